Background: an optimization exercise with open tools, aiming at small area and a short achievable clock period. Do not read the settings as production practice. RTL that was checked went through simulation tests only; none was proved equivalent to the original. Order is by start time. A run may have started before the one above it ended, and the first run may already hold edits. Some runs may be left out. An edit can pass the tests and still lose a function that they never use. For runs 1 to 8, 11 to 14, 17, 18, 26, 27 and 30, only the layout was checked, not whether the RTL still works.

`flow/constraint.sdc`:
```
create_clock -name core_clock -period 16.0 [get_ports {clk}]
set_input_delay 3.2000 -clock core_clock [delete_from_list [all_inputs] [get_ports {clk}]]
set_output_delay 3.2000 -clock core_clock [all_outputs]
set_load 0.01 [all_outputs]
```
`flow/design.v`:
```
module hb_filter(input logic clk,
		 input logic reset_n,
		 input logic signed [15:0] x_in,    
		 output logic signed [15:0] y_out
		 );
	logic signed [15:0] taps [26:0];   
	logic signed [30:0] sum;
	logic signed [30:0] p[0:6];       
	function automatic logic signed [15:0] w(input int i);
		case (i)
			0: w =   460;
			1: w =  -483;
			2: w =   750;
			3: w = -1153;
			4: w =  1835;
			5: w = -3322;
			default: w = 10378;
		endcase
	endfunction
	localparam logic signed [15:0] w13=16384;
	always_ff @(posedge clk or negedge reset_n) begin
		if (~reset_n) begin
		  for (int k = 0; k < 27; k = k+1)
		    taps[k] <= 16'b0000000000000000;
		end else begin
		  for (int k = 26; k > 0; k = k-1)
		    taps[k] <= taps[k-1];
		  taps[0] <= x_in;
		end
	end
  always_comb begin
	for (int i = 0; i < 7; i = i+1)
		p[i] = w(i) * (taps[i*2] + taps[26-i*2]);
    sum = p[0] + p[1] + p[2] + p[3] + p[4] + p[5] + p[6] + w13*taps[13];  
  end
    always_ff @(posedge clk or negedge reset_n) begin
		if (~reset_n) 
			y_out <=0;
		else 
			y_out <= sum >>> 15;    
	end
endmodule
```
`flow/run.sh`:
```
#!/bin/bash
# synth_recipe.tcl (not shown) runs the flow's synth.tcl, then flattens the netlist and writes it again
# the make line also repeats each setting of config.mk as NAME=value (left out here)
make -C /OpenROAD-flow-scripts/flow DESIGN_CONFIG=/design/flow/config.mk WORK_HOME=/design/flow/orfs CLKGATE_MAP_FILE= SYNTH_SCRIPT=/design/flow/synth_recipe.tcl finish
```
`flow/config.mk`:
```
export PLATFORM = sky130hd
export DESIGN_NAME = hb_filter
export DESIGN_NICKNAME = hb_filter
export VERILOG_FILES = /design/flow/design.v
export SDC_FILE = /design/flow/constraint.sdc
export NUM_CORES = 4
export LEC_CHECK = 0
export CAP_MARGIN = 20
export CORE_MARGIN = 2
export CORE_UTILIZATION = 40
export SLEW_MARGIN = 20
```
==> results of run 1 <==
==> placed cells by master (no fill, tap or decap), types with 7 or more instances in the layout <==
| cell | netlist | final |
|---|---|---|
| o21bai_1 | 27 | 27 |
| mux2i_1 | 7 | 7 |
| xnor2_1 | 185 | 185 |
| nand3_1 | 40 | 40 |
| a31oi_1 | 15 | 15 |
| nand2b_1 | 19 | 19 |
| o21ai_0 | 69 | 69 |
| inv_1 | 1092 | 1092 |
| or2_2 | 12 | 12 |
| or3_1 | 18 | 18 |
| a21oi_1 | 147 | 147 |
| a211o_1 | 8 | 8 |
| clkbuf_16 | 0 | 47 |
| nor2b_1 | 26 | 26 |
| xor2_1 | 72 | 72 |
| nand2_1 | 70 | 70 |
| a21o_1 | 44 | 44 |
| ha_1 | 666 | 666 |
| o211ai_1 | 11 | 11 |
| fa_1 | 698 | 698 |
| dfrtp_1 | 448 | 448 |
| buf_4 | 1 | 36 |
| bufinv_16 | 0 | 9 |
| nor2_1 | 108 | 108 |
| and2_1 | 13 | 13 |
| clkbuf_8 | 0 | 7 |
| o21a_1 | 29 | 29 |
| nand4_1 | 9 | 9 |
| nor3b_1 | 8 | 8 |
| a211oi_1 | 14 | 13 |
| o31a_1 | 7 | 7 |
| nand3b_1 | 7 | 7 |
| clkdlybuf4s50_1 | 0 | 32 |
| nor3_1 | 49 | 49 |
| and3_1 | 26 | 26 |
==> layout make-up <==
class	count	share of cell area [%]
Inverter	1093	8.28
Clock buffer	58	2.60
Sequential cell	448	22.6
Tap cell	1500	3.79
Timing Repair Buffer	70	1.24
Multi-Input combinational cell	2523	60.6
Clock inverter	26	0.866
Antenna cell	1	0.00505
==> cells by family after synthesis <==
| group | after synthesis | synth area share (%) |
|---|---|---|
| compound gates | 460 | 6.89 |
| xor+xnor | 260 | 5.08 |
| fa+ha+maj | 1364 | 49.1 |
| buf+inv | 1100 | 9.12 |
| flops | 448 | 24.7 |
| mux | 13 | 0.303 |
| simple gates | 426 | 4.78 |
==> per-layer routing <==
metal	routed length (microns)	vias to the layer above	global-route usage, %
li1	-	13000	-
met2	46700	579	28.8
met4	3820	2	6.25
met1	51800	13800	29.4
met3	6440	110	3.87
met5	7	-	0
==> critical path: cells and delay by family, from the launching register on <==
| family | cells | cell delay, ns |
|---|---|---|
| buffers and inverters | 8 | 0.61 |
| AND/OR/NAND/NOR | 1 | 0.10 |
| flip-flops | 1 | 0.40 |
| AO/OA/AOI/OAI | 18 | 5.20 |
| adder cells (fa/ha/maj) | 15 | 6.78 |
| XOR/XNOR | 2 | 0.68 |
==> state kept, by name (all words and copies together), names as in the netlist <==
register  flops
taps        432
y_out        16
==> worst paths after layout <==
path                                        from                     end  slack [ns]  cells after the start
setup / recovery            taps[4][1]$_DFF_PN0_     y_out[15]$_DFF_PN0_        2.10                     44
hold / removal             taps[11][1]$_DFF_PN0_   taps[12][1]$_DFF_PN0_        0.34                      0
setup reg to reg            taps[4][1]$_DFF_PN0_     y_out[15]$_DFF_PN0_        2.10                     44
hold reg to reg            taps[11][1]$_DFF_PN0_   taps[12][1]$_DFF_PN0_        0.34                      0
max in group asynchronous                reset_n  taps[20][15]$_DFF_PN0_       11.10                      3
min in group asynchronous                reset_n   taps[25][3]$_DFF_PN0_        2.58                      1
==> through the flow <==
stage,instance area [sq um],hold WS (ns),setup slack (ns)
after global routing,49600,0.351,1.41
final,49600,0.343,2.10
after global placement,47800,0.331,2.51
after CTS,49600,0.344,2.22
after detailed placement,47800,0.335,2.28
after floorplan,45400,0.331,4.06
==> results.py, run 1 <==
metrics = {
    "worst_setup_path": {
        "cpPeakStageDelay_ns": 0.66,
        "path_class": "reg2reg",
        "crit_fanout": 7,
        "worst_path_most_repeated_cell": "fa_1",
        "worstSetupEndpointType": "flop",
        "slowest_stage": "a311oi_1",
        "arrival_ns": 14.39,
        "cp_data_required_time_ns": 16.49,
        "critPathLaunchType": "flop",
    },
    "detailed_routing": {
        "drc": 0,
        "via_per_inst": 4.80,
        "num_vias": 27400,
        "wl_per_cell_microns": 19.0,
        "drt_iter0_markers": 1551,
        "ant_nets": 0,
        "wl_mm": 109,
        "drt-pass1-iter-count": 5,
    },
    "clock_tree": {
        "clock-sinks": 448,
        "hold_buffers": 0,
        "cts_buffer_depth": 3,
        "cts_tree": "done",
        "htreeDepth": 2,
        "clk_latency_ns": 0.62,
        "cts_resized": 0,
        "cts_buffers": 46,
        "path_clk_slew_ns": 0.07,
        "root_buffer": "clkbuf_16",
        "cts_setup_buffers": 0,
    },
    "sta": {
        "drv_slew": 0,
        "setup-tns-final_ns": 0,
        "fin_crit_ns": 13.90,
        "period_share_pct": 86.8,
        "slew_headroom_pct": 26.2,
        "rsz0062_at_grt": "no",
        "setup_viol": 0,
        "hold_viol": 0,
        "fin_worst_skew_ns": 0.0363,
        "worst_pin_slew_ns": 1.10,
        "fmaxAchievable_mhz": 72.0,
    },
    "synthesis": {
        "synth-async-reset-ratio_pct": 100,
        "synth_area_leaders": "fa_1 31%, dfrtp_1 25%, ha_1 18%",
        "synthMostInstantiatedCell": "inv_1",
        "synthesis.nets": 5453,
        "synth-main-ff-cell": "dfrtp_1",
        "synth.largest_area_cell": "fa_1",
        "synth_area_sq_um": 45400,
        "ys_types": 92,
        "ys_warn_count": 3,
        "synth_top_cell_area_share_pct": 30.8,
        "ys_seq_elements": 448,
        "synth_edf_count": 0,
        "ys_top_cells_by_count": "1,092 x inv_1, 698 x fa_1, 666 x ha_1",
        "synthCells": 4071,
        "synth-seq-area-share_pct": 24.7,
        "syn_area_per_cell_sq_um": 11.2,
    },
    "place": {
        "hpwl_mm": 94.5,
        "portBuffers": 33,
        "placed_cells": 5634,
        "gp_congestion": 0.937,
    },
    "worst_hold_path": {
        "hold_class": "reg2reg",
    },
    "final_layout": {
        "fin_util_pct": 44.1,
        "fill_cells": 10500,
        "nNetsFinal": 5564,
        "layout.cells.non_filler": 5719,
        "multiInputGateArea_sq_um": 30000,
        "seq_area_sq_um": 11200,
        "drive_gt1_share_pct": 4.03,
        "syn2layout_area_growth_pct": 9.22,
    },
    "floorplanning": {
        "core_area_sq_um": 112000,
        "die_w_microns": 341,
        "die-height_microns": 341,
        "row_count": 123,
        "start_util_pct": 40.3,
        "io_pins": 34,
        "die-area_sq_um": 116000,
    },
    "global_route": {
        "grt_pass1_wl_mm": 172,
        "grt-ovfl-total": 0,
        "antenna_found_initial": 3,
        "grt_usage_pct": 19.7,
        "first_global_vias": 28500,
        "grt_max_degree": 87,
    },
    "run": {
        "drv_cap": 0,
    },
    "run_status": {
        "outcome": "complete, no violations",
    },
}
Power of run 1 is not shown: default switching activity piles up to over one toggle a cycle in this logic, so the estimate is an artifact.
--- run 2: outline of the changes from run 1 ---
flow/design.v: 42 -> 1888 lines; modules unchanged: 0
  hb_filter: edited, 42 -> 1888 lines, shown in part
==> module hb_filter, changes in run 2, first 57 of 1928 lines <==
@@ -1,42 +1,1888 @@
 module hb_filter(input logic clk,
-		 input logic reset_n,
-		 input logic signed [15:0] x_in,    
-		 output logic signed [15:0] y_out
-		 );
-	logic signed [15:0] taps [26:0];   
-	logic signed [30:0] sum;
-	logic signed [30:0] p[0:6];       
-	function automatic logic signed [15:0] w(input int i);
-		case (i)
-			0: w =   460;
-			1: w =  -483;
-			2: w =   750;
-			3: w = -1153;
-			4: w =  1835;
-			5: w = -3322;
-			default: w = 10378;
-		endcase
-	endfunction
-	localparam logic signed [15:0] w13=16384;
-	always_ff @(posedge clk or negedge reset_n) begin
-		if (~reset_n) begin
-		  for (int k = 0; k < 27; k = k+1)
-		    taps[k] <= 16'b0000000000000000;
-		end else begin
-		  for (int k = 26; k > 0; k = k-1)
-		    taps[k] <= taps[k-1];
-		  taps[0] <= x_in;
-		end
-	end
-  always_comb begin
-	for (int i = 0; i < 7; i = i+1)
-		p[i] = w(i) * (taps[i*2] + taps[26-i*2]);
-    sum = p[0] + p[1] + p[2] + p[3] + p[4] + p[5] + p[6] + w13*taps[13];  
+                 input logic reset_n,
+                 input logic signed [15:0] x_in,
+                 output logic signed [15:0] y_out);
+  logic signed [15:0] taps [0:24];
+  always_ff @(posedge clk or negedge reset_n) begin
+    if (~reset_n) begin
+      for (int k = 0; k < 25; k = k + 1) taps[k] <= 16'sd0;
+    end else begin
+      for (int k = 24; k > 0; k = k - 1) taps[k] <= taps[k-1];
+      taps[0] <= x_in;
+    end
   end
-    always_ff @(posedge clk or negedge reset_n) begin
-		if (~reset_n) 
-			y_out <=0;
-		else 
-			y_out <= sum >>> 15;    
-	end
+  wire signed [16:0] u0_2 = taps[2] + taps[20];
+  wire signed [16:0] u0_3 = taps[4] + taps[18];
+  wire signed [16:0] u0_4 = taps[6] + taps[16];
+  wire signed [16:0] u0_5 = taps[8] + taps[14];
==> run 2 against run 1 <==
Effect of this change:
- die area fell by 29%
- critical endpoint is now sreg1[27]$_DFF_PN0_
- final cell count is 34% lower
- sequential share of layout area is 11 points higher
- still clean
- hold slack lost 0.020 ns
- critical path depth down 24
==> results.py, run 2 <==
metrics = {
    "global_route": {
        "grt-ovfl-total": 0,
        "grt_pass1_wl_mm": 126,
        "grt_usage_pct": 21.2,
        "antenna_found_initial": 1,
        "first_global_vias": 19900,
        "grt_max_degree": 104,
    },
    "clock_tree": {
        "path_clk_slew_ns": 0.06,
        "clk_latency_ns": 0.62,
        "hold_buffers": 0,
        "root_buffer": "clkbuf_16",
        "cts_buffer_depth": 3,
        "cts_resized": 0,
        "cts_tree": "done",
        "htreeDepth": 2,
        "cts_buffers": 54,
        "cts_setup_buffers": 0,
        "clock-sinks": 492,
    },
    "synthesis": {
        "synth-seq-area-share_pct": 37.9,
        "synth_area_sq_um": 31900,
        "synth.largest_area_cell": "dfrtp_1",
        "synth-async-reset-ratio_pct": 90.4,
        "synth-main-ff-cell": "dfrtp_1",
        "synthCells": 2562,
        "ys_top_cells_by_count": "773 x inv_1, 535 x fa_1, 445 x dfrtp_1",
        "ys_warn_count": 2,
        "synth_edf_count": 0,
        "ys_types": 69,
        "ys_seq_elements": 492,
        "synthMostInstantiatedCell": "inv_1",
        "syn_area_per_cell_sq_um": 12.4,
        "synthesis.nets": 3286,
        "synth_top_cell_area_share_pct": 34.9,
        "synth_area_leaders": "dfrtp_1 35%, fa_1 34%, inv_1 9.1%",
    },
    "worst_setup_path": {
        "reg2reg_to": "sreg1[27]$_DFF_PN0_",
        "rrSetupSlack_ns": 8.12,
        "cp_data_required_time_ns": 16.52,
        "r2r_start": "taps[23][1]$_DFF_PN0_",
        "worstSetupEndpointType": "flop",
        "arrival_ns": 8.39,
        "r2r_cells": 20,
        "crit_fanout": 4,
        "critPathLaunchType": "flop",
        "path_class": "reg2reg",
    },
    "detailed_routing": {
        "drt_iter0_markers": 1021,
        "via_per_inst": 4.60,
        "wl_met2_mm": 38.4,
        "wl_per_cell_microns": 21.6,
        "drt-met1-wl_mm": 36.2,
        "ant_nets": 0,
        "dr_wl_met3_mm": 3.28,
        "wl_mm": 80.9,
        "drt-pass1-iter-count": 5,
        "highest_layer": "met5",
        "drc": 0,
        "num_vias": 17300,
    },
    "place": {
        "placed_cells": 3653,
        "gp_congestion": 0.934,
        "portBuffers": 33,
        "hpwl_mm": 68.8,
        "place_area_sq_um": 33600,
    },
    "sta": {
        "setup-tns-final_ns": 0,
        "rsz0062_at_grt": "no",
        "period_share_pct": 49.2,
        "fmaxAchievable_mhz": 127,
        "fin_crit_ns": 7.88,
        "worst_pin_slew_ns": 1.05,
        "slew_headroom_pct": 29.3,
        "drv_slew": 0,
        "setup_viol": 0,
        "hold_viol": 0,
        "fin_worst_skew_ns": 0.0310,
    },
    "final_layout": {
        "largest_register_ffs": 400,
        "drive_gt1_share_pct": 5.14,
        "antenna_cells": 0,
        "nNetsFinal": 3383,
        "multiInputGateArea_sq_um": 16900,
        "final_common_cell": "inv_1",
        "layout_common_cells": "773 x inv_1, 535 x fa_1, 445 x dfrtp_1",
        "seq_area_sq_um": 12100,
        "reg.largest.list": "taps (400), sreg1 (29), y_out (16)",
        "syn2layout_area_growth_pct": 11.3,
        "top_register": "taps",
        "fill_cells": 7214,
        "layout.cells.non_filler": 3754,
        "finish.instance_area_sq_um": 35500,
        "fin_util_pct": 44.9,
    },
    "worst_hold_path": {
        "whs_endpoint": "taps[23][9]$_DFF_PN0_",
        "min-delay-start": "taps[22][9]$_DFF_PN0_",
        "hold_depth": 0,
        "hold_class": "reg2reg",
    },
    "floorplanning": {
        "row_count": 103,
        "core_area_sq_um": 79000,
        "die-height_microns": 286,
        "die-area_sq_um": 82000,
        "io_pins": 34,
        "die_w_microns": 286,
        "start_util_pct": 40.3,
    },
    "run_status": {
        "outcome": "complete, no violations",
    },
    "run": {
        "drv_cap": 0,
    },
}
run 2: changes by cell type in the layout (fill, tap and decap cells not counted), sizes merged, moves of 25 or more:
| cell | delta |
|---|---|
| buf | -27 |
| fa | -163 |
| nor2 | -51 |
| ha | -495 |
| nand2 | -37 |
| inv | -323 |
| a21oi | -80 |
| xnor2 | -97 |
| a21o | -25 |
| dfxtp | +47 |
| o21ai | -35 |
run 2: worst max-delay path by stage:
stage,from,endpoint
finish,taps[23][1]$_DFF_PN0_,sreg1[27]$_DFF_PN0_
global route,taps[23][1]$_DFF_PN0_,sreg1[27]$_DFF_PN0_
CTS,taps[23][1]$_DFF_PN0_,sreg1[27]$_DFF_PN0_
detailed placement,taps[14][0]$_DFF_PN0_,r0_20_0$_DFF_P_
global placement,taps[6][1]$_DFF_PN0_,r0_20_0$_DFF_P_
floorplan,taps[8][0]$_DFF_PN0_,r0_20_0$_DFF_P_
run 2: worst max-delay path, cell delays in order (launching register included):
cell and delay [ns]:
dfrtp_1 0.44, ha_1 0.31, a21oi_1 0.22, a2bb2oi_1 0.40, a211oi_1 0.19, o31ai_1 0.66
xnor2_1 0.48, fa_1 0.58, fa_1 0.51, fa_1 0.43, fa_1 0.46, fa_1 0.46
fa_1 0.61, and4_1 0.22, nand2_1 0.06, o21bai_1 0.22, a31oi_1 0.18, o21bai_1 0.41
a21boi_0 0.31, or4_1 0.52, o2111ai_1 0.11
run 2: cell type report:
type	count	share of cell area [%]
clock buffers	73	4.18
clock inverters	28	1.09
inverters	774	8.19
multi-input cells	1294	47.6
flip-flops and latches	492	34.1
well taps	1050	3.70
repair buffers	43	1.16
run 2: cell families after synthesis:
kind of cell / synth area share [%]
fa+ha+maj: 40.4
compound gates: 5.18
simple gates: 3.18
xor+xnor: 4.19
flops: 37.9
buf+inv: 9.15
run 2: per-layer routing:
layer / global-route usage, % / vias up
met5: 0 / -
met4: 7.16 / 2
met3: 3.29 / 117
met2: 34.5 / 321
met1: 29.2 / 9064
li1: - / 7777
run 2: per-stage QoR:
step	worst slack [ns]	hold slack (ns)
after CTS	8.21	0.323
after floorplan	9.21	0.331
after global placement	8.27	0.331
after detailed placement	8.24	0.335
after global routing	7.74	0.349
final	8.12	0.323
Power of run 2 is left out for the same reason.
--- run 3: outline of the changes from run 2 ---
flow/design.v: 1888 -> 1888 lines; modules unchanged: 0
  hb_filter: edited, 1888 -> 1888 lines, shown in part
==> module hb_filter, changes in run 3, first 42 of 2931 lines <==
@@ -17,1301 +17,1301 @@
   wire signed [16:0] u0_5 = taps[8] + taps[14];
   wire signed [16:0] u0_6 = taps[10] + taps[12];
   wire s1, c2;
-  assign s1 = ~(~u0_2[0] ^ ~u0_5[0]);
-  assign c2 = ~u0_2[0] | ~u0_5[0];
+  assign s1 = u0_2[0] ^ u0_5[0];
+  assign c2 = u0_2[0] & u0_5[0];
   wire s3, c4;
-  assign s3 = ~u0_6[0] ^ u0_3[1] ^ u0_4[1];
-  assign c4 = (~u0_6[0] & u0_3[1]) | (~u0_6[0] & u0_4[1]) | (u0_3[1] & u0_4[1]);
+  assign s3 = u0_3[1] ^ u0_4[1] ^ s1;
+  assign c4 = (u0_3[1] & u0_4[1]) | (u0_3[1] & s1) | (u0_4[1] & s1);
   wire s5, c6;
-  assign s5 = ~(~taps[24][0] ^ ~u0_4[0]);
-  assign c6 = ~taps[24][0] | ~u0_4[0];
+  assign s5 = taps[24][0] ^ u0_4[0];
+  assign c6 = taps[24][0] & u0_4[0];
   wire s7, c8;
-  assign s7 = u0_2[1] ^ u0_5[1] ^ ~u0_6[1];
-  assign c8 = (u0_2[1] & u0_5[1]) | (u0_2[1] & ~u0_6[1]) | (u0_5[1] & ~u0_6[1]);
+  assign s7 = u0_2[1] ^ u0_5[1] ^ u0_3[2];
+  assign c8 = (u0_2[1] & u0_5[1]) | (u0_2[1] & u0_3[2]) | (u0_5[1] & u0_3[2]);
   wire s9, c10;
-  assign s9 = u0_3[2] ^ u0_4[2] ^ ~c2;
-  assign c10 = (u0_3[2] & u0_4[2]) | (u0_3[2] & ~c2) | (u0_4[2] & ~c2);
+  assign s9 = u0_4[2] ^ c2 ^ s5;
+  assign c10 = (u0_4[2] & c2) | (u0_4[2] & s5) | (c2 & s5);
   wire s11, c12;
-  assign s11 = ~s5 ^ c4 ^ s7;
-  assign c12 = (~s5 & c4) | (~s5 & s7) | (c4 & s7);
+  assign s11 = s7 ^ c4 ^ s9;
+  assign c12 = (s7 & c4) | (s7 & s9) | (c4 & s9);
   wire s13, c14;
-  assign s13 = ~(~taps[24][1] ^ u0_5[0]);
-  assign c14 = ~taps[24][1] | u0_5[0];
+  assign s13 = taps[24][1] ^ u0_4[1];
+  assign c14 = taps[24][1] & u0_4[1];
   wire s15, c16;
-  assign s15 = ~u0_6[0] ^ u0_4[1] ^ u0_2[2];
-  assign c16 = (~u0_6[0] & u0_4[1]) | (~u0_6[0] & u0_2[2]) | (u0_4[1] & u0_2[2]);
+  assign s15 = u0_5[0] ^ u0_6[0] ^ u0_6[2];
removed: flow/run.sh
==> flow/flow/run.sh (new file) <==
#!/bin/bash
# Standard layout; synthesis skips Yosys's early "abc -fast" so that the full-adder
# trees written in the RTL reach extract_fa unchanged.
set -euo pipefail
bash standard.sh SYNTH_ARGS=-noabc finish > standard.log 2>&1
==> flow/standard.sh (new file) <==
#!/bin/bash
# synth_recipe.tcl (not shown) runs the flow's synth.tcl, then flattens the netlist and writes it again
# the make line also repeats each setting of config.mk as NAME=value (left out here)
make -C /OpenROAD-flow-scripts/flow DESIGN_CONFIG=/design/flow/config.mk WORK_HOME=/design/flow/orfs CLKGATE_MAP_FILE= SYNTH_SCRIPT=/design/flow/synth_recipe.tcl "${@:-finish}"
==> run 3 against run 2 <==
Effect of this change:
- register-to-register slack worse by 0.65 ns
- synthesized cell count shrank 22%
- global-route usage down 0.54 points
- sequential share of layout area up 2.2 points
- routed wire length decreased by 9.5%
- hold slack better by 0.013 ns
- fmax is 7.6% lower
- largest cell class unchanged
==> results.py, run 3 <==
metrics = {
    "clock_tree": {
        "root_buffer": "clkbuf_16",
        "cts_resized": 0,
        "clk_latency_ns": 0.60,
        "cts_setup_buffers": 0,
        "clock-sinks": 492,
        "cts_buffers": 51,
        "htreeDepth": 2,
        "cts_buffer_depth": 3,
        "path_clk_slew_ns": 0.06,
        "cts_tree": "done",
        "hold_buffers": 0,
    },
    "worst_hold_path": {
        "whs_endpoint": "taps[23][10]$_DFF_PN0_",
        "hold_class": "reg2reg",
        "hold_depth": 0,
        "min-delay-start": "taps[22][10]$_DFF_PN0_",
    },
    "synthesis": {
        "synth-seq-area-share_pct": 40.7,
        "synth.largest_area_cell": "dfrtp_1",
        "ys_top_cells_by_count": "548 x fa_1, 445 x dfrtp_1, 256 x inv_1",
        "ys_seq_elements": 492,
        "synth_area_leaders": "dfrtp_1 38%, fa_1 37%, ha_1 6.8%",
        "synthCells": 2007,
        "syn_area_per_cell_sq_um": 14.8,
        "synth-async-reset-ratio_pct": 90.4,
        "synth_area_sq_um": 29600,
        "synth_edf_count": 0,
        "ys_types": 65,
        "synth-main-ff-cell": "dfrtp_1",
        "synthMostInstantiatedCell": "fa_1",
        "synth_mux_area_share_pct": 0.135,
        "synthesis.nets": 2734,
        "synth-xor-area-share_pct": 3.43,
        "synth_top_cell_area_share_pct": 37.6,
        "synth_top_family_by_area": "adder cells",
        "ys_warn_count": 2,
        "synth_compound_area_share_pct": 5.57,
        "synth_fa_ha_area_share_pct": 43.8,
        "yosys.area_share.simple_pct": 3.02,
    },
    "sta": {
        "period_share_pct": 53.3,
        "slew_headroom_pct": 14.3,
        "hold_viol": 0,
        "fin_crit_ns": 8.52,
        "rsz0062_at_grt": "no",
        "setup_viol": 0,
        "fin_worst_skew_ns": 0.0220,
        "worst_pin_slew_ns": 1.28,
        "fmaxAchievable_mhz": 117,
        "setup-tns-final_ns": 0,
        "drv_slew": 0,
    },
    "floorplanning": {
        "core_area_sq_um": 73200,
        "io_pins": 34,
        "die-area_sq_um": 76300,
        "die-height_microns": 276,
        "die_w_microns": 276,
        "row_count": 99,
        "start_util_pct": 40.5,
    },
    "global_route": {
        "grt_max_degree": 86,
        "grt_pass1_wl_mm": 116,
        "use_met2_pct": 32.4,
        "grtUsageMet3_pct": 3.91,
        "antenna_found_initial": 0,
        "first_global_vias": 18100,
        "met1_usage_pct": 28.7,
        "top_usage_layer": "met2",
        "grt_usage_pct": 20.7,
        "grt-ovfl-total": 0,
    },
    "worst_setup_path": {
        "cp_data_required_time_ns": 16.47,
        "slowest_stage": "xnor2_1",
        "reg2reg_to": "r0_27_0$_DFF_P_",
        "cpPeakStageDelay_ns": 0.67,
        "crit_fanout": 5,
        "cp_num_buf_inv": 5,
        "cp_top_family": "adder cells",
        "path_class": "reg2reg",
        "arrival_ns": 9.00,
        "worstSetupEndpointType": "flop",
        "r2r_start": "taps[12][0]$_DFF_PN0_",
        "critPathLaunchType": "flop",
        "rrSetupSlack_ns": 7.48,
        "r2r_cells": 25,
        "worst_path_most_repeated_cell": "fa_1",
    },
    "final_layout": {
        "nNetsFinal": 2865,
        "top_register": "taps",
        "largest_register_ffs": 400,
        "drive_gt1_share_pct": 7.47,
        "final_common_cell": "fa_1",
        "syn2layout_area_growth_pct": 12.3,
        "reg.largest.list": "taps (400), sreg1 (29), y_out (16)",
        "layout_common_cells": "548 x fa_1, 445 x dfrtp_1, 256 x inv_1",
        "antenna_cells": 0,
    },
    "detailed_routing": {
        "num_vias": 15600,
        "drc": 0,
        "drt-pass1-iter-count": 6,
        "ant_nets": 0,
        "via_per_inst": 4.96,
        "wl_per_cell_microns": 23.3,
        "wl_mm": 73.2,
        "drt_iter0_markers": 1031,
    },
    "place": {
        "hpwl_mm": 59.9,
        "portBuffers": 33,
        "gp_congestion": 0.924,
    },
    "run": {
        "drv_cap": 0,
    },
    "run_status": {
        "outcome": "complete, no violations",
    },
}
-- run 3: changes by cell type after synthesis, sizes merged, moves of 11 or more --
| cell | previous run | this run |
|---|---|---|
| xnor2 | 90 | 75 |
| a21oi | 69 | 81 |
| nor3 | 26 | 15 |
| a21o | 19 | 40 |
| xor2 | 59 | 41 |
| inv | 774 | 256 |
| fa | 535 | 548 |
-- run 3: how the worst max path moves through the flow --
| stage | from | end | slack [ns] | cells after the start |
|---|---|---|---|---|
| final | taps[12][0]$_DFF_PN0_ | r0_27_0$_DFF_P_ | 7.48 | 25 |
| after global routing | taps[12][0]$_DFF_PN0_ | r0_27_0$_DFF_P_ | 7.02 | 25 |
| after CTS | taps[12][0]$_DFF_PN0_ | r0_27_0$_DFF_P_ | 7.51 | 25 |
| after detailed placement | taps[10][0]$_DFF_PN0_ | r0_27_0$_DFF_P_ | 7.57 | 25 |
| after global placement | taps[12][0]$_DFF_PN0_ | r0_27_0$_DFF_P_ | 7.75 | 25 |
| after floorplan | taps[6][0]$_DFF_PN0_ | r0_27_0$_DFF_P_ | 8.36 | 23 |
-- run 3: final cells by class --
type / instances / area (sq um)
clock buffer: 73 / 1450
clock inverter: 23 / 220
fill: 6428 / 39900
inverter: 256 / 961
multi-input combinational: 1256 / 16700
sequential: 492 / 12100
tap: 959 / 1200
timing repair buffer: 81 / 703
-- run 3: through the flow --
stage / hold WS (ns) / utilization (%) / area, sq um / instances / setup slack, ns
floorplan: 0.331 / - / 29600 / 2007 / 8.36
global placement: 0.332 / 43.1 / 31600 / 3044 / 7.75
detailed placement: 0.335 / 43.2 / 31600 / 3044 / 7.57
CTS: 0.343 / 45.5 / 33300 / 3140 / 7.51
global route: 0.336 / 45.5 / 33300 / 3140 / 7.02
finish: 0.336 / 45.5 / 33300 / 3140 / 7.48
-- run 3: worst reg2reg max path: stages, from the launching register on --
cell,delay (ns)
dfrtp_1,0.40
ha_1,0.23
fa_1,0.44
a21oi_1,0.22
o21ai_0,0.19
a2111oi_0,0.56
buf_4,0.21
o32ai_1,0.14
nor4_1,0.22
nor3_1,0.11
xnor2_1,0.67
fa_1,0.58
fa_1,0.41
fa_1,0.49
fa_1,0.41
fa_1,0.53
inv_1,0.06
fa_1,0.39
inv_1,0.09
fa_1,0.41
inv_1,0.08
fa_1,0.19
inv_1,0.07
fa_1,0.42
fa_1,0.43
fa_1,0.45
-- run 3: layer usage --
layer | vias to the layer above | wire length (microns) | share of wire, %
li1 | 6691 | - | -
met1 | 8395 | 32100 | 44
met2 | 355 | 34400 | 47
met3 | 137 | 3510 | 4.8
met4 | 0 | 3190 | 4.4
met5 | - | 0 | 0
-- run 3: logic make-up after synthesis --
group / Yosys count
adder cells (fa/ha/maj): 710
flip-flops: 492
buffers and inverters: 259
AO/OA/AOI/OAI: 250
AND/OR/NAND/NOR: 176
XOR/XNOR: 116
multiplexers: 4
Power of run 3 is left out for the same reason.
==> run 4: changes to the inputs <==
==> flow/flow/run.sh (replaced) <==
#!/bin/bash
# Standard layout; synthesis skips Yosys's early "abc -fast" so that the full-adder
# trees written in the RTL reach extract_fa unchanged; repair aims at a large setup margin.
set -euo pipefail
bash standard.sh SYNTH_ARGS=-noabc SETUP_SLACK_MARGIN=11 finish > standard.log 2>&1
==> run 4 against run 3 <==
Effect of this change:
- still clean on timing, DRC and antenna
- register-to-register slack better by 1.4 ns
- die area unchanged
- clock skew increased by 0.0036 ns
- final cell count is 3.4% higher
- utilization up 4.3 points
- area after synthesis did not move
- flip-flop and latch count unchanged
- hold slack better by 0.0063 ns
- synthesized cell count stayed put
- fmax rose by 20%
- critical endpoint is now r0_20_0$_DFF_P_
- largest cell class unchanged
- highest routed layer is now met5
==> results.py, run 4 <==
metrics = {
    "floorplanning": {
        "start_util_pct": 40.5,
        "die_w_microns": 276,
        "row_count": 99,
        "core_area_sq_um": 73200,
        "die-area_sq_um": 76300,
        "io_pins": 34,
        "die-height_microns": 276,
    },
    "sta": {
        "setup_viol": 0,
        "setup-tns-final_ns": 0,
        "rsz0062_at_grt": "yes",
        "worst_pin_slew_ns": 1.02,
        "fin_crit_ns": 7.08,
        "drv_slew": 0,
        "slew_headroom_pct": 31.5,
        "hold_viol": 0,
        "fin_worst_skew_ns": 0.0256,
        "period_share_pct": 44.3,
        "fmaxAchievable_mhz": 141,
    },
    "detailed_routing": {
        "drt-pass1-iter-count": 5,
        "highest_layer": "met5",
        "ant_nets": 0,
        "wl_met2_mm": 38.3,
        "drt_iter0_markers": 920,
        "dr_wl_met3_mm": 3.75,
        "num_vias": 16100,
        "via_per_inst": 4.96,
        "drt-met1-wl_mm": 33.9,
        "wl_per_cell_microns": 24.3,
        "wl_mm": 78.8,
        "drc": 0,
    },
    "final_layout": {
        "drive_gt1_share_pct": 27.0,
        "largest_register_ffs": 400,
        "syn2layout_area_growth_pct": 22.9,
        "nNetsFinal": 2972,
        "reg.largest.list": "taps (400), sreg1 (29), y_out (16)",
        "top_register": "taps",
        "multiInputGateArea_sq_um": 18600,
        "fill_cells": 6163,
        "seq_area_sq_um": 12100,
        "finish.instance_area_sq_um": 36400,
        "layout_common_cells": "433 x fa_1, 433 x dfrtp_1, 202 x inv_1",
        "antenna_cells": 0,
    },
    "global_route": {
        "grt_usage_pct": 22.0,
        "antenna_found_initial": 4,
        "grt_max_degree": 105,
        "first_global_vias": 18800,
        "grt_pass1_wl_mm": 122,
        "grt-ovfl-total": 0,
    },
    "synthesis": {
        "ys_types": 65,
        "synthMostInstantiatedCell": "fa_1",
        "ys_warn_count": 2,
        "ys_seq_elements": 492,
        "synthesis.nets": 2734,
        "synth-seq-area-share_pct": 40.7,
        "synthCells": 2007,
        "synth_edf_count": 0,
        "synth-async-reset-ratio_pct": 90.4,
        "synth-main-ff-cell": "dfrtp_1",
        "synth.largest_area_cell": "dfrtp_1",
        "synth_top_cell_area_share_pct": 37.6,
        "ys_top_cells_by_count": "548 x fa_1, 445 x dfrtp_1, 256 x inv_1",
        "syn_area_per_cell_sq_um": 14.8,
        "synth_area_leaders": "dfrtp_1 38%, fa_1 37%, ha_1 6.8%",
        "synth_area_sq_um": 29600,
    },
    "worst_setup_path": {
        "worst_path_most_repeated_cell": "fa_2",
        "crit_fanout": 3,
        "cp_num_buf_inv": 2,
        "arrival_ns": 7.60,
        "critPathLaunchType": "flop",
        "rrSetupSlack_ns": 8.92,
        "slowest_stage": "fa_1",
        "cpPeakStageDelay_ns": 0.55,
        "cp_data_required_time_ns": 16.52,
        "crit_chain": "ha_4 -> fa_2 -> a211oi_4 -> o211ai_1 -> a31oi_2 -> a21oi_4 -> a311o_1 -> a21oi_2 -> xnor2_4 -> fa_2 -> fa_1 -> fa_1 -> fa_1 -> fa_2 -> fa_1 -> inv_2 -> fa_2 -> fa_2 -> fa_2 -> inv_1",
        "worstSetupEndpointType": "flop",
        "cp_top_family": "adder cells",
        "path_class": "reg2reg",
    },
    "run_status": {
        "outcome": "complete, no violations",
    },
    "clock_tree": {
        "htreeDepth": 2,
        "path_clk_slew_ns": 0.07,
        "clock-sinks": 492,
        "root_buffer": "clkbuf_16",
        "cts_buffer_depth": 3,
        "cts_tree": "done",
        "cts_buffers": 53,
        "hold_buffers": 0,
        "clk_latency_ns": 0.62,
    },
    "place": {
        "hpwl_mm": 61.7,
        "place_area_sq_um": 32200,
        "gp_congestion": 0.891,
        "portBuffers": 33,
    },
    "worst_hold_path": {
        "hold_class": "reg2reg",
    },
    "run": {
        "drv_cap": 0,
    },
}
## run 4: cell counts after synthesis
Identical to the previous run, type by type.
## run 4: routing by layer
layer	vias to the layer above	GRT usage, %
li1	6912	-
met5	-	0
met4	4	7.02
met2	333	35.8
met1	8712	30.2
met3	132	3.91
## run 4: logic make-up after synthesis
kind of cell | count (synthesis) | synth area share [%]
fa+ha+maj | 710 | 43.8
flops | 492 | 40.7
buf+inv | 259 | 3.28
compound gates | 250 | 5.57
simple gates | 176 | 3.02
xor+xnor | 116 | 3.43
mux | 4 | 0.135
## run 4: path summary, 6_finish.rpt
check / startpoint / to / cells after the start
worst max-delay path: taps[4][0]$_DFF_PN0_ / r0_20_0$_DFF_P_ / 20
worst min-delay path: taps[22][12]$_DFF_PN0_ / taps[23][12]$_DFF_PN0_ / 0
worst max register to register: taps[4][0]$_DFF_PN0_ / r0_20_0$_DFF_P_ / 20
worst min register to register: taps[22][12]$_DFF_PN0_ / taps[23][12]$_DFF_PN0_ / 0
max in group asynchronous: reset_n / taps[20][12]$_DFF_PN0_ / 3
min in group asynchronous: reset_n / taps[6][6]$_DFF_PN0_ / 1
## run 4: layout make-up
cell class	count	area share, %
timing repair buffer	186	4.53
sequential	492	33.2
clock inverter	25	1.21
tap	959	3.29
inverter	256	2.64
clock buffer	73	4.15
multi-input combinational	1256	51.0
## run 4: timing repair
item / in CTS / in global routing
hold endpoints to repair: 0 / 0
endpoints found under the setup margin: 144 / 219
setup buffers: 73 / 50
pin swaps: 91 / 93
resized for setup: 189 / 82
## run 4: per-stage QoR
stage                     hold slack, ns  cells  setup WS, ns  utilization (%)
after floorplan                    0.331   2007          9.15                -
after global placement             0.332   3026          8.37             44.0
after detailed placement           0.335   3026          8.34             44.0
after CTS                          0.348   3197          8.79             48.7
after global routing               0.353   3247          8.69             49.8
final                              0.342   3247          8.92             49.8
Power of run 4 is left out for the same reason.
==> run 5: too many edits to list; what changed since run 4 <==
flow/design.v: 1888 -> 2328 lines; modules unchanged: 0
  hb_filter: edited, 1888 -> 2328 lines, shown in part
==> module hb_filter, changes in run 5, first 44 of 3719 lines <==
@@ -11,1878 +11,2318 @@
       taps[0] <= x_in;
     end
   end
-  wire signed [16:0] u0_2 = taps[2] + taps[20];
-  wire signed [16:0] u0_3 = taps[4] + taps[18];
-  wire signed [16:0] u0_4 = taps[6] + taps[16];
-  wire signed [16:0] u0_5 = taps[8] + taps[14];
-  wire signed [16:0] u0_6 = taps[10] + taps[12];
+  logic signed [16:0] u0_2;
+  always_ff @(posedge clk) u0_2 <= taps[1] + taps[19];
+  logic signed [16:0] u0_3;
+  always_ff @(posedge clk) u0_3 <= taps[3] + taps[17];
+  logic signed [16:0] u0_4;
+  always_ff @(posedge clk) u0_4 <= taps[5] + taps[15];
+  logic signed [16:0] u0_5;
+  always_ff @(posedge clk) u0_5 <= taps[7] + taps[13];
+  logic signed [16:0] u0_6;
+  always_ff @(posedge clk) u0_6 <= taps[9] + taps[11];
   wire s1, c2;
-  assign s1 = u0_2[0] ^ u0_5[0];
-  assign c2 = u0_2[0] & u0_5[0];
+  assign s1 = u0_4[2] ^ u0_5[5];
+  assign c2 = u0_4[2] & u0_5[5];
   wire s3, c4;
-  assign s3 = u0_3[1] ^ u0_4[1] ^ s1;
-  assign c4 = (u0_3[1] & u0_4[1]) | (u0_3[1] & s1) | (u0_4[1] & s1);
+  assign s3 = u0_4[3] ^ u0_5[6] ^ u0_6[8];
+  assign c4 = (u0_4[3] & u0_5[6]) | (u0_4[3] & u0_6[8]) | (u0_5[6] & u0_6[8]);
   wire s5, c6;
-  assign s5 = taps[24][0] ^ u0_4[0];
-  assign c6 = taps[24][0] & u0_4[0];
+  assign s5 = u0_6[6] ^ u0_6[2];
+  assign c6 = u0_6[6] & u0_6[2];
   wire s7, c8;
-  assign s7 = u0_2[1] ^ u0_5[1] ^ u0_3[2];
-  assign c8 = (u0_2[1] & u0_5[1]) | (u0_2[1] & u0_3[2]) | (u0_5[1] & u0_3[2]);
+  assign s7 = u0_2[0] ^ u0_4[4] ^ u0_5[7];
+  assign c8 = (u0_2[0] & u0_4[4]) | (u0_2[0] & u0_5[7]) | (u0_4[4] & u0_5[7]);
   wire s9, c10;
-  assign s9 = u0_4[2] ^ c2 ^ s5;
-  assign c10 = (u0_4[2] & c2) | (u0_4[2] & s5) | (c2 & s5);
+  assign s9 = u0_5[0] ^ u0_6[9] ^ u0_6[7];
+  assign c10 = (u0_5[0] & u0_6[9]) | (u0_5[0] & u0_6[7]) | (u0_6[9] & u0_6[7]);
==> flow/flow/run.sh (replaced) <==
#!/bin/bash
# Standard layout; synthesis skips Yosys's early "abc -fast" so that the full-adder
# trees written in the RTL reach extract_fa unchanged.
set -euo pipefail
bash standard.sh SYNTH_ARGS=-noabc finish > standard.log 2>&1
==> run 5 against run 4 <==
Effect of this change:
- largest cell class unchanged
- routed wire length is 6.7% higher
- worst setup slack better by 1.5 ns
- final cell count is 13% higher
- clock skew is 0.025 ns higher
- still clean
- area after synthesis is 16% higher
- utilization is 4.4 points lower
- sequential share of layout area is 7.1 points higher
==> results.py, run 5 <==
metrics = {
    "floorplanning": {
        "die-area_sq_um": 88500,
        "die-height_microns": 298,
        "row_count": 107,
        "io_pins": 34,
        "die_w_microns": 298,
        "start_util_pct": 40.4,
        "core_area_sq_um": 85300,
    },
    "global_route": {
        "met1_usage_pct": 27.7,
        "grt_pass1_wl_mm": 129,
        "antenna_found_initial": 7,
        "first_global_vias": 20400,
        "grt-ovfl-total": 0,
        "grt_usage_pct": 19.9,
        "use_met2_pct": 32.6,
        "top_usage_layer": "met2",
        "grtUsageMet3_pct": 3.51,
        "grt_max_degree": 136,
    },
    "synthesis": {
        "synthesis.nets": 3144,
        "synth_area_leaders": "dfrtp_1 35%, fa_1 32%, ha_1 7.8%",
        "ys_top_cells_by_count": "547 x fa_1, 487 x dfrtp_1, 412 x inv_1",
        "ys_seq_elements": 641,
        "synth_edf_count": 0,
        "synthMostInstantiatedCell": "fa_1",
        "syn_area_per_cell_sq_um": 14.6,
        "synth-async-reset-ratio_pct": 84.1,
        "ys_warn_count": 2,
        "synthCells": 2363,
        "synth-main-ff-cell": "dfrtp_1",
        "synth_top_cell_area_share_pct": 35.4,
        "ys_types": 66,
        "synth.largest_area_cell": "dfrtp_1",
        "synth-seq-area-share_pct": 45.3,
        "synth_area_sq_um": 34500,
    },
    "final_layout": {
        "syn2layout_area_growth_pct": 12.3,
        "drive_gt1_share_pct": 7.61,
        "top_register": "taps",
        "nNetsFinal": 3247,
        "fill_cells": 7479,
        "antenna_cells": 0,
        "final_common_cell": "fa_1",
        "largest_register_ffs": 400,
        "layout_common_cells": "547 x fa_1, 487 x dfrtp_1, 412 x inv_1",
    },
    "place": {
        "gp_congestion": 0.920,
        "hpwl_mm": 68.3,
        "portBuffers": 33,
    },
    "run_status": {
        "outcome": "complete, no violations",
    },
    "worst_setup_path": {
        "worstSetupEndpointType": "async pin",
        "crit_fanout": 135,
        "arrival_ns": 6.19,
        "rrSetupSlack_ns": 11.35,
        "critPathLaunchType": "input pin",
        "path_class": "in2async",
        "cp_data_required_time_ns": 16.60,
    },
    "detailed_routing": {
        "drc": 0,
        "wl_per_cell_microns": 22.9,
        "drt_iter0_markers": 1122,
        "drt-pass1-iter-count": 5,
        "num_vias": 17900,
        "via_per_inst": 4.87,
        "ant_nets": 0,
        "wl_mm": 84.0,
    },
    "sta": {
        "setup_viol": 0,
        "setup-tns-final_ns": 0,
        "slew_headroom_pct": 35.3,
        "hold_viol": 0,
        "period_share_pct": 35.0,
        "fmaxAchievable_mhz": 179,
        "fin_worst_skew_ns": 0.0507,
        "drv_slew": 0,
        "worst_pin_slew_ns": 0.970,
        "rsz0062_at_grt": "no",
        "fin_crit_ns": 5.60,
    },
    "clock_tree": {
        "cts_buffers": 69,
        "cts_resized": 0,
        "path_clk_slew_ns": 0.06,
        "clock-sinks": 641,
        "cts_setup_buffers": 0,
        "cts_buffer_depth": 3,
        "root_buffer": "clkbuf_16",
        "hold_buffers": 0,
        "htreeDepth": 3,
        "clk_latency_ns": 0.64,
        "cts_tree": "done",
    },
    "worst_hold_path": {
        "hold_class": "reg2reg",
    },
    "run": {
        "drv_cap": 0,
    },
}
[run 5: final timing paths]
path	from	to	cells past startpoint
min reg2reg	taps[14][8]$_DFF_PN0_	taps[15][8]$_DFF_PN0_	0
max	reset_n	r1_12_1$_DFF_PN0_	4
min	taps[14][8]$_DFF_PN0_	taps[15][8]$_DFF_PN0_	0
max in group core_clock	y_out[12]$_DFF_PN0_	y_out[12]	1
min in group asynchronous	reset_n	taps[8][13]$_DFF_PN0_	1
max reg2reg	u0_4[6]$_DFF_P_	r0_18_1$_DFF_PN1_	10
[run 5: area by class of cell]
type / count / area, sq um / area share (%)
Multi-Input combinational cell: 1301 / 17300 / 44.6
Sequential cell: 641 / 15600 / 40.3
Clock buffer: 97 / 1950 / 5.04
Inverter: 412 / 1550 / 3.99
Tap cell: 1144 / 1430 / 3.70
Clock inverter: 31 / 518 / 1.34
Timing Repair Buffer: 41 / 395 / 1.02
[run 5: per-stage QoR]
step	hold WS (ns)	util [%]	cells	area, sq um	setup WS (ns)
after CTS	0.343	45.4	3667	38700	10.21
after floorplan	0.331	-	2363	34500	11.85
after detailed placement	0.335	42.5	3539	36200	9.56
after global placement	0.331	42.5	3539	36200	9.65
after global routing	0.347	45.4	3667	38700	9.79
final	0.343	45.4	3667	38700	10.40
[run 5: worst max-delay path, stage by stage]
cell   delay, ns
buf_8       0.67
buf_4       0.78
buf_4       0.58
buf_4       0.77
[run 5: routing by layer]
layer | part of all wire (%) | vias up
li1 | - | 7704
met2 | 48 | 393
met5 | 0 | -
met4 | 1.9 | 0
met1 | 45 | 9668
met3 | 5.2 | 100
[run 5: cells by family after synthesis]
kind of cell | Yosys count | synth area share [%]
fa+ha+maj | 763 | 39.6
flops | 641 | 45.3
buf+inv | 421 | 4.64
compound gates | 282 | 5.57
simple gates | 157 | 2.39
xor+xnor | 96 | 2.44
mux | 3 | 0.0908
Power of run 5 is left out for the same reason.
==> run 6: changes to the inputs <==
==> flow/flow/run.sh (replaced) <==
#!/bin/bash
# Standard layout; synthesis skips Yosys's early "abc -fast" so that the full-adder
# trees written in the RTL reach extract_fa unchanged; repair aims at a large setup margin.
set -euo pipefail
bash standard.sh SYNTH_ARGS=-noabc SETUP_SLACK_MARGIN=11 finish > standard.log 2>&1
==> run 6 against run 5 <==
Effect of this change:
- fmax up 20%
- utilization about the same
- first-iteration DRC count down 0.18%
- non-clock buffer count unchanged
- highest routed layer unchanged
- still clean on timing, DRC and antenna
==> results.py, run 6 <==
metrics = {
    "sta": {
        "period_share_pct": 29.2,
        "fin_crit_ns": 4.67,
        "final.setup.worst_slack_ns": 11.33,
        "drv_slew": 0,
        "fmaxAchievable_mhz": 214,
        "worst_pin_slew_ns": 0.908,
        "fin_worst_skew_ns": 0.0502,
        "setup-tns-final_ns": 0,
        "hold_viol": 0,
        "setup_viol": 0,
        "slew_headroom_pct": 39.5,
        "rsz0062_at_grt": "no",
    },
    "synthesis": {
        "synth-seq-area-share_pct": 45.3,
        "synth_top_cell_area_share_pct": 35.4,
        "synth-async-reset-ratio_pct": 84.1,
        "ys_warn_count": 2,
        "synthCells": 2363,
        "synth_area_leaders": "dfrtp_1 35%, fa_1 32%, ha_1 7.8%",
        "ys_top_cells_by_count": "547 x fa_1, 487 x dfrtp_1, 412 x inv_1",
        "synth.largest_area_cell": "dfrtp_1",
        "synthesis.nets": 3144,
        "synthMostInstantiatedCell": "fa_1",
        "syn_area_per_cell_sq_um": 14.6,
        "synth-main-ff-cell": "dfrtp_1",
        "ys_types": 66,
        "synth_edf_count": 0,
        "ys_seq_elements": 641,
        "synth_area_sq_um": 34500,
    },
    "worst_setup_path": {
        "cp_data_required_time_ns": 12.80,
        "crit_chain": "clkdlybuf4s50_1",
        "path_class": "reg2out",
        "worstSetupPathDepth": 1,
        "cpPeakStageDelay_ns": 0.53,
        "crit_fanout": 1,
        "cp_num_buf_inv": 1,
        "slowest_stage": "clkdlybuf4s50_1",
        "r2r_cells": 10,
        "critPathLaunchType": "flop",
        "cp_top_family": "buffers and inverters",
        "r2r_start": "u0_4[6]$_DFF_P_",
        "worstSetupEndpointType": "output pin",
        "endpoint": "y_out[12]",
        "rrSetupSlack_ns": 11.36,
        "arrival_ns": 1.47,
        "crit_path_start": "y_out[12]$_DFF_PN0_",
        "reg2reg_to": "r0_18_1$_DFF_PN1_",
    },
    "detailed_routing": {
        "drc": 0,
        "drt_iter0_markers": 1120,
        "wl_mm": 84.1,
        "ant_nets": 0,
        "drt-pass1-iter-count": 7,
        "via_per_inst": 4.87,
        "num_vias": 17900,
        "wl_per_cell_microns": 22.9,
    },
    "floorplanning": {
        "die-area_sq_um": 88500,
        "core_area_sq_um": 85300,
        "die_w_microns": 298,
        "row_count": 107,
        "die-height_microns": 298,
        "start_util_pct": 40.4,
        "io_pins": 34,
    },
    "clock_tree": {
        "clk_latency_ns": 0.64,
        "cts_buffer_depth": 3,
        "cts_tree": "done",
        "clock-sinks": 641,
        "root_buffer": "clkbuf_16",
        "hold_buffers": 0,
        "htreeDepth": 3,
        "cts_setup_buffers": 0,
        "cts_buffers": 69,
        "path_clk_slew_ns": 0.06,
    },
    "run": {
        "drv_cap": 0,
    },
    "place": {
        "gp_congestion": 0.920,
        "hpwl_mm": 68.3,
        "placed_cells": 3539,
        "dp_slack_ns": 9.56,
        "portBuffers": 33,
    },
    "final_layout": {
        "top_register": "taps",
        "syn2layout_area_growth_pct": 12.4,
        "final_common_cell": "fa_1",
        "layout.cells.non_filler": 3667,
        "largest_register_ffs": 400,
        "antenna_cells": 0,
        "layout_common_cells": "547 x fa_1, 487 x dfrtp_1, 412 x inv_1",
        "drive_gt1_share_pct": 7.61,
        "fill_cells": 7471,
        "nNetsFinal": 3247,
    },
    "worst_hold_path": {
        "hold_class": "reg2reg",
    },
    "global_route": {
        "first_global_vias": 20400,
        "grt_usage_pct": 19.9,
        "grt_pass1_wl_mm": 129,
        "grt-ovfl-total": 0,
        "antenna_found_initial": 7,
        "grt_max_degree": 136,
    },
    "run_status": {
        "outcome": "complete, no violations",
    },
}
[run 6: cell counts after synthesis]
No cell type changed its count.
[run 6: worst min-delay path by stage]
| stage | from | end | slack [ns] | cells after the start |
|---|---|---|---|---|
| CTS | taps[20][12]$_DFF_PN0_ | taps[21][12]$_DFF_PN0_ | 0.34 | 0 |
| global route | taps[16][15]$_DFF_PN0_ | taps[17][15]$_DFF_PN0_ | 0.35 | 0 |
| floorplan | taps[10][0]$_DFF_PN0_ | taps[11][0]$_DFF_PN0_ | 0.33 | 0 |
| finish | taps[16][14]$_DFF_PN0_ | taps[17][14]$_DFF_PN0_ | 0.34 | 0 |
| detailed placement | taps[14][15]$_DFF_PN0_ | taps[15][15]$_DFF_PN0_ | 0.33 | 0 |
| global placement | taps[23][3]$_DFF_PN0_ | taps[24][3]$_DFF_PN0_ | 0.33 | 0 |
[run 6: cells by family (layout without fill, tap and decap cells)]
family	after synthesis	count (layout)	synth area share [%]
AO/OA/AOI/OAI	282	282	5.57
adder cells (fa/ha/maj)	763	763	39.6
AND/OR/NAND/NOR	157	157	2.39
XOR/XNOR	96	96	2.44
flip-flops	641	641	45.3
multiplexers	3	3	0.0908
buffers and inverters	421	581	4.64
[run 6: layer usage]
metal | vias up | GRT usage (%) | wire length, microns
met5 | - | 0 | 0
met4 | 0 | 4.77 | 1630
met3 | 104 | 3.51 | 4300
met2 | 379 | 32.6 | 40200
met1 | 9689 | 27.7 | 38000
li1 | 7699 | - | -
[run 6: stage by stage]
step / hold slack [ns] / util, % / instance area, sq um
final: 0.343 / 45.4 / 38700
after global routing: 0.347 / 45.4 / 38700
after CTS: 0.343 / 45.4 / 38700
after detailed placement: 0.335 / 42.5 / 36200
after global placement: 0.331 / 42.5 / 36200
after floorplan: 0.331 / - / 34500
[run 6: what timing repair did]
item	in CTS	in global routing
resized for setup	6	3
hold endpoints to repair	0	0
setup endpoints to repair	148	74
[run 6: layout make-up]
cell class | instances | area (sq um) | share of cell area [%]
multi-input combinational | 1301 | 17300 | 44.6
sequential | 641 | 15600 | 40.3
clock buffer | 97 | 1950 | 5.04
inverter | 412 | 1550 | 3.99
tap | 1144 | 1430 | 3.69
clock inverter | 31 | 518 | 1.34
timing repair buffer | 41 | 425 | 1.10
Power of run 6 is left out for the same reason.
==> run 7: changes to the inputs <==
==> flow/flow/run.sh (replaced) <==
#!/bin/bash
# Standard layout; synthesis skips Yosys's early "abc -fast" so that the full-adder
# trees written in the RTL reach extract_fa unchanged; repair aims at a large setup margin.
set -euo pipefail
bash standard.sh SYNTH_ARGS=-noabc SETUP_SLACK_MARGIN=12 finish > standard.log 2>&1
==> run 7 against run 6 <==
Effect of this change:
- critical path depth up 11
- first-iteration DRC count is 1.3% higher
- global-route usage up 0.17 points
- fmax grew 7.5%
- design area increased by 3.7%
- die area unchanged
- clock-buffer cell count rose by 10
- utilization grew 1.7 points
- critical path type is now reg2reg
- final cell count increased by 2.6%
==> results.py, run 7 <==
metrics = {
    "detailed_routing": {
        "drt-met1-wl_mm": 37.1,
        "drc": 0,
        "via_per_inst": 4.82,
        "highest_layer": "met5",
        "num_vias": 18100,
        "drt-pass1-iter-count": 5,
        "dr_wl_met3_mm": 5.64,
        "drt_iter0_markers": 1134,
        "wl_mm": 85.3,
        "wl_per_cell_microns": 22.7,
        "wl_met2_mm": 39.6,
        "ant_nets": 0,
    },
    "global_route": {
        "grt_usage_pct": 20.1,
        "first_global_vias": 20700,
        "grt-ovfl-total": 0,
        "grt_max_degree": 95,
        "grt_pass1_wl_mm": 130,
        "antenna_found_initial": 3,
    },
    "worst_setup_path": {
        "slowest_stage": "fa_2",
        "r2r_cells": 12,
        "critPathLaunchType": "flop",
        "cp_top_family": "adder cells",
        "crit_fanout": 3,
        "worst_path_most_repeated_cell": "fa_2",
        "rrSetupSlack_ns": 11.65,
        "cp_num_buf_inv": 5,
        "r2r_start": "taps[24][9]$_DFF_PN0_",
        "crit_chain": "fa_2 -> fa_1 -> fa_1 -> inv_2 -> fa_2 -> inv_2 -> fa_2 -> inv_2 -> fa_2 -> inv_2 -> fa_2 -> inv_1",
        "reg2reg_to": "r0_13_1$_DFF_PN1_",
        "path_class": "reg2reg",
        "arrival_ns": 4.90,
        "cpPeakStageDelay_ns": 0.58,
        "cp_data_required_time_ns": 16.55,
        "worstSetupEndpointType": "flop",
    },
    "floorplanning": {
        "die-height_microns": 298,
        "core_area_sq_um": 85300,
        "start_util_pct": 40.4,
        "io_pins": 34,
        "die-area_sq_um": 88500,
        "die_w_microns": 298,
        "row_count": 107,
    },
    "place": {
        "dp_slack_ns": 10.43,
        "portBuffers": 33,
        "gp_congestion": 0.910,
        "place_area_sq_um": 36300,
        "hpwl_mm": 67.1,
    },
    "final_layout": {
        "nNetsFinal": 3340,
        "fill_cells": 7396,
        "multiInputGateArea_sq_um": 17700,
        "seq_area_sq_um": 15900,
        "finish.instance_area_sq_um": 40200,
        "final_common_cell": "fa_1",
        "top_register": "taps",
        "largest_register_ffs": 400,
        "drive_gt1_share_pct": 20.0,
        "syn2layout_area_growth_pct": 16.6,
        "layout_common_cells": "496 x fa_1, 464 x dfrtp_1, 384 x inv_1",
    },
    "worst_hold_path": {
        "hold_class": "reg2reg",
        "min-delay-start": "taps[18][7]$_DFF_PN0_",
        "hold_depth": 0,
        "whs_endpoint": "taps[19][7]$_DFF_PN0_",
    },
    "clock_tree": {
        "htreeDepth": 3,
        "path_clk_slew_ns": 0.06,
        "cts_buffers": 72,
        "clock-sinks": 641,
        "clk_latency_ns": 0.62,
        "hold_buffers": 0,
        "cts_buffer_depth": 3,
        "cts_tree": "done",
        "root_buffer": "clkbuf_16",
    },
    "sta": {
        "hold_viol": 0,
        "setup-tns-final_ns": 0,
        "period_share_pct": 27.2,
        "fin_crit_ns": 4.35,
        "slew_headroom_pct": 46.8,
        "fmaxAchievable_mhz": 230,
        "fin_worst_skew_ns": 0.0241,
        "drv_slew": 0,
        "rsz0062_at_grt": "yes",
        "final.setup.worst_slack_ns": 11.65,
        "setup_viol": 0,
        "hold_ws_ns": 0.339,
        "worst_pin_slew_ns": 0.789,
    },
    "synthesis": {
        "ys_warn_count": 2,
        "synth_top_cell_area_share_pct": 35.4,
        "ys_top_cells_by_count": "547 x fa_1, 487 x dfrtp_1, 412 x inv_1",
        "synthesis.nets": 3144,
        "synthCells": 2363,
        "synth_area_leaders": "dfrtp_1 35%, fa_1 32%, ha_1 7.8%",
        "synth_area_sq_um": 34500,
        "ys_seq_elements": 641,
        "synth-seq-area-share_pct": 45.3,
        "synthMostInstantiatedCell": "fa_1",
        "synth-async-reset-ratio_pct": 84.1,
        "synth.largest_area_cell": "dfrtp_1",
        "synth-main-ff-cell": "dfrtp_1",
        "syn_area_per_cell_sq_um": 14.6,
        "ys_types": 66,
        "synth_edf_count": 0,
    },
    "run_status": {
        "outcome": "complete, no violations",
    },
    "run": {
        "drv_cap": 0,
    },
}
[run 7: cell counts after synthesis]
No cell type changed its count.
[run 7: metal layers]
metal  vias to the layer above  global-route usage, %
met5                         -                      0
met2                       447                   31.9
li1                       7897                      -
met1                      9617                   27.0
met4                         2                   6.23
met3                       161                   5.41
[run 7: cells by family after synthesis]
logic type	count (synthesis)	share of synthesized area (%)
fa+ha+maj	763	39.6
flops	641	45.3
buf+inv	421	4.64
compound gates	282	5.57
simple gates	157	2.39
xor+xnor	96	2.44
mux	3	0.0908
[run 7: what timing repair did]
item | CTS | global route
resized for setup | 254 | 92
setup endpoints to repair | 443 | 130
endpoints found under the hold margin | 0 | 0
setup buffers | 58 | 34
gates cloned | 1 | 0
pin swaps | 51 | 57
[run 7: layout make-up]
class	instances	area share, %
Multi-Input combinational cell	1301	44.0
Sequential cell	641	39.5
Clock buffer	107	5.36
Inverter	412	3.85
Tap cell	1144	3.56
Timing Repair Buffer	131	2.92
Clock inverter	25	0.778
Antenna cell	1	0.00623
[run 7: how the worst max path moves through the flow]
stage                           from               endpoint  slack [ns]  depth (start not counted)
2_1_floorplan  taps[24][9]$_DFF_PN0_      r0_13_1$_DFF_PN1_       11.99                         12
3_3_place_gp                 reset_n  taps[17][0]$_DFF_PN0_       10.50                          3
3_5_place_dp                 reset_n  taps[17][1]$_DFF_PN0_       10.43                          3
4_1_cts          y_out[12]$_DFF_PN0_              y_out[12]       11.62                          1
5_1_grt        taps[24][9]$_DFF_PN0_      r0_13_1$_DFF_PN1_       11.57                         12
6_report       taps[24][9]$_DFF_PN0_      r0_13_1$_DFF_PN1_       11.65                         12
[run 7: stage by stage]
stage / cells / util [%]
final: 3762 / 47.1
after global routing: 3761 / 47.1
after CTS: 3727 / 46.4
after detailed placement: 3536 / 42.5
after global placement: 3536 / 42.5
after floorplan: 2363 / -
Power of run 7 is left out for the same reason.
==> run 8: changes to the inputs <==
==> flow/flow/run.sh (replaced) <==
#!/bin/bash
# Standard layout; synthesis skips Yosys's early "abc -fast" so that the full-adder
# trees written in the RTL reach extract_fa unchanged; repair aims at a large setup margin.
set -euo pipefail
bash standard.sh SYNTH_ARGS=-noabc SETUP_SLACK_MARGIN=12 CTS_CLUSTER_SIZE=30 CTS_CLUSTER_DIAMETER=100 finish > standard.log 2>&1
==> run 8 against run 7 <==
Effect of this change:
- utilization is 1.6 points lower
- still clean
- highest routed layer unchanged
- design area shrank 3.5%
- fmax fell by 0.47%
- clock-buffer cell count down 67
- critical path type is now reg2out
- register-to-register slack worse by 0.02 ns
- via count decreased by 1.7%
- area after synthesis did not move
- largest cell class unchanged
- final cell count down 1.8%
==> results.py, run 8 <==
metrics = {
    "detailed_routing": {
        "drt_iter0_markers": 1104,
        "drc": 0,
        "drt-pass1-iter-count": 5,
        "ant_nets": 0,
        "via_per_inst": 4.82,
        "wl_per_cell_microns": 22.7,
        "wl_mm": 84.1,
        "num_vias": 17800,
    },
    "synthesis": {
        "synthMostInstantiatedCell": "fa_1",
        "synthesis.nets": 3144,
        "synth-seq-area-share_pct": 45.3,
        "synth.largest_area_cell": "dfrtp_1",
        "synthCells": 2363,
        "synth-main-ff-cell": "dfrtp_1",
        "synth_top_cell_area_share_pct": 35.4,
        "ys_types": 66,
        "ys_seq_elements": 641,
        "synth_edf_count": 0,
        "ys_top_cells_by_count": "547 x fa_1, 487 x dfrtp_1, 412 x inv_1",
        "synth_area_leaders": "dfrtp_1 35%, fa_1 32%, ha_1 7.8%",
        "ys_warn_count": 2,
        "synth-async-reset-ratio_pct": 84.1,
        "synth_area_sq_um": 34500,
        "syn_area_per_cell_sq_um": 14.6,
    },
    "global_route": {
        "antenna_found_initial": 5,
        "first_global_vias": 20300,
        "grt_usage_pct": 19.6,
        "grt_max_degree": 95,
        "grt_pass1_wl_mm": 128,
        "grt-ovfl-total": 0,
    },
    "run_status": {
        "outcome": "complete, no violations",
    },
    "sta": {
        "fin_crit_ns": 4.37,
        "period_share_pct": 27.3,
        "fin_worst_skew_ns": 0.0600,
        "setup-tns-final_ns": 0,
        "worst_pin_slew_ns": 0.751,
        "setup_viol": 0,
        "hold_viol": 0,
        "drv_slew": 0,
        "fmaxAchievable_mhz": 229,
        "slew_headroom_pct": 49.4,
        "rsz0062_at_grt": "yes",
    },
    "final_layout": {
        "top_register": "taps",
        "nNetsFinal": 3309,
        "final_common_cell": "fa_1",
        "syn2layout_area_growth_pct": 12.6,
        "layout_common_cells": "492 x fa_1, 463 x dfrtp_1, 385 x inv_1",
        "drive_gt1_share_pct": 18.3,
        "largest_register_ffs": 400,
    },
    "floorplanning": {
        "die-area_sq_um": 88500,
        "core_area_sq_um": 85300,
        "start_util_pct": 40.4,
        "io_pins": 34,
        "row_count": 107,
        "die-height_microns": 298,
        "die_w_microns": 298,
    },
    "clock_tree": {
        "root_buffer": "clkbuf_16",
        "clk_latency_ns": 0.65,
        "hold_buffers": 0,
        "htreeDepth": 1,
        "cts_buffer_depth": 3,
        "cts_buffers": 29,
        "clock-sinks": 641,
        "path_clk_slew_ns": 0.11,
        "cts_tree": "done",
    },
    "place": {
        "portBuffers": 33,
        "gp_congestion": 0.910,
        "hpwl_mm": 67.1,
    },
    "worst_setup_path": {
        "path_class": "reg2out",
        "cp_data_required_time_ns": 12.80,
        "arrival_ns": 1.17,
        "slowest_stage": "dfrtp_1",
        "cp_num_buf_inv": 1,
        "crit_chain": "buf_2",
        "worstSetupEndpointType": "output pin",
        "crit_fanout": 1,
        "cpPeakStageDelay_ns": 0.40,
        "critPathLaunchType": "flop",
        "cp_top_family": "flip-flops",
    },
    "worst_hold_path": {
        "hold_class": "reg2reg",
    },
    "run": {
        "drv_cap": 0,
    },
}
[run 8: cell types whose count changed in the layout (fill, tap and decap cells not counted), sizes merged]
cell      previous run  this run
inv                415       418
clkinv              14         7
clkbuf             107        40
clkinvlp             4         0
bufinv               4         1
buf                115       127
[run 8: per-layer routing]
layer  global-route usage (%)  wire, microns  vias to the layer above
li1                         -              -                     7782
met1                     27.2          37400                     9501
met5                        0             12                        -
met2                     31.6          38900                      408
met4                     5.22           2700                        2
met3                     4.17           5000                      117
[run 8: timing repair]
item                       CTS  global route
setup endpoints to repair  417           129
gates resized for setup    281            66
pin swaps                   59            56
cloned                       1             0
setup buffers               66            38
[run 8: cell families (layout without fill, tap and decap cells)]
family	count (synthesis)	in the layout	share of synthesized area [%]
adders and majority gates	763	763	39.6
DFF	641	641	45.3
buffers and inverters	421	609	4.64
AOI/OAI and AO/OA	282	282	5.57
and+or+nand+nor	157	157	2.39
xor gates and xnor gates	96	96	2.44
muxes	3	3	0.0908
other	0	1	0
[run 8: final timing paths]
| check | cells past startpoint | slack [ns] | endpoint | start |
|---|---|---|---|---|
| worst max-delay path | 1 | 11.63 | y_out[12] | y_out[12]$_DFF_PN0_ |
| worst min-delay path | 0 | 0.34 | taps[3][2]$_DFF_PN0_ | taps[2][2]$_DFF_PN0_ |
| worst max register to register | 12 | 11.63 | r0_13_1$_DFF_PN1_ | taps[24][9]$_DFF_PN0_ |
| worst min register to register | 0 | 0.34 | taps[3][2]$_DFF_PN0_ | taps[2][2]$_DFF_PN0_ |
| max in group asynchronous | 3 | 12.22 | taps[15][0]$_DFF_PN0_ | reset_n |
| min in group asynchronous | 1 | 2.48 | taps[5][13]$_DFF_PN0_ | reset_n |
[run 8: area by class of cell]
| class | instances | area (sq um) |
|---|---|---|
| fillers | 7545 | 46500 |
| diodes | 1 | 2.50 |
| multi-input cells | 1301 | 17700 |
| flip-flops and latches | 641 | 15900 |
| clock buffers | 40 | 767 |
| repair buffers | 143 | 1260 |
| clock inverters | 14 | 218 |
| inverters | 412 | 1550 |
| well taps | 1144 | 1430 |
[run 8: per-stage QoR]
| stage | area [sq um] | cells | setup slack [ns] | hold slack (ns) | util [%] |
|---|---|---|---|---|---|
| finish | 38800 | 3696 | 11.63 | 0.340 | 45.5 |
| global route | 38800 | 3695 | 11.55 | 0.353 | 45.5 |
| floorplan | 34500 | 2363 | 11.99 | 0.331 | - |
| CTS | 38300 | 3657 | 11.58 | 0.342 | 44.9 |
| global placement | 36300 | 3536 | 10.50 | 0.331 | 42.5 |
| detailed placement | 36300 | 3536 | 10.43 | 0.335 | 42.5 |
Power of run 8 is left out for the same reason.
--- run 9: outline of the changes from run 8 ---
flow/design.v: 2328 -> 2027 lines; modules unchanged: 0
  hb_filter: edited, 2328 -> 2027 lines, shown in part
==> module hb_filter, changes in run 9, first 41 of 3671 lines <==
@@ -2,1327 +2,1567 @@
                  input logic reset_n,
                  input logic signed [15:0] x_in,
                  output logic signed [15:0] y_out);
-  logic signed [15:0] taps [0:24];
+  logic signed [15:0] taps [0:25];
   always_ff @(posedge clk or negedge reset_n) begin
     if (~reset_n) begin
-      for (int k = 0; k < 25; k = k + 1) taps[k] <= 16'sd0;
+      for (int k = 0; k < 26; k = k + 1) taps[k] <= 16'sd0;
     end else begin
-      for (int k = 24; k > 0; k = k - 1) taps[k] <= taps[k-1];
+      for (int k = 25; k > 0; k = k - 1) taps[k] <= taps[k-1];
       taps[0] <= x_in;
     end
   end
+  logic signed [16:0] u0_1;
+  always_ff @(posedge clk) u0_1 <= taps[0] + taps[22];
   logic signed [16:0] u0_2;
-  always_ff @(posedge clk) u0_2 <= taps[1] + taps[19];
+  always_ff @(posedge clk) u0_2 <= ~(taps[2] + taps[20]);
   logic signed [16:0] u0_3;
-  always_ff @(posedge clk) u0_3 <= taps[3] + taps[17];
+  always_ff @(posedge clk) u0_3 <= ~(taps[4] + taps[18]);
   logic signed [16:0] u0_4;
-  always_ff @(posedge clk) u0_4 <= taps[5] + taps[15];
+  always_ff @(posedge clk) u0_4 <= ~(taps[6] + taps[16]);
   logic signed [16:0] u0_5;
-  always_ff @(posedge clk) u0_5 <= taps[7] + taps[13];
+  always_ff @(posedge clk) u0_5 <= ~(taps[8] + taps[14]);
   logic signed [16:0] u0_6;
-  always_ff @(posedge clk) u0_6 <= taps[9] + taps[11];
+  always_ff @(posedge clk) u0_6 <= taps[10] + taps[12];
   wire s1, c2;
-  assign s1 = u0_4[2] ^ u0_5[5];
-  assign c2 = u0_4[2] & u0_5[5];
+  assign s1 = u0_1[11] ^ u0_1[6] ^ u0_2[10];
+  assign c2 = (u0_1[11] & u0_1[6]) | (u0_1[11] & u0_2[10]) | (u0_1[6] & u0_2[10]);
   wire s3, c4;
-  assign s3 = u0_4[3] ^ u0_5[6] ^ u0_6[8];
-  assign c4 = (u0_4[3] & u0_5[6]) | (u0_4[3] & u0_6[8]) | (u0_5[6] & u0_6[8]);
==> run 9 against run 8 <==
Effect of this change:
- highest routed layer unchanged
- still clean
- area after synthesis is 6.1% lower
- sequential share of layout area is 0.55 points lower
- die area is 6.0% lower
- utilization is 0.059 points lower
- routed wire length is 4.1% lower
- register-to-register slack worse by 0.17 ns
- via count is 5.6% lower
- critical path depth is 12 higher
==> results.py, run 9 <==
metrics = {
    "floorplanning": {
        "die-area_sq_um": 83200,
        "die_w_microns": 288,
        "core_area_sq_um": 80300,
        "io_pins": 34,
        "die-height_microns": 288,
        "row_count": 104,
        "start_util_pct": 40.3,
    },
    "worst_setup_path": {
        "path_class": "reg2reg",
        "arrival_ns": 5.07,
        "rrSetupSlack_ns": 11.47,
        "reg2reg_to": "r0_17_1$_DFF_PN0_",
        "worstSetupEndpointType": "flop",
        "crit_fanout": 3,
        "cp_data_required_time_ns": 16.54,
        "critPathLaunchType": "flop",
        "r2r_cells": 13,
        "r2r_start": "u0_4[15]$_DFF_P_",
    },
    "global_route": {
        "first_global_vias": 19200,
        "grt_max_degree": 106,
        "grt-ovfl-total": 0,
        "antenna_found_initial": 3,
        "grt_pass1_wl_mm": 122,
        "grt_usage_pct": 20.4,
    },
    "synthesis": {
        "synth_area_sq_um": 32400,
        "synth_top_cell_area_share_pct": 35.7,
        "synth_edf_count": 0,
        "ys_seq_elements": 596,
        "synth.largest_area_cell": "dfrtp_1",
        "syn_area_per_cell_sq_um": 14.8,
        "synth-async-reset-ratio_pct": 82.9,
        "synth_area_leaders": "dfrtp_1 36%, fa_1 34%, ha_1 7.0%",
        "ys_warn_count": 2,
        "synthesis.nets": 2927,
        "synth-main-ff-cell": "dfrtp_1",
        "synthCells": 2181,
        "ys_top_cells_by_count": "548 x fa_1, 462 x dfrtp_1, 358 x inv_1",
        "ys_types": 66,
        "synth-seq-area-share_pct": 44.6,
        "synthMostInstantiatedCell": "fa_1",
    },
    "place": {
        "place_area_sq_um": 34100,
        "portBuffers": 33,
        "hpwl_mm": 63.1,
        "dp_slack_ns": 9.41,
        "gp_congestion": 0.934,
    },
    "sta": {
        "setup_viol": 0,
        "drv_slew": 0,
        "worst_pin_slew_ns": 1.00,
        "setup-tns-final_ns": 0,
        "hold_ws_ns": 0.314,
        "fmaxAchievable_mhz": 221,
        "fin_worst_skew_ns": 0.0508,
        "period_share_pct": 28.3,
        "slew_headroom_pct": 32.5,
        "rsz0062_at_grt": "yes",
        "fin_crit_ns": 4.53,
        "final.setup.worst_slack_ns": 11.47,
        "hold_viol": 0,
    },
    "clock_tree": {
        "clock-sinks": 596,
        "cts_tree": "done",
        "path_clk_slew_ns": 0.11,
        "clk_latency_ns": 0.63,
        "cts_buffer_depth": 3,
        "cts_buffers": 26,
        "htreeDepth": 1,
        "root_buffer": "clkbuf_16",
    },
    "detailed_routing": {
        "drt-pass1-iter-count": 5,
        "drc": 0,
        "wl_per_cell_microns": 23.8,
        "drt_iter0_markers": 1264,
        "num_vias": 16800,
        "via_per_inst": 4.95,
        "ant_nets": 0,
        "wl_mm": 80.6,
    },
    "final_layout": {
        "nNetsFinal": 3056,
        "finish.instance_area_sq_um": 36500,
        "top_register": "taps",
        "largest_register_ffs": 416,
        "syn2layout_area_growth_pct": 12.7,
        "final_common_cell": "fa_1",
        "drive_gt1_share_pct": 19.1,
        "layout_common_cells": "470 x fa_1, 441 x dfrtp_1, 321 x inv_1",
    },
    "run": {
        "drv_cap": 0,
    },
    "worst_hold_path": {
        "whs_endpoint": "taps[18][8]$_DFF_PN0_",
        "hold_depth": 0,
        "min-delay-start": "taps[17][8]$_DFF_PN0_",
        "hold_class": "reg2reg",
    },
    "run_status": {
        "outcome": "complete, no violations",
    },
}
## run 9: how the worst max path moves through the flow
stage                          start                    to  slack, ns
finish              u0_4[15]$_DFF_P_     r0_17_1$_DFF_PN0_      11.47
global placement             reset_n  taps[0][1]$_DFF_PN0_       9.55
detailed placement           reset_n  taps[0][2]$_DFF_PN0_       9.41
CTS                  u0_3[6]$_DFF_P_     r0_17_1$_DFF_PN0_      11.46
floorplan            u0_4[8]$_DFF_P_     r0_17_1$_DFF_PN0_      11.65
global route        u0_4[15]$_DFF_P_     r0_17_1$_DFF_PN0_      11.35
## run 9: repair_timing
item                       CTS  global route
hold buffers                 0             0
resized for setup          280            91
pin swaps                   79            64
setup endpoints to repair  452           250
gates cloned                 3             2
setup buffers               40            27
## run 9: layout make-up
type	count	area (sq um)
sequential	596	14700
clock inverter	6	108
multi-input combinational	1218	17000
antenna	2	5.00
tap	1060	1330
inverter	358	1350
timing repair buffer	110	1170
clock buffer	42	742
fill	7061	43800
## run 9: worst max-delay path, stage by stage, from the launching register on
cell     delay, ns
dfxtp_4       0.39
buf_6         0.12
fa_2          0.38
fa_2          0.40
fa_1          0.54
inv_2         0.04
fa_1          0.46
fa_1          0.52
inv_1         0.05
fa_1          0.45
fa_1          0.51
inv_2         0.04
fa_2          0.52
inv_1         0.04
## run 9: kinds of logic (layout without fill, tap and decap cells)
family | after synthesis | in the layout | share of synthesized area, %
compound gates | 224 | 224 | 4.75
xor+xnor | 95 | 95 | 2.57
fa+ha+maj | 728 | 728 | 40.9
buf+inv | 367 | 516 | 4.26
flops | 596 | 596 | 44.6
mux | 3 | 3 | 0.0967
other cells | 0 | 2 | 0
simple gates | 168 | 168 | 2.82
## run 9: routing by layer
metal  track usage [%]  wire length, microns  vias up
li1                  -                     -     7156
met5                 0                     7        -
met3              3.93                  4820      126
met4              5.95                  2680        2
met1              27.2                 33500     9093
met2              34.0                 39600      430
## run 9: through the flow
| stage | std cells | utilization, % |
|---|---|---|
| after floorplan | 2181 | - |
| after global placement | 3270 | 42.5 |
| after detailed placement | 3270 | 42.5 |
| after CTS | 3361 | 44.7 |
| after global routing | 3390 | 45.4 |
| final | 3392 | 45.4 |
Power of run 9 is left out for the same reason.
==> run 10: changes to the inputs <==
==> flow/flow/run.sh (replaced) <==
#!/bin/bash
# Standard layout; synthesis skips Yosys's early "abc -fast" so that the full-adder
# trees written in the RTL reach extract_fa unchanged; repair aims at a large setup margin.
set -euo pipefail
bash standard.sh SYNTH_ARGS=-noabc SETUP_SLACK_MARGIN=12 CTS_CLUSTER_SIZE=20 CTS_CLUSTER_DIAMETER=80 finish > standard.log 2>&1
==> run 10 against run 9 <==
Effect of this change:
- hold slack gained 0.020 ns
- via count is essentially flat
- die area is the same
- clock skew shrank 0.026 ns
- first-iteration DRC count shrank 14%
- area after synthesis is the same
- worst setup slack lost 0.019 ns
- routed wire length is essentially flat
- clock-buffer cell count grew 18
- highest routed layer unchanged
==> results.py, run 10 <==
metrics = {
    "detailed_routing": {
        "ant_nets": 0,
        "via_per_inst": 4.93,
        "drt_iter0_markers": 1085,
        "num_vias": 16800,
        "wl_per_cell_microns": 23.7,
        "drt-pass1-iter-count": 5,
        "drc": 0,
        "wl_mm": 80.6,
    },
    "sta": {
        "setup_viol": 0,
        "period_share_pct": 28.5,
        "drv_slew": 0,
        "fin_crit_ns": 4.55,
        "worst_pin_slew_ns": 1.04,
        "rsz0062_at_grt": "yes",
        "hold_ws_ns": 0.334,
        "hold_viol": 0,
        "fmaxAchievable_mhz": 220,
        "fin_worst_skew_ns": 0.0251,
        "setup-tns-final_ns": 0,
        "slew_headroom_pct": 30.0,
    },
    "final_layout": {
        "finish.instance_area_sq_um": 36700,
        "top_register": "taps",
        "fill_cells": 7009,
        "nNetsFinal": 3060,
        "largest_register_ffs": 416,
        "multiInputGateArea_sq_um": 17000,
        "syn2layout_area_growth_pct": 13.5,
        "final_common_cell": "fa_1",
        "layout.cells.non_filler": 3406,
        "layout_common_cells": "471 x fa_1, 444 x dfrtp_1, 320 x inv_1",
        "drive_gt1_share_pct": 18.9,
        "seq_area_sq_um": 14700,
    },
    "worst_setup_path": {
        "slowest_stage": "fa_1",
        "r2r_start": "u0_6[13]$_DFF_P_",
        "cp_data_required_time_ns": 16.48,
        "crit_chain": "ha_1 -> fa_2 -> fa_1 -> inv_2 -> fa_1 -> fa_1 -> inv_1 -> fa_1 -> fa_1 -> inv_2 -> fa_2 -> inv_1",
        "cpPeakStageDelay_ns": 0.57,
        "crit_fanout": 4,
        "critPathLaunchType": "flop",
        "r2r_cells": 12,
        "worst_path_most_repeated_cell": "fa_1",
        "crit_path_start": "u0_6[13]$_DFF_P_",
        "path_class": "reg2reg",
        "arrival_ns": 5.04,
        "worstSetupEndpointType": "flop",
    },
    "global_route": {
        "grt-ovfl-total": 0,
        "grt_usage_pct": 20.6,
        "antenna_found_initial": 3,
        "grt_max_degree": 84,
        "first_global_vias": 19500,
        "grt_pass1_wl_mm": 123,
    },
    "synthesis": {
        "synthesis.nets": 2927,
        "synthCells": 2181,
        "synth_area_sq_um": 32400,
        "synth.largest_area_cell": "dfrtp_1",
        "synth_edf_count": 0,
        "synth_top_cell_area_share_pct": 35.7,
        "ys_warn_count": 2,
        "synthMostInstantiatedCell": "fa_1",
        "synth_area_leaders": "dfrtp_1 36%, fa_1 34%, ha_1 7.0%",
        "syn_area_per_cell_sq_um": 14.8,
        "synth-main-ff-cell": "dfrtp_1",
        "ys_types": 66,
        "ys_seq_elements": 596,
        "synth-seq-area-share_pct": 44.6,
        "synth-async-reset-ratio_pct": 82.9,
        "ys_top_cells_by_count": "548 x fa_1, 462 x dfrtp_1, 358 x inv_1",
    },
    "floorplanning": {
        "die-area_sq_um": 83200,
        "io_pins": 34,
        "start_util_pct": 40.3,
        "row_count": 104,
        "core_area_sq_um": 80300,
        "die-height_microns": 288,
        "die_w_microns": 288,
    },
    "place": {
        "gp_congestion": 0.934,
        "portBuffers": 33,
        "hpwl_mm": 63.1,
        "placed_cells": 3270,
        "place_area_sq_um": 34100,
    },
    "run_status": {
        "outcome": "complete, no violations",
    },
    "worst_hold_path": {
        "hold_class": "reg2reg",
        "min-delay-start": "taps[3][8]$_DFF_PN0_",
        "hold_depth": 0,
    },
    "clock_tree": {
        "clk_latency_ns": 0.59,
        "clock-sinks": 596,
        "cts_tree": "done",
        "cts_buffers": 40,
        "htreeDepth": 2,
        "cts_buffer_depth": 3,
        "root_buffer": "clkbuf_16",
        "path_clk_slew_ns": 0.08,
    },
    "run": {
        "drv_cap": 0,
    },
}
run 10: cell counts after synthesis:
No cell type changed its count.
run 10: repair_timing:
item	in CTS	in global routing
resized for setup	295	79
buffers inserted	42	16
hold buffers	0	0
cloned	3	1
setup endpoints to repair	453	110
pin swaps	80	30
run 10: per-layer routing:
metal | track usage, % | part of all wire, % | vias to the layer above
li1 | - | - | 7182
met1 | 27.4 | 42 | 9006
met2 | 34.2 | 49 | 465
met3 | 4.14 | 5.7 | 150
met4 | 6.70 | 3.5 | 2
met5 | 0 | 0.012 | -
run 10: critical path, delay by kind of cell (launching register included):
family                     cells  cell delay, ns
DFF                            1            0.41
adders and majority gates      8            3.85
buffers and inverters          4            0.18
run 10: final timing paths:
path | endpoint | slack, ns
setup / recovery | r0_17_1$_DFF_PN0_ | 11.45
hold / removal | taps[4][8]$_DFF_PN0_ | 0.33
setup reg to reg | r0_17_1$_DFF_PN0_ | 11.45
hold reg to reg | taps[4][8]$_DFF_PN0_ | 0.33
max in group asynchronous | taps[18][2]$_DFF_PN0_ | 12.18
min in group asynchronous | taps[20][8]$_DFF_PN0_ | 2.49
run 10: cell type report:
class	instances	area share, %
Antenna cell	1	0.00681
Tap cell	1060	3.61
Inverter	358	3.67
Timing Repair Buffer	100	2.89
Sequential cell	596	40.1
Clock buffer	60	2.93
Multi-Input combinational cell	1218	46.3
Clock inverter	13	0.470
run 10: cell families after synthesis:
group | count (synthesis) | share of synthesized area [%]
AO/OA/AOI/OAI | 224 | 4.75
multiplexers | 3 | 0.0967
adder cells (fa/ha/maj) | 728 | 40.9
XOR/XNOR | 95 | 2.57
buffers and inverters | 367 | 4.26
AND/OR/NAND/NOR | 168 | 2.82
flip-flops | 596 | 44.6
run 10: stage by stage:
stage,utilization [%],worst slack [ns]
floorplan,-,11.65
global placement,42.5,9.55
detailed placement,42.5,9.41
CTS,45.2,11.44
global route,45.7,11.32
finish,45.8,11.45
Power of run 10 is left out for the same reason.
--- run 11: outline of the changes from run 10 ---
flow/design.v: 2027 -> 1735 lines; modules unchanged: 0
  hb_filter: edited, 2027 -> 1735 lines, shown in part
==> module hb_filter, changes in run 11, first 42 of 3165 lines <==
@@ -2,1563 +2,1271 @@
                  input logic reset_n,
                  input logic signed [15:0] x_in,
                  output logic signed [15:0] y_out);
-  logic signed [15:0] taps [0:25];
+  logic signed [15:0] taps [0:24];
   always_ff @(posedge clk or negedge reset_n) begin
     if (~reset_n) begin
-      for (int k = 0; k < 26; k = k + 1) taps[k] <= 16'sd0;
+      for (int k = 0; k < 25; k = k + 1) taps[k] <= 16'sd0;
     end else begin
-      for (int k = 25; k > 0; k = k - 1) taps[k] <= taps[k-1];
+      for (int k = 24; k > 0; k = k - 1) taps[k] <= taps[k-1];
       taps[0] <= x_in;
     end
   end
-  logic signed [16:0] u0_1;
-  always_ff @(posedge clk) u0_1 <= taps[0] + taps[22];
-  logic signed [16:0] u0_2;
-  always_ff @(posedge clk) u0_2 <= ~(taps[2] + taps[20]);
-  logic signed [16:0] u0_3;
-  always_ff @(posedge clk) u0_3 <= ~(taps[4] + taps[18]);
-  logic signed [16:0] u0_4;
-  always_ff @(posedge clk) u0_4 <= ~(taps[6] + taps[16]);
-  logic signed [16:0] u0_5;
-  always_ff @(posedge clk) u0_5 <= ~(taps[8] + taps[14]);
-  logic signed [16:0] u0_6;
-  always_ff @(posedge clk) u0_6 <= taps[10] + taps[12];
+  logic signed [16:0] u1;
+  always_ff @(posedge clk) u1 <= taps[0] + taps[22];
+  logic signed [16:0] u2;
+  always_ff @(posedge clk) u2 <= ~(taps[2] + taps[20]);
+  logic signed [18:0] w35;
+  always_ff @(posedge clk) w35 <= ~(taps[8] * 19'sd2 + taps[14] * 19'sd2 + taps[4] + taps[18]);
+  logic signed [16:0] u5;
+  always_ff @(posedge clk) u5 <= taps[8] + taps[14];
+  logic signed [16:0] u6;
+  always_ff @(posedge clk) u6 <= taps[10] + taps[12];
+  logic signed [19:0] w4;
+  always_ff @(posedge clk) w4 <= taps[6] * 20'sd4 + taps[16] * 20'sd4 + taps[24];
+  logic signed [16:0] u4;
+  always_ff @(posedge clk) u4 <= ~(taps[6] + taps[16]);
==> flow/flow/run.sh (replaced) <==
#!/bin/bash
# Standard layout; synthesis skips Yosys's early "abc -fast" so that the full-adder
# trees written in the RTL reach extract_fa unchanged; repair aims at a large setup margin.
set -euo pipefail
bash standard.sh SYNTH_ARGS=-noabc SETUP_SLACK_MARGIN=12 CTS_CLUSTER_SIZE=30 CTS_CLUSTER_DIAMETER=100 finish > standard.log 2>&1
==> run 11 against run 10 <==
Effect of this change:
- highest routed layer is now met4
- utilization down 0.77 points
- sequential share of layout area increased by 1.4 points
- non-clock buffer count rose by 3
- design area shrank 3.4%
- flip-flop and latch count is 6 higher
- clock-buffer cell count decreased by 20
- critical endpoint is now y_out[11]
- via count down 1.7%
- final cell count down 0.76%
- register-to-register slack better by 0.22 ns
- fmax grew 4.8%
==> results.py, run 11 <==
metrics = {
    "run_status": {
        "outcome": "complete, no violations",
    },
    "worst_setup_path": {
        "cp_top_family": "flip-flops",
        "crit_fanout": 1,
        "slowest_stage": "dfrtp_1",
        "crit_chain": "buf_6",
        "cp_data_required_time_ns": 12.80,
        "worstSetupPathDepth": 1,
        "r2r_start": "r0_18_0$_DFF_PN1_",
        "cp_num_buf_inv": 1,
        "cpPeakStageDelay_ns": 0.41,
        "endpoint": "y_out[11]",
        "rrSetupSlack_ns": 11.67,
        "critPathLaunchType": "flop",
        "r2r_cells": 14,
        "worstSetupEndpointType": "output pin",
        "crit_path_start": "y_out[11]$_DFF_PN0_",
        "reg2reg_to": "y_out[15]$_DFF_PN0_",
        "arrival_ns": 1.15,
        "path_class": "reg2out",
    },
    "synthesis": {
        "synth_area_sq_um": 31800,
        "synth_edf_count": 0,
        "ys_warn_count": 2,
        "ys_types": 59,
        "synthCells": 2177,
        "syn_area_per_cell_sq_um": 14.6,
        "synth-seq-area-share_pct": 45.6,
        "synthesis.nets": 2893,
        "synth.largest_area_cell": "dfrtp_1",
        "synthMostInstantiatedCell": "fa_1",
        "ys_top_cells_by_count": "500 x fa_1, 448 x dfrtp_1, 322 x inv_1",
        "synth_top_cell_area_share_pct": 35.3,
        "synth_area_leaders": "dfrtp_1 35%, fa_1 31%, dfxtp_1 7.8%",
        "synth-main-ff-cell": "dfrtp_1",
        "synth-async-reset-ratio_pct": 79.4,
        "ys_seq_elements": 602,
    },
    "sta": {
        "fmaxAchievable_mhz": 230,
        "slew_headroom_pct": 56.6,
        "hold_viol": 0,
        "setup-tns-final_ns": 0,
        "setup_viol": 0,
        "fin_worst_skew_ns": 0.0443,
        "period_share_pct": 27.2,
        "worst_pin_slew_ns": 0.651,
        "fin_crit_ns": 4.35,
        "rsz0062_at_grt": "yes",
        "drv_slew": 0,
    },
    "clock_tree": {
        "path_clk_slew_ns": 0.11,
        "htreeDepth": 1,
        "root_buffer": "clkbuf_16",
        "clock-sinks": 602,
        "hold_buffers": 0,
        "cts_buffer_depth": 3,
        "cts_buffers": 26,
        "clk_latency_ns": 0.63,
        "cts_tree": "done",
    },
    "final_layout": {
        "syn2layout_area_growth_pct": 11.6,
        "drive_gt1_share_pct": 14.6,
        "layout_common_cells": "461 x fa_1, 432 x dfrtp_1, 317 x inv_1",
        "top_register": "taps",
        "reg.largest.list": "taps (400), w4 (20), w35 (19)",
        "nNetsFinal": 3024,
        "layout.cells.non_filler": 3380,
        "largest_register_ffs": 400,
        "final_common_cell": "fa_1",
    },
    "place": {
        "hpwl_mm": 62.2,
        "placed_cells": 3264,
        "gp_congestion": 0.939,
        "portBuffers": 33,
    },
    "floorplanning": {
        "die-area_sq_um": 81700,
        "io_pins": 34,
        "row_count": 103,
        "die_w_microns": 286,
        "core_area_sq_um": 78900,
        "start_util_pct": 40.3,
        "die-height_microns": 286,
    },
    "global_route": {
        "grt_usage_pct": 19.6,
        "antenna_found_initial": 6,
        "grt-ovfl-total": 0,
        "grt_max_degree": 103,
        "grt_pass1_wl_mm": 117,
        "first_global_vias": 18400,
    },
    "detailed_routing": {
        "via_per_inst": 4.89,
        "drc": 0,
        "drt_iter0_markers": 1085,
        "drt-pass1-iter-count": 5,
        "wl_per_cell_microns": 22.8,
        "num_vias": 16500,
        "wl_mm": 77.1,
        "ant_nets": 0,
    },
    "run": {
        "drv_cap": 0,
    },
    "worst_hold_path": {
        "hold_class": "reg2reg",
    },
}
==> run 11: logic make-up after synthesis <==
group / synth area share [%]
AO/OA/AOI/OAI: 5.41
flip-flops: 45.6
AND/OR/NAND/NOR: 2.86
buffers and inverters: 3.80
XOR/XNOR: 3.03
multiplexers: 0.0354
adder cells (fa/ha/maj): 39.3
==> run 11: worst register-to-register path, cell delays in order, from the launching register on <==
cell and delay, ns:
dfstp_2 0.56, ha_4 0.20, fa_1 0.53, fa_1 0.45, fa_1 0.54, ha_4 0.32, nand2_2 0.05, o211ai_1 0.10
buf_4 0.18, nor3_4 0.05, a211oi_4 0.42, a41oi_2 0.24, a21oi_4 0.28, and4_1 0.24, nor3_2 0.05
==> run 11: through the flow <==
step / hold slack (ns) / area, sq um / setup WS, ns / utilization [%]
floorplan: 0.317 / 31800 / 12.07 / -
global placement: 0.330 / 33500 / 9.62 / 42.4
detailed placement: 0.333 / 33500 / 9.54 / 42.4
CTS: 0.340 / 34900 / 11.61 / 44.2
global route: 0.350 / 35500 / 11.57 / 45.0
finish: 0.334 / 35500 / 11.65 / 45.0
==> run 11: layer usage <==
metal,wire (microns),track usage (%)
met1,35900,29.1
met2,35300,31.1
met3,3600,2.09
met4,2320,4.65
met5,0,0
==> run 11: final cells by class <==
type,instances,area [sq um]
fillers,6960,43400
repair buffers,103,965
clock inverters,8,97.6
diodes,2,5.00
flip-flops and latches,602,14700
multi-input cells,1253,16400
clock buffers,40,744
well taps,1050,1310
inverters,322,1210
==> run 11: how the worst min path moves through the flow <==
stage                          start                     to  slack (ns)  depth (start not counted)
6_report       taps[15][1]$_DFF_PN0_  taps[16][1]$_DFF_PN0_        0.33                          0
4_1_cts        taps[15][1]$_DFF_PN0_  taps[16][1]$_DFF_PN0_        0.34                          0
3_3_place_gp   taps[24][0]$_DFF_PN0_          w4[0]$_DFF_P_        0.33                          0
3_5_place_dp   taps[24][1]$_DFF_PN0_          w4[1]$_DFF_P_        0.33                          0
5_1_grt        taps[13][7]$_DFF_PN0_  taps[14][7]$_DFF_PN0_        0.35                          0
2_1_floorplan          u4[0]$_DFF_P_       r0_0_1$_DFF_PN1_        0.32                          0
==> run 11: what timing repair did <==
item / CTS / global route
resized for setup: 233 / 77
pin swaps: 26 / 35
cloned: 2 / 1
setup endpoints to repair: 268 / 124
setup buffers: 28 / 35
Power of run 11 is left out for the same reason.
==> run 12: changes to the inputs <==
==> flow/flow/run.sh (replaced) <==
#!/bin/bash
# Standard layout; synthesis skips Yosys's early "abc -fast" so that the full-adder
# trees written in the RTL reach extract_fa unchanged; repair aims at a large setup margin.
set -euo pipefail
bash standard.sh SYNTH_ARGS=-noabc SETUP_SLACK_MARGIN=12 CTS_CLUSTER_SIZE=20 CTS_CLUSTER_DIAMETER=80 finish > standard.log 2>&1
==> run 12 against run 11 <==
Effect of this change:
- worst setup slack improved by 0.032 ns
- synthesized cell count did not move
- hold slack got worse by 0.012 ns
- clock skew is 0.0046 ns higher
- flip-flop and latch count unchanged
- non-clock buffer count shrank 1
- register-to-register slack better by 0.08 ns
- fmax is 0.73% higher
- final cell count is 0.56% higher
- routed wire length increased by 1.1%
==> results.py, run 12 <==
metrics = {
    "synthesis": {
        "synth-main-ff-cell": "dfrtp_1",
        "synth_area_sq_um": 31800,
        "ys_seq_elements": 602,
        "synth-async-reset-ratio_pct": 79.4,
        "synth_top_cell_area_share_pct": 35.3,
        "syn_area_per_cell_sq_um": 14.6,
        "ys_types": 59,
        "synth_edf_count": 0,
        "synth-seq-area-share_pct": 45.6,
        "synth.largest_area_cell": "dfrtp_1",
        "synthCells": 2177,
        "ys_warn_count": 2,
        "synthMostInstantiatedCell": "fa_1",
        "synthesis.nets": 2893,
        "ys_top_cells_by_count": "500 x fa_1, 448 x dfrtp_1, 322 x inv_1",
        "synth_area_leaders": "dfrtp_1 35%, fa_1 31%, dfxtp_1 7.8%",
    },
    "floorplanning": {
        "die-area_sq_um": 81700,
        "die-height_microns": 286,
        "io_pins": 34,
        "die_w_microns": 286,
        "start_util_pct": 40.3,
        "row_count": 103,
        "core_area_sq_um": 78900,
    },
    "final_layout": {
        "layout_common_cells": "462 x fa_1, 434 x dfrtp_1, 313 x inv_1",
        "fill_cells": 6930,
        "finish.instance_area_sq_um": 35800,
        "multiInputGateArea_sq_um": 16400,
        "reg.largest.list": "taps (400), w4 (20), w35 (19)",
        "top_register": "taps",
        "seq_area_sq_um": 14700,
        "largest_register_ffs": 400,
        "drive_gt1_share_pct": 14.8,
        "final_common_cell": "fa_1",
        "nNetsFinal": 3035,
        "syn2layout_area_growth_pct": 12.8,
        "layout.cells.non_filler": 3399,
    },
    "worst_setup_path": {
        "slowest_stage": "dfrtp_1",
        "path_class": "reg2out",
        "critPathLaunchType": "flop",
        "worstSetupEndpointType": "output pin",
        "cp_num_buf_inv": 1,
        "r2r_start": "r0_18_0$_DFF_PN1_",
        "cp_data_required_time_ns": 12.80,
        "cpPeakStageDelay_ns": 0.40,
        "rrSetupSlack_ns": 11.75,
        "crit_path_start": "y_out[11]$_DFF_PN0_",
        "cp_top_family": "flip-flops",
        "arrival_ns": 1.11,
        "crit_chain": "buf_6",
        "crit_fanout": 1,
    },
    "global_route": {
        "grt-ovfl-total": 0,
        "grt_max_degree": 103,
        "antenna_found_initial": 6,
        "grt_pass1_wl_mm": 119,
        "grt_usage_pct": 19.9,
        "first_global_vias": 18600,
    },
    "detailed_routing": {
        "via_per_inst": 4.89,
        "ant_nets": 0,
        "num_vias": 16600,
        "drt-pass1-iter-count": 5,
        "wl_per_cell_microns": 22.9,
        "drc": 0,
        "wl_mm": 77.9,
        "drt_iter0_markers": 1152,
    },
    "place": {
        "hpwl_mm": 62.2,
        "placed_cells": 3264,
        "gp_congestion": 0.939,
        "place_area_sq_um": 33500,
        "portBuffers": 33,
    },
    "sta": {
        "fin_crit_ns": 4.31,
        "setup_viol": 0,
        "drv_slew": 0,
        "setup-tns-final_ns": 0,
        "fin_worst_skew_ns": 0.0489,
        "rsz0062_at_grt": "yes",
        "slew_headroom_pct": 56.2,
        "period_share_pct": 27.0,
        "hold_viol": 0,
        "worst_pin_slew_ns": 0.657,
        "fmaxAchievable_mhz": 232,
    },
    "worst_hold_path": {
        "min-delay-start": "taps[7][8]$_DFF_PN0_",
        "hold_class": "reg2reg",
    },
    "run": {
        "drv_cap": 0,
    },
    "clock_tree": {
        "clock-sinks": 602,
        "cts_buffer_depth": 3,
        "clk_latency_ns": 0.62,
        "cts_tree": "done",
        "cts_buffers": 38,
        "path_clk_slew_ns": 0.09,
        "htreeDepth": 2,
        "root_buffer": "clkbuf_16",
    },
    "run_status": {
        "outcome": "complete, no violations",
    },
}
## run 12: area by class of cell
type	count	area share (%)
antenna	2	0.0140
clock buffer	60	2.94
clock inverter	8	0.349
inverter	322	3.37
multi-input combinational	1253	45.8
sequential	602	41.0
tap	1050	3.67
timing repair buffer	102	2.80
## run 12: worst reg2reg max path: cells and delay by family, from the launching register on
family,cells,cell delay [ns]
adders and majority gates,5,2.03
and+or+nand+nor,4,0.37
DFF,1,0.55
AOI/OAI and AO/OA,4,0.82
buffers and inverters,2,0.35
## run 12: cells by family (layout without fill, tap and decap cells)
logic type                 Yosys count  in the layout  synth area share, %
AOI/OAI and AO/OA                  264            264                 5.41
xor gates and xnor gates           110            110                 3.03
adders and majority gates          698            698                 39.3
buffers and inverters              322            492                 3.80
DFF                                602            602                 45.6
muxes                                1              1               0.0354
other                                0              2                    0
and+or+nand+nor                    180            180                 2.86
## run 12: path summary, 6_finish.rpt
check | end | cells after the start
hold reg to reg | taps[8][8]$_DFF_PN0_ | 0
setup reg to reg | y_out[15]$_DFF_PN0_ | 15
min in group asynchronous | taps[16][1]$_DFF_PN0_ | 1
max in group asynchronous | taps[11][13]$_DFF_PN0_ | 4
setup / recovery | y_out[11] | 1
hold / removal | taps[8][8]$_DFF_PN0_ | 0
## run 12: repair_timing
action | in CTS | in global routing
endpoints found under the setup margin | 283 | 184
pin swaps | 34 | 37
gates cloned | 2 | 1
setup buffers | 26 | 36
hold buffers | 0 | 0
resized for setup | 237 | 71
## run 12: stage by stage
stage	hold slack, ns	worst slack [ns]	util, %
2_1_floorplan	0.317	12.07	-
3_3_place_gp	0.330	9.62	42.4
3_5_place_dp	0.333	9.54	42.4
4_1_cts	0.328	11.65	44.7
5_1_grt	0.343	11.60	45.4
6_report	0.322	11.69	45.4
## run 12: layer usage
layer	global-route usage (%)	part of all wire [%]
met1	29.2	47
met2	31.3	45
met3	2.85	4.8
met4	5.38	2.9
met5	0	0
Power of run 12 is left out for the same reason.
==> run 13: changes to the inputs <==
--- a/flow/design.v
+++ b/flow/design.v
@@ -11,20 +11,23 @@
       taps[0] <= x_in;
     end
   end
+  wire signed [16:0] pc3 = taps[4] + taps[18];
+  wire signed [16:0] pc4 = taps[6] + taps[16];
+  wire signed [16:0] pc5 = taps[8] + taps[14];
   logic signed [16:0] u1;
   always_ff @(posedge clk) u1 <= taps[0] + taps[22];
   logic signed [16:0] u2;
   always_ff @(posedge clk) u2 <= ~(taps[2] + taps[20]);
   logic signed [18:0] w35;
-  always_ff @(posedge clk) w35 <= ~(taps[8] * 19'sd2 + taps[14] * 19'sd2 + taps[4] + taps[18]);
+  always_ff @(posedge clk) w35 <= ~((pc5 * 19'sd2) + pc3);
   logic signed [16:0] u5;
-  always_ff @(posedge clk) u5 <= taps[8] + taps[14];
+  always_ff @(posedge clk) u5 <= pc5;
   logic signed [16:0] u6;
   always_ff @(posedge clk) u6 <= taps[10] + taps[12];
   logic signed [19:0] w4;
-  always_ff @(posedge clk) w4 <= taps[6] * 20'sd4 + taps[16] * 20'sd4 + taps[24];
+  always_ff @(posedge clk) w4 <= (pc4 * 20'sd4) + taps[24];
   logic signed [16:0] u4;
-  always_ff @(posedge clk) u4 <= ~(taps[6] + taps[16]);
+  always_ff @(posedge clk) u4 <= ~(pc4);
   wire s1, c2;
   assign s1 = u1[9] ^ u1[4];
   assign c2 = u1[9] & u1[4];
==> flow/flow/run.sh (replaced) <==
#!/bin/bash
# Standard layout; synthesis skips Yosys's early "abc -fast" so that the full-adder
# trees written in the RTL reach extract_fa unchanged; repair aims at a large setup margin.
set -euo pipefail
bash standard.sh SYNTH_ARGS=-noabc SETUP_SLACK_MARGIN=12 CTS_CLUSTER_SIZE=30 CTS_CLUSTER_DIAMETER=100 finish > standard.log 2>&1
==> run 13 against run 12 <==
Effect of this change:
- largest cell class unchanged
- register-to-register slack worse by 0.07 ns
- worst setup slack worse by 0.040 ns
- highest routed layer is now met5
- critical path type unchanged
- critical path depth unchanged
- fmax down 0.92%
==> results.py, run 13 <==
metrics = {
    "run_status": {
        "outcome": "complete, no violations",
    },
    "synthesis": {
        "synth.largest_area_cell": "dfrtp_1",
        "ys_types": 59,
        "synth_area_leaders": "dfrtp_1 36%, fa_1 30%, ha_1 8.0%",
        "synth-seq-area-share_pct": 46.0,
        "ys_warn_count": 2,
        "synth_area_sq_um": 31500,
        "ys_top_cells_by_count": "468 x fa_1, 448 x dfrtp_1, 326 x inv_1",
        "synth_edf_count": 0,
        "synthesis.nets": 2876,
        "synthCells": 2190,
        "synthMostInstantiatedCell": "fa_1",
        "syn_area_per_cell_sq_um": 14.4,
        "synth-async-reset-ratio_pct": 79.4,
        "synth-main-ff-cell": "dfrtp_1",
        "ys_seq_elements": 602,
        "synth_top_cell_area_share_pct": 35.6,
    },
    "floorplanning": {
        "die-height_microns": 284,
        "die-area_sq_um": 80900,
        "core_area_sq_um": 77700,
        "row_count": 102,
        "start_util_pct": 40.5,
        "io_pins": 34,
        "die_w_microns": 284,
    },
    "final_layout": {
        "drive_gt1_share_pct": 18.1,
        "nNetsFinal": 3039,
        "syn2layout_area_growth_pct": 13.9,
        "multiInputGateArea_sq_um": 16500,
        "top_register": "taps",
        "final_common_cell": "fa_1",
        "largest_register_ffs": 400,
        "layout_common_cells": "436 x fa_1, 431 x dfrtp_1, 313 x inv_1",
        "seq_area_sq_um": 14700,
        "reg.largest.list": "taps (400), w4 (20), w35 (19)",
        "fill_cells": 6817,
    },
    "sta": {
        "worst_pin_slew_ns": 0.813,
        "fmaxAchievable_mhz": 230,
        "slew_headroom_pct": 44.4,
        "rsz0062_at_grt": "yes",
        "fin_crit_ns": 4.35,
        "setup_viol": 0,
        "setup-tns-final_ns": 0,
        "hold_viol": 0,
        "fin_worst_skew_ns": 0.0561,
        "drv_slew": 0,
        "period_share_pct": 27.2,
    },
    "worst_setup_path": {
        "crit_chain": "buf_6",
        "cpPeakStageDelay_ns": 0.40,
        "cp_num_buf_inv": 1,
        "r2r_start": "taps[14][0]$_DFF_PN0_",
        "worstSetupEndpointType": "output pin",
        "arrival_ns": 1.15,
        "critPathLaunchType": "flop",
        "cp_top_family": "flip-flops",
        "cp_data_required_time_ns": 12.80,
        "path_class": "reg2out",
        "slowest_stage": "dfrtp_1",
        "crit_fanout": 1,
        "crit_path_start": "y_out[4]$_DFF_PN0_",
    },
    "clock_tree": {
        "clk_latency_ns": 0.64,
        "hold_buffers": 0,
        "htreeDepth": 1,
        "root_buffer": "clkbuf_16",
        "cts_buffers": 28,
        "path_clk_slew_ns": 0.11,
        "cts_tree": "done",
        "clock-sinks": 602,
        "cts_buffer_depth": 3,
    },
    "detailed_routing": {
        "drt_iter0_markers": 1117,
        "drt-pass1-iter-count": 5,
        "ant_nets": 0,
        "drc": 0,
        "num_vias": 16600,
        "wl_per_cell_microns": 22.5,
        "wl_mm": 76.9,
        "via_per_inst": 4.86,
    },
    "global_route": {
        "grt-ovfl-total": 0,
        "antenna_found_initial": 3,
        "grt_usage_pct": 19.9,
        "first_global_vias": 18600,
        "grt_max_degree": 91,
        "grt_pass1_wl_mm": 118,
    },
    "place": {
        "portBuffers": 33,
        "gp_congestion": 0.922,
        "hpwl_mm": 61.8,
    },
    "run": {
        "drv_cap": 0,
    },
    "worst_hold_path": {
        "hold_class": "reg2reg",
        "min-delay-start": "u4[0]$_DFF_P_",
    },
}
-- run 13: per-layer routing --
metal / up-vias / global-route usage (%) / wire [microns]
li1: 7333 / - / -
met1: 8875 / 28.9 / 36100
met2: 325 / 31.8 / 35600
met3: 76 / 2.92 / 3570
met4: 2 / 4.39 / 1710
met5: - / 0 / 13
-- run 13: final cells by class --
| cell class | count | area share (%) |
|---|---|---|
| multi-input cells | 1258 | 45.9 |
| flip-flops and latches | 602 | 41.1 |
| well taps | 1040 | 3.63 |
| inverters | 326 | 3.42 |
| repair buffers | 137 | 3.30 |
| clock buffers | 41 | 2.15 |
| clock inverters | 11 | 0.482 |
| diodes | 2 | 0.0140 |
-- run 13: path summary, 6_finish.rpt --
| kind | to | slack [ns] | cells after the start |
|---|---|---|---|
| max | y_out[4] | 11.65 | 1 |
| min | r0_0_1$_DFF_PN1_ | 0.34 | 0 |
| max reg2reg | w35[18]$_DFF_P_ | 11.68 | 20 |
| min reg2reg | r0_0_1$_DFF_PN1_ | 0.34 | 0 |
| max in group asynchronous | r0_23_0$_DFF_PN1_ | 12.24 | 3 |
| min in group asynchronous | taps[5][2]$_DFF_PN0_ | 2.51 | 1 |
-- run 13: what timing repair did --
item	in CTS	in global routing
setup buffers	52	47
setup endpoints to repair	457	299
pin swaps	75	77
resized for setup	335	62
-- run 13: through the flow --
step           util (%)  setup WS (ns)  area, sq um  instances  hold WS (ns)
3_5_place_dp       42.6          10.24        33100       3264         0.327
5_1_grt            46.1          11.48        35800       3415         0.356
2_1_floorplan         -          12.00        31500       2190         0.317
4_1_cts            45.3          11.59        35200       3368         0.344
3_3_place_gp       42.6          10.31        33100       3264         0.327
6_report           46.1          11.65        35800       3417         0.336
-- run 13: kinds of logic after synthesis --
logic type / Yosys count / synth area share [%]
and+or+nand+nor: 166 / 2.62
xor gates and xnor gates: 114 / 3.17
adders and majority gates: 668 / 37.7
buffers and inverters: 330 / 3.94
AOI/OAI and AO/OA: 307 / 6.42
muxes: 3 / 0.0954
DFF: 602 / 46.0
Power of run 13 is left out for the same reason.
==> run 14: changes to the inputs <==
==> flow/flow/run.sh (replaced) <==
#!/bin/bash
# Standard layout; synthesis skips Yosys's early "abc -fast" so that the full-adder
# trees written in the RTL reach extract_fa unchanged; repair aims at a large setup margin.
set -euo pipefail
bash standard.sh SYNTH_ARGS=-noabc SETUP_SLACK_MARGIN=12 CTS_CLUSTER_SIZE=20 CTS_CLUSTER_DIAMETER=80 finish > standard.log 2>&1
==> run 14 against run 13 <==
Effect of this change:
- still clean
- area after synthesis is the same
- flip-flop and latch count unchanged
- synthesized cell count is the same
- non-clock buffer count rose by 8
- clock skew down 0.035 ns
- critical endpoint is now w35[18]$_DFF_P_
==> results.py, run 14 <==
metrics = {
    "detailed_routing": {
        "ant_nets": 0,
        "wl_mm": 77.9,
        "drc": 0,
        "drt-pass1-iter-count": 5,
        "num_vias": 16700,
        "drt_iter0_markers": 1061,
        "wl_per_cell_microns": 22.6,
        "via_per_inst": 4.86,
    },
    "sta": {
        "rsz0062_at_grt": "yes",
        "worst_pin_slew_ns": 0.839,
        "setup-tns-final_ns": 0,
        "fmaxAchievable_mhz": 231,
        "drv_slew": 0,
        "fin_worst_skew_ns": 0.0209,
        "hold_viol": 0,
        "setup_viol": 0,
        "slew_headroom_pct": 42.6,
        "fin_crit_ns": 4.33,
        "period_share_pct": 27.0,
    },
    "clock_tree": {
        "clk_latency_ns": 0.59,
        "htreeDepth": 2,
        "clock-sinks": 602,
        "root_buffer": "clkbuf_16",
        "hold_buffers": 0,
        "path_clk_slew_ns": 0.08,
        "cts_buffer_depth": 3,
        "cts_tree": "done",
        "cts_buffers": 39,
    },
    "synthesis": {
        "synth-async-reset-ratio_pct": 79.4,
        "synth.largest_area_cell": "dfrtp_1",
        "synth_fa_ha_area_share_pct": 37.7,
        "synth_area_sq_um": 31500,
        "syn_area_per_cell_sq_um": 14.4,
        "synth-main-ff-cell": "dfrtp_1",
        "synth_top_family_by_area": "adder cells",
        "ys_warn_count": 2,
        "ys_top_cells_by_count": "468 x fa_1, 448 x dfrtp_1, 326 x inv_1",
        "synthesis.nets": 2876,
        "synth-xor-area-share_pct": 3.17,
        "synth_top_cell_area_share_pct": 35.6,
        "synth_compound_area_share_pct": 6.42,
        "yosys.area_share.simple_pct": 2.62,
        "ys_types": 59,
        "synthCells": 2190,
        "synth_area_leaders": "dfrtp_1 36%, fa_1 30%, ha_1 8.0%",
        "ys_seq_elements": 602,
        "synth-seq-area-share_pct": 46.0,
        "synth_edf_count": 0,
        "synth_mux_area_share_pct": 0.0954,
        "synthMostInstantiatedCell": "fa_1",
    },
    "worst_setup_path": {
        "crit_fanout": 3,
        "cpPeakStageDelay_ns": 0.49,
        "cp_num_buf_inv": 4,
        "worst_path_most_repeated_cell": "a21oi_2",
        "cp_top_family": "compound AO/OA/AOI/OAI gates",
        "critPathLaunchType": "flop",
        "crit_chain": "ha_4 -> fa_2 -> a21o_1 -> a21oi_2 -> o21bai_2 -> a211oi_2 -> buf_4 -> buf_12 -> nor2_2 -> a211o_1 -> a21oi_2 -> xnor2_2 -> fa_1 -> ha_4 -> buf_4 -> nand4_1 -> inv_1 -> a31o_2 -> a21oi_2 -> xnor2_1",
        "path_class": "reg2reg",
        "arrival_ns": 4.85,
        "worstSetupEndpointType": "flop",
        "slowest_stage": "fa_1",
        "cp_data_required_time_ns": 16.52,
    },
    "place": {
        "hpwl_mm": 61.8,
        "gp_congestion": 0.922,
        "place_area_sq_um": 33100,
        "portBuffers": 33,
        "placed_cells": 3264,
    },
    "final_layout": {
        "finish.instance_area_sq_um": 36200,
        "final_common_cell": "fa_1",
        "layout_common_cells": "432 x fa_1, 431 x dfrtp_1, 313 x inv_1",
        "reg.largest.list": "taps (400), w4 (20), w35 (19)",
        "layout.cells.non_filler": 3443,
        "syn2layout_area_growth_pct": 15.1,
        "drive_gt1_share_pct": 19.0,
        "top_register": "taps",
        "largest_register_ffs": 400,
        "fin_util_pct": 46.6,
        "nNetsFinal": 3058,
        "fill_cells": 6795,
    },
    "global_route": {
        "antenna_found_initial": 5,
        "grt-ovfl-total": 0,
        "grt_pass1_wl_mm": 118,
        "first_global_vias": 18700,
        "grt_max_degree": 91,
        "grt_usage_pct": 20.1,
    },
    "worst_hold_path": {
        "hold_class": "reg2reg",
    },
    "floorplanning": {
        "row_count": 102,
        "die-height_microns": 284,
        "io_pins": 34,
        "core_area_sq_um": 77700,
        "start_util_pct": 40.5,
        "die-area_sq_um": 80900,
        "die_w_microns": 284,
    },
    "run_status": {
        "outcome": "complete, no violations",
    },
    "run": {
        "drv_cap": 0,
    },
}
-- run 14: cells by family after synthesis --
family	count (synthesis)
AO/OA/AOI/OAI	307
buffers and inverters	330
adder cells (fa/ha/maj)	668
XOR/XNOR	114
multiplexers	3
flip-flops	602
AND/OR/NAND/NOR	166
-- run 14: worst register-to-register path, stage by stage (launching register included) --
cell and delay [ns]:
dfrtp_1 0.42, ha_4 0.19, fa_2 0.34, a21o_1 0.20, a21oi_2 0.19, o21bai_2 0.10
a211oi_2 0.18, buf_4 0.16, buf_12 0.10, nor2_2 0.03, a211o_1 0.37, a21oi_2 0.20
xnor2_2 0.16, fa_1 0.49, ha_4 0.26, buf_4 0.14, nand4_1 0.15, inv_1 0.06
a31o_2 0.26, a21oi_2 0.14, xnor2_1 0.12
-- run 14: path summary, 6_finish.rpt --
| kind | from | endpoint | slack, ns | cells past startpoint |
|---|---|---|---|---|
| max | taps[8][0]$_DFF_PN0_ | w35[18]$_DFF_P_ | 11.67 | 20 |
| min | u4[0]$_DFF_P_ | r0_0_1$_DFF_PN1_ | 0.34 | 0 |
| max reg2reg | taps[8][0]$_DFF_PN0_ | w35[18]$_DFF_P_ | 11.67 | 20 |
| min reg2reg | u4[0]$_DFF_P_ | r0_0_1$_DFF_PN1_ | 0.34 | 0 |
| max in group asynchronous | reset_n | r0_21_1$_DFF_PN1_ | 12.29 | 3 |
| min in group asynchronous | reset_n | taps[5][4]$_DFF_PN0_ | 2.57 | 1 |
-- run 14: through the flow --
stage,worst slack [ns],hold slack (ns)
finish,11.67,0.337
floorplan,12.00,0.317
global route,11.51,0.350
global placement,10.31,0.327
CTS,11.66,0.339
detailed placement,10.24,0.327
-- run 14: cell type report --
class | count | area (sq um) | area share [%]
antenna | 2 | 5.00 | 0.0138
multi-input combinational | 1258 | 16500 | 45.6
clock buffer | 60 | 1080 | 2.97
clock inverter | 10 | 93.8 | 0.259
sequential | 602 | 14700 | 40.6
inverter | 326 | 1230 | 3.38
timing repair buffer | 145 | 1270 | 3.51
tap | 1040 | 1300 | 3.59
-- run 14: per-layer routing --
metal	track usage [%]	wire, microns	vias up
met3	5.29	5200	123
met5	0	16	-
met4	6.12	2690	2
met1	27.6	34700	8830
met2	31.3	35300	395
li1	-	-	7371
-- run 14: timing repair --
item | in CTS | in global routing
resized for setup | 327 | 87
endpoints found under the hold margin | 0 | 0
pin swaps | 81 | 88
setup buffers | 54 | 51
gates cloned | 0 | 2
endpoints found under the setup margin | 457 | 242
Power of run 14 is left out for the same reason.
==> run 15: changes to the inputs <==
--- a/flow/design.v
+++ b/flow/design.v
@@ -1733,6 +1733,5 @@
   wire [30:0] ca1 = {c1006, c1004, c1002, c1000, c998, ~c996, ~c994, c992, ~c990, ~c988, ~c986, ~c984, c982, c980, c978, c976, c974, ~c972, c970, c968, ~c966, ~c964, c962, ~c960, c958, ~c956, ~c954, c952, s951, r0_1_0, r0_0_0};
   wire [30:0] cb1 = {s1007, s1005, s1003, s1001, s999, s997, ~s995, ~s993, s991, ~s989, ~s987, ~s985, ~s983, s981, s979, s977, s975, s973, ~s971, s969, s967, ~s965, ~s963, s961, ~s959, s957, ~s955, ~s953, 1'b1, r0_1_1, r0_0_1};
   wire [30:0] cs1 = ca1 + cb1;
-  always_ff @(posedge clk or negedge reset_n)
-    if (~reset_n) y_out <= 16'sd0; else y_out <= cs1[30:15];
+  always_ff @(posedge clk) y_out <= cs1[30:15];
 endmodule
==> flow/flow/run.sh (replaced) <==
#!/bin/bash
# Standard layout; synthesis skips Yosys's early "abc -fast" so that the full-adder
# trees written in the RTL reach extract_fa unchanged; repair aims at a large setup margin.
set -euo pipefail
bash standard.sh SYNTH_ARGS=-noabc SETUP_SLACK_MARGIN=11.5 CTS_CLUSTER_SIZE=20 CTS_CLUSTER_DIAMETER=80 finish > standard.log 2>&1
==> run 15 against run 14 <==
Effect of this change:
- flip-flop and latch count unchanged
- still clean on timing, DRC and antenna
- non-clock buffer count fell by 83
- routed wire length shrank 0.73%
- design area down 4.3%
==> results.py, run 15 <==
metrics = {
    "worst_setup_path": {
        "crit_fanout": 1,
        "slowest_stage": "dfxtp_1",
        "worstSetupEndpointType": "output pin",
        "cp_data_required_time_ns": 12.80,
        "critPathLaunchType": "flop",
        "path_class": "reg2out",
        "cp_top_family": "flip-flops",
        "r2r_start": "u6[14]$_DFF_P_",
        "cp_num_buf_inv": 1,
        "crit_chain": "dlygate4sd2_1",
        "crit_path_start": "y_out[10]$_DFF_P_",
        "cpPeakStageDelay_ns": 0.33,
        "arrival_ns": 1.23,
    },
    "synthesis": {
        "ys_seq_elements": 602,
        "synthCells": 2190,
        "synthMostInstantiatedCell": "fa_1",
        "synth_area_sq_um": 31400,
        "ys_types": 59,
        "ys_top_cells_by_count": "468 x fa_1, 432 x dfrtp_1, 326 x inv_1",
        "synth-seq-area-share_pct": 45.9,
        "ys_warn_count": 2,
        "synth_area_leaders": "dfrtp_1 34%, fa_1 30%, dfxtp_1 8.9%",
        "synth-async-reset-ratio_pct": 76.7,
        "synth-main-ff-cell": "dfrtp_1",
        "synthesis.nets": 2876,
        "synth.largest_area_cell": "dfrtp_1",
        "synth_top_cell_area_share_pct": 34.4,
        "syn_area_per_cell_sq_um": 14.3,
        "synth_edf_count": 0,
    },
    "sta": {
        "worst_pin_slew_ns": 0.926,
        "fmaxAchievable_mhz": 226,
        "hold_viol": 0,
        "setup-tns-final_ns": 0,
        "rsz0062_at_grt": "yes",
        "fin_worst_skew_ns": 0.0200,
        "slew_headroom_pct": 38.3,
        "period_share_pct": 27.7,
        "drv_slew": 0,
        "setup_viol": 0,
        "fin_crit_ns": 4.43,
    },
    "final_layout": {
        "syn2layout_area_growth_pct": 10.5,
        "top_register": "taps",
        "layout_common_cells": "467 x fa_1, 421 x dfrtp_1, 326 x inv_1",
        "reg.largest.list": "taps (400), w4 (20), w35 (19)",
        "final_common_cell": "fa_1",
        "largest_register_ffs": 400,
        "nNetsFinal": 2975,
        "drive_gt1_share_pct": 7.59,
        "antenna_cells": 0,
    },
    "global_route": {
        "grt-ovfl-total": 0,
        "antenna_found_initial": 3,
        "grt_max_degree": 123,
        "grt_usage_pct": 20.2,
        "grt_pass1_wl_mm": 119,
        "first_global_vias": 18600,
    },
    "clock_tree": {
        "cts_buffer_depth": 3,
        "cts_tree": "done",
        "cts_buffers": 39,
        "path_clk_slew_ns": 0.08,
        "htreeDepth": 2,
        "clk_latency_ns": 0.60,
        "root_buffer": "clkbuf_16",
        "clock-sinks": 602,
    },
    "floorplanning": {
        "die_w_microns": 284,
        "start_util_pct": 40.4,
        "io_pins": 34,
        "row_count": 102,
        "die-height_microns": 284,
        "die-area_sq_um": 80700,
        "core_area_sq_um": 77600,
    },
    "place": {
        "gp_congestion": 0.906,
        "portBuffers": 33,
        "hpwl_mm": 63.0,
    },
    "detailed_routing": {
        "via_per_inst": 4.93,
        "drt-pass1-iter-count": 5,
        "drt_iter0_markers": 1113,
        "drc": 0,
        "wl_mm": 77.3,
        "num_vias": 16600,
        "wl_per_cell_microns": 23.0,
        "ant_nets": 0,
    },
    "run_status": {
        "outcome": "complete, no violations",
    },
    "worst_hold_path": {
        "min-delay-start": "taps[15][3]$_DFF_PN0_",
        "hold_class": "reg2reg",
    },
    "run": {
        "drv_cap": 0,
    },
}
run 15: cell count changes in the layout (fill, tap and decap cells not counted), sizes merged:
cell / before / now
buf: 127 / 30
dfrtp: 448 / 432
dfxtp: 124 / 140
dlygate4sd2: 0 / 16
clkinvlp: 1 / 3
diode: 2 / 0
inv: 333 / 331
run 15: through the flow:
stage	cell area, sq um	hold slack, ns	instances	setup slack, ns	utilization (%)
final	34700	0.343	3360	11.57	44.7
after global routing	34700	0.349	3360	11.39	44.7
after CTS	34400	0.344	3343	11.49	44.3
after detailed placement	33100	0.335	3265	9.51	42.6
after global placement	33100	0.331	3265	9.65	42.6
after floorplan	31400	0.317	2190	11.86	-
run 15: area by class of cell:
type,count,area (sq um)
repair buffers,62,589
fillers,7013,42900
flip-flops and latches,602,14400
clock buffers,62,1080
well taps,1040,1300
clock inverters,10,123
multi-input cells,1258,15900
inverters,326,1220
run 15: path summary, 6_finish.rpt:
kind	slack (ns)	depth (start not counted)	end
setup / recovery	11.57	1	y_out[10]
hold / removal	0.34	0	taps[16][3]$_DFF_PN0_
setup reg to reg	11.63	9	r0_16_1$_DFF_PN1_
hold reg to reg	0.34	0	taps[16][3]$_DFF_PN0_
max in group asynchronous	11.77	4	r0_21_1$_DFF_PN1_
min in group asynchronous	2.55	1	taps[7][1]$_DFF_PN0_
run 15: cell families (layout without fill, tap and decap cells):
kind of cell | Yosys count | after routing | share of synthesized area (%)
buffers and inverters | 330 | 460 | 3.95
adder cells (fa/ha/maj) | 668 | 668 | 37.8
AO/OA/AOI/OAI | 307 | 307 | 6.43
multiplexers | 3 | 3 | 0.0957
XOR/XNOR | 114 | 114 | 3.18
flip-flops | 602 | 602 | 45.9
AND/OR/NAND/NOR | 166 | 166 | 2.62
run 15: repair_timing:
action | 4_1_cts | 5_1_grt
setup buffers | 6 | 17
gates resized for setup | 50 | 40
hold buffers | 0 | 0
setup endpoints to repair | 218 | 95
pin swaps | 7 | 14
run 15: metal layers:
metal  share of wire [%]  up-vias  track usage [%]
met4                 2.6        0             5.33
met5                   0        -                0
met1                  46     8873             28.9
met2                  46      366             32.1
li1                    -     7227                -
met3                 5.0      105             3.31
Power of run 15 is left out for the same reason.
==> run 16: changes to the inputs <==
==> flow/flow/run.sh (replaced) <==
#!/bin/bash
# Standard layout; synthesis skips Yosys's early "abc -fast" so that the full-adder
# trees written in the RTL reach extract_fa unchanged; repair aims at a large setup margin.
set -euo pipefail
bash standard.sh SYNTH_ARGS=-noabc SETUP_SLACK_MARGIN=11.7 CTS_CLUSTER_SIZE=20 CTS_CLUSTER_DIAMETER=80 finish > standard.log 2>&1
==> run 16 against run 15 <==
Effect of this change:
- global-route usage increased by 0.073 points
- critical path depth increased by 18
- non-clock buffer count increased by 18
- via count increased by 0.20%
- sequential share of layout area decreased by 0.29 points
- fmax increased by 3.2%
- final cell count increased by 0.57%
- die area unchanged
- worst setup slack improved by 0.14 ns
- clock skew decreased by 0.00053 ns
- hold slack improved by 0.0014 ns
- design area increased by 1.0%
- highest routed layer is now met5
==> results.py, run 16 <==
metrics = {
    "worst_setup_path": {
        "path_class": "reg2reg",
        "cpPeakStageDelay_ns": 0.52,
        "worst_path_most_repeated_cell": "a21oi_2",
        "slowest_stage": "fa_1",
        "crit_fanout": 4,
        "cp_top_family": "compound AO/OA/AOI/OAI gates",
        "critPathLaunchType": "flop",
        "cp_data_required_time_ns": 16.53,
        "cp_num_buf_inv": 1,
        "worstSetupEndpointType": "flop",
        "arrival_ns": 4.82,
        "crit_chain": "ha_4 -> fa_2 -> a21o_1 -> a21oi_2 -> o21bai_2 -> a211oi_2 -> o31ai_2 -> xor2_1 -> buf_4 -> fa_1 -> ha_4 -> a21o_1 -> a21oi_2 -> nand2_1 -> a21oi_2 -> a21oi_4 -> a211o_1 -> a21oi_2 -> xor2_1",
    },
    "floorplanning": {
        "io_pins": 34,
        "start_util_pct": 40.4,
        "core_area_sq_um": 77600,
        "die_w_microns": 284,
        "row_count": 102,
        "die-area_sq_um": 80700,
        "die-height_microns": 284,
    },
    "final_layout": {
        "top_register": "taps",
        "layout.cells.non_filler": 3379,
        "largest_register_ffs": 400,
        "final_common_cell": "fa_1",
        "nNetsFinal": 2993,
        "finish.instance_area_sq_um": 35000,
        "layout_common_cells": "467 x fa_1, 418 x dfrtp_1, 326 x inv_1",
        "syn2layout_area_growth_pct": 11.6,
        "reg.largest.list": "taps (400), w4 (20), w35 (19)",
        "drive_gt1_share_pct": 11.7,
    },
    "synthesis": {
        "synth_top_cell_area_share_pct": 34.4,
        "synthesis.nets": 2876,
        "ys_top_cells_by_count": "468 x fa_1, 432 x dfrtp_1, 326 x inv_1",
        "synth_area_sq_um": 31400,
        "ys_warn_count": 2,
        "synth.largest_area_cell": "dfrtp_1",
        "synth_edf_count": 0,
        "ys_types": 59,
        "synth-async-reset-ratio_pct": 76.7,
        "syn_area_per_cell_sq_um": 14.3,
        "synthCells": 2190,
        "synthMostInstantiatedCell": "fa_1",
        "synth-seq-area-share_pct": 45.9,
        "synth-main-ff-cell": "dfrtp_1",
        "ys_seq_elements": 602,
        "synth_area_leaders": "dfrtp_1 34%, fa_1 30%, dfxtp_1 8.9%",
    },
    "worst_hold_path": {
        "hold_class": "reg2reg",
    },
    "clock_tree": {
        "cts_buffers": 39,
        "clk_latency_ns": 0.59,
        "cts_tree": "done",
        "clock-sinks": 602,
        "htreeDepth": 2,
        "path_clk_slew_ns": 0.08,
        "root_buffer": "clkbuf_16",
        "cts_buffer_depth": 3,
    },
    "global_route": {
        "grt_usage_pct": 20.3,
        "grt-ovfl-total": 0,
        "grt_pass1_wl_mm": 120,
        "grt_max_degree": 123,
        "antenna_found_initial": 2,
        "first_global_vias": 18700,
    },
    "place": {
        "place_area_sq_um": 33100,
        "hpwl_mm": 63.0,
        "gp_congestion": 0.906,
        "portBuffers": 33,
        "placed_cells": 3265,
    },
    "sta": {
        "fin_crit_ns": 4.29,
        "hold_viol": 0,
        "slew_headroom_pct": 38.6,
        "worst_pin_slew_ns": 0.921,
        "setup_viol": 0,
        "drv_slew": 0,
        "period_share_pct": 26.8,
        "rsz0062_at_grt": "yes",
        "fin_worst_skew_ns": 0.0194,
        "setup-tns-final_ns": 0,
        "fmaxAchievable_mhz": 233,
    },
    "detailed_routing": {
        "via_per_inst": 4.91,
        "drc": 0,
        "num_vias": 16600,
        "ant_nets": 0,
        "wl_per_cell_microns": 23.1,
        "drt-pass1-iter-count": 5,
        "wl_mm": 78.0,
        "drt_iter0_markers": 1059,
    },
    "run_status": {
        "outcome": "complete, no violations",
    },
    "run": {
        "drv_cap": 0,
    },
}
[run 16: cell types whose count changed in the layout (fill, tap and decap cells not counted), moves of 8 or more]
cell,before,now
dfxtp_1,134,99
dfxtp_2,6,41
buf_4,25,41
dlygate4sd2_1,16,0
buf_2,0,15
a21oi_1,86,78
[run 16: logic make-up after synthesis]
logic type | Yosys count | synth area share, %
buffers and inverters | 330 | 3.95
and+or+nand+nor | 166 | 2.62
adders and majority gates | 668 | 37.8
muxes | 3 | 0.0957
DFF | 602 | 45.9
xor gates and xnor gates | 114 | 3.18
AOI/OAI and AO/OA | 307 | 6.43
[run 16: area by class of cell]
type,instances,area (sq um)
Fill cell,6985,42600
Sequential cell,602,14500
Multi-Input combinational cell,1258,16100
Tap cell,1040,1300
Timing Repair Buffer,80,709
Antenna cell,1,2.50
Clock inverter,10,123
Inverter,326,1220
Clock buffer,62,1080
[run 16: repair_timing]
item,in CTS,in global routing
resized for setup,140,73
setup buffers,17,23
cloned,0,1
hold buffers,0,0
pin swaps,19,34
setup endpoints to repair,265,151
[run 16: layer usage]
metal  share of wire, %  global-route usage [%]  wire, microns  vias up
met4                2.7                    5.32           2140        2
met2                 46                    32.2          36300      344
met5              0.017                       0             13        -
li1                   -                       -              -     7251
met3                5.0                    3.50           3930      105
met1                 46                    28.9          35700     8902
[run 16: stage by stage]
step	util (%)	setup WS, ns	hold WS [ns]
2_1_floorplan	-	11.86	0.317
5_1_grt	45.1	11.48	0.349
4_1_cts	44.6	11.67	0.344
3_5_place_dp	42.6	9.51	0.335
6_report	45.1	11.71	0.344
3_3_place_gp	42.6	9.65	0.331
[run 16: worst reg2reg max path: cells and delay by family (launching register included)]
family	cells	cell delay (ns)
AO/OA/AOI/OAI	11	1.98
adder cells (fa/ha/maj)	4	1.25
flip-flops	1	0.43
XOR/XNOR	2	0.31
buffers and inverters	1	0.16
AND/OR/NAND/NOR	1	0.10
[run 16: final timing paths]
kind / depth (start not counted) / start / endpoint / slack (ns)
min reg2reg: 0 / taps[15][3]$_DFF_PN0_ / taps[16][3]$_DFF_PN0_ / 0.34
min in group asynchronous: 1 / reset_n / taps[10][4]$_DFF_PN0_ / 2.50
max reg2reg: 19 / taps[8][0]$_DFF_PN0_ / w35[16]$_DFF_P_ / 11.71
max: 19 / taps[8][0]$_DFF_PN0_ / w35[16]$_DFF_P_ / 11.71
max in group asynchronous: 4 / reset_n / r0_21_1$_DFF_PN1_ / 12.00
min: 0 / taps[15][3]$_DFF_PN0_ / taps[16][3]$_DFF_PN0_ / 0.34
Power of run 16 is left out for the same reason.
==> run 17: changes to the inputs <==
==> flow/design.v (replaced) <==
module hb_filter(input logic clk,
                 input logic reset_n,
                 input logic signed [15:0] x_in,
                 output logic signed [15:0] y_out);
  logic signed [15:0] taps [0:24];
  always_ff @(posedge clk or negedge reset_n) begin
    if (~reset_n) begin
      for (int k = 0; k < 25; k = k + 1) taps[k] <= 16'sd0;
    end else begin
      for (int k = 24; k > 0; k = k - 1) taps[k] <= taps[k-1];
      taps[0] <= x_in;
    end
  end
  wire signed [16:0] pc3 = taps[4] + taps[18];
  wire signed [16:0] pc4 = taps[6] + taps[16];
  wire signed [16:0] pc5 = taps[8] + taps[14];
  logic signed [16:0] u1;
  always_ff @(posedge clk) u1 <= ~(taps[0] + taps[22]);
  logic signed [16:0] u2;
  always_ff @(posedge clk) u2 <= ~(taps[2] + taps[20]);
  logic signed [18:0] w35;
  always_ff @(posedge clk) w35 <= ~((pc5 * 19'sd2) + pc3);
  logic signed [16:0] u5;
  always_ff @(posedge clk) u5 <= ~(pc5);
  logic signed [16:0] u6;
  always_ff @(posedge clk) u6 <= taps[10] + taps[12];
  logic signed [19:0] w4;
  always_ff @(posedge clk) w4 <= (pc4 * 20'sd4) + taps[24];
  logic signed [16:0] u4;
  always_ff @(posedge clk) u4 <= ~(pc4);
  wire s1, c2;
  assign s1 = u1[7] ^ u1[0];
  assign c2 = u1[7] & u1[0];
  wire s3, c4;
  assign s3 = u1[8] ^ u1[1] ^ u2[9];
  assign c4 = (u1[8] & u1[1]) | (u1[8] & u2[9]) | (u1[1] & u2[9]);
  wire s5, c6;
  assign s5 = u2[6] ^ u2[2] ^ w35[10];
  assign c6 = (u2[6] & u2[2]) | (u2[6] & w35[10]) | (u2[2] & w35[10]);
  wire s7, c8;
  assign s7 = u1[9] ^ u1[2] ^ u2[10];
  assign c8 = (u1[9] & u1[2]) | (u1[9] & u2[10]) | (u1[2] & u2[10]);
  wire s9, c10;
  assign s9 = u2[7] ^ u2[3] ^ w35[11];
  assign c10 = (u2[7] & u2[3]) | (u2[7] & w35[11]) | (u2[3] & w35[11]);
  wire s11, c12;
  assign s11 = w35[4] ^ w35[1] ^ u5[1];
  assign c12 = (w35[4] & w35[1]) | (w35[4] & u5[1]) | (w35[1] & u5[1]);
  wire s13, c14;
  assign s13 = u6[10] ^ u6[8];
  assign c14 = u6[10] & u6[8];
  wire s15, c16;
  assign s15 = u1[10] ^ u1[3] ^ u2[11];
  assign c16 = (u1[10] & u1[3]) | (u1[10] & u2[11]) | (u1[3] & u2[11]);
  wire s17, c18;
  assign s17 = u2[8] ^ u2[4] ^ w35[12];
  assign c18 = (u2[8] & u2[4]) | (u2[8] & w35[12]) | (u2[4] & w35[12]);
  wire s19, c20;
  assign s19 = w35[5] ^ w35[2] ^ u5[2];
  assign c20 = (w35[5] & w35[2]) | (w35[5] & u5[2]) | (w35[2] & u5[2]);
  wire s21, c22;
  assign s21 = u6[11] ^ u6[9] ^ u6[5];
  assign c22 = (u6[11] & u6[9]) | (u6[11] & u6[5]) | (u6[9] & u6[5]);
  wire s23, c24;
  assign s23 = u1[11] ^ u1[4] ^ u2[12];
  assign c24 = (u1[11] & u1[4]) | (u1[11] & u2[12]) | (u1[4] & u2[12]);
  wire s25, c26;
  assign s25 = u2[9] ^ u2[5] ^ w35[13];
  assign c26 = (u2[9] & u2[5]) | (u2[9] & w35[13]) | (u2[5] & w35[13]);
  wire s27, c28;
  assign s27 = w35[6] ^ w35[3] ^ u5[3];
  assign c28 = (w35[6] & w35[3]) | (w35[6] & u5[3]) | (w35[3] & u5[3]);
  wire s29, c30;
  assign s29 = u6[12] ^ u6[10] ^ u6[6];
  assign c30 = (u6[12] & u6[10]) | (u6[12] & u6[6]) | (u6[10] & u6[6]);
  wire s31, c32;
  assign s31 = u6[2] ^ u6[0];
  assign c32 = u6[2] & u6[0];
  wire s33, c34;
  assign s33 = u1[12] ^ u1[5] ^ u2[13];
  assign c34 = (u1[12] & u1[5]) | (u1[12] & u2[13]) | (u1[5] & u2[13]);
  wire s35, c36;
  assign s35 = u2[10] ^ u2[6] ^ w35[14];
  assign c36 = (u2[10] & u2[6]) | (u2[10] & w35[14]) | (u2[6] & w35[14]);
  wire s37, c38;
  assign s37 = w35[7] ^ w35[4] ^ u5[4];
  assign c38 = (w35[7] & w35[4]) | (w35[7] & u5[4]) | (w35[4] & u5[4]);
  wire s39, c40;
  assign s39 = u6[13] ^ u6[11] ^ u6[7];
  assign c40 = (u6[13] & u6[11]) | (u6[13] & u6[7]) | (u6[11] & u6[7]);
  wire s41, c42;
  assign s41 = u6[3] ^ u6[1] ^ w4[10];
  assign c42 = (u6[3] & u6[1]) | (u6[3] & w4[10]) | (u6[1] & w4[10]);
  wire s43, c44;
  assign s43 = w4[5] ^ u4[14];
  assign c44 = w4[5] & u4[14];
  wire s45, c46;
  assign s45 = u1[13] ^ u1[6] ^ u2[14];
  assign c46 = (u1[13] & u1[6]) | (u1[13] & u2[14]) | (u1[6] & u2[14]);
  wire s47, c48;
  assign s47 = u2[11] ^ u2[7] ^ w35[15];
  assign c48 = (u2[11] & u2[7]) | (u2[11] & w35[15]) | (u2[7] & w35[15]);
  wire s49, c50;
  assign s49 = w35[8] ^ w35[5] ^ u5[5];
  assign c50 = (w35[8] & w35[5]) | (w35[8] & u5[5]) | (w35[5] & u5[5]);
  wire s51, c52;
  assign s51 = u6[14] ^ u6[12] ^ u6[8];
  assign c52 = (u6[14] & u6[12]) | (u6[14] & u6[8]) | (u6[12] & u6[8]);
  wire s53, c54;
  assign s53 = u6[4] ^ u6[2] ^ w4[11];
  assign c54 = (u6[4] & u6[2]) | (u6[4] & w4[11]) | (u6[2] & w4[11]);
  wire s55, c56;
  assign s55 = w4[6] ^ u4[15] ^ u4[13];
  assign c56 = (w4[6] & u4[15]) | (w4[6] & u4[13]) | (u4[15] & u4[13]);
  wire s57, c58;
  assign s57 = u1[16] ^ u1[14] ^ u1[7];
  assign c58 = (u1[16] & u1[14]) | (u1[16] & u1[7]) | (u1[14] & u1[7]);
  wire s59, c60;
  assign s59 = u2[15] ^ u2[12] ^ u2[8];
  assign c60 = (u2[15] & u2[12]) | (u2[15] & u2[8]) | (u2[12] & u2[8]);
  wire s61, c62;
  assign s61 = w35[16] ^ w35[9] ^ w35[6];
  assign c62 = (w35[16] & w35[9]) | (w35[16] & w35[6]) | (w35[9] & w35[6]);
  wire s63, c64;
  assign s63 = u5[6] ^ u6[15] ^ u6[13];
  assign c64 = (u5[6] & u6[15]) | (u5[6] & u6[13]) | (u6[15] & u6[13]);
  wire s65, c66;
  assign s65 = u6[9] ^ u6[5] ^ u6[3];
  assign c66 = (u6[9] & u6[5]) | (u6[9] & u6[3]) | (u6[5] & u6[3]);
  wire s67, c68;
  assign s67 = w4[12] ^ w4[7] ^ u4[14];
  assign c68 = (w4[12] & w4[7]) | (w4[12] & u4[14]) | (w4[7] & u4[14]);
  wire s69, c70;
  assign s69 = u1[15] ^ u1[8] ^ u2[13];
  assign c70 = (u1[15] & u1[8]) | (u1[15] & u2[13]) | (u1[8] & u2[13]);
  wire s71, c72;
  assign s71 = u2[9] ^ w35[17] ^ w35[10];
  assign c72 = (u2[9] & w35[17]) | (u2[9] & w35[10]) | (w35[17] & w35[10]);
  wire s73, c74;
  assign s73 = w35[7] ^ u5[7] ^ u6[14];
  assign c74 = (w35[7] & u5[7]) | (w35[7] & u6[14]) | (u5[7] & u6[14]);
  wire s75, c76;
  assign s75 = u6[10] ^ u6[6] ^ u6[4];
  assign c76 = (u6[10] & u6[6]) | (u6[10] & u6[4]) | (u6[6] & u6[4]);
  wire s77, c78;
  assign s77 = w4[13] ^ w4[8] ^ u4[15];
  assign c78 = (w4[13] & w4[8]) | (w4[13] & u4[15]) | (w4[8] & u4[15]);
  wire s79, c80;
  assign s79 = ~u1[12] ^ ~u2[16];
  assign c80 = ~u1[12] & ~u2[16];
  wire s81, c82;
  assign s81 = u1[9] ^ u2[14] ^ u2[10];
  assign c82 = (u1[9] & u2[14]) | (u1[9] & u2[10]) | (u2[14] & u2[10]);
  wire s83, c84;
  assign s83 = w35[11] ^ w35[8] ^ u5[8];
  assign c84 = (w35[11] & w35[8]) | (w35[11] & u5[8]) | (w35[8] & u5[8]);
  wire s85, c86;
  assign s85 = u6[15] ^ u6[11] ^ u6[7];
  assign c86 = (u6[15] & u6[11]) | (u6[15] & u6[7]) | (u6[11] & u6[7]);
  wire s87, c88;
  assign s87 = u6[5] ^ w4[14] ^ w4[9];
  assign c88 = (u6[5] & w4[14]) | (u6[5] & w4[9]) | (w4[14] & w4[9]);
  wire s89, c90;
  assign s89 = ~u1[16] ^ ~u1[13];
  assign c90 = ~u1[16] & ~u1[13];
  wire s91, c92;
  assign s91 = u1[10] ^ u2[15] ^ u2[11];
  assign c92 = (u1[10] & u2[15]) | (u1[10] & u2[11]) | (u2[15] & u2[11]);
  wire s93, c94;
  assign s93 = w35[12] ^ w35[9] ^ u5[16];
  assign c94 = (w35[12] & w35[9]) | (w35[12] & u5[16]) | (w35[9] & u5[16]);
  wire s95, c96;
  assign s95 = u5[9] ^ u6[12];
  assign c96 = u5[9] & u6[12];
  wire s97, c98;
  assign s97 = u1[3] ^ u2[4];
  assign c98 = u1[3] & u2[4];
  wire s99, c100;
  assign s99 = u1[4] ^ u2[5] ^ u2[2];
  assign c100 = (u1[4] & u2[5]) | (u1[4] & u2[2]) | (u2[5] & u2[2]);
  wire s101, c102;
  assign s101 = w35[6] ^ u6[5];
  assign c102 = w35[6] & u6[5];
  wire s103, c104;
  assign s103 = u1[5] ^ u2[6] ^ u2[3];
  assign c104 = (u1[5] & u2[6]) | (u1[5] & u2[3]) | (u2[6] & u2[3]);
  wire s105, c106;
  assign s105 = w35[7] ^ w35[0] ^ u6[6];
  assign c106 = (w35[7] & w35[0]) | (w35[7] & u6[6]) | (w35[0] & u6[6]);
  wire s107, c108;
  assign s107 = u6[4] ^ u6[0] ^ w4[3];
  assign c108 = (u6[4] & u6[0]) | (u6[4] & w4[3]) | (u6[0] & w4[3]);
  wire s109, c110;
  assign s109 = u1[6] ^ u2[7] ^ u2[4];
  assign c110 = (u1[6] & u2[7]) | (u1[6] & u2[4]) | (u2[7] & u2[4]);
  wire s111, c112;
  assign s111 = u2[0] ^ w35[8] ^ w35[1];
  assign c112 = (u2[0] & w35[8]) | (u2[0] & w35[1]) | (w35[8] & w35[1]);
  wire s113, c114;
  assign s113 = u6[7] ^ u6[5] ^ u6[1];
  assign c114 = (u6[7] & u6[5]) | (u6[7] & u6[1]) | (u6[5] & u6[1]);
  wire s115, c116;
  assign s115 = w4[4] ^ u4[8] ^ u4[6];
  assign c116 = (w4[4] & u4[8]) | (w4[4] & u4[6]) | (u4[8] & u4[6]);
  wire s117, c118;
  assign s117 = u2[8] ^ u2[5] ^ u2[1];
  assign c118 = (u2[8] & u2[5]) | (u2[8] & u2[1]) | (u2[5] & u2[1]);
  wire s119, c120;
  assign s119 = w35[9] ^ w35[2] ^ u6[8];
  assign c120 = (w35[9] & w35[2]) | (w35[9] & u6[8]) | (w35[2] & u6[8]);
  wire s121, c122;
  assign s121 = u6[6] ^ u6[2] ^ w4[5];
  assign c122 = (u6[6] & u6[2]) | (u6[6] & w4[5]) | (u6[2] & w4[5]);
  wire s123, c124;
  assign s123 = w4[0] ^ u4[9] ^ u4[7];
  assign c124 = (w4[0] & u4[9]) | (w4[0] & u4[7]) | (u4[9] & u4[7]);
  wire s125, c126;
  assign s125 = u1[9] ^ u1[4] ^ u5[6];
  assign c126 = (u1[9] & u1[4]) | (u1[9] & u5[6]) | (u1[4] & u5[6]);
  wire s127, c128;
  assign s127 = w35[3] ^ w35[0] ^ u5[0];
  assign c128 = (w35[3] & w35[0]) | (w35[3] & u5[0]) | (w35[0] & u5[0]);
  wire s129, c130;
  assign s129 = u6[9] ^ u6[7] ^ u6[3];
  assign c130 = (u6[9] & u6[7]) | (u6[9] & u6[3]) | (u6[7] & u6[3]);
  wire s131, c132;
  assign s131 = w4[6] ^ w4[1] ^ u4[10];
  assign c132 = (w4[6] & w4[1]) | (w4[6] & u4[10]) | (w4[1] & u4[10]);
  wire s133, c134;
  assign s133 = u1[10] ^ u1[5] ^ u2[0];
  assign c134 = (u1[10] & u1[5]) | (u1[10] & u2[0]) | (u1[5] & u2[0]);
  wire s135, c136;
  assign s135 = u5[7] ^ w4[8] ^ w4[4];
  assign c136 = (u5[7] & w4[8]) | (u5[7] & w4[4]) | (w4[8] & w4[4]);
  wire s137, c138;
  assign s137 = u4[8] ^ c2;
  assign c138 = u4[8] & c2;
  wire s139, c140;
  assign s139 = u6[4] ^ u6[0] ^ w4[7];
  assign c140 = (u6[4] & u6[0]) | (u6[4] & w4[7]) | (u6[0] & w4[7]);
  wire s141, c142;
  assign s141 = w4[2] ^ u4[11] ^ u4[9];
  assign c142 = (w4[2] & u4[11]) | (w4[2] & u4[9]) | (u4[11] & u4[9]);
  wire s143, c144;
  assign s143 = u1[11] ^ u1[6] ^ u2[1];
  assign c144 = (u1[11] & u1[6]) | (u1[11] & u2[1]) | (u1[6] & u2[1]);
  wire s145, c146;
  assign s145 = u5[8] ^ w4[9] ^ w4[5];
  assign c146 = (u5[8] & w4[9]) | (u5[8] & w4[5]) | (w4[9] & w4[5]);
  wire s147, c148;
  assign s147 = s13 ^ c4 ^ c6;
  assign c148 = (s13 & c4) | (s13 & c6) | (c4 & c6);
  wire s149, c150;
  assign s149 = s7 ^ s9 ^ s11;
  assign c150 = (s7 & s9) | (s7 & s11) | (s9 & s11);
  wire s151, c152;
  assign s151 = u6[1] ^ w4[8] ^ w4[3];
  assign c152 = (u6[1] & w4[8]) | (u6[1] & w4[3]) | (w4[8] & w4[3]);
  wire s153, c154;
  assign s153 = u1[12] ^ u1[7] ^ u2[2];
  assign c154 = (u1[12] & u1[7]) | (u1[12] & u2[2]) | (u1[7] & u2[2]);
  wire s155, c156;
  assign s155 = u5[9] ^ w4[10] ^ w4[6];
  assign c156 = (u5[9] & w4[10]) | (u5[9] & w4[6]) | (w4[10] & w4[6]);
  wire s157, c158;
  assign s157 = u4[12] ^ u4[10] ^ c14;
  assign c158 = (u4[12] & u4[10]) | (u4[12] & c14) | (u4[10] & c14);
  wire s159, c160;
  assign s159 = c8 ^ c10 ^ c12;
  assign c160 = (c8 & c10) | (c8 & c12) | (c10 & c12);
  wire s161, c162;
  assign s161 = s15 ^ s17 ^ s19;
  assign c162 = (s15 & s17) | (s15 & s19) | (s17 & s19);
  wire s163, c164;
  assign s163 = w4[9] ^ w4[4] ^ u4[13];
  assign c164 = (w4[9] & w4[4]) | (w4[9] & u4[13]) | (w4[4] & u4[13]);
  wire s165, c166;
  assign s165 = u1[13] ^ u1[8] ^ u2[3];
  assign c166 = (u1[13] & u1[8]) | (u1[13] & u2[3]) | (u1[8] & u2[3]);
  wire s167, c168;
  assign s167 = u5[10] ^ w4[11] ^ w4[7];
  assign c168 = (u5[10] & w4[11]) | (u5[10] & w4[7]) | (w4[11] & w4[7]);
  wire s169, c170;
  assign s169 = u4[11] ^ s31 ^ c16;
  assign c170 = (u4[11] & s31) | (u4[11] & c16) | (s31 & c16);
  wire s171, c172;
  assign s171 = c18 ^ c20 ^ c22;
  assign c172 = (c18 & c20) | (c18 & c22) | (c20 & c22);
  wire s173, c174;
  assign s173 = s23 ^ s25 ^ s27;
  assign c174 = (s23 & s25) | (s23 & s27) | (s25 & s27);
  wire s175, c176;
  assign s175 = u1[14] ^ u1[9] ^ u2[4];
  assign c176 = (u1[14] & u1[9]) | (u1[14] & u2[4]) | (u1[9] & u2[4]);
  wire s177, c178;
  assign s177 = u5[11] ^ w4[12] ^ w4[8];
  assign c178 = (u5[11] & w4[12]) | (u5[11] & w4[8]) | (w4[12] & w4[8]);
  wire s179, c180;
  assign s179 = u4[12] ^ taps[12][0] ^ c32;
  assign c180 = (u4[12] & taps[12][0]) | (u4[12] & c32) | (taps[12][0] & c32);
  wire s181, c182;
  assign s181 = s43 ^ c24 ^ c26;
  assign c182 = (s43 & c24) | (s43 & c26) | (c24 & c26);
  wire s183, c184;
  assign s183 = c28 ^ c30 ^ s33;
  assign c184 = (c28 & c30) | (c28 & s33) | (c30 & s33);
  wire s185, c186;
  assign s185 = s35 ^ s37 ^ s39;
  assign c186 = (s35 & s37) | (s35 & s39) | (s37 & s39);
  wire s187, c188;
  assign s187 = u1[15] ^ u1[10] ^ u2[5];
  assign c188 = (u1[15] & u1[10]) | (u1[15] & u2[5]) | (u1[10] & u2[5]);
  wire s189, c190;
  assign s189 = u5[12] ^ w4[13] ^ w4[9];
  assign c190 = (u5[12] & w4[13]) | (u5[12] & w4[9]) | (w4[13] & w4[9]);
  wire s191, c192;
  assign s191 = taps[12][1] ^ c44 ^ c34;
  assign c192 = (taps[12][1] & c44) | (taps[12][1] & c34) | (c44 & c34);
  wire s193, c194;
  assign s193 = c36 ^ c38 ^ c40;
  assign c194 = (c36 & c38) | (c36 & c40) | (c38 & c40);
  wire s195, c196;
  assign s195 = c42 ^ s45 ^ s47;
  assign c196 = (c42 & s45) | (c42 & s47) | (s45 & s47);
  wire s197, c198;
  assign s197 = s49 ^ s51 ^ s53;
  assign c198 = (s49 & s51) | (s49 & s53) | (s51 & s53);
  wire s199, c200;
  assign s199 = u1[11] ^ u2[6] ^ u5[13];
  assign c200 = (u1[11] & u2[6]) | (u1[11] & u5[13]) | (u2[6] & u5[13]);
  wire s201, c202;
  assign s201 = w4[14] ^ w4[10] ^ u4[16];
  assign c202 = (w4[14] & w4[10]) | (w4[14] & u4[16]) | (w4[10] & u4[16]);
  wire s203, c204;
  assign s203 = taps[12][2] ^ c46 ^ c48;
  assign c204 = (taps[12][2] & c46) | (taps[12][2] & c48) | (c46 & c48);
  wire s205, c206;
  assign s205 = c50 ^ c52 ^ c54;
  assign c206 = (c50 & c52) | (c50 & c54) | (c52 & c54);
  wire s207, c208;
  assign s207 = c56 ^ s57 ^ s59;
  assign c208 = (c56 & s57) | (c56 & s59) | (s57 & s59);
  wire s209, c210;
  assign s209 = s61 ^ s63 ^ s65;
  assign c210 = (s61 & s63) | (s61 & s65) | (s63 & s65);
  wire s211, c212;
  assign s211 = u2[7] ^ u5[14] ^ u6[16];
  assign c212 = (u2[7] & u5[14]) | (u2[7] & u6[16]) | (u5[14] & u6[16]);
  wire s213, c214;
  assign s213 = w4[15] ^ w4[11];
  assign c214 = w4[15] & w4[11];
  wire s215, c216;
  assign s215 = taps[12][3] ^ s79 ^ c58;
  assign c216 = (taps[12][3] & s79) | (taps[12][3] & c58) | (s79 & c58);
  wire s217, c218;
  assign s217 = c60 ^ c62 ^ c64;
  assign c218 = (c60 & c62) | (c60 & c64) | (c62 & c64);
  wire s219, c220;
  assign s219 = c66 ^ c68 ^ s69;
  assign c220 = (c66 & c68) | (c66 & s69) | (c68 & s69);
  wire s221, c222;
  assign s221 = s71 ^ s73 ^ s75;
  assign c222 = (s71 & s73) | (s71 & s75) | (s73 & s75);
  wire s223, c224;
  assign s223 = u2[8] ^ w35[18] ^ u5[15];
  assign c224 = (u2[8] & w35[18]) | (u2[8] & u5[15]) | (w35[18] & u5[15]);
  wire s225, c226;
  assign s225 = w4[16] ^ w4[12] ^ u4[16];
  assign c226 = (w4[16] & w4[12]) | (w4[16] & u4[16]) | (w4[12] & u4[16]);
  wire s227, c228;
  assign s227 = taps[12][4] ^ c80 ^ s89;
  assign c228 = (taps[12][4] & c80) | (taps[12][4] & s89) | (c80 & s89);
  wire s229, c230;
  assign s229 = c70 ^ c72 ^ c74;
  assign c230 = (c70 & c72) | (c70 & c74) | (c72 & c74);
  wire s231, c232;
  assign s231 = c76 ^ c78 ^ s81;
  assign c232 = (c76 & c78) | (c76 & s81) | (c78 & s81);
  wire s233, c234;
  assign s233 = s83 ^ s85 ^ s87;
  assign c234 = (s83 & s85) | (s83 & s87) | (s85 & s87);
  wire s235, c236;
  assign s235 = u6[8] ^ u6[6] ^ w4[15];
  assign c236 = (u6[8] & u6[6]) | (u6[8] & w4[15]) | (u6[6] & w4[15]);
  wire s237, c238;
  assign s237 = u1[14] ^ u2[9] ^ u6[16];
  assign c238 = (u1[14] & u2[9]) | (u1[14] & u6[16]) | (u2[9] & u6[16]);
  wire s239, c240;
  assign s239 = w4[17] ^ w4[13];
  assign c240 = w4[17] & w4[13];
  wire s241, c242;
  assign s241 = w4[10] ^ taps[12][5] ^ c90;
  assign c242 = (w4[10] & taps[12][5]) | (w4[10] & c90) | (taps[12][5] & c90);
  wire s243, c244;
  assign s243 = s95 ^ c82 ^ c84;
  assign c244 = (s95 & c82) | (s95 & c84) | (c82 & c84);
  wire s245, c246;
  assign s245 = c86 ^ c88 ^ s91;
  assign c246 = (c86 & c88) | (c86 & s91) | (c88 & s91);
  wire s247, c248;
  assign s247 = u1[11] ^ u2[12] ^ w35[13];
  assign c248 = (u1[11] & u2[12]) | (u1[11] & w35[13]) | (u2[12] & w35[13]);
  wire s249, c250;
  assign s249 = w35[10] ^ u5[10] ^ u6[13];
  assign c250 = (w35[10] & u5[10]) | (w35[10] & u6[13]) | (u5[10] & u6[13]);
  wire s251, c252;
  assign s251 = u6[9] ^ u6[7] ^ w4[16];
  assign c252 = (u6[9] & u6[7]) | (u6[9] & w4[16]) | (u6[7] & w4[16]);
  wire s253, c254;
  assign s253 = u1[15] ^ u2[16] ^ u2[10];
  assign c254 = (u1[15] & u2[16]) | (u1[15] & u2[10]) | (u2[16] & u2[10]);
  wire s255, c256;
  assign s255 = w4[11] ^ taps[12][6] ^ c96;
  assign c256 = (w4[11] & taps[12][6]) | (w4[11] & c96) | (taps[12][6] & c96);
  wire s257, c258;
  assign s257 = ~w4[18] ^ ~w4[14] ^ c92;
  assign c258 = (~w4[18] & ~w4[14]) | (~w4[18] & c92) | (~w4[14] & c92);
  wire s259, c260;
  assign s259 = u1[16] ^ u1[12] ^ u2[13];
  assign c260 = (u1[16] & u1[12]) | (u1[16] & u2[13]) | (u1[12] & u2[13]);
  wire s261, c262;
  assign s261 = w35[14] ^ w35[11] ^ u5[11];
  assign c262 = (w35[14] & w35[11]) | (w35[14] & u5[11]) | (w35[11] & u5[11]);
  wire s263, c264;
  assign s263 = u6[14] ^ u6[10] ^ u6[8];
  assign c264 = (u6[14] & u6[10]) | (u6[14] & u6[8]) | (u6[10] & u6[8]);
  wire s265, c266;
  assign s265 = w4[19] ^ w4[17] ^ w4[12];
  assign c266 = (w4[19] & w4[17]) | (w4[19] & w4[12]) | (w4[17] & w4[12]);
  wire s267, c268;
  assign s267 = u1[13] ^ u2[14] ^ w35[15];
  assign c268 = (u1[13] & u2[14]) | (u1[13] & w35[15]) | (u2[14] & w35[15]);
  wire s269, c270;
  assign s269 = w35[12] ^ u5[12] ^ u6[15];
  assign c270 = (w35[12] & u5[12]) | (w35[12] & u6[15]) | (u5[12] & u6[15]);
  wire s271, c272;
  assign s271 = u1[14] ^ u2[15] ^ w35[16];
  assign c272 = (u1[14] & u2[15]) | (u1[14] & w35[16]) | (u2[15] & w35[16]);
  wire s273, c274;
  assign s273 = w35[13] ^ u5[13];
  assign c274 = w35[13] & u5[13];
  wire s275, c276;
  assign s275 = u1[15] ^ w35[17];
  assign c276 = u1[15] & w35[17];
  wire s277, c278;
  assign s277 = u1[1] ^ u2[2];
  assign c278 = u1[1] & u2[2];
  wire s279, c280;
  assign s279 = u1[2] ^ u2[3] ^ u2[0];
  assign c280 = (u1[2] & u2[3]) | (u1[2] & u2[0]) | (u2[3] & u2[0]);
  wire s281, c282;
  assign s281 = w35[4] ^ u6[3] ^ u6[1];
  assign c282 = (w35[4] & u6[3]) | (w35[4] & u6[1]) | (u6[3] & u6[1]);
  wire s283, c284;
  assign s283 = u2[1] ^ w35[5] ^ u6[4];
  assign c284 = (u2[1] & w35[5]) | (u2[1] & u6[4]) | (w35[5] & u6[4]);
  wire s285, c286;
  assign s285 = u6[2] ^ w4[1] ^ u4[5];
  assign c286 = (u6[2] & w4[1]) | (u6[2] & u4[5]) | (w4[1] & u4[5]);
  wire s287, c288;
  assign s287 = u1[5] ^ u1[0] ^ u5[2];
  assign c288 = (u1[5] & u1[0]) | (u1[5] & u5[2]) | (u1[0] & u5[2]);
  wire s289, c290;
  assign s289 = u6[3] ^ w4[2] ^ u4[6];
  assign c290 = (u6[3] & w4[2]) | (u6[3] & u4[6]) | (w4[2] & u4[6]);
  wire s291, c292;
  assign s291 = u1[6] ^ u1[1] ^ u5[3];
  assign c292 = (u1[6] & u1[1]) | (u1[6] & u5[3]) | (u1[1] & u5[3]);
  wire s293, c294;
  assign s293 = w4[4] ^ w4[0];
  assign c294 = w4[4] & w4[0];
  wire s295, c296;
  assign s295 = u4[4] ^ c98;
  assign c296 = u4[4] & c98;
  wire s297, c298;
  assign s297 = u1[7] ^ u1[2] ^ u5[4];
  assign c298 = (u1[7] & u1[2]) | (u1[7] & u5[4]) | (u1[2] & u5[4]);
  wire s299, c300;
  assign s299 = w4[5] ^ w4[1];
  assign c300 = w4[5] & w4[1];
  wire s301, c302;
  assign s301 = u4[7] ^ u4[5] ^ c102;
  assign c302 = (u4[7] & u4[5]) | (u4[7] & c102) | (u4[5] & c102);
  wire s303, c304;
  assign s303 = c100 ^ s103 ^ s105;
  assign c304 = (c100 & s103) | (c100 & s105) | (s103 & s105);
  wire s305, c306;
  assign s305 = u1[8] ^ u1[3] ^ u5[5];
  assign c306 = (u1[8] & u1[3]) | (u1[8] & u5[5]) | (u1[3] & u5[5]);
  wire s307, c308;
  assign s307 = w4[6] ^ w4[2];
  assign c308 = w4[6] & w4[2];
  wire s309, c310;
  assign s309 = c104 ^ c106 ^ c108;
  assign c310 = (c104 & c106) | (c104 & c108) | (c106 & c108);
  wire s311, c312;
  assign s311 = s109 ^ s111 ^ s113;
  assign c312 = (s109 & s111) | (s109 & s113) | (s111 & s113);
  wire s313, c314;
  assign s313 = w4[7] ^ w4[3];
  assign c314 = w4[7] & w4[3];
  wire s315, c316;
  assign s315 = s1 ^ c110 ^ c112;
  assign c316 = (s1 & c110) | (s1 & c112) | (c110 & c112);
  wire s317, c318;
  assign s317 = c114 ^ c116 ^ s117;
  assign c318 = (c114 & c116) | (c114 & s117) | (c116 & s117);
  wire s319, c320;
  assign s319 = s119 ^ s121 ^ s123;
  assign c320 = (s119 & s121) | (s119 & s123) | (s121 & s123);
  wire s321, c322;
  assign s321 = c118 ^ c120 ^ c122;
  assign c322 = (c118 & c120) | (c118 & c122) | (c120 & c122);
  wire s323, c324;
  assign s323 = c124 ^ s127 ^ s129;
  assign c324 = (c124 & s127) | (c124 & s129) | (s127 & s129);
  wire s325, c326;
  assign s325 = s131 ^ s3 ^ s5;
  assign c326 = (s131 & s3) | (s131 & s5) | (s3 & s5);
  wire s327, c328;
  assign s327 = c126 ^ s133 ^ s135;
  assign c328 = (c126 & s133) | (c126 & s135) | (s133 & s135);
  wire s329, c330;
  assign s329 = c128 ^ c130 ^ c132;
  assign c330 = (c128 & c130) | (c128 & c132) | (c130 & c132);
  wire s331, c332;
  assign s331 = c134 ^ c136;
  assign c332 = c134 & c136;
  wire s333, c334;
  assign s333 = c138 ^ s139 ^ s141;
  assign c334 = (c138 & s139) | (c138 & s141) | (s139 & s141);
  wire s335, c336;
  assign s335 = ~s143 ^ ~s145 ^ s147;
  assign c336 = (~s143 & ~s145) | (~s143 & s147) | (~s145 & s147);
  wire s337, c338;
  assign s337 = c140 ^ c142 ^ s151;
  assign c338 = (c140 & c142) | (c140 & s151) | (c142 & s151);
  wire s339, c340;
  assign s339 = c144 ^ c146 ^ s153;
  assign c340 = (c144 & c146) | (c144 & s153) | (c146 & s153);
  wire s341, c342;
  assign s341 = s21 ^ s157 ^ c148;
  assign c342 = (s21 & s157) | (s21 & c148) | (s157 & c148);
  wire s343, c344;
  assign s343 = c150 ^ s159 ^ s161;
  assign c344 = (c150 & s159) | (c150 & s161) | (s159 & s161);
  wire s345, c346;
  assign s345 = c152 ^ s163 ^ s29;
  assign c346 = (c152 & s163) | (c152 & s29) | (s163 & s29);
  wire s347, c348;
  assign s347 = c154 ^ c156 ^ s165;
  assign c348 = (c154 & c156) | (c154 & s165) | (c156 & s165);
  wire s349, c350;
  assign s349 = c158 ^ c160 ^ c162;
  assign c350 = (c158 & c160) | (c158 & c162) | (c160 & c162);
  wire s351, c352;
  assign s351 = s169 ^ s171 ^ s173;
  assign c352 = (s169 & s171) | (s169 & s173) | (s171 & s173);
  wire s353, c354;
  assign s353 = c166 ^ c168 ^ s175;
  assign c354 = (c166 & c168) | (c166 & s175) | (c168 & s175);
  wire s355, c356;
  assign s355 = c164 ^ s41 ^ s179;
  assign c356 = (c164 & s41) | (c164 & s179) | (s41 & s179);
  wire s357, c358;
  assign s357 = c170 ^ c172 ^ c174;
  assign c358 = (c170 & c172) | (c170 & c174) | (c172 & c174);
  wire s359, c360;
  assign s359 = s181 ^ s183 ^ s185;
  assign c360 = (s181 & s183) | (s181 & s185) | (s183 & s185);
  wire s361, c362;
  assign s361 = c176 ^ c178 ^ s187;
  assign c362 = (c176 & c178) | (c176 & s187) | (c178 & s187);
  wire s363, c364;
  assign s363 = s55 ^ c180 ^ c182;
  assign c364 = (s55 & c180) | (s55 & c182) | (c180 & c182);
  wire s365, c366;
  assign s365 = c184 ^ c186 ^ s191;
  assign c366 = (c184 & c186) | (c184 & s191) | (c186 & s191);
  wire s367, c368;
  assign s367 = s193 ^ s195 ^ s197;
  assign c368 = (s193 & s195) | (s193 & s197) | (s195 & s197);
  wire s369, c370;
  assign s369 = c188 ^ c190 ^ s199;
  assign c370 = (c188 & c190) | (c188 & s199) | (c190 & s199);
  wire s371, c372;
  assign s371 = s67 ^ c192 ^ c194;
  assign c372 = (s67 & c192) | (s67 & c194) | (c192 & c194);
  wire s373, c374;
  assign s373 = c196 ^ c198 ^ s203;
  assign c374 = (c196 & c198) | (c196 & s203) | (c198 & s203);
  wire s375, c376;
  assign s375 = s205 ^ s207 ^ s209;
  assign c376 = (s205 & s207) | (s205 & s209) | (s207 & s209);
  wire s377, c378;
  assign s377 = s213 ^ c200 ^ c202;
  assign c378 = (s213 & c200) | (s213 & c202) | (c200 & c202);
  wire s379, c380;
  assign s379 = s77 ^ c204 ^ c206;
  assign c380 = (s77 & c204) | (s77 & c206) | (c204 & c206);
  wire s381, c382;
  assign s381 = c208 ^ c210 ^ s215;
  assign c382 = (c208 & c210) | (c208 & s215) | (c210 & s215);
  wire s383, c384;
  assign s383 = s217 ^ s219 ^ s221;
  assign c384 = (s217 & s219) | (s217 & s221) | (s219 & s221);
  wire s385, c386;
  assign s385 = c214 ^ c212;
  assign c386 = c214 & c212;
  wire s387, c388;
  assign s387 = s227 ^ c216 ^ c218;
  assign c388 = (s227 & c216) | (s227 & c218) | (c216 & c218);
  wire s389, c390;
  assign s389 = c220 ^ c222 ^ s229;
  assign c390 = (c220 & c222) | (c220 & s229) | (c222 & s229);
  wire s391, c392;
  assign s391 = ~s223 ^ ~s225 ^ s231;
  assign c392 = (~s223 & ~s225) | (~s223 & s231) | (~s225 & s231);
  wire s393, c394;
  assign s393 = s239 ^ c224 ^ c226;
  assign c394 = (s239 & c224) | (s239 & c226) | (c224 & c226);
  wire s395, c396;
  assign s395 = s235 ^ s93 ^ c228;
  assign c396 = (s235 & s93) | (s235 & c228) | (s93 & c228);
  wire s397, c398;
  assign s397 = s241 ^ c230 ^ c232;
  assign c398 = (s241 & c230) | (s241 & c232) | (c230 & c232);
  wire s399, c400;
  assign s399 = c234 ^ s243 ^ s245;
  assign c400 = (c234 & s243) | (c234 & s245) | (s243 & s245);
  wire s401, c402;
  assign s401 = c236 ^ c94 ^ s247;
  assign c402 = (c236 & c94) | (c236 & s247) | (c94 & s247);
  wire s403, c404;
  assign s403 = c240 ^ c238 ^ s253;
  assign c404 = (c240 & c238) | (c240 & s253) | (c238 & s253);
  wire s405, c406;
  assign s405 = s249 ^ s251 ^ c242;
  assign c406 = (s249 & s251) | (s249 & c242) | (s251 & c242);
  wire s407, c408;
  assign s407 = s255 ^ c244 ^ c246;
  assign c408 = (s255 & c244) | (s255 & c246) | (c244 & c246);
  wire s409, c410;
  assign s409 = ~u2[11] ^ ~w4[15] ^ taps[12][7];
  assign c410 = (~u2[11] & ~w4[15]) | (~u2[11] & taps[12][7]) | (~w4[15] & taps[12][7]);
  wire s411, c412;
  assign s411 = c248 ^ c250 ^ c252;
  assign c412 = (c248 & c250) | (c248 & c252) | (c250 & c252);
  wire s413, c414;
  assign s413 = s259 ^ s261 ^ s263;
  assign c414 = (s259 & s261) | (s259 & s263) | (s261 & s263);
  wire s415, c416;
  assign s415 = s265 ^ c256 ^ c258;
  assign c416 = (s265 & c256) | (s265 & c258) | (c256 & c258);
  wire s417, c418;
  assign s417 = u6[11] ^ u6[9] ^ w4[18];
  assign c418 = (u6[11] & u6[9]) | (u6[11] & w4[18]) | (u6[9] & w4[18]);
  wire s419, c420;
  assign s419 = ~u2[12] ^ ~w4[16] ^ w4[13];
  assign c420 = (~u2[12] & ~w4[16]) | (~u2[12] & w4[13]) | (~w4[16] & w4[13]);
  wire s421, c422;
  assign s421 = taps[12][8] ^ c260 ^ c262;
  assign c422 = (taps[12][8] & c260) | (taps[12][8] & c262) | (c260 & c262);
  wire s423, c424;
  assign s423 = c264 ^ c266 ^ s267;
  assign c424 = (c264 & c266) | (c264 & s267) | (c266 & s267);
  wire s425, c426;
  assign s425 = u6[12] ^ u6[10] ^ w4[14];
  assign c426 = (u6[12] & u6[10]) | (u6[12] & w4[14]) | (u6[10] & w4[14]);
  wire s427, c428;
  assign s427 = u2[13] ^ u6[16] ^ w4[19];
  assign c428 = (u2[13] & u6[16]) | (u2[13] & w4[19]) | (u6[16] & w4[19]);
  wire s429, c430;
  assign s429 = taps[12][9] ^ s273 ^ c268;
  assign c430 = (taps[12][9] & s273) | (taps[12][9] & c268) | (s273 & c268);
  wire s431, c432;
  assign s431 = ~(c270 ^ s271);
  assign c432 = c270 | s271;
  wire s433, c434;
  assign s433 = w35[14] ^ u5[14] ^ u6[13];
  assign c434 = (w35[14] & u5[14]) | (w35[14] & u6[13]) | (u5[14] & u6[13]);
  wire s435, c436;
  assign s435 = u6[11] ^ w4[15] ^ taps[12][10];
  assign c436 = (u6[11] & w4[15]) | (u6[11] & taps[12][10]) | (w4[15] & taps[12][10]);
  wire s437, c438;
  assign s437 = u2[16] ^ u2[14] ^ w4[18];
  assign c438 = (u2[16] & u2[14]) | (u2[16] & w4[18]) | (u2[14] & w4[18]);
  wire s439, c440;
  assign s439 = c274 ^ s275 ^ c272;
  assign c440 = (c274 & s275) | (c274 & c272) | (s275 & c272);
  wire s441, c442;
  assign s441 = w35[15] ^ u5[15] ^ u6[14];
  assign c442 = (w35[15] & u5[15]) | (w35[15] & u6[14]) | (u5[15] & u6[14]);
  wire s443, c444;
  assign s443 = u6[12] ^ w4[19] ^ w4[16];
  assign c444 = (u6[12] & w4[19]) | (u6[12] & w4[16]) | (w4[19] & w4[16]);
  wire s445, c446;
  assign s445 = u1[16] ^ u2[15] ^ w35[18];
  assign c446 = (u1[16] & u2[15]) | (u1[16] & w35[18]) | (u2[15] & w35[18]);
  wire s447, c448;
  assign s447 = taps[12][11] ^ c276;
  assign c448 = taps[12][11] & c276;
  wire s449, c450;
  assign s449 = u2[16] ^ w35[16] ^ u6[15];
  assign c450 = (u2[16] & w35[16]) | (u2[16] & u6[15]) | (w35[16] & u6[15]);
  wire s451, c452;
  assign s451 = u6[13] ^ w4[17];
  assign c452 = u6[13] & w4[17];
  wire s453, c454;
  assign s453 = u1[0] ^ u2[1] ^ w35[2];
  assign c454 = (u1[0] & u2[1]) | (u1[0] & w35[2]) | (u2[1] & w35[2]);
  wire s455, c456;
  assign s455 = w35[3] ^ u6[2] ^ u6[0];
  assign c456 = (w35[3] & u6[2]) | (w35[3] & u6[0]) | (u6[2] & u6[0]);
  wire s457, c458;
  assign s457 = u1[3] ^ u5[0] ^ w4[1];
  assign c458 = (u1[3] & u5[0]) | (u1[3] & w4[1]) | (u5[0] & w4[1]);
  wire s459, c460;
  assign s459 = w4[0] ^ u4[4] ^ u4[2];
  assign c460 = (w4[0] & u4[4]) | (w4[0] & u4[2]) | (u4[4] & u4[2]);
  wire s461, c462;
  assign s461 = u1[4] ^ u5[1] ^ w4[2];
  assign c462 = (u1[4] & u5[1]) | (u1[4] & w4[2]) | (u5[1] & w4[2]);
  wire s463, c464;
  assign s463 = c278 ^ s279;
  assign c464 = c278 & s279;
  wire s465, c466;
  assign s465 = u4[3] ^ s97 ^ c280;
  assign c466 = (u4[3] & s97) | (u4[3] & c280) | (s97 & c280);
  wire s467, c468;
  assign s467 = c282 ^ s283 ^ s285;
  assign c468 = (c282 & s283) | (c282 & s285) | (s283 & s285);
  wire s469, c470;
  assign s469 = w4[3] ^ s287;
  assign c470 = w4[3] & s287;
  wire s471, c472;
  assign s471 = s101 ^ c284 ^ c286;
  assign c472 = (s101 & c284) | (s101 & c286) | (c284 & c286);
  wire s473, c474;
  assign s473 = s293 ^ c288 ^ s291;
  assign c474 = (s293 & c288) | (s293 & s291) | (c288 & s291);
  wire s475, c476;
  assign s475 = s289 ^ s99 ^ s295;
  assign c476 = (s289 & s99) | (s289 & s295) | (s99 & s295);
  wire s477, c478;
  assign s477 = c294 ^ s299 ^ c292;
  assign c478 = (c294 & s299) | (c294 & c292) | (s299 & c292);
  wire s479, c480;
  assign s479 = c290 ^ c296 ^ s107;
  assign c480 = (c290 & c296) | (c290 & s107) | (c296 & s107);
  wire s481, c482;
  assign s481 = s297 ^ ~s301 ^ ~s303;
  assign c482 = (s297 & ~s301) | (s297 & ~s303) | (~s301 & ~s303);
  wire s483, c484;
  assign s483 = c300 ^ s307 ^ c298;
  assign c484 = (c300 & s307) | (c300 & c298) | (s307 & c298);
  wire s485, c486;
  assign s485 = s115 ^ c302 ^ c304;
  assign c486 = (s115 & c302) | (s115 & c304) | (c302 & c304);
  wire s487, c488;
  assign s487 = s305 ^ ~s309 ^ ~s311;
  assign c488 = (s305 & ~s309) | (s305 & ~s311) | (~s309 & ~s311);
  wire s489, c490;
  assign s489 = c308 ^ s313 ^ c306;
  assign c490 = (c308 & s313) | (c308 & c306) | (s313 & c306);
  wire s491, c492;
  assign s491 = c310 ^ c312 ^ s315;
  assign c492 = (c310 & c312) | (c310 & s315) | (c312 & s315);
  wire s493, c494;
  assign s493 = s125 ^ ~s317 ^ ~s319;
  assign c494 = (s125 & ~s317) | (s125 & ~s319) | (~s317 & ~s319);
  wire s495, c496;
  assign s495 = s137 ^ c316 ^ c318;
  assign c496 = (s137 & c316) | (s137 & c318) | (c316 & c318);
  wire s497, c498;
  assign s497 = c320 ^ s321 ^ s323;
  assign c498 = (c320 & s321) | (c320 & s323) | (s321 & s323);
  wire s499, c500;
  assign s499 = ~c314 ^ s325 ^ ~s327;
  assign c500 = (~c314 & s325) | (~c314 & ~s327) | (s325 & ~s327);
  wire s501, c502;
  assign s501 = c322 ^ c324 ^ c326;
  assign c502 = (c322 & c324) | (c322 & c326) | (c324 & c326);
  wire s503, c504;
  assign s503 = s329 ^ s333 ^ s149;
  assign c504 = (s329 & s333) | (s329 & s149) | (s333 & s149);
  wire s505, c506;
  assign s505 = ~s331 ^ ~c328 ^ s335;
  assign c506 = (~s331 & ~c328) | (~s331 & s335) | (~c328 & s335);
  wire s507, c508;
  assign s507 = c330 ^ c334 ^ s337;
  assign c508 = (c330 & c334) | (c330 & s337) | (c334 & s337);
  wire s509, c510;
  assign s509 = s155 ^ c332 ^ s339;
  assign c510 = (s155 & c332) | (s155 & s339) | (c332 & s339);
  wire s511, c512;
  assign s511 = c336 ^ s341 ^ s343;
  assign c512 = (c336 & s341) | (c336 & s343) | (s341 & s343);
  wire s513, c514;
  assign s513 = s167 ^ c340 ^ s347;
  assign c514 = (s167 & c340) | (s167 & s347) | (c340 & s347);
  wire s515, c516;
  assign s515 = c338 ^ s345 ^ c342;
  assign c516 = (c338 & s345) | (c338 & c342) | (s345 & c342);
  wire s517, c518;
  assign s517 = c344 ^ s349 ^ s351;
  assign c518 = (c344 & s349) | (c344 & s351) | (s349 & s351);
  wire s519, c520;
  assign s519 = s177 ^ c348 ^ s353;
  assign c520 = (s177 & c348) | (s177 & s353) | (c348 & s353);
  wire s521, c522;
  assign s521 = c346 ^ s355 ^ c350;
  assign c522 = (c346 & s355) | (c346 & c350) | (s355 & c350);
  wire s523, c524;
  assign s523 = c352 ^ s357 ^ s359;
  assign c524 = (c352 & s357) | (c352 & s359) | (s357 & s359);
  wire s525, c526;
  assign s525 = s189 ^ c354 ^ s361;
  assign c526 = (s189 & c354) | (s189 & s361) | (c354 & s361);
  wire s527, c528;
  assign s527 = c356 ^ c358 ^ s363;
  assign c528 = (c356 & c358) | (c356 & s363) | (c358 & s363);
  wire s529, c530;
  assign s529 = c360 ^ s365 ^ s367;
  assign c530 = (c360 & s365) | (c360 & s367) | (s365 & s367);
  wire s531, c532;
  assign s531 = s201 ^ c362 ^ s369;
  assign c532 = (s201 & c362) | (s201 & s369) | (c362 & s369);
  wire s533, c534;
  assign s533 = c364 ^ c366 ^ s371;
  assign c534 = (c364 & c366) | (c364 & s371) | (c366 & s371);
  wire s535, c536;
  assign s535 = c368 ^ s373 ^ s375;
  assign c536 = (c368 & s373) | (c368 & s375) | (s373 & s375);
  wire s537, c538;
  assign s537 = s211 ^ c370 ^ s377;
  assign c538 = (s211 & c370) | (s211 & s377) | (c370 & s377);
  wire s539, c540;
  assign s539 = c372 ^ c374 ^ s379;
  assign c540 = (c372 & c374) | (c372 & s379) | (c374 & s379);
  wire s541, c542;
  assign s541 = c376 ^ s381 ^ s383;
  assign c542 = (c376 & s381) | (c376 & s383) | (s381 & s383);
  wire s543, c544;
  assign s543 = ~s385 ^ ~c378 ^ s233;
  assign c544 = (~s385 & ~c378) | (~s385 & s233) | (~c378 & s233);
  wire s545, c546;
  assign s545 = c380 ^ c382 ^ s387;
  assign c546 = (c380 & c382) | (c380 & s387) | (c382 & s387);
  wire s547, c548;
  assign s547 = c384 ^ s389 ^ s391;
  assign c548 = (c384 & s389) | (c384 & s391) | (s389 & s391);
  wire s549, c550;
  assign s549 = s237 ^ c386 ^ s393;
  assign c550 = (s237 & c386) | (s237 & s393) | (c386 & s393);
  wire s551, c552;
  assign s551 = s395 ^ c388 ^ c390;
  assign c552 = (s395 & c388) | (s395 & c390) | (c388 & c390);
  wire s553, c554;
  assign s553 = c392 ^ s397 ^ s399;
  assign c554 = (c392 & s397) | (c392 & s399) | (s397 & s399);
  wire s555, c556;
  assign s555 = s257 ^ s401 ^ c396;
  assign c556 = (s257 & s401) | (s257 & c396) | (s401 & c396);
  wire s557, c558;
  assign s557 = s405 ^ c398 ^ c400;
  assign c558 = (s405 & c398) | (s405 & c400) | (c398 & c400);
  wire s559, c560;
  assign s559 = ~c394 ^ ~s403 ^ s407;
  assign c560 = (~c394 & ~s403) | (~c394 & s407) | (~s403 & s407);
  wire s561, c562;
  assign s561 = s409 ^ c402 ^ s411;
  assign c562 = (s409 & c402) | (s409 & s411) | (c402 & s411);
  wire s563, c564;
  assign s563 = ~c254 ^ ~c404 ^ s413;
  assign c564 = (~c254 & ~c404) | (~c254 & s413) | (~c404 & s413);
  wire s565, c566;
  assign s565 = c406 ^ c408 ^ s415;
  assign c566 = (c406 & c408) | (c406 & s415) | (c408 & s415);
  wire s567, c568;
  assign s567 = c410 ^ s417 ^ s419;
  assign c568 = (c410 & s417) | (c410 & s419) | (s417 & s419);
  wire s569, c570;
  assign s569 = s269 ^ c412 ^ c414;
  assign c570 = (s269 & c412) | (s269 & c414) | (c412 & c414);
  wire s571, c572;
  assign s571 = s421 ^ s423 ^ c416;
  assign c572 = (s421 & s423) | (s421 & c416) | (s423 & c416);
  wire s573, c574;
  assign s573 = c418 ^ c420 ^ s425;
  assign c574 = (c418 & c420) | (c418 & s425) | (c420 & s425);
  wire s575, c576;
  assign s575 = s431 ^ c422 ^ c424;
  assign c576 = (s431 & c422) | (s431 & c424) | (c422 & c424);
  wire s577, c578;
  assign s577 = ~w4[17] ^ ~s427 ^ s429;
  assign c578 = (~w4[17] & ~s427) | (~w4[17] & s429) | (~s427 & s429);
  wire s579, c580;
  assign s579 = c426 ^ s433 ^ s435;
  assign c580 = (c426 & s433) | (c426 & s435) | (s433 & s435);
  wire s581, c582;
  assign s581 = c428 ^ s437;
  assign c582 = c428 & s437;
  wire s583, c584;
  assign s583 = c432 ^ c430 ^ s439;
  assign c584 = (c432 & c430) | (c432 & s439) | (c430 & s439);
  wire s585, c586;
  assign s585 = c434 ^ c436 ^ s441;
  assign c586 = (c434 & c436) | (c434 & s441) | (c436 & s441);
  wire s587, c588;
  assign s587 = c438 ^ s445;
  assign c588 = c438 & s445;
  wire s589, c590;
  assign s589 = s443 ^ s447 ^ c440;
  assign c590 = (s443 & s447) | (s443 & c440) | (s447 & c440);
  wire s591, c592;
  assign s591 = taps[12][12] ^ s451 ^ c442;
  assign c592 = (taps[12][12] & s451) | (taps[12][12] & c442) | (s451 & c442);
  wire s593, c594;
  assign s593 = u5[16] ^ c446;
  assign c594 = u5[16] & c446;
  wire s595, c596;
  assign s595 = c444 ^ c448 ^ s449;
  assign c596 = (c444 & c448) | (c444 & s449) | (c448 & s449);
  wire s597, c598;
  assign s597 = w35[17] ^ u6[14] ^ w4[18];
  assign c598 = (w35[17] & u6[14]) | (w35[17] & w4[18]) | (u6[14] & w4[18]);
  wire s599, c600;
  assign s599 = taps[12][13] ^ c452 ^ c450;
  assign c600 = (taps[12][13] & c452) | (taps[12][13] & c450) | (c452 & c450);
  wire s601, c602;
  assign s601 = u2[0] ^ w35[1];
  assign c602 = u2[0] & w35[1];
  wire s603, c604;
  assign s603 = u6[1] ^ u4[2] ^ u4[0];
  assign c604 = (u6[1] & u4[2]) | (u6[1] & u4[0]) | (u4[2] & u4[0]);
  wire s605, c606;
  assign s605 = ~u1[2] ^ ~w4[0];
  assign c606 = ~u1[2] & ~w4[0];
  wire s607, c608;
  assign s607 = u4[3] ^ u4[1] ^ s277;
  assign c608 = (u4[3] & u4[1]) | (u4[3] & s277) | (u4[1] & s277);
  wire s609, c610;
  assign s609 = ~c454 ^ ~s455 ^ s457;
  assign c610 = (~c454 & ~s455) | (~c454 & s457) | (~s455 & s457);
  wire s611, c612;
  assign s611 = c456 ^ s459 ^ s281;
  assign c612 = (c456 & s459) | (c456 & s281) | (s459 & s281);
  wire s613, c614;
  assign s613 = ~c458 ^ ~s461 ^ s463;
  assign c614 = (~c458 & ~s461) | (~c458 & s463) | (~s461 & s463);
  wire s615, c616;
  assign s615 = c460 ^ c464 ^ s465;
  assign c616 = (c460 & c464) | (c460 & s465) | (c464 & s465);
  wire s617, c618;
  assign s617 = ~c462 ^ ~s469 ^ s467;
  assign c618 = (~c462 & ~s469) | (~c462 & s467) | (~s469 & s467);
  wire s619, c620;
  assign s619 = c466 ^ c468 ^ s471;
  assign c620 = (c466 & c468) | (c466 & s471) | (c468 & s471);
  wire s621, c622;
  assign s621 = ~c470 ^ ~s473 ^ s475;
  assign c622 = (~c470 & ~s473) | (~c470 & s475) | (~s473 & s475);
  wire s623, c624;
  assign s623 = c472 ^ c476 ^ s479;
  assign c624 = (c472 & c476) | (c472 & s479) | (c476 & s479);
  wire s625, c626;
  assign s625 = c474 ^ s477 ^ s481;
  assign c626 = (c474 & s477) | (c474 & s481) | (s477 & s481);
  wire s627, c628;
  assign s627 = ~c478 ^ c480 ^ ~s483;
  assign c628 = (~c478 & c480) | (~c478 & ~s483) | (c480 & ~s483);
  wire s629, c630;
  assign s629 = ~c482 ^ s485 ^ ~s487;
  assign c630 = (~c482 & s485) | (~c482 & ~s487) | (s485 & ~s487);
  wire s631, c632;
  assign s631 = c484 ^ s489 ^ c488;
  assign c632 = (c484 & s489) | (c484 & c488) | (s489 & c488);
  wire s633, c634;
  assign s633 = ~c486 ^ ~s491 ^ s493;
  assign c634 = (~c486 & ~s491) | (~c486 & s493) | (~s491 & s493);
  wire s635, c636;
  assign s635 = c492 ^ s495 ^ s497;
  assign c636 = (c492 & s495) | (c492 & s497) | (s495 & s497);
  wire s637, c638;
  assign s637 = ~c490 ^ ~c494 ^ s499;
  assign c638 = (~c490 & ~c494) | (~c490 & s499) | (~c494 & s499);
  wire s639, c640;
  assign s639 = c496 ^ c498 ^ c500;
  assign c640 = (c496 & c498) | (c496 & c500) | (c498 & c500);
  wire s641, c642;
  assign s641 = s501 ^ s503 ^ s505;
  assign c642 = (s501 & s503) | (s501 & s505) | (s503 & s505);
  wire s643, c644;
  assign s643 = c502 ^ c504 ^ s507;
  assign c644 = (c502 & c504) | (c502 & s507) | (c504 & s507);
  wire s645, c646;
  assign s645 = s509 ^ ~c506 ^ ~s511;
  assign c646 = (s509 & ~c506) | (s509 & ~s511) | (~c506 & ~s511);
  wire s647, c648;
  assign s647 = c508 ^ ~c510 ^ ~s513;
  assign c648 = (c508 & ~c510) | (c508 & ~s513) | (~c510 & ~s513);
  wire s649, c650;
  assign s649 = s515 ^ c512 ^ s517;
  assign c650 = (s515 & c512) | (s515 & s517) | (c512 & s517);
  wire s651, c652;
  assign s651 = c516 ^ s521 ^ c518;
  assign c652 = (c516 & s521) | (c516 & c518) | (s521 & c518);
  wire s653, c654;
  assign s653 = ~c514 ^ ~s519 ^ s523;
  assign c654 = (~c514 & ~s519) | (~c514 & s523) | (~s519 & s523);
  wire s655, c656;
  assign s655 = c522 ^ s527 ^ c524;
  assign c656 = (c522 & s527) | (c522 & c524) | (s527 & c524);
  wire s657, c658;
  assign s657 = ~c520 ^ ~s525 ^ s529;
  assign c658 = (~c520 & ~s525) | (~c520 & s529) | (~s525 & s529);
  wire s659, c660;
  assign s659 = c528 ^ s533 ^ c530;
  assign c660 = (c528 & s533) | (c528 & c530) | (s533 & c530);
  wire s661, c662;
  assign s661 = ~c526 ^ ~s531 ^ s535;
  assign c662 = (~c526 & ~s531) | (~c526 & s535) | (~s531 & s535);
  wire s663, c664;
  assign s663 = c534 ^ s539 ^ c536;
  assign c664 = (c534 & s539) | (c534 & c536) | (s539 & c536);
  wire s665, c666;
  assign s665 = ~c532 ^ ~s537 ^ s541;
  assign c666 = (~c532 & ~s537) | (~c532 & s541) | (~s537 & s541);
  wire s667, c668;
  assign s667 = s543 ^ c540 ^ s545;
  assign c668 = (s543 & c540) | (s543 & s545) | (c540 & s545);
  wire s669, c670;
  assign s669 = c538 ^ ~c542 ^ ~s547;
  assign c670 = (c538 & ~c542) | (c538 & ~s547) | (~c542 & ~s547);
  wire s671, c672;
  assign s671 = c544 ^ c546 ^ s551;
  assign c672 = (c544 & c546) | (c544 & s551) | (c546 & s551);
  wire s673, c674;
  assign s673 = s549 ^ ~c548 ^ ~s553;
  assign c674 = (s549 & ~c548) | (s549 & ~s553) | (~c548 & ~s553);
  wire s675, c676;
  assign s675 = s555 ^ c552 ^ c554;
  assign c676 = (s555 & c552) | (s555 & c554) | (c552 & c554);
  wire s677, c678;
  assign s677 = c550 ^ ~s557 ^ ~s559;
  assign c678 = (c550 & ~s557) | (c550 & ~s559) | (~s557 & ~s559);
  wire s679, c680;
  assign s679 = s561 ^ s563 ^ c556;
  assign c680 = (s561 & s563) | (s561 & c556) | (s563 & c556);
  wire s681, c682;
  assign s681 = c558 ^ c560 ^ s565;
  assign c682 = (c558 & c560) | (c558 & s565) | (c560 & s565);
  wire s683, c684;
  assign s683 = s567 ^ c562 ^ c564;
  assign c684 = (s567 & c562) | (s567 & c564) | (c562 & c564);
  wire s685, c686;
  assign s685 = s569 ^ c566 ^ s571;
  assign c686 = (s569 & c566) | (s569 & s571) | (c566 & s571);
  wire s687, c688;
  assign s687 = c568 ^ s573 ^ c570;
  assign c688 = (c568 & s573) | (c568 & c570) | (s573 & c570);
  wire s689, c690;
  assign s689 = s575 ^ s577 ^ c572;
  assign c690 = (s575 & s577) | (s575 & c572) | (s577 & c572);
  wire s691, c692;
  assign s691 = s581 ^ ~c574 ^ ~s579;
  assign c692 = (s581 & ~c574) | (s581 & ~s579) | (~c574 & ~s579);
  wire s693, c694;
  assign s693 = c576 ^ c578 ^ s583;
  assign c694 = (c576 & c578) | (c576 & s583) | (c578 & s583);
  wire s695, c696;
  assign s695 = ~c582 ^ ~s587 ^ c580;
  assign c696 = (~c582 & ~s587) | (~c582 & c580) | (~s587 & c580);
  wire s697, c698;
  assign s697 = s585 ^ c584 ^ s589;
  assign c698 = (s585 & c584) | (s585 & s589) | (c584 & s589);
  wire s699, c700;
  assign s699 = c586 ^ s591 ^ s595;
  assign c700 = (c586 & s591) | (c586 & s595) | (s591 & s595);
  wire s701, c702;
  assign s701 = ~c588 ^ ~s593 ^ c590;
  assign c702 = (~c588 & ~s593) | (~c588 & c590) | (~s593 & c590);
  wire s703, c704;
  assign s703 = s597 ^ c592 ^ c596;
  assign c704 = (s597 & c592) | (s597 & c596) | (c592 & c596);
  wire s705, c706;
  assign s705 = ~u6[16] ^ ~c594 ^ s599;
  assign c706 = (~u6[16] & ~c594) | (~u6[16] & s599) | (~c594 & s599);
  wire s707, c708;
  assign s707 = ~w35[18] ^ u6[15] ^ ~w4[19];
  assign c708 = (~w35[18] & u6[15]) | (~w35[18] & ~w4[19]) | (u6[15] & ~w4[19]);
  wire s709, c710;
  assign s709 = taps[12][14] ^ c598 ^ c600;
  assign c710 = (taps[12][14] & c598) | (taps[12][14] & c600) | (c598 & c600);
  wire s711, c712;
  assign s711 = u6[0] ^ u4[1];
  assign c712 = u6[0] & u4[1];
  wire s713, c714;
  assign s713 = c602 ^ s605 ^ s603;
  assign c714 = (c602 & s605) | (c602 & s603) | (s605 & s603);
  wire s715, c716;
  assign s715 = c606 ^ c604 ^ s607;
  assign c716 = (c606 & c604) | (c606 & s607) | (c604 & s607);
  wire s717, c718;
  assign s717 = c608 ^ s611 ^ s613;
  assign c718 = (c608 & s611) | (c608 & s613) | (s611 & s613);
  wire s719, c720;
  assign s719 = c612 ^ c614 ^ s615;
  assign c720 = (c612 & c614) | (c612 & s615) | (c614 & s615);
  wire s721, c722;
  assign s721 = c616 ^ c618 ^ s619;
  assign c722 = (c616 & c618) | (c616 & s619) | (c618 & s619);
  wire s723, c724;
  assign s723 = c620 ^ c622 ^ s623;
  assign c724 = (c620 & c622) | (c620 & s623) | (c622 & s623);
  wire s725, c726;
  assign s725 = c624 ^ s627 ^ s629;
  assign c726 = (c624 & s627) | (c624 & s629) | (s627 & s629);
  wire s727, c728;
  assign s727 = ~c628 ^ ~c630 ^ s631;
  assign c728 = (~c628 & ~c630) | (~c628 & s631) | (~c630 & s631);
  wire s729, c730;
  assign s729 = ~c632 ^ ~c634 ^ s635;
  assign c730 = (~c632 & ~c634) | (~c632 & s635) | (~c634 & s635);
  wire s731, c732;
  assign s731 = c636 ^ c638 ^ s639;
  assign c732 = (c636 & c638) | (c636 & s639) | (c638 & s639);
  wire s733, c734;
  assign s733 = c640 ^ s643 ^ c642;
  assign c734 = (c640 & s643) | (c640 & c642) | (s643 & c642);
  wire s735, c736;
  assign s735 = c644 ^ s647 ^ s649;
  assign c736 = (c644 & s647) | (c644 & s649) | (s647 & s649);
  wire s737, c738;
  assign s737 = c648 ^ c650 ^ s651;
  assign c738 = (c648 & c650) | (c648 & s651) | (c650 & s651);
  wire s739, c740;
  assign s739 = c652 ^ c654 ^ s655;
  assign c740 = (c652 & c654) | (c652 & s655) | (c654 & s655);
  wire s741, c742;
  assign s741 = c656 ^ c658 ^ s659;
  assign c742 = (c656 & c658) | (c656 & s659) | (c658 & s659);
  wire s743, c744;
  assign s743 = c660 ^ c662 ^ s663;
  assign c744 = (c660 & c662) | (c660 & s663) | (c662 & s663);
  wire s745, c746;
  assign s745 = c664 ^ s667 ^ c666;
  assign c746 = (c664 & s667) | (c664 & c666) | (s667 & c666);
  wire s747, c748;
  assign s747 = ~c668 ^ ~s671 ^ c670;
  assign c748 = (~c668 & ~s671) | (~c668 & c670) | (~s671 & c670);
  wire s749, c750;
  assign s749 = ~c672 ^ c674 ^ ~s675;
  assign c750 = (~c672 & c674) | (~c672 & ~s675) | (c674 & ~s675);
  wire s751, c752;
  assign s751 = s679 ^ c676 ^ s681;
  assign c752 = (s679 & c676) | (s679 & s681) | (c676 & s681);
  wire s753, c754;
  assign s753 = s683 ^ c680 ^ c682;
  assign c754 = (s683 & c680) | (s683 & c682) | (c680 & c682);
  wire s755, c756;
  assign s755 = c684 ^ s687 ^ s689;
  assign c756 = (c684 & s687) | (c684 & s689) | (s687 & s689);
  wire s757, c758;
  assign s757 = c688 ^ s693 ^ c690;
  assign c758 = (c688 & s693) | (c688 & c690) | (s693 & c690);
  wire s759, c760;
  assign s759 = s695 ^ c694 ^ s697;
  assign c760 = (s695 & c694) | (s695 & s697) | (c694 & s697);
  wire s761, c762;
  assign s761 = c696 ^ s699 ^ c698;
  assign c762 = (c696 & s699) | (c696 & c698) | (s699 & c698);
  wire s763, c764;
  assign s763 = c700 ^ s703 ^ s705;
  assign c764 = (c700 & s703) | (c700 & s705) | (s703 & s705);
  wire s765, c766;
  assign s765 = s707 ^ c704 ^ c706;
  assign c766 = (s707 & c704) | (s707 & c706) | (c704 & c706);
  wire s767, c768;
  assign s767 = ~u6[16] ^ ~taps[12][15] ^ c708;
  assign c768 = (~u6[16] & ~taps[12][15]) | (~u6[16] & c708) | (~taps[12][15] & c708);
  wire s769, c770;
  assign s769 = w35[0] ^ u4[0];
  assign c770 = w35[0] & u4[0];
  wire s771, c772;
  assign s771 = u1[1] ^ ~s711 ^ ~s601;
  assign c772 = (u1[1] & ~s711) | (u1[1] & ~s601) | (~s711 & ~s601);
  wire s773, c774;
  assign s773 = c712 ^ s453 ^ s713;
  assign c774 = (c712 & s453) | (c712 & s713) | (s453 & s713);
  wire s775, c776;
  assign s775 = ~c714 ^ s609 ^ ~s715;
  assign c776 = (~c714 & s609) | (~c714 & ~s715) | (s609 & ~s715);
  wire s777, c778;
  assign s777 = c610 ^ ~c716 ^ ~s717;
  assign c778 = (c610 & ~c716) | (c610 & ~s717) | (~c716 & ~s717);
  wire s779, c780;
  assign s779 = s617 ^ c718 ^ s719;
  assign c780 = (s617 & c718) | (s617 & s719) | (c718 & s719);
  wire s781, c782;
  assign s781 = s621 ^ c720 ^ s721;
  assign c782 = (s621 & c720) | (s621 & s721) | (c720 & s721);
  wire s783, c784;
  assign s783 = ~c722 ^ ~s723 ^ s625;
  assign c784 = (~c722 & ~s723) | (~c722 & s625) | (~s723 & s625);
  wire s785, c786;
  assign s785 = ~c724 ^ c626 ^ ~s725;
  assign c786 = (~c724 & c626) | (~c724 & ~s725) | (c626 & ~s725);
  wire s787, c788;
  assign s787 = ~s633 ^ c726 ^ ~s727;
  assign c788 = (~s633 & c726) | (~s633 & ~s727) | (c726 & ~s727);
  wire s789, c790;
  assign s789 = ~s637 ^ c728 ^ ~s729;
  assign c790 = (~s637 & c728) | (~s637 & ~s729) | (c728 & ~s729);
  wire s791, c792;
  assign s791 = c730 ^ s731 ^ s641;
  assign c792 = (c730 & s731) | (c730 & s641) | (s731 & s641);
  wire s793, c794;
  assign s793 = ~c732 ^ s645 ^ ~s733;
  assign c794 = (~c732 & s645) | (~c732 & ~s733) | (s645 & ~s733);
  wire s795, c796;
  assign s795 = c646 ^ ~c734 ^ ~s735;
  assign c796 = (c646 & ~c734) | (c646 & ~s735) | (~c734 & ~s735);
  wire s797, c798;
  assign s797 = s653 ^ c736 ^ s737;
  assign c798 = (s653 & c736) | (s653 & s737) | (c736 & s737);
  wire s799, c800;
  assign s799 = s657 ^ c738 ^ s739;
  assign c800 = (s657 & c738) | (s657 & s739) | (c738 & s739);
  wire s801, c802;
  assign s801 = s661 ^ c740 ^ s741;
  assign c802 = (s661 & c740) | (s661 & s741) | (c740 & s741);
  wire s803, c804;
  assign s803 = s665 ^ c742 ^ s743;
  assign c804 = (s665 & c742) | (s665 & s743) | (c742 & s743);
  wire s805, c806;
  assign s805 = s669 ^ ~c744 ^ ~s745;
  assign c806 = (s669 & ~c744) | (s669 & ~s745) | (~c744 & ~s745);
  wire s807, c808;
  assign s807 = ~s673 ^ c746 ^ ~s747;
  assign c808 = (~s673 & c746) | (~s673 & ~s747) | (c746 & ~s747);
  wire s809, c810;
  assign s809 = s677 ^ c748 ^ s749;
  assign c810 = (s677 & c748) | (s677 & s749) | (c748 & s749);
  wire s811, c812;
  assign s811 = ~c678 ^ s751 ^ ~c750;
  assign c812 = (~c678 & s751) | (~c678 & ~c750) | (s751 & ~c750);
  wire s813, c814;
  assign s813 = s685 ^ c752 ^ s753;
  assign c814 = (s685 & c752) | (s685 & s753) | (c752 & s753);
  wire s815, c816;
  assign s815 = c686 ^ s755 ^ c754;
  assign c816 = (c686 & s755) | (c686 & c754) | (s755 & c754);
  wire s817, c818;
  assign s817 = s691 ^ ~c756 ^ ~s757;
  assign c818 = (s691 & ~c756) | (s691 & ~s757) | (~c756 & ~s757);
  wire s819, c820;
  assign s819 = c692 ^ ~s759 ^ ~c758;
  assign c820 = (c692 & ~s759) | (c692 & ~c758) | (~s759 & ~c758);
  wire s821, c822;
  assign s821 = s701 ^ s761 ^ c760;
  assign c822 = (s701 & s761) | (s701 & c760) | (s761 & c760);
  wire s823, c824;
  assign s823 = c702 ^ s763 ^ c762;
  assign c824 = (c702 & s763) | (c702 & c762) | (s763 & c762);
  wire s825, c826;
  assign s825 = s709 ^ c764 ^ s765;
  assign c826 = (s709 & c764) | (s709 & s765) | (c764 & s765);
  wire s827, c828;
  assign s827 = s767 ^ c710 ^ c766;
  assign c828 = (s767 & c710) | (s767 & c766) | (c710 & c766);
  logic r0_0_0;
  logic r0_0_1;
  logic r0_1_0;
  logic r0_1_1;
  logic r0_2_0;
  logic r0_2_1;
  logic r0_3_0;
  logic r0_3_1;
  logic r0_4_0;
  logic r0_4_1;
  logic r0_5_0;
  logic r0_5_1;
  logic r0_6_0;
  logic r0_6_1;
  logic r0_7_0;
  logic r0_7_1;
  logic r0_8_0;
  logic r0_8_1;
  logic r0_9_0;
  logic r0_9_1;
  logic r0_10_0;
  logic r0_10_1;
  logic r0_11_0;
  logic r0_11_1;
  logic r0_12_0;
  logic r0_12_1;
  logic r0_13_0;
  logic r0_13_1;
  logic r0_14_0;
  logic r0_14_1;
  logic r0_15_0;
  logic r0_15_1;
  logic r0_16_0;
  logic r0_16_1;
  logic r0_17_0;
  logic r0_17_1;
  logic r0_18_0;
  logic r0_18_1;
  logic r0_19_0;
  logic r0_19_1;
  logic r0_20_0;
  logic r0_20_1;
  logic r0_21_0;
  logic r0_21_1;
  logic r0_22_0;
  logic r0_22_1;
  logic r0_23_0;
  logic r0_23_1;
  logic r0_24_0;
  logic r0_24_1;
  logic r0_25_0;
  logic r0_25_1;
  logic r0_26_0;
  logic r0_26_1;
  logic r0_27_0;
  logic r0_27_1;
  logic r0_28_0;
  logic r0_28_1;
  logic r0_29_0;
  logic r0_29_1;
  logic r0_30_0;
  logic r0_30_1;
  always_ff @(posedge clk or negedge reset_n)
    if (~reset_n) begin
      r0_0_0 <= 1'b0;
      r0_0_1 <= 1'b1;
      r0_1_0 <= 1'b1;
      r0_1_1 <= 1'b0;
      r0_2_0 <= 1'b1;
      r0_2_1 <= 1'b1;
      r0_3_0 <= 1'b0;
      r0_3_1 <= 1'b0;
      r0_4_0 <= 1'b0;
      r0_4_1 <= 1'b1;
      r0_5_0 <= 1'b0;
      r0_5_1 <= 1'b0;
      r0_6_0 <= 1'b1;
      r0_6_1 <= 1'b0;
      r0_7_0 <= 1'b0;
      r0_7_1 <= 1'b0;
      r0_8_0 <= 1'b1;
      r0_8_1 <= 1'b0;
      r0_9_0 <= 1'b1;
      r0_9_1 <= 1'b1;
      r0_10_0 <= 1'b1;
      r0_10_1 <= 1'b1;
      r0_11_0 <= 1'b0;
      r0_11_1 <= 1'b0;
      r0_12_0 <= 1'b0;
      r0_12_1 <= 1'b0;
      r0_13_0 <= 1'b1;
      r0_13_1 <= 1'b0;
      r0_14_0 <= 1'b1;
      r0_14_1 <= 1'b1;
      r0_15_0 <= 1'b1;
      r0_15_1 <= 1'b0;
      r0_16_0 <= 1'b1;
      r0_16_1 <= 1'b0;
      r0_17_0 <= 1'b0;
      r0_17_1 <= 1'b1;
      r0_18_0 <= 1'b1;
      r0_18_1 <= 1'b1;
      r0_19_0 <= 1'b0;
      r0_19_1 <= 1'b0;
      r0_20_0 <= 1'b0;
      r0_20_1 <= 1'b0;
      r0_21_0 <= 1'b0;
      r0_21_1 <= 1'b0;
      r0_22_0 <= 1'b1;
      r0_22_1 <= 1'b0;
      r0_23_0 <= 1'b1;
      r0_23_1 <= 1'b0;
      r0_24_0 <= 1'b0;
      r0_24_1 <= 1'b0;
      r0_25_0 <= 1'b0;
      r0_25_1 <= 1'b1;
      r0_26_0 <= 1'b1;
      r0_26_1 <= 1'b1;
      r0_27_0 <= 1'b0;
      r0_27_1 <= 1'b1;
      r0_28_0 <= 1'b1;
      r0_28_1 <= 1'b0;
      r0_29_0 <= 1'b0;
      r0_29_1 <= 1'b1;
      r0_30_0 <= 1'b0;
      r0_30_1 <= 1'b1;
    end else begin
      r0_0_0 <= s769;
      r0_0_1 <= u1[0];
      r0_1_0 <= c770;
      r0_1_1 <= s771;
      r0_2_0 <= c772;
      r0_2_1 <= s773;
      r0_3_0 <= c774;
      r0_3_1 <= s775;
      r0_4_0 <= c776;
      r0_4_1 <= s777;
      r0_5_0 <= c778;
      r0_5_1 <= s779;
      r0_6_0 <= c780;
      r0_6_1 <= s781;
      r0_7_0 <= c782;
      r0_7_1 <= s783;
      r0_8_0 <= c784;
      r0_8_1 <= s785;
      r0_9_0 <= c786;
      r0_9_1 <= s787;
      r0_10_0 <= c788;
      r0_10_1 <= s789;
      r0_11_0 <= c790;
      r0_11_1 <= s791;
      r0_12_0 <= c792;
      r0_12_1 <= s793;
      r0_13_0 <= c794;
      r0_13_1 <= s795;
      r0_14_0 <= c796;
      r0_14_1 <= s797;
      r0_15_0 <= c798;
      r0_15_1 <= s799;
      r0_16_0 <= c800;
      r0_16_1 <= s801;
      r0_17_0 <= c802;
      r0_17_1 <= s803;
      r0_18_0 <= c804;
      r0_18_1 <= s805;
      r0_19_0 <= c806;
      r0_19_1 <= s807;
      r0_20_0 <= c808;
      r0_20_1 <= s809;
      r0_21_0 <= c810;
      r0_21_1 <= s811;
      r0_22_0 <= c812;
      r0_22_1 <= s813;
      r0_23_0 <= c814;
      r0_23_1 <= s815;
      r0_24_0 <= c816;
      r0_24_1 <= s817;
      r0_25_0 <= c818;
      r0_25_1 <= s819;
      r0_26_0 <= c820;
      r0_26_1 <= s821;
      r0_27_0 <= c822;
      r0_27_1 <= s823;
      r0_28_0 <= c824;
      r0_28_1 <= s825;
      r0_29_0 <= c826;
      r0_29_1 <= s827;
      r0_30_0 <= c828;
      r0_30_1 <= c768;
    end
  wire s829, c830;
  assign s829 = r0_17_0 ^ r0_17_1;
  assign c830 = r0_17_0 & r0_17_1;
  wire s831, c832;
  assign s831 = r0_18_0 ^ taps[0][14];
  assign c832 = r0_18_0 & taps[0][14];
  wire s833, c834;
  assign s833 = r0_6_0 ^ r0_6_1 ^ taps[0][2];
  assign c834 = (r0_6_0 & r0_6_1) | (r0_6_0 & taps[0][2]) | (r0_6_1 & taps[0][2]);
  wire s835, c836;
  assign s835 = r0_7_1 ^ taps[0][5] ^ taps[0][1];
  assign c836 = (r0_7_1 & taps[0][5]) | (r0_7_1 & taps[0][1]) | (taps[0][5] & taps[0][1]);
  wire s837, c838;
  assign s837 = r0_8_0 ^ r0_8_1 ^ taps[0][6];
  assign c838 = (r0_8_0 & r0_8_1) | (r0_8_0 & taps[0][6]) | (r0_8_1 & taps[0][6]);
  wire s839, c840;
  assign s839 = r0_9_1 ^ taps[0][5] ^ taps[0][0];
  assign c840 = (r0_9_1 & taps[0][5]) | (r0_9_1 & taps[0][0]) | (taps[0][5] & taps[0][0]);
  wire s841, c842;
  assign s841 = ~r0_9_0 ^ ~taps[0][7];
  assign c842 = ~r0_9_0 & ~taps[0][7];
  wire s843, c844;
  assign s843 = r0_10_0 ^ taps[0][6] ^ taps[0][1];
  assign c844 = (r0_10_0 & taps[0][6]) | (r0_10_0 & taps[0][1]) | (taps[0][6] & taps[0][1]);
  wire s845, c846;
  assign s845 = r0_10_1 ^ taps[0][8] ^ taps[0][4];
  assign c846 = (r0_10_1 & taps[0][8]) | (r0_10_1 & taps[0][4]) | (taps[0][8] & taps[0][4]);
  wire s847, c848;
  assign s847 = r0_11_1 ^ taps[0][7] ^ taps[0][2];
  assign c848 = (r0_11_1 & taps[0][7]) | (r0_11_1 & taps[0][2]) | (taps[0][7] & taps[0][2]);
  wire s849, c850;
  assign s849 = r0_11_0 ^ taps[0][9] ^ taps[0][5];
  assign c850 = (r0_11_0 & taps[0][9]) | (r0_11_0 & taps[0][5]) | (taps[0][9] & taps[0][5]);
  wire s851, c852;
  assign s851 = r0_12_0 ^ taps[0][8] ^ taps[0][3];
  assign c852 = (r0_12_0 & taps[0][8]) | (r0_12_0 & taps[0][3]) | (taps[0][8] & taps[0][3]);
  wire s853, c854;
  assign s853 = r0_12_1 ^ taps[0][10] ^ taps[0][6];
  assign c854 = (r0_12_1 & taps[0][10]) | (r0_12_1 & taps[0][6]) | (taps[0][10] & taps[0][6]);
  wire s855, c856;
  assign s855 = r0_13_0 ^ r0_13_1 ^ taps[0][11];
  assign c856 = (r0_13_0 & r0_13_1) | (r0_13_0 & taps[0][11]) | (r0_13_1 & taps[0][11]);
  wire s857, c858;
  assign s857 = ~taps[0][9] ^ taps[0][7] ^ ~taps[0][4];
  assign c858 = (~taps[0][9] & taps[0][7]) | (~taps[0][9] & ~taps[0][4]) | (taps[0][7] & ~taps[0][4]);
  wire s859, c860;
  assign s859 = r0_14_1 ^ taps[0][10] ^ taps[0][5];
  assign c860 = (r0_14_1 & taps[0][10]) | (r0_14_1 & taps[0][5]) | (taps[0][10] & taps[0][5]);
  wire s861, c862;
  assign s861 = r0_14_0 ^ taps[0][12] ^ taps[0][8];
  assign c862 = (r0_14_0 & taps[0][12]) | (r0_14_0 & taps[0][8]) | (taps[0][12] & taps[0][8]);
  wire s863, c864;
  assign s863 = r0_15_0 ^ r0_15_1 ^ taps[0][11];
  assign c864 = (r0_15_0 & r0_15_1) | (r0_15_0 & taps[0][11]) | (r0_15_1 & taps[0][11]);
  wire s865, c866;
  assign s865 = ~taps[0][13] ^ ~taps[0][9] ^ taps[0][6];
  assign c866 = (~taps[0][13] & ~taps[0][9]) | (~taps[0][13] & taps[0][6]) | (~taps[0][9] & taps[0][6]);
  wire s867, c868;
  assign s867 = r0_16_0 ^ r0_16_1 ^ taps[0][12];
  assign c868 = (r0_16_0 & r0_16_1) | (r0_16_0 & taps[0][12]) | (r0_16_1 & taps[0][12]);
  wire s869, c870;
  assign s869 = ~taps[0][14] ^ ~taps[0][10] ^ taps[0][7];
  assign c870 = (~taps[0][14] & ~taps[0][10]) | (~taps[0][14] & taps[0][7]) | (~taps[0][10] & taps[0][7]);
  wire s871, c872;
  assign s871 = taps[0][15] ^ taps[0][13] ^ taps[0][8];
  assign c872 = (taps[0][15] & taps[0][13]) | (taps[0][15] & taps[0][8]) | (taps[0][13] & taps[0][8]);
  wire s873, c874;
  assign s873 = ~(~taps[0][11] ^ s829);
  assign c874 = ~taps[0][11] | s829;
  wire s875, c876;
  assign s875 = r0_18_1 ^ taps[0][12];
  assign c876 = r0_18_1 & taps[0][12];
  wire s877, c878;
  assign s877 = taps[0][9] ^ c830 ^ s831;
  assign c878 = (taps[0][9] & c830) | (taps[0][9] & s831) | (c830 & s831);
  wire s879, c880;
  assign s879 = r0_19_0 ^ taps[0][15] ^ taps[0][13];
  assign c880 = (r0_19_0 & taps[0][15]) | (r0_19_0 & taps[0][13]) | (taps[0][15] & taps[0][13]);
  wire s881, c882;
  assign s881 = r0_19_1 ^ taps[0][10] ^ c832;
  assign c882 = (r0_19_1 & taps[0][10]) | (r0_19_1 & c832) | (taps[0][10] & c832);
  wire s883, c884;
  assign s883 = r0_20_1 ^ taps[0][14];
  assign c884 = r0_20_1 & taps[0][14];
  wire s885, c886;
  assign s885 = r0_20_0 ^ taps[0][11];
  assign c886 = r0_20_0 & taps[0][11];
  wire s887, c888;
  assign s887 = r0_21_1 ^ taps[0][15] ^ taps[0][12];
  assign c888 = (r0_21_1 & taps[0][15]) | (r0_21_1 & taps[0][12]) | (taps[0][15] & taps[0][12]);
  wire s889, c890;
  assign s889 = r0_22_0 ^ r0_22_1;
  assign c890 = r0_22_0 & r0_22_1;
  wire s891, c892;
  assign s891 = r0_23_0 ^ r0_23_1;
  assign c892 = r0_23_0 & r0_23_1;
  wire s893, c894;
  assign s893 = ~r0_2_0 ^ ~taps[0][0];
  assign c894 = ~r0_2_0 & ~taps[0][0];
  wire s895, c896;
  assign s895 = ~r0_3_1 ^ ~taps[0][1];
  assign c896 = ~r0_3_1 & ~taps[0][1];
  wire s897, c898;
  assign s897 = r0_4_0 ^ r0_4_1 ^ taps[0][2];
  assign c898 = (r0_4_0 & r0_4_1) | (r0_4_0 & taps[0][2]) | (r0_4_1 & taps[0][2]);
  wire s899, c900;
  assign s899 = ~r0_5_0 ^ r0_5_1 ^ ~taps[0][3];
  assign c900 = (~r0_5_0 & r0_5_1) | (~r0_5_0 & ~taps[0][3]) | (r0_5_1 & ~taps[0][3]);
  wire s901, c902;
  assign s901 = taps[0][4] ^ taps[0][0];
  assign c902 = taps[0][4] & taps[0][0];
  wire s903, c904;
  assign s903 = r0_7_0 ^ taps[0][3] ^ c834;
  assign c904 = (r0_7_0 & taps[0][3]) | (r0_7_0 & c834) | (taps[0][3] & c834);
  wire s905, c906;
  assign s905 = taps[0][2] ^ c836 ^ s837;
  assign c906 = (taps[0][2] & c836) | (taps[0][2] & s837) | (c836 & s837);
  wire s907, c908;
  assign s907 = ~taps[0][3] ^ s841 ^ ~c838;
  assign c908 = (~taps[0][3] & s841) | (~taps[0][3] & ~c838) | (s841 & ~c838);
  wire s909, c910;
  assign s909 = c842 ^ c840 ^ s843;
  assign c910 = (c842 & c840) | (c842 & s843) | (c840 & s843);
  wire s911, c912;
  assign s911 = ~c844 ^ c846 ^ ~s847;
  assign c912 = (~c844 & c846) | (~c844 & ~s847) | (c846 & ~s847);
  wire s913, c914;
  assign s913 = ~c848 ^ c850 ^ ~s851;
  assign c914 = (~c848 & c850) | (~c848 & ~s851) | (c850 & ~s851);
  wire s915, c916;
  assign s915 = c854 ^ s855 ^ s857;
  assign c916 = (c854 & s855) | (c854 & s857) | (s855 & s857);
  wire s917, c918;
  assign s917 = c856 ^ c858 ^ s861;
  assign c918 = (c856 & c858) | (c856 & s861) | (c858 & s861);
  wire s919, c920;
  assign s919 = c860 ^ s863 ^ s865;
  assign c920 = (c860 & s863) | (c860 & s865) | (s863 & s865);
  wire s921, c922;
  assign s921 = c864 ^ c866 ^ s867;
  assign c922 = (c864 & c866) | (c864 & s867) | (c866 & s867);
  wire s923, c924;
  assign s923 = c868 ^ c870 ^ s871;
  assign c924 = (c868 & c870) | (c868 & s871) | (c870 & s871);
  wire s925, c926;
  assign s925 = c872 ^ c874 ^ s877;
  assign c926 = (c872 & c874) | (c872 & s877) | (c874 & s877);
  wire s927, c928;
  assign s927 = ~c876 ^ ~s879 ^ c878;
  assign c928 = (~c876 & ~s879) | (~c876 & c878) | (~s879 & c878);
  wire s929, c930;
  assign s929 = ~s883 ^ s885 ^ ~c880;
  assign c930 = (~s883 & s885) | (~s883 & ~c880) | (s885 & ~c880);
  wire s931, c932;
  assign s931 = ~r0_21_0 ^ ~c884 ^ c886;
  assign c932 = (~r0_21_0 & ~c884) | (~r0_21_0 & c886) | (~c884 & c886);
  wire s933, c934;
  assign s933 = taps[0][13] ^ s889 ^ c888;
  assign c934 = (taps[0][13] & s889) | (taps[0][13] & c888) | (s889 & c888);
  wire s935, c936;
  assign s935 = taps[0][14] ^ c890 ^ s891;
  assign c936 = (taps[0][14] & c890) | (taps[0][14] & s891) | (c890 & s891);
  wire s937, c938;
  assign s937 = r0_24_0 ^ ~r0_24_1 ^ ~taps[0][15];
  assign c938 = (r0_24_0 & ~r0_24_1) | (r0_24_0 & ~taps[0][15]) | (~r0_24_1 & ~taps[0][15]);
  wire s939, c940;
  assign s939 = ~r0_25_0 ^ ~r0_25_1;
  assign c940 = ~r0_25_0 & ~r0_25_1;
  wire s941, c942;
  assign s941 = ~r0_26_0 ^ r0_26_1;
  assign c942 = ~r0_26_0 & r0_26_1;
  wire s943, c944;
  assign s943 = r0_27_0 ^ r0_27_1;
  assign c944 = r0_27_0 & r0_27_1;
  wire s945, c946;
  assign s945 = r0_28_0 ^ r0_28_1;
  assign c946 = r0_28_0 & r0_28_1;
  wire s947, c948;
  assign s947 = r0_29_0 ^ r0_29_1;
  assign c948 = r0_29_0 & r0_29_1;
  wire s949, c950;
  assign s949 = r0_30_0 ^ r0_30_1;
  assign c950 = r0_30_0 & r0_30_1;
  wire s951, c952;
  assign s951 = r0_2_1 ^ s893;
  assign c952 = r0_2_1 & s893;
  wire s953, c954;
  assign s953 = r0_3_0 ^ c894 ^ s895;
  assign c954 = (r0_3_0 & c894) | (r0_3_0 & s895) | (c894 & s895);
  wire s955, c956;
  assign s955 = ~taps[0][0] ^ ~c896 ^ s897;
  assign c956 = (~taps[0][0] & ~c896) | (~taps[0][0] & s897) | (~c896 & s897);
  wire s957, c958;
  assign s957 = ~taps[0][1] ^ c898 ^ ~s899;
  assign c958 = (~taps[0][1] & c898) | (~taps[0][1] & ~s899) | (c898 & ~s899);
  wire s959, c960;
  assign s959 = s901 ^ ~c900 ^ ~s833;
  assign c960 = (s901 & ~c900) | (s901 & ~s833) | (~c900 & ~s833);
  wire s961, c962;
  assign s961 = ~c902 ^ ~s835 ^ s903;
  assign c962 = (~c902 & ~s835) | (~c902 & s903) | (~s835 & s903);
  wire s963, c964;
  assign s963 = ~taps[0][4] ^ ~c904 ^ s905;
  assign c964 = (~taps[0][4] & ~c904) | (~taps[0][4] & s905) | (~c904 & s905);
  wire s965, c966;
  assign s965 = ~s839 ^ c906 ^ ~s907;
  assign c966 = (~s839 & c906) | (~s839 & ~s907) | (c906 & ~s907);
  wire s967, c968;
  assign s967 = s845 ^ ~c908 ^ ~s909;
  assign c968 = (s845 & ~c908) | (s845 & ~s909) | (~c908 & ~s909);
  wire s969, c970;
  assign s969 = ~s849 ^ c910 ^ ~s911;
  assign c970 = (~s849 & c910) | (~s849 & ~s911) | (c910 & ~s911);
  wire s971, c972;
  assign s971 = s853 ^ c912 ^ s913;
  assign c972 = (s853 & c912) | (s853 & s913) | (c912 & s913);
  wire s973, c974;
  assign s973 = c852 ^ ~c914 ^ ~s915;
  assign c974 = (c852 & ~c914) | (c852 & ~s915) | (~c914 & ~s915);
  wire s975, c976;
  assign s975 = s859 ^ ~c916 ^ ~s917;
  assign c976 = (s859 & ~c916) | (s859 & ~s917) | (~c916 & ~s917);
  wire s977, c978;
  assign s977 = ~c862 ^ ~c918 ^ s919;
  assign c978 = (~c862 & ~c918) | (~c862 & s919) | (~c918 & s919);
  wire s979, c980;
  assign s979 = s869 ^ c920 ^ s921;
  assign c980 = (s869 & c920) | (s869 & s921) | (c920 & s921);
  wire s981, c982;
  assign s981 = s873 ^ c922 ^ s923;
  assign c982 = (s873 & c922) | (s873 & s923) | (c922 & s923);
  wire s983, c984;
  assign s983 = s875 ^ ~c924 ^ ~s925;
  assign c984 = (s875 & ~c924) | (s875 & ~s925) | (~c924 & ~s925);
  wire s985, c986;
  assign s985 = s881 ^ c926 ^ s927;
  assign c986 = (s881 & c926) | (s881 & s927) | (c926 & s927);
  wire s987, c988;
  assign s987 = c882 ^ s929 ^ c928;
  assign c988 = (c882 & s929) | (c882 & c928) | (s929 & c928);
  wire s989, c990;
  assign s989 = s887 ^ s931 ^ c930;
  assign c990 = (s887 & s931) | (s887 & c930) | (s931 & c930);
  wire s991, c992;
  assign s991 = ~(c932 ^ s933);
  assign c992 = c932 | s933;
  wire s993, c994;
  assign s993 = ~(s935 ^ c934);
  assign c994 = s935 | c934;
  wire s995, c996;
  assign s995 = c892 ^ s937 ^ c936;
  assign c996 = (c892 & s937) | (c892 & c936) | (s937 & c936);
  wire s997, c998;
  assign s997 = ~(s939 ^ c938);
  assign c998 = s939 | c938;
  wire s999, c1000;
  assign s999 = ~(c940 ^ s941);
  assign c1000 = c940 | s941;
  wire s1001, c1002;
  assign s1001 = ~(c942 ^ s943);
  assign c1002 = c942 | s943;
  wire s1003, c1004;
  assign s1003 = ~(c944 ^ s945);
  assign c1004 = c944 | s945;
  wire s1005, c1006;
  assign s1005 = ~(c946 ^ s947);
  assign c1006 = c946 | s947;
  wire s1007, c1008;
  assign s1007 = ~(c948 ^ s949);
  assign c1008 = c948 | s949;
  wire [30:0] ca1 = {c1006, c1004, c1002, c1000, c998, c996, c994, c992, c990, c988, c986, ~c984, c982, c980, c978, c976, c974, ~c972, c970, ~c968, ~c966, ~c964, c962, ~c960, ~c958, ~c956, c954, c952, s951, r0_1_0, r0_0_0};
  wire [30:0] cb1 = {s1007, s1005, s1003, s1001, s999, s997, s995, s993, s991, s989, s987, s985, ~s983, s981, s979, s977, s975, s973, ~s971, s969, ~s967, ~s965, ~s963, s961, ~s959, ~s957, ~s955, s953, 1'b1, ~r0_1_1, ~r0_0_1};
  wire [30:0] cs1 = ca1 + cb1;
  always_ff @(posedge clk) y_out <= cs1[30:15];
endmodule
==> run 17 against run 16 <==
Effect of this change:
- critical path depth stayed put
- fmax decreased by 0.11%
- clock skew grew 0.0082 ns
- first-iteration DRC count grew 4.8%
- non-clock buffer count fell by 1
- synthesized cell count grew 0.59%
- critical path type unchanged
- largest cell class unchanged
==> results.py, run 17 <==
metrics = {
    "run_status": {
        "outcome": "complete, no violations",
    },
    "worst_setup_path": {
        "critPathLaunchType": "flop",
        "cp_num_buf_inv": 1,
        "cpPeakStageDelay_ns": 0.56,
        "worstSetupEndpointType": "flop",
        "path_class": "reg2reg",
        "crit_chain": "ha_2 -> fa_2 -> a21o_1 -> a21oi_2 -> o21bai_1 -> a21oi_2 -> o21bai_2 -> a21oi_2 -> buf_4 -> o21ai_4 -> mux2_4 -> fa_2 -> ha_4 -> a21oi_2 -> nor2_1 -> nor2_2 -> nor2_1 -> a2111oi_2 -> o211ai_1",
        "slowest_stage": "fa_2",
        "arrival_ns": 4.76,
        "worst_path_most_repeated_cell": "a21oi_2",
        "cp_data_required_time_ns": 16.47,
        "cp_top_family": "compound AO/OA/AOI/OAI gates",
        "crit_fanout": 6,
    },
    "final_layout": {
        "fill_cells": 6950,
        "multiInputGateArea_sq_um": 16500,
        "layout_common_cells": "460 x fa_1, 419 x dfrtp_1, 323 x inv_1",
        "reg.largest.list": "taps (400), w4 (20), w35 (19)",
        "final_common_cell": "fa_1",
        "largest_register_ffs": 400,
        "finish.instance_area_sq_um": 35500,
        "nNetsFinal": 3007,
        "seq_area_sq_um": 14500,
        "drive_gt1_share_pct": 13.9,
        "syn2layout_area_growth_pct": 12.3,
        "top_register": "taps",
    },
    "clock_tree": {
        "clock-sinks": 602,
        "root_buffer": "clkbuf_16",
        "htreeDepth": 2,
        "path_clk_slew_ns": 0.09,
        "cts_buffer_depth": 3,
        "clk_latency_ns": 0.61,
        "hold_buffers": 0,
        "cts_tree": "done",
        "cts_buffers": 40,
    },
    "synthesis": {
        "synth-async-reset-ratio_pct": 76.7,
        "ys_warn_count": 2,
        "synth_edf_count": 0,
        "syn_area_per_cell_sq_um": 14.3,
        "ys_seq_elements": 602,
        "ys_top_cells_by_count": "467 x fa_1, 434 x dfrtp_1, 325 x inv_1",
        "synth_area_sq_um": 31600,
        "synth-main-ff-cell": "dfrtp_1",
        "synth_area_leaders": "dfrtp_1 34%, fa_1 30%, dfxtp_1 8.9%",
        "synth.largest_area_cell": "dfrtp_1",
        "synth_top_cell_area_share_pct": 34.4,
        "synthCells": 2203,
        "synthMostInstantiatedCell": "fa_1",
        "ys_types": 74,
        "synthesis.nets": 2890,
        "synth-seq-area-share_pct": 45.6,
    },
    "place": {
        "gp_congestion": 0.928,
        "portBuffers": 33,
        "hpwl_mm": 63.6,
        "place_area_sq_um": 33300,
    },
    "sta": {
        "setup_viol": 0,
        "hold_ws_ns": 0.333,
        "fin_worst_skew_ns": 0.0277,
        "fin_crit_ns": 4.29,
        "fmaxAchievable_mhz": 233,
        "period_share_pct": 26.8,
        "hold_viol": 0,
        "slew_headroom_pct": 55.6,
        "drv_slew": 0,
        "rsz0062_at_grt": "yes",
        "worst_pin_slew_ns": 0.660,
        "setup-tns-final_ns": 0,
    },
    "global_route": {
        "grt_pass1_wl_mm": 122,
        "grt-ovfl-total": 0,
        "antenna_found_initial": 2,
        "first_global_vias": 19000,
        "grt_max_degree": 111,
        "grt_usage_pct": 20.4,
    },
    "detailed_routing": {
        "ant_nets": 0,
        "via_per_inst": 4.93,
        "num_vias": 16800,
        "wl_mm": 79.1,
        "drt_iter0_markers": 1110,
        "wl_per_cell_microns": 23.3,
        "drc": 0,
        "drt-pass1-iter-count": 5,
    },
    "run": {
        "drv_cap": 0,
    },
    "floorplanning": {
        "die-area_sq_um": 81200,
        "io_pins": 34,
        "die_w_microns": 285,
        "die-height_microns": 285,
        "start_util_pct": 40.2,
        "core_area_sq_um": 78600,
        "row_count": 103,
    },
    "worst_hold_path": {
        "hold_class": "reg2reg",
    },
}
[run 17: cell count changes after synthesis, sizes merged, moves of 8 or more]
| cell | delta |
|---|---|
| nor2 | +21 |
| o21ai | -15 |
| nand2b | -9 |
| a21oi | -21 |
| xor2 | -8 |
| o31ai | +10 |
| nor3 | +11 |
| a21o | -25 |
[run 17: metrics by stage]
step / instances / setup slack [ns] / util (%)
after detailed placement: 3286 / 10.32 / 42.3
after floorplan: 2203 / 11.79 / -
after global routing: 3400 / 11.54 / 45.1
final: 3402 / 11.71 / 45.1
after global placement: 3286 / 10.43 / 42.3
after CTS: 3387 / 11.69 / 44.5
[run 17: kinds of logic after synthesis]
kind of cell	after synthesis	share of synthesized area, %
buffers and inverters	329	3.91
muxes	7	0.234
adders and majority gates	669	37.6
xor gates and xnor gates	113	3.13
AOI/OAI and AO/OA	269	6.10
DFF	602	45.6
and+or+nand+nor	214	3.46
[run 17: worst paths after layout]
| check | from | endpoint | slack (ns) | cells past startpoint |
|---|---|---|---|---|
| max | taps[8][0]$_DFF_PN0_ | w35[18]$_DFF_P_ | 11.71 | 19 |
| min | taps[5][6]$_DFF_PN0_ | taps[6][6]$_DFF_PN0_ | 0.33 | 0 |
| max reg2reg | taps[8][0]$_DFF_PN0_ | w35[18]$_DFF_P_ | 11.71 | 19 |
| min reg2reg | taps[5][6]$_DFF_PN0_ | taps[6][6]$_DFF_PN0_ | 0.33 | 0 |
| max in group asynchronous | reset_n | r0_16_0$_DFF_PN1_ | 11.92 | 3 |
| min in group asynchronous | reset_n | taps[13][4]$_DFF_PN0_ | 2.57 | 1 |
[run 17: what timing repair did]
item,CTS,global route
pin swaps,29,41
endpoints found under the setup margin,284,186
resized for setup,145,106
cloned,1,0
setup buffers,28,13
[run 17: cell type report]
type                            count  area share (%)
Antenna cell                        2          0.0141
Sequential cell                   602            40.9
Inverter                          325            3.44
Tap cell                         1050            3.70
Clock buffer                       59            3.02
Timing Repair Buffer               79            1.96
Multi-Input combinational cell   1272            46.4
Clock inverter                     13           0.561
[run 17: routing by layer]
metal	vias up	GRT usage [%]	wire length, microns
met3	107	2.52	3180
met4	0	5.20	2340
met2	352	32.8	36800
met5	-	0	0
met1	8992	29.6	36800
li1	7311	-	-
Power of run 17 is left out for the same reason.
==> run 18: changes to the inputs <==
==> flow/flow/run.sh (replaced) <==
#!/bin/bash
# Standard layout; synthesis skips Yosys's early "abc -fast" so that the full-adder
# trees written in the RTL reach extract_fa unchanged; repair aims at a large setup margin.
set -euo pipefail
bash standard.sh SYNTH_ARGS=-noabc SETUP_SLACK_MARGIN=11.85 CTS_CLUSTER_SIZE=20 CTS_CLUSTER_DIAMETER=80 finish > standard.log 2>&1
==> run 18 against run 17 <==
Effect of this change:
- first-iteration DRC count down 5.9%
- design area up 1.9%
- synthesized cell count unchanged
- clock-buffer cell count up 2
- critical endpoint is now w35[17]$_DFF_P_
- worst setup slack worse by 0.015 ns
- non-clock buffer count up 39
- global-route usage down 0.28 points
- fmax down 0.35%
- critical path depth up 1
- register-to-register slack about the same
- sequential share of layout area down 0.49 points
- flip-flop and latch count unchanged
==> results.py, run 18 <==
metrics = {
    "worst_setup_path": {
        "worst_path_most_repeated_cell": "a21oi_2",
        "r2r_start": "taps[14][0]$_DFF_PN0_",
        "reg2reg_to": "w35[17]$_DFF_P_",
        "crit_path_start": "taps[14][0]$_DFF_PN0_",
        "cp_data_required_time_ns": 16.53,
        "slowest_stage": "fa_1",
        "crit_fanout": 3,
        "cp_num_buf_inv": 2,
        "cp_top_family": "compound AO/OA/AOI/OAI gates",
        "worstSetupEndpointType": "flop",
        "r2r_cells": 20,
        "cpPeakStageDelay_ns": 0.50,
        "critPathLaunchType": "flop",
        "crit_chain": "ha_4 -> fa_2 -> a21o_1 -> a21oi_2 -> o21bai_1 -> a21oi_2 -> o21bai_2 -> a21oi_2 -> buf_4 -> xor2_4 -> inv_2 -> fa_1 -> ha_4 -> o21ai_2 -> nand2b_1 -> nand2_2 -> o21ai_4 -> a41oi_4 -> o31ai_2 -> xnor2_1",
        "path_class": "reg2reg",
        "rrSetupSlack_ns": 11.69,
        "arrival_ns": 4.84,
    },
    "floorplanning": {
        "start_util_pct": 40.2,
        "die_w_microns": 285,
        "die-area_sq_um": 81200,
        "core_area_sq_um": 78600,
        "io_pins": 34,
        "row_count": 103,
        "die-height_microns": 285,
    },
    "sta": {
        "slew_headroom_pct": 53.1,
        "period_share_pct": 26.9,
        "drv_slew": 0,
        "worst_pin_slew_ns": 0.698,
        "fin_worst_skew_ns": 0.0325,
        "rsz0062_at_grt": "yes",
        "hold_viol": 0,
        "fmaxAchievable_mhz": 232,
        "setup-tns-final_ns": 0,
        "setup_viol": 0,
        "fin_crit_ns": 4.31,
    },
    "final_layout": {
        "fill_cells": 6960,
        "reg.largest.list": "taps (400), w4 (20), w35 (19)",
        "layout_common_cells": "444 x fa_1, 420 x dfrtp_1, 319 x inv_1",
        "top_register": "taps",
        "syn2layout_area_growth_pct": 14.5,
        "final_common_cell": "fa_1",
        "nNetsFinal": 3044,
        "largest_register_ffs": 400,
        "drive_gt1_share_pct": 17.6,
    },
    "detailed_routing": {
        "wl_per_cell_microns": 23.1,
        "ant_nets": 0,
        "via_per_inst": 4.91,
        "drc": 0,
        "drt-pass1-iter-count": 5,
        "drt_iter0_markers": 1044,
        "wl_mm": 79.4,
        "num_vias": 16900,
    },
    "clock_tree": {
        "clk_latency_ns": 0.61,
        "cts_buffers": 38,
        "htreeDepth": 2,
        "clock-sinks": 602,
        "hold_buffers": 0,
        "root_buffer": "clkbuf_16",
        "path_clk_slew_ns": 0.08,
        "cts_buffer_depth": 3,
        "cts_tree": "done",
    },
    "synthesis": {
        "synth_edf_count": 0,
        "ys_warn_count": 2,
        "synthMostInstantiatedCell": "fa_1",
        "synth_area_sq_um": 31600,
        "synth.largest_area_cell": "dfrtp_1",
        "synth-seq-area-share_pct": 45.6,
        "synth_area_leaders": "dfrtp_1 34%, fa_1 30%, dfxtp_1 8.9%",
        "synth-main-ff-cell": "dfrtp_1",
        "synth-async-reset-ratio_pct": 76.7,
        "ys_types": 74,
        "synthCells": 2203,
        "ys_seq_elements": 602,
        "synthesis.nets": 2890,
        "ys_top_cells_by_count": "467 x fa_1, 434 x dfrtp_1, 325 x inv_1",
        "synth_top_cell_area_share_pct": 34.4,
        "syn_area_per_cell_sq_um": 14.3,
    },
    "place": {
        "gp_congestion": 0.933,
        "hpwl_mm": 63.1,
        "portBuffers": 33,
    },
    "run_status": {
        "outcome": "complete, no violations",
    },
    "run": {
        "drv_cap": 0,
    },
    "global_route": {
        "first_global_vias": 18800,
        "antenna_found_initial": 2,
        "grt_max_degree": 181,
        "grt_pass1_wl_mm": 120,
        "grt_usage_pct": 20.1,
        "grt-ovfl-total": 0,
    },
    "worst_hold_path": {
        "min-delay-start": "taps[19][1]$_DFF_PN0_",
        "whs_endpoint": "taps[20][1]$_DFF_PN0_",
        "hold_class": "reg2reg",
        "hold_depth": 0,
    },
}
## run 18: cell counts after synthesis
No cell type changed its count.
## run 18: metrics by stage
stage                     hold WS (ns)  utilization (%)  instances  setup WS (ns)  cell area (sq um)
after floorplan                  0.324                -       2203          11.87              31600
after global placement           0.331             42.3       3286          10.17              33300
after detailed placement         0.335             42.3       3286          10.08              33300
after CTS                        0.335             45.0       3399          11.69              35400
after global routing             0.334             46.0       3436          11.47              36200
final                            0.336             46.0       3438          11.69              36200
## run 18: final cells by class
cell class / instances / area (sq um) / share of cell area [%]
inverter: 325 / 1220 / 3.38
clock inverter: 8 / 123 / 0.339
antenna: 2 / 5.00 / 0.0138
sequential: 602 / 14600 / 40.4
clock buffer: 61 / 1100 / 3.04
timing repair buffer: 118 / 1040 / 2.88
multi-input combinational: 1272 / 16800 / 46.3
tap: 1050 / 1310 / 3.63
## run 18: cells by family after synthesis
group / share of synthesized area (%)
AOI/OAI and AO/OA: 6.10
xor gates and xnor gates: 3.13
adders and majority gates: 37.6
buffers and inverters: 3.91
DFF: 45.6
muxes: 0.234
and+or+nand+nor: 3.46
## run 18: worst max-delay path by stage
stage	cells past startpoint	end	slack, ns
6_report	20	w35[17]$_DFF_P_	11.69
5_1_grt	17	w35[16]$_DFF_P_	11.47
4_1_cts	18	w35[15]$_DFF_P_	11.69
3_5_place_dp	3	r0_16_1$_DFF_PN0_	10.08
3_3_place_gp	3	r0_16_1$_DFF_PN0_	10.17
2_1_floorplan	18	w35[18]$_DFF_P_	11.87
## run 18: metal layers
layer	share of wire, %	track usage (%)
met1	46	29.0
met2	48	32.8
met3	3.5	2.00
met4	2.6	5.34
met5	0	0
## run 18: what timing repair did
| item | 4_1_cts | 5_1_grt |
|---|---|---|
| endpoints found under the hold margin | 0 | 0 |
| setup buffers | 44 | 36 |
| gates resized for setup | 230 | 130 |
| cloned | 0 | 1 |
| pin swaps | 58 | 53 |
| endpoints found under the setup margin | 368 | 260 |
Power of run 18 is left out for the same reason.
--- run 19: outline of the changes from run 18 ---
flow/design.v: 1737 -> 1983 lines; modules unchanged: 0
  hb_filter: edited, 1737 -> 1983 lines, shown in part
==> module hb_filter, changes in run 19, first 43 of 3500 lines <==
@@ -14,1262 +14,1508 @@
   wire signed [16:0] pc3 = taps[4] + taps[18];
   wire signed [16:0] pc4 = taps[6] + taps[16];
   wire signed [16:0] pc5 = taps[8] + taps[14];
-  logic signed [16:0] u1;
-  always_ff @(posedge clk) u1 <= ~(taps[0] + taps[22]);
-  logic signed [16:0] u2;
-  always_ff @(posedge clk) u2 <= ~(taps[2] + taps[20]);
-  logic signed [18:0] w35;
-  always_ff @(posedge clk) w35 <= ~((pc5 * 19'sd2) + pc3);
-  logic signed [16:0] u5;
-  always_ff @(posedge clk) u5 <= ~(pc5);
-  logic signed [16:0] u6;
-  always_ff @(posedge clk) u6 <= taps[10] + taps[12];
-  logic signed [19:0] w4;
-  always_ff @(posedge clk) w4 <= (pc4 * 20'sd4) + taps[24];
-  logic signed [16:0] u4;
-  always_ff @(posedge clk) u4 <= ~(pc4);
+  logic [7:0] u1_l;
+  logic u1_c;
+  logic [8:0] u1_h;
   wire s1, c2;
-  assign s1 = u1[7] ^ u1[0];
-  assign c2 = u1[7] & u1[0];
+  assign s1 = taps[0][0] ^ taps[22][0];
+  assign c2 = taps[0][0] & taps[22][0];
+  always_ff @(posedge clk) u1_l[0] <= s1;
   wire s3, c4;
-  assign s3 = u1[8] ^ u1[1] ^ u2[9];
-  assign c4 = (u1[8] & u1[1]) | (u1[8] & u2[9]) | (u1[1] & u2[9]);
+  assign s3 = taps[0][1] ^ taps[22][1] ^ c2;
+  assign c4 = (taps[0][1] & taps[22][1]) | (taps[0][1] & c2) | (taps[22][1] & c2);
+  always_ff @(posedge clk) u1_l[1] <= s3;
   wire s5, c6;
-  assign s5 = u2[6] ^ u2[2] ^ w35[10];
-  assign c6 = (u2[6] & u2[2]) | (u2[6] & w35[10]) | (u2[2] & w35[10]);
+  assign s5 = taps[0][2] ^ taps[22][2] ^ c4;
+  assign c6 = (taps[0][2] & taps[22][2]) | (taps[0][2] & c4) | (taps[22][2] & c4);
+  always_ff @(posedge clk) u1_l[2] <= s5;
   wire s7, c8;
-  assign s7 = u1[9] ^ u1[2] ^ u2[10];
-  assign c8 = (u1[9] & u1[2]) | (u1[9] & u2[10]) | (u1[2] & u2[10]);
+  assign s7 = taps[0][3] ^ taps[22][3] ^ c6;
==> flow/flow/run.sh (replaced) <==
#!/bin/bash
# Standard layout; synthesis skips Yosys's early "abc -fast" so that the full-adder
# trees written in the RTL reach extract_fa unchanged; repair aims at a large setup margin.
set -euo pipefail
bash standard.sh SYNTH_ARGS=-noabc SETUP_SLACK_MARGIN=11.7 CTS_CLUSTER_SIZE=20 CTS_CLUSTER_DIAMETER=80 finish > standard.log 2>&1
==> run 19 against run 18 <==
Effect of this change:
- flip-flop and latch count is 3 higher
- global-route usage is 0.45 points lower
- largest cell class unchanged
- non-clock buffer count is 22 lower
- first-iteration DRC count decreased by 3.4%
- die area decreased by 3.1%
- worst setup slack got worse by 0.0029 ns
- fmax barely moved
- clock skew increased by 0.0046 ns
- final cell count decreased by 8.4%
==> results.py, run 19 <==
metrics = {
    "sta": {
        "period_share_pct": 26.9,
        "fin_crit_ns": 4.31,
        "setup-tns-final_ns": 0,
        "final.setup.worst_slack_ns": 11.69,
        "hold_ws_ns": 0.328,
        "setup_viol": 0,
        "rsz0062_at_grt": "yes",
        "drv_slew": 0,
        "fin_worst_skew_ns": 0.0372,
        "slew_headroom_pct": 32.2,
        "hold_viol": 0,
        "fmaxAchievable_mhz": 232,
        "worst_pin_slew_ns": 0.992,
    },
    "synthesis": {
        "ys_seq_elements": 605,
        "synth-seq-area-share_pct": 47.3,
        "synthesis.nets": 2701,
        "synthCells": 2005,
        "synth-main-ff-cell": "dfrtp_1",
        "synthMostInstantiatedCell": "fa_1",
        "ys_top_cells_by_count": "520 x fa_1, 434 x dfrtp_1, 340 x inv_1",
        "syn_area_per_cell_sq_um": 15.3,
        "synth_edf_count": 0,
        "synth.largest_area_cell": "dfrtp_1",
        "synth_area_leaders": "dfrtp_1 35%, fa_1 34%, dfxtp_1 9.4%",
        "synth_top_cell_area_share_pct": 35.5,
        "ys_warn_count": 2,
        "synth-async-reset-ratio_pct": 76.4,
        "ys_types": 53,
        "synth_area_sq_um": 30600,
    },
    "floorplanning": {
        "row_count": 101,
        "core_area_sq_um": 75800,
        "io_pins": 34,
        "die-area_sq_um": 78700,
        "start_util_pct": 40.3,
        "die-height_microns": 281,
        "die_w_microns": 281,
    },
    "clock_tree": {
        "clock-sinks": 605,
        "cts_buffer_depth": 3,
        "clk_latency_ns": 0.61,
        "root_buffer": "clkbuf_16",
        "htreeDepth": 2,
        "hold_buffers": 0,
        "cts_tree": "done",
        "cts_buffers": 38,
        "path_clk_slew_ns": 0.09,
    },
    "final_layout": {
        "drive_gt1_share_pct": 15.5,
        "syn2layout_area_growth_pct": 12.9,
        "reg.largest.list": "taps (400), w4 (20), w35 (19)",
        "top_register": "taps",
        "nNetsFinal": 2834,
        "seq_area_sq_um": 14600,
        "fill_cells": 6635,
        "final_common_cell": "fa_1",
        "multiInputGateArea_sq_um": 15400,
        "largest_register_ffs": 400,
        "layout_common_cells": "512 x fa_1, 414 x dfrtp_1, 336 x inv_1",
        "finish.instance_area_sq_um": 34500,
    },
    "worst_setup_path": {
        "rrSetupSlack_ns": 11.69,
        "cp_num_buf_inv": 2,
        "crit_chain": "ha_4 -> fa_2 -> a21o_1 -> a21o_1 -> a21oi_2 -> inv_1 -> a21oi_2 -> xor2_2 -> inv_1 -> fa_2 -> ha_4 -> a211o_1 -> o311a_4 -> a211oi_4 -> o21ai_2 -> o41ai_2 -> xnor2_1",
        "cp_data_required_time_ns": 16.54,
        "path_class": "reg2reg",
        "cpPeakStageDelay_ns": 0.56,
        "slowest_stage": "fa_2",
        "crit_fanout": 3,
        "critPathLaunchType": "flop",
        "arrival_ns": 4.86,
        "worstSetupEndpointType": "flop",
        "cp_top_family": "compound AO/OA/AOI/OAI gates",
    },
    "global_route": {
        "first_global_vias": 17200,
        "grt-ovfl-total": 0,
        "grt_max_degree": 111,
        "grt_pass1_wl_mm": 110,
        "antenna_found_initial": 2,
        "grt_usage_pct": 19.7,
    },
    "detailed_routing": {
        "via_per_inst": 4.77,
        "drt-pass1-iter-count": 5,
        "wl_mm": 73.0,
        "ant_nets": 0,
        "wl_per_cell_microns": 23.2,
        "num_vias": 15000,
        "drt_iter0_markers": 1009,
        "drc": 0,
    },
    "worst_hold_path": {
        "hold_class": "reg2reg",
    },
    "place": {
        "gp_congestion": 0.936,
        "place_area_sq_um": 32200,
        "dp_slack_ns": 9.26,
        "hpwl_mm": 58.7,
        "portBuffers": 33,
    },
    "run": {
        "drv_cap": 0,
    },
    "run_status": {
        "outcome": "complete, no violations",
    },
}
## run 19: changes by cell type in the layout (fill, tap and decap cells not counted), sizes merged, moves of 11 or more
cell,change
ha,-44
buf,-21
inv,+16
nand3,-11
fa,+53
xnor2,-32
a21o,-15
o31ai,-15
o21ai,-11
a21oi,-22
nand2,-14
nor2,-25
## run 19: metrics by stage
step | std cells | utilization (%)
6_report | 3149 | 45.6
3_5_place_dp | 3018 | 42.4
3_3_place_gp | 3018 | 42.4
2_1_floorplan | 2005 | -
4_1_cts | 3110 | 44.7
5_1_grt | 3146 | 45.6
## run 19: cell families after synthesis
logic type	share of synthesized area (%)
buf+inv	4.21
simple gates	2.19
fa+ha+maj	40.5
xor+xnor	2.32
mux	0.0695
flops	47.3
compound gates	3.46
## run 19: timing repair
item / CTS / global route
pin swaps: 19 / 37
buffers inserted: 22 / 35
setup endpoints to repair: 280 / 189
cloned: 0 / 1
gates resized for setup: 194 / 100
## run 19: cell type report
| cell class | count | share of cell area, % |
|---|---|---|
| Clock buffer | 60 | 2.99 |
| Sequential cell | 605 | 42.3 |
| Clock inverter | 10 | 0.456 |
| Tap cell | 978 | 3.54 |
| Inverter | 340 | 3.69 |
| Antenna cell | 3 | 0.0217 |
| Multi-Input combinational cell | 1057 | 44.5 |
| Timing Repair Buffer | 96 | 2.45 |
## run 19: layer usage
| layer | track usage [%] | wire [microns] | up-vias |
|---|---|---|---|
| met5 | 0 | 0 | - |
| met4 | 5.81 | 2160 | 0 |
| met3 | 4.50 | 4190 | 97 |
| met2 | 30.8 | 33900 | 327 |
| met1 | 27.6 | 32800 | 8128 |
| li1 | - | - | 6467 |
## run 19: final timing paths
check / endpoint / cells after the start / startpoint
hold reg to reg: taps[12][6]$_DFF_PN0_ / 0 / taps[11][6]$_DFF_PN0_
setup reg to reg: w35[18]$_DFF_P_ / 17 / taps[8][0]$_DFF_PN0_
min in group asynchronous: taps[19][7]$_DFF_PN0_ / 1 / reset_n
hold / removal: taps[12][6]$_DFF_PN0_ / 0 / taps[11][6]$_DFF_PN0_
setup / recovery: w35[18]$_DFF_P_ / 17 / taps[8][0]$_DFF_PN0_
max in group asynchronous: r0_28_0$_DFF_PN1_ / 4 / reset_n
Power of run 19 is left out for the same reason.
==> run 20: changes to the inputs <==
==> flow/flow/run.sh (replaced) <==
#!/bin/bash
# Standard layout; synthesis skips Yosys's early "abc -fast" so that the full-adder
# trees written in the RTL reach extract_fa unchanged; repair aims at a large setup margin.
set -euo pipefail
bash standard.sh SYNTH_ARGS=-noabc SETUP_SLACK_MARGIN=11.55 CTS_CLUSTER_SIZE=20 CTS_CLUSTER_DIAMETER=80 finish > standard.log 2>&1
==> run 20 against run 19 <==
Effect of this change:
- design area shrank 1.7%
- non-clock buffer count is 31 lower
- clock-buffer cell count is the same
- die area unchanged
- flip-flop and latch count unchanged
- register-to-register slack lost 0.07 ns
- highest routed layer unchanged
- worst setup slack got worse by 0.093 ns
- critical endpoint is now y_out[9]
==> results.py, run 20 <==
metrics = {
    "run_status": {
        "outcome": "complete, no violations",
    },
    "synthesis": {
        "synth-main-ff-cell": "dfrtp_1",
        "synth_area_leaders": "dfrtp_1 35%, fa_1 34%, dfxtp_1 9.4%",
        "ys_top_cells_by_count": "520 x fa_1, 434 x dfrtp_1, 340 x inv_1",
        "synthesis.nets": 2701,
        "synth-async-reset-ratio_pct": 76.4,
        "synthMostInstantiatedCell": "fa_1",
        "synth_top_cell_area_share_pct": 35.5,
        "synth_area_sq_um": 30600,
        "synth_edf_count": 0,
        "syn_area_per_cell_sq_um": 15.3,
        "ys_types": 53,
        "synth.largest_area_cell": "dfrtp_1",
        "synth-seq-area-share_pct": 47.3,
        "ys_seq_elements": 605,
        "ys_warn_count": 2,
        "synthCells": 2005,
    },
    "worst_setup_path": {
        "slowest_stage": "dfxtp_1",
        "crit_chain": "dlygate4sd2_1",
        "cpPeakStageDelay_ns": 0.34,
        "critPathLaunchType": "flop",
        "arrival_ns": 1.20,
        "crit_fanout": 1,
        "cp_data_required_time_ns": 12.80,
        "cp_num_buf_inv": 1,
        "worstSetupEndpointType": "output pin",
        "cp_top_family": "flip-flops",
        "path_class": "reg2out",
    },
    "clock_tree": {
        "htreeDepth": 2,
        "cts_buffers": 38,
        "root_buffer": "clkbuf_16",
        "path_clk_slew_ns": 0.09,
        "cts_buffer_depth": 3,
        "clk_latency_ns": 0.60,
        "cts_tree": "done",
        "clock-sinks": 605,
    },
    "detailed_routing": {
        "dr_wl_met3_mm": 4.19,
        "drt-pass1-iter-count": 5,
        "drt-met1-wl_mm": 32.5,
        "wl_per_cell_microns": 23.1,
        "wl_mm": 72.1,
        "ant_nets": 0,
        "via_per_inst": 4.78,
        "highest_layer": "met4",
        "drt_iter0_markers": 1004,
        "wl_met2_mm": 33.2,
        "drc": 0,
        "num_vias": 14900,
    },
    "sta": {
        "worst_pin_slew_ns": 0.942,
        "hold_viol": 0,
        "rsz0062_at_grt": "yes",
        "slew_headroom_pct": 35.6,
        "final.setup.worst_slack_ns": 11.60,
        "fmaxAchievable_mhz": 227,
        "drv_slew": 0,
        "fin_crit_ns": 4.40,
        "fin_worst_skew_ns": 0.0352,
        "setup-tns-final_ns": 0,
        "period_share_pct": 27.5,
        "setup_viol": 0,
    },
    "place": {
        "place_area_sq_um": 32200,
        "portBuffers": 33,
        "dp_slack_ns": 9.26,
        "gp_congestion": 0.936,
        "hpwl_mm": 58.7,
    },
    "worst_hold_path": {
        "hold_class": "reg2reg",
    },
    "global_route": {
        "grt_max_degree": 111,
        "grt_usage_pct": 19.6,
        "grt_pass1_wl_mm": 110,
        "first_global_vias": 17100,
        "grt-ovfl-total": 0,
        "antenna_found_initial": 2,
    },
    "final_layout": {
        "drive_gt1_share_pct": 9.69,
        "top_register": "taps",
        "largest_register_ffs": 400,
        "reg.largest.list": "taps (400), w4 (20), w35 (19)",
        "layout_common_cells": "518 x fa_1, 420 x dfrtp_1, 340 x inv_1",
        "finish.instance_area_sq_um": 34000,
        "syn2layout_area_growth_pct": 11.0,
        "final_common_cell": "fa_1",
        "nNetsFinal": 2803,
    },
    "floorplanning": {
        "io_pins": 34,
        "start_util_pct": 40.3,
        "die-area_sq_um": 78700,
        "die-height_microns": 281,
        "core_area_sq_um": 75800,
        "row_count": 101,
        "die_w_microns": 281,
    },
    "run": {
        "drv_cap": 0,
    },
}
-- run 20: final cells by class --
type                       count  area [sq um]
tap                          978          1220
multi-input combinational   1057         15100
inverter                     340          1280
fill                        6706         41900
clock inverter                10           158
clock buffer                  60          1030
antenna                        3          7.51
timing repair buffer          65           634
sequential                   605         14500
-- run 20: stage by stage --
step / hold WS (ns) / util, % / instances
floorplan: 0.301 / - / 2005
global route: 0.343 / 44.8 / 3115
detailed placement: 0.326 / 42.4 / 3018
finish: 0.327 / 44.8 / 3118
CTS: 0.322 / 44.5 / 3104
global placement: 0.331 / 42.4 / 3018
-- run 20: kinds of logic (layout without fill, tap and decap cells) --
family	count (synthesis)	in the layout	share of synthesized area, %
AO/OA/AOI/OAI	161	161	3.46
XOR/XNOR	81	81	2.32
adder cells (fa/ha/maj)	678	678	40.5
buffers and inverters	343	475	4.21
flip-flops	605	605	47.3
multiplexers	2	2	0.0695
other	0	3	0
AND/OR/NAND/NOR	135	135	2.19
-- run 20: routing by layer --
layer / vias up / global-route usage, %
met3: 97 / 4.44
met1: 8079 / 27.6
met4: 0 / 5.65
li1: 6398 / -
met5: - / 0
met2: 331 / 30.8
-- run 20: worst paths after layout --
path	start	end	slack, ns	depth (start not counted)
setup / recovery	y_out[9]$_DFF_P_	y_out[9]	11.60	1
hold / removal	taps[11][6]$_DFF_PN0_	taps[12][6]$_DFF_PN0_	0.33	0
setup reg to reg	taps[14][1]$_DFF_PN0_	w35[17]$_DFF_P_	11.62	16
hold reg to reg	taps[11][6]$_DFF_PN0_	taps[12][6]$_DFF_PN0_	0.33	0
max in group asynchronous	reset_n	r0_28_0$_DFF_PN1_	11.79	4
min in group asynchronous	reset_n	taps[7][1]$_DFF_PN0_	2.57	1
-- run 20: what timing repair did --
action	CTS	global route
pin swaps	15	12
setup buffers	16	11
setup endpoints to repair	266	143
resized for setup	78	54
hold buffers	0	0
Power of run 20 is left out for the same reason.
==> run 21: changes to the inputs <==
==> flow/flow/run.sh (replaced) <==
#!/bin/bash
# Standard layout; synthesis skips Yosys's early "abc -fast" so that the full-adder
# trees written in the RTL reach extract_fa unchanged; repair aims at a large setup margin.
set -euo pipefail
bash standard.sh SYNTH_ARGS=-noabc SETUP_SLACK_MARGIN=11.55 CORE_UTILIZATION=55 CTS_CLUSTER_SIZE=20 CTS_CLUSTER_DIAMETER=80 finish > standard.log 2>&1
==> run 21 against run 20 <==
Effect of this change:
- still clean on timing, DRC and antenna
- critical path type unchanged
- sequential share of layout area rose by 0.49 points
- register-to-register slack barely moved
- final cell count fell by 7.7%
==> results.py, run 21 <==
metrics = {
    "clock_tree": {
        "cts_buffers": 39,
        "root_buffer": "clkbuf_16",
        "cts_buffer_depth": 3,
        "cts_tree": "done",
        "clock-sinks": 605,
        "htreeDepth": 2,
        "path_clk_slew_ns": 0.08,
        "hold_buffers": 0,
        "clk_latency_ns": 0.59,
    },
    "worst_setup_path": {
        "cp_num_buf_inv": 1,
        "cpPeakStageDelay_ns": 0.33,
        "critPathLaunchType": "flop",
        "rrSetupSlack_ns": 11.62,
        "slowest_stage": "dfxtp_1",
        "crit_fanout": 1,
        "crit_chain": "dlygate4sd2_1",
        "arrival_ns": 1.19,
        "path_class": "reg2out",
        "worstSetupEndpointType": "output pin",
        "cp_top_family": "flip-flops",
        "cp_data_required_time_ns": 12.80,
    },
    "synthesis": {
        "ys_warn_count": 2,
        "synth_top_cell_area_share_pct": 35.5,
        "ys_types": 53,
        "synth-main-ff-cell": "dfrtp_1",
        "synthCells": 2005,
        "synth-async-reset-ratio_pct": 76.4,
        "synthMostInstantiatedCell": "fa_1",
        "ys_top_cells_by_count": "520 x fa_1, 434 x dfrtp_1, 340 x inv_1",
        "synthesis.nets": 2701,
        "synth_edf_count": 0,
        "synth_area_sq_um": 30600,
        "ys_seq_elements": 605,
        "synth_area_leaders": "dfrtp_1 35%, fa_1 34%, dfxtp_1 9.4%",
        "synth-seq-area-share_pct": 47.3,
        "syn_area_per_cell_sq_um": 15.3,
        "synth.largest_area_cell": "dfrtp_1",
    },
    "final_layout": {
        "fin_util_pct": 60.9,
        "drive_gt1_share_pct": 9.35,
        "largest_register_ffs": 400,
        "final_common_cell": "fa_1",
        "top_register": "taps",
        "reg.largest.list": "taps (400), w4 (20), w35 (19)",
        "layout_common_cells": "519 x fa_1, 419 x dfrtp_1, 340 x inv_1",
        "finish.instance_area_sq_um": 33600,
        "nNetsFinal": 2794,
        "syn2layout_area_growth_pct": 9.71,
    },
    "global_route": {
        "grt-ovfl-total": 0,
        "antenna_found_initial": 1,
        "grt_pass1_wl_mm": 107,
        "first_global_vias": 16800,
        "grt_max_degree": 116,
        "grt_usage_pct": 26.5,
    },
    "floorplanning": {
        "core_area_sq_um": 55100,
        "die-area_sq_um": 57500,
        "start_util_pct": 55.5,
        "row_count": 86,
        "die_w_microns": 240,
        "io_pins": 34,
        "die-height_microns": 240,
    },
    "detailed_routing": {
        "wl_per_cell_microns": 24.4,
        "via_per_inst": 5.13,
        "drc": 0,
        "drt-pass1-iter-count": 5,
        "ant_nets": 0,
        "wl_mm": 70.1,
        "drt_iter0_markers": 896,
        "num_vias": 14800,
    },
    "sta": {
        "period_share_pct": 27.4,
        "fin_crit_ns": 4.39,
        "slew_headroom_pct": 40.1,
        "worst_pin_slew_ns": 0.896,
        "drv_slew": 0,
        "rsz0062_at_grt": "yes",
        "fmaxAchievable_mhz": 228,
        "setup_viol": 0,
        "fin_worst_skew_ns": 0.0226,
        "setup-tns-final_ns": 0,
        "hold_viol": 0,
    },
    "run_status": {
        "outcome": "complete, no violations",
    },
    "worst_hold_path": {
        "hold_class": "reg2reg",
    },
    "place": {
        "portBuffers": 33,
        "hpwl_mm": 57.3,
        "gp_congestion": 0.930,
        "place_area_sq_um": 31900,
    },
    "run": {
        "drv_cap": 0,
    },
}
[run 21: layer usage]
metal,global-route usage (%),up-vias,routed length [microns]
li1,-,6375,-
met1,41.8,7973,34400
met2,39.0,334,30400
met3,3.86,96,3350
met4,7.57,0,1990
met5,0,-,0
[run 21: path summary, 6_finish.rpt]
kind                                           start                   end  cells after the start
worst max register to register  taps[8][0]$_DFF_PN0_       w35[17]$_DFF_P_                     18
worst min register to register         u4[0]$_DFF_P_      r0_0_1$_DFF_PN1_                      0
min in group asynchronous                    reset_n  taps[4][2]$_DFF_PN0_                      1
max in group asynchronous                    reset_n     r0_24_1$_DFF_PN1_                      3
worst min-delay path                   u4[0]$_DFF_P_      r0_0_1$_DFF_PN1_                      0
worst max-delay path                y_out[9]$_DFF_P_              y_out[9]                      1
[run 21: what timing repair did]
item                                    4_1_cts  5_1_grt
gates resized for setup                      53       66
buffers inserted                              5       11
pin swaps                                     5       16
endpoints found under the setup margin      106       89
gates cloned                                  0        0
[run 21: per-stage QoR]
stage | std cells | hold WS, ns | setup slack (ns)
after floorplan | 2005 | 0.301 | 11.88
after global placement | 2788 | 0.321 | 10.29
after detailed placement | 2788 | 0.328 | 10.20
after CTS | 2865 | 0.339 | 11.56
after global routing | 2877 | 0.341 | 11.44
final | 2878 | 0.343 | 11.61
[run 21: cells by family after synthesis]
logic type / Yosys count / share of synthesized area (%)
muxes: 2 / 0.0695
AOI/OAI and AO/OA: 161 / 3.46
xor gates and xnor gates: 81 / 2.32
and+or+nand+nor: 135 / 2.19
adders and majority gates: 678 / 40.5
buffers and inverters: 343 / 4.21
DFF: 605 / 47.3
[run 21: layout make-up]
type                    count  area, sq um
clock buffers              63         1110
flip-flops and latches    605        14500
repair buffers             55          520
diodes                      1         2.50
clock inverters             9          110
fillers                  4291        21500
well taps                 748          936
multi-input cells        1057        15100
inverters                 340         1280
Power of run 21 is left out for the same reason.
==> run 22: changes to the inputs <==
==> flow/flow/run.sh (replaced) <==
#!/bin/bash
# Standard layout; synthesis skips Yosys's early "abc -fast" so that the full-adder
# trees written in the RTL reach extract_fa unchanged; repair aims at a large setup margin.
set -euo pipefail
bash standard.sh SYNTH_ARGS=-noabc SETUP_SLACK_MARGIN=11.55 CORE_UTILIZATION=65 PLACE_DENSITY=0.75 CTS_CLUSTER_SIZE=20 CTS_CLUSTER_DIAMETER=80 finish > standard.log 2>&1
==> run 22 against run 21 <==
Effect of this change:
- highest routed layer unchanged
- routed wire length is 2.6% lower
- utilization increased by 11 points
- synthesized cell count unchanged
- hold slack worse by 0.018 ns
- fmax barely moved
==> results.py, run 22 <==
metrics = {
    "worst_setup_path": {
        "crit_fanout": 4,
        "path_class": "reg2reg",
        "critPathLaunchType": "flop",
        "arrival_ns": 4.91,
        "cp_data_required_time_ns": 16.52,
        "cpPeakStageDelay_ns": 0.62,
        "cp_num_buf_inv": 2,
        "worstSetupEndpointType": "flop",
        "cp_top_family": "compound AO/OA/AOI/OAI gates",
        "slowest_stage": "fa_1",
        "rrSetupSlack_ns": 11.61,
        "crit_chain": "ha_2 -> fa_2 -> a21o_1 -> a21o_1 -> a21oi_2 -> inv_1 -> a21oi_2 -> xor2_1 -> inv_1 -> fa_1 -> ha_4 -> a211o_1 -> o311a_4 -> a211oi_4 -> o21ai_2 -> o41ai_2 -> xnor2_1",
    },
    "synthesis": {
        "ys_top_cells_by_count": "520 x fa_1, 434 x dfrtp_1, 340 x inv_1",
        "ys_warn_count": 2,
        "ys_seq_elements": 605,
        "synth_area_leaders": "dfrtp_1 35%, fa_1 34%, dfxtp_1 9.4%",
        "ys_types": 53,
        "synth-seq-area-share_pct": 47.3,
        "synth_area_sq_um": 30600,
        "synthCells": 2005,
        "synthMostInstantiatedCell": "fa_1",
        "synth-main-ff-cell": "dfrtp_1",
        "synth-async-reset-ratio_pct": 76.4,
        "synth_edf_count": 0,
        "syn_area_per_cell_sq_um": 15.3,
        "synthesis.nets": 2701,
        "synth_top_cell_area_share_pct": 35.5,
        "synth.largest_area_cell": "dfrtp_1",
    },
    "floorplanning": {
        "core_area_sq_um": 46500,
        "die-area_sq_um": 48800,
        "row_count": 79,
        "die-height_microns": 221,
        "io_pins": 34,
        "die_w_microns": 221,
        "start_util_pct": 65.9,
    },
    "detailed_routing": {
        "num_vias": 15200,
        "wl_per_cell_microns": 24.9,
        "dr_wl_met3_mm": 5.16,
        "drt-pass1-iter-count": 7,
        "ant_nets": 0,
        "via_per_inst": 5.54,
        "highest_layer": "met4",
        "drt-met1-wl_mm": 29.6,
        "wl_mm": 68.3,
        "wl_met2_mm": 30.8,
        "drt_iter0_markers": 1284,
        "drc": 0,
    },
    "place": {
        "hpwl_mm": 54.9,
        "portBuffers": 33,
        "gp_congestion": 0.979,
    },
    "final_layout": {
        "final_common_cell": "fa_1",
        "reg.largest.list": "taps (400), w4 (20), w35 (19)",
        "layout_common_cells": "518 x fa_1, 419 x dfrtp_1, 340 x inv_1",
        "fill_cells": 2956,
        "top_register": "taps",
        "drive_gt1_share_pct": 9.41,
        "largest_register_ffs": 400,
        "syn2layout_area_growth_pct": 9.17,
        "nNetsFinal": 2803,
    },
    "run": {
        "drv_cap": 0,
    },
    "global_route": {
        "grt_pass1_wl_mm": 104,
        "grt_usage_pct": 29.6,
        "grt_max_degree": 188,
        "antenna_found_initial": 1,
        "first_global_vias": 17000,
        "grt-ovfl-total": 0,
    },
    "clock_tree": {
        "path_clk_slew_ns": 0.08,
        "hold_buffers": 0,
        "cts_tree": "done",
        "root_buffer": "clkbuf_16",
        "htreeDepth": 2,
        "cts_buffer_depth": 3,
        "clk_latency_ns": 0.60,
        "cts_buffers": 39,
        "clock-sinks": 605,
    },
    "run_status": {
        "outcome": "complete, no violations",
    },
    "sta": {
        "rsz0062_at_grt": "yes",
        "fmaxAchievable_mhz": 228,
        "hold_ws_ns": 0.326,
        "drv_slew": 0,
        "setup_viol": 0,
        "slew_headroom_pct": 38.5,
        "hold_viol": 0,
        "setup-tns-final_ns": 0,
        "fin_crit_ns": 4.39,
        "worst_pin_slew_ns": 0.900,
        "period_share_pct": 27.4,
        "fin_worst_skew_ns": 0.0504,
    },
    "worst_hold_path": {
        "hold_class": "reg2reg",
    },
}
run 22: changes by cell type in the layout (fill, tap and decap cells not counted), moves of 2 or more:
cell	previous run	this run
a21oi_4	2	0
buf_4	19	27
buf_6	0	2
clkinv_4	0	3
clkinvlp_4	2	0
dfxtp_2	39	26
dfxtp_4	1	15
diode_2	1	3
ha_4	4	2
o21ai_0	10	12
run 22: stage by stage:
stage	setup WS, ns	instances	util [%]	instance area (sq um)
finish	11.61	2746	71.9	33400
global route	11.40	2743	71.9	33400
CTS	11.55	2720	71.1	33000
detailed placement	10.77	2646	68.3	31700
global placement	10.83	2646	68.3	31700
floorplan	11.88	2005	-	30600
run 22: kinds of logic (layout without fill, tap and decap cells):
| group | after synthesis | in the layout | synth area share (%) |
|---|---|---|---|
| compound gates | 161 | 161 | 3.46 |
| xor+xnor | 81 | 81 | 2.32 |
| simple gates | 135 | 135 | 2.19 |
| mux | 2 | 2 | 0.0695 |
| flops | 605 | 605 | 47.3 |
| other cells | 0 | 3 | 0 |
| buf+inv | 343 | 474 | 4.21 |
| fa+ha+maj | 678 | 678 | 40.5 |
run 22: repair_timing:
| item | 4_1_cts | 5_1_grt |
|---|---|---|
| cloned | 0 | 1 |
| resized for setup | 52 | 68 |
| setup buffers | 4 | 22 |
| pin swaps | 5 | 20 |
| setup endpoints to repair | 99 | 84 |
run 22: final cells by class:
type | instances | area (sq um) | share of cell area (%)
inverter | 340 | 1280 | 3.82
sequential | 605 | 14600 | 43.6
clock buffer | 63 | 1090 | 3.26
tap | 607 | 759 | 2.27
multi-input combinational | 1057 | 15000 | 44.9
antenna | 3 | 7.51 | 0.0225
clock inverter | 7 | 100 | 0.300
timing repair buffer | 64 | 593 | 1.78
run 22: path summary, 6_finish.rpt:
path                       cells past startpoint                     to                   from
max reg2reg                                   17        w35[18]$_DFF_P_  taps[14][0]$_DFF_PN0_
min reg2reg                                    0  taps[18][0]$_DFF_PN0_  taps[17][0]$_DFF_PN0_
max in group asynchronous                      2   taps[0][8]$_DFF_PN0_                reset_n
max                                           17        w35[18]$_DFF_P_  taps[14][0]$_DFF_PN0_
min                                            0  taps[18][0]$_DFF_PN0_  taps[17][0]$_DFF_PN0_
min in group asynchronous                      1   taps[4][1]$_DFF_PN0_                reset_n
run 22: metal layers:
| layer | GRT usage, % | vias up |
|---|---|---|
| li1 | - | 6396 |
| met1 | 44.3 | 8178 |
| met2 | 44.2 | 501 |
| met3 | 6.81 | 133 |
| met4 | 9.94 | 0 |
| met5 | 0 | - |
run 22: worst register-to-register path: cells and delay by family (launching register included):
kind	cells	cell delay (ns)
XOR/XNOR	2	0.34
AO/OA/AOI/OAI	9	2.01
buffers and inverters	2	0.17
adder cells (fa/ha/maj)	4	1.41
flip-flops	1	0.39
Power of run 22 is left out for the same reason.
==> run 23: changes to the inputs <==
==> flow/flow/run.sh (replaced) <==
#!/bin/bash
# Standard layout; synthesis skips Yosys's early "abc -fast" so that the full-adder
# trees written in the RTL reach extract_fa unchanged; repair aims at a large setup margin.
set -euo pipefail
bash standard.sh SYNTH_ARGS=-noabc SETUP_SLACK_MARGIN=11.55 CORE_UTILIZATION=55 CTS_CLUSTER_SIZE=25 CTS_CLUSTER_DIAMETER=90 finish > standard.log 2>&1
==> run 23 against run 22 <==
Effect of this change:
- still clean on timing, DRC and antenna
- clock-buffer cell count is 15 lower
- critical path depth is 16 lower
- flip-flop and latch count stayed put
- first-iteration DRC count is 36% lower
- via count is 3.7% lower
- hold slack better by 0.018 ns
- global-route usage is 3.5 points lower
==> results.py, run 23 <==
metrics = {
    "synthesis": {
        "ys_seq_elements": 605,
        "synth-async-reset-ratio_pct": 76.4,
        "synthesis.nets": 2701,
        "ys_top_cells_by_count": "520 x fa_1, 434 x dfrtp_1, 340 x inv_1",
        "syn_area_per_cell_sq_um": 15.3,
        "ys_types": 53,
        "synthCells": 2005,
        "synthMostInstantiatedCell": "fa_1",
        "synth-main-ff-cell": "dfrtp_1",
        "synth_area_leaders": "dfrtp_1 35%, fa_1 34%, dfxtp_1 9.4%",
        "synth-seq-area-share_pct": 47.3,
        "synth_edf_count": 0,
        "synth_top_cell_area_share_pct": 35.5,
        "synth_area_sq_um": 30600,
        "synth.largest_area_cell": "dfrtp_1",
        "ys_warn_count": 2,
    },
    "worst_setup_path": {
        "cpPeakStageDelay_ns": 0.31,
        "worstSetupEndpointType": "output pin",
        "critPathLaunchType": "flop",
        "arrival_ns": 1.19,
        "slowest_stage": "dfxtp_1",
        "crit_fanout": 1,
        "cp_top_family": "flip-flops",
        "crit_chain": "dlygate4sd2_1",
        "path_class": "reg2out",
        "cp_num_buf_inv": 1,
        "cp_data_required_time_ns": 12.80,
    },
    "place": {
        "portBuffers": 33,
        "gp_congestion": 0.930,
        "hpwl_mm": 57.3,
    },
    "run_status": {
        "outcome": "complete, no violations",
    },
    "sta": {
        "hold_viol": 0,
        "rsz0062_at_grt": "yes",
        "slew_headroom_pct": 43.6,
        "period_share_pct": 27.4,
        "setup_viol": 0,
        "setup-tns-final_ns": 0,
        "fmaxAchievable_mhz": 228,
        "fin_crit_ns": 4.39,
        "fin_worst_skew_ns": 0.0202,
        "hold_ws_ns": 0.344,
        "drv_slew": 0,
        "worst_pin_slew_ns": 0.843,
    },
    "global_route": {
        "top_usage_layer": "met1",
        "first_global_vias": 16700,
        "grt-ovfl-total": 0,
        "grt_max_degree": 116,
        "use_met2_pct": 38.8,
        "grt_usage_pct": 26.2,
        "grt_pass1_wl_mm": 106,
        "antenna_found_initial": 4,
        "met1_usage_pct": 40.7,
        "grtUsageMet3_pct": 4.83,
    },
    "clock_tree": {
        "root_buffer": "clkbuf_16",
        "clock-sinks": 605,
        "path_clk_slew_ns": 0.10,
        "cts_buffers": 31,
        "hold_buffers": 0,
        "htreeDepth": 1,
        "clk_latency_ns": 0.61,
        "cts_tree": "done",
        "cts_buffer_depth": 3,
    },
    "floorplanning": {
        "die-height_microns": 240,
        "die_w_microns": 240,
        "io_pins": 34,
        "core_area_sq_um": 55100,
        "die-area_sq_um": 57500,
        "row_count": 86,
        "start_util_pct": 55.5,
    },
    "final_layout": {
        "syn2layout_area_growth_pct": 9.24,
        "drive_gt1_share_pct": 9.48,
        "layout_common_cells": "519 x fa_1, 418 x dfrtp_1, 339 x inv_1",
        "nNetsFinal": 2792,
        "final_common_cell": "fa_1",
        "largest_register_ffs": 400,
        "fin_util_pct": 60.7,
        "top_register": "taps",
        "reg.largest.list": "taps (400), w4 (20), w35 (19)",
    },
    "detailed_routing": {
        "drc": 0,
        "drt_iter0_markers": 827,
        "wl_per_cell_microns": 24.3,
        "num_vias": 14700,
        "via_per_inst": 5.10,
        "drt-pass1-iter-count": 5,
        "wl_mm": 69.7,
        "ant_nets": 0,
    },
    "worst_hold_path": {
        "hold_class": "reg2reg",
    },
    "run": {
        "drv_cap": 0,
    },
}
-- run 23: cell count changes in the layout (fill, tap and decap cells not counted), moves of 3 or more --
cell             delta
clkbuf_1            -6
clkbuf_16          -10
clkdlybuf4s15_1     +6
clkinv_4            -3
dfxtp_2            +14
dfxtp_4            -13
dlygate4sd2_1       -6
-- run 23: stage by stage --
step / instance area, sq um / std cells / setup WS (ns)
2_1_floorplan: 30600 / 2005 / 11.88
3_3_place_gp: 31900 / 2788 / 10.29
3_5_place_dp: 31900 / 2788 / 10.20
4_1_cts: 33000 / 2851 / 11.55
5_1_grt: 33400 / 2869 / 11.47
6_report: 33400 / 2871 / 11.61
-- run 23: layout make-up --
| type | count | area, sq um |
|---|---|---|
| diodes | 2 | 5.00 |
| clock buffers | 48 | 840 |
| clock inverters | 10 | 169 |
| fillers | 4281 | 21700 |
| inverters | 340 | 1280 |
| multi-input cells | 1057 | 15100 |
| flip-flops and latches | 605 | 14500 |
| well taps | 748 | 936 |
| repair buffers | 61 | 573 |
-- run 23: path summary, 6_finish.rpt --
check                      cells past startpoint                endpoint  slack, ns                   start
max                                            1                y_out[8]      11.61        y_out[8]$_DFF_P_
min                                            0  taps[18][14]$_DFF_PN0_       0.34  taps[17][14]$_DFF_PN0_
max reg2reg                                    9       r0_15_1$_DFF_PN0_      11.65         u2_l[4]$_DFF_P_
min reg2reg                                    0  taps[18][14]$_DFF_PN0_       0.34  taps[17][14]$_DFF_PN0_
max in group asynchronous                      3       r0_24_1$_DFF_PN1_      11.94                 reset_n
min in group asynchronous                      1    taps[4][2]$_DFF_PN0_       2.55                 reset_n
-- run 23: per-layer routing --
layer / part of all wire, % / vias to the layer above / wire [microns]
met2: 44 / 370 / 30400
met3: 6.2 / 97 / 4290
met4: 2.7 / 0 / 1880
li1: - / 6361 / -
met1: 48 / 7823 / 33100
met5: 0 / - / 0
-- run 23: cell families after synthesis --
group,count (synthesis),synth area share [%]
AO/OA/AOI/OAI,161,3.46
XOR/XNOR,81,2.32
adder cells (fa/ha/maj),678,40.5
buffers and inverters,343,4.21
flip-flops,605,47.3
multiplexers,2,0.0695
AND/OR/NAND/NOR,135,2.19
-- run 23: repair_timing --
action	CTS	global route
pin swaps	4	23
resized for setup	54	78
setup buffers	5	17
endpoints found under the setup margin	106	96
Power of run 23 is left out for the same reason.
==> run 24: changes to the inputs <==
==> flow/flow/run.sh (replaced) <==
#!/bin/bash
# Standard layout; synthesis skips Yosys's early "abc -fast" so that the full-adder
# trees written in the RTL reach extract_fa unchanged; repair aims at a large setup margin.
set -euo pipefail
bash standard.sh SYNTH_ARGS=-noabc SETUP_SLACK_MARGIN=11.65 CORE_UTILIZATION=55 CTS_CLUSTER_SIZE=20 CTS_CLUSTER_DIAMETER=80 finish > standard.log 2>&1
==> run 24 against run 23 <==
Effect of this change:
- critical path type unchanged
- routed wire length up 0.93%
- still clean
- largest cell class unchanged
- via count up 1.2%
- flip-flop and latch count unchanged
- utilization up 0.68 points
- highest routed layer unchanged
==> results.py, run 24 <==
metrics = {
    "sta": {
        "worst_pin_slew_ns": 0.835,
        "fin_crit_ns": 4.30,
        "hold_viol": 0,
        "period_share_pct": 26.9,
        "rsz0062_at_grt": "yes",
        "setup_viol": 0,
        "fmaxAchievable_mhz": 233,
        "drv_slew": 0,
        "setup-tns-final_ns": 0,
        "slew_headroom_pct": 44.3,
        "fin_worst_skew_ns": 0.0226,
    },
    "global_route": {
        "grt_pass1_wl_mm": 107,
        "grt_usage_pct": 26.5,
        "first_global_vias": 16800,
        "antenna_found_initial": 1,
        "grt_max_degree": 116,
        "grt-ovfl-total": 0,
    },
    "worst_setup_path": {
        "cp_num_buf_inv": 1,
        "cp_top_family": "flip-flops",
        "critPathLaunchType": "flop",
        "cpPeakStageDelay_ns": 0.31,
        "cp_data_required_time_ns": 12.80,
        "slowest_stage": "dfxtp_1",
        "crit_fanout": 1,
        "path_class": "reg2out",
        "arrival_ns": 1.10,
        "r2r_cells": 11,
        "worstSetupPathDepth": 1,
        "worstSetupEndpointType": "output pin",
        "crit_chain": "clkdlybuf4s15_2",
    },
    "synthesis": {
        "synth_fa_ha_area_share_pct": 40.5,
        "yosys.area_share.simple_pct": 2.19,
        "synth-xor-area-share_pct": 2.32,
        "syn_area_per_cell_sq_um": 15.3,
        "synth-async-reset-ratio_pct": 76.4,
        "synth_edf_count": 0,
        "synth_area_leaders": "dfrtp_1 35%, fa_1 34%, dfxtp_1 9.4%",
        "synth_compound_area_share_pct": 3.46,
        "ys_types": 53,
        "synth-seq-area-share_pct": 47.3,
        "synth.largest_area_cell": "dfrtp_1",
        "ys_warn_count": 2,
        "synth_mux_area_share_pct": 0.0695,
        "synth_top_family_by_area": "adder cells",
        "synth-main-ff-cell": "dfrtp_1",
        "synth_top_cell_area_share_pct": 35.5,
        "synthCells": 2005,
        "ys_top_cells_by_count": "520 x fa_1, 434 x dfrtp_1, 340 x inv_1",
        "synthesis.nets": 2701,
        "ys_seq_elements": 605,
        "synth_area_sq_um": 30600,
        "synthMostInstantiatedCell": "fa_1",
    },
    "detailed_routing": {
        "drt-pass1-iter-count": 5,
        "via_per_inst": 5.13,
        "drt_iter0_markers": 860,
        "num_vias": 14800,
        "drc": 0,
        "wl_per_cell_microns": 24.3,
        "ant_nets": 0,
        "wl_mm": 70.4,
    },
    "clock_tree": {
        "cts_tree": "done",
        "cts_buffers": 39,
        "clk_latency_ns": 0.59,
        "cts_buffer_depth": 3,
        "root_buffer": "clkbuf_16",
        "path_clk_slew_ns": 0.08,
        "hold_buffers": 0,
        "clock-sinks": 605,
        "htreeDepth": 2,
    },
    "place": {
        "portBuffers": 33,
        "hpwl_mm": 57.3,
        "gp_congestion": 0.930,
    },
    "final_layout": {
        "fill_cells": 4262,
        "nNetsFinal": 2807,
        "fin_util_pct": 61.3,
        "final_common_cell": "fa_1",
        "drive_gt1_share_pct": 12.4,
        "seq_area_sq_um": 14600,
        "syn2layout_area_growth_pct": 10.5,
        "largest_register_ffs": 400,
        "reg.largest.list": "taps (400), w4 (20), w35 (19)",
        "multiInputGateArea_sq_um": 15200,
        "top_register": "taps",
        "layout_common_cells": "517 x fa_1, 417 x dfrtp_1, 339 x inv_1",
    },
    "floorplanning": {
        "die-height_microns": 240,
        "start_util_pct": 55.5,
        "die_w_microns": 240,
        "io_pins": 34,
        "die-area_sq_um": 57500,
        "row_count": 86,
        "core_area_sq_um": 55100,
    },
    "run_status": {
        "outcome": "complete, no violations",
    },
    "worst_hold_path": {
        "hold_class": "reg2reg",
        "hold_depth": 0,
    },
    "run": {
        "drv_cap": 0,
    },
}
==> run 24: layer usage <==
metal  global-route usage, %  vias up  wire, microns
met1                    41.7     8009          34200
li1                        -     6398              -
met4                    7.42        0           2020
met3                    3.86      104           3550
met2                    39.0      314          30600
met5                       0        -              0
==> run 24: worst paths after layout <==
path | start | to | slack (ns)
setup / recovery | y_out[15]$_DFF_P_ | y_out[15] | 11.70
hold / removal | u4[0]$_DFF_P_ | r0_0_1$_DFF_PN1_ | 0.34
hold reg to reg | u4[0]$_DFF_P_ | r0_0_1$_DFF_PN1_ | 0.34
setup reg to reg | w35[9]$_DFF_P_ | r0_16_1$_DFF_PN0_ | 11.75
min in group asynchronous | reset_n | taps[5][1]$_DFF_PN0_ | 2.59
max in group asynchronous | reset_n | r0_24_1$_DFF_PN1_ | 12.01
==> run 24: final cells by class <==
| class | count | area share (%) |
|---|---|---|
| Antenna cell | 1 | 0.00740 |
| Clock buffer | 63 | 3.28 |
| Clock inverter | 9 | 0.326 |
| Inverter | 340 | 3.78 |
| Multi-Input combinational cell | 1057 | 44.9 |
| Sequential cell | 605 | 43.2 |
| Tap cell | 748 | 2.77 |
| Timing Repair Buffer | 68 | 1.68 |
==> run 24: cell families after synthesis <==
logic type	after synthesis
and+or+nand+nor	135
xor gates and xnor gates	81
adders and majority gates	678
AOI/OAI and AO/OA	161
DFF	605
buffers and inverters	343
muxes	2
==> run 24: timing repair <==
action | in CTS | in global routing
resized for setup | 131 | 97
pin swaps | 10 | 22
gates cloned | 0 | 0
buffers inserted | 6 | 23
endpoints found under the setup margin | 114 | 150
==> run 24: metrics by stage <==
stage	instance area, sq um	worst slack (ns)	hold WS (ns)	cells
3_3_place_gp	31900	10.29	0.321	2788
3_5_place_dp	31900	10.20	0.328	2788
2_1_floorplan	30600	11.88	0.301	2005
4_1_cts	33300	11.65	0.339	2866
5_1_grt	33800	11.56	0.341	2890
6_report	33800	11.70	0.342	2891
Power of run 24 is left out for the same reason.
==> run 25: changes to the inputs <==
==> flow/flow/run.sh (replaced) <==
#!/bin/bash
# Standard layout; synthesis skips Yosys's early "abc -fast" so that the full-adder
# trees written in the RTL reach extract_fa unchanged; repair aims at a large setup margin.
set -euo pipefail
bash standard.sh SYNTH_ARGS=-noabc SETUP_SLACK_MARGIN=11.75 CORE_UTILIZATION=55 CTS_CLUSTER_SIZE=20 CTS_CLUSTER_DIAMETER=80 finish > standard.log 2>&1
==> run 25 against run 24 <==
Effect of this change:
- non-clock buffer count is 28 higher
- flip-flop and latch count did not move
- fmax increased by 1.8%
- final cell count rose by 0.97%
- still clean
- worst setup slack gained 0.074 ns
- first-iteration DRC count shrank 6.4%
- sequential share of layout area decreased by 0.38 points
- critical path depth is the same
- synthesized cell count unchanged
- clock-buffer cell count stayed put
- hold slack about the same
==> results.py, run 25 <==
metrics = {
    "synthesis": {
        "synth_edf_count": 0,
        "synth_area_sq_um": 30600,
        "synth-seq-area-share_pct": 47.3,
        "ys_top_cells_by_count": "520 x fa_1, 434 x dfrtp_1, 340 x inv_1",
        "ys_warn_count": 2,
        "synth_area_leaders": "dfrtp_1 35%, fa_1 34%, dfxtp_1 9.4%",
        "synth_top_cell_area_share_pct": 35.5,
        "synth.largest_area_cell": "dfrtp_1",
        "ys_seq_elements": 605,
        "ys_types": 53,
        "synth-main-ff-cell": "dfrtp_1",
        "synth-async-reset-ratio_pct": 76.4,
        "synthCells": 2005,
        "synthMostInstantiatedCell": "fa_1",
        "syn_area_per_cell_sq_um": 15.3,
        "synthesis.nets": 2701,
    },
    "worst_hold_path": {
        "min-delay-start": "u4[0]$_DFF_P_",
        "whs_endpoint": "r0_0_1$_DFF_PN1_",
        "hold_class": "reg2reg",
        "hold_depth": 0,
    },
    "global_route": {
        "grt_pass1_wl_mm": 108,
        "grt-ovfl-total": 0,
        "antenna_found_initial": 1,
        "grt_usage_pct": 26.6,
        "grt_max_degree": 116,
        "first_global_vias": 16800,
    },
    "worst_setup_path": {
        "path_class": "reg2out",
        "cp_data_required_time_ns": 12.80,
        "reg2reg_to": "r0_16_1$_DFF_PN0_",
        "cp_num_buf_inv": 1,
        "crit_chain": "buf_6",
        "cp_top_family": "flip-flops",
        "slowest_stage": "dfxtp_2",
        "arrival_ns": 1.03,
        "r2r_start": "u6_l[3]$_DFF_P_",
        "r2r_cells": 11,
        "worstSetupEndpointType": "output pin",
        "critPathLaunchType": "flop",
        "rrSetupSlack_ns": 11.78,
        "crit_fanout": 1,
        "cpPeakStageDelay_ns": 0.33,
    },
    "final_layout": {
        "fill_cells": 4223,
        "syn2layout_area_growth_pct": 11.9,
        "layout_common_cells": "511 x fa_1, 414 x dfrtp_1, 339 x inv_1",
        "final_common_cell": "fa_1",
        "layout.cells.non_filler": 2919,
        "largest_register_ffs": 400,
        "top_register": "taps",
        "nNetsFinal": 2835,
        "reg.largest.list": "taps (400), w4 (20), w35 (19)",
        "drive_gt1_share_pct": 15.5,
    },
    "clock_tree": {
        "root_buffer": "clkbuf_16",
        "cts_buffers": 39,
        "htreeDepth": 2,
        "clk_latency_ns": 0.59,
        "clock-sinks": 605,
        "cts_buffer_depth": 3,
        "cts_tree": "done",
        "path_clk_slew_ns": 0.08,
    },
    "detailed_routing": {
        "wl_per_cell_microns": 24.2,
        "drc": 0,
        "wl_mm": 70.7,
        "drt_iter0_markers": 805,
        "num_vias": 14900,
        "ant_nets": 0,
        "drt-pass1-iter-count": 5,
        "via_per_inst": 5.10,
    },
    "sta": {
        "rsz0062_at_grt": "yes",
        "fmaxAchievable_mhz": 237,
        "drv_slew": 0,
        "fin_worst_skew_ns": 0.0261,
        "worst_pin_slew_ns": 0.836,
        "hold_viol": 0,
        "period_share_pct": 26.4,
        "slew_headroom_pct": 44.3,
        "setup-tns-final_ns": 0,
        "fin_crit_ns": 4.23,
        "setup_viol": 0,
    },
    "floorplanning": {
        "core_area_sq_um": 55100,
        "io_pins": 34,
        "die-height_microns": 240,
        "start_util_pct": 55.5,
        "row_count": 86,
        "die_w_microns": 240,
        "die-area_sq_um": 57500,
    },
    "place": {
        "gp_congestion": 0.930,
        "portBuffers": 33,
        "placed_cells": 2788,
        "hpwl_mm": 57.3,
    },
    "run": {
        "drv_cap": 0,
    },
    "run_status": {
        "outcome": "complete, no violations",
    },
}
-- run 25: cell families (layout without fill, tap and decap cells) --
group	Yosys count	count (layout)	share of synthesized area (%)
other	0	1	0
AND/OR/NAND/NOR	135	135	2.19
buffers and inverters	343	508	4.21
AO/OA/AOI/OAI	161	161	3.46
adder cells (fa/ha/maj)	678	678	40.5
flip-flops	605	605	47.3
XOR/XNOR	81	81	2.32
multiplexers	2	2	0.0695
-- run 25: worst max-delay path by stage --
stage	start	to	slack, ns	cells after the start
floorplan	taps[8][0]$_DFF_PN0_	w35[18]$_DFF_P_	11.88	17
global placement	reset_n	taps[1][14]$_DFF_PN0_	10.29	3
detailed placement	reset_n	taps[2][14]$_DFF_PN0_	10.20	3
CTS	taps[8][0]$_DFF_PN0_	w35[18]$_DFF_P_	11.68	18
global route	taps[8][0]$_DFF_PN0_	w35[18]$_DFF_P_	11.63	16
finish	y_out[9]$_DFF_P_	y_out[9]	11.77	1
-- run 25: area by class of cell --
class                           instances  area [sq um]  share of cell area, %
Timing Repair Buffer                   96           833                   2.44
Clock buffer                           63          1110                   3.24
Tap cell                              748           936                   2.74
Clock inverter                          9           110                  0.322
Sequential cell                       605         14700                   42.8
Inverter                              340          1280                   3.73
Antenna cell                            1          2.50                0.00731
Multi-Input combinational cell       1057         15300                   44.7
-- run 25: per-stage QoR --
step | setup WS, ns | hold WS (ns) | utilization (%) | cell area (sq um)
2_1_floorplan | 11.88 | 0.301 | - | 30600
3_3_place_gp | 10.29 | 0.321 | 57.9 | 31900
3_5_place_dp | 10.20 | 0.328 | 57.9 | 31900
4_1_cts | 11.68 | 0.339 | 60.9 | 33500
5_1_grt | 11.63 | 0.341 | 62.1 | 34200
6_report | 11.77 | 0.342 | 62.1 | 34200
-- run 25: layer usage --
metal  up-vias  wire, microns  GRT usage [%]
met5         -              0              0
met1      8002          34000           41.8
met4         0           1870           7.51
met2       342          31100           39.3
li1       6450              -              -
met3        98           3780           3.84
-- run 25: what timing repair did --
action                                  in CTS  in global routing
buffers inserted                            19                 38
pin swaps                                   18                 42
hold endpoints to repair                     0                  0
endpoints found under the setup margin     172                120
hold buffers                                 0                  0
resized for setup                          196                 96
Power of run 25 is left out for the same reason.
==> run 26: changes to the inputs <==
--- a/flow/design.v
+++ b/flow/design.v
@@ -1516,12 +1516,14 @@
   wire s952, c953;
   assign s952 = s892 ^ c835 ^ c891;
   assign c953 = (s892 & c835) | (s892 & c891) | (c835 & c891);
-  logic r0_0_0;
-  logic r0_0_1;
-  logic r0_1_0;
-  logic r0_1_1;
+  wire c954;
+  assign c954 = s894 & u4[0];
+  wire s955, c956;
+  assign s955 = ~c895 ^ ~c954 ^ s896;
+  assign c956 = (~c895 & ~c954) | (~c895 & s896) | (~c954 & s896);
   logic r0_2_0;
   logic r0_2_1;
+  logic r0_2_2;
   logic r0_3_0;
   logic r0_3_1;
   logic r0_4_0;
@@ -1580,12 +1582,9 @@
   logic r0_30_1;
   always_ff @(posedge clk or negedge reset_n)
     if (~reset_n) begin
-      r0_0_0 <= 1'b1;
-      r0_0_1 <= 1'b1;
-      r0_1_0 <= 1'b0;
-      r0_1_1 <= 1'b0;
       r0_2_0 <= 1'b0;
       r0_2_1 <= 1'b1;
+      r0_2_2 <= 1'b0;
       r0_3_0 <= 1'b0;
       r0_3_1 <= 1'b1;
       r0_4_0 <= 1'b0;
@@ -1643,12 +1642,9 @@
       r0_30_0 <= 1'b0;
       r0_30_1 <= 1'b1;
     end else begin
-      r0_0_0 <= s894;
-      r0_0_1 <= u4[0];
-      r0_1_0 <= c895;
-      r0_1_1 <= s896;
       r0_2_0 <= c897;
       r0_2_1 <= s898;
+      r0_2_2 <= c956;
       r0_3_0 <= c899;
       r0_3_1 <= s900;
       r0_4_0 <= c901;
@@ -1706,278 +1702,281 @@
       r0_30_0 <= c953;
       r0_30_1 <= c893;
     end
-  wire s954, c955;
-  assign s954 = r0_17_0 ^ r0_17_1;
-  assign c955 = r0_17_0 & r0_17_1;
-  wire s956, c957;
-  assign s956 = r0_18_0 ^ r0_18_1;
-  assign c957 = r0_18_0 & r0_18_1;
-  wire s958, c959;
-  assign s958 = r0_6_0 ^ taps[0][4] ^ taps[0][0];
-  assign c959 = (r0_6_0 & taps[0][4]) | (r0_6_0 & taps[0][0]) | (taps[0][4] & taps[0][0]);
-  wire s960, c961;
-  assign s960 = r0_7_0 ^ r0_7_1 ^ taps[0][3];
-  assign c961 = (r0_7_0 & r0_7_1) | (r0_7_0 & taps[0][3]) | (r0_7_1 & taps[0][3]);
-  wire s962, c963;
-  assign s962 = r0_8_0 ^ r0_8_1 ^ taps[0][4];
-  assign c963 = (r0_8_0 & r0_8_1) | (r0_8_0 & taps[0][4]) | (r0_8_1 & taps[0][4]);
-  wire s964, c965;
-  assign s964 = r0_9_0 ^ taps[0][5] ^ taps[0][0];
-  assign c965 = (r0_9_0 & taps[0][5]) | (r0_9_0 & taps[0][0]) | (taps[0][5] & taps[0][0]);
-  wire s966, c967;
-  assign s966 = ~r0_9_1 ^ ~taps[0][7];
-  assign c967 = ~r0_9_1 & ~taps[0][7];
-  wire s968, c969;
-  assign s968 = r0_10_1 ^ taps[0][6] ^ taps[0][1];
-  assign c969 = (r0_10_1 & taps[0][6]) | (r0_10_1 & taps[0][1]) | (taps[0][6] & taps[0][1]);
-  wire s970, c971;
-  assign s970 = r0_10_0 ^ taps[0][8] ^ taps[0][4];
-  assign c971 = (r0_10_0 & taps[0][8]) | (r0_10_0 & taps[0][4]) | (taps[0][8] & taps[0][4]);
-  wire s972, c973;
-  assign s972 = r0_11_0 ^ r0_11_1 ^ taps[0][7];
-  assign c973 = (r0_11_0 & r0_11_1) | (r0_11_0 & taps[0][7]) | (r0_11_1 & taps[0][7]);
-  wire s974, c975;
-  assign s974 = ~taps[0][9] ^ ~taps[0][5] ^ taps[0][2];
-  assign c975 = (~taps[0][9] & ~taps[0][5]) | (~taps[0][9] & taps[0][2]) | (~taps[0][5] & taps[0][2]);
-  wire s976, c977;
-  assign s976 = r0_12_0 ^ r0_12_1 ^ taps[0][8];
-  assign c977 = (r0_12_0 & r0_12_1) | (r0_12_0 & taps[0][8]) | (r0_12_1 & taps[0][8]);
-  wire s978, c979;
-  assign s978 = ~taps[0][10] ^ ~taps[0][6] ^ taps[0][3];
-  assign c979 = (~taps[0][10] & ~taps[0][6]) | (~taps[0][10] & taps[0][3]) | (~taps[0][6] & taps[0][3]);
-  wire s980, c981;
-  assign s980 = r0_13_0 ^ r0_13_1 ^ taps[0][9];
-  assign c981 = (r0_13_0 & r0_13_1) | (r0_13_0 & taps[0][9]) | (r0_13_1 & taps[0][9]);
-  wire s982, c983;
-  assign s982 = ~taps[0][11] ^ ~taps[0][7] ^ taps[0][4];
-  assign c983 = (~taps[0][11] & ~taps[0][7]) | (~taps[0][11] & taps[0][4]) | (~taps[0][7] & taps[0][4]);
-  wire s984, c985;
-  assign s984 = r0_14_0 ^ r0_14_1 ^ taps[0][10];
-  assign c985 = (r0_14_0 & r0_14_1) | (r0_14_0 & taps[0][10]) | (r0_14_1 & taps[0][10]);
-  wire s986, c987;
-  assign s986 = ~taps[0][12] ^ ~taps[0][8] ^ taps[0][5];
-  assign c987 = (~taps[0][12] & ~taps[0][8]) | (~taps[0][12] & taps[0][5]) | (~taps[0][8] & taps[0][5]);
-  wire s988, c989;
-  assign s988 = r0_15_0 ^ r0_15_1 ^ taps[0][11];
-  assign c989 = (r0_15_0 & r0_15_1) | (r0_15_0 & taps[0][11]) | (r0_15_1 & taps[0][11]);
-  wire s990, c991;
-  assign s990 = ~taps[0][13] ^ ~taps[0][9] ^ taps[0][6];
-  assign c991 = (~taps[0][13] & ~taps[0][9]) | (~taps[0][13] & taps[0][6]) | (~taps[0][9] & taps[0][6]);
-  wire s992, c993;
-  assign s992 = r0_16_0 ^ r0_16_1 ^ taps[0][12];
-  assign c993 = (r0_16_0 & r0_16_1) | (r0_16_0 & taps[0][12]) | (r0_16_1 & taps[0][12]);
-  wire s994, c995;
-  assign s994 = ~taps[0][14] ^ ~taps[0][10] ^ taps[0][7];
-  assign c995 = (~taps[0][14] & ~taps[0][10]) | (~taps[0][14] & taps[0][7]) | (~taps[0][10] & taps[0][7]);
-  wire s996, c997;
-  assign s996 = taps[0][15] ^ taps[0][13] ^ taps[0][8];
-  assign c997 = (taps[0][15] & taps[0][13]) | (taps[0][15] & taps[0][8]) | (taps[0][13] & taps[0][8]);
-  wire s998, c999;
-  assign s998 = ~(~taps[0][11] ^ s954);
-  assign c999 = ~taps[0][11] | s954;
-  wire s1000, c1001;
-  assign s1000 = taps[0][14] ^ taps[0][9] ^ c955;
-  assign c1001 = (taps[0][14] & taps[0][9]) | (taps[0][14] & c955) | (taps[0][9] & c955);
-  wire s1002, c1003;
-  assign s1002 = ~(~taps[0][12] ^ s956);
-  assign c1003 = ~taps[0][12] | s956;
-  wire s1004, c1005;
-  assign s1004 = r0_19_0 ^ r0_19_1 ^ taps[0][10];
-  assign c1005 = (r0_19_0 & r0_19_1) | (r0_19_0 & taps[0][10]) | (r0_19_1 & taps[0][10]);
-  wire s1006, c1007;
-  assign s1006 = ~taps[0][15] ^ ~taps[0][13] ^ c957;
-  assign c1007 = (~taps[0][15] & ~taps[0][13]) | (~taps[0][15] & c957) | (~taps[0][13] & c957);
-  wire s1008, c1009;
-  assign s1008 = r0_20_0 ^ r0_20_1 ^ taps[0][11];
-  assign c1009 = (r0_20_0 & r0_20_1) | (r0_20_0 & taps[0][11]) | (r0_20_1 & taps[0][11]);
-  wire s1010, c1011;
-  assign s1010 = taps[0][14];
-  assign c1011 = taps[0][14];
-  wire s1012, c1013;
-  assign s1012 = r0_21_0 ^ taps[0][15] ^ taps[0][12];
-  assign c1013 = (r0_21_0 & taps[0][15]) | (r0_21_0 & taps[0][12]) | (taps[0][15] & taps[0][12]);
-  wire s1014, c1015;
-  assign s1014 = ~r0_22_0 ^ ~r0_22_1;
-  assign c1015 = ~r0_22_0 & ~r0_22_1;
-  wire s1016, c1017;
-  assign s1016 = ~r0_23_0 ^ ~r0_23_1;
-  assign c1017 = ~r0_23_0 & ~r0_23_1;
-  wire s1018, c1019;
-  assign s1018 = ~r0_2_0 ^ ~r0_2_1;
-  assign c1019 = ~r0_2_0 & ~r0_2_1;
-  wire s1020, c1021;
-  assign s1020 = ~r0_3_0 ^ ~r0_3_1;
-  assign c1021 = ~r0_3_0 & ~r0_3_1;
-  wire s1022, c1023;
-  assign s1022 = ~r0_4_0 ^ r0_4_1 ^ ~taps[0][2];
-  assign c1023 = (~r0_4_0 & r0_4_1) | (~r0_4_0 & ~taps[0][2]) | (r0_4_1 & ~taps[0][2]);
-  wire s1024, c1025;
-  assign s1024 = r0_5_0 ^ ~r0_5_1 ^ ~taps[0][3];
-  assign c1025 = (r0_5_0 & ~r0_5_1) | (r0_5_0 & ~taps[0][3]) | (~r0_5_1 & ~taps[0][3]);
-  wire s1026, c1027;
-  assign s1026 = ~(r0_6_1 ^ taps[0][2]);
-  assign c1027 = r0_6_1 | taps[0][2];
-  wire s1028, c1029;
-  assign s1028 = taps[0][5] ^ taps[0][1] ^ c959;
-  assign c1029 = (taps[0][5] & taps[0][1]) | (taps[0][5] & c959) | (taps[0][1] & c959);
-  wire s1030, c1031;
-  assign s1030 = ~taps[0][6] ^ ~taps[0][2] ^ c961;
-  assign c1031 = (~taps[0][6] & ~taps[0][2]) | (~taps[0][6] & c961) | (~taps[0][2] & c961);
-  wire s1032, c1033;
-  assign s1032 = s966 ^ c963 ^ s964;
-  assign c1033 = (s966 & c963) | (s966 & s964) | (c963 & s964);
-  wire s1034, c1035;
-  assign s1034 = c967 ^ c965 ^ s968;
-  assign c1035 = (c967 & c965) | (c967 & s968) | (c965 & s968);
-  wire s1036, c1037;
-  assign s1036 = c969 ^ s972 ^ s974;
-  assign c1037 = (c969 & s972) | (c969 & s974) | (s972 & s974);
-  wire s1038, c1039;
-  assign s1038 = c973 ^ c975 ^ s976;
-  assign c1039 = (c973 & c975) | (c973 & s976) | (c975 & s976);
-  wire s1040, c1041;
-  assign s1040 = c977 ^ c979 ^ s980;
-  assign c1041 = (c977 & c979) | (c977 & s980) | (c979 & s980);
-  wire s1042, c1043;
-  assign s1042 = c981 ^ c983 ^ s984;
-  assign c1043 = (c981 & c983) | (c981 & s984) | (c983 & s984);
-  wire s1044, c1045;
-  assign s1044 = c985 ^ c987 ^ s988;
-  assign c1045 = (c985 & c987) | (c985 & s988) | (c987 & s988);
-  wire s1046, c1047;
-  assign s1046 = c989 ^ c991 ^ s992;
-  assign c1047 = (c989 & c991) | (c989 & s992) | (c991 & s992);
-  wire s1048, c1049;
-  assign s1048 = c993 ^ c995 ^ s996;
-  assign c1049 = (c993 & c995) | (c993 & s996) | (c995 & s996);
-  wire s1050, c1051;
-  assign s1050 = c997 ^ c999 ^ s1002;
-  assign c1051 = (c997 & c999) | (c997 & s1002) | (c999 & s1002);
-  wire s1052, c1053;
-  assign s1052 = s1004 ^ c1003 ^ c1001;
-  assign c1053 = (s1004 & c1003) | (s1004 & c1001) | (c1003 & c1001);
-  wire s1054, c1055;
-  assign s1054 = s1010 ^ c1005 ^ s1008;
-  assign c1055 = (s1010 & c1005) | (s1010 & s1008) | (c1005 & s1008);
-  wire s1056, c1057;
-  assign s1056 = ~c1011 ^ ~r0_21_1 ^ c1009;
-  assign c1057 = (~c1011 & ~r0_21_1) | (~c1011 & c1009) | (~r0_21_1 & c1009);
-  wire s1058, c1059;
-  assign s1058 = taps[0][13] ^ s1014 ^ c1013;
-  assign c1059 = (taps[0][13] & s1014) | (taps[0][13] & c1013) | (s1014 & c1013);
-  wire s1060, c1061;
-  assign s1060 = taps[0][14] ^ c1015 ^ s1016;
-  assign c1061 = (taps[0][14] & c1015) | (taps[0][14] & s1016) | (c1015 & s1016);
-  wire s1062, c1063;
-  assign s1062 = r0_24_0 ^ r0_24_1 ^ taps[0][15];
-  assign c1063 = (r0_24_0 & r0_24_1) | (r0_24_0 & taps[0][15]) | (r0_24_1 & taps[0][15]);
-  wire s1064, c1065;
-  assign s1064 = ~r0_25_0 ^ ~r0_25_1;
-  assign c1065 = ~r0_25_0 & ~r0_25_1;
-  wire s1066, c1067;
-  assign s1066 = ~r0_26_0 ^ r0_26_1;
-  assign c1067 = ~r0_26_0 & r0_26_1;
-  wire s1068, c1069;
-  assign s1068 = r0_27_0 ^ r0_27_1;
-  assign c1069 = r0_27_0 & r0_27_1;
-  wire s1070, c1071;
-  assign s1070 = r0_28_0 ^ r0_28_1;
-  assign c1071 = r0_28_0 & r0_28_1;
-  wire s1072, c1073;
-  assign s1072 = r0_29_0 ^ r0_29_1;
-  assign c1073 = r0_29_0 & r0_29_1;
-  wire s1074, c1075;
-  assign s1074 = r0_30_0 ^ r0_30_1;
-  assign c1075 = r0_30_0 & r0_30_1;
-  wire s1076, c1077;
-  assign s1076 = ~taps[0][0] ^ s1018;
-  assign c1077 = ~taps[0][0] & s1018;
-  wire s1078, c1079;
-  assign s1078 = taps[0][1] ^ ~c1019 ^ ~s1020;
-  assign c1079 = (taps[0][1] & ~c1019) | (taps[0][1] & ~s1020) | (~c1019 & ~s1020);
-  wire s1080, c1081;
-  assign s1080 = taps[0][0] ^ c1021 ^ s1022;
-  assign c1081 = (taps[0][0] & c1021) | (taps[0][0] & s1022) | (c1021 & s1022);
-  wire s1082, c1083;
-  assign s1082 = taps[0][1] ^ c1023 ^ s1024;
-  assign c1083 = (taps[0][1] & c1023) | (taps[0][1] & s1024) | (c1023 & s1024);
-  wire s1084, c1085;
-  assign s1084 = ~s1026 ^ ~c1025 ^ s958;
-  assign c1085 = (~s1026 & ~c1025) | (~s1026 & s958) | (~c1025 & s958);
-  wire s1086, c1087;
-  assign s1086 = ~c1027 ^ ~s960 ^ s1028;
-  assign c1087 = (~c1027 & ~s960) | (~c1027 & s1028) | (~s960 & s1028);
-  wire s1088, c1089;
-  assign s1088 = ~s962 ^ c1029 ^ ~s1030;
-  assign c1089 = (~s962 & c1029) | (~s962 & ~s1030) | (c1029 & ~s1030);
-  wire s1090, c1091;
-  assign s1090 = taps[0][3] ^ ~c1031 ^ ~s1032;
-  assign c1091 = (taps[0][3] & ~c1031) | (taps[0][3] & ~s1032) | (~c1031 & ~s1032);
-  wire s1092, c1093;
-  assign s1092 = s970 ^ ~c1033 ^ ~s1034;
-  assign c1093 = (s970 & ~c1033) | (s970 & ~s1034) | (~c1033 & ~s1034);
-  wire s1094, c1095;
-  assign s1094 = c971 ^ ~c1035 ^ ~s1036;
-  assign c1095 = (c971 & ~c1035) | (c971 & ~s1036) | (~c1035 & ~s1036);
-  wire s1096, c1097;
-  assign s1096 = s978 ^ c1037 ^ s1038;
-  assign c1097 = (s978 & c1037) | (s978 & s1038) | (c1037 & s1038);
-  wire s1098, c1099;
-  assign s1098 = s982 ^ c1039 ^ s1040;
-  assign c1099 = (s982 & c1039) | (s982 & s1040) | (c1039 & s1040);
-  wire s1100, c1101;
-  assign s1100 = s986 ^ c1041 ^ s1042;
-  assign c1101 = (s986 & c1041) | (s986 & s1042) | (c1041 & s1042);
-  wire s1102, c1103;
-  assign s1102 = s990 ^ c1043 ^ s1044;
-  assign c1103 = (s990 & c1043) | (s990 & s1044) | (c1043 & s1044);
-  wire s1104, c1105;
-  assign s1104 = s994 ^ c1045 ^ s1046;
-  assign c1105 = (s994 & c1045) | (s994 & s1046) | (c1045 & s1046);
-  wire s1106, c1107;
-  assign s1106 = s998 ^ c1047 ^ s1048;
-  assign c1107 = (s998 & c1047) | (s998 & s1048) | (c1047 & s1048);
-  wire s1108, c1109;
-  assign s1108 = s1000 ^ c1049 ^ s1050;
-  assign c1109 = (s1000 & c1049) | (s1000 & s1050) | (c1049 & s1050);
-  wire s1110, c1111;
-  assign s1110 = s1006 ^ c1051 ^ s1052;
-  assign c1111 = (s1006 & c1051) | (s1006 & s1052) | (c1051 & s1052);
-  wire s1112, c1113;
-  assign s1112 = c1007 ^ s1054 ^ c1053;
-  assign c1113 = (c1007 & s1054) | (c1007 & c1053) | (s1054 & c1053);
-  wire s1114, c1115;
-  assign s1114 = s1012 ^ c1055 ^ s1056;
-  assign c1115 = (s1012 & c1055) | (s1012 & s1056) | (c1055 & s1056);
-  wire s1116, c1117;
-  assign s1116 = ~(c1057 ^ s1058);
-  assign c1117 = c1057 | s1058;
-  wire s1118, c1119;
-  assign s1118 = ~(s1060 ^ c1059);
-  assign c1119 = s1060 | c1059;
-  wire s1120, c1121;
-  assign s1120 = ~c1017 ^ s1062 ^ ~c1061;
-  assign c1121 = (~c1017 & s1062) | (~c1017 & ~c1061) | (s1062 & ~c1061);
-  wire s1122, c1123;
-  assign s1122 = ~(s1064 ^ ~c1063);
-  assign c1123 = s1064 | ~c1063;
-  wire s1124, c1125;
-  assign s1124 = ~(c1065 ^ s1066);
-  assign c1125 = c1065 | s1066;
-  wire s1126, c1127;
-  assign s1126 = ~(c1067 ^ s1068);
-  assign c1127 = c1067 | s1068;
-  wire s1128, c1129;
-  assign s1128 = ~(c1069 ^ s1070);
-  assign c1129 = c1069 | s1070;
-  wire s1130, c1131;
-  assign s1130 = ~(c1071 ^ s1072);
-  assign c1131 = c1071 | s1072;
-  wire s1132, c1133;
-  assign s1132 = ~(c1073 ^ s1074);
-  assign c1133 = c1073 | s1074;
-  wire [30:0] ca1 = {c1131, c1129, c1127, c1125, c1123, ~c1121, c1119, c1117, c1115, c1113, c1111, c1109, c1107, c1105, c1103, c1101, c1099, c1097, ~c1095, ~c1093, ~c1091, ~c1089, ~c1087, ~c1085, c1083, c1081, ~c1079, c1077, s1076, r0_1_0, r0_0_0};
-  wire [30:0] cb1 = {s1132, s1130, s1128, s1126, s1124, s1122, ~s1120, s1118, s1116, s1114, s1112, s1110, s1108, s1106, s1104, s1102, s1100, s1098, s1096, ~s1094, ~s1092, ~s1090, ~s1088, ~s1086, ~s1084, s1082, s1080, ~s1078, 1'b1, ~r0_1_1, r0_0_1};
-  wire [30:0] cs1 = ca1 + cb1;
-  always_ff @(posedge clk) y_out <= cs1[30:15];
+  wire s957, c958;
+  assign s957 = r0_17_0 ^ r0_17_1;
+  assign c958 = r0_17_0 & r0_17_1;
+  wire s959, c960;
+  assign s959 = r0_18_0 ^ r0_18_1;
+  assign c960 = r0_18_0 & r0_18_1;
+  wire s961, c962;
+  assign s961 = ~r0_2_0 ^ ~r0_2_1;
+  assign c962 = ~r0_2_0 & ~r0_2_1;
+  wire s963, c964;
+  assign s963 = r0_6_0 ^ taps[0][4] ^ taps[0][0];
+  assign c964 = (r0_6_0 & taps[0][4]) | (r0_6_0 & taps[0][0]) | (taps[0][4] & taps[0][0]);
+  wire s965, c966;
+  assign s965 = r0_7_0 ^ r0_7_1 ^ taps[0][3];
+  assign c966 = (r0_7_0 & r0_7_1) | (r0_7_0 & taps[0][3]) | (r0_7_1 & taps[0][3]);
+  wire s967, c968;
+  assign s967 = r0_8_0 ^ r0_8_1 ^ taps[0][4];
+  assign c968 = (r0_8_0 & r0_8_1) | (r0_8_0 & taps[0][4]) | (r0_8_1 & taps[0][4]);
+  wire s969, c970;
+  assign s969 = r0_9_0 ^ taps[0][5] ^ taps[0][0];
+  assign c970 = (r0_9_0 & taps[0][5]) | (r0_9_0 & taps[0][0]) | (taps[0][5] & taps[0][0]);
+  wire s971, c972;
+  assign s971 = ~r0_9_1 ^ ~taps[0][7];
+  assign c972 = ~r0_9_1 & ~taps[0][7];
+  wire s973, c974;
+  assign s973 = r0_10_1 ^ taps[0][6] ^ taps[0][1];
+  assign c974 = (r0_10_1 & taps[0][6]) | (r0_10_1 & taps[0][1]) | (taps[0][6] & taps[0][1]);
+  wire s975, c976;
+  assign s975 = r0_10_0 ^ taps[0][8] ^ taps[0][4];
+  assign c976 = (r0_10_0 & taps[0][8]) | (r0_10_0 & taps[0][4]) | (taps[0][8] & taps[0][4]);
+  wire s977, c978;
+  assign s977 = r0_11_0 ^ r0_11_1 ^ taps[0][7];
+  assign c978 = (r0_11_0 & r0_11_1) | (r0_11_0 & taps[0][7]) | (r0_11_1 & taps[0][7]);
+  wire s979, c980;
+  assign s979 = ~taps[0][9] ^ ~taps[0][5] ^ taps[0][2];
+  assign c980 = (~taps[0][9] & ~taps[0][5]) | (~taps[0][9] & taps[0][2]) | (~taps[0][5] & taps[0][2]);
+  wire s981, c982;
+  assign s981 = r0_12_0 ^ r0_12_1 ^ taps[0][8];
+  assign c982 = (r0_12_0 & r0_12_1) | (r0_12_0 & taps[0][8]) | (r0_12_1 & taps[0][8]);
+  wire s983, c984;
+  assign s983 = ~taps[0][10] ^ ~taps[0][6] ^ taps[0][3];
+  assign c984 = (~taps[0][10] & ~taps[0][6]) | (~taps[0][10] & taps[0][3]) | (~taps[0][6] & taps[0][3]);
+  wire s985, c986;
+  assign s985 = r0_13_0 ^ r0_13_1 ^ taps[0][9];
+  assign c986 = (r0_13_0 & r0_13_1) | (r0_13_0 & taps[0][9]) | (r0_13_1 & taps[0][9]);
+  wire s987, c988;
+  assign s987 = ~taps[0][11] ^ ~taps[0][7] ^ taps[0][4];
+  assign c988 = (~taps[0][11] & ~taps[0][7]) | (~taps[0][11] & taps[0][4]) | (~taps[0][7] & taps[0][4]);
+  wire s989, c990;
+  assign s989 = r0_14_0 ^ r0_14_1 ^ taps[0][10];
+  assign c990 = (r0_14_0 & r0_14_1) | (r0_14_0 & taps[0][10]) | (r0_14_1 & taps[0][10]);
+  wire s991, c992;
+  assign s991 = ~taps[0][12] ^ ~taps[0][8] ^ taps[0][5];
+  assign c992 = (~taps[0][12] & ~taps[0][8]) | (~taps[0][12] & taps[0][5]) | (~taps[0][8] & taps[0][5]);
+  wire s993, c994;
+  assign s993 = r0_15_0 ^ r0_15_1 ^ taps[0][11];
+  assign c994 = (r0_15_0 & r0_15_1) | (r0_15_0 & taps[0][11]) | (r0_15_1 & taps[0][11]);
+  wire s995, c996;
+  assign s995 = ~taps[0][13] ^ ~taps[0][9] ^ taps[0][6];
+  assign c996 = (~taps[0][13] & ~taps[0][9]) | (~taps[0][13] & taps[0][6]) | (~taps[0][9] & taps[0][6]);
+  wire s997, c998;
+  assign s997 = r0_16_0 ^ r0_16_1 ^ taps[0][12];
+  assign c998 = (r0_16_0 & r0_16_1) | (r0_16_0 & taps[0][12]) | (r0_16_1 & taps[0][12]);
+  wire s999, c1000;
+  assign s999 = ~taps[0][14] ^ ~taps[0][10] ^ taps[0][7];
+  assign c1000 = (~taps[0][14] & ~taps[0][10]) | (~taps[0][14] & taps[0][7]) | (~taps[0][10] & taps[0][7]);
+  wire s1001, c1002;
+  assign s1001 = taps[0][15] ^ taps[0][13] ^ taps[0][8];
+  assign c1002 = (taps[0][15] & taps[0][13]) | (taps[0][15] & taps[0][8]) | (taps[0][13] & taps[0][8]);
+  wire s1003, c1004;
+  assign s1003 = ~(~taps[0][11] ^ s957);
+  assign c1004 = ~taps[0][11] | s957;
+  wire s1005, c1006;
+  assign s1005 = taps[0][14] ^ taps[0][9] ^ c958;
+  assign c1006 = (taps[0][14] & taps[0][9]) | (taps[0][14] & c958) | (taps[0][9] & c958);
+  wire s1007, c1008;
+  assign s1007 = ~(~taps[0][12] ^ s959);
+  assign c1008 = ~taps[0][12] | s959;
+  wire s1009, c1010;
+  assign s1009 = r0_19_0 ^ r0_19_1 ^ taps[0][10];
+  assign c1010 = (r0_19_0 & r0_19_1) | (r0_19_0 & taps[0][10]) | (r0_19_1 & taps[0][10]);
+  wire s1011, c1012;
+  assign s1011 = ~taps[0][15] ^ ~taps[0][13] ^ c960;
+  assign c1012 = (~taps[0][15] & ~taps[0][13]) | (~taps[0][15] & c960) | (~taps[0][13] & c960);
+  wire s1013, c1014;
+  assign s1013 = r0_20_0 ^ r0_20_1 ^ taps[0][11];
+  assign c1014 = (r0_20_0 & r0_20_1) | (r0_20_0 & taps[0][11]) | (r0_20_1 & taps[0][11]);
+  wire s1015, c1016;
+  assign s1015 = taps[0][14];
+  assign c1016 = taps[0][14];
+  wire s1017, c1018;
+  assign s1017 = r0_21_0 ^ taps[0][15] ^ taps[0][12];
+  assign c1018 = (r0_21_0 & taps[0][15]) | (r0_21_0 & taps[0][12]) | (taps[0][15] & taps[0][12]);
+  wire s1019, c1020;
+  assign s1019 = ~r0_22_0 ^ ~r0_22_1;
+  assign c1020 = ~r0_22_0 & ~r0_22_1;
+  wire s1021, c1022;
+  assign s1021 = ~r0_23_0 ^ ~r0_23_1;
+  assign c1022 = ~r0_23_0 & ~r0_23_1;
+  wire s1023, c1024;
+  assign s1023 = ~r0_2_2 ^ ~taps[0][0];
+  assign c1024 = ~r0_2_2 & ~taps[0][0];
+  wire s1025, c1026;
+  assign s1025 = r0_3_0 ^ r0_3_1 ^ taps[0][1];
+  assign c1026 = (r0_3_0 & r0_3_1) | (r0_3_0 & taps[0][1]) | (r0_3_1 & taps[0][1]);
+  wire s1027, c1028;
+  assign s1027 = ~r0_4_0 ^ r0_4_1 ^ ~taps[0][2];
+  assign c1028 = (~r0_4_0 & r0_4_1) | (~r0_4_0 & ~taps[0][2]) | (r0_4_1 & ~taps[0][2]);
+  wire s1029, c1030;
+  assign s1029 = r0_5_0 ^ ~r0_5_1 ^ ~taps[0][3];
+  assign c1030 = (r0_5_0 & ~r0_5_1) | (r0_5_0 & ~taps[0][3]) | (~r0_5_1 & ~taps[0][3]);
+  wire s1031, c1032;
+  assign s1031 = ~(r0_6_1 ^ taps[0][2]);
+  assign c1032 = r0_6_1 | taps[0][2];
+  wire s1033, c1034;
+  assign s1033 = taps[0][5] ^ taps[0][1] ^ c964;
+  assign c1034 = (taps[0][5] & taps[0][1]) | (taps[0][5] & c964) | (taps[0][1] & c964);
+  wire s1035, c1036;
+  assign s1035 = ~taps[0][6] ^ ~taps[0][2] ^ c966;
+  assign c1036 = (~taps[0][6] & ~taps[0][2]) | (~taps[0][6] & c966) | (~taps[0][2] & c966);
+  wire s1037, c1038;
+  assign s1037 = s971 ^ c968 ^ s969;
+  assign c1038 = (s971 & c968) | (s971 & s969) | (c968 & s969);
+  wire s1039, c1040;
+  assign s1039 = c972 ^ c970 ^ s973;
+  assign c1040 = (c972 & c970) | (c972 & s973) | (c970 & s973);
+  wire s1041, c1042;
+  assign s1041 = c974 ^ s977 ^ s979;
+  assign c1042 = (c974 & s977) | (c974 & s979) | (s977 & s979);
+  wire s1043, c1044;
+  assign s1043 = c978 ^ c980 ^ s981;
+  assign c1044 = (c978 & c980) | (c978 & s981) | (c980 & s981);
+  wire s1045, c1046;
+  assign s1045 = c982 ^ c984 ^ s985;
+  assign c1046 = (c982 & c984) | (c982 & s985) | (c984 & s985);
+  wire s1047, c1048;
+  assign s1047 = c986 ^ c988 ^ s989;
+  assign c1048 = (c986 & c988) | (c986 & s989) | (c988 & s989);
+  wire s1049, c1050;
+  assign s1049 = c990 ^ c992 ^ s993;
+  assign c1050 = (c990 & c992) | (c990 & s993) | (c992 & s993);
+  wire s1051, c1052;
+  assign s1051 = c994 ^ c996 ^ s997;
+  assign c1052 = (c994 & c996) | (c994 & s997) | (c996 & s997);
+  wire s1053, c1054;
+  assign s1053 = c998 ^ c1000 ^ s1001;
+  assign c1054 = (c998 & c1000) | (c998 & s1001) | (c1000 & s1001);
+  wire s1055, c1056;
+  assign s1055 = c1002 ^ c1004 ^ s1007;
+  assign c1056 = (c1002 & c1004) | (c1002 & s1007) | (c1004 & s1007);
+  wire s1057, c1058;
+  assign s1057 = s1009 ^ c1008 ^ c1006;
+  assign c1058 = (s1009 & c1008) | (s1009 & c1006) | (c1008 & c1006);
+  wire s1059, c1060;
+  assign s1059 = s1015 ^ c1010 ^ s1013;
+  assign c1060 = (s1015 & c1010) | (s1015 & s1013) | (c1010 & s1013);
+  wire s1061, c1062;
+  assign s1061 = ~c1016 ^ ~r0_21_1 ^ c1014;
+  assign c1062 = (~c1016 & ~r0_21_1) | (~c1016 & c1014) | (~r0_21_1 & c1014);
+  wire s1063, c1064;
+  assign s1063 = taps[0][13] ^ s1019 ^ c1018;
+  assign c1064 = (taps[0][13] & s1019) | (taps[0][13] & c1018) | (s1019 & c1018);
+  wire s1065, c1066;
+  assign s1065 = taps[0][14] ^ c1020 ^ s1021;
+  assign c1066 = (taps[0][14] & c1020) | (taps[0][14] & s1021) | (c1020 & s1021);
+  wire s1067, c1068;
+  assign s1067 = r0_24_0 ^ r0_24_1 ^ taps[0][15];
+  assign c1068 = (r0_24_0 & r0_24_1) | (r0_24_0 & taps[0][15]) | (r0_24_1 & taps[0][15]);
+  wire s1069, c1070;
+  assign s1069 = ~r0_25_0 ^ ~r0_25_1;
+  assign c1070 = ~r0_25_0 & ~r0_25_1;
+  wire s1071, c1072;
+  assign s1071 = ~r0_26_0 ^ r0_26_1;
+  assign c1072 = ~r0_26_0 & r0_26_1;
+  wire s1073, c1074;
+  assign s1073 = r0_27_0 ^ r0_27_1;
+  assign c1074 = r0_27_0 & r0_27_1;
+  wire s1075, c1076;
+  assign s1075 = r0_28_0 ^ r0_28_1;
+  assign c1076 = r0_28_0 & r0_28_1;
+  wire s1077, c1078;
+  assign s1077 = r0_29_0 ^ r0_29_1;
+  assign c1078 = r0_29_0 & r0_29_1;
+  wire s1079, c1080;
+  assign s1079 = r0_30_0 ^ r0_30_1;
+  assign c1080 = r0_30_0 & r0_30_1;
+  wire s1081, c1082;
+  assign s1081 = s1023 ^ s961;
+  assign c1082 = s1023 & s961;
+  wire s1083, c1084;
+  assign s1083 = ~c1024 ^ ~c962 ^ s1025;
+  assign c1084 = (~c1024 & ~c962) | (~c1024 & s1025) | (~c962 & s1025);
+  wire s1085, c1086;
+  assign s1085 = ~taps[0][0] ^ c1026 ^ ~s1027;
+  assign c1086 = (~taps[0][0] & c1026) | (~taps[0][0] & ~s1027) | (c1026 & ~s1027);
+  wire s1087, c1088;
+  assign s1087 = taps[0][1] ^ c1028 ^ s1029;
+  assign c1088 = (taps[0][1] & c1028) | (taps[0][1] & s1029) | (c1028 & s1029);
+  wire s1089, c1090;
+  assign s1089 = ~s1031 ^ ~c1030 ^ s963;
+  assign c1090 = (~s1031 & ~c1030) | (~s1031 & s963) | (~c1030 & s963);
+  wire s1091, c1092;
+  assign s1091 = ~c1032 ^ ~s965 ^ s1033;
+  assign c1092 = (~c1032 & ~s965) | (~c1032 & s1033) | (~s965 & s1033);
+  wire s1093, c1094;
+  assign s1093 = ~s967 ^ c1034 ^ ~s1035;
+  assign c1094 = (~s967 & c1034) | (~s967 & ~s1035) | (c1034 & ~s1035);
+  wire s1095, c1096;
+  assign s1095 = taps[0][3] ^ ~c1036 ^ ~s1037;
+  assign c1096 = (taps[0][3] & ~c1036) | (taps[0][3] & ~s1037) | (~c1036 & ~s1037);
+  wire s1097, c1098;
+  assign s1097 = s975 ^ ~c1038 ^ ~s1039;
+  assign c1098 = (s975 & ~c1038) | (s975 & ~s1039) | (~c1038 & ~s1039);
+  wire s1099, c1100;
+  assign s1099 = c976 ^ ~c1040 ^ ~s1041;
+  assign c1100 = (c976 & ~c1040) | (c976 & ~s1041) | (~c1040 & ~s1041);
+  wire s1101, c1102;
+  assign s1101 = s983 ^ c1042 ^ s1043;
+  assign c1102 = (s983 & c1042) | (s983 & s1043) | (c1042 & s1043);
+  wire s1103, c1104;
+  assign s1103 = s987 ^ c1044 ^ s1045;
+  assign c1104 = (s987 & c1044) | (s987 & s1045) | (c1044 & s1045);
+  wire s1105, c1106;
+  assign s1105 = s991 ^ c1046 ^ s1047;
+  assign c1106 = (s991 & c1046) | (s991 & s1047) | (c1046 & s1047);
+  wire s1107, c1108;
+  assign s1107 = s995 ^ c1048 ^ s1049;
+  assign c1108 = (s995 & c1048) | (s995 & s1049) | (c1048 & s1049);
+  wire s1109, c1110;
+  assign s1109 = s999 ^ c1050 ^ s1051;
+  assign c1110 = (s999 & c1050) | (s999 & s1051) | (c1050 & s1051);
+  wire s1111, c1112;
+  assign s1111 = s1003 ^ c1052 ^ s1053;
+  assign c1112 = (s1003 & c1052) | (s1003 & s1053) | (c1052 & s1053);
+  wire s1113, c1114;
+  assign s1113 = s1005 ^ c1054 ^ s1055;
+  assign c1114 = (s1005 & c1054) | (s1005 & s1055) | (c1054 & s1055);
+  wire s1115, c1116;
+  assign s1115 = s1011 ^ c1056 ^ s1057;
+  assign c1116 = (s1011 & c1056) | (s1011 & s1057) | (c1056 & s1057);
+  wire s1117, c1118;
+  assign s1117 = c1012 ^ s1059 ^ c1058;
+  assign c1118 = (c1012 & s1059) | (c1012 & c1058) | (s1059 & c1058);
+  wire s1119, c1120;
+  assign s1119 = s1017 ^ c1060 ^ s1061;
+  assign c1120 = (s1017 & c1060) | (s1017 & s1061) | (c1060 & s1061);
+  wire s1121, c1122;
+  assign s1121 = ~(c1062 ^ s1063);
+  assign c1122 = c1062 | s1063;
+  wire s1123, c1124;
+  assign s1123 = ~(s1065 ^ c1064);
+  assign c1124 = s1065 | c1064;
+  wire s1125, c1126;
+  assign s1125 = ~c1022 ^ s1067 ^ ~c1066;
+  assign c1126 = (~c1022 & s1067) | (~c1022 & ~c1066) | (s1067 & ~c1066);
+  wire s1127, c1128;
+  assign s1127 = ~(s1069 ^ ~c1068);
+  assign c1128 = s1069 | ~c1068;
+  wire s1129, c1130;
+  assign s1129 = ~(c1070 ^ s1071);
+  assign c1130 = c1070 | s1071;
+  wire s1131, c1132;
+  assign s1131 = ~(c1072 ^ s1073);
+  assign c1132 = c1072 | s1073;
+  wire s1133, c1134;
+  assign s1133 = ~(c1074 ^ s1075);
+  assign c1134 = c1074 | s1075;
+  wire s1135, c1136;
+  assign s1135 = ~(c1076 ^ s1077);
+  assign c1136 = c1076 | s1077;
+  wire s1137, c1138;
+  assign s1137 = ~(c1078 ^ s1079);
+  assign c1138 = c1078 | s1079;
+  wire [28:0] ca1 = {c1136, c1134, c1132, c1130, c1128, ~c1126, c1124, c1122, c1120, c1118, c1116, c1114, c1112, c1110, c1108, c1106, c1104, c1102, ~c1100, ~c1098, ~c1096, ~c1094, ~c1092, ~c1090, c1088, ~c1086, ~c1084, c1082, s1081};
+  wire [28:0] cb1 = {s1137, s1135, s1133, s1131, s1129, s1127, ~s1125, s1123, s1121, s1119, s1117, s1115, s1113, s1111, s1109, s1107, s1105, s1103, s1101, ~s1099, ~s1097, ~s1095, ~s1093, ~s1091, ~s1089, s1087, ~s1085, ~s1083, 1'b1};
+  wire [28:0] cs1 = ca1 + cb1;
+  always_ff @(posedge clk) y_out <= cs1[28:13];
 endmodule
==> flow/flow/run.sh (replaced) <==
#!/bin/bash
# Standard layout; synthesis skips Yosys's early "abc -fast" so that the full-adder
# trees written in the RTL reach extract_fa unchanged; repair aims at a large setup margin.
set -euo pipefail
bash standard.sh SYNTH_ARGS=-noabc SETUP_SLACK_MARGIN=11.65 CORE_UTILIZATION=55 CTS_CLUSTER_SIZE=25 CTS_CLUSTER_DIAMETER=90 finish > standard.log 2>&1
==> run 26 against run 25 <==
Effect of this change:
- utilization shrank 2.0 points
- synthesized cell count up 3.7%
- register-to-register slack got worse by 0.05 ns
- via count increased by 3.0%
- die area up 1.3%
- sequential share of layout area increased by 0.29 points
- area after synthesis rose by 1.4%
- largest cell class unchanged
==> results.py, run 26 <==
metrics = {
    "detailed_routing": {
        "via_per_inst": 5.22,
        "drt-pass1-iter-count": 5,
        "num_vias": 15300,
        "dr_wl_met3_mm": 4.51,
        "drt_iter0_markers": 828,
        "wl_met2_mm": 32.7,
        "drc": 0,
        "wl_mm": 73.5,
        "highest_layer": "met4",
        "wl_per_cell_microns": 25.0,
        "drt-met1-wl_mm": 34.8,
        "ant_nets": 0,
    },
    "place": {
        "gp_congestion": 0.929,
        "hpwl_mm": 60.6,
        "portBuffers": 33,
    },
    "clock_tree": {
        "cts_tree": "done",
        "clk_latency_ns": 0.64,
        "path_clk_slew_ns": 0.10,
        "root_buffer": "clkbuf_16",
        "cts_buffer_depth": 3,
        "cts_buffers": 31,
        "hold_buffers": 0,
        "htreeDepth": 1,
        "clock-sinks": 602,
    },
    "synthesis": {
        "synth-main-ff-cell": "dfrtp_1",
        "ys_types": 63,
        "synth_area_sq_um": 31000,
        "synth_area_leaders": "dfrtp_1 35%, fa_1 34%, dfxtp_1 9.2%",
        "synth-async-reset-ratio_pct": 76.2,
        "ys_warn_count": 2,
        "syn_area_per_cell_sq_um": 14.9,
        "ys_top_cells_by_count": "521 x fa_1, 433 x dfrtp_1, 342 x inv_1",
        "synthMostInstantiatedCell": "fa_1",
        "ys_seq_elements": 602,
        "synth-seq-area-share_pct": 46.4,
        "synthCells": 2079,
        "synthesis.nets": 2775,
        "synth_edf_count": 0,
        "synth_top_cell_area_share_pct": 34.9,
        "synth.largest_area_cell": "dfrtp_1",
    },
    "worst_setup_path": {
        "cpPeakStageDelay_ns": 0.33,
        "cp_data_required_time_ns": 12.80,
        "arrival_ns": 1.09,
        "crit_chain": "buf_2",
        "crit_fanout": 1,
        "cp_top_family": "flip-flops",
        "slowest_stage": "dfxtp_1",
        "worstSetupEndpointType": "output pin",
        "path_class": "reg2out",
        "r2r_start": "u1_h[4]$_DFF_P_",
        "crit_path_start": "y_out[12]$_DFF_P_",
        "cp_num_buf_inv": 1,
        "critPathLaunchType": "flop",
    },
    "final_layout": {
        "top_register": "taps",
        "drive_gt1_share_pct": 10.2,
        "nNetsFinal": 2851,
        "multiInputGateArea_sq_um": 15500,
        "fill_cells": 4361,
        "final_common_cell": "fa_1",
        "fin_util_pct": 60.1,
        "seq_area_sq_um": 14500,
        "reg.largest.list": "taps (400), w4 (20), w35 (19)",
        "layout_common_cells": "519 x fa_1, 421 x dfrtp_1, 342 x inv_1",
        "largest_register_ffs": 400,
        "syn2layout_area_growth_pct": 8.59,
    },
    "sta": {
        "slew_headroom_pct": 35.0,
        "hold_viol": 0,
        "fin_crit_ns": 4.29,
        "setup-tns-final_ns": 0,
        "worst_pin_slew_ns": 0.976,
        "setup_viol": 0,
        "drv_slew": 0,
        "fin_worst_skew_ns": 0.0345,
        "fmaxAchievable_mhz": 233,
        "period_share_pct": 26.8,
        "rsz0062_at_grt": "yes",
    },
    "worst_hold_path": {
        "hold_class": "reg2reg",
        "min-delay-start": "taps[17][13]$_DFF_PN0_",
    },
    "floorplanning": {
        "io_pins": 34,
        "core_area_sq_um": 56100,
        "die_w_microns": 241,
        "die-height_microns": 241,
        "start_util_pct": 55.3,
        "die-area_sq_um": 58300,
        "row_count": 87,
    },
    "global_route": {
        "antenna_found_initial": 4,
        "first_global_vias": 16800,
        "grt_usage_pct": 26.9,
        "grt-ovfl-total": 0,
        "grt_pass1_wl_mm": 109,
        "grt_max_degree": 87,
    },
    "run": {
        "drv_cap": 0,
    },
    "run_status": {
        "outcome": "complete, no violations",
    },
}
-- run 26: cell types whose count changed after synthesis, sizes merged, moves of 10 or more --
cell,before,now
a21o,19,34
o21ai,24,38
a31oi,5,16
nor2,32,43
a21oi,56,66
-- run 26: worst paths after layout --
kind	end	slack (ns)	cells after the start
worst min-delay path	taps[18][13]$_DFF_PN0_	0.34	0
worst max-delay path	y_out[12]	11.71	1
worst min register to register	taps[18][13]$_DFF_PN0_	0.34	0
worst max register to register	r0_13_1$_DFF_PN0_	11.73	9
min in group asynchronous	taps[4][3]$_DFF_PN0_	2.51	1
max in group asynchronous	taps[0][13]$_DFF_PN0_	11.96	2
-- run 26: area by class of cell --
type,count,area share (%)
Tap cell,756,2.81
Timing Repair Buffer,51,1.23
Inverter,342,3.81
Sequential cell,602,43.1
Clock buffer,48,2.56
Clock inverter,10,0.368
Antenna cell,1,0.00743
Multi-Input combinational cell,1127,46.1
-- run 26: stage by stage --
| step | setup slack (ns) | hold WS, ns | instances | area [sq um] |
|---|---|---|---|---|
| 4_1_cts | 11.65 | 0.346 | 2925 | 33400 |
| 3_5_place_dp | 10.38 | 0.329 | 2865 | 32300 |
| 2_1_floorplan | 11.89 | 0.324 | 2079 | 31000 |
| 3_3_place_gp | 10.47 | 0.326 | 2865 | 32300 |
| 5_1_grt | 11.59 | 0.349 | 2936 | 33700 |
| 6_report | 11.71 | 0.336 | 2937 | 33700 |
-- run 26: repair_timing --
item,4_1_cts,5_1_grt
endpoints found under the setup margin,203,188
resized for setup,133,74
setup buffers,2,11
pin swaps,5,4
hold endpoints to repair,0,0
-- run 26: kinds of logic (layout without fill, tap and decap cells) --
family	count (synthesis)	count (layout)	synth area share, %
compound gates	218	218	4.75
flops	602	602	46.4
fa+ha+maj	678	678	40.0
xor+xnor	79	79	2.23
other cells	0	1	0
mux	2	2	0.0646
simple gates	150	150	2.34
buf+inv	350	451	4.27
-- run 26: routing by layer --
| layer | global-route usage, % | up-vias |
|---|---|---|
| met1 | 41.3 | 8260 |
| met2 | 40.3 | 355 |
| met3 | 5.80 | 76 |
| met5 | 0 | - |
| li1 | - | 6651 |
| met4 | 5.72 | 0 |
Power of run 26 is left out for the same reason.
==> run 27: changes to the inputs <==
==> flow/flow/run.sh (replaced) <==
#!/bin/bash
# Standard layout; synthesis skips Yosys's early "abc -fast" so that the full-adder
# trees written in the RTL reach extract_fa unchanged; repair aims at a large setup margin.
set -euo pipefail
bash standard.sh SYNTH_ARGS=-noabc SETUP_SLACK_MARGIN=11.65 CORE_UTILIZATION=55 CTS_CLUSTER_SIZE=20 CTS_CLUSTER_DIAMETER=80 finish > standard.log 2>&1
==> run 27 against run 26 <==
Effect of this change:
- utilization is 0.35 points higher
- first-iteration DRC count is 16% higher
- clock-buffer cell count is 13 higher
- design area is 0.58% higher
- worst setup slack worse by 0.014 ns
- area after synthesis stayed put
- fmax is 0.31% lower
- critical path depth stayed put
==> results.py, run 27 <==
metrics = {
    "floorplanning": {
        "die-height_microns": 241,
        "row_count": 87,
        "io_pins": 34,
        "die_w_microns": 241,
        "die-area_sq_um": 58300,
        "core_area_sq_um": 56100,
        "start_util_pct": 55.3,
    },
    "global_route": {
        "grt_usage_pct": 27.2,
        "antenna_found_initial": 5,
        "grt_pass1_wl_mm": 110,
        "grt_max_degree": 87,
        "first_global_vias": 16900,
        "grt-ovfl-total": 0,
    },
    "final_layout": {
        "layout.cells.non_filler": 2944,
        "final_common_cell": "fa_1",
        "fin_util_pct": 60.4,
        "largest_register_ffs": 400,
        "top_register": "taps",
        "layout_common_cells": "518 x fa_1, 421 x dfrtp_1, 342 x inv_1",
        "syn2layout_area_growth_pct": 9.21,
        "reg.largest.list": "taps (400), w4 (20), w35 (19)",
        "nNetsFinal": 2853,
        "drive_gt1_share_pct": 10.3,
        "fill_cells": 4332,
    },
    "synthesis": {
        "synthMostInstantiatedCell": "fa_1",
        "ys_top_cells_by_count": "521 x fa_1, 433 x dfrtp_1, 342 x inv_1",
        "synth_top_cell_area_share_pct": 34.9,
        "synthesis.nets": 2775,
        "synth-seq-area-share_pct": 46.4,
        "syn_area_per_cell_sq_um": 14.9,
        "synth-async-reset-ratio_pct": 76.2,
        "ys_warn_count": 2,
        "synthCells": 2079,
        "synth.largest_area_cell": "dfrtp_1",
        "ys_types": 63,
        "synth_area_sq_um": 31000,
        "synth_area_leaders": "dfrtp_1 35%, fa_1 34%, dfxtp_1 9.2%",
        "synth-main-ff-cell": "dfrtp_1",
        "synth_edf_count": 0,
        "ys_seq_elements": 602,
    },
    "place": {
        "dp_slack_ns": 10.38,
        "gp_congestion": 0.929,
        "placed_cells": 2865,
        "hpwl_mm": 60.6,
        "portBuffers": 33,
    },
    "worst_setup_path": {
        "cp_top_family": "flip-flops",
        "cpPeakStageDelay_ns": 0.32,
        "cp_num_buf_inv": 1,
        "rrSetupSlack_ns": 11.73,
        "crit_fanout": 1,
        "critPathLaunchType": "flop",
        "slowest_stage": "dfxtp_1",
        "arrival_ns": 1.10,
        "cp_data_required_time_ns": 12.80,
        "worstSetupEndpointType": "output pin",
        "path_class": "reg2out",
        "crit_chain": "clkdlybuf4s15_2",
    },
    "sta": {
        "slew_headroom_pct": 35.8,
        "worst_pin_slew_ns": 0.963,
        "final.setup.worst_slack_ns": 11.70,
        "setup-tns-final_ns": 0,
        "hold_viol": 0,
        "setup_viol": 0,
        "drv_slew": 0,
        "rsz0062_at_grt": "yes",
        "period_share_pct": 26.9,
        "fin_crit_ns": 4.30,
        "fmaxAchievable_mhz": 233,
        "fin_worst_skew_ns": 0.0191,
    },
    "detailed_routing": {
        "drc": 0,
        "ant_nets": 0,
        "wl_mm": 73.8,
        "via_per_inst": 5.22,
        "wl_per_cell_microns": 25.1,
        "num_vias": 15400,
        "drt-pass1-iter-count": 4,
        "drt_iter0_markers": 963,
    },
    "worst_hold_path": {
        "hold_class": "reg2reg",
    },
    "clock_tree": {
        "cts_buffer_depth": 3,
        "clock-sinks": 602,
        "hold_buffers": 0,
        "clk_latency_ns": 0.58,
        "cts_buffers": 38,
        "root_buffer": "clkbuf_16",
        "htreeDepth": 2,
        "path_clk_slew_ns": 0.08,
        "cts_tree": "done",
    },
    "run_status": {
        "outcome": "complete, no violations",
    },
    "run": {
        "drv_cap": 0,
    },
}
[run 27: cell counts after synthesis]
No cell type changed its count.
[run 27: per-layer routing]
| layer | track usage, % | routed length, microns | vias to the layer above |
|---|---|---|---|
| met4 | 6.49 | 1770 | 0 |
| met3 | 6.36 | 4160 | 94 |
| met2 | 40.6 | 33000 | 329 |
| met5 | 0 | 0 | - |
| li1 | - | - | 6665 |
| met1 | 41.1 | 34900 | 8270 |
[run 27: per-stage QoR]
stage	cell area, sq um	hold WS [ns]
final	33900	0.346
after CTS	33700	0.348
after detailed placement	32300	0.329
after global routing	33900	0.355
after floorplan	31000	0.324
after global placement	32300	0.326
[run 27: cell type report]
cell class	instances	area [sq um]	share of cell area (%)
multi-input cells	1127	15500	45.9
flip-flops and latches	602	14500	42.8
inverters	342	1280	3.79
clock buffers	61	1060	3.12
well taps	756	946	2.79
repair buffers	46	392	1.16
clock inverters	8	130	0.384
diodes	2	5.00	0.0148
[run 27: final timing paths]
kind                                        from               endpoint  cells after the start
max in group asynchronous                reset_n  taps[0][15]$_DFF_PN0_                      2
min                        taps[24][0]$_DFF_PN0_          w4[0]$_DFF_P_                      0
max reg2reg                      w35[10]$_DFF_P_      r0_11_1$_DFF_PN0_                      9
min reg2reg                taps[24][0]$_DFF_PN0_          w4[0]$_DFF_P_                      0
max                             y_out[2]$_DFF_P_               y_out[2]                      1
min in group asynchronous                reset_n   taps[3][3]$_DFF_PN0_                      1
[run 27: cell families (layout without fill, tap and decap cells)]
logic type               after synthesis  count (layout)  share of synthesized area (%)
multiplexers                           2               2                         0.0646
other                                  0               2                              0
adder cells (fa/ha/maj)              678             678                           40.0
AND/OR/NAND/NOR                      150             150                           2.34
buffers and inverters                350             457                           4.27
AO/OA/AOI/OAI                        218             218                           4.75
XOR/XNOR                              79              79                           2.23
flip-flops                           602             602                           46.4
[run 27: what timing repair did]
item,CTS,global route
buffers inserted,2,6
pin swaps,4,10
setup endpoints to repair,202,198
resized for setup,122,82
Power of run 27 is left out for the same reason.
==> run 28: changes to the inputs <==
==> flow/design.v: back to that of run 19 <==
==> flow/flow/run.sh (replaced) <==
#!/bin/bash
# Standard layout; synthesis skips Yosys's early "abc -fast" so that the full-adder
# trees written in the RTL reach extract_fa unchanged; repair aims at a large setup margin.
set -euo pipefail
bash standard.sh SYNTH_ARGS=-noabc SETUP_SLACK_MARGIN=11.65 CORE_UTILIZATION=55 CTS_CLUSTER_SIZE=25 CTS_CLUSTER_DIAMETER=90 finish > standard.log 2>&1
==> run 28 against run 27 <==
Effect of this change:
- fmax is 0.70% higher
- utilization rose by 0.81 points
- non-clock buffer count increased by 39
- largest cell class unchanged
- critical endpoint is now y_out[9]
- clock-buffer cell count fell by 13
- still clean
- area after synthesis is 1.4% lower
- flip-flop and latch count is 3 higher
- first-iteration DRC count decreased by 12%
- sequential share of layout area increased by 0.50 points
- synthesized cell count down 3.6%
- hold slack got worse by 0.0018 ns
==> results.py, run 28 <==
metrics = {
    "sta": {
        "fin_worst_skew_ns": 0.0203,
        "period_share_pct": 26.7,
        "setup_viol": 0,
        "slew_headroom_pct": 44.3,
        "hold_viol": 0,
        "drv_slew": 0,
        "rsz0062_at_grt": "yes",
        "worst_pin_slew_ns": 0.833,
        "fmaxAchievable_mhz": 234,
        "setup-tns-final_ns": 0,
        "fin_crit_ns": 4.27,
    },
    "final_layout": {
        "final_common_cell": "fa_1",
        "drive_gt1_share_pct": 13.0,
        "top_register": "taps",
        "nNetsFinal": 2816,
        "reg.largest.list": "taps (400), w4 (20), w35 (19)",
        "syn2layout_area_growth_pct": 10.3,
        "largest_register_ffs": 400,
        "layout_common_cells": "515 x fa_1, 417 x dfrtp_1, 339 x inv_1",
    },
    "global_route": {
        "grt_max_degree": 116,
        "first_global_vias": 16700,
        "antenna_found_initial": 4,
        "grt_usage_pct": 26.2,
        "grt_pass1_wl_mm": 106,
        "grt-ovfl-total": 0,
    },
    "synthesis": {
        "synth-main-ff-cell": "dfrtp_1",
        "synthCells": 2005,
        "synth_area_leaders": "dfrtp_1 35%, fa_1 34%, dfxtp_1 9.4%",
        "ys_types": 53,
        "synthesis.nets": 2701,
        "ys_top_cells_by_count": "520 x fa_1, 434 x dfrtp_1, 340 x inv_1",
        "ys_seq_elements": 605,
        "synth-async-reset-ratio_pct": 76.4,
        "syn_area_per_cell_sq_um": 15.3,
        "synth_top_cell_area_share_pct": 35.5,
        "synth-seq-area-share_pct": 47.3,
        "synth_edf_count": 0,
        "synthMostInstantiatedCell": "fa_1",
        "synth.largest_area_cell": "dfrtp_1",
        "ys_warn_count": 2,
        "synth_area_sq_um": 30600,
    },
    "worst_setup_path": {
        "arrival_ns": 1.07,
        "rrSetupSlack_ns": 11.76,
        "path_class": "reg2out",
        "cp_num_buf_inv": 1,
        "cp_top_family": "flip-flops",
        "crit_chain": "buf_2",
        "reg2reg_to": "r0_20_1$_DFF_PN0_",
        "cp_data_required_time_ns": 12.80,
        "critPathLaunchType": "flop",
        "r2r_cells": 9,
        "cpPeakStageDelay_ns": 0.33,
        "slowest_stage": "dfxtp_1",
        "crit_fanout": 1,
        "worstSetupEndpointType": "output pin",
        "r2r_start": "w35[10]$_DFF_P_",
    },
    "worst_hold_path": {
        "hold_class": "reg2reg",
        "min-delay-start": "taps[17][14]$_DFF_PN0_",
        "hold_depth": 0,
        "whs_endpoint": "taps[18][14]$_DFF_PN0_",
    },
    "run": {
        "drv_cap": 0,
    },
    "floorplanning": {
        "row_count": 86,
        "die-height_microns": 240,
        "io_pins": 34,
        "die-area_sq_um": 57500,
        "core_area_sq_um": 55100,
        "start_util_pct": 55.5,
        "die_w_microns": 240,
    },
    "detailed_routing": {
        "wl_per_cell_microns": 24.2,
        "drt-pass1-iter-count": 5,
        "wl_mm": 70.0,
        "via_per_inst": 5.10,
        "ant_nets": 0,
        "drc": 0,
        "num_vias": 14800,
        "drt_iter0_markers": 850,
    },
    "clock_tree": {
        "htreeDepth": 1,
        "cts_tree": "done",
        "clk_latency_ns": 0.61,
        "cts_buffer_depth": 3,
        "cts_buffers": 31,
        "clock-sinks": 605,
        "path_clk_slew_ns": 0.10,
        "root_buffer": "clkbuf_16",
        "hold_buffers": 0,
    },
    "place": {
        "hpwl_mm": 57.3,
        "portBuffers": 33,
        "gp_congestion": 0.930,
    },
    "run_status": {
        "outcome": "complete, no violations",
    },
}
run 28: changes by cell type after synthesis, moves of 9 or more:
cell     change
a31oi_1     -10
a21oi_1     -11
nor2_1      -10
a21o_1      -15
o21ai_0     -23
o21ai_1      +9
run 28: worst max path at each step:
stage                               start                     to  slack [ns]  cells after the start
CTS                 taps[0][10]$_DFF_PN0_      y_out[10]$_DFF_P_       11.65                     15
detailed placement                reset_n  taps[2][14]$_DFF_PN0_       10.20                      3
global placement                  reset_n  taps[1][14]$_DFF_PN0_       10.29                      3
global route        taps[14][1]$_DFF_PN0_        w35[17]$_DFF_P_       11.56                     18
finish                   y_out[9]$_DFF_P_               y_out[9]       11.73                      1
floorplan            taps[8][0]$_DFF_PN0_        w35[18]$_DFF_P_       11.88                     17
run 28: layout make-up:
type	count	area (sq um)
Inverter	340	1280
Clock inverter	10	169
Sequential cell	605	14600
Multi-Input combinational cell	1057	15200
Antenna cell	2	5.00
Clock buffer	48	840
Fill cell	4256	21400
Timing Repair Buffer	85	691
Tap cell	748	936
run 28: kinds of logic after synthesis:
family / count (synthesis) / synth area share, %
XOR/XNOR: 81 / 2.32
flip-flops: 605 / 47.3
AO/OA/AOI/OAI: 161 / 3.46
multiplexers: 2 / 0.0695
adder cells (fa/ha/maj): 678 / 40.5
AND/OR/NAND/NOR: 135 / 2.19
buffers and inverters: 343 / 4.21
run 28: through the flow:
step	area (sq um)	setup WS [ns]	utilization, %	cells	hold slack [ns]
2_1_floorplan	30600	11.88	-	2005	0.301
3_3_place_gp	31900	10.29	57.9	2788	0.321
3_5_place_dp	31900	10.20	57.9	2788	0.328
4_1_cts	33100	11.65	60.1	2858	0.343
5_1_grt	33700	11.56	61.2	2893	0.351
6_report	33700	11.73	61.2	2895	0.344
run 28: what timing repair did:
item | in CTS | in global routing
cloned | 0 | 0
endpoints found under the setup margin | 116 | 137
buffers inserted | 12 | 34
gates resized for setup | 147 | 89
pin swaps | 11 | 22
run 28: metal layers:
layer | up-vias | GRT usage [%] | wire, microns
met5 | - | 0 | 0
met4 | 0 | 6.14 | 1840
met1 | 7887 | 40.7 | 33200
li1 | 6404 | - | -
met3 | 92 | 4.85 | 4440
met2 | 372 | 38.9 | 30500
Power of run 28 is left out for the same reason.
==> run 29: changes to the inputs <==
==> flow/flow/run.sh (replaced) <==
#!/bin/bash
# Standard layout; synthesis skips Yosys's early "abc -fast" so that the full-adder
# trees written in the RTL reach extract_fa unchanged; repair aims at a large setup margin.
set -euo pipefail
bash standard.sh SYNTH_ARGS=-noabc SETUP_SLACK_MARGIN=11.65 CORE_UTILIZATION=55 PLACE_DENSITY=0.7 CTS_CLUSTER_SIZE=25 CTS_CLUSTER_DIAMETER=90 finish > standard.log 2>&1
==> run 29 against run 28 <==
Effect of this change:
- the layout now fails its checks (antenna rules)
- final cell count shrank 0.21%
- first-iteration DRC count grew 8.9%
- synthesized cell count is the same
- worst setup slack lost 0.067 ns
- sequential share of layout area grew 0.083 points
- area after synthesis is the same
- non-clock buffer count shrank 7
- global-route usage shrank 0.26 points
- design area shrank 0.23%
- critical endpoint is now w35[17]$_DFF_P_
==> results.py, run 29 <==
metrics = {
    "final_layout": {
        "syn2layout_area_growth_pct": 10.0,
        "layout_common_cells": "518 x fa_1, 417 x dfrtp_1, 339 x inv_1",
        "drive_gt1_share_pct": 12.8,
        "top_register": "taps",
        "final_common_cell": "fa_1",
        "nNetsFinal": 2808,
        "largest_register_ffs": 400,
        "reg.largest.list": "taps (400), w4 (20), w35 (19)",
    },
    "clock_tree": {
        "root_buffer": "clkbuf_16",
        "cts_buffer_depth": 3,
        "htreeDepth": 1,
        "cts_buffers": 30,
        "clk_latency_ns": 0.62,
        "path_clk_slew_ns": 0.10,
        "cts_tree": "done",
        "clock-sinks": 605,
    },
    "global_route": {
        "first_global_vias": 17100,
        "grt_usage_pct": 25.9,
        "grt_max_degree": 122,
        "antenna_found_initial": 2,
        "grt_pass1_wl_mm": 106,
        "grt-ovfl-total": 0,
    },
    "sta": {
        "fin_worst_skew_ns": 0.0286,
        "worst_pin_slew_ns": 0.691,
        "fmaxAchievable_mhz": 231,
        "setup-tns-final_ns": 0,
        "slew_headroom_pct": 53.9,
        "fin_crit_ns": 4.34,
        "setup_viol": 0,
        "period_share_pct": 27.1,
        "hold_viol": 0,
        "rsz0062_at_grt": "yes",
        "drv_slew": 0,
    },
    "worst_setup_path": {
        "cpPeakStageDelay_ns": 0.47,
        "crit_chain": "ha_4 -> fa_2 -> a21o_1 -> a21o_1 -> a21oi_4 -> o21ai_2 -> a21oi_1 -> xor2_1 -> inv_1 -> fa_2 -> ha_1 -> a21o_1 -> a21oi_2 -> nor2b_1 -> a41oi_4 -> nand2_2 -> a31o_1 -> a21oi_2 -> xor2_1",
        "cp_top_family": "compound AO/OA/AOI/OAI gates",
        "cp_data_required_time_ns": 16.56,
        "crit_fanout": 3,
        "worst_path_most_repeated_cell": "a21o_1",
        "critPathLaunchType": "flop",
        "cp_num_buf_inv": 1,
        "arrival_ns": 4.90,
        "worstSetupEndpointType": "flop",
        "slowest_stage": "fa_2",
        "path_class": "reg2reg",
    },
    "floorplanning": {
        "die_w_microns": 240,
        "start_util_pct": 55.5,
        "core_area_sq_um": 55100,
        "row_count": 86,
        "die-area_sq_um": 57500,
        "die-height_microns": 240,
        "io_pins": 34,
    },
    "synthesis": {
        "syn_area_per_cell_sq_um": 15.3,
        "synth-seq-area-share_pct": 47.3,
        "ys_types": 53,
        "synthCells": 2005,
        "synth.largest_area_cell": "dfrtp_1",
        "synth_top_cell_area_share_pct": 35.5,
        "synth_top_family_by_area": "adder cells",
        "synth_area_sq_um": 30600,
        "synthesis.nets": 2701,
        "synth-main-ff-cell": "dfrtp_1",
        "yosys.area_share.simple_pct": 2.19,
        "synth_edf_count": 0,
        "ys_warn_count": 2,
        "synthMostInstantiatedCell": "fa_1",
        "synth_area_leaders": "dfrtp_1 35%, fa_1 34%, dfxtp_1 9.4%",
        "ys_top_cells_by_count": "520 x fa_1, 434 x dfrtp_1, 340 x inv_1",
        "ys_seq_elements": 605,
        "synth-async-reset-ratio_pct": 76.4,
        "synth_compound_area_share_pct": 3.46,
        "synth_mux_area_share_pct": 0.0695,
        "synth_fa_ha_area_share_pct": 40.5,
        "synth-xor-area-share_pct": 2.32,
    },
    "detailed_routing": {
        "num_vias": 15000,
        "drc": 0,
        "wl_mm": 68.8,
        "drt-pass1-iter-count": 4,
        "ant_nets": 1,
        "via_per_inst": 5.19,
        "wl_per_cell_microns": 23.8,
        "drt_iter0_markers": 926,
    },
    "place": {
        "hpwl_mm": 55.7,
        "gp_congestion": 0.982,
        "portBuffers": 33,
    },
    "run_status": {
        "check-failures": "antenna rules",
        "outcome": "failed layout checks",
    },
    "worst_hold_path": {
        "hold_class": "reg2reg",
    },
    "run": {
        "drv_cap": 0,
    },
}
==> run 29: cell types whose count changed in the layout (fill, tap and decap cells not counted), moves of 4 or more <==
cell | previous run | this run
dfxtp_1 | 83 | 76
ha_1 | 148 | 152
dfxtp_4 | 26 | 20
dfxtp_2 | 34 | 47
buf_4 | 49 | 41
diode_2 | 2 | 6
==> run 29: layout make-up <==
| class | count | area, sq um |
|---|---|---|
| repair buffers | 78 | 663 |
| clock buffers | 49 | 852 |
| well taps | 748 | 936 |
| clock inverters | 6 | 98.8 |
| fillers | 4169 | 21400 |
| multi-input cells | 1057 | 15200 |
| diodes | 6 | 15.0 |
| flip-flops and latches | 605 | 14600 |
| inverters | 340 | 1280 |
==> run 29: what timing repair did <==
| action | 4_1_cts | 5_1_grt |
|---|---|---|
| hold buffers | 0 | 0 |
| pin swaps | 14 | 22 |
| resized for setup | 149 | 90 |
| setup endpoints to repair | 314 | 127 |
| setup buffers | 18 | 23 |
| gates cloned | 1 | 0 |
==> run 29: cells by family (layout without fill, tap and decap cells) <==
logic type / count (synthesis) / count (layout)
compound gates: 161 / 161
xor+xnor: 81 / 81
fa+ha+maj: 678 / 678
buf+inv: 343 / 473
flops: 605 / 605
mux: 2 / 2
other cells: 0 / 6
simple gates: 135 / 135
==> run 29: final timing paths <==
path | from | end | slack [ns] | depth (start not counted)
min in group asynchronous | reset_n | taps[5][7]$_DFF_PN0_ | 2.56 | 1
worst max-delay path | taps[14][0]$_DFF_PN0_ | w35[17]$_DFF_P_ | 11.66 | 19
worst min register to register | u4[0]$_DFF_P_ | r0_0_1$_DFF_PN1_ | 0.34 | 0
worst max register to register | taps[14][0]$_DFF_PN0_ | w35[17]$_DFF_P_ | 11.66 | 19
worst min-delay path | u4[0]$_DFF_P_ | r0_0_1$_DFF_PN1_ | 0.34 | 0
max in group asynchronous | reset_n | r0_16_0$_DFF_PN1_ | 11.97 | 3
==> run 29: layer usage <==
metal | wire, microns | part of all wire [%] | up-vias | global-route usage [%]
met3 | 3620 | 5.3 | 118 | 4.30
met5 | 0 | 0 | - | 0
met4 | 2940 | 4.3 | 0 | 9.15
met1 | 30800 | 45 | 8090 | 38.2
li1 | - | - | 6400 | -
met2 | 31400 | 46 | 377 | 39.8
==> run 29: metrics by stage <==
stage | area, sq um | hold WS [ns] | setup slack [ns] | instances | util [%]
after floorplan | 30600 | 0.301 | 11.88 | 2005 | -
after global placement | 31900 | 0.322 | 10.27 | 2786 | 57.9
after detailed placement | 31900 | 0.327 | 10.19 | 2786 | 57.9
after CTS | 33200 | 0.337 | 11.57 | 2860 | 60.2
after global routing | 33600 | 0.345 | 11.47 | 2883 | 61.1
final | 33700 | 0.336 | 11.66 | 2889 | 61.1
Power of run 29 is left out for the same reason.
==> run 30: changes to the inputs <==
==> flow/design.v: back to that of run 26 <==
==> flow/flow/run.sh (replaced) <==
#!/bin/bash
# Standard layout; synthesis skips Yosys's early "abc -fast" so that the full-adder
# trees written in the RTL reach extract_fa unchanged; repair aims at a large setup margin.
set -euo pipefail
bash standard.sh SYNTH_ARGS=-noabc SETUP_SLACK_MARGIN=11.65 CORE_UTILIZATION=50 CTS_CLUSTER_SIZE=25 CTS_CLUSTER_DIAMETER=90 finish > standard.log 2>&1
==> run 30 against run 29 <==
Effect of this change:
- clock-buffer cell count rose by 6
- synthesized cell count rose by 3.7%
- largest cell class unchanged
- flip-flop and latch count decreased by 3
- fmax grew 0.85%
- critical path depth is 18 lower
- the run now finishes clean
- clock skew up 0.0042 ns
- final cell count grew 3.1%
- global-route usage shrank 1.2 points
- routed wire length rose by 7.0%
- worst setup slack gained 0.036 ns
- area after synthesis grew 1.4%
==> results.py, run 30 <==
metrics = {
    "sta": {
        "fmaxAchievable_mhz": 233,
        "slew_headroom_pct": 34.9,
        "drv_slew": 0,
        "fin_crit_ns": 4.30,
        "fin_worst_skew_ns": 0.0329,
        "rsz0062_at_grt": "yes",
        "period_share_pct": 26.9,
        "hold_viol": 0,
        "worst_pin_slew_ns": 0.976,
        "setup-tns-final_ns": 0,
        "setup_viol": 0,
    },
    "clock_tree": {
        "clock-sinks": 602,
        "hold_buffers": 0,
        "cts_buffers": 35,
        "root_buffer": "clkbuf_16",
        "clk_latency_ns": 0.59,
        "cts_buffer_depth": 3,
        "cts_tree": "done",
        "htreeDepth": 2,
        "path_clk_slew_ns": 0.09,
    },
    "floorplanning": {
        "die-area_sq_um": 64000,
        "core_area_sq_um": 61500,
        "start_util_pct": 50.4,
        "row_count": 91,
        "die-height_microns": 253,
        "die_w_microns": 253,
        "io_pins": 34,
    },
    "worst_hold_path": {
        "hold_class": "reg2reg",
    },
    "final_layout": {
        "multiInputGateArea_sq_um": 15500,
        "layout_common_cells": "520 x fa_1, 420 x dfrtp_1, 342 x inv_1",
        "fill_cells": 4970,
        "final_common_cell": "fa_1",
        "reg.largest.list": "taps (400), w4 (20), w35 (19)",
        "syn2layout_area_growth_pct": 9.47,
        "nNetsFinal": 2857,
        "top_register": "taps",
        "drive_gt1_share_pct": 10.5,
        "seq_area_sq_um": 14500,
        "largest_register_ffs": 400,
        "antenna_cells": 0,
    },
    "detailed_routing": {
        "drc": 0,
        "wl_per_cell_microns": 24.7,
        "drt_iter0_markers": 1173,
        "ant_nets": 0,
        "wl_mm": 73.6,
        "via_per_inst": 5.25,
        "num_vias": 15600,
        "drt-pass1-iter-count": 7,
    },
    "place": {
        "gp_congestion": 0.935,
        "portBuffers": 33,
        "hpwl_mm": 59.7,
    },
    "synthesis": {
        "synthesis.nets": 2775,
        "synth_mux_area_share_pct": 0.0646,
        "ys_seq_elements": 602,
        "syn_area_per_cell_sq_um": 14.9,
        "synth_top_cell_area_share_pct": 34.9,
        "synth_compound_area_share_pct": 4.75,
        "ys_top_cells_by_count": "521 x fa_1, 433 x dfrtp_1, 342 x inv_1",
        "synth.largest_area_cell": "dfrtp_1",
        "synth-async-reset-ratio_pct": 76.2,
        "ys_warn_count": 2,
        "synth_fa_ha_area_share_pct": 40.0,
        "yosys.area_share.simple_pct": 2.34,
        "synth_area_sq_um": 31000,
        "synth_top_family_by_area": "adder cells",
        "synthMostInstantiatedCell": "fa_1",
        "synth_edf_count": 0,
        "synthCells": 2079,
        "ys_types": 63,
        "synth-seq-area-share_pct": 46.4,
        "synth-xor-area-share_pct": 2.23,
        "synth-main-ff-cell": "dfrtp_1",
        "synth_area_leaders": "dfrtp_1 35%, fa_1 34%, dfxtp_1 9.2%",
    },
    "worst_setup_path": {
        "crit_chain": "clkdlybuf4s15_1",
        "cpPeakStageDelay_ns": 0.31,
        "critPathLaunchType": "flop",
        "crit_fanout": 1,
        "arrival_ns": 1.10,
        "cp_top_family": "flip-flops",
        "path_class": "reg2out",
        "cp_num_buf_inv": 1,
        "worstSetupEndpointType": "output pin",
        "slowest_stage": "dfxtp_1",
        "cp_data_required_time_ns": 12.80,
    },
    "global_route": {
        "first_global_vias": 17500,
        "grt_pass1_wl_mm": 112,
        "grt_max_degree": 188,
        "grt-ovfl-total": 0,
        "antenna_found_initial": 7,
        "grt_usage_pct": 24.7,
    },
    "run_status": {
        "outcome": "complete, no violations",
    },
    "run": {
        "drv_cap": 0,
    },
}
## run 30: repair_timing
item,in CTS,in global routing
gates resized for setup,96,97
endpoints found under the setup margin,70,299
setup buffers,2,14
pin swaps,6,15
gates cloned,0,1
## run 30: final timing paths
kind | endpoint | slack (ns) | cells after the start | from
max | y_out[7] | 11.70 | 1 | y_out[7]$_DFF_P_
min | taps[16][3]$_DFF_PN0_ | 0.34 | 0 | taps[15][3]$_DFF_PN0_
max reg2reg | w35[18]$_DFF_P_ | 11.71 | 16 | taps[8][0]$_DFF_PN0_
min reg2reg | taps[16][3]$_DFF_PN0_ | 0.34 | 0 | taps[15][3]$_DFF_PN0_
max in group asynchronous | taps[20][14]$_DFF_PN0_ | 11.97 | 2 | reset_n
min in group asynchronous | taps[17][2]$_DFF_PN0_ | 2.70 | 1 | reset_n
## run 30: final cells by class
cell class	count	share of cell area (%)
clock inverter	9	0.402
timing repair buffer	53	1.37
clock buffer	55	2.96
inverter	342	3.78
sequential	602	42.8
tap	790	2.91
multi-input combinational	1127	45.8
## run 30: metal layers
layer | vias to the layer above | part of all wire, % | track usage [%]
met3 | 112 | 4.4 | 3.28
met5 | - | 0 | 0
met2 | 376 | 46 | 38.7
met1 | 8495 | 46 | 36.7
met4 | 0 | 3.2 | 7.25
li1 | 6639 | - | -
## run 30: kinds of logic (layout without fill, tap and decap cells)
| family | after synthesis | after routing |
|---|---|---|
| buffers and inverters | 350 | 459 |
| AND/OR/NAND/NOR | 150 | 150 |
| flip-flops | 602 | 602 |
| adder cells (fa/ha/maj) | 678 | 678 |
| XOR/XNOR | 79 | 79 |
| multiplexers | 2 | 2 |
| AO/OA/AOI/OAI | 218 | 218 |
## run 30: per-stage QoR
step	hold slack [ns]	worst slack, ns	area, sq um	util (%)	std cells
finish	0.337	11.70	34000	55.2	2978
floorplan	0.324	11.89	31000	-	2079
CTS	0.337	11.64	33600	54.7	2963
global route	0.348	11.54	34000	55.2	2978
global placement	0.326	11.06	32300	52.6	2897
detailed placement	0.330	11.01	32300	52.6	2897
Power of run 30 is left out for the same reason.
==> run 31: changes to the inputs <==
==> flow/design.v: back to that of run 19 <==
==> flow/flow/run.sh (replaced) <==
#!/bin/bash
# Standard layout; synthesis skips Yosys's early "abc -fast" so that the full-adder
# trees written in the RTL reach extract_fa unchanged; repair aims at a large setup margin.
set -euo pipefail
bash standard.sh SYNTH_ARGS=-noabc SETUP_SLACK_MARGIN=11.6 CORE_UTILIZATION=55 CTS_CLUSTER_SIZE=25 CTS_CLUSTER_DIAMETER=90 finish > standard.log 2>&1
==> run 31 against run 30 <==
Effect of this change:
- global-route usage grew 1.4 points
- final cell count fell by 3.7%
- non-clock buffer count is 6 higher
- routed wire length fell by 5.4%
- die area shrank 10%
- still clean on timing, DRC and antenna
- largest cell class unchanged
- critical path type is now reg2reg
- sequential share of layout area up 0.82 points
- hold slack better by 0.0058 ns
==> results.py, run 31 <==
metrics = {
    "run_status": {
        "outcome": "complete, no violations",
    },
    "sta": {
        "period_share_pct": 27.3,
        "fin_crit_ns": 4.37,
        "fmaxAchievable_mhz": 229,
        "hold_viol": 0,
        "hold_ws_ns": 0.342,
        "rsz0062_at_grt": "yes",
        "worst_pin_slew_ns": 0.869,
        "setup-tns-final_ns": 0,
        "fin_worst_skew_ns": 0.0199,
        "drv_slew": 0,
        "slew_headroom_pct": 41.9,
        "setup_viol": 0,
    },
    "final_layout": {
        "top_register": "taps",
        "layout.cells.non_filler": 2869,
        "largest_register_ffs": 400,
        "syn2layout_area_growth_pct": 9.21,
        "final_common_cell": "fa_1",
        "layout_common_cells": "519 x fa_1, 418 x dfrtp_1, 339 x inv_1",
        "reg.largest.list": "taps (400), w4 (20), w35 (19)",
        "drive_gt1_share_pct": 10.6,
        "nNetsFinal": 2790,
    },
    "detailed_routing": {
        "wl_per_cell_microns": 24.3,
        "num_vias": 14600,
        "dr_wl_met3_mm": 4.11,
        "drt-met1-wl_mm": 33.4,
        "highest_layer": "met4",
        "wl_mm": 69.7,
        "ant_nets": 0,
        "via_per_inst": 5.10,
        "drt_iter0_markers": 795,
        "wl_met2_mm": 30.4,
        "drc": 0,
        "drt-pass1-iter-count": 4,
    },
    "synthesis": {
        "synth_top_cell_area_share_pct": 35.5,
        "synth.largest_area_cell": "dfrtp_1",
        "synth-xor-area-share_pct": 2.32,
        "synth_compound_area_share_pct": 3.46,
        "synth_edf_count": 0,
        "synth-async-reset-ratio_pct": 76.4,
        "synthesis.nets": 2701,
        "synth_mux_area_share_pct": 0.0695,
        "synthCells": 2005,
        "syn_area_per_cell_sq_um": 15.3,
        "ys_top_cells_by_count": "520 x fa_1, 434 x dfrtp_1, 340 x inv_1",
        "ys_types": 53,
        "ys_seq_elements": 605,
        "synth_area_leaders": "dfrtp_1 35%, fa_1 34%, dfxtp_1 9.4%",
        "synth-main-ff-cell": "dfrtp_1",
        "synth-seq-area-share_pct": 47.3,
        "ys_warn_count": 2,
        "synth_area_sq_um": 30600,
        "yosys.area_share.simple_pct": 2.19,
        "synthMostInstantiatedCell": "fa_1",
        "synth_fa_ha_area_share_pct": 40.5,
        "synth_top_family_by_area": "adder cells",
    },
    "worst_setup_path": {
        "crit_chain": "ha_1 -> fa_2 -> a21o_1 -> a21o_1 -> a21oi_2 -> o21ai_2 -> a211oi_2 -> xnor2_1 -> inv_1 -> fa_1 -> ha_4 -> and3_1 -> a41oi_2 -> nand2_1 -> a31o_1 -> a21oi_1 -> xor2_1",
        "worstSetupEndpointType": "flop",
        "critPathLaunchType": "flop",
        "cp_num_buf_inv": 1,
        "cpPeakStageDelay_ns": 0.59,
        "cp_data_required_time_ns": 16.55,
        "worst_path_most_repeated_cell": "a21o_1",
        "path_class": "reg2reg",
        "slowest_stage": "fa_1",
        "cp_top_family": "compound AO/OA/AOI/OAI gates",
        "crit_fanout": 4,
        "arrival_ns": 4.92,
    },
    "floorplanning": {
        "die-area_sq_um": 57500,
        "io_pins": 34,
        "core_area_sq_um": 55100,
        "die-height_microns": 240,
        "row_count": 86,
        "start_util_pct": 55.5,
        "die_w_microns": 240,
    },
    "global_route": {
        "grt_pass1_wl_mm": 106,
        "grt_usage_pct": 26.2,
        "antenna_found_initial": 4,
        "grt-ovfl-total": 0,
        "first_global_vias": 16700,
        "grt_max_degree": 116,
    },
    "clock_tree": {
        "cts_tree": "done",
        "clock-sinks": 605,
        "cts_buffer_depth": 3,
        "path_clk_slew_ns": 0.10,
        "htreeDepth": 1,
        "root_buffer": "clkbuf_16",
        "clk_latency_ns": 0.61,
        "cts_buffers": 31,
    },
    "run": {
        "drv_cap": 0,
    },
    "place": {
        "placed_cells": 2788,
        "portBuffers": 33,
        "hpwl_mm": 57.3,
        "gp_congestion": 0.930,
    },
    "worst_hold_path": {
        "hold_class": "reg2reg",
    },
}
==> run 31: what timing repair did <==
action,CTS,global route
setup endpoints to repair,112,106
gates cloned,0,0
pin swaps,10,16
hold buffers,0,0
setup buffers,5,15
gates resized for setup,101,73
==> run 31: per-stage QoR <==
stage	instance area [sq um]	utilization, %	setup WS [ns]
detailed placement	31900	57.9	10.20
global placement	31900	57.9	10.29
floorplan	30600	-	11.88
CTS	33100	60.1	11.60
finish	33400	60.6	11.63
global route	33400	60.6	11.42
==> run 31: cell families after synthesis <==
logic type / Yosys count
multiplexers: 2
XOR/XNOR: 81
flip-flops: 605
buffers and inverters: 343
AND/OR/NAND/NOR: 135
AO/OA/AOI/OAI: 161
adder cells (fa/ha/maj): 678
==> run 31: metal layers <==
| layer | up-vias | global-route usage, % |
|---|---|---|
| met1 | 7843 | 40.7 |
| met2 | 357 | 38.8 |
| met4 | 0 | 6.19 |
| met5 | - | 0 |
| li1 | 6358 | - |
| met3 | 88 | 4.83 |
==> run 31: final timing paths <==
check | cells after the start | to | slack [ns] | startpoint
min in group asynchronous | 1 | taps[4][2]$_DFF_PN0_ | 2.55 | reset_n
worst min-delay path | 0 | taps[18][14]$_DFF_PN0_ | 0.34 | taps[17][14]$_DFF_PN0_
max in group asynchronous | 3 | taps[3][12]$_DFF_PN0_ | 11.94 | reset_n
worst max register to register | 17 | w35[17]$_DFF_P_ | 11.63 | taps[8][0]$_DFF_PN0_
worst max-delay path | 17 | w35[17]$_DFF_P_ | 11.63 | taps[8][0]$_DFF_PN0_
worst min register to register | 0 | taps[18][14]$_DFF_PN0_ | 0.34 | taps[17][14]$_DFF_PN0_
==> run 31: cell type report <==
class                   instances  area, sq um
flip-flops and latches        605        14600
repair buffers                 59          531
fillers                      4272        21700
clock buffers                  48          840
diodes                          2         5.00
multi-input cells            1057        15100
inverters                     340         1280
clock inverters                10          169
well taps                     748          936
Power of run 31 is left out for the same reason.
==> run 32: changes to the inputs <==
==> flow/flow/run.sh (replaced) <==
#!/bin/bash
# Standard layout; synthesis skips Yosys's early "abc -fast" so that the full-adder
# trees written in the RTL reach extract_fa unchanged; repair aims at a large setup margin.
set -euo pipefail
bash standard.sh SYNTH_ARGS=-noabc SETUP_SLACK_MARGIN=11.65 CORE_UTILIZATION=55 GPL_TIMING_DRIVEN=0 CTS_CLUSTER_SIZE=25 CTS_CLUSTER_DIAMETER=90 finish > standard.log 2>&1
==> run 32 against run 31 <==
Effect of this change:
- non-clock buffer count grew 38
- flip-flop and latch count is the same
- design area is 2.3% higher
- die area unchanged
- clock skew is 0.016 ns higher
==> results.py, run 32 <==
metrics = {
    "run_status": {
        "outcome": "complete, no violations",
    },
    "sta": {
        "fmaxAchievable_mhz": 232,
        "fin_crit_ns": 4.31,
        "rsz0062_at_grt": "yes",
        "drv_slew": 0,
        "worst_pin_slew_ns": 0.838,
        "fin_worst_skew_ns": 0.0361,
        "period_share_pct": 26.9,
        "setup_viol": 0,
        "final.setup.worst_slack_ns": 11.69,
        "hold_viol": 0,
        "slew_headroom_pct": 44.0,
    },
    "place": {
        "gp_congestion": 0.924,
        "portBuffers": 33,
        "hpwl_mm": 57.8,
        "dp_slack_ns": 10.81,
    },
    "detailed_routing": {
        "ant_nets": 0,
        "drc": 0,
        "drt-pass1-iter-count": 5,
        "drt_iter0_markers": 832,
        "via_per_inst": 5.16,
        "wl_per_cell_microns": 24.8,
        "num_vias": 15000,
        "wl_mm": 72.2,
    },
    "final_layout": {
        "largest_register_ffs": 400,
        "layout_common_cells": "513 x fa_1, 415 x dfrtp_1, 339 x inv_1",
        "final_common_cell": "fa_1",
        "reg.largest.list": "taps (400), w4 (20), w35 (19)",
        "fin_util_pct": 62.0,
        "top_register": "taps",
        "drive_gt1_share_pct": 14.3,
        "fill_cells": 4139,
        "syn2layout_area_growth_pct": 11.7,
        "nNetsFinal": 2831,
    },
    "worst_setup_path": {
        "worstSetupPathDepth": 1,
        "crit_chain": "clkdlybuf4s15_1",
        "crit_fanout": 1,
        "worstSetupEndpointType": "output pin",
        "cp_num_buf_inv": 1,
        "path_class": "reg2out",
        "critPathLaunchType": "flop",
        "r2r_cells": 17,
        "cp_data_required_time_ns": 12.80,
        "cpPeakStageDelay_ns": 0.31,
        "cp_top_family": "flip-flops",
        "slowest_stage": "dfxtp_1",
        "arrival_ns": 1.11,
    },
    "synthesis": {
        "synthMostInstantiatedCell": "fa_1",
        "synth_edf_count": 0,
        "syn_area_per_cell_sq_um": 15.3,
        "synth_area_sq_um": 30600,
        "synthesis.nets": 2701,
        "ys_top_cells_by_count": "520 x fa_1, 434 x dfrtp_1, 340 x inv_1",
        "synth-async-reset-ratio_pct": 76.4,
        "synth-seq-area-share_pct": 47.3,
        "synth_top_cell_area_share_pct": 35.5,
        "ys_warn_count": 2,
        "synth.largest_area_cell": "dfrtp_1",
        "ys_seq_elements": 605,
        "synth-main-ff-cell": "dfrtp_1",
        "ys_types": 53,
        "synth_area_leaders": "dfrtp_1 35%, fa_1 34%, dfxtp_1 9.4%",
        "synthCells": 2005,
    },
    "clock_tree": {
        "cts_tree": "done",
        "clk_latency_ns": 0.59,
        "cts_buffer_depth": 3,
        "cts_buffers": 34,
        "hold_buffers": 0,
        "path_clk_slew_ns": 0.10,
        "root_buffer": "clkbuf_16",
        "htreeDepth": 2,
        "clock-sinks": 605,
    },
    "global_route": {
        "antenna_found_initial": 7,
        "grt_max_degree": 101,
        "first_global_vias": 16900,
        "grt_pass1_wl_mm": 108,
        "grt_usage_pct": 27.1,
        "grt-ovfl-total": 0,
    },
    "floorplanning": {
        "row_count": 86,
        "die_w_microns": 240,
        "core_area_sq_um": 55100,
        "die-height_microns": 240,
        "die-area_sq_um": 57500,
        "start_util_pct": 55.5,
        "io_pins": 34,
    },
    "worst_hold_path": {
        "hold_depth": 0,
        "hold_class": "reg2reg",
    },
    "run": {
        "drv_cap": 0,
    },
}
[run 32: repair_timing]
action / in CTS / in global routing
endpoints found under the setup margin: 139 / 50
gates cloned: 1 / 1
pin swaps: 15 / 28
buffers inserted: 35 / 20
gates resized for setup: 123 / 115
[run 32: layer usage]
| layer | up-vias | wire length (microns) | global-route usage (%) |
|---|---|---|---|
| met1 | 8178 | 34400 | 41.6 |
| met3 | 93 | 2890 | 3.48 |
| met5 | - | 0 | 0 |
| met2 | 310 | 32900 | 41.3 |
| met4 | 0 | 1980 | 7.75 |
| li1 | 6435 | - | - |
[run 32: logic make-up (layout without fill, tap and decap cells)]
logic type | count (synthesis) | count (layout) | synth area share, %
adder cells (fa/ha/maj) | 678 | 678 | 40.5
flip-flops | 605 | 605 | 47.3
buffers and inverters | 343 | 499 | 4.21
AO/OA/AOI/OAI | 161 | 161 | 3.46
AND/OR/NAND/NOR | 135 | 135 | 2.19
XOR/XNOR | 81 | 81 | 2.32
multiplexers | 2 | 2 | 0.0695
other | 0 | 1 | 0
[run 32: layout make-up]
cell class	instances	area, sq um	share of cell area [%]
Clock buffer	52	981	2.87
Tap cell	748	936	2.74
Inverter	340	1280	3.74
Multi-Input combinational cell	1057	15300	44.8
Antenna cell	1	2.50	0.00733
Sequential cell	605	14600	42.8
Timing Repair Buffer	94	880	2.57
Clock inverter	10	139	0.407
Buffer	3	11.3	0.0330
[run 32: path summary, 6_finish.rpt]
check | startpoint | to | slack, ns
min in group asynchronous | reset_n | taps[8][2]$_DFF_PN0_ | 2.54
max | y_out[11]$_DFF_P_ | y_out[11] | 11.69
min | u4[0]$_DFF_P_ | r0_0_1$_DFF_PN1_ | 0.33
max in group asynchronous | reset_n | r0_24_1$_DFF_PN1_ | 12.04
max reg2reg | taps[14][0]$_DFF_PN0_ | w35[18]$_DFF_P_ | 11.71
min reg2reg | u4[0]$_DFF_P_ | r0_0_1$_DFF_PN1_ | 0.33
[run 32: through the flow]
| step | TNS (ns) | cells | hold slack (ns) | instance area [sq um] |
|---|---|---|---|---|
| 2_1_floorplan | 0 | 2005 | 0.301 | 30600 |
| 3_3_place_gp | -3374.49 | 2786 | 0.318 | 31900 |
| 3_5_place_dp | 0 | 2790 | 0.321 | 32000 |
| 4_1_cts | 0 | 2888 | 0.335 | 33700 |
| 5_1_grt | 0 | 2909 | 0.345 | 34200 |
| 6_report | 0 | 2910 | 0.330 | 34200 |
Power of run 32 is left out for the same reason.
==> run 33: changes to the inputs <==
==> flow/flow/run.sh (replaced) <==
#!/bin/bash
# Standard layout; synthesis skips Yosys's early "abc -fast" so that the full-adder
# trees written in the RTL reach extract_fa unchanged; repair aims at a large setup margin.
set -euo pipefail
bash standard.sh SYNTH_ARGS=-noabc SETUP_SLACK_MARGIN=11.65 CORE_UTILIZATION=55 GPL_ROUTABILITY_DRIVEN=0 CTS_CLUSTER_SIZE=25 CTS_CLUSTER_DIAMETER=90 finish > standard.log 2>&1
==> run 33 against run 32 <==
Effect of this change:
- design area fell by 2.2%
- global-route usage fell by 1.5 points
- non-clock buffer count down 23
- final cell count is 1.0% lower
- sequential share of layout area increased by 0.86 points
- highest routed layer unchanged
==> results.py, run 33 <==
metrics = {
    "run_status": {
        "outcome": "complete, no violations",
    },
    "worst_setup_path": {
        "cp_top_family": "flip-flops",
        "worstSetupEndpointType": "output pin",
        "slowest_stage": "dfxtp_2",
        "worstSetupPathDepth": 1,
        "arrival_ns": 1.08,
        "path_class": "reg2out",
        "r2r_cells": 17,
        "cp_data_required_time_ns": 12.80,
        "rrSetupSlack_ns": 11.73,
        "crit_chain": "buf_2",
        "cpPeakStageDelay_ns": 0.32,
        "cp_num_buf_inv": 1,
        "critPathLaunchType": "flop",
        "crit_fanout": 1,
    },
    "worst_hold_path": {
        "hold_depth": 0,
        "hold_class": "reg2reg",
    },
    "synthesis": {
        "syn_area_per_cell_sq_um": 15.3,
        "ys_types": 53,
        "synthCells": 2005,
        "ys_seq_elements": 605,
        "synth_edf_count": 0,
        "synthMostInstantiatedCell": "fa_1",
        "ys_warn_count": 2,
        "synth_area_sq_um": 30600,
        "ys_top_cells_by_count": "520 x fa_1, 434 x dfrtp_1, 340 x inv_1",
        "synthesis.nets": 2701,
        "synth-seq-area-share_pct": 47.3,
        "synth_area_leaders": "dfrtp_1 35%, fa_1 34%, dfxtp_1 9.4%",
        "synth-async-reset-ratio_pct": 76.4,
        "synth-main-ff-cell": "dfrtp_1",
        "synth.largest_area_cell": "dfrtp_1",
        "synth_top_cell_area_share_pct": 35.5,
    },
    "clock_tree": {
        "cts_buffer_depth": 3,
        "clock-sinks": 605,
        "clk_latency_ns": 0.63,
        "root_buffer": "clkbuf_16",
        "htreeDepth": 1,
        "path_clk_slew_ns": 0.10,
        "hold_buffers": 0,
        "cts_tree": "done",
        "cts_buffers": 30,
    },
    "detailed_routing": {
        "wl_per_cell_microns": 23.7,
        "via_per_inst": 5.17,
        "ant_nets": 0,
        "drc": 0,
        "num_vias": 14900,
        "wl_mm": 68.2,
        "drt-pass1-iter-count": 5,
        "drt_iter0_markers": 983,
    },
    "global_route": {
        "grt_pass1_wl_mm": 105,
        "grt_max_degree": 182,
        "first_global_vias": 16800,
        "grt-ovfl-total": 0,
        "grt_usage_pct": 25.6,
        "antenna_found_initial": 5,
    },
    "final_layout": {
        "fin_util_pct": 60.7,
        "final_common_cell": "fa_1",
        "largest_register_ffs": 400,
        "fill_cells": 4238,
        "top_register": "taps",
        "reg.largest.list": "taps (400), w4 (20), w35 (19)",
        "layout_common_cells": "518 x fa_1, 417 x dfrtp_1, 340 x inv_1",
        "antenna_cells": 0,
        "drive_gt1_share_pct": 12.0,
        "nNetsFinal": 2804,
        "syn2layout_area_growth_pct": 9.26,
    },
    "sta": {
        "fin_crit_ns": 4.28,
        "rsz0062_at_grt": "yes",
        "hold_viol": 0,
        "slew_headroom_pct": 31.2,
        "fin_worst_skew_ns": 0.0394,
        "worst_pin_slew_ns": 1.03,
        "setup-tns-final_ns": 0,
        "drv_slew": 0,
        "fmaxAchievable_mhz": 234,
        "setup_viol": 0,
        "period_share_pct": 26.8,
    },
    "floorplanning": {
        "die-area_sq_um": 57500,
        "io_pins": 34,
        "core_area_sq_um": 55100,
        "start_util_pct": 55.5,
        "die_w_microns": 240,
        "row_count": 86,
        "die-height_microns": 240,
    },
    "place": {
        "portBuffers": 33,
        "hpwl_mm": 55.6,
    },
    "run": {
        "drv_cap": 0,
    },
}
## run 33: layout make-up
class	instances	area [sq um]	share of cell area [%]
well taps	748	936	2.80
clock inverters	6	81.3	0.243
repair buffers	74	587	1.76
multi-input cells	1057	15100	45.2
inverters	340	1280	3.82
flip-flops and latches	605	14600	43.7
clock buffers	50	857	2.56
## run 33: timing repair
action | CTS | global route
pin swaps | 12 | 16
endpoints found under the hold margin | 0 | 0
gates resized for setup | 123 | 88
endpoints found under the setup margin | 111 | 88
setup buffers | 9 | 28
## run 33: final timing paths
check / from / to
max: y_out[14]$_DFF_P_ / y_out[14]
min: taps[3][8]$_DFF_PN0_ / taps[4][8]$_DFF_PN0_
max reg2reg: taps[14][0]$_DFF_PN0_ / w35[18]$_DFF_P_
min reg2reg: taps[3][8]$_DFF_PN0_ / taps[4][8]$_DFF_PN0_
max in group asynchronous: reset_n / taps[23][9]$_DFF_PN0_
min in group asynchronous: reset_n / taps[8][3]$_DFF_PN0_
## run 33: layer usage
metal  vias to the layer above  GRT usage [%]  wire (microns)
li1                       6381              -               -
met1                      8004           38.9           31800
met2                       387           37.8           29600
met3                       126           4.94            4270
met4                         0           7.75            2420
met5                         -              0               0
## run 33: logic make-up after synthesis
kind of cell / synth area share [%]
fa+ha+maj: 40.5
flops: 47.3
buf+inv: 4.21
compound gates: 3.46
simple gates: 2.19
xor+xnor: 2.32
mux: 0.0695
## run 33: through the flow
stage / worst slack, ns / hold slack, ns / area (sq um) / instances
finish: 11.72 / 0.334 / 33400 / 2880
CTS: 11.65 / 0.336 / 33000 / 2852
floorplan: 11.88 / 0.301 / 30600 / 2005
global placement: 10.64 / 0.331 / 31900 / 2787
detailed placement: 10.58 / 0.329 / 31900 / 2787
global route: 11.54 / 0.342 / 33400 / 2880
Power of run 33 is left out for the same reason.

## static timing again, ports no longer ideal
The results above use ideal ports. As a check the final layouts listed here were re-extracted and re-timed, cells and wires unchanged. Step 1, drivers: a clkbuf_16 drives clk and a buf_2 each remaining input, both assumed. Step 2 adds t to the input delays and takes it off the output delays; t is the mean of the earliest and latest rising clock arrival at the registers after step 1. Input paths then give back, and output paths get back, about the clock's delay inside the block. a / b / c = ideal ports / drivers / drivers and shift; a / b = the first two.
| run | t, ns | slack for setup (ns) | worst data-port slew with drivers (ns) |
|---|---|---|---|
| run 1 | 0.656 | 2.104 / 2.104 / 2.104 | 0.05 |
| run 2 | 0.671 | 8.123 / 8.123 / 8.123 | 0.05 |
| run 3 | 0.655 | 7.475 / 7.475 / 7.475 | 0.05 |
| run 4 | 0.666 | 8.918 / 8.918 / 8.918 | 0.05 |
| run 5 | 0.684 | 10.405 / 10.433 / 9.749 | 0.05 |
| run 6 | 0.683 | 11.330 / 11.259 / 10.707 | 0.06 |
| run 7 | 0.677 | 11.655 / 11.614 / 11.565 | 0.06 |
| run 8 | 0.685 | 11.634 / 11.569 / 11.534 | 0.06 |
| run 9 | 0.668 | 11.465 / 11.465 / 11.465 | 0.20 |
| run 10 | 0.636 | 11.447 / 11.447 / 11.447 | 0.15 |
| run 11 | 0.672 | 11.653 / 11.589 / 11.564 | 0.10 |
| run 12 | 0.653 | 11.685 / 11.623 / 11.551 | 0.10 |
| run 13 | 0.675 | 11.645 / 11.583 / 11.567 | 0.06 |
| run 14 | 0.635 | 11.672 / 11.651 / 11.651 | 0.06 |
| run 15 | 0.650 | 11.572 / 11.508 / 11.088 | 0.09 |
| run 16 | 0.647 | 11.712 / 11.682 / 11.235 | 0.18 |
| run 17 | 0.656 | 11.707 / 11.688 / 11.233 | 0.09 |
| run 18 | 0.654 | 11.692 / 11.692 / 11.381 | 0.12 |
| run 19 | 0.650 | 11.689 / 11.681 / 11.250 | 0.11 |
| run 20 | 0.648 | 11.596 / 11.535 / 11.096 | 0.11 |
| run 21 | 0.631 | 11.610 / 11.553 / 11.264 | 0.06 |
| run 22 | 0.631 | 11.608 / 11.585 / 11.503 | 0.05 |
| run 23 | 0.662 | 11.608 / 11.548 / 11.274 | 0.06 |
| run 24 | 0.633 | 11.700 / 11.643 / 11.376 | 0.06 |
| run 25 | 0.633 | 11.775 / 11.717 / 11.390 | 0.06 |
| run 26 | 0.686 | 11.713 / 11.654 / 11.283 | 0.05 |
| run 27 | 0.636 | 11.700 / 11.638 / 11.275 | 0.05 |
| run 28 | 0.663 | 11.730 / 11.671 / 11.387 | 0.06 |
| run 29 | 0.665 | 11.663 / 11.663 / 11.285 | 0.07 |
| run 30 | 0.635 | 11.699 / 11.635 / 11.352 | 0.05 |
| run 31 | 0.663 | 11.631 / 11.593 / 11.274 | 0.06 |
| run 32 | 0.635 | 11.691 / 11.629 / 11.403 | 0.06 |
| run 33 | 0.669 | 11.719 / 11.659 / 11.318 | 0.05 |
The setup slack of run 5, which loses most, moves by +0.028 ns with the drivers and by -0.656 ns with both steps. The worst setup slack also covers recovery checks on asynchronous resets.
